Source: an optimization exercise on an open RTL-to-GDS flow (aim: small area and a short achievable clock period). Production flows keep margins and buffers that such runs may drop. RTL that was checked went through simulation tests only; none was proved equivalent to the original. Runs are listed by start time; runs that overlapped did not see each other's results, and the first one shown may already differ from the original design. The series may have gaps, and a smaller design here may also do less where the tests do not look. The RTL of runs 2 to 8, 10 to 12, 14 and 22 to 24 was laid out without a check of its function. Power and IR drop assume default switching activity.

[config.mk]
export PLATFORM = sky130hd
export DESIGN_NAME = design_1
export DESIGN_NICKNAME = design_1
export VERILOG_FILES = /design/flow/design.v
export SDC_FILE = /design/flow/constraint.sdc
export NUM_CORES = 4
export LEC_CHECK = 0
export CAP_MARGIN = 20
export CORE_MARGIN = 2
export CORE_UTILIZATION = 40
export PLACE_DENSITY = 0.6
export SLEW_MARGIN = 20
[constraint.sdc]
create_clock -name core_clock -period 9.0 [get_ports {clk}]
set_input_delay 1.8000 -clock core_clock [delete_from_list [all_inputs] [get_ports {clk}]]
set_output_delay 1.8000 -clock core_clock [all_outputs]
set_load 0.01 [all_outputs]
[design.v]
module design_1
   (bias,
    bias_1,
    bias_2,
    bias_3,
    clk,
    in1,
    in1_1,
    in1_2,
    in1_3,
    in2,
    in2_1,
    in2_2,
    in2_3,
    in3,
    in3_1,
    in3_2,
    in3_3,
    in4,
    in4_1,
    in4_2,
    in4_3,
    mac,
    n_en,
    n_in,
    n_in_1,
    n_in_2,
    n_in_3,
    n_out,
    n_out_1,
    n_out_2,
    n_out_3,
    outen,
    outen_1,
    outen_2,
    outen_3,
    p_en,
    p_out,
    p_out_1,
    p_out_2,
    p_out_3,
    rst,
    wgh,
    wgh_1,
    wgh_2,
    wgh_3);
  input [15:0]bias;
  input [15:0]bias_1;
  input [15:0]bias_2;
  input [15:0]bias_3;
  input clk;
  input [15:0]in1;
  input [15:0]in1_1;
  input [15:0]in1_2;
  input [15:0]in1_3;
  input [15:0]in2;
  input [15:0]in2_1;
  input [15:0]in2_2;
  input [15:0]in2_3;
  input [15:0]in3;
  input [15:0]in3_1;
  input [15:0]in3_2;
  input [15:0]in3_3;
  input [15:0]in4;
  input [15:0]in4_1;
  input [15:0]in4_2;
  input [15:0]in4_3;
  input mac;
  input n_en;
  input [15:0]n_in;
  input [15:0]n_in_1;
  input [15:0]n_in_2;
  input [15:0]n_in_3;
  output [15:0]n_out;
  output [15:0]n_out_1;
  output [15:0]n_out_2;
  output [15:0]n_out_3;
  output outen;
  output outen_1;
  output outen_2;
  output outen_3;
  input p_en;
  output [15:0]p_out;
  output [15:0]p_out_1;
  output [15:0]p_out_2;
  output [15:0]p_out_3;
  input rst;
  input [15:0]wgh;
  input [15:0]wgh_1;
  input [15:0]wgh_2;
  input [15:0]wgh_3;
  wire [15:0]\^bias_1 ;
  wire [15:0]bias_1_1;
  wire [15:0]bias_2_1;
  wire [15:0]bias_3_1;
  wire clk_1;
  wire en_1;
  wire en_2;
  wire [15:0]\^in1_1 ;
  wire [15:0]in1_1_1;
  wire [15:0]in1_2_1;
  wire [15:0]in1_3_1;
  wire [15:0]\^in2_1 ;
  wire [15:0]in2_1_1;
  wire [15:0]in2_2_1;
  wire [15:0]in2_3_1;
  wire [15:0]\^in3_1 ;
  wire [15:0]in3_1_1;
  wire [15:0]in3_2_1;
  wire [15:0]in3_3_1;
  wire [15:0]\^in4_1 ;
  wire [15:0]in4_1_1;
  wire [15:0]in4_2_1;
  wire [15:0]in4_3_1;
  wire mac_1;
  wire [15:0]\^n_in_1 ;
  wire [15:0]n_in_1_1;
  wire [15:0]n_in_2_1;
  wire [15:0]n_in_3_1;
  wire [15:0]neuron_0_n_out;
  wire [15:0]neuron_1_n_out;
  wire [15:0]neuron_2_n_out;
  wire [15:0]neuron_3_n_out;
  wire pooling_0_outen;
  wire [15:0]pooling_0_p_out;
  wire pooling_1_outen;
  wire [15:0]pooling_1_p_out;
  wire pooling_2_outen;
  wire [15:0]pooling_2_p_out;
  wire pooling_3_outen;
  wire [15:0]pooling_3_p_out;
  wire rst_1;
  wire [15:0]\^wgh_1 ;
  wire [15:0]wgh_1_1;
  wire [15:0]wgh_2_1;
  wire [15:0]wgh_3_1;
  assign \^bias_1 [15:0] = bias[15:0];
  assign \^in1_1 [15:0] = in1[15:0];
  assign \^in2_1 [15:0] = in2[15:0];
  assign \^in3_1 [15:0] = in3[15:0];
  assign \^in4_1 [15:0] = in4[15:0];
  assign \^n_in_1 [15:0] = n_in[15:0];
  assign \^wgh_1 [15:0] = wgh[15:0];
  assign bias_1_1 = bias_1[15:0];
  assign bias_2_1 = bias_2[15:0];
  assign bias_3_1 = bias_3[15:0];
  assign clk_1 = clk;
  assign en_1 = n_en;
  assign en_2 = p_en;
  assign in1_1_1 = in1_1[15:0];
  assign in1_2_1 = in1_2[15:0];
  assign in1_3_1 = in1_3[15:0];
  assign in2_1_1 = in2_1[15:0];
  assign in2_2_1 = in2_2[15:0];
  assign in2_3_1 = in2_3[15:0];
  assign in3_1_1 = in3_1[15:0];
  assign in3_2_1 = in3_2[15:0];
  assign in3_3_1 = in3_3[15:0];
  assign in4_1_1 = in4_1[15:0];
  assign in4_2_1 = in4_2[15:0];
  assign in4_3_1 = in4_3[15:0];
  assign mac_1 = mac;
  assign n_in_1_1 = n_in_1[15:0];
  assign n_in_2_1 = n_in_2[15:0];
  assign n_in_3_1 = n_in_3[15:0];
  assign n_out[15:0] = neuron_3_n_out;
  assign n_out_1[15:0] = neuron_0_n_out;
  assign n_out_2[15:0] = neuron_1_n_out;
  assign n_out_3[15:0] = neuron_2_n_out;
  assign outen = pooling_0_outen;
  assign outen_1 = pooling_1_outen;
  assign outen_2 = pooling_2_outen;
  assign outen_3 = pooling_3_outen;
  assign p_out[15:0] = pooling_0_p_out;
  assign p_out_1[15:0] = pooling_1_p_out;
  assign p_out_2[15:0] = pooling_2_p_out;
  assign p_out_3[15:0] = pooling_3_p_out;
  assign rst_1 = rst;
  assign wgh_1_1 = wgh_1[15:0];
  assign wgh_2_1 = wgh_2[15:0];
  assign wgh_3_1 = wgh_3[15:0];
  neuron neuron_0
       (.bias(bias_1_1),
        .clk(clk_1),
        .en(en_1),
        .mac(mac_1),
        .n_in(n_in_1_1),
        .n_out(neuron_0_n_out),
        .rst(rst_1),
        .wgh(wgh_1_1));
  neuron neuron_1
       (.bias(bias_2_1),
        .clk(clk_1),
        .en(en_1),
        .mac(mac_1),
        .n_in(n_in_2_1),
        .n_out(neuron_1_n_out),
        .rst(rst_1),
        .wgh(wgh_2_1));
  neuron neuron_2
       (.bias(bias_3_1),
        .clk(clk_1),
        .en(en_1),
        .mac(mac_1),
        .n_in(n_in_3_1),
        .n_out(neuron_2_n_out),
        .rst(rst_1),
        .wgh(wgh_3_1));
  neuron neuron_3
       (.bias(\^bias_1 ),
        .clk(clk_1),
        .en(en_1),
        .mac(mac_1),
        .n_in(\^n_in_1 ),
        .n_out(neuron_3_n_out),
        .rst(rst_1),
        .wgh(\^wgh_1 ));
  pooling pooling_0
       (.clk(clk_1),
        .en(en_2),
        .in1(\^in1_1 ),
        .in2(\^in2_1 ),
        .in3(\^in3_1 ),
        .in4(\^in4_1 ),
        .outen(pooling_0_outen),
        .p_out(pooling_0_p_out));
  pooling pooling_1
       (.clk(clk_1),
        .en(en_2),
        .in1(in1_1_1),
        .in2(in2_1_1),
        .in3(in3_1_1),
        .in4(in4_1_1),
        .outen(pooling_1_outen),
        .p_out(pooling_1_p_out));
  pooling pooling_2
       (.clk(clk_1),
        .en(en_2),
        .in1(in1_2_1),
        .in2(in2_2_1),
        .in3(in3_2_1),
        .in4(in4_2_1),
        .outen(pooling_2_outen),
        .p_out(pooling_2_p_out));
  pooling pooling_3
       (.clk(clk_1),
        .en(en_2),
        .in1(in1_3_1),
        .in2(in2_3_1),
        .in3(in3_3_1),
        .in4(in4_3_1),
        .outen(pooling_3_outen),
        .p_out(pooling_3_p_out));
endmodule
module neuron(
input [15:0] n_in,
input [15:0] wgh,
input [15:0] bias,
input clk,
input en,
input rst,
input mac,
output reg [15:0] n_out
    );
    reg [29:0] t;
    reg [15:0] temp;
    reg [15:0] sum;
    reg [15:0] tsum;
    always@(posedge clk)
    begin
    if(rst)
    begin
       n_out<=0;
       sum<=0;
       temp<=0;
       t<=0;
       tsum<=0;
    end
    else if(en)
         begin
	    if(en && mac)
       begin
          tsum<=sum+bias;
                       if(sum[14:0]>bias[14:0])
                       begin
                           if(bias[15]&&sum[15])
                           begin
                              if(!tsum[15])
                              begin
                                 sum<=16'b1111111110000000;
                              end
                              else sum<={1'b1,(sum[14:0]+bias[14:0])}; 
                           end
                           else if(bias[15]&&(!sum[15]))
                           begin
                              sum<={1'b0,(sum[14:0]-bias[14:0])};
                           end
                           else if((!bias[15])&&sum[15])
                           begin
                               sum<={1'b1,(sum[14:0]-bias[14:0])};
                           end
                           else
                           begin
                              if(tsum[15])
                              begin
                                 sum<=16'b0111111110000000;
                              end
                              else sum<={1'b0,(sum[14:0]+bias[14:0])};
                           end
                       end
                       else if(sum[14:0]<bias[14:0])
                       begin
                          if(bias[15]&&sum[15])
                          begin
                             if(!tsum[15])
                             begin
                                sum<=16'b1111111110000000;
                             end
                             else sum<={1'b1,(sum[14:0]+bias[14:0])}; 
                          end
                          else if(bias[15]&&(!sum[15]))
                          begin
                             sum<={1'b1,(bias[14:0]-sum[14:0])};
                          end
                          else if((!bias[15])&&sum[15])
                          begin
                             sum<={1'b0,(bias[14:0]-sum[14:0])};
                          end
                          else
                          begin
                             if(tsum[15])
                             begin
                                sum<=16'b0111111110000000;
                             end
                             else sum<={1'b0,(sum[14:0]+bias[14:0])};
                          end
                       end
                       if(sum[15])
                       begin
                          n_out<=0;
                       end
                       else
                       begin
                          n_out<=sum;
                       end
       end
            else if(!mac)
            begin
                t<=n_in[14:0]*wgh[14:0];
                if(n_in[15]^wgh[15])
                begin
                    temp<={1'b1,t[21:7]};
                end
                else
                begin
                    temp<={1'b0,t[21:7]};
                end
                tsum<=sum+temp;
                if(sum[14:0]>temp[14:0])
                begin
                    if(temp[15]&&sum[15])
                    begin
                       if(!tsum[15])
                       begin
                          sum<=16'b1111111110000000;
                       end
                       else sum<={1'b1,(sum[14:0]+temp[14:0])}; 
                    end
                    else if(temp[15]&&(!sum[15]))
                    begin
                       sum<={1'b0,(sum[14:0]-temp[14:0])};
                    end
                    else if((!temp[15])&&sum[15])
                    begin
                        sum<={1'b1,(sum[14:0]-temp[14:0])};
                    end
                    else
                    begin
                       if(tsum[15])
                       begin
                          sum<=16'b0111111110000000;
                       end
                       else sum<={1'b0,(sum[14:0]+temp[14:0])};
                    end
                end
                else if(sum[14:0]<temp[14:0])
                begin
                   if(temp[15]&&sum[15])
                   begin
                      if(!tsum[15])
                      begin
                         sum<=16'b1111111110000000;
                      end
                      else sum<={1'b1,(sum[14:0]+temp[14:0])}; 
                   end
                   else if(temp[15]&&(!sum[15]))
                   begin
                      sum<={1'b1,(temp[14:0]-sum[14:0])};
                   end
                   else if((!temp[15])&&sum[15])
                   begin
                      sum<={1'b0,(temp[14:0]-sum[14:0])};
                   end
                   else
                   begin
                      if(tsum[15])
                      begin
                         sum<=16'b0111111110000000;
                      end
                      else sum<={1'b0,(sum[14:0]+temp[14:0])};
                   end
                end               
            end
         end
    end
endmodule
module pooling(
input clk,
input [15:0] in1,
input [15:0] in2,
input [15:0] in3,
input [15:0] in4,
input en,
output reg [15:0] p_out,
output reg outen
    );
   parameter inimax= 16'b000000000000000;
   always @ (posedge clk) begin
           if(en) begin
               if(inimax < (in1)) begin
                   if((in2) < (in1)) begin
                       if((in3) < (in1)) begin
                           if((in4) < (in1)) begin
                               p_out <= in1;
                               outen <= 1;
                           end
                           else begin
                               p_out <= in4;
                               outen <= 1;
                           end
                       end
                       else begin
                           if((in3) < (in4)) begin
                               p_out <= in4;
                               outen <= 1;
                           end
                           else begin
                               p_out <= in3;
                               outen <= 1;
                           end
                       end
                   end
                   else begin
                       if((in3) < (in2)) begin
                           if((in4) < (in2)) begin
                               p_out <= in2;
                               outen <= 1;
                           end
                           else begin
                               p_out <= in4;
                               outen <= 1;
                           end
                       end
                       else begin
                           if((in3) < (in4)) begin
                               p_out <= in4;
                               outen <= 1;
                           end
                           else begin
                               p_out <= in3;
                               outen <= 1;
                           end
                       end
                   end
               end
               else begin
                   p_out <= inimax;
                   outen <= 1;
               end
           end
           else begin
               p_out <= 0;
               outen <= 0;
           end
       end
endmodule
[run.sh]
#!/bin/bash
# synth_recipe.tcl (not shown) runs the flow's synth.tcl, then flattens the netlist and writes it again
# the make line also repeats each setting of config.mk as NAME=value (left out here)
make -C /OpenROAD-flow-scripts/flow DESIGN_CONFIG=/design/flow/config.mk WORK_HOME=/design/flow/orfs CLKGATE_MAP_FILE= SYNTH_SCRIPT=/design/flow/synth_recipe.tcl finish
==> results of run 1 <==
[flip-flops by register name (all words and copies together) (netlist names), 16 cells and up, named ones only]
register         cells
pooling_2.p_out     16
pooling_0.p_out     16
pooling_3.p_out     16
neuron_0.temp       16
neuron_2.temp       16
neuron_1.temp       16
pooling_1.p_out     16
neuron_3.temp       16
[worst max-delay path, cell delays in order]
cell	delay [ps]
clkdlybuf4s50_1	770
and2_1	360
fa_1	480
inv_1	50
fa_1	470
inv_1	50
fa_1	510
inv_1	60
fa_1	520
inv_1	50
fa_1	470
inv_1	50
fa_1	470
inv_1	40
ha_1	190
a2111oi_0	370
o21ai_1	120
a31oi_1	360
o21a_1	220
o21ai_1	170
o21a_1	220
or3_1	320
a32o_1	270
[logic make-up after synthesis]
family / count (synthesis) / synth area share
other: 1 / 0.0000588
buffers and inverters: 1568 / 0.0941
xor gates and xnor gates: 214 / 0.0294
muxes: 104 / 0.0168
adders and majority gates: 1568 / 0.377
AOI/OAI and AO/OA: 1945 / 0.204
and+or+nand+nor: 2350 / 0.179
DFF: 317 / 0.0996
[metrics by stage]
step           setup slack (ps)  area [um^2]   util  power (mW)  instances
6_report                   1130        72900  0.461        19.0      10500
3_5_place_dp                488        71200  0.450        16.9      10400
3_3_place_gp                635        71200  0.450        16.7      10400
2_1_floorplan              1410        63700      -        12.8       8070
5_1_grt                     840        72900  0.461        21.1      10500
4_1_cts                    1230        72900  0.460        19.1      10500
[power by group]
part | switching (mW) | leakage, nW | internal [mW]
clock | 0.859 | 0.798 | 1.17
sequential | 0.303 | 2.60 | 1.65
combinational | 8.59 | 30.9 | 6.37
[final cells by class]
cell class                 count  area [um^2]
antenna                        9         22.5
clock buffer                  64         1370
clock inverter                25          299
fill                       15700        85400
inverter                    1178         4420
multi-input combinational   6185        51400
sequential                   317         6350
tap                         2072         2590
timing repair buffer         665         6450
[routing by layer]
layer,track usage,up-vias
met5,0,-
met4,0.0593,14
met3,0.0354,277
met2,0.413,1881
met1,0.366,28800
li1,-,28000
[path summary, 6_finish.rpt]
| check | from | end | slack (ps) | depth (start not counted) |
|---|---|---|---|---|
| setup / recovery | n_in[5] | neuron_3.t[20]$_SDFFE_PP0P_ | 1130 | 23 |
| hold reg to reg | neuron_2.t[12]$_SDFFE_PP0P_ | neuron_2.temp[5]$_SDFFE_PP0P_ | 430 | 2 |
| hold / removal | neuron_2.t[12]$_SDFFE_PP0P_ | neuron_2.temp[5]$_SDFFE_PP0P_ | 430 | 2 |
| setup reg to reg | neuron_1.sum[8]$_SDFFE_PP0P_ | neuron_1.sum[4]$_SDFFE_PP0P_ | 4110 | 13 |
[cell usage in the layout (no fill, tap or decap), types with 81 or more instances in the layout]
cell type / netlist / layout
dfxtp_1: 317 / 317
nand2b_1: 85 / 85
a21o_1: 185 / 185
a21oi_1: 530 / 530
nor2_1: 433 / 431
ha_1: 984 / 984
o21ai_0: 326 / 326
nand3_1: 81 / 81
nor3_1: 179 / 179
nand2_1: 785 / 783
inv_1: 1178 / 1178
o22ai_1: 83 / 83
buf_4: 12 / 85
fa_1: 584 / 584
and2_1: 481 / 480
o221ai_1: 102 / 102
clkdlybuf4s50_1: 0 / 579
xnor2_1: 156 / 156
==> reports/results.txt, run 1 <==
Status: finished clean
CP Launch Type: primary input
Routed vias: 59.0k
Root Driver: clkbuf_16
Area fraction of the dominant cell type after synthesis: 0.193
DIE HEIGHT: 403 um
Total leakage power: 34.3 nW
Site row count: 146
H-tree depth: 2
Skew-Pair Late Insertion Delay: 690 ps
Slew HR: 0.193
Vias in the first global route: 58.3k
Cell area after synthesis: 63,700 um^2
Slew Viols, Final: 0
Port Buf Inserts: 580
Die ar.: 163,000 um^2
Post-CTS setup buffer count: 0
Count of different cell masters after synthesis: 96
Clock skew: 61.5 ps
Met2 WL: 96,700 um
Top cells by area, synth: ha_1 19%, fa_1 18%, dfxtp_1 10%, inv_1 6.9%, and2_1 4.7%
Ys flop type: dfxtp_1
Ys async rst share: 0
Syn avg cell area: 7.90 um^2
Min Tclk post-route: 7870 ps
Clk slew on worst S/H paths: 60 ps
CTS tree: done
Most common cell in the synthesized netlist: inv_1
CTS Buf Count: 48
GRT Resource Usage Total: 0.257
DP HPWL: 175,000 um
Hold Slack: 427 ps
I/O pins: 585
Sink Count: 317
Initial antenna violation count: 19
Synth top cells by count: 1,178 x inv_1, 984 x ha_1, 785 x nand2_1
Synth area leader: ha_1
Setup TNS: 0 ps
Data required, critical path: 9520 ps
Routed Wire Length: 214,000 um
Initial DRC count: 4,482
Per-cell routed wire length: 20.4 um
Fmax: 0.127 GHz
Critical Path AT: 8390 ps
Core Footprint: 158,000 um^2
Post-CTS Resized: 0
Sequential-to-total area share from yosys stat: 0.0996
Vias per cell: 5.61
Largest net degree at the start of global routing: 82
Worst Max-Slew Pin Slew: 1210 ps
Final period utilization: 0.874
Number of synthesized flops with an enable pin: 0
ANT nets after route: 0
Die Wd: 403 um
Max cap viols: 0
Yosys warnings: 2
Crit end category: register
Hold-fix buffers at CTS: 0
RSZ-0062 raised after global routing: false
Critical path class: primary input to register
Initial Util: 0.402
Setup violators final: 0
Total global routing overflow: 0
First-pass GRT wire length: 335,000 um
Metal-1 WL: 98,900 um
Layout cell share with drive strength beyond 1: 0.0321
First-pass DRT Iterations: 6
PwrDens: 260 nW/um^2
Peak supply drop: 0.431 mV
Crit Path Max Fanout: 15
Flops & latches, synth: 317
Hold Path Class: register to register
Top Metal Used: met5
Fin nets: 10.4k
RD Place Congestion: 0.972
Final Hold Viols: 0
WL met3: 13,700 um
DRC errors left: 0
Area Overhead vs Synth: 14.5%
CTS max path bufs: 3
Post-synthesis cell count: 8,067
==> run 2, diff against run 1 <==
==> design.v (replaced) <==
module design_1
   (bias, bias_1, bias_2, bias_3, clk,
    in1, in1_1, in1_2, in1_3, in2, in2_1, in2_2, in2_3,
    in3, in3_1, in3_2, in3_3, in4, in4_1, in4_2, in4_3,
    mac, n_en, n_in, n_in_1, n_in_2, n_in_3,
    n_out, n_out_1, n_out_2, n_out_3,
    outen, outen_1, outen_2, outen_3, p_en,
    p_out, p_out_1, p_out_2, p_out_3, rst,
    wgh, wgh_1, wgh_2, wgh_3);
  input [15:0]bias;
  input [15:0]bias_1;
  input [15:0]bias_2;
  input [15:0]bias_3;
  input clk;
  input [15:0]in1;
  input [15:0]in1_1;
  input [15:0]in1_2;
  input [15:0]in1_3;
  input [15:0]in2;
  input [15:0]in2_1;
  input [15:0]in2_2;
  input [15:0]in2_3;
  input [15:0]in3;
  input [15:0]in3_1;
  input [15:0]in3_2;
  input [15:0]in3_3;
  input [15:0]in4;
  input [15:0]in4_1;
  input [15:0]in4_2;
  input [15:0]in4_3;
  input mac;
  input n_en;
  input [15:0]n_in;
  input [15:0]n_in_1;
  input [15:0]n_in_2;
  input [15:0]n_in_3;
  output [15:0]n_out;
  output [15:0]n_out_1;
  output [15:0]n_out_2;
  output [15:0]n_out_3;
  output outen;
  output outen_1;
  output outen_2;
  output outen_3;
  input p_en;
  output [15:0]p_out;
  output [15:0]p_out_1;
  output [15:0]p_out_2;
  output [15:0]p_out_3;
  input rst;
  input [15:0]wgh;
  input [15:0]wgh_1;
  input [15:0]wgh_2;
  input [15:0]wgh_3;
  neuron neuron_0 (.clk(clk), .rst(rst), .en(n_en), .mac(mac),
    .n_in(n_in),   .wgh(wgh),   .bias(bias),   .n_out(n_out));
  neuron neuron_1 (.clk(clk), .rst(rst), .en(n_en), .mac(mac),
    .n_in(n_in_1), .wgh(wgh_1), .bias(bias_1), .n_out(n_out_1));
  neuron neuron_2 (.clk(clk), .rst(rst), .en(n_en), .mac(mac),
    .n_in(n_in_2), .wgh(wgh_2), .bias(bias_2), .n_out(n_out_2));
  neuron neuron_3 (.clk(clk), .rst(rst), .en(n_en), .mac(mac),
    .n_in(n_in_3), .wgh(wgh_3), .bias(bias_3), .n_out(n_out_3));
  pooling pooling_0 (.clk(clk), .en(p_en), .in1(in1),   .in2(in2),   .in3(in3),   .in4(in4),   .p_out(p_out),   .outen(outen));
  pooling pooling_1 (.clk(clk), .en(p_en), .in1(in1_1), .in2(in2_1), .in3(in3_1), .in4(in4_1), .p_out(p_out_1), .outen(outen_1));
  pooling pooling_2 (.clk(clk), .en(p_en), .in1(in1_2), .in2(in2_2), .in3(in3_2), .in4(in4_2), .p_out(p_out_2), .outen(outen_2));
  pooling pooling_3 (.clk(clk), .en(p_en), .in1(in1_3), .in2(in2_3), .in3(in3_3), .in4(in4_3), .p_out(p_out_3), .outen(outen_3));
endmodule
module neuron(
  input [15:0] n_in,
  input [15:0] wgh,
  input [15:0] bias,
  input clk,
  input en,
  input rst,
  input mac,
  output [15:0] n_out
);
  reg [14:0] a, b;       
  reg [15:0] temp;       
  reg [15:0] sum;
  reg        tsum;       
  reg [14:0] nout;
  wire [21:0] prod = a * b;
  wire [15:0] x  = mac ? bias : temp;
  wire [14:0] sm = sum[14:0];
  wire [14:0] xm = x[14:0];
  wire [15:0] add = {1'b0, sm} + {1'b0, xm};
  wire        gt = sm > xm;
  wire        eq = sm == xm;
  wire [14:0] dif = gt ? sm - xm : xm - sm;
  wire        same = sum[15] == x[15];
  wire [15:0] nsum = same ? {sum[15], (tsum == sum[15]) ? add[14:0] : 15'h7f80}
                          : {gt ? sum[15] : x[15], dif};
  always @(posedge clk) begin
    if (rst) begin
      a <= 0; b <= 0; temp <= 0; sum <= 0; tsum <= 0; nout <= 0;
    end else if (en) begin
      tsum <= sum[15] ^ x[15] ^ add[15];
      if (!eq) sum <= nsum;
      if (mac) begin
        nout <= sum[15] ? 15'd0 : sum[14:0];
      end else begin
        a <= n_in[14:0];
        b <= wgh[14:0];
        temp <= {n_in[15] ^ wgh[15], prod[21:7]};
      end
    end
  end
  assign n_out = {1'b0, nout};
endmodule
module pooling(
  input clk,
  input [15:0] in1,
  input [15:0] in2,
  input [15:0] in3,
  input [15:0] in4,
  input en,
  output reg [15:0] p_out,
  output reg outen
);
  wire [15:0] m12 = (in1 < in2) ? in2 : in1;
  wire [15:0] m34 = (in3 < in4) ? in4 : in3;
  wire [15:0] m   = (m12 < m34) ? m34 : m12;
  always @(posedge clk) begin
    outen <= en;
    p_out <= (en && in1 != 0) ? m : 16'd0;
  end
endmodule
==> run 2 against run 1 <==
Compared with the run above:
- sequential cell count increased by 60
- worst setup slack better by 820 ps
- synthesized area decreased by 17%
- wire length is 22% lower
- clock skew is 43 ps lower
- register-to-register slack worse by 2000 ps
- critical path depth shrank 1
- non-clock buffer count decreased by 51
- first-iteration DRC count is 38% lower
- count of clock-buffer cells in the layout down 4
- sequential share of layout area increased by 3.6 points
- via count down 23%
- critical endpoint is now pooling_1.p_out[5]$_SDFF_PN0_
- highest routed layer unchanged
==> reports/results.txt, run 2 <==
Setup TNS: 0 ps (unchanged)
Worst path max stage delay: 650 ps (-120 ps)
Syn avg cell area: 8.22 um^2 (+4.1%)
Hold Slack: 450 ps (+23.0 ps)
Routed vias: 45.5k (-23%)
Root Driver: clkbuf_16
Ys async rst share: 0 (unchanged)
Final period utilization: 0.783 (-0.0915)
Crit end category: register
CP most frequent cell: a21o_1
Fin util: 0.468 (+0.00786)
CTS Buf Count: 49 (+2.1%)
Initial Util: 0.403 (about the same)
H-tree depth: 2 (unchanged)
Die ar.: 135,000 um^2 (-17%)
Core Footprint: 131,000 um^2 (-17%)
I/O pins: 585 (unchanged)
Cell area after synthesis: 52,900 um^2 (-17%)
Reg2reg end: neuron_0.temp[14]$_SDFFE_PP0P_
Ys flop type: dfxtp_1
R2R depth: 24 (+11)
Die Wd: 368 um (-8.8%)
ANT nets after route: 0 (unchanged)
Sw Share: 0.405 (-0.109)
Slew Viols, Final: 0 (unchanged)
Post-CTS setup buffer count: 0 (unchanged)
Layout cell share with drive strength beyond 1: 0.0402 (+0.00808)
RD Place Congestion: 0.916 (-5.7%)
Data required, critical path: 9570 ps (+50 ps)
Crit Path Max Fanout: 16 (+1)
Final Cell Area: 61,600 um^2 (-16%)
Port Buf Inserts: 580 (unchanged)
DRC errors left: 0 (unchanged)
Area fraction of the dominant cell type after synthesis: 0.216 (+0.0231)
Crit-path cells: clkdlybuf4s50_1 -> inv_1 -> ha_1 -> a21o_1 -> a21o_1 -> a221oi_1 -> o21ai_1 -> a311o_1 -> a221o_1 -> a21o_2 -> mux2i_2 -> ha_1 -> a21o_1 -> a21o_1 -> a21o_1 -> a21o_1 -> a21oi_1 -> nor2_1 -> a211oi_1 -> nand3_1 -> a2bb2oi_1 -> nand3_1
Worst R2R Start: neuron_0.b[1]$_SDFFE_PP0P_
Delay-heaviest family, CP: compound AO/OA/AOI/OAI gates
Number of synthesized flops with an enable pin: 0 (unchanged)
First-pass GRT wire length: 263,000 um (-22%)
Vias per cell: 5.32 (-5.3%)
Post-CTS Resized: 0 (unchanged)
Yosys warnings: 2 (unchanged)
Internal Power: 4.70 mW (-49%)
Sw Pwr: 3.21 mW (-67%)
Routed Wire Length: 168,000 um (-22%)
Sink Count: 377 (+19%)
CTS tree: done
Hold Path Depth: 2 (unchanged)
Initial antenna violation count: 17 (-2)
Most frequent cells in the layout: 991 x inv_1, 764 x nand2_1, 580 x ha_1, 578 x clkdlybuf4s50_1, 572 x fa_1
Clk slew on worst S/H paths: 60 ps (about the same)
Site row count: 133 (-8.9%)
Critical path class: primary input to register
# fillers: 13.0k (-17%)
Most common cell in the synthesized netlist: inv_1
RSZ-0062 raised after global routing: false
Cell Area, Placed: 59,800 um^2 (-16%)
Largest net degree at the start of global routing: 161 (+96%)
Critical Path AT: 7620 ps (-770 ps)
Slew HR: 0.201 (+0.00854)
DP HPWL: 132,000 um (-25%)
Clock power frac: 0.279 (+0.172)
Area Overhead vs Synth: 16.3%
Fin nets: 8,359 (-20%)
Fmax: 0.142 GHz (+12%)
Top cells by area, synth: fa_1 22%, dfxtp_1 14%, ha_1 14%, inv_1 7.0%, and2_1 5.6%
Worst Max-Slew Pin Slew: 1190 ps (-13.4 ps)
Max cap viols: 0 (unchanged)
Setup crit start: in4_1[5]
Initial DRC count: 2,770 (-38%)
Setup violators final: 0 (unchanged)
Status: finished clean
Vias in the first global route: 45.6k (-22%)
Total Power: 7.91 mW (-58%)
CP Launch Type: primary input
Hold Crit Start: neuron_2.temp[2]$_SDFFE_PP0P_
Flops & latches, synth: 377 (+19%)
Synth area leader: fa_1
Count of different cell masters after synthesis: 101 (+5.2%)
Sequential-to-total area share from yosys stat: 0.143 (+0.0430)
Power share of the sequential group: 0.267 (+0.164)
Skew-Pair Late Insertion Delay: 640 ps (-50 ps)
CP Buf/Inv Count: 2 (-5)
DIE HEIGHT: 368 um (-8.8%)
Hold-fix buffers at CTS: 0 (unchanged)
Total leakage power: 28.7 nW (-16%)
Total global routing overflow: 0 (unchanged)
Synth top cells by count: 991 x inv_1, 765 x nand2_1, 580 x ha_1
Min Tclk post-route: 7050 ps (-823 ps)
Slowest CP cell: nand3_1
PwrDens: 128 nW/um^2 (-51%)
First-pass DRT Iterations: 6 (unchanged)
Clock skew: 18.4 ps (-43.0 ps)
CTS max path bufs: 3 (unchanged)
Peak supply drop: 0.150 mV (-65%)
Final Hold Viols: 0 (unchanged)
Min-Delay Endpoint: neuron_2.temp[2]$_SDFFE_PP0P_
Post-synthesis cell count: 6,438 (-20%)
Hold Path Class: register to register
GRT Resource Usage Total: 0.245 (-0.0128)
Per-cell routed wire length: 19.6 um (-3.7%)
Combinational power share: 0.455 (-0.335)
Leading cell type in the layout, fill and taps excluded: inv_1
R2R Setup Slk: 2080 ps (-2030 ps)
[run 2: through the flow]
| stage | cells | worst slack (ps) |
|---|---|---|
| finish | 8555 | 1950 |
| global route | 8554 | 1670 |
| CTS | 8544 | 1880 |
| detailed placement | 8458 | 1210 |
| global placement | 8458 | 1290 |
| floorplan | 6441 | 2720 |
[run 2: cell type report]
cell class,count,area [um^2],share of cell area
antenna,11,27.5,0.000447
multi-input combinational,4716,40300,0.654
inverter,996,3740,0.0607
tap,1755,2200,0.0357
timing repair buffer,614,6080,0.0987
sequential,377,7550,0.123
clock buffer,60,1320,0.0214
clock inverter,26,407,0.00660
[run 2: cell families after synthesis]
kind of cell / after synthesis / share of synthesized area
AND/OR/NAND/NOR: 1979 / 0.184
buffers and inverters: 1348 / 0.0989
AO/OA/AOI/OAI: 1190 / 0.147
adder cells (fa/ha/maj): 1152 / 0.353
flip-flops: 377 / 0.143
multiplexers: 241 / 0.0493
XOR/XNOR: 150 / 0.0248
other: 1 / 0.0000708
[run 2: power by group through the flow]
stage               clock network, mW  registers, mW  logic [mW]
finish                           2.20           2.11        3.59
detailed placement                  0           2.14        3.53
floorplan                           0           2.02        2.47
CTS                              2.27           2.11        3.55
global placement                    0           2.14        3.50
global route                     2.32           2.14        3.94
[run 2: worst max-delay path by stage]
stage                                      to  slack, ps  cells past startpoint
3_5_place_dp    pooling_1.p_out[5]$_SDFF_PN0_       1210                     22
3_3_place_gp   pooling_1.p_out[15]$_SDFF_PN0_       1290                     22
4_1_cts         pooling_1.p_out[5]$_SDFF_PN0_       1880                     22
2_1_floorplan  pooling_1.p_out[12]$_SDFF_PN0_       2720                     24
5_1_grt        neuron_0.temp[14]$_SDFFE_PP0P_       1670                     24
6_report        pooling_1.p_out[5]$_SDFF_PN0_       1950                     22
[run 2: worst reg2reg max path, delay by kind of cell, from the launching register on]
family                     cells  cell delay, ps
and+or+nand+nor                3             920
adders and majority gates      7            3340
DFF                            1             540
xor gates and xnor gates       1             490
AOI/OAI and AO/OA              7            1180
buffers and inverters          6             310
[run 2: routing by layer]
metal,track usage,part of all wire,vias to the layer above
li1,-,-,21800
met1,0.338,0.46,22200
met2,0.400,0.46,1248
met3,0.0308,0.054,219
met4,0.0713,0.028,8
met5,0,0.00028,-
==> run 3, diff against run 2 <==
--- a/design.v
+++ b/design.v
@@ -82,3 +82,4 @@
   reg [14:0] nout;
-  wire [21:0] prod = a * b;
+  wire [21:0] prod;
+  mul15x15_lo22 mul (.a(a), .b(b), .p(prod));
   wire [15:0] x  = mac ? bias : temp;
@@ -95,3 +96,3 @@
     if (rst) begin
-      a <= 0; b <= 0; temp <= 0; sum <= 0; tsum <= 0; nout <= 0;
+      b <= 0; temp <= 0; sum <= 0; tsum <= 0; nout <= 0;
     end else if (en) begin
@@ -120,9 +121,538 @@
 );
-  wire [15:0] m12 = (in1 < in2) ? in2 : in1;
-  wire [15:0] m34 = (in3 < in4) ? in4 : in3;
-  wire [15:0] m   = (m12 < m34) ? m34 : m12;
+  wire c12 = in1 < in2, c13 = in1 < in3, c14 = in1 < in4;
+  wire c23 = in2 < in3, c24 = in2 < in4, c34 = in3 < in4;
+  wire s1 = ~c12 & ~c13 & ~c14;
+  wire s2 =  c12 & ~c23 & ~c24;
+  wire s3 =  c13 &  c23 & ~c34;
+  wire s4 = ~(s1 | s2 | s3);
+  wire v  = en && in1 != 0;
+  wire [15:0] m = ({16{s1}} & in1) | ({16{s2}} & in2) | ({16{s3}} & in3) | ({16{s4}} & in4);
   always @(posedge clk) begin
     outen <= en;
-    p_out <= (en && in1 != 0) ? m : 16'd0;
+    p_out <= v ? m : 16'd0;
   end
 endmodule
+module mul15x15_lo22(input [14:0] a, input [14:0] b, output [21:0] p);
+  wire pp0_0 = a[0] & b[0];
+  wire pp0_1 = a[1] & b[0];
+  wire pp0_2 = a[2] & b[0];
+  wire pp0_3 = a[3] & b[0];
+  wire pp0_4 = a[4] & b[0];
+  wire pp0_5 = a[5] & b[0];
+  wire pp0_6 = a[6] & b[0];
+  wire pp0_7 = a[7] & b[0];
+  wire pp0_8 = a[8] & b[0];
+  wire pp0_9 = a[9] & b[0];
+  wire pp0_10 = a[10] & b[0];
+  wire pp0_11 = a[11] & b[0];
+  wire pp0_12 = a[12] & b[0];
+  wire pp0_13 = a[13] & b[0];
+  wire pp0_14 = a[14] & b[0];
+  wire pp1_0 = a[0] & b[1];
+  wire pp1_1 = a[1] & b[1];
+  wire pp1_2 = a[2] & b[1];
+  wire pp1_3 = a[3] & b[1];
+  wire pp1_4 = a[4] & b[1];
+  wire pp1_5 = a[5] & b[1];
+  wire pp1_6 = a[6] & b[1];
+  wire pp1_7 = a[7] & b[1];
+  wire pp1_8 = a[8] & b[1];
+  wire pp1_9 = a[9] & b[1];
+  wire pp1_10 = a[10] & b[1];
+  wire pp1_11 = a[11] & b[1];
+  wire pp1_12 = a[12] & b[1];
+  wire pp1_13 = a[13] & b[1];
+  wire pp1_14 = a[14] & b[1];
+  wire pp2_0 = a[0] & b[2];
+  wire pp2_1 = a[1] & b[2];
+  wire pp2_2 = a[2] & b[2];
+  wire pp2_3 = a[3] & b[2];
+  wire pp2_4 = a[4] & b[2];
+  wire pp2_5 = a[5] & b[2];
+  wire pp2_6 = a[6] & b[2];
+  wire pp2_7 = a[7] & b[2];
+  wire pp2_8 = a[8] & b[2];
+  wire pp2_9 = a[9] & b[2];
+  wire pp2_10 = a[10] & b[2];
+  wire pp2_11 = a[11] & b[2];
+  wire pp2_12 = a[12] & b[2];
+  wire pp2_13 = a[13] & b[2];
+  wire pp2_14 = a[14] & b[2];
+  wire pp3_0 = a[0] & b[3];
+  wire pp3_1 = a[1] & b[3];
+  wire pp3_2 = a[2] & b[3];
+  wire pp3_3 = a[3] & b[3];
+  wire pp3_4 = a[4] & b[3];
+  wire pp3_5 = a[5] & b[3];
+  wire pp3_6 = a[6] & b[3];
+  wire pp3_7 = a[7] & b[3];
+  wire pp3_8 = a[8] & b[3];
+  wire pp3_9 = a[9] & b[3];
+  wire pp3_10 = a[10] & b[3];
+  wire pp3_11 = a[11] & b[3];
+  wire pp3_12 = a[12] & b[3];
+  wire pp3_13 = a[13] & b[3];
+  wire pp3_14 = a[14] & b[3];
+  wire pp4_0 = a[0] & b[4];
+  wire pp4_1 = a[1] & b[4];
+  wire pp4_2 = a[2] & b[4];
+  wire pp4_3 = a[3] & b[4];
+  wire pp4_4 = a[4] & b[4];
+  wire pp4_5 = a[5] & b[4];
+  wire pp4_6 = a[6] & b[4];
+  wire pp4_7 = a[7] & b[4];
+  wire pp4_8 = a[8] & b[4];
+  wire pp4_9 = a[9] & b[4];
+  wire pp4_10 = a[10] & b[4];
+  wire pp4_11 = a[11] & b[4];
+  wire pp4_12 = a[12] & b[4];
+  wire pp4_13 = a[13] & b[4];
+  wire pp4_14 = a[14] & b[4];
+  wire pp5_0 = a[0] & b[5];
+  wire pp5_1 = a[1] & b[5];
+  wire pp5_2 = a[2] & b[5];
+  wire pp5_3 = a[3] & b[5];
+  wire pp5_4 = a[4] & b[5];
+  wire pp5_5 = a[5] & b[5];
+  wire pp5_6 = a[6] & b[5];
+  wire pp5_7 = a[7] & b[5];
+  wire pp5_8 = a[8] & b[5];
+  wire pp5_9 = a[9] & b[5];
+  wire pp5_10 = a[10] & b[5];
+  wire pp5_11 = a[11] & b[5];
+  wire pp5_12 = a[12] & b[5];
+  wire pp5_13 = a[13] & b[5];
+  wire pp5_14 = a[14] & b[5];
+  wire pp6_0 = a[0] & b[6];
+  wire pp6_1 = a[1] & b[6];
+  wire pp6_2 = a[2] & b[6];
+  wire pp6_3 = a[3] & b[6];
+  wire pp6_4 = a[4] & b[6];
+  wire pp6_5 = a[5] & b[6];
+  wire pp6_6 = a[6] & b[6];
+  wire pp6_7 = a[7] & b[6];
+  wire pp6_8 = a[8] & b[6];
+  wire pp6_9 = a[9] & b[6];
+  wire pp6_10 = a[10] & b[6];
+  wire pp6_11 = a[11] & b[6];
+  wire pp6_12 = a[12] & b[6];
+  wire pp6_13 = a[13] & b[6];
+  wire pp6_14 = a[14] & b[6];
+  wire pp7_0 = a[0] & b[7];
+  wire pp7_1 = a[1] & b[7];
+  wire pp7_2 = a[2] & b[7];
+  wire pp7_3 = a[3] & b[7];
+  wire pp7_4 = a[4] & b[7];
+  wire pp7_5 = a[5] & b[7];
+  wire pp7_6 = a[6] & b[7];
+  wire pp7_7 = a[7] & b[7];
+  wire pp7_8 = a[8] & b[7];
+  wire pp7_9 = a[9] & b[7];
+  wire pp7_10 = a[10] & b[7];
+  wire pp7_11 = a[11] & b[7];
+  wire pp7_12 = a[12] & b[7];
+  wire pp7_13 = a[13] & b[7];
+  wire pp7_14 = a[14] & b[7];
+  wire pp8_0 = a[0] & b[8];
+  wire pp8_1 = a[1] & b[8];
+  wire pp8_2 = a[2] & b[8];
+  wire pp8_3 = a[3] & b[8];
+  wire pp8_4 = a[4] & b[8];
+  wire pp8_5 = a[5] & b[8];
+  wire pp8_6 = a[6] & b[8];
+  wire pp8_7 = a[7] & b[8];
+  wire pp8_8 = a[8] & b[8];
+  wire pp8_9 = a[9] & b[8];
+  wire pp8_10 = a[10] & b[8];
+  wire pp8_11 = a[11] & b[8];
+  wire pp8_12 = a[12] & b[8];
+  wire pp8_13 = a[13] & b[8];
+  wire pp9_0 = a[0] & b[9];
+  wire pp9_1 = a[1] & b[9];
+  wire pp9_2 = a[2] & b[9];
+  wire pp9_3 = a[3] & b[9];
+  wire pp9_4 = a[4] & b[9];
+  wire pp9_5 = a[5] & b[9];
+  wire pp9_6 = a[6] & b[9];
+  wire pp9_7 = a[7] & b[9];
+  wire pp9_8 = a[8] & b[9];
+  wire pp9_9 = a[9] & b[9];
+  wire pp9_10 = a[10] & b[9];
+  wire pp9_11 = a[11] & b[9];
+  wire pp9_12 = a[12] & b[9];
+  wire pp10_0 = a[0] & b[10];
+  wire pp10_1 = a[1] & b[10];
+  wire pp10_2 = a[2] & b[10];
+  wire pp10_3 = a[3] & b[10];
+  wire pp10_4 = a[4] & b[10];
+  wire pp10_5 = a[5] & b[10];
+  wire pp10_6 = a[6] & b[10];
+  wire pp10_7 = a[7] & b[10];
+  wire pp10_8 = a[8] & b[10];
+  wire pp10_9 = a[9] & b[10];
+  wire pp10_10 = a[10] & b[10];
+  wire pp10_11 = a[11] & b[10];
+  wire pp11_0 = a[0] & b[11];
+  wire pp11_1 = a[1] & b[11];
+  wire pp11_2 = a[2] & b[11];
+  wire pp11_3 = a[3] & b[11];
+  wire pp11_4 = a[4] & b[11];
+  wire pp11_5 = a[5] & b[11];
+  wire pp11_6 = a[6] & b[11];
+  wire pp11_7 = a[7] & b[11];
+  wire pp11_8 = a[8] & b[11];
+  wire pp11_9 = a[9] & b[11];
+  wire pp11_10 = a[10] & b[11];
+  wire pp12_0 = a[0] & b[12];
+  wire pp12_1 = a[1] & b[12];
+  wire pp12_2 = a[2] & b[12];
+  wire pp12_3 = a[3] & b[12];
+  wire pp12_4 = a[4] & b[12];
+  wire pp12_5 = a[5] & b[12];
+  wire pp12_6 = a[6] & b[12];
+  wire pp12_7 = a[7] & b[12];
+  wire pp12_8 = a[8] & b[12];
+  wire pp12_9 = a[9] & b[12];
+  wire pp13_0 = a[0] & b[13];
+  wire pp13_1 = a[1] & b[13];
+  wire pp13_2 = a[2] & b[13];
+  wire pp13_3 = a[3] & b[13];
+  wire pp13_4 = a[4] & b[13];
+  wire pp13_5 = a[5] & b[13];
+  wire pp13_6 = a[6] & b[13];
+  wire pp13_7 = a[7] & b[13];
+  wire pp13_8 = a[8] & b[13];
+  wire pp14_0 = a[0] & b[14];
+  wire pp14_1 = a[1] & b[14];
+  wire pp14_2 = a[2] & b[14];
+  wire pp14_3 = a[3] & b[14];
+  wire pp14_4 = a[4] & b[14];
+  wire pp14_5 = a[5] & b[14];
+  wire pp14_6 = a[6] & b[14];
+  wire pp14_7 = a[7] & b[14];
+  wire s0 = pp0_13 ^ pp10_3;
+  wire c0 = pp0_13 & pp10_3;
+  wire s1 = pp0_14 ^ pp10_4 ^ pp11_3;
+  wire c1 = (pp0_14 & pp10_4) | (pp0_14 & pp11_3) | (pp10_4 & pp11_3);
+  wire s2 = pp12_2 ^ pp13_1;
+  wire c2 = pp12_2 & pp13_1;
+  wire s3 = pp10_5 ^ pp11_4 ^ pp12_3;
+  wire c3 = (pp10_5 & pp11_4) | (pp10_5 & pp12_3) | (pp11_4 & pp12_3);
+  wire s4 = pp13_2 ^ pp14_1;
+  wire c4 = pp13_2 & pp14_1;
+  wire s5 = pp10_6 ^ pp11_5 ^ pp12_4;
+  wire c5 = (pp10_6 & pp11_5) | (pp10_6 & pp12_4) | (pp11_5 & pp12_4);
+  wire s6 = pp0_9 ^ pp1_8;
+  wire c6 = pp0_9 & pp1_8;
+  wire s7 = pp0_10 ^ pp10_0 ^ pp1_9;
+  wire c7 = (pp0_10 & pp10_0) | (pp0_10 & pp1_9) | (pp10_0 & pp1_9);
+  wire s8 = pp2_8 ^ pp3_7;
+  wire c8 = pp2_8 & pp3_7;
+  wire s9 = pp0_11 ^ pp10_1 ^ pp11_0;
+  wire c9 = (pp0_11 & pp10_1) | (pp0_11 & pp11_0) | (pp10_1 & pp11_0);
+  wire s10 = pp1_10 ^ pp2_9 ^ pp3_8;
+  wire c10 = (pp1_10 & pp2_9) | (pp1_10 & pp3_8) | (pp2_9 & pp3_8);
+  wire s11 = pp4_7 ^ pp5_6;
+  wire c11 = pp4_7 & pp5_6;
+  wire s12 = pp0_12 ^ pp10_2 ^ pp11_1;
+  wire c12 = (pp0_12 & pp10_2) | (pp0_12 & pp11_1) | (pp10_2 & pp11_1);
+  wire s13 = pp12_0 ^ pp1_11 ^ pp2_10;
+  wire c13 = (pp12_0 & pp1_11) | (pp12_0 & pp2_10) | (pp1_11 & pp2_10);
+  wire s14 = pp3_9 ^ pp4_8 ^ pp5_7;
+  wire c14 = (pp3_9 & pp4_8) | (pp3_9 & pp5_7) | (pp4_8 & pp5_7);
+  wire s15 = pp6_6 ^ pp7_5;
+  wire c15 = pp6_6 & pp7_5;
+  wire s16 = pp11_2 ^ pp12_1 ^ pp13_0;
+  wire c16 = (pp11_2 & pp12_1) | (pp11_2 & pp13_0) | (pp12_1 & pp13_0);
+  wire s17 = pp1_12 ^ pp2_11 ^ pp3_10;
+  wire c17 = (pp1_12 & pp2_11) | (pp1_12 & pp3_10) | (pp2_11 & pp3_10);
+  wire s18 = pp4_9 ^ pp5_8 ^ pp6_7;
+  wire c18 = (pp4_9 & pp5_8) | (pp4_9 & pp6_7) | (pp5_8 & pp6_7);
+  wire s19 = pp7_6 ^ pp8_5 ^ pp9_4;
+  wire c19 = (pp7_6 & pp8_5) | (pp7_6 & pp9_4) | (pp8_5 & pp9_4);
+  wire s20 = pp14_0 ^ pp1_13 ^ pp2_12;
+  wire c20 = (pp14_0 & pp1_13) | (pp14_0 & pp2_12) | (pp1_13 & pp2_12);
+  wire s21 = pp3_11 ^ pp4_10 ^ pp5_9;
+  wire c21 = (pp3_11 & pp4_10) | (pp3_11 & pp5_9) | (pp4_10 & pp5_9);
+  wire s22 = pp6_8 ^ pp7_7 ^ pp8_6;
+  wire c22 = (pp6_8 & pp7_7) | (pp6_8 & pp8_6) | (pp7_7 & pp8_6);
+  wire s23 = pp9_5 ^ c0 ^ s2;
+  wire c23 = (pp9_5 & c0) | (pp9_5 & s2) | (c0 & s2);
+  wire s24 = pp1_14 ^ pp2_13 ^ pp3_12;
+  wire c24 = (pp1_14 & pp2_13) | (pp1_14 & pp3_12) | (pp2_13 & pp3_12);
+  wire s25 = pp4_11 ^ pp5_10 ^ pp6_9;
+  wire c25 = (pp4_11 & pp5_10) | (pp4_11 & pp6_9) | (pp5_10 & pp6_9);
+  wire s26 = pp7_8 ^ pp8_7 ^ pp9_6;
+  wire c26 = (pp7_8 & pp8_7) | (pp7_8 & pp9_6) | (pp8_7 & pp9_6);
+  wire s27 = c2 ^ s4 ^ c1;
+  wire c27 = (c2 & s4) | (c2 & c1) | (s4 & c1);
+  wire s28 = pp13_3 ^ pp14_2 ^ pp2_14;
+  wire c28 = (pp13_3 & pp14_2) | (pp13_3 & pp2_14) | (pp14_2 & pp2_14);
+  wire s29 = pp3_13 ^ pp4_12 ^ pp5_11;
+  wire c29 = (pp3_13 & pp4_12) | (pp3_13 & pp5_11) | (pp4_12 & pp5_11);
+  wire s30 = pp6_10 ^ pp7_9 ^ pp8_8;
+  wire c30 = (pp6_10 & pp7_9) | (pp6_10 & pp8_8) | (pp7_9 & pp8_8);
+  wire s31 = pp9_7 ^ c4 ^ c3;
+  wire c31 = (pp9_7 & c4) | (pp9_7 & c3) | (c4 & c3);
+  wire s32 = pp10_7 ^ pp11_6 ^ pp12_5;
+  wire c32 = (pp10_7 & pp11_6) | (pp10_7 & pp12_5) | (pp11_6 & pp12_5);
+  wire s33 = pp13_4 ^ pp14_3 ^ pp3_14;
+  wire c33 = (pp13_4 & pp14_3) | (pp13_4 & pp3_14) | (pp14_3 & pp3_14);
+  wire s34 = pp4_13 ^ pp5_12 ^ pp6_11;
+  wire c34 = (pp4_13 & pp5_12) | (pp4_13 & pp6_11) | (pp5_12 & pp6_11);
+  wire s35 = pp7_10 ^ pp8_9 ^ pp9_8;
+  wire c35 = (pp7_10 & pp8_9) | (pp7_10 & pp9_8) | (pp8_9 & pp9_8);
+  wire s36 = pp10_8 ^ pp11_7 ^ pp12_6;
+  wire c36 = (pp10_8 & pp11_7) | (pp10_8 & pp12_6) | (pp11_7 & pp12_6);
+  wire s37 = pp13_5 ^ pp14_4 ^ pp4_14;
+  wire c37 = (pp13_5 & pp14_4) | (pp13_5 & pp4_14) | (pp14_4 & pp4_14);
+  wire s38 = pp5_13 ^ pp6_12 ^ pp7_11;
+  wire c38 = (pp5_13 & pp6_12) | (pp5_13 & pp7_11) | (pp6_12 & pp7_11);
+  wire s39 = pp10_9 ^ pp11_8 ^ pp12_7;
+  wire c39 = (pp10_9 & pp11_8) | (pp10_9 & pp12_7) | (pp11_8 & pp12_7);
+  wire s40 = pp13_6 ^ pp14_5 ^ pp5_14;
+  wire c40 = (pp13_6 & pp14_5) | (pp13_6 & pp5_14) | (pp14_5 & pp5_14);
+  wire s41 = pp10_10 ^ pp11_9 ^ pp12_8;
+  wire c41 = (pp10_10 & pp11_9) | (pp10_10 & pp12_8) | (pp11_9 & pp12_8);
+  wire s42 = pp0_6 ^ pp1_5;
+  wire c42 = pp0_6 & pp1_5;
+  wire s43 = pp0_7 ^ pp1_6 ^ pp2_5;
+  wire c43 = (pp0_7 & pp1_6) | (pp0_7 & pp2_5) | (pp1_6 & pp2_5);
+  wire s44 = pp3_4 ^ pp4_3;
+  wire c44 = pp3_4 & pp4_3;
+  wire s45 = pp0_8 ^ pp1_7 ^ pp2_6;
+  wire c45 = (pp0_8 & pp1_7) | (pp0_8 & pp2_6) | (pp1_7 & pp2_6);
+  wire s46 = pp3_5 ^ pp4_4 ^ pp5_3;
+  wire c46 = (pp3_5 & pp4_4) | (pp3_5 & pp5_3) | (pp4_4 & pp5_3);
+  wire s47 = pp6_2 ^ pp7_1;
+  wire c47 = pp6_2 & pp7_1;
+  wire s48 = pp2_7 ^ pp3_6 ^ pp4_5;
+  wire c48 = (pp2_7 & pp3_6) | (pp2_7 & pp4_5) | (pp3_6 & pp4_5);
+  wire s49 = pp5_4 ^ pp6_3 ^ pp7_2;
+  wire c49 = (pp5_4 & pp6_3) | (pp5_4 & pp7_2) | (pp6_3 & pp7_2);
+  wire s50 = pp8_1 ^ pp9_0 ^ s6;
+  wire c50 = (pp8_1 & pp9_0) | (pp8_1 & s6) | (pp9_0 & s6);
+  wire s51 = pp4_6 ^ pp5_5 ^ pp6_4;
+  wire c51 = (pp4_6 & pp5_5) | (pp4_6 & pp6_4) | (pp5_5 & pp6_4);
+  wire s52 = pp7_3 ^ pp8_2 ^ pp9_1;
+  wire c52 = (pp7_3 & pp8_2) | (pp7_3 & pp9_1) | (pp8_2 & pp9_1);
+  wire s53 = c6 ^ s8 ^ s7;
+  wire c53 = (c6 & s8) | (c6 & s7) | (s8 & s7);
+  wire s54 = pp6_5 ^ pp7_4 ^ pp8_3;
+  wire c54 = (pp6_5 & pp7_4) | (pp6_5 & pp8_3) | (pp7_4 & pp8_3);
+  wire s55 = pp9_2 ^ c8 ^ s11;
+  wire c55 = (pp9_2 & c8) | (pp9_2 & s11) | (c8 & s11);
+  wire s56 = c7 ^ s10 ^ s9;
+  wire c56 = (c7 & s10) | (c7 & s9) | (s10 & s9);
+  wire s57 = pp8_4 ^ pp9_3 ^ c11;
+  wire c57 = (pp8_4 & pp9_3) | (pp8_4 & c11) | (pp9_3 & c11);
+  wire s58 = s15 ^ c10 ^ c9;
+  wire c58 = (s15 & c10) | (s15 & c9) | (c10 & c9);
+  wire s59 = s12 ^ s13 ^ s14;
+  wire c59 = (s12 & s13) | (s12 & s14) | (s13 & s14);
+  wire s60 = c15 ^ s0 ^ c12;
+  wire c60 = (c15 & s0) | (c15 & c12) | (s0 & c12);
+  wire s61 = c13 ^ c14 ^ s16;
+  wire c61 = (c13 & c14) | (c13 & s16) | (c14 & s16);
+  wire s62 = s17 ^ s18 ^ s19;
+  wire c62 = (s17 & s18) | (s17 & s19) | (s18 & s19);
+  wire s63 = c16 ^ c17 ^ c18;
+  wire c63 = (c16 & c17) | (c16 & c18) | (c17 & c18);
+  wire s64 = c19 ^ s1 ^ s20;
+  wire c64 = (c19 & s1) | (c19 & s20) | (s1 & s20);
+  wire s65 = s21 ^ s22 ^ s23;
+  wire c65 = (s21 & s22) | (s21 & s23) | (s22 & s23);
+  wire s66 = c20 ^ c21 ^ c22;
+  wire c66 = (c20 & c21) | (c20 & c22) | (c21 & c22);
+  wire s67 = s24 ^ s25 ^ s26;
+  wire c67 = (s24 & s25) | (s24 & s26) | (s25 & s26);
+  wire s68 = s3 ^ c23 ^ s27;
+  wire c68 = (s3 & c23) | (s3 & s27) | (c23 & s27);
+  wire s69 = c24 ^ c25 ^ c26;
+  wire c69 = (c24 & c25) | (c24 & c26) | (c25 & c26);
+  wire s70 = s28 ^ s29 ^ s30;
+  wire c70 = (s28 & s29) | (s28 & s30) | (s29 & s30);
+  wire s71 = s5 ^ c27 ^ s31;
+  wire c71 = (s5 & c27) | (s5 & s31) | (c27 & s31);
+  wire s72 = c28 ^ c29 ^ c30;
+  wire c72 = (c28 & c29) | (c28 & c30) | (c29 & c30);
+  wire s73 = c5 ^ s32 ^ s33;
+  wire c73 = (c5 & s32) | (c5 & s33) | (s32 & s33);
+  wire s74 = s34 ^ s35 ^ c31;
+  wire c74 = (s34 & s35) | (s34 & c31) | (s35 & c31);
+  wire s75 = pp8_10 ^ pp9_9 ^ c32;
+  wire c75 = (pp8_10 & pp9_9) | (pp8_10 & c32) | (pp9_9 & c32);
+  wire s76 = c33 ^ c34 ^ c35;
+  wire c76 = (c33 & c34) | (c33 & c35) | (c34 & c35);
+  wire s77 = s36 ^ s37 ^ s38;
+  wire c77 = (s36 & s37) | (s36 & s38) | (s37 & s38);
+  wire s78 = pp6_13 ^ pp7_12 ^ pp8_11;
+  wire c78 = (pp6_13 & pp7_12) | (pp6_13 & pp8_11) | (pp7_12 & pp8_11);
+  wire s79 = pp9_10 ^ c36 ^ c37;
+  wire c79 = (pp9_10 & c36) | (pp9_10 & c37) | (c36 & c37);
+  wire s80 = c38 ^ s39 ^ s40;
+  wire c80 = (c38 & s39) | (c38 & s40) | (s39 & s40);
+  wire s81 = pp13_7 ^ pp14_6 ^ pp6_14;
+  wire c81 = (pp13_7 & pp14_6) | (pp13_7 & pp6_14) | (pp14_6 & pp6_14);
+  wire s82 = pp7_13 ^ pp8_12 ^ pp9_11;
+  wire c82 = (pp7_13 & pp8_12) | (pp7_13 & pp9_11) | (pp8_12 & pp9_11);
+  wire s83 = c39 ^ c40 ^ s41;
+  wire c83 = (c39 & c40) | (c39 & s41) | (c40 & s41);
+  wire s84 = pp10_11 ^ pp11_10 ^ pp12_9;
+  wire c84 = (pp10_11 & pp11_10) | (pp10_11 & pp12_9) | (pp11_10 & pp12_9);
+  wire s85 = pp13_8 ^ pp14_7 ^ pp7_14;
+  wire c85 = (pp13_8 & pp14_7) | (pp13_8 & pp7_14) | (pp14_7 & pp7_14);
+  wire s86 = pp8_13 ^ pp9_12 ^ c41;
+  wire c86 = (pp8_13 & pp9_12) | (pp8_13 & c41) | (pp9_12 & c41);
+  wire s87 = pp0_4 ^ pp1_3;
+  wire c87 = pp0_4 & pp1_3;
+  wire s88 = pp0_5 ^ pp1_4 ^ pp2_3;
+  wire c88 = (pp0_5 & pp1_4) | (pp0_5 & pp2_3) | (pp1_4 & pp2_3);
+  wire s89 = pp3_2 ^ pp4_1;
+  wire c89 = pp3_2 & pp4_1;
+  wire s90 = pp2_4 ^ pp3_3 ^ pp4_2;
+  wire c90 = (pp2_4 & pp3_3) | (pp2_4 & pp4_2) | (pp3_3 & pp4_2);
+  wire s91 = pp5_1 ^ pp6_0 ^ s42;
+  wire c91 = (pp5_1 & pp6_0) | (pp5_1 & s42) | (pp6_0 & s42);
+  wire s92 = pp5_2 ^ pp6_1 ^ pp7_0;
+  wire c92 = (pp5_2 & pp6_1) | (pp5_2 & pp7_0) | (pp6_1 & pp7_0);
+  wire s93 = c42 ^ s44 ^ s43;
+  wire c93 = (c42 & s44) | (c42 & s43) | (s44 & s43);
+  wire s94 = pp8_0 ^ c44 ^ s47;
+  wire c94 = (pp8_0 & c44) | (pp8_0 & s47) | (c44 & s47);
+  wire s95 = c43 ^ s45 ^ s46;
+  wire c95 = (c43 & s45) | (c43 & s46) | (s45 & s46);
+  wire s96 = c47 ^ c45 ^ c46;
+  wire c96 = (c47 & c45) | (c47 & c46) | (c45 & c46);
+  wire s97 = s48 ^ s49 ^ s50;
+  wire c97 = (s48 & s49) | (s48 & s50) | (s49 & s50);
+  wire s98 = c48 ^ c49 ^ s51;
+  wire c98 = (c48 & c49) | (c48 & s51) | (c49 & s51);
+  wire s99 = s52 ^ c50 ^ s53;
+  wire c99 = (s52 & c50) | (s52 & s53) | (c50 & s53);
+  wire s100 = c51 ^ c52 ^ s54;
+  wire c100 = (c51 & c52) | (c51 & s54) | (c52 & s54);
+  wire s101 = s55 ^ c53 ^ s56;
+  wire c101 = (s55 & c53) | (s55 & s56) | (c53 & s56);
+  wire s102 = c54 ^ c55 ^ s57;
+  wire c102 = (c54 & c55) | (c54 & s57) | (c55 & s57);
+  wire s103 = c56 ^ s58 ^ s59;
+  wire c103 = (c56 & s58) | (c56 & s59) | (s58 & s59);
+  wire s104 = c57 ^ c58 ^ c59;
+  wire c104 = (c57 & c58) | (c57 & c59) | (c58 & c59);
+  wire s105 = s60 ^ s61 ^ s62;
+  wire c105 = (s60 & s61) | (s60 & s62) | (s61 & s62);
+  wire s106 = c60 ^ c61 ^ c62;
+  wire c106 = (c60 & c61) | (c60 & c62) | (c61 & c62);
+  wire s107 = s63 ^ s64 ^ s65;
+  wire c107 = (s63 & s64) | (s63 & s65) | (s64 & s65);
+  wire s108 = c63 ^ c64 ^ s66;
+  wire c108 = (c63 & c64) | (c63 & s66) | (c64 & s66);
+  wire s109 = s67 ^ c65 ^ s68;
+  wire c109 = (s67 & c65) | (s67 & s68) | (c65 & s68);
+  wire s110 = c66 ^ c67 ^ s69;
+  wire c110 = (c66 & c67) | (c66 & s69) | (c67 & s69);
+  wire s111 = s70 ^ c68 ^ s71;
+  wire c111 = (s70 & c68) | (s70 & s71) | (c68 & s71);
+  wire s112 = c69 ^ c70 ^ s72;
+  wire c112 = (c69 & c70) | (c69 & s72) | (c70 & s72);
+  wire s113 = s73 ^ c71 ^ s74;
+  wire c113 = (s73 & c71) | (s73 & s74) | (c71 & s74);
+  wire s114 = c72 ^ c73 ^ s75;
+  wire c114 = (c72 & c73) | (c72 & s75) | (c73 & s75);
+  wire s115 = s76 ^ s77 ^ c74;
+  wire c115 = (s76 & s77) | (s76 & c74) | (s77 & c74);
+  wire s116 = s78 ^ c75 ^ c76;
+  wire c116 = (s78 & c75) | (s78 & c76) | (c75 & c76);
+  wire s117 = c77 ^ s79 ^ s80;
+  wire c117 = (c77 & s79) | (c77 & s80) | (s79 & s80);
+  wire s118 = c78 ^ s81 ^ s82;
+  wire c118 = (c78 & s81) | (c78 & s82) | (s81 & s82);
+  wire s119 = c79 ^ c80 ^ s83;
+  wire c119 = (c79 & c80) | (c79 & s83) | (c80 & s83);
+  wire s120 = c81 ^ c82 ^ s84;
+  wire c120 = (c81 & c82) | (c81 & s84) | (c82 & s84);
+  wire s121 = s85 ^ c83 ^ s86;
+  wire c121 = (s85 & c83) | (s85 & s86) | (c83 & s86);
+  wire s122 = pp0_3 ^ pp1_2;
+  wire c122 = pp0_3 & pp1_2;
+  wire s123 = pp2_2 ^ pp3_1 ^ pp4_0;
+  wire c123 = (pp2_2 & pp3_1) | (pp2_2 & pp4_0) | (pp3_1 & pp4_0);
+  wire s124 = pp5_0 ^ c87 ^ s89;
+  wire c124 = (pp5_0 & c87) | (pp5_0 & s89) | (c87 & s89);
+  wire s125 = c89 ^ c88 ^ s90;
+  wire c125 = (c89 & c88) | (c89 & s90) | (c88 & s90);
+  wire s126 = c90 ^ s92 ^ c91;
+  wire c126 = (c90 & s92) | (c90 & c91) | (s92 & c91);
+  wire s127 = c92 ^ s94 ^ c93;
+  wire c127 = (c92 & s94) | (c92 & c93) | (s94 & c93);
+  wire s128 = c94 ^ c95 ^ s96;
+  wire c128 = (c94 & c95) | (c94 & s96) | (c95 & s96);
+  wire s129 = c96 ^ s98 ^ c97;
+  wire c129 = (c96 & s98) | (c96 & c97) | (s98 & c97);
+  wire s130 = c98 ^ s100 ^ c99;
+  wire c130 = (c98 & s100) | (c98 & c99) | (s100 & c99);
+  wire s131 = c100 ^ s102 ^ c101;
+  wire c131 = (c100 & s102) | (c100 & c101) | (s102 & c101);
+  wire s132 = c102 ^ c103 ^ s104;
+  wire c132 = (c102 & c103) | (c102 & s104) | (c103 & s104);
+  wire s133 = c104 ^ c105 ^ s106;
+  wire c133 = (c104 & c105) | (c104 & s106) | (c105 & s106);
+  wire s134 = c106 ^ s108 ^ c107;
+  wire c134 = (c106 & s108) | (c106 & c107) | (s108 & c107);
+  wire s135 = c108 ^ s110 ^ c109;
+  wire c135 = (c108 & s110) | (c108 & c109) | (s110 & c109);
+  wire s136 = c110 ^ s112 ^ c111;
+  wire c136 = (c110 & s112) | (c110 & c111) | (s112 & c111);
+  wire s137 = c112 ^ s114 ^ c113;
+  wire c137 = (c112 & s114) | (c112 & c113) | (s114 & c113);
+  wire s138 = c114 ^ s116 ^ s117;
+  wire c138 = (c114 & s116) | (c114 & s117) | (s116 & s117);
+  wire s139 = s118 ^ c116 ^ c117;
+  wire c139 = (s118 & c116) | (s118 & c117) | (c116 & c117);
+  wire s140 = c118 ^ s120 ^ c119;
+  wire c140 = (c118 & s120) | (c118 & c119) | (s120 & c119);
+  wire s141 = pp0_2 ^ pp1_1;
+  wire c141 = pp0_2 & pp1_1;
+  wire s142 = pp2_1 ^ pp3_0 ^ s122;
+  wire c142 = (pp2_1 & pp3_0) | (pp2_1 & s122) | (pp3_0 & s122);
+  wire s143 = c122 ^ s87 ^ s123;
+  wire c143 = (c122 & s87) | (c122 & s123) | (s87 & s123);
+  wire s144 = c123 ^ s88 ^ s124;
+  wire c144 = (c123 & s88) | (c123 & s124) | (s88 & s124);
+  wire s145 = c124 ^ s91 ^ s125;
+  wire c145 = (c124 & s91) | (c124 & s125) | (s91 & s125);
+  wire s146 = c125 ^ s93 ^ s126;
+  wire c146 = (c125 & s93) | (c125 & s126) | (s93 & s126);
+  wire s147 = s95 ^ c126 ^ s127;
+  wire c147 = (s95 & c126) | (s95 & s127) | (c126 & s127);
+  wire s148 = c127 ^ s97 ^ s128;
+  wire c148 = (c127 & s97) | (c127 & s128) | (s97 & s128);
+  wire s149 = c128 ^ s99 ^ s129;
+  wire c149 = (c128 & s99) | (c128 & s129) | (s99 & s129);
+  wire s150 = s101 ^ c129 ^ s130;
+  wire c150 = (s101 & c129) | (s101 & s130) | (c129 & s130);
+  wire s151 = s103 ^ c130 ^ s131;
+  wire c151 = (s103 & c130) | (s103 & s131) | (c130 & s131);
+  wire s152 = s105 ^ c131 ^ s132;
+  wire c152 = (s105 & c131) | (s105 & s132) | (c131 & s132);
+  wire s153 = c132 ^ s107 ^ s133;
+  wire c153 = (c132 & s107) | (c132 & s133) | (s107 & s133);
+  wire s154 = c133 ^ s109 ^ s134;
+  wire c154 = (c133 & s109) | (c133 & s134) | (s109 & s134);
+  wire s155 = s111 ^ c134 ^ s135;
+  wire c155 = (s111 & c134) | (s111 & s135) | (c134 & s135);
+  wire s156 = s113 ^ c135 ^ s136;
+  wire c156 = (s113 & c135) | (s113 & s136) | (c135 & s136);
+  wire s157 = s115 ^ c136 ^ s137;
+  wire c157 = (s115 & c136) | (s115 & s137) | (c136 & s137);
+  wire s158 = c115 ^ s138 ^ c137;
+  wire c158 = (c115 & s138) | (c115 & c137) | (s138 & c137);
+  wire s159 = s119 ^ c138 ^ s139;
+  wire c159 = (s119 & c138) | (s119 & s139) | (c138 & s139);
+  wire s160 = s121 ^ c139 ^ s140;
+  wire c160 = (s121 & c139) | (s121 & s140) | (c139 & s140);
+  wire [21:0] r0 = {c159, s159, c157, c156, c155, c154, c153, c152, c151, c150, c149, c148, c147, c146, c145, c144, c143, c142, c141, pp2_0, pp0_1, pp0_0};
+  wire [21:0] r1 = {s160, c158, s158, s157, s156, s155, s154, s153, s152, s151, s150, s149, s148, s147, s146, s145, s144, s143, s142, s141, pp1_0, 1'b0};
+  assign p = r0 + r1;
+endmodule
==> run 3 against run 2 <==
Compared with the run above:
- sequential cell count unchanged
- synthesized area increased by 1.7%
- hold slack got worse by 3.2 ps
- count of clock-buffer cells in the layout is 18 higher
- sequential share of layout area grew 0.70 points
- first-iteration DRC count is 28% higher
- fmax increased by 17%
- wire length rose by 5.8%
- synthesized cell count down 0.43%
- global-route usage up 1.2 points
- still clean
- critical endpoint is now neuron_0.temp[11]$_SDFFE_PP0P_
==> reports/results.txt, run 3 <==
Status: finished clean
Layout cell share with drive strength beyond 1: 0.0281 (-0.0121)
Most frequent cells in the layout: 1,076 x inv_1, 668 x ha_1, 612 x nand2_1, 578 x clkdlybuf4s50_1, 572 x fa_1
Largest net degree at the start of global routing: 87 (-46%)
DIE HEIGHT: 371 um (+0.84%)
Synth top cells by count: 1,076 x inv_1, 668 x ha_1, 613 x nand2_1
Max cap viols: 0 (unchanged)
Routed Wire Length: 178,000 um (+5.8%)
Final worst slack: 2990 ps (+1040 ps)
Sequential-to-total area share from yosys stat: 0.151 (+0.00878)
Delay-heaviest family, CP: adder cells
RSZ-0062 raised after global routing: false
Area fraction of the dominant cell type after synthesis: 0.213 (-0.00361)
Worst slack at placement: 2610 ps (+1400 ps)
Fin nets: 8,479 (+1.4%)
Post-CTS Resized: 0 (unchanged)
Synth area leader: fa_1
Combinational power share: 0.508 (+0.053)
I/O pins: 585 (unchanged)
Yosys warnings: 2 (unchanged)
Initial Util: 0.403 (+0.000714)
Slowest CP cell: edfxtp_1
Per-cell routed wire length: 20.6 um (+5.2%)
Sw Pwr: 3.95 mW (+23%)
CTS tree: done
Critical path class: register to register
Ys flop type: dfxtp_1
# fillers: 13.1k (+0.98%)
Final Cell Area: 62,900 um^2 (+2.1%)
DRC errors left: 0 (unchanged)
Top cells by area, synth: fa_1 21%, ha_1 16%, dfxtp_1 12%, inv_1 7.5%, and2_1 6.1%
Die Wd: 371 um (+0.84%)
Number of synthesized flops with an enable pin: 60 (+60)
Core Footprint: 133,000 um^2 (+1.5%)
Peak supply drop: 0.132 mV (-12%)
Fmax: 0.166 GHz (+17%)
CTS Buf Count: 54 (+10%)
Flops & latches, synth: 377 (unchanged)
CP most frequent cell: fa_1
R2R Setup Slk: 2990 ps (+910 ps)
Vias in the first global route: 48.0k (+5.3%)
Final period utilization: 0.668 (-0.115)
Slew HR: 0.265 (+0.0637)
Clock power frac: 0.255 (-0.024)
GRT Resource Usage Total: 0.257 (+0.0119)
Leading cell type in the layout, fill and taps excluded: inv_1
H-tree depth: 2 (unchanged)
Die ar.: 138,000 um^2 (+1.7%)
PwrDens: 147 nW/um^2 (+14%)
Skew-Pair Late Insertion Delay: 660 ps (+20 ps)
Count of different cell masters after synthesis: 104 (+3.0%)
Cell Area, Placed: 61,000 um^2 (+1.9%)
First-pass DRT Iterations: 6 (unchanged)
Hold Slack: 447 ps (-3.22 ps)
Setup TNS: 0 ps (unchanged)
Area Overhead vs Synth: 16.9%
Worst Max-Slew Pin Slew: 1100 ps (-93.1 ps)
Power share of the sequential group: 0.237 (-0.030)
Clk slew on worst S/H paths: 60 ps (about the same)
Crit-path cells: and2_1 -> fa_1 -> inv_1 -> fa_1 -> fa_1 -> fa_1 -> fa_1 -> inv_1 -> ha_1 -> o21a_1 -> o21a_1 -> a21o_1 -> a21oi_1 -> o31a_2 -> nor2_1 -> a2111oi_4 -> nor2b_1 -> or3_1 -> a32o_1
Total global routing overflow: 0 (unchanged)
DP HPWL: 138,000 um (+4.6%)
RD Place Congestion: 0.947 (+3.4%)
Site row count: 134 (+0.75%)
Ys async rst share: 0 (unchanged)
Hold-fix buffers at CTS: 0 (unchanged)
Clock skew: 36.5 ps (+18.1 ps)
Data required, critical path: 9560 ps (about the same)
CP Buf/Inv Count: 2 (unchanged)
Sw Share: 0.428 (+0.0229)
Sink Count: 377 (unchanged)
Initial antenna violation count: 17 (unchanged)
Worst path max stage delay: 650 ps (about the same)
Total Power: 9.22 mW (+17%)
Crit end category: register
Most common cell in the synthesized netlist: inv_1
CTS max path bufs: 3 (unchanged)
Port Buf Inserts: 580 (unchanged)
Root Driver: clkbuf_16
Final Hold Viols: 0 (unchanged)
Min Tclk post-route: 6010 ps (-1040 ps)
ANT nets after route: 0 (unchanged)
Hold Path Class: register to register
Initial DRC count: 3,544 (+28%)
Slew Viols, Final: 0 (unchanged)
Routed vias: 46.7k (+2.7%)
Cell area after synthesis: 53,800 um^2 (+1.7%)
Syn avg cell area: 8.40 um^2 (+2.1%)
Vias per cell: 5.43 (+2.1%)
CP Launch Type: register
Internal Power: 5.27 mW (+12%)
Setup violators final: 0 (unchanged)
Post-synthesis cell count: 6,410 (-0.43%)
Post-CTS setup buffer count: 0 (unchanged)
Total leakage power: 29.4 nW (+2.4%)
Critical Path AT: 6570 ps (-1050 ps)
First-pass GRT wire length: 278,000 um (+5.5%)
Crit Path Max Fanout: 13 (-3)
==> run 3: cell types whose count changed in the layout (fill, tap and decap cells not counted), sizes merged, moves of 60 or more <==
cell    before   now
a21o        92   174
a222oi       0    64
dfxtp      377   317
edfxtp       0    60
ha         580   668
inv        999  1082
mux2        75    10
mux2i      166   105
nand2      765   614
nand3      115    41
==> run 3: worst paths after layout <==
check | depth (start not counted) | start | to
setup / recovery | 19 | neuron_0.a[9]$_DFFE_PP_ | neuron_0.temp[11]$_SDFFE_PP0P_
hold / removal | 2 | neuron_3.temp[8]$_SDFFE_PP0P_ | neuron_3.temp[8]$_SDFFE_PP0P_
setup reg to reg | 19 | neuron_0.a[9]$_DFFE_PP_ | neuron_0.temp[11]$_SDFFE_PP0P_
hold reg to reg | 2 | neuron_3.temp[8]$_SDFFE_PP0P_ | neuron_3.temp[8]$_SDFFE_PP0P_
==> run 3: area by class of cell <==
class                           instances  area (um^2)  area share
Antenna cell                            6         15.0    0.000239
Clock buffer                           78         1580      0.0252
Clock inverter                         22          324     0.00515
Inverter                             1077         4040      0.0643
Multi-Input combinational cell       4663        40500       0.644
Sequential cell                       377         8150       0.130
Tap cell                             1768         2210      0.0352
Timing Repair Buffer                  613         6060      0.0963
==> run 3: worst register-to-register path, stage by stage, from the launching register on <==
cell,delay (ps)
edfxtp_1,650
and2_1,310
fa_1,550
inv_1,60
fa_1,510
fa_1,460
fa_1,540
fa_1,560
inv_1,40
ha_1,320
o21a_1,120
o21a_1,190
a21o_1,170
a21oi_1,210
o31a_2,200
nor2_1,70
a2111oi_4,310
nor2b_1,90
or3_1,310
a32o_1,250
==> run 3: cells by family (layout without fill, tap and decap cells) <==
family / count (synthesis) / in the layout / share of synthesized area
adders and majority gates: 1240 / 1240 / 0.368
AOI/OAI and AO/OA: 1317 / 1317 / 0.167
DFF: 377 / 377 / 0.151
muxes: 115 / 115 / 0.0217
other: 1 / 10 / 0.0000697
xor gates and xnor gates: 137 / 137 / 0.0223
buffers and inverters: 1373 / 1790 / 0.0978
and+or+nand+nor: 1850 / 1850 / 0.172
==> run 3: per-stage QoR <==
stage	cells	util
after detailed placement	8498	0.457
final	8604	0.471
after CTS	8598	0.471
after global placement	8498	0.457
after global routing	8603	0.471
after floorplan	6413	-
==> run 3: power groups by stage <==
stage                     registers (mW)  logic (mW)  clock network [mW]
after floorplan                     2.07        3.33                   0
after CTS                           2.18        4.65                2.42
after detailed placement            2.22        4.62                   0
after global placement              2.21        4.60                   0
final                               2.19        4.69                2.35
after global routing                2.21        5.21                2.48
==> run 3: per-layer routing <==
| metal | share of wire | GRT usage | up-vias |
|---|---|---|---|
| met5 | 0.00061 | 0 | - |
| met4 | 0.028 | 0.0741 | 16 |
| met3 | 0.074 | 0.0462 | 253 |
| met2 | 0.44 | 0.403 | 1561 |
| met1 | 0.46 | 0.359 | 22800 |
| li1 | - | - | 22000 |
==> run 4, diff against run 3 <==
--- a/config.mk
+++ b/config.mk
@@ -11,2 +11,3 @@
 export PLACE_DENSITY = 0.6
+export SETUP_SLACK_MARGIN = 3.5
 export SLEW_MARGIN = 20
==> run 4 against run 3 <==
Compared with the run above:
- largest power group unchanged
- via count up 1.1%
- critical path depth increased by 1
- worst setup slack gained 550 ps
- die area did not move
- count of clock-buffer cells in the layout shrank 15
- fmax grew 10%
- hold slack gained 5.9 ps
- synthesized cell count stayed put
==> reports/results.txt, run 4 <==
Initial Util: 0.403 (unchanged)
Crit-path cells: buf_6 -> and2_1 -> ha_1 -> inv_2 -> fa_1 -> fa_2 -> fa_1 -> inv_1 -> fa_1 -> ha_4 -> o21a_1 -> o21a_1 -> a21o_1 -> a21oi_2 -> o31a_2 -> nor2_2 -> a2111oi_4 -> nor2b_1 -> or3_1 -> a32o_1
Max cap viols: 0 (unchanged)
Per-cell routed wire length: 20.6 um (-0.13%)
Number of synthesized flops with an enable pin: 60 (unchanged)
Crit end category: register
Total Power: 9.31 mW (+0.96%)
Flops & latches, synth: 377 (unchanged)
Initial DRC count: 3,364 (-5.1%)
Total global routing overflow: 0 (unchanged)
Cell Area, Placed: 61,000 um^2 (about the same)
Root Driver: clkbuf_16
Sequential-to-total area share from yosys stat: 0.151 (unchanged)
Min Tclk post-route: 5460 ps (-546 ps)
Total leakage power: 30.0 nW (+2.2%)
Clock skew: 37.7 ps (+1.13 ps)
DP HPWL: 137,000 um (-0.55%)
Slew HR: 0.250 (-0.0149)
Post-synthesis cell count: 6,410 (unchanged)
Area fraction of the dominant cell type after synthesis: 0.213 (unchanged)
Hold Path Class: register to register
Delay-heaviest family, CP: adder cells
Core Footprint: 133,000 um^2 (unchanged)
Synth area leader: fa_1
Slew Viols, Final: 0 (unchanged)
Slowest CP cell: fa_1
CP Launch Type: register
Register area: 8210 um^2 (+0.80%)
First-pass DRT Iterations: 7 (+1)
PwrDens: 145 nW/um^2 (-1.3%)
Fmax: 0.183 GHz (+10%)
Status: finished clean
Vias in the first global route: 47.9k (-0.21%)
Final Hold Viols: 0 (unchanged)
Synth top cells by count: 1,076 x inv_1, 668 x ha_1, 613 x nand2_1
Ys async rst share: 0 (unchanged)
Largest net degree at the start of global routing: 94 (+8.0%)
CTS max path bufs: 3 (unchanged)
I/O pins: 585 (unchanged)
# fillers: 13.1k (-0.20%)
Routed Wire Length: 180,000 um (+1.3%)
Site row count: 134 (unchanged)
DRC errors left: 0 (unchanged)
Setup TNS: 0 ps (unchanged)
GRT Resource Usage Total: 0.256 (-0.000451)
Setup violators final: 0 (unchanged)
Syn avg cell area: 8.40 um^2 (unchanged)
CTS Buf Count: 53 (-1.9%)
Final period utilization: 0.607 (-0.0607)
Most frequent cells in the layout: 1,070 x inv_1, 643 x ha_1, 607 x nand2_1, 577 x clkdlybuf4s50_1, 560 x fa_1
Layout cell share with drive strength beyond 1: 0.0638 (+0.0357)
Data required, critical path: 9540 ps (-20 ps)
Top cells by area, synth: fa_1 21%, ha_1 16%, dfxtp_1 12%, inv_1 7.5%, and2_1 6.1%
CTS tree: done
Vias per cell: 5.41 (-0.32%)
Skew-Pair Late Insertion Delay: 680 ps (+20 ps)
Final Cell Area: 64,300 um^2 (+2.3%)
Most common cell in the synthesized netlist: inv_1
Crit Path Max Fanout: 3 (-10)
Worst path max stage delay: 560 ps (-90 ps)
Critical path class: register to register
Die Wd: 371 um (unchanged)
RSZ-0062 raised after global routing: true
Multi-input gate area: 41,000 um^2 (+1.1%)
Hold Slack: 453 ps (+5.93 ps)
Ys flop type: dfxtp_1
Initial antenna violation count: 11 (-6)
RD Place Congestion: 0.925 (-2.3%)
ANT nets after route: 0 (unchanged)
First-pass GRT wire length: 277,000 um (-0.28%)
Area Overhead vs Synth: 19.5%
CP most frequent cell: fa_1
Count of different cell masters after synthesis: 104 (unchanged)
Cell area after synthesis: 53,800 um^2 (unchanged)
Die ar.: 138,000 um^2 (unchanged)
Worst Max-Slew Pin Slew: 1120 ps (+19.7 ps)
Routed vias: 47.2k (+1.1%)
CP Buf/Inv Count: 3 (+1)
DIE HEIGHT: 371 um (unchanged)
Fin nets: 8,608 (+1.5%)
Peak supply drop: 0.208 mV (+58%)
Yosys warnings: 2 (unchanged)
Port Buf Inserts: 580 (unchanged)
Sink Count: 377 (unchanged)
Clk slew on worst S/H paths: 60 ps (about the same)
Fin util: 0.482 (+0.0107)
Critical Path AT: 6000 ps (-570 ps)
ANT cells: 0 (-6)
H-tree depth: 2 (unchanged)
Leading cell type in the layout, fill and taps excluded: inv_1
[run 4: tightest hold or removal path, cell delays in order, from the launching register on]
cell,delay (ps)
dfxtp_1,310
nand2_1,50
a21oi_1,50
[run 4: what timing repair did]
item | CTS | global route
pin swaps | 5 | 60
gates resized for setup | 38 | 114
cloned | 1 | 0
buffers inserted | 89 | 40
hold buffers | 0 | 0
setup endpoints to repair | 45 | 38
[run 4: final cells by class]
| type | instances | share of cell area |
|---|---|---|
| Clock inverter | 36 | 0.00615 |
| Multi-Input combinational cell | 4664 | 0.637 |
| Inverter | 1077 | 0.0628 |
| Sequential cell | 377 | 0.128 |
| Timing Repair Buffer | 742 | 0.111 |
| Clock buffer | 63 | 0.0217 |
| Tap cell | 1768 | 0.0344 |
[run 4: worst paths after layout]
check	depth (start not counted)	startpoint	endpoint	slack, ps
max	20	neuron_0.a[9]$_DFFE_PP_	neuron_0.temp[11]$_SDFFE_PP0P_	3540
min	2	neuron_3.temp[8]$_SDFFE_PP0P_	neuron_3.temp[8]$_SDFFE_PP0P_	450
max reg2reg	20	neuron_0.a[9]$_DFFE_PP_	neuron_0.temp[11]$_SDFFE_PP0P_	3540
min reg2reg	2	neuron_3.temp[8]$_SDFFE_PP0P_	neuron_3.temp[8]$_SDFFE_PP0P_	450
[run 4: routing by layer]
| metal | vias to the layer above | track usage | routed length, um |
|---|---|---|---|
| li1 | 22300 | - | - |
| met1 | 23200 | 0.354 | 81500 |
| met2 | 1422 | 0.415 | 81600 |
| met3 | 238 | 0.0448 | 12400 |
| met4 | 24 | 0.0610 | 4230 |
| met5 | - | 0 | 156 |
[run 4: per-stage QoR]
stage               std cells  setup WS (ps)
floorplan                6413           3530
global placement         8498           2310
detailed placement       8498           2270
CTS                      8687           3500
global route             8727           3410
finish                   8727           3540
[run 4: cells by family (layout without fill, tap and decap cells)]
logic type                 Yosys count  in the layout  synth area share
and+or+nand+nor                   1850           1850             0.172
buffers and inverters             1373           1918            0.0978
AOI/OAI and AO/OA                 1317           1318             0.167
adders and majority gates         1240           1240             0.368
DFF                                377            377             0.151
xor gates and xnor gates           137            137            0.0223
muxes                              115            115            0.0217
other                                1              4         0.0000697
[run 4: where the power goes]
group	internal, mW	leakage, nW	switching [mW]
combinational	2.08	26.0	2.86
sequential	1.91	3.17	0.245
clock	1.31	0.865	0.918
==> run 5, diff against run 4 <==
--- a/design.v
+++ b/design.v
@@ -82,2 +82,18 @@
   reg [14:0] nout;
+  function [29:0] prefix15(input [14:0] g, input [14:0] p);
+    reg [14:0] G, P, Gn, Pn;
+    integer i, k;
+    begin
+      G = g; P = p;
+      for (k = 1; k < 15; k = k * 2) begin
+        Gn = G; Pn = P;
+        for (i = k; i < 15; i = i + 1) begin
+          Gn[i] = G[i] | (P[i] & G[i-k]);
+          Pn[i] = P[i] & P[i-k];
+        end
+        G = Gn; P = Pn;
+      end
+      prefix15 = {P, G};
+    end
+  endfunction
   wire [21:0] prod;
@@ -87,6 +103,11 @@
   wire [14:0] xm = x[14:0];
-  wire [15:0] add = {1'b0, sm} + {1'b0, xm};
-  wire        gt = sm > xm;
-  wire        eq = sm == xm;
-  wire [14:0] dif = gt ? sm - xm : xm - sm;
+  wire [14:0] pd = sm ^ ~xm;
+  wire [29:0] d  = prefix15(sm & ~xm, pd);
+  wire [14:0] gd = d[14:0], ad = d[29:15];
+  wire        gt = gd[14];
+  wire        eq = ad[14];
+  wire [14:0] dif = gt ? (pd ^ {gd[13:0] | ad[13:0], 1'b1}) : ~(pd ^ {gd[13:0], 1'b0});
+  wire [14:0] pa = sm ^ xm;
+  wire [29:0] s  = prefix15(sm & xm, pa);
+  wire [15:0] add = {s[14], pa ^ {s[13:0], 1'b0}};
   wire        same = sum[15] == x[15];
==> flow/run.sh (new file) <==
#!/bin/bash
# The standard layout, with the ports buffered by the smallest plain buffer
# (buffer_ports otherwise picks a clkdlybuf4s50_1 delay cell for every port).
set -euo pipefail
export BUFFER_PORTS_ARGS="-buffer_cell sky130_fd_sc_hd__buf_1"
bash standard.sh > standard.log 2>&1
==> standard.sh (new file) <==
#!/bin/bash
# synth_recipe.tcl (not shown) runs the flow's synth.tcl, then flattens the netlist and writes it again
# the make line also repeats each setting of config.mk as NAME=value (left out here)
make -C /OpenROAD-flow-scripts/flow DESIGN_CONFIG=/design/flow/config.mk WORK_HOME=/design/flow/orfs CLKGATE_MAP_FILE= SYNTH_SCRIPT=/design/flow/synth_recipe.tcl "${@:-finish}"
--- a/config.mk
+++ b/config.mk
@@ -11,3 +11,2 @@
 export PLACE_DENSITY = 0.6
-export SETUP_SLACK_MARGIN = 3.5
 export SLEW_MARGIN = 20
removed: run.sh
==> run 5 against run 4 <==
Compared with the run above:
- highest routed layer unchanged
- sequential power grew 2%
- clock skew down 13 ps
- total power shrank 7.7%
- final cell count shrank 3.8%
- wire length is 7.0% lower
- clock power rose by 6%
- fmax fell by 8.7%
- count of clock-buffer cells in the layout is 4 higher
- non-clock buffer count shrank 129
- sequential cell count unchanged
==> reports/results.txt, run 5 <==
Status: finished clean
Syn avg cell area: 8.39 um^2 (about the same)
DP HPWL: 131,000 um (-4.8%)
Area fraction of the dominant cell type after synthesis: 0.218 (+0.00549)
Max cap viols: 0 (unchanged)
Vias in the first global route: 45.5k (-5.1%)
Flops & latches, synth: 377 (unchanged)
Multi-input gate area: 39,300 um^2 (-4.1%)
Number of synthesized flops with an enable pin: 60 (unchanged)
Core Footprint: 129,000 um^2 (-3.1%)
Initial DRC count: 3,368 (+0.12%)
CTS Buf Count: 54 (+1.9%)
Cell area after synthesis: 52,100 um^2 (-3.2%)
I/O pins: 585 (unchanged)
H-tree depth: 2 (unchanged)
Post-CTS Resized: 0 (-100%)
Layout cell share with drive strength beyond 1: 0.0269 (-0.0369)
Final period utilization: 0.664 (+0.0575)
Setup violators final: 0 (unchanged)
Per-cell routed wire length: 19.9 um (-3.3%)
RSZ-0062 raised after global routing: false
Fmax: 0.167 GHz (-8.7%)
Skew-Pair Late Insertion Delay: 660 ps (-20 ps)
Setup TNS: 0 ps (unchanged)
ANT nets after route: 0 (unchanged)
# fillers: 13.1k (+0.19%)
RD Place Congestion: 0.915 (-1.1%)
Crit end category: register
Worst Max-Slew Pin Slew: 1100 ps (-22.0 ps)
Clock skew: 24.6 ps (-13.1 ps)
Min Tclk post-route: 5980 ps (+517 ps)
Critical path class: register to register
Slowest CP cell: edfxtp_1
Post-synthesis cell count: 6,208 (-3.2%)
Fin nets: 8,237 (-4.3%)
Slew HR: 0.265 (+0.0146)
CP Launch Type: register
Root Driver: clkbuf_16
Initial antenna violation count: 17 (+6)
Final Hold Viols: 0 (unchanged)
Data required, critical path: 9560 ps (+20 ps)
PwrDens: 149 nW/um^2 (+3.1%)
CTS tree: done
Sequential-to-total area share from yosys stat: 0.156 (+0.00500)
CP most frequent cell: fa_1
Ys async rst share: 0 (unchanged)
Area Overhead vs Synth: 10.6%
CTS max path bufs: 3 (unchanged)
Peak supply drop: 0.157 mV (-24%)
GRT Resource Usage Total: 0.249 (-0.00713)
Largest net degree at the start of global routing: 180 (+91%)
Fin util: 0.446 (-0.0364)
Die Wd: 365 um (-1.6%)
Routed vias: 45.3k (-4.0%)
Hold-fix buffers at CTS: 0 (unchanged)
Leading cell type in the layout, fill and taps excluded: inv_1
Site row count: 132 (-1.5%)
Crit Path Max Fanout: 14 (+11)
Die ar.: 133,000 um^2 (-3.2%)
Delay-heaviest family, CP: adder cells
Yosys warnings: 2 (unchanged)
Register area: 8150 um^2 (-0.79%)
Total global routing overflow: 0 (unchanged)
Top cells by area, synth: fa_1 22%, ha_1 15%, dfxtp_1 12%, inv_1 6.9%, and2_1 6.1%
First-pass GRT wire length: 261,000 um (-5.8%)
Crit-path cells: and2_1 -> fa_1 -> inv_1 -> fa_1 -> inv_1 -> fa_1 -> fa_1 -> inv_1 -> fa_1 -> inv_1 -> ha_1 -> nand2_1 -> o21ai_0 -> a31o_2 -> a311oi_1 -> a21oi_1 -> a31o_2 -> xor2_1 -> a22o_1
Vias per cell: 5.40 (-0.24%)
First-pass DRT Iterations: 10 (+3)
DRC errors left: 0 (unchanged)
Most common cell in the synthesized netlist: inv_1
Slew Viols, Final: 0 (unchanged)
Total leakage power: 26.7 nW (-11%)
Total Power: 8.60 mW (-7.7%)
Count of different cell masters after synthesis: 95 (-8.7%)
Synth area leader: fa_1
Worst path max stage delay: 640 ps (+80 ps)
Sink Count: 377 (unchanged)
Port Buf Inserts: 580 (unchanged)
Synth top cells by count: 964 x inv_1, 648 x nand2_1, 616 x ha_1
Critical Path AT: 6540 ps (+540 ps)
CP Buf/Inv Count: 4 (+1)
DIE HEIGHT: 365 um (-1.6%)
Initial Util: 0.403 (about the same)
Hold Path Class: register to register
Ys flop type: dfxtp_1
Post-CTS setup buffer count: 0 (-100%)
Hold Slack: 448 ps (-5.14 ps)
Routed Wire Length: 167,000 um (-7.0%)
Clk slew on worst S/H paths: 60 ps (about the same)
Most frequent cells in the layout: 964 x inv_1, 647 x nand2_1, 616 x ha_1, 577 x buf_1, 568 x fa_1
run 5: cell count changes in the layout (fill, tap and decap cells not counted), sizes merged, moves of 17 or more:
cell	before	now
xor2	23	46
nand2	614	648
and2	528	508
inv	1082	971
buf	164	610
clkdlybuf4s50	577	0
ha	668	616
a21o	174	157
mux2i	105	80
a22oi	6	25
nor3	113	72
a22o	54	35
nor3b	11	56
run 5: worst paths after layout:
path	start	endpoint	slack, ps	cells after the start
hold / removal	neuron_3.temp[3]$_SDFFE_PP0P_	neuron_3.temp[3]$_SDFFE_PP0P_	450	2
setup / recovery	neuron_1.a[0]$_DFFE_PP_	neuron_1.temp[13]$_SDFFE_PP0P_	3020	19
setup reg to reg	neuron_1.a[0]$_DFFE_PP_	neuron_1.temp[13]$_SDFFE_PP0P_	3020	19
hold reg to reg	neuron_3.temp[3]$_SDFFE_PP0P_	neuron_3.temp[3]$_SDFFE_PP0P_	450	2
run 5: area by class of cell:
class / instances / share of cell area
diodes: 11 / 0.000478
clock buffers: 67 / 0.0255
clock inverters: 34 / 0.00758
inverters: 965 / 0.0629
multi-input cells: 4589 / 0.682
flip-flops and latches: 377 / 0.141
well taps: 1742 / 0.0378
repair buffers: 613 / 0.0427
run 5: power breakdown:
part | switching, mW | total, mW | internal (mW)
Sequential | 0.287 | 2.19 | 1.90
Combinational | 2.42 | 4.06 | 1.64
Clock | 0.934 | 2.35 | 1.42
run 5: through the flow:
step | cells | cell area [um^2] | setup WS [ps]
floorplan | 6211 | 52100 | 3390
global placement | 8286 | 55700 | 2830
detailed placement | 8286 | 55700 | 2790
CTS | 8387 | 57600 | 3020
global route | 8393 | 57600 | 2720
finish | 8398 | 57600 | 3020
run 5: worst min-delay path, stage by stage (launching register included):
cell and delay (ps):
dfxtp_1 300, nand2_1 50, a21oi_1 50
run 5: per-layer routing:
| layer | vias up | wire (um) | track usage |
|---|---|---|---|
| li1 | 21500 | - | - |
| met1 | 22200 | 75700 | 0.340 |
| met2 | 1321 | 75000 | 0.396 |
| met3 | 250 | 11400 | 0.0480 |
| met4 | 16 | 5250 | 0.0804 |
| met5 | - | 100 | 0 |
run 5: cell families after synthesis:
| group | count (synthesis) | synth area share |
|---|---|---|
| AOI/OAI and AO/OA | 1274 | 0.161 |
| xor gates and xnor gates | 163 | 0.0274 |
| adders and majority gates | 1184 | 0.366 |
| buffers and inverters | 1245 | 0.0911 |
| DFF | 377 | 0.156 |
| muxes | 85 | 0.0164 |
| other | 1 | 0.0000720 |
| and+or+nand+nor | 1879 | 0.181 |
==> run 6, diff against run 5 <==
--- a/design.v
+++ b/design.v
@@ -78,3 +78,5 @@
   reg [14:0] a, b;       
-  reg [15:0] temp;       
+  reg        ts;         
+  reg [14:0] th0, th1;   
+  reg        tci;        
   reg [15:0] sum;
@@ -98,4 +100,9 @@
   endfunction
-  wire [21:0] prod;
-  mul15x15_lo22 mul (.a(a), .b(b), .p(prod));
+  wire [14:0] ph0, ph1;
+  wire        pci;
+  mul15x15_cs mul (.a(a), .b(b), .hi0(ph0), .hi1(ph1), .ci(pci));
+  wire [14:0] tp = th0 ^ th1;
+  wire [14:0] tg = (th0 & th1) | {14'd0, tp[0] & tci};
+  wire [29:0] tc = prefix15(tg, tp);
+  wire [15:0] temp = {ts, tp ^ {tc[13:0], tci}};
   wire [15:0] x  = mac ? bias : temp;
@@ -117,3 +124,3 @@
     if (rst) begin
-      b <= 0; temp <= 0; sum <= 0; tsum <= 0; nout <= 0;
+      b <= 0; ts <= 0; th0 <= 0; th1 <= 0; tci <= 0; sum <= 0; tsum <= 0; nout <= 0;
     end else if (en) begin
@@ -126,3 +133,4 @@
         b <= wgh[14:0];
-        temp <= {n_in[15] ^ wgh[15], prod[21:7]};
+        ts <= n_in[15] ^ wgh[15];
+        th0 <= ph0; th1 <= ph1; tci <= pci;
       end
@@ -155,3 +163,3 @@
 endmodule
-module mul15x15_lo22(input [14:0] a, input [14:0] b, output [21:0] p);
+module mul15x15_cs(input [14:0] a, input [14:0] b, output [14:0] hi0, output [14:0] hi1, output ci);
   wire pp0_0 = a[0] & b[0];
@@ -677,3 +685,6 @@
   wire [21:0] r1 = {s160, c158, s158, s157, s156, s155, s154, s153, s152, s151, s150, s149, s148, s147, s146, s145, s144, s143, s142, s141, pp1_0, 1'b0};
-  assign p = r0 + r1;
+  wire [6:0] lg = r0[6:0] & r1[6:0], lp = r0[6:0] ^ r1[6:0];
+  assign ci = (lg[6]) | (lg[5] & lp[6]) | (lg[4] & lp[5] & lp[6]) | (lg[3] & lp[4] & lp[5] & lp[6]) | (lg[2] & lp[3] & lp[4] & lp[5] & lp[6]) | (lg[1] & lp[2] & lp[3] & lp[4] & lp[5] & lp[6]) | (lg[0] & lp[1] & lp[2] & lp[3] & lp[4] & lp[5] & lp[6]);
+  assign hi0 = r0[21:7];
+  assign hi1 = r1[21:7];
 endmodule
--- a/config.mk
+++ b/config.mk
@@ -11,2 +11,3 @@
 export PLACE_DENSITY = 0.6
+export SETUP_SLACK_MARGIN = 4.0
 export SLEW_MARGIN = 20
==> run 6 against run 5 <==
Compared with the run above:
- total power grew 4.5%
- critical path depth grew 5
- sequential share of layout area grew 1.2 points
- clock power grew 7%
- via count grew 5.1%
- first-iteration DRC count shrank 22%
- final cell count grew 4.8%
- core utilization grew 0.36 points
- register-to-register slack gained 1000 ps
- wire length grew 2.1%
- count of clock-buffer cells in the layout grew 9
- die area grew 5.6%
==> reports/results.txt, run 6 <==
Max cap viols: 0 (unchanged)
ANT nets after route: 0 (unchanged)
Sw Pwr: 3.66 mW (+0.56%)
Clk slew on worst S/H paths: 70 ps (about the same)
Slew HR: 0.246 (-0.0185)
Area fraction of the dominant cell type after synthesis: 0.209 (-0.00884)
Hold-fix buffers at CTS: 0 (unchanged)
Hold Path Class: register to register
Sw Share: 0.407 (-0.0161)
Die ar.: 141,000 um^2 (+5.6%)
Fin nets: 8,594 (+4.3%)
Peak supply drop: 0.167 mV (+6.3%)
Die Wd: 375 um (+2.8%)
Initial DRC count: 2,620 (-22%)
Final worst slack: 4070 ps (+1050 ps)
Routed Wire Length: 171,000 um (+2.1%)
Hold Slack: 458 ps (+10.3 ps)
Critical Path AT: 5520 ps (-1020 ps)
Combinational power share: 0.445 (-0.027)
I/O pins: 585 (unchanged)
Fmax: 0.203 GHz (+21%)
CTS Buf Count: 60 (+11%)
Largest net degree at the start of global routing: 133 (-26%)
Setup TNS: 0 ps (unchanged)
H-tree depth: 2 (unchanged)
Ys async rst share: 0 (unchanged)
CP Launch Type: register
Total Power: 8.99 mW (+4.5%)
Post-synthesis cell count: 6,542 (+5.4%)
Number of synthesized flops with an enable pin: 60 (unchanged)
DRC errors left: 0 (unchanged)
Yosys warnings: 2 (unchanged)
Most frequent cells in the layout: 920 x inv_1, 670 x nand2_1, 604 x ha_1, 583 x and2_1, 577 x buf_1
Initial Util: 0.402 (-0.00140)
Crit-path cells: fa_2 -> inv_2 -> fa_2 -> nor2b_4 -> o31a_1 -> o211ai_1 -> a21o_1 -> nand2_2 -> o41ai_4 -> buf_4 -> xor2_4 -> nor2_2 -> a21o_1 -> ha_4 -> nor2b_2 -> o21bai_1 -> a21oi_2 -> a211oi_2 -> o21ai_4 -> buf_6 -> buf_6 -> o21a_1 -> or3_1 -> a32o_1
Clock skew: 25.8 ps (+1.28 ps)
Status: finished clean
Synth top cells by count: 924 x inv_1, 673 x nand2_1, 620 x ha_1
GRT Resource Usage Total: 0.239 (-0.00962)
Per-cell routed wire length: 19.4 um (-2.5%)
Vias per cell: 5.41 (+0.35%)
Site row count: 136 (+3.0%)
Leading cell type in the layout, fill and taps excluded: inv_1
Cell Area, Placed: 58,500 um^2 (+5.1%)
Slowest CP cell: fa_2
Internal Power: 5.33 mW (+7.5%)
Clock power frac: 0.280 (+0.006)
CTS tree: done
Worst slack at placement: 2610 ps (-182 ps)
Skew-Pair Late Insertion Delay: 690 ps (+30 ps)
Critical path class: register to register
Worst Max-Slew Pin Slew: 1120 ps (+25.0 ps)
Fin cells: 8,797 (+4.8%)
Cell area after synthesis: 55,100 um^2 (+5.7%)
# fillers: 13.8k (+5.3%)
DIE HEIGHT: 375 um (+2.8%)
Port Buf Inserts: 580 (unchanged)
Fin util: 0.449 (+0.00357)
Vias in the first global route: 48.4k (+6.4%)
PwrDens: 146 nW/um^2 (-2.2%)
Hold Path Depth: 2 (unchanged)
DP HPWL: 130,000 um (-0.58%)
Synth area leader: fa_1
Core Footprint: 137,000 um^2 (+6.1%)
Post-Place Cells: 8,625 (+4.1%)
Layout cell share with drive strength beyond 1: 0.0549 (+0.0280)
Most common cell in the synthesized netlist: inv_1
Flops & latches, synth: 441 (+17%)
Worst path depth: 24 (+5)
Total leakage power: 27.6 nW (+3.5%)
Setup violators final: 0 (unchanged)
CTS max path bufs: 3 (unchanged)
Top cells by area, synth: fa_1 21%, ha_1 14%, dfxtp_1 14%, and2_1 6.6%, inv_1 6.3%
Delay-heaviest family, CP: compound AO/OA/AOI/OAI gates
Sink Count: 441 (+17%)
Syn avg cell area: 8.42 um^2 (+0.29%)
RSZ-0062 raised after global routing: true
Final Cell Area: 61,600 um^2 (+6.9%)
Area Overhead vs Synth: 11.9%
First-pass DRT Iterations: 8 (-2)
First-pass GRT wire length: 269,000 um (+3.3%)
Final Hold Viols: 0 (unchanged)
Final period utilization: 0.548 (-0.117)
Total global routing overflow: 0 (unchanged)
Ys flop type: dfxtp_1
Slew Viols, Final: 0 (unchanged)
Worst path max stage delay: 410 ps (-230 ps)
Root Driver: clkbuf_16
Data required, critical path: 9580 ps (+20 ps)
Power share of the sequential group: 0.274 (+0.020)
CP Buf/Inv Count: 4 (unchanged)
Routed vias: 47.6k (+5.1%)
Sequential-to-total area share from yosys stat: 0.171 (+0.0148)
R2R depth: 24 (+5)
Min Tclk post-route: 4930 ps (-1050 ps)
Initial antenna violation count: 17 (unchanged)
RD Place Congestion: 0.919 (+0.38%)
Crit end category: register
Count of different cell masters after synthesis: 105 (+11%)
Crit Path Max Fanout: 6 (-8)
run 6: power by group through the flow:
stage | Clock [mW] | Sequential [mW] | Combinational, mW
final | 2.52 | 2.47 | 4.00
after global routing | 2.67 | 2.49 | 4.45
after CTS | 2.60 | 2.46 | 3.76
after detailed placement | 0 | 2.50 | 3.60
after global placement | 0 | 2.50 | 3.56
after floorplan | 0 | 2.36 | 2.72
run 6: final cells by class:
| cell class | instances | area (um^2) | area share |
|---|---|---|---|
| clock inverters | 37 | 425 | 0.00691 |
| repair buffers | 656 | 2860 | 0.0464 |
| flip-flops and latches | 441 | 9430 | 0.153 |
| multi-input cells | 4860 | 41500 | 0.674 |
| clock buffers | 76 | 1600 | 0.0260 |
| well taps | 1794 | 2240 | 0.0364 |
| inverters | 926 | 3480 | 0.0564 |
| diodes | 7 | 17.5 | 0.000284 |
run 6: cell families (layout without fill, tap and decap cells):
group           count (synthesis)  after routing  share of synthesized area
xor+xnor                      148            148                     0.0235
buf+inv                      1245           1695                     0.0876
flops                         441            441                      0.171
fa+ha+maj                    1196           1196                      0.350
compound gates               1397           1398                      0.167
mux                            73             73                     0.0139
simple gates                 2041           2041                      0.186
other cells                     1             11                  0.0000681
run 6: layer usage:
metal | vias up | GRT usage | share of wire
met2 | 1399 | 0.402 | 0.47
met3 | 306 | 0.0306 | 0.057
li1 | 22600 | - | -
met1 | 23300 | 0.318 | 0.44
met4 | 16 | 0.0786 | 0.032
met5 | - | 0 | 0.00067
run 6: timing repair:
item	in CTS	in global routing
pin swaps	11	59
cloned	1	0
buffers inserted	23	28
endpoints found under the setup margin	60	61
gates resized for setup	24	104
run 6: final timing paths:
path / startpoint / endpoint / slack [ps]
min reg2reg: neuron_3.th1[4]$_SDFFE_PP0P_ / neuron_3.th1[4]$_SDFFE_PP0P_ / 460
max: neuron_0.th0[0]$_SDFFE_PP0P_ / neuron_0.sum[9]$_SDFFE_PP0P_ / 4070
min: neuron_3.th1[4]$_SDFFE_PP0P_ / neuron_3.th1[4]$_SDFFE_PP0P_ / 460
max reg2reg: neuron_0.th0[0]$_SDFFE_PP0P_ / neuron_0.sum[9]$_SDFFE_PP0P_ / 4070
run 6: worst reg2reg max path: cells and delay by family, from the launching register on:
family	cells	cell delay (ps)
AO/OA/AOI/OAI	11	2320
adder cells (fa/ha/maj)	3	920
buffers and inverters	4	530
AND/OR/NAND/NOR	5	530
flip-flops	1	330
XOR/XNOR	1	190
==> run 7, diff against run 6 <==
--- a/config.mk
+++ b/config.mk
@@ -11,3 +11,3 @@
 export PLACE_DENSITY = 0.6
-export SETUP_SLACK_MARGIN = 4.0
+export SETUP_SLACK_MARGIN = 4.5
 export SLEW_MARGIN = 20
==> run 7 against run 6 <==
Compared with the run above:
- hold slack hardly changed
- wire length is 5.8% higher
- first-iteration DRC count increased by 16%
- count of clock-buffer cells in the layout decreased by 8
- non-clock buffer count up 68
- clock skew is 6.9 ps higher
- sequential power about the same
==> reports/results.txt, run 7 <==
Status: finished clean
Setup TNS: 0 ps (unchanged)
Number of synthesized flops with an enable pin: 60 (unchanged)
Synth area leader: fa_1
Final period utilization: 0.527 (-0.0210)
Reg2reg end: neuron_1.sum[8]$_SDFFE_PP0P_
Vias per cell: 5.45 (+0.65%)
R2R Setup Slk: 4260 ps (+190 ps)
Ys flop type: dfxtp_1
First-pass GRT wire length: 280,000 um (+4.0%)
RSZ-0062 raised after global routing: true
Crit end category: register
Routed vias: 48.4k (+1.6%)
First-pass DRT Iterations: 6 (-2)
Ys async rst share: 0 (unchanged)
Clk slew on worst S/H paths: 60 ps (about the same)
Initial Util: 0.402 (unchanged)
Skew-Pair Late Insertion Delay: 710 ps (+20 ps)
Initial DRC count: 3,031 (+16%)
Fmax: 0.211 GHz (+4.0%)
CTS max path bufs: 3 (unchanged)
Final Hold Viols: 0 (unchanged)
Hold Crit Start: neuron_0.th1[8]$_SDFFE_PP0P_
Root Driver: clkbuf_16
Min Tclk post-route: 4740 ps (-189 ps)
Die Wd: 375 um (unchanged)
Fin util: 0.464 (+0.0147)
Peak supply drop: 0.195 mV (+17%)
Top cells by area, synth: fa_1 21%, ha_1 14%, dfxtp_1 14%, and2_1 6.6%, inv_1 6.3%
CP Buf/Inv Count: 2 (-2)
Worst Max-Slew Pin Slew: 1260 ps (+132 ps)
I/O pins: 585 (unchanged)
Site row count: 136 (unchanged)
DP HPWL: 136,000 um (+4.4%)
Vias in the first global route: 49.1k (+1.4%)
ANT nets after route: 0 (unchanged)
Crit Path Max Fanout: 7 (+1)
Hold Path Class: register to register
Min-Delay Endpoint: neuron_0.th1[8]$_SDFFE_PP0P_
Area fraction of the dominant cell type after synthesis: 0.209 (unchanged)
Fin nets: 8,667 (+0.85%)
CTS tree: done
Hold Path Depth: 2 (unchanged)
PwrDens: 152 nW/um^2 (+4.0%)
Total leakage power: 28.3 nW (+2.4%)
Initial antenna violation count: 25 (+8)
Routed Wire Length: 181,000 um (+5.8%)
Crit-path cells: fa_2 -> inv_2 -> fa_2 -> nor2b_2 -> o31a_1 -> o211ai_1 -> a21oi_1 -> nor2b_1 -> a21o_1 -> xor2_1 -> nor2_1 -> a21o_1 -> ha_4 -> or3_4 -> or3_4 -> inv_4 -> a211o_4 -> mux2_4 -> a221o_1 -> a31oi_1
# fillers: 13.5k (-2.3%)
Cell area after synthesis: 55,100 um^2 (unchanged)
Slowest CP cell: fa_2
Sink Count: 441 (unchanged)
Total global routing overflow: 0 (unchanged)
Slew HR: 0.157 (-0.0887)
Data required, critical path: 9630 ps (+50 ps)
RD Place Congestion: 0.927 (+0.93%)
Clock skew: 32.7 ps (+6.88 ps)
Setup violators final: 0 (unchanged)
R2R depth: 20 (-17%)
Post-synthesis cell count: 6,542 (unchanged)
Area Overhead vs Synth: 15.5%
Critical Path AT: 5370 ps (-150 ps)
DRC errors left: 0 (unchanged)
Delay-heaviest family, CP: compound AO/OA/AOI/OAI gates
DIE HEIGHT: 375 um (unchanged)
Hold Slack: 458 ps (-0.230 ps)
GRT Resource Usage Total: 0.251 (+0.0120)
Leading cell type in the layout, fill and taps excluded: inv_1
Largest net degree at the start of global routing: 207 (+56%)
Core Footprint: 137,000 um^2 (unchanged)
Layout cell share with drive strength beyond 1: 0.0885 (+0.0337)
Synth top cells by count: 924 x inv_1, 673 x nand2_1, 620 x ha_1
Count of different cell masters after synthesis: 105 (unchanged)
Port Buf Inserts: 580 (unchanged)
Flops & latches, synth: 441 (unchanged)
Yosys warnings: 2 (unchanged)
Max cap viols: 0 (unchanged)
H-tree depth: 2 (unchanged)
Slew Viols, Final: 0 (unchanged)
Worst R2R Start: neuron_1.th1[0]$_SDFFE_PP0P_
Die ar.: 141,000 um^2 (unchanged)
Syn avg cell area: 8.42 um^2 (unchanged)
Most frequent cells in the layout: 912 x inv_1, 666 x nand2_1, 583 x and2_1, 582 x ha_1, 579 x buf_1
CTS Buf Count: 61 (+1.7%)
Per-cell routed wire length: 20.4 um (+4.9%)
CP Launch Type: register
Critical path class: register to register
Worst path max stage delay: 420 ps (about the same)
Most common cell in the synthesized netlist: inv_1
Sequential-to-total area share from yosys stat: 0.171 (unchanged)
run 7: cell count changes in the layout (fill, tap and decap cells not counted), sizes merged, moves of 2 or more:
cell	change
diode	+6
buf	+65
inv	+5
clkinvlp	+5
clkbuf	-7
bufbuf	+2
clkinv	-2
bufinv	+2
run 7: cell type report:
type / count / area [um^2] / share of cell area
multi-input combinational: 4864 / 42700 / 0.671
sequential: 441 / 9440 / 0.148
timing repair buffer: 724 / 3520 / 0.0553
inverter: 926 / 3490 / 0.0548
tap: 1794 / 2240 / 0.0353
clock buffer: 68 / 1600 / 0.0252
clock inverter: 47 / 619 / 0.00973
antenna: 13 / 32.5 / 0.000511
run 7: cell families (layout without fill, tap and decap cells):
group | Yosys count | in the layout | synth area share
compound gates | 1397 | 1402 | 0.167
xor+xnor | 148 | 148 | 0.0235
fa+ha+maj | 1196 | 1196 | 0.350
buf+inv | 1245 | 1765 | 0.0876
flops | 441 | 441 | 0.171
mux | 73 | 73 | 0.0139
other cells | 1 | 17 | 0.0000681
simple gates | 2041 | 2041 | 0.186
run 7: worst max path at each step:
stage / startpoint / depth (start not counted) / endpoint
floorplan: mac / 18 / neuron_1.sum[2]$_SDFFE_PP0P_
global placement: mac / 13 / neuron_1.sum[13]$_SDFFE_PP0P_
detailed placement: mac / 13 / neuron_1.sum[13]$_SDFFE_PP0P_
CTS: neuron_0.tci$_SDFFE_PP0P_ / 24 / neuron_0.sum[9]$_SDFFE_PP0P_
global route: neuron_0.tci$_SDFFE_PP0P_ / 24 / neuron_0.sum[9]$_SDFFE_PP0P_
finish: neuron_1.th1[0]$_SDFFE_PP0P_ / 20 / neuron_1.sum[8]$_SDFFE_PP0P_
run 7: through the flow:
step	setup slack (ps)	area, um^2	std cells	power, mW
after floorplan	4110	55600	6545	5.18
after global placement	2920	58700	8624	6.20
after detailed placement	2890	58800	8624	6.23
after CTS	4250	62600	8824	9.37
after global routing	4040	63600	8872	10.3
final	4260	63600	8877	9.65
run 7: worst reg2reg max path, cell delays in order (launching register included):
cell      delay (ps)
dfxtp_2          330
fa_2             420
inv_2             70
fa_2             190
nor2b_2           50
o31a_1           260
o211ai_1         270
a21oi_1          110
nor2b_1          210
a21o_1           180
xor2_1           190
nor2_1            90
a21o_1           190
ha_4             270
or3_4            340
or3_4            410
inv_4             90
a211o_4          240
mux2_4           340
a221o_1          290
a31oi_1          150
run 7: timing repair:
action,CTS,global route
pin swaps,113,114
resized for setup,192,150
gates cloned,6,1
buffers inserted,79,39
endpoints found under the setup margin,67,87
hold buffers,0,0
run 7: per-layer routing:
metal	vias to the layer above	share of wire	global-route usage
met2	1502	0.45	0.408
met3	314	0.067	0.0424
met5	-	0.0014	0
met4	18	0.038	0.0931
met1	23700	0.44	0.335
li1	22800	-	-
run 7: where the power goes:
part	leakage [nW]	switching (mW)	internal, mW
Sequential	3.68	0.296	2.18
Combinational	23.6	2.55	1.93
Clock	1.06	1.12	1.57
==> run 8, diff against run 7 <==
--- a/design.v
+++ b/design.v
@@ -104,5 +104,5 @@
   wire [14:0] tp = th0 ^ th1;
-  wire [14:0] tg = (th0 & th1) | {14'd0, tp[0] & tci};
-  wire [29:0] tc = prefix15(tg, tp);
-  wire [15:0] temp = {ts, tp ^ {tc[13:0], tci}};
+  wire [29:0] tc = prefix15(th0 & th1, tp);
+  wire [13:0] tcarry = tc[13:0] | (tc[28:15] & {14{tci}});
+  wire [15:0] temp = {ts, tp ^ {tcarry, tci}};
   wire [15:0] x  = mac ? bias : temp;
==> run 8 against run 7 <==
Compared with the run above:
- still clean on timing, DRC and antenna
- register-to-register slack improved by 120 ps
- via count decreased by 1.8%
- count of clock-buffer cells in the layout increased by 5
- clock power decreased by 4%
- synthesized area decreased by 0.75%
- worst setup slack improved by 120 ps
- global-route usage decreased by 0.73 points
- core utilization decreased by 0.23 points
- final cell count decreased by 1.2%
- non-clock buffer count decreased by 7
- sequential cell count unchanged
- combinational power about the same
- largest cell class unchanged
==> reports/results.txt, run 8 <==
Total global routing overflow: 0 (unchanged)
Top Metal Used: met5
First-pass GRT wire length: 273,000 um (-2.6%)
Largest net degree at the start of global routing: 146 (-29%)
Vias per cell: 5.42 (-0.60%)
Hold-fix buffers at CTS: 0 (unchanged)
Layout cell share with drive strength beyond 1: 0.0735 (-0.0151)
Slew Viols, Final: 0 (unchanged)
Site row count: 135 (-0.74%)
Crit-path cells: ha_4 -> a211oi_4 -> o21bai_2 -> nand4_1 -> a31oi_4 -> a41oi_2 -> a21bo_2 -> nor2b_4 -> xnor2_2 -> mux2_4 -> ha_4 -> inv_4 -> a21o_1 -> a22o_1 -> a311oi_4 -> o21ai_4 -> mux2_4 -> a221oi_2 -> a21oi_1 -> a211oi_1
Vias in the first global route: 47.8k (-2.5%)
Setup violators final: 0 (unchanged)
RD Place Congestion: 0.938 (+1.2%)
Reg2reg end: neuron_3.sum[10]$_SDFFE_PP0P_
Initial DRC count: 2,796 (-7.8%)
Initial antenna violation count: 19 (-24%)
First-pass DRT Iterations: 8 (+2)
Cell Area, Placed: 58,300 um^2 (-0.86%)
Hold Crit Start: neuron_0.th1[5]$_SDFFE_PP0P_
Hold Path Class: register to register
Final worst slack: 4380 ps (+119 ps)
Leading cell type in the layout, fill and taps excluded: inv_1
PwrDens: 153 nW/um^2 (+0.93%)
Crit Path Max Fanout: 7 (unchanged)
Worst R2R Start: neuron_3.th0[0]$_SDFFE_PP0P_
CTS Buf Count: 61 (unchanged)
Fmax: 0.216 GHz (+2.6%)
Ys flop type: dfxtp_1
Clock skew: 23.0 ps (-9.76 ps)
Total Power: 9.58 mW (-0.80%)
Skew-Pair Late Insertion Delay: 690 ps (-20 ps)
Fin nets: 8,581 (-0.99%)
Initial Util: 0.404 (+0.00195)
H-tree depth: 2 (unchanged)
Min Tclk post-route: 4620 ps (-119 ps)
Peak supply drop: 0.167 mV (-14%)
Total leakage power: 28.1 nW (-0.84%)
Per-cell routed wire length: 19.8 um (-2.6%)
DP HPWL: 131,000 um (-3.2%)
Die ar.: 140,000 um^2 (-0.74%)
Critical path class: register to register
Ys async rst share: 0 (unchanged)
Cell area after synthesis: 54,700 um^2 (-0.75%)
Final Hold Viols: 0 (unchanged)
R2R depth: 20 (unchanged)
Flops & latches, synth: 441 (unchanged)
Root Driver: clkbuf_16
Sequential-to-total area share from yosys stat: 0.172 (+0.00129)
Critical Path AT: 5230 ps (-140 ps)
Crit end category: register
Routed Wire Length: 174,000 um (-3.7%)
Synth top cells by count: 920 x inv_1, 696 x nand2_1, 624 x ha_1
WL met3: 9960 um (-18%)
Met2 WL: 80,300 um (-2.0%)
Clk slew on worst S/H paths: 70 ps (about the same)
Most common cell in the synthesized netlist: inv_1
DIE HEIGHT: 374 um (-0.37%)
Slew HR: 0.143 (-0.0142)
Syn avg cell area: 8.45 um^2 (+0.42%)
I/O pins: 585 (unchanged)
CTS max path bufs: 3 (unchanged)
Count of different cell masters after synthesis: 98 (-6.7%)
Data required, critical path: 9600 ps (-30 ps)
Hold Path Depth: 2 (unchanged)
Number of synthesized flops with an enable pin: 60 (unchanged)
CTS tree: done
Min-Delay Endpoint: neuron_0.th1[5]$_SDFFE_PP0P_
Post-synthesis cell count: 6,466 (-1.2%)
Max cap viols: 0 (unchanged)
Area Overhead vs Synth: 14.4%
RSZ-0062 raised after global routing: true
Area fraction of the dominant cell type after synthesis: 0.209 (about the same)
Yosys warnings: 2 (unchanged)
Final period utilization: 0.514 (-0.0133)
Routed vias: 47.5k (-1.8%)
Top cells by area, synth: fa_1 21%, ha_1 14%, dfxtp_1 14%, and2_1 6.7%, inv_1 6.3%
Fin cells: 8,773 (-1.2%)
Metal-1 WL: 78,900 um (-0.90%)
Status: finished clean
Slowest CP cell: a311oi_4
Worst path max stage delay: 380 ps (-40 ps)
Port Buf Inserts: 580 (unchanged)
Sink Count: 441 (unchanged)
Synth area leader: fa_1
CP Launch Type: register
GRT Resource Usage Total: 0.244 (-0.00727)
Worst slack at placement: 2830 ps (-65.6 ps)
Final Cell Area: 62,500 um^2 (-1.7%)
R2R Setup Slk: 4380 ps (+120 ps)
Most frequent cells in the layout: 911 x inv_1, 692 x nand2_1, 587 x ha_1, 581 x and2_1, 577 x buf_1
Core Footprint: 135,000 um^2 (-1.2%)
Die Wd: 374 um (-0.37%)
ANT nets after route: 0 (unchanged)
Post-Place Cells: 8,542 (-0.95%)
DRC errors left: 0 (unchanged)
Worst Max-Slew Pin Slew: 1280 ps (+21.1 ps)
Setup TNS: 0 ps (unchanged)
[run 8: metrics by stage]
step | hold slack, ps | utilization
final | 456 | 0.462
after detailed placement | 451 | 0.430
after floorplan | 440 | -
after global placement | 448 | 0.430
after CTS | 459 | 0.452
after global routing | 476 | 0.462
[run 8: metal layers]
metal | GRT usage | vias to the layer above
met2 | 0.401 | 1437
met4 | 0.0718 | 4
li1 | - | 22400
met3 | 0.0326 | 297
met1 | 0.334 | 23300
met5 | 0 | -
[run 8: kinds of logic after synthesis]
family	count (synthesis)	synth area share
AND/OR/NAND/NOR	2047	0.189
buffers and inverters	1239	0.0871
flip-flops	441	0.172
XOR/XNOR	160	0.0256
adder cells (fa/ha/maj)	1196	0.352
AO/OA/AOI/OAI	1298	0.158
other	1	0.0000686
multiplexers	84	0.0161
[run 8: final cells by class]
cell class              count  area, um^2
repair buffers            717        3470
fillers                 13500       72900
clock buffers              73        1630
well taps                1781        2230
clock inverters            42         457
flip-flops and latches    441        9460
inverters                 921        3480
diodes                      8        20.0
multi-input cells        4790       41800
[run 8: timing repair]
| action | in CTS | in global routing |
|---|---|---|
| cloned | 3 | 2 |
| setup buffers | 41 | 61 |
| resized for setup | 102 | 145 |
| pin swaps | 46 | 98 |
| setup endpoints to repair | 68 | 67 |
[run 8: critical path, delay by kind of cell (launching register included)]
| kind | cells | cell delay [ps] |
|---|---|---|
| flops | 1 | 350 |
| buf+inv | 1 | 30 |
| mux | 2 | 640 |
| fa+ha+maj | 2 | 580 |
| simple gates | 2 | 350 |
| compound gates | 12 | 2450 |
| xor+xnor | 1 | 150 |
[run 8: worst max-delay path by stage]
| stage | end | slack, ps | start |
|---|---|---|---|
| floorplan | neuron_1.sum[13]$_SDFFE_PP0P_ | 4200 | mac |
| finish | neuron_3.sum[10]$_SDFFE_PP0P_ | 4380 | neuron_3.th0[0]$_SDFFE_PP0P_ |
| CTS | neuron_3.sum[10]$_SDFFE_PP0P_ | 4440 | neuron_3.th1[0]$_SDFFE_PP0P_ |
| global placement | neuron_2.sum[12]$_SDFFE_PP0P_ | 2930 | mac |
| global route | neuron_3.sum[10]$_SDFFE_PP0P_ | 4190 | neuron_3.th1[0]$_SDFFE_PP0P_ |
| detailed placement | neuron_2.sum[12]$_SDFFE_PP0P_ | 2830 | mac |
[run 8: power breakdown]
| part | switching, mW | internal, mW |
|---|---|---|
| combinational | 2.54 | 1.96 |
| sequential | 0.307 | 2.19 |
| clock | 1.07 | 1.50 |
| total | 3.92 | 5.66 |
==> run 9, diff against run 8 <==
==> design.v (replaced) <==
module design_1
   (bias, bias_1, bias_2, bias_3, clk,
    in1, in1_1, in1_2, in1_3, in2, in2_1, in2_2, in2_3,
    in3, in3_1, in3_2, in3_3, in4, in4_1, in4_2, in4_3,
    mac, n_en, n_in, n_in_1, n_in_2, n_in_3,
    n_out, n_out_1, n_out_2, n_out_3,
    outen, outen_1, outen_2, outen_3, p_en,
    p_out, p_out_1, p_out_2, p_out_3, rst,
    wgh, wgh_1, wgh_2, wgh_3);
  input [15:0]bias;
  input [15:0]bias_1;
  input [15:0]bias_2;
  input [15:0]bias_3;
  input clk;
  input [15:0]in1;
  input [15:0]in1_1;
  input [15:0]in1_2;
  input [15:0]in1_3;
  input [15:0]in2;
  input [15:0]in2_1;
  input [15:0]in2_2;
  input [15:0]in2_3;
  input [15:0]in3;
  input [15:0]in3_1;
  input [15:0]in3_2;
  input [15:0]in3_3;
  input [15:0]in4;
  input [15:0]in4_1;
  input [15:0]in4_2;
  input [15:0]in4_3;
  input mac;
  input n_en;
  input [15:0]n_in;
  input [15:0]n_in_1;
  input [15:0]n_in_2;
  input [15:0]n_in_3;
  output [15:0]n_out;
  output [15:0]n_out_1;
  output [15:0]n_out_2;
  output [15:0]n_out_3;
  output outen;
  output outen_1;
  output outen_2;
  output outen_3;
  input p_en;
  output [15:0]p_out;
  output [15:0]p_out_1;
  output [15:0]p_out_2;
  output [15:0]p_out_3;
  input rst;
  input [15:0]wgh;
  input [15:0]wgh_1;
  input [15:0]wgh_2;
  input [15:0]wgh_3;
  neuron neuron_0 (.clk(clk), .rst(rst), .en(n_en), .mac(mac),
    .n_in(n_in),   .wgh(wgh),   .bias(bias),   .n_out(n_out));
  neuron neuron_1 (.clk(clk), .rst(rst), .en(n_en), .mac(mac),
    .n_in(n_in_1), .wgh(wgh_1), .bias(bias_1), .n_out(n_out_1));
  neuron neuron_2 (.clk(clk), .rst(rst), .en(n_en), .mac(mac),
    .n_in(n_in_2), .wgh(wgh_2), .bias(bias_2), .n_out(n_out_2));
  neuron neuron_3 (.clk(clk), .rst(rst), .en(n_en), .mac(mac),
    .n_in(n_in_3), .wgh(wgh_3), .bias(bias_3), .n_out(n_out_3));
  pooling pooling_0 (.clk(clk), .en(p_en), .in1(in1),   .in2(in2),   .in3(in3),   .in4(in4),   .p_out(p_out),   .outen(outen));
  pooling pooling_1 (.clk(clk), .en(p_en), .in1(in1_1), .in2(in2_1), .in3(in3_1), .in4(in4_1), .p_out(p_out_1), .outen(outen_1));
  pooling pooling_2 (.clk(clk), .en(p_en), .in1(in1_2), .in2(in2_2), .in3(in3_2), .in4(in4_2), .p_out(p_out_2), .outen(outen_2));
  pooling pooling_3 (.clk(clk), .en(p_en), .in1(in1_3), .in2(in2_3), .in3(in3_3), .in4(in4_3), .p_out(p_out_3), .outen(outen_3));
endmodule
module neuron(
  input [15:0] n_in,
  input [15:0] wgh,
  input [15:0] bias,
  input clk,
  input en,
  input rst,
  input mac,
  output [15:0] n_out
);
  reg [14:0] a;          
  reg [7:0]  one, two;   
  reg [6:0]  neg;        
  reg [15:0] temp;       
  reg [15:0] sum;
  reg        tsum;       
  reg [14:0] nout;
  function [29:0] prefix15(input [14:0] g, input [14:0] p);
    reg [14:0] G, P, Gn, Pn;
    integer i, k;
    begin
      G = g; P = p;
      for (k = 1; k < 15; k = k * 2) begin
        Gn = G; Pn = P;
        for (i = k; i < 15; i = i + 1) begin
          Gn[i] = G[i] | (P[i] & G[i-k]);
          Pn[i] = P[i] & P[i-k];
        end
        G = Gn; P = Pn;
      end
      prefix15 = {P, G};
    end
  endfunction
  wire [17:0] bb = {2'b00, wgh[14:0], 1'b0};
  reg  [7:0]  one_d, two_d;
  reg  [6:0]  neg_d;
  integer k;
  always @* begin
    for (k = 0; k < 8; k = k + 1) begin
      one_d[k] = bb[2*k+1] ^ bb[2*k];
      two_d[k] = (bb[2*k+2] & ~bb[2*k+1] & ~bb[2*k]) | (~bb[2*k+2] & bb[2*k+1] & bb[2*k]);
      if (k < 7) neg_d[k] = bb[2*k+2];
    end
  end
  wire [21:0] prod;
  mul15x15_booth mul (.a(a), .one(one), .two(two), .neg(neg), .p(prod));
  wire [15:0] x  = mac ? bias : temp;
  wire [14:0] sm = sum[14:0];
  wire [14:0] xm = x[14:0];
  wire [14:0] pd = sm ^ ~xm;
  wire [29:0] d  = prefix15(sm & ~xm, pd);
  wire [14:0] gd = d[14:0], ad = d[29:15];
  wire        gt = gd[14];
  wire        eq = ad[14];
  wire [14:0] dif = gt ? (pd ^ {gd[13:0] | ad[13:0], 1'b1}) : ~(pd ^ {gd[13:0], 1'b0});
  wire [14:0] pa = sm ^ xm;
  wire [29:0] s  = prefix15(sm & xm, pa);
  wire [15:0] add = {s[14], pa ^ {s[13:0], 1'b0}};
  wire        same = sum[15] == x[15];
  wire [15:0] nsum = same ? {sum[15], (tsum == sum[15]) ? add[14:0] : 15'h7f80}
                          : {gt ? sum[15] : x[15], dif};
  always @(posedge clk) begin
    if (rst) begin
      a <= 0; temp <= 0; sum <= 0; tsum <= 0; nout <= 0;
    end else if (en) begin
      tsum <= sum[15] ^ x[15] ^ add[15];
      if (!eq) sum <= nsum;
      if (mac) begin
        nout <= sum[15] ? 15'd0 : sum[14:0];
      end else begin
        a <= n_in[14:0];
        one <= one_d; two <= two_d; neg <= neg_d;
        temp <= {n_in[15] ^ wgh[15], prod[21:7]};
      end
    end
  end
  assign n_out = {1'b0, nout};
endmodule
module pooling(
  input clk,
  input [15:0] in1,
  input [15:0] in2,
  input [15:0] in3,
  input [15:0] in4,
  input en,
  output reg [15:0] p_out,
  output reg outen
);
  wire c12 = in1 < in2, c13 = in1 < in3, c14 = in1 < in4;
  wire c23 = in2 < in3, c24 = in2 < in4, c34 = in3 < in4;
  wire s1 = ~c12 & ~c13 & ~c14;
  wire s2 =  c12 & ~c23 & ~c24;
  wire s3 =  c13 &  c23 & ~c34;
  wire s4 = ~(s1 | s2 | s3);
  wire v  = en && in1 != 0;
  wire [15:0] m = ({16{s1}} & in1) | ({16{s2}} & in2) | ({16{s3}} & in3) | ({16{s4}} & in4);
  always @(posedge clk) begin
    outen <= en;
    p_out <= v ? m : 16'd0;
  end
endmodule
module mul15x15_booth(input [14:0] a, input [7:0] one, input [7:0] two, input [6:0] neg, output [21:0] p);
  wire one0 = one[0];
  wire two0 = two[0];
  wire neg0 = neg[0];
  wire m0_0 = ((one0 & a[0])) ^ neg0;
  wire m0_1 = ((one0 & a[1]) | (two0 & a[0])) ^ neg0;
  wire m0_2 = ((one0 & a[2]) | (two0 & a[1])) ^ neg0;
  wire m0_3 = ((one0 & a[3]) | (two0 & a[2])) ^ neg0;
  wire m0_4 = ((one0 & a[4]) | (two0 & a[3])) ^ neg0;
  wire m0_5 = ((one0 & a[5]) | (two0 & a[4])) ^ neg0;
  wire m0_6 = ((one0 & a[6]) | (two0 & a[5])) ^ neg0;
  wire m0_7 = ((one0 & a[7]) | (two0 & a[6])) ^ neg0;
  wire m0_8 = ((one0 & a[8]) | (two0 & a[7])) ^ neg0;
  wire m0_9 = ((one0 & a[9]) | (two0 & a[8])) ^ neg0;
  wire m0_10 = ((one0 & a[10]) | (two0 & a[9])) ^ neg0;
  wire m0_11 = ((one0 & a[11]) | (two0 & a[10])) ^ neg0;
  wire m0_12 = ((one0 & a[12]) | (two0 & a[11])) ^ neg0;
  wire m0_13 = ((one0 & a[13]) | (two0 & a[12])) ^ neg0;
  wire m0_14 = ((one0 & a[14]) | (two0 & a[13])) ^ neg0;
  wire m0_15 = ((two0 & a[14])) ^ neg0;
  wire one1 = one[1];
  wire two1 = two[1];
  wire neg1 = neg[1];
  wire m1_0 = ((one1 & a[0])) ^ neg1;
  wire m1_1 = ((one1 & a[1]) | (two1 & a[0])) ^ neg1;
  wire m1_2 = ((one1 & a[2]) | (two1 & a[1])) ^ neg1;
  wire m1_3 = ((one1 & a[3]) | (two1 & a[2])) ^ neg1;
  wire m1_4 = ((one1 & a[4]) | (two1 & a[3])) ^ neg1;
  wire m1_5 = ((one1 & a[5]) | (two1 & a[4])) ^ neg1;
  wire m1_6 = ((one1 & a[6]) | (two1 & a[5])) ^ neg1;
  wire m1_7 = ((one1 & a[7]) | (two1 & a[6])) ^ neg1;
  wire m1_8 = ((one1 & a[8]) | (two1 & a[7])) ^ neg1;
  wire m1_9 = ((one1 & a[9]) | (two1 & a[8])) ^ neg1;
  wire m1_10 = ((one1 & a[10]) | (two1 & a[9])) ^ neg1;
  wire m1_11 = ((one1 & a[11]) | (two1 & a[10])) ^ neg1;
  wire m1_12 = ((one1 & a[12]) | (two1 & a[11])) ^ neg1;
  wire m1_13 = ((one1 & a[13]) | (two1 & a[12])) ^ neg1;
  wire m1_14 = ((one1 & a[14]) | (two1 & a[13])) ^ neg1;
  wire m1_15 = ((two1 & a[14])) ^ neg1;
  wire one2 = one[2];
  wire two2 = two[2];
  wire neg2 = neg[2];
  wire m2_0 = ((one2 & a[0])) ^ neg2;
  wire m2_1 = ((one2 & a[1]) | (two2 & a[0])) ^ neg2;
  wire m2_2 = ((one2 & a[2]) | (two2 & a[1])) ^ neg2;
  wire m2_3 = ((one2 & a[3]) | (two2 & a[2])) ^ neg2;
  wire m2_4 = ((one2 & a[4]) | (two2 & a[3])) ^ neg2;
  wire m2_5 = ((one2 & a[5]) | (two2 & a[4])) ^ neg2;
  wire m2_6 = ((one2 & a[6]) | (two2 & a[5])) ^ neg2;
  wire m2_7 = ((one2 & a[7]) | (two2 & a[6])) ^ neg2;
  wire m2_8 = ((one2 & a[8]) | (two2 & a[7])) ^ neg2;
  wire m2_9 = ((one2 & a[9]) | (two2 & a[8])) ^ neg2;
  wire m2_10 = ((one2 & a[10]) | (two2 & a[9])) ^ neg2;
  wire m2_11 = ((one2 & a[11]) | (two2 & a[10])) ^ neg2;
  wire m2_12 = ((one2 & a[12]) | (two2 & a[11])) ^ neg2;
  wire m2_13 = ((one2 & a[13]) | (two2 & a[12])) ^ neg2;
  wire m2_14 = ((one2 & a[14]) | (two2 & a[13])) ^ neg2;
  wire m2_15 = ((two2 & a[14])) ^ neg2;
  wire one3 = one[3];
  wire two3 = two[3];
  wire neg3 = neg[3];
  wire m3_0 = ((one3 & a[0])) ^ neg3;
  wire m3_1 = ((one3 & a[1]) | (two3 & a[0])) ^ neg3;
  wire m3_2 = ((one3 & a[2]) | (two3 & a[1])) ^ neg3;
  wire m3_3 = ((one3 & a[3]) | (two3 & a[2])) ^ neg3;
  wire m3_4 = ((one3 & a[4]) | (two3 & a[3])) ^ neg3;
  wire m3_5 = ((one3 & a[5]) | (two3 & a[4])) ^ neg3;
  wire m3_6 = ((one3 & a[6]) | (two3 & a[5])) ^ neg3;
  wire m3_7 = ((one3 & a[7]) | (two3 & a[6])) ^ neg3;
  wire m3_8 = ((one3 & a[8]) | (two3 & a[7])) ^ neg3;
  wire m3_9 = ((one3 & a[9]) | (two3 & a[8])) ^ neg3;
  wire m3_10 = ((one3 & a[10]) | (two3 & a[9])) ^ neg3;
  wire m3_11 = ((one3 & a[11]) | (two3 & a[10])) ^ neg3;
  wire m3_12 = ((one3 & a[12]) | (two3 & a[11])) ^ neg3;
  wire m3_13 = ((one3 & a[13]) | (two3 & a[12])) ^ neg3;
  wire m3_14 = ((one3 & a[14]) | (two3 & a[13])) ^ neg3;
  wire m3_15 = ((two3 & a[14])) ^ neg3;
  wire one4 = one[4];
  wire two4 = two[4];
  wire neg4 = neg[4];
  wire m4_0 = ((one4 & a[0])) ^ neg4;
  wire m4_1 = ((one4 & a[1]) | (two4 & a[0])) ^ neg4;
  wire m4_2 = ((one4 & a[2]) | (two4 & a[1])) ^ neg4;
  wire m4_3 = ((one4 & a[3]) | (two4 & a[2])) ^ neg4;
  wire m4_4 = ((one4 & a[4]) | (two4 & a[3])) ^ neg4;
  wire m4_5 = ((one4 & a[5]) | (two4 & a[4])) ^ neg4;
  wire m4_6 = ((one4 & a[6]) | (two4 & a[5])) ^ neg4;
  wire m4_7 = ((one4 & a[7]) | (two4 & a[6])) ^ neg4;
  wire m4_8 = ((one4 & a[8]) | (two4 & a[7])) ^ neg4;
  wire m4_9 = ((one4 & a[9]) | (two4 & a[8])) ^ neg4;
  wire m4_10 = ((one4 & a[10]) | (two4 & a[9])) ^ neg4;
  wire m4_11 = ((one4 & a[11]) | (two4 & a[10])) ^ neg4;
  wire m4_12 = ((one4 & a[12]) | (two4 & a[11])) ^ neg4;
  wire m4_13 = ((one4 & a[13]) | (two4 & a[12])) ^ neg4;
  wire one5 = one[5];
  wire two5 = two[5];
  wire neg5 = neg[5];
  wire m5_0 = ((one5 & a[0])) ^ neg5;
  wire m5_1 = ((one5 & a[1]) | (two5 & a[0])) ^ neg5;
  wire m5_2 = ((one5 & a[2]) | (two5 & a[1])) ^ neg5;
  wire m5_3 = ((one5 & a[3]) | (two5 & a[2])) ^ neg5;
  wire m5_4 = ((one5 & a[4]) | (two5 & a[3])) ^ neg5;
  wire m5_5 = ((one5 & a[5]) | (two5 & a[4])) ^ neg5;
  wire m5_6 = ((one5 & a[6]) | (two5 & a[5])) ^ neg5;
  wire m5_7 = ((one5 & a[7]) | (two5 & a[6])) ^ neg5;
  wire m5_8 = ((one5 & a[8]) | (two5 & a[7])) ^ neg5;
  wire m5_9 = ((one5 & a[9]) | (two5 & a[8])) ^ neg5;
  wire m5_10 = ((one5 & a[10]) | (two5 & a[9])) ^ neg5;
  wire m5_11 = ((one5 & a[11]) | (two5 & a[10])) ^ neg5;
  wire one6 = one[6];
  wire two6 = two[6];
  wire neg6 = neg[6];
  wire m6_0 = ((one6 & a[0])) ^ neg6;
  wire m6_1 = ((one6 & a[1]) | (two6 & a[0])) ^ neg6;
  wire m6_2 = ((one6 & a[2]) | (two6 & a[1])) ^ neg6;
  wire m6_3 = ((one6 & a[3]) | (two6 & a[2])) ^ neg6;
  wire m6_4 = ((one6 & a[4]) | (two6 & a[3])) ^ neg6;
  wire m6_5 = ((one6 & a[5]) | (two6 & a[4])) ^ neg6;
  wire m6_6 = ((one6 & a[6]) | (two6 & a[5])) ^ neg6;
  wire m6_7 = ((one6 & a[7]) | (two6 & a[6])) ^ neg6;
  wire m6_8 = ((one6 & a[8]) | (two6 & a[7])) ^ neg6;
  wire m6_9 = ((one6 & a[9]) | (two6 & a[8])) ^ neg6;
  wire one7 = one[7];
  wire two7 = two[7];
  wire m7_0 = (one7 & a[0]);
  wire m7_1 = (one7 & a[1]) | (two7 & a[0]);
  wire m7_2 = (one7 & a[2]) | (two7 & a[1]);
  wire m7_3 = (one7 & a[3]) | (two7 & a[2]);
  wire m7_4 = (one7 & a[4]) | (two7 & a[3]);
  wire m7_5 = (one7 & a[5]) | (two7 & a[4]);
  wire m7_6 = (one7 & a[6]) | (two7 & a[5]);
  wire m7_7 = (one7 & a[7]) | (two7 & a[6]);
  wire s0 = neg5 ^ m0_10;
  wire c0 = neg5 & m0_10;
  wire s1 = m0_11 ^ m1_9;
  wire c1 = m0_11 & m1_9;
  wire s2 = neg6 ^ m0_12 ^ m1_10;
  wire c2 = (neg6 & m0_12) | (neg6 & m1_10) | (m0_12 & m1_10);
  wire s3 = m2_8 ^ m3_6;
  wire c3 = m2_8 & m3_6;
  wire s4 = m0_13 ^ m1_11 ^ m2_9;
  wire c4 = (m0_13 & m1_11) | (m0_13 & m2_9) | (m1_11 & m2_9);
  wire s5 = m3_7 ^ m4_5;
  wire c5 = m3_7 & m4_5;
  wire s6 = m0_14 ^ m1_12 ^ m2_10;
  wire c6 = (m0_14 & m1_12) | (m0_14 & m2_10) | (m1_12 & m2_10);
  wire s7 = m3_8 ^ m4_6 ^ m5_4;
  wire c7 = (m3_8 & m4_6) | (m3_8 & m5_4) | (m4_6 & m5_4);
  wire s8 = m0_15 ^ m1_13 ^ m2_11;
  wire c8 = (m0_15 & m1_13) | (m0_15 & m2_11) | (m1_13 & m2_11);
  wire s9 = m3_9 ^ m4_7 ^ m5_5;
  wire c9 = (m3_9 & m4_7) | (m3_9 & m5_5) | (m4_7 & m5_5);
  wire s10 = 1'b1 ^ ~neg0 ^ m1_14;
  wire c10 = (1'b1 & ~neg0) | (1'b1 & m1_14) | (~neg0 & m1_14);
  wire s11 = m2_12 ^ m3_10 ^ m4_8;
  wire c11 = (m2_12 & m3_10) | (m2_12 & m4_8) | (m3_10 & m4_8);
  wire s12 = m5_6 ^ m6_4;
  wire c12 = m5_6 & m6_4;
  wire s13 = 1'b1 ^ m1_15 ^ m2_13;
  wire c13 = (1'b1 & m1_15) | (1'b1 & m2_13) | (m1_15 & m2_13);
  wire s14 = m3_11 ^ m4_9 ^ m5_7;
  wire c14 = (m3_11 & m4_9) | (m3_11 & m5_7) | (m4_9 & m5_7);
  wire s15 = m6_5 ^ m7_3;
  wire c15 = m6_5 & m7_3;
  wire s16 = ~neg1 ^ m2_14 ^ m3_12;
  wire c16 = (~neg1 & m2_14) | (~neg1 & m3_12) | (m2_14 & m3_12);
  wire s17 = m4_10 ^ m5_8 ^ m6_6;
  wire c17 = (m4_10 & m5_8) | (m4_10 & m6_6) | (m5_8 & m6_6);
  wire s18 = 1'b1 ^ m2_15 ^ m3_13;
  wire c18 = (1'b1 & m2_15) | (1'b1 & m3_13) | (m2_15 & m3_13);
  wire s19 = m4_11 ^ m5_9;
  wire c19 = m4_11 & m5_9;
  wire s20 = ~neg2 ^ m3_14 ^ m4_12;
  wire c20 = (~neg2 & m3_14) | (~neg2 & m4_12) | (m3_14 & m4_12);
  wire s21 = 1'b1 ^ m3_15;
  wire c21 = 1'b1 & m3_15;
  wire s22 = neg3 ^ m0_6;
  wire c22 = neg3 & m0_6;
  wire s23 = m0_7 ^ m1_5;
  wire c23 = m0_7 & m1_5;
  wire s24 = neg4 ^ m0_8 ^ m1_6;
  wire c24 = (neg4 & m0_8) | (neg4 & m1_6) | (m0_8 & m1_6);
  wire s25 = m2_4 ^ m3_2;
  wire c25 = m2_4 & m3_2;
  wire s26 = m0_9 ^ m1_7 ^ m2_5;
  wire c26 = (m0_9 & m1_7) | (m0_9 & m2_5) | (m1_7 & m2_5);
  wire s27 = m3_3 ^ m4_1;
  wire c27 = m3_3 & m4_1;
  wire s28 = m1_8 ^ m2_6 ^ m3_4;
  wire c28 = (m1_8 & m2_6) | (m1_8 & m3_4) | (m2_6 & m3_4);
  wire s29 = m4_2 ^ m5_0 ^ s0;
  wire c29 = (m4_2 & m5_0) | (m4_2 & s0) | (m5_0 & s0);
  wire s30 = m2_7 ^ m3_5 ^ m4_3;
  wire c30 = (m2_7 & m3_5) | (m2_7 & m4_3) | (m3_5 & m4_3);
  wire s31 = m5_1 ^ c0 ^ s1;
  wire c31 = (m5_1 & c0) | (m5_1 & s1) | (c0 & s1);
  wire s32 = m4_4 ^ m5_2 ^ m6_0;
  wire c32 = (m4_4 & m5_2) | (m4_4 & m6_0) | (m5_2 & m6_0);
  wire s33 = c1 ^ s3 ^ s2;
  wire c33 = (c1 & s3) | (c1 & s2) | (s3 & s2);
  wire s34 = m5_3 ^ m6_1 ^ c3;
  wire c34 = (m5_3 & m6_1) | (m5_3 & c3) | (m6_1 & c3);
  wire s35 = s5 ^ c2 ^ s4;
  wire c35 = (s5 & c2) | (s5 & s4) | (c2 & s4);
  wire s36 = m6_2 ^ m7_0 ^ c5;
  wire c36 = (m6_2 & m7_0) | (m6_2 & c5) | (m7_0 & c5);
  wire s37 = c4 ^ s6 ^ s7;
  wire c37 = (c4 & s6) | (c4 & s7) | (s6 & s7);
  wire s38 = m6_3 ^ m7_1 ^ c6;
  wire c38 = (m6_3 & m7_1) | (m6_3 & c6) | (m7_1 & c6);
  wire s39 = c7 ^ s8 ^ s9;
  wire c39 = (c7 & s8) | (c7 & s9) | (s8 & s9);
  wire s40 = m7_2 ^ s12 ^ c8;
  wire c40 = (m7_2 & s12) | (m7_2 & c8) | (s12 & c8);
  wire s41 = c9 ^ s10 ^ s11;
  wire c41 = (c9 & s10) | (c9 & s11) | (s10 & s11);
  wire s42 = c12 ^ s15 ^ c10;
  wire c42 = (c12 & s15) | (c12 & c10) | (s15 & c10);
  wire s43 = c11 ^ s13 ^ s14;
  wire c43 = (c11 & s13) | (c11 & s14) | (s13 & s14);
  wire s44 = m7_4 ^ c15 ^ c13;
  wire c44 = (m7_4 & c15) | (m7_4 & c13) | (c15 & c13);
  wire s45 = c14 ^ s16 ^ s17;
  wire c45 = (c14 & s16) | (c14 & s17) | (s16 & s17);
  wire s46 = m6_7 ^ m7_5 ^ s19;
  wire c46 = (m6_7 & m7_5) | (m6_7 & s19) | (m7_5 & s19);
  wire s47 = c16 ^ c17 ^ s18;
  wire c47 = (c16 & c17) | (c16 & s18) | (c17 & s18);
  wire s48 = m5_10 ^ m6_8 ^ m7_6;
  wire c48 = (m5_10 & m6_8) | (m5_10 & m7_6) | (m6_8 & m7_6);
  wire s49 = c19 ^ c18 ^ s20;
  wire c49 = (c19 & c18) | (c19 & s20) | (c18 & s20);
  wire s50 = m4_13 ^ m5_11 ^ m6_9;
  wire c50 = (m4_13 & m5_11) | (m4_13 & m6_9) | (m5_11 & m6_9);
  wire s51 = m7_7 ^ s21 ^ c20;
  wire c51 = (m7_7 & s21) | (m7_7 & c20) | (s21 & c20);
  wire s52 = neg2 ^ m0_4;
  wire c52 = neg2 & m0_4;
  wire s53 = m0_5 ^ m1_3;
  wire c53 = m0_5 & m1_3;
  wire s54 = m1_4 ^ m2_2 ^ m3_0;
  wire c54 = (m1_4 & m2_2) | (m1_4 & m3_0) | (m2_2 & m3_0);
  wire s55 = m2_3 ^ m3_1 ^ c22;
  wire c55 = (m2_3 & m3_1) | (m2_3 & c22) | (m3_1 & c22);
  wire s56 = m4_0 ^ c23 ^ s25;
  wire c56 = (m4_0 & c23) | (m4_0 & s25) | (c23 & s25);
  wire s57 = c25 ^ s27 ^ c24;
  wire c57 = (c25 & s27) | (c25 & c24) | (s27 & c24);
  wire s58 = c27 ^ c26 ^ s28;
  wire c58 = (c27 & c26) | (c27 & s28) | (c26 & s28);
  wire s59 = c28 ^ s30 ^ c29;
  wire c59 = (c28 & s30) | (c28 & c29) | (s30 & c29);
  wire s60 = c30 ^ s32 ^ c31;
  wire c60 = (c30 & s32) | (c30 & c31) | (s32 & c31);
  wire s61 = c32 ^ s34 ^ c33;
  wire c61 = (c32 & s34) | (c32 & c33) | (s34 & c33);
  wire s62 = c34 ^ s36 ^ c35;
  wire c62 = (c34 & s36) | (c34 & c35) | (s36 & c35);
  wire s63 = c36 ^ c37 ^ s38;
  wire c63 = (c36 & c37) | (c36 & s38) | (c37 & s38);
  wire s64 = c38 ^ c39 ^ s40;
  wire c64 = (c38 & c39) | (c38 & s40) | (c39 & s40);
  wire s65 = c40 ^ c41 ^ s42;
  wire c65 = (c40 & c41) | (c40 & s42) | (c41 & s42);
  wire s66 = c42 ^ c43 ^ s44;
  wire c66 = (c42 & c43) | (c42 & s44) | (c43 & s44);
  wire s67 = c44 ^ s46 ^ c45;
  wire c67 = (c44 & s46) | (c44 & c45) | (s46 & c45);
  wire s68 = s48 ^ c46 ^ c47;
  wire c68 = (s48 & c46) | (s48 & c47) | (c46 & c47);
  wire s69 = c48 ^ s50 ^ c49;
  wire c69 = (c48 & s50) | (c48 & c49) | (s50 & c49);
  wire s70 = neg1 ^ m0_2;
  wire c70 = neg1 & m0_2;
  wire s71 = m0_3 ^ m1_1;
  wire c71 = m0_3 & m1_1;
  wire s72 = m1_2 ^ m2_0 ^ s52;
  wire c72 = (m1_2 & m2_0) | (m1_2 & s52) | (m2_0 & s52);
  wire s73 = m2_1 ^ c52 ^ s53;
  wire c73 = (m2_1 & c52) | (m2_1 & s53) | (c52 & s53);
  wire s74 = c53 ^ s22 ^ s54;
  wire c74 = (c53 & s22) | (c53 & s54) | (s22 & s54);
  wire s75 = s23 ^ c54 ^ s55;
  wire c75 = (s23 & c54) | (s23 & s55) | (c54 & s55);
  wire s76 = s24 ^ c55 ^ s56;
  wire c76 = (s24 & c55) | (s24 & s56) | (c55 & s56);
  wire s77 = s26 ^ c56 ^ s57;
  wire c77 = (s26 & c56) | (s26 & s57) | (c56 & s57);
  wire s78 = c57 ^ s29 ^ s58;
  wire c78 = (c57 & s29) | (c57 & s58) | (s29 & s58);
  wire s79 = s31 ^ c58 ^ s59;
  wire c79 = (s31 & c58) | (s31 & s59) | (c58 & s59);
  wire s80 = s33 ^ c59 ^ s60;
  wire c80 = (s33 & c59) | (s33 & s60) | (c59 & s60);
  wire s81 = s35 ^ c60 ^ s61;
  wire c81 = (s35 & c60) | (s35 & s61) | (c60 & s61);
  wire s82 = s37 ^ c61 ^ s62;
  wire c82 = (s37 & c61) | (s37 & s62) | (c61 & s62);
  wire s83 = s39 ^ c62 ^ s63;
  wire c83 = (s39 & c62) | (s39 & s63) | (c62 & s63);
  wire s84 = s41 ^ c63 ^ s64;
  wire c84 = (s41 & c63) | (s41 & s64) | (c63 & s64);
  wire s85 = s43 ^ c64 ^ s65;
  wire c85 = (s43 & c64) | (s43 & s65) | (c64 & s65);
  wire s86 = s45 ^ c65 ^ s66;
  wire c86 = (s45 & c65) | (s45 & s66) | (c65 & s66);
  wire s87 = s47 ^ c66 ^ s67;
  wire c87 = (s47 & c66) | (s47 & s67) | (c66 & s67);
  wire s88 = s49 ^ c67 ^ s68;
  wire c88 = (s49 & c67) | (s49 & s68) | (c67 & s68);
  wire s89 = s51 ^ c68 ^ s69;
  wire c89 = (s51 & c68) | (s51 & s69) | (c68 & s69);
  wire [21:0] r0 = {c88, c87, c86, c85, c84, c83, c82, c81, c80, c79, c78, c77, c76, c75, c74, c73, c72, c71, c70, m1_0, m0_1, neg0};
  wire [21:0] r1 = {s89, s88, s87, s86, s85, s84, s83, s82, s81, s80, s79, s78, s77, s76, s75, s74, s73, s72, s71, s70, 1'b0, m0_0};
  wire [21:0] g0 = r0 & r1, p0 = r0 ^ r1;
  wire [21:0] g1, p1;
  assign g1 = g0 | (p0 & {g0[20:0], 1'b0});
  assign p1 = p0 & {p0[20:0], {1{1'b1}}};
  wire [21:0] g2, p2;
  assign g2 = g1 | (p1 & {g1[19:0], 2'b0});
  assign p2 = p1 & {p1[19:0], {2{1'b1}}};
  wire [21:0] g4, p4;
  assign g4 = g2 | (p2 & {g2[17:0], 4'b0});
  assign p4 = p2 & {p2[17:0], {4{1'b1}}};
  wire [21:0] g8, p8;
  assign g8 = g4 | (p4 & {g4[13:0], 8'b0});
  assign p8 = p4 & {p4[13:0], {8{1'b1}}};
  wire [21:0] g16, p16;
  assign g16 = g8 | (p8 & {g8[5:0], 16'b0});
  assign p16 = p8 & {p8[5:0], {16{1'b1}}};
  assign p = p0 ^ {g16[20:0], 1'b0};
endmodule
--- a/config.mk
+++ b/config.mk
@@ -9,4 +9,4 @@
 export CORE_MARGIN = 2
-export CORE_UTILIZATION = 40
-export PLACE_DENSITY = 0.6
+export CORE_UTILIZATION = 60
+export PLACE_DENSITY = 0.75
 export SETUP_SLACK_MARGIN = 4.5
==> run 9 against run 8 <==
Compared with the run above:
- still clean on timing, DRC and antenna
- count of clock-buffer cells in the layout is 12 lower
- core utilization increased by 24 points
- hold slack got worse by 3.5 ps
- die area is 39% lower
- combinational power up 130%
- clock skew grew 2.7 ps
- synthesized area is 9.7% lower
- worst setup slack got worse by 390 ps
- sequential power fell by 4%
- wire length down 10%
- global-route usage rose by 11 points
- sequential share of layout area rose by 0.83 points
- critical path type unchanged
- largest cell class unchanged
==> reports/results.txt, run 9 <==
Clock skew: 25.7 ps (+2.70 ps)
Site row count: 105 (-22%)
Max cap viols: 0 (unchanged)
Leading cell type in the layout, fill and taps excluded: ha_1
Fin nets: 7,765 (-9.5%)
Syn avg cell area: 8.50 um^2 (+0.51%)
Clk slew on worst S/H paths: 60 ps (about the same)
Total leakage power: 25.0 nW (-11%)
CTS max path bufs: 3 (unchanged)
Vias in the first global route: 45.6k (-4.6%)
Synth area leader: ha_1
Die Wd: 291 um (-22%)
CTS tree: done
Multi-input gate area: 38,000 um^2 (-9.1%)
First-pass GRT wire length: 245,000 um (-10%)
Data required, critical path: 9510 ps (-90 ps)
Worst Max-Slew Pin Slew: 1160 ps (-114 ps)
Port Buf Inserts: 580 (unchanged)
Skew-Pair Late Insertion Delay: 630 ps (-60 ps)
DIE HEIGHT: 291 um (-22%)
Cell area after synthesis: 49,400 um^2 (-9.7%)
Cell Area, Placed: 52,200 um^2 (-10%)
Area Overhead vs Synth: 16.9%
Hold-fix buffers at CTS: 0 (unchanged)
Total global routing overflow: 0 (unchanged)
Initial Util: 0.604 (+0.201)
Fmax: 0.199 GHz (-7.8%)
Ys flop type: dfxtp_1
DRC errors left: 0 (unchanged)
First-pass DRT Iterations: 8 (unchanged)
Crit end category: register
Peak supply drop: 0.199 mV (+19%)
Critical path class: register to register
Core Footprint: 81,700 um^2 (-40%)
Yosys warnings: 2 (unchanged)
GRT Resource Usage Total: 0.354 (+0.110)
Ys async rst share: 0 (unchanged)
Hold Slack: 452 ps (-3.53 ps)
Status: finished clean
I/O pins: 585 (unchanged)
Register area: 9210 um^2 (-2.6%)
Post-synthesis cell count: 5,810 (-10%)
RD Place Congestion: 0.942 (+0.44%)
Largest net degree at the start of global routing: 80 (-45%)
Final period utilization: 0.557 (+0.0436)
PwrDens: 261 nW/um^2 (+70%)
Hold Path Class: register to register
Root Driver: clkbuf_16
Top cells by area, synth: ha_1 16%, dfxtp_1 13%, fa_1 11%, xnor2_1 6.0%, a22oi_1 5.8%
Layout cell share with drive strength beyond 1: 0.124 (+0.0505)
Min Tclk post-route: 5010 ps (+392 ps)
Sink Count: 409 (-7.3%)
Die ar.: 84,600 um^2 (-39%)
Flops & latches, synth: 409 (-7.3%)
Most common cell in the synthesized netlist: ha_1
Area fraction of the dominant cell type after synthesis: 0.161 (-0.0483)
Critical Path AT: 5520 ps (+290 ps)
ANT nets after route: 0 (unchanged)
Sequential-to-total area share from yosys stat: 0.185 (+0.0120)
Routed vias: 47.0k (-1.2%)
CP Launch Type: register
Initial DRC count: 4,033 (+44%)
Routed Wire Length: 156,000 um (-10%)
RSZ-0062 raised after global routing: true
Per-cell routed wire length: 20.8 um (+4.7%)
H-tree depth: 2 (unchanged)
Setup violators final: 0 (unchanged)
# fillers: 6,412 (-52%)
Final Hold Viols: 0 (unchanged)
Initial antenna violation count: 11 (-8)
Synth top cells by count: 636 x ha_1, 604 x inv_1, 487 x a21oi_1
Slew Viols, Final: 0 (unchanged)
DP HPWL: 111,000 um (-16%)
Crit Path Max Fanout: 9 (+2)
Count of different cell masters after synthesis: 81 (-17%)
Vias per cell: 6.24 (+15%)
Setup TNS: 0 ps (unchanged)
Final Cell Area: 57,700 um^2 (-7.7%)
Slew HR: 0.220 (+0.0772)
CTS Buf Count: 49 (-20%)
Number of synthesized flops with an enable pin: 92 (+53%)
Most frequent cells in the layout: 595 x ha_1, 582 x inv_1, 578 x buf_1, 456 x a21oi_1, 374 x nand2_1
run 9: cell count changes in the layout (fill, tap and decap cells not counted), sizes merged, moves of 119 or more:
cell	before	now
a22oi	39	381
and2	582	23
buf	711	919
fa	572	276
inv	922	614
nand2	697	379
nor2	320	201
xnor2	114	336
xor2	46	209
run 9: repair_timing:
action	4_1_cts	5_1_grt
resized for setup	169	150
cloned	2	2
endpoints found under the setup margin	160	118
setup buffers	234	69
pin swaps	79	101
run 9: worst paths after layout:
path                                 start  slack, ps  depth (start not counted)                        endpoint
max              neuron_0.two[0]$_DFFE_PP_       3990                         18  neuron_0.temp[14]$_SDFFE_PP0P_
min          neuron_3.temp[4]$_SDFFE_PP0P_        450                          2   neuron_3.temp[4]$_SDFFE_PP0P_
max reg2reg      neuron_0.two[0]$_DFFE_PP_       3990                         18  neuron_0.temp[14]$_SDFFE_PP0P_
min reg2reg  neuron_3.temp[4]$_SDFFE_PP0P_        450                          2   neuron_3.temp[4]$_SDFFE_PP0P_
run 9: kinds of logic (layout without fill, tap and decap cells):
logic type / Yosys count / count (layout) / synth area share
buffers and inverters: 1001 / 1626 / 0.0787
adder cells (fa/ha/maj): 912 / 912 / 0.273
other: 1 / 19 / 0.0000760
AO/OA/AOI/OAI: 1664 / 1665 / 0.229
flip-flops: 409 / 409 / 0.185
XOR/XNOR: 545 / 545 / 0.0967
AND/OR/NAND/NOR: 1193 / 1193 / 0.121
multiplexers: 85 / 85 / 0.0175
run 9: power breakdown:
group          internal, mW  switching [mW]
Clock                  1.24           0.890
Combinational          5.05            5.46
Sequential             2.12           0.292
Total                  8.41            6.64
run 9: area by class of cell:
cell class / count / share of cell area
antenna: 15 / 0.000650
clock buffer: 61 / 0.0232
clock inverter: 29 / 0.00642
inverter: 612 / 0.0404
multi-input combinational: 4404 / 0.658
sequential: 409 / 0.160
tap: 1070 / 0.0232
timing repair buffer: 924 / 0.0885
run 9: worst max-delay path: stages (launching register included):
cell and delay (ps):
edfxtp_1 430, buf_6 180, a22oi_1 360, xor2_1 170, fa_2 390, fa_1 540
inv_1 50, fa_1 500, fa_1 560, ha_4 230, a21oi_2 160, o21ai_2 80
a21oi_2 220, o21ai_2 90, a211o_1 290, a21o_1 230, a21oi_2 140, xnor2_1 100
a22o_1 190
run 9: metal layers:
| metal | vias up | routed length [um] | global-route usage |
|---|---|---|---|
| met3 | 487 | 11700 | 0.0473 |
| li1 | 21700 | - | - |
| met5 | - | 0 | 0 |
| met2 | 2217 | 74000 | 0.592 |
| met1 | 22500 | 63500 | 0.457 |
| met4 | 0 | 7120 | 0.156 |
run 9: per-stage QoR:
stage | total power, mW | utilization | setup slack, ps | std cells
floorplan | 9.07 | - | 4370 | 5813
global placement | 10.6 | 0.638 | 3170 | 7112
detailed placement | 10.8 | 0.638 | 3100 | 7112
CTS | 14.1 | 0.691 | 4220 | 7438
global route | 16.2 | 0.706 | 3660 | 7520
finish | 15.1 | 0.706 | 3990 | 7524
==> run 10, diff against run 9 <==
--- a/design.v
+++ b/design.v
@@ -84,8 +84,13 @@
   reg [14:0] nout;
-  function [29:0] prefix15(input [14:0] g, input [14:0] p);
-    reg [14:0] G, P, Gn, Pn;
+  function [29:0] prefix15(input [14:0] x, input [14:0] y);
+    reg [14:0] G, P, Gn, Pn, g, p;
     integer i, k;
     begin
+      g = x & y; p = x ^ y;
       G = g; P = p;
-      for (k = 1; k < 15; k = k * 2) begin
+      for (i = 1; i < 15; i = i + 1) begin
+        G[i] = g[i] | (p[i] & x[i-1] & y[i-1]);
+        P[i] = p[i] & p[i-1];
+      end
+      for (k = 2; k < 15; k = k * 2) begin
         Gn = G; Pn = P;
@@ -117,3 +122,3 @@
   wire [14:0] pd = sm ^ ~xm;
-  wire [29:0] d  = prefix15(sm & ~xm, pd);
+  wire [29:0] d  = prefix15(sm, ~xm);
   wire [14:0] gd = d[14:0], ad = d[29:15];
@@ -123,3 +128,3 @@
   wire [14:0] pa = sm ^ xm;
-  wire [29:0] s  = prefix15(sm & xm, pa);
+  wire [29:0] s  = prefix15(sm, xm);
   wire [15:0] add = {s[14], pa ^ {s[13:0], 1'b0}};
@@ -483,5 +488,4 @@
   wire [21:0] g0 = r0 & r1, p0 = r0 ^ r1;
-  wire [21:0] g1, p1;
-  assign g1 = g0 | (p0 & {g0[20:0], 1'b0});
-  assign p1 = p0 & {p0[20:0], {1{1'b1}}};
+  wire [21:0] g1 = g0 | (p0 & {r0[20:0], 1'b0} & {r1[20:0], 1'b0});
+  wire [21:0] p1 = p0 & {p0[20:0], 1'b1};
   wire [21:0] g2, p2;
--- a/config.mk
+++ b/config.mk
@@ -9,4 +9,4 @@
 export CORE_MARGIN = 2
-export CORE_UTILIZATION = 60
-export PLACE_DENSITY = 0.75
+export CORE_UTILIZATION = 40
+export PLACE_DENSITY = 0.6
 export SETUP_SLACK_MARGIN = 4.5
==> run 10 against run 9 <==
Compared with the run above:
- synthesized area grew 3.5%
- total power grew 21%
- final area grew 6.1%
- non-clock buffer count grew 14
- fmax grew 6.3%
- wire length grew 12%
- core utilization shrank 22 points
- global-route usage shrank 9.6 points
- critical path type unchanged
- critical endpoint is now neuron_3.temp[14]$_SDFFE_PP0P_
==> reports/results.txt, run 10 <==
Die Wd: 361 um (+24%)
Vias in the first global route: 47.0k (+2.9%)
Area Overhead vs Synth: 19.8%
Top cells by area, synth: ha_1 17%, dfxtp_1 12%, fa_1 10%, xnor2_1 6.2%, a22oi_1 6.1%
Peak supply drop: 0.317 mV (+59%)
Min Tclk post-route: 4720 ps (-296 ps)
Total global routing overflow: 0 (unchanged)
Critical Path AT: 5250 ps (-270 ps)
Worst slack at placement: 2930 ps (-177 ps)
Skew-Pair Late Insertion Delay: 710 ps (+80 ps)
Port Buf Inserts: 580 (unchanged)
Flops & latches, synth: 409 (unchanged)
Fin cells: 8,365 (+11%)
Clock power frac: 0.135 (-0.007)
Largest net degree at the start of global routing: 108 (+35%)
Most frequent cells in the layout: 633 x ha_1, 577 x buf_1, 563 x inv_1, 479 x nand2_1, 378 x a21oi_1
Total Power: 18.1 mW (+21%)
Sequential-to-total area share from yosys stat: 0.178 (-0.00628)
ANT nets after route: 0 (unchanged)
Initial DRC count: 3,528 (-13%)
Sink Count: 409 (unchanged)
Slowest CP cell: fa_2
Post-Place Cells: 7,908 (+11%)
CP Launch Type: register
Final Cell Area: 61,200 um^2 (+6.1%)
Die ar.: 131,000 um^2 (+54%)
I/O pins: 585 (unchanged)
H-tree depth: 2 (unchanged)
Power share of the sequential group: 0.142 (-0.018)
CP Buf/Inv Count: 2 (unchanged)
Crit end category: register
Yosys warnings: 2 (unchanged)
Root Driver: clkbuf_16
Ys async rst share: 0 (unchanged)
Total leakage power: 25.6 nW (+2.7%)
Final worst slack: 4280 ps (+296 ps)
Synth area leader: ha_1
Number of synthesized flops with an enable pin: 92 (unchanged)
Most common cell in the synthesized netlist: ha_1
Fin util: 0.481 (-0.225)
Core Footprint: 127,000 um^2 (+56%)
Data required, critical path: 9530 ps (+20 ps)
Clk slew on worst S/H paths: 60 ps (about the same)
Slew Viols, Final: 0 (unchanged)
Internal Power: 9.85 mW (+17%)
Status: finished clean
DIE HEIGHT: 361 um (+24%)
Worst path max stage delay: 580 ps (+20 ps)
GRT Resource Usage Total: 0.258 (-0.0965)
Syn avg cell area: 8.54 um^2 (+0.50%)
CTS Buf Count: 57 (+16%)
Final period utilization: 0.524 (-0.0329)
Sw Share: 0.457 (+0.0155)
Cell area after synthesis: 51,100 um^2 (+3.5%)
Vias per cell: 5.73 (-8.3%)
CTS max path bufs: 3 (unchanged)
RSZ-0062 raised after global routing: true
Ys flop type: dfxtp_1
Slew HR: 0.290 (+0.0698)
RD Place Congestion: 0.955 (+1.3%)
Critical path class: register to register
Initial antenna violation count: 26 (+15)
Hold Path Class: register to register
Routed Wire Length: 175,000 um (+12%)
Clock skew: 54.4 ps (+28.8 ps)
# fillers: 12.3k (+92%)
Hold Slack: 455 ps (+2.37 ps)
Delay-heaviest family, CP: adder cells
Count of different cell masters after synthesis: 105 (+30%)
Site row count: 131 (+25%)
Worst Max-Slew Pin Slew: 1060 ps (-100 ps)
Post-synthesis cell count: 5,985 (+3.0%)
Routed vias: 47.9k (+2.0%)
DRC errors left: 0 (unchanged)
Sw Pwr: 8.28 mW (+25%)
Setup TNS: 0 ps (unchanged)
First-pass GRT wire length: 270,000 um (+9.9%)
Initial Util: 0.402 (-0.202)
Per-cell routed wire length: 21.0 um (+0.88%)
DP HPWL: 128,000 um (+16%)
Fmax: 0.212 GHz (+6.3%)
Crit-path cells: buf_12 -> a22oi_2 -> xor2_1 -> fa_1 -> inv_1 -> fa_1 -> fa_2 -> ha_4 -> or2_2 -> a22oi_2 -> o31ai_4 -> a221o_1 -> a221oi_2 -> xnor2_2 -> a21oi_1
Crit Path Max Fanout: 9 (unchanged)
Setup violators final: 0 (unchanged)
Fin nets: 8,041 (+3.6%)
Combinational power share: 0.723 (+0.025)
PwrDens: 296 nW/um^2 (+14%)
Cell Area, Placed: 54,500 um^2 (+4.4%)
Layout cell share with drive strength beyond 1: 0.146 (+0.0225)
CTS tree: done
Area fraction of the dominant cell type after synthesis: 0.167 (+0.00626)
Leading cell type in the layout, fill and taps excluded: ha_1
First-pass DRT Iterations: 6 (-2)
Final Hold Viols: 0 (unchanged)
Synth top cells by count: 684 x ha_1, 589 x inv_1, 484 x nand2_1
Max cap viols: 0 (unchanged)
==> run 10: cell count changes after synthesis, sizes merged, moves of 43 or more <==
cell / before / now
nand2: 379 / 485
a21oi: 487 / 396
o21ai: 185 / 259
a221o: 86 / 20
nand3: 114 / 53
a21o: 179 / 121
a22o: 32 / 87
ha: 636 / 684
nor2: 201 / 246
o221ai: 19 / 62
==> run 10: final timing paths <==
check        depth (start not counted)                        endpoint  slack, ps                          start
max reg2reg                         15  neuron_3.temp[14]$_SDFFE_PP0P_       4280      neuron_3.one[2]$_DFFE_PP_
min reg2reg                          2   neuron_0.temp[8]$_SDFFE_PP0P_        450  neuron_0.temp[8]$_SDFFE_PP0P_
min                                  2   neuron_0.temp[8]$_SDFFE_PP0P_        450  neuron_0.temp[8]$_SDFFE_PP0P_
max                                 15  neuron_3.temp[14]$_SDFFE_PP0P_       4280      neuron_3.one[2]$_DFFE_PP_
==> run 10: cell families (layout without fill, tap and decap cells) <==
family / Yosys count / count (layout) / share of synthesized area
buf+inv: 954 / 1647 / 0.0733
mux: 105 / 105 / 0.0225
flops: 409 / 409 / 0.178
fa+ha+maj: 952 / 952 / 0.272
xor+xnor: 601 / 601 / 0.103
other cells: 1 / 23 / 0.0000734
simple gates: 1221 / 1222 / 0.115
compound gates: 1742 / 1744 / 0.235
==> run 10: power by group through the flow <==
stage	clock (mW)	sequential (mW)	combinational [mW]
2_1_floorplan	0	2.40	8.07
3_3_place_gp	0	2.64	9.97
3_5_place_dp	0	2.64	10.1
4_1_cts	2.51	2.55	11.6
5_1_grt	2.57	2.60	14.4
6_report	2.45	2.57	13.1
==> run 10: metal layers <==
metal / GRT usage / part of all wire / vias to the layer above
li1: - / - / 22700
met4: 0.101 / 0.038 / 10
met1: 0.344 / 0.44 / 23200
met2: 0.419 / 0.46 / 1708
met5: 0 / 0.00029 / -
met3: 0.0369 / 0.062 / 341
==> run 10: cell type report <==
class / count / area [um^2] / share of cell area
clock buffers: 65 / 1490 / 0.0243
well taps: 1662 / 2080 / 0.0340
inverters: 602 / 2280 / 0.0372
repair buffers: 938 / 5280 / 0.0863
diodes: 19 / 47.5 / 0.000777
multi-input cells: 4628 / 40400 / 0.659
flip-flops and latches: 409 / 9200 / 0.150
clock inverters: 42 / 497 / 0.00811
==> run 10: repair_timing <==
action                     CTS  global route
setup endpoints to repair  202            98
hold buffers                 0             0
gates resized for setup    268           226
pin swaps                  128           169
gates cloned                 5             2
buffers inserted           249            75
==> run 10: worst register-to-register path: cells and delay by family, from the launching register on <==
| kind | cells | cell delay (ps) |
|---|---|---|
| buffers and inverters | 2 | 280 |
| AO/OA/AOI/OAI | 6 | 1440 |
| AND/OR/NAND/NOR | 1 | 310 |
| adder cells (fa/ha/maj) | 4 | 1650 |
| flip-flops | 1 | 510 |
| XOR/XNOR | 2 | 400 |
==> run 11, diff against run 10 <==
--- a/design.v
+++ b/design.v
@@ -157,17 +157,30 @@
   input en,
-  output reg [15:0] p_out,
+  output [15:0] p_out,
   output reg outen
 );
-  wire c12 = in1 < in2, c13 = in1 < in3, c14 = in1 < in4;
-  wire c23 = in2 < in3, c24 = in2 < in4, c34 = in3 < in4;
-  wire s1 = ~c12 & ~c13 & ~c14;
-  wire s2 =  c12 & ~c23 & ~c24;
-  wire s3 =  c13 &  c23 & ~c34;
-  wire s4 = ~(s1 | s2 | s3);
-  wire v  = en && in1 != 0;
-  wire [15:0] m = ({16{s1}} & in1) | ({16{s2}} & in2) | ({16{s3}} & in3) | ({16{s4}} & in4);
+  function lt16(input [15:0] a, input [15:0] b);
+    reg [15:0] l, e;
+    reg [15:0] ln, en;
+    integer i, k;
+    begin
+      l = ~a & b; e = ~(a ^ b);
+      for (k = 1; k < 16; k = k * 2) begin
+        ln = l; en = e;
+        for (i = 0; i + k < 16; i = i + 2 * k) begin
+          ln[i] = l[i + k] | (e[i + k] & l[i]);
+          en[i] = e[i + k] & e[i];
+        end
+        l = ln; e = en;
+      end
+      lt16 = l[0];
+    end
+  endfunction
+  reg  [15:0] m12, m34;    
+  wire        v = en && in1 != 0;
   always @(posedge clk) begin
     outen <= en;
-    p_out <= v ? m : 16'd0;
+    m12 <= v ? (lt16(in1, in2) ? in2 : in1) : 16'd0;
+    m34 <= v ? (lt16(in3, in4) ? in4 : in3) : 16'd0;
   end
+  assign p_out = lt16(m12, m34) ? m34 : m12;
 endmodule
==> run 11 against run 10 <==
Compared with the run above:
- final cell count decreased by 4.3%
- largest power group unchanged
- sequential share of layout area grew 2.6 points
- die area down 2.9%
- largest cell class unchanged
- sequential cell count up 64
- total power grew 2.3%
- critical path depth down 2
- critical path type is now register to output pin
- synthesized cell count decreased by 4.3%
- via count decreased by 7.6%
==> reports/results.txt, run 11 <==
Status: finished clean
Per-cell routed wire length: 19.8 um (-5.8%)
Syn avg cell area: 8.66 um^2 (+1.4%)
Routed vias: 44.3k (-7.6%)
Ys flop type: dfxtp_1
Critical Path AT: 3090 ps (-2160 ps)
H-tree depth: 2 (unchanged)
DRC errors left: 0 (unchanged)
Hold-fix buffers at CTS: 0 (unchanged)
RD Place Congestion: 0.915 (-4.2%)
Total global routing overflow: 0 (unchanged)
Hold Crit Start: neuron_0.temp[6]$_SDFFE_PP0P_
Min Tclk post-route: 4890 ps (+176 ps)
Slew Viols, Final: 0 (unchanged)
Most common cell in the synthesized netlist: inv_1
Crit Path Max Fanout: 8 (-1)
# fillers: 11.9k (-3.6%)
Die Wd: 356 um (-1.5%)
Max cap viols: 0 (unchanged)
Worst Max-Slew Pin Slew: 1140 ps (+80.0 ps)
Routed Wire Length: 158,000 um (-9.8%)
PwrDens: 311 nW/um^2 (+5.0%)
Hold Path Depth: 2 (unchanged)
Total Power: 18.6 mW (+2.3%)
DIE HEIGHT: 356 um (-1.5%)
Setup crit start: pooling_3.m12[1]$_SDFF_PN0_
Area Overhead vs Synth: 20.3%
Final period utilization: 0.544 (+0.0195)
DP HPWL: 117,000 um (-8.8%)
Ys async rst share: 0 (unchanged)
Vias per cell: 5.53 (-3.4%)
Clock skew: 20.7 ps (-33.8 ps)
Number of synthesized flops with an enable pin: 92 (unchanged)
Slew HR: 0.238 (-0.0527)
CTS Buf Count: 60 (+5.3%)
Initial antenna violation count: 26 (unchanged)
CP Launch Type: register
CTS max path bufs: 3 (unchanged)
Cell area after synthesis: 49,600 um^2 (-3.0%)
Sink Count: 473 (+16%)
Hold Path Class: register to register
Hold Slack: 451 ps (-3.96 ps)
RSZ-0062 raised after global routing: true
Critical path class: register to output pin
Initial DRC count: 3,603 (+2.1%)
Vias in the first global route: 42.7k (-9.1%)
Port Buf Inserts: 580 (unchanged)
Site row count: 129 (-1.5%)
Clk slew on worst S/H paths: 60 ps (about the same)
Root Driver: clkbuf_16
Data required, critical path: 7200 ps (-2330 ps)
Synth area leader: dfxtp_1
Largest net degree at the start of global routing: 78 (-28%)
CP most frequent cell: o21a_1
Fmax: 0.204 GHz (-3.6%)
Initial Util: 0.402 (about the same)
Total leakage power: 25.1 nW (-2.2%)
Yosys warnings: 2 (unchanged)
First-pass DRT Iterations: 6 (unchanged)
ANT nets after route: 0 (unchanged)
Sequential-to-total area share from yosys stat: 0.210 (+0.0313)
CTS tree: done
Leading cell type in the layout, fill and taps excluded: inv_1
Crit end category: output pin
Count of different cell masters after synthesis: 100 (-4.8%)
Setup TNS: 0 ps (unchanged)
Synth top cells by count: 565 x inv_1, 504 x ha_1, 437 x nand2_1
Core Footprint: 123,000 um^2 (-3.0%)
Final Hold Viols: 0 (unchanged)
Die ar.: 127,000 um^2 (-2.9%)
Worst path max stage delay: 330 ps (-250 ps)
Skew-Pair Late Insertion Delay: 670 ps (-40 ps)
Post-synthesis cell count: 5,726 (-4.3%)
Area fraction of the dominant cell type after synthesis: 0.154 (-0.0137)
R2R Setup Slk: 4200 ps (-80 ps)
Setup violators final: 0 (unchanged)
Flops & latches, synth: 473 (+16%)
R2R depth: 17 (+2)
I/O pins: 585 (unchanged)
Most frequent cells in the layout: 547 x inv_1, 514 x buf_1, 460 x ha_1, 426 x nand2_1, 361 x xnor2_1
GRT Resource Usage Total: 0.238 (-0.0200)
First-pass GRT wire length: 242,000 um (-10%)
Peak supply drop: 0.273 mV (-14%)
Layout cell share with drive strength beyond 1: 0.152 (+0.00573)
Top cells by area, synth: dfxtp_1 15%, ha_1 13%, fa_1 11%, xnor2_1 6.6%, a22oi_1 5.8%
Fin nets: 7,536 (-6.3%)
Crit-path cells: inv_2 -> ha_4 -> and3b_1 -> o21a_1 -> o21a_1 -> o21a_1 -> o21ai_2 -> a211o_1 -> a31oi_1 -> nor2_2 -> buf_6 -> mux2_4 -> buf_6
Worst R2R Start: neuron_2.two[0]$_DFFE_PP_
Slowest CP cell: dfxtp_2
==> run 11: critical path: cells and delay by family (launching register included) <==
kind	cells	cell delay [ps]
adder cells (fa/ha/maj)	1	190
AND/OR/NAND/NOR	2	330
AO/OA/AOI/OAI	6	900
flip-flops	1	330
buffers and inverters	3	370
multiplexers	1	320
==> run 11: path summary, 6_finish.rpt <==
path                                    end
min           neuron_0.temp[6]$_SDFFE_PP0P_
min reg2reg   neuron_0.temp[6]$_SDFFE_PP0P_
max reg2reg  neuron_2.temp[13]$_SDFFE_PP0P_
max                             p_out_3[12]
==> run 11: final cells by class <==
type	count	area (um^2)	share of cell area
diodes	11	27.5	0.000462
clock buffers	80	1720	0.0288
clock inverters	31	349	0.00585
inverters	577	2170	0.0364
multi-input cells	4325	37700	0.632
flip-flops and latches	473	10500	0.176
well taps	1637	2050	0.0343
repair buffers	874	5120	0.0858
==> run 11: through the flow <==
stage | util | cells | cell area, um^2 | setup WS (ps)
CTS | 0.474 | 7946 | 58500 | 3990
detailed placement | 0.430 | 7628 | 53000 | 2960
global placement | 0.430 | 7628 | 53000 | 3040
floorplan | - | 5729 | 50300 | 4290
global route | 0.484 | 8006 | 59600 | 3910
finish | 0.484 | 8008 | 59600 | 4110
==> run 11: timing repair <==
item | in CTS | in global routing
buffers inserted | 203 | 49
pin swaps | 122 | 125
cloned | 4 | 2
endpoints found under the setup margin | 237 | 156
gates resized for setup | 470 | 169
==> run 11: cell families (layout without fill, tap and decap cells) <==
kind of cell               count (synthesis)  count (layout)  share of synthesized area
AOI/OAI and AO/OA                       1389            1390                      0.190
xor gates and xnor gates                 604             604                      0.107
adders and majority gates                772             772                      0.235
buffers and inverters                    932            1562                     0.0732
DFF                                      473             473                      0.210
muxes                                    307             307                     0.0645
other                                      1              15                  0.0000756
and+or+nand+nor                         1248            1248                      0.120
==> run 11: per-layer routing <==
layer  part of all wire  global-route usage  up-vias  routed length, um
li1                   -                   -    21200                  -
met1               0.46               0.335    21500              73300
met2               0.45               0.378     1354              71600
met3              0.057              0.0299      230               8950
met4              0.027              0.0723       18               4220
met5            0.00074                   0        -                117
==> run 11: power breakdown <==
part	leakage (nW)	switching (mW)	internal [mW]
Sequential	3.98	0.451	2.44
Combinational	20.1	6.91	6.18
Clock	1.01	1.06	1.51
Total	25.1	8.42	10.1
==> run 12, diff against run 11 <==
--- a/design.v
+++ b/design.v
@@ -80,3 +80,6 @@
   reg [6:0]  neg;        
-  reg [15:0] temp;       
+  reg        ts;         
+  reg [7:0]  tlo;        
+  reg [6:0]  th0, th1;   
+  reg        tci;        
   reg [15:0] sum;
@@ -116,4 +119,9 @@
   end
-  wire [21:0] prod;
-  mul15x15_booth mul (.a(a), .one(one), .two(two), .neg(neg), .p(prod));
+  wire [7:0] plo;
+  wire [6:0] ph0, ph1;
+  wire       pci;
+  mul15x15_booth_split mul (.a(a), .one(one), .two(two), .neg(neg),
+    .lo(plo), .hi0(ph0), .hi1(ph1), .ci(pci));
+  wire [6:0]  thi = th0 + th1 + tci;
+  wire [15:0] temp = {ts, thi, tlo};
   wire [15:0] x  = mac ? bias : temp;
@@ -135,3 +143,3 @@
     if (rst) begin
-      a <= 0; temp <= 0; sum <= 0; tsum <= 0; nout <= 0;
+      a <= 0; ts <= 0; tlo <= 0; th0 <= 0; th1 <= 0; tci <= 0; sum <= 0; tsum <= 0; nout <= 0;
     end else if (en) begin
@@ -144,3 +152,4 @@
         one <= one_d; two <= two_d; neg <= neg_d;
-        temp <= {n_in[15] ^ wgh[15], prod[21:7]};
+        ts <= n_in[15] ^ wgh[15];
+        tlo <= plo; th0 <= ph0; th1 <= ph1; tci <= pci;
       end
@@ -157,32 +166,20 @@
   input en,
-  output [15:0] p_out,
+  output reg [15:0] p_out,
   output reg outen
 );
-  function lt16(input [15:0] a, input [15:0] b);
-    reg [15:0] l, e;
-    reg [15:0] ln, en;
-    integer i, k;
-    begin
-      l = ~a & b; e = ~(a ^ b);
-      for (k = 1; k < 16; k = k * 2) begin
-        ln = l; en = e;
-        for (i = 0; i + k < 16; i = i + 2 * k) begin
-          ln[i] = l[i + k] | (e[i + k] & l[i]);
-          en[i] = e[i + k] & e[i];
-        end
-        l = ln; e = en;
-      end
-      lt16 = l[0];
-    end
-  endfunction
-  reg  [15:0] m12, m34;    
-  wire        v = en && in1 != 0;
+  wire c12 = in1 < in2, c13 = in1 < in3, c14 = in1 < in4;
+  wire c23 = in2 < in3, c24 = in2 < in4, c34 = in3 < in4;
+  wire s1 = ~c12 & ~c13 & ~c14;
+  wire s2 =  c12 & ~c23 & ~c24;
+  wire s3 =  c13 &  c23 & ~c34;
+  wire s4 = ~(s1 | s2 | s3);
+  wire v  = en && in1 != 0;
+  wire [15:0] m = ({16{s1}} & in1) | ({16{s2}} & in2) | ({16{s3}} & in3) | ({16{s4}} & in4);
   always @(posedge clk) begin
     outen <= en;
-    m12 <= v ? (lt16(in1, in2) ? in2 : in1) : 16'd0;
-    m34 <= v ? (lt16(in3, in4) ? in4 : in3) : 16'd0;
+    p_out <= v ? m : 16'd0;
   end
-  assign p_out = lt16(m12, m34) ? m34 : m12;
 endmodule
-module mul15x15_booth(input [14:0] a, input [7:0] one, input [7:0] two, input [6:0] neg, output [21:0] p);
+module mul15x15_booth_split(input [14:0] a, input [7:0] one, input [7:0] two, input [6:0] neg,
+  output [7:0] lo, output [6:0] hi0, output [6:0] hi1, output ci);
   wire one0 = one[0];
@@ -500,18 +497,20 @@
   wire [21:0] r1 = {s89, s88, s87, s86, s85, s84, s83, s82, s81, s80, s79, s78, s77, s76, s75, s74, s73, s72, s71, s70, 1'b0, m0_0};
-  wire [21:0] g0 = r0 & r1, p0 = r0 ^ r1;
-  wire [21:0] g1 = g0 | (p0 & {r0[20:0], 1'b0} & {r1[20:0], 1'b0});
-  wire [21:0] p1 = p0 & {p0[20:0], 1'b1};
-  wire [21:0] g2, p2;
-  assign g2 = g1 | (p1 & {g1[19:0], 2'b0});
-  assign p2 = p1 & {p1[19:0], {2{1'b1}}};
-  wire [21:0] g4, p4;
-  assign g4 = g2 | (p2 & {g2[17:0], 4'b0});
-  assign p4 = p2 & {p2[17:0], {4{1'b1}}};
-  wire [21:0] g8, p8;
-  assign g8 = g4 | (p4 & {g4[13:0], 8'b0});
-  assign p8 = p4 & {p4[13:0], {8{1'b1}}};
-  wire [21:0] g16, p16;
-  assign g16 = g8 | (p8 & {g8[5:0], 16'b0});
-  assign p16 = p8 & {p8[5:0], {16{1'b1}}};
-  assign p = p0 ^ {g16[20:0], 1'b0};
+  wire [14:0] x = r0[14:0], y = r1[14:0];
+  wire [14:0] g0 = x & y, p0 = x ^ y;
+  wire [14:0] g1 = g0 | (p0 & {x[13:0], 1'b0} & {y[13:0], 1'b0});
+  wire [14:0] p1 = p0 & {p0[13:0], 1'b1};
+  wire [14:0] g2, p2;
+  assign g2 = g1 | (p1 & {g1[12:0], 2'b0});
+  assign p2 = p1 & {p1[12:0], {2{1'b1}}};
+  wire [14:0] g4, p4;
+  assign g4 = g2 | (p2 & {g2[10:0], 4'b0});
+  assign p4 = p2 & {p2[10:0], {4{1'b1}}};
+  wire [14:0] g8, p8;
+  assign g8 = g4 | (p4 & {g4[6:0], 8'b0});
+  assign p8 = p4 & {p4[6:0], {8{1'b1}}};
+  wire [14:0] sl = p0 ^ {g8[13:0], 1'b0};
+  assign lo = sl[14:7];
+  assign ci = g8[14];
+  assign hi0 = r0[21:15];
+  assign hi1 = r1[21:15];
 endmodule
==> run 12 against run 11 <==
Compared with the run above:
- first-iteration DRC count decreased by 0.25%
- wire length rose by 5.9%
- synthesized cell count increased by 8.0%
- still clean
==> reports/results.txt, run 12 <==
H-tree depth: 2 (unchanged)
Ys flop type: dfxtp_1
Vias per cell: 5.57 (+0.82%)
RSZ-0062 raised after global routing: true
Area fraction of the dominant cell type after synthesis: 0.160 (+0.00649)
CP Launch Type: primary input
Core Footprint: 129,000 um^2 (+5.0%)
Vias in the first global route: 44.9k (+5.3%)
Flops & latches, synth: 441 (-6.8%)
Sink Count: 441 (-6.8%)
Syn avg cell area: 8.43 um^2 (-2.6%)
Largest net degree at the start of global routing: 154 (+97%)
I/O pins: 585 (unchanged)
Top cells by area, synth: ha_1 16%, dfxtp_1 13%, fa_1 11%, a22oi_1 5.9%, xnor2_1 5.6%
Port Buf Inserts: 580 (unchanged)
Hold Path Class: register to register
Routed Wire Length: 167,000 um (+5.9%)
Slew HR: 0.302 (+0.0647)
Fin nets: 8,057 (+6.9%)
Fin cells: 8,454 (+5.6%)
Data required, critical path: 9570 ps (+2370 ps)
Critical Path AT: 5050 ps (+1960 ps)
Slew Viols, Final: 0 (unchanged)
Count of different cell masters after synthesis: 102 (+2.0%)
Ys async rst share: 0 (unchanged)
Worst slack at placement: 2600 ps (-359 ps)
Routed vias: 47.1k (+6.4%)
First-pass GRT wire length: 257,000 um (+6.5%)
Total leakage power: 25.2 nW (+0.44%)
Die ar.: 133,000 um^2 (+5.1%)
DP HPWL: 128,000 um (+9.4%)
Worst path max stage delay: 400 ps (+70 ps)
CTS max path bufs: 3 (unchanged)
Total Power: 13.5 mW (-27%)
PwrDens: 224 nW/um^2 (-28%)
Synth area leader: ha_1
Area Overhead vs Synth: 15.3%
ANT nets after route: 0 (unchanged)
Fmax: 0.224 GHz (+9.4%)
RD Place Congestion: 0.939 (+2.6%)
Synth top cells by count: 668 x ha_1, 652 x inv_1, 542 x nand2_1
Slowest CP cell: a311oi_2
WL met3: 11,100 um (+24%)
Initial DRC count: 3,594 (-0.25%)
Final worst slack: 4530 ps (+422 ps)
Status: finished clean
Initial Util: 0.403 (+0.000537)
Crit-path cells: clkbuf_16 -> clkbuf_16 -> mux2i_4 -> inv_2 -> ha_1 -> and3b_1 -> a311oi_2 -> nor4_2 -> o211a_1 -> nor2_1 -> o21ai_1 -> a221oi_2 -> o2bb2ai_2 -> and3_1 -> o31a_1
Min Tclk post-route: 4470 ps (-422 ps)
Post-Place Cells: 8,175 (+7.2%)
Die Wd: 365 um (+2.5%)
Most common cell in the synthesized netlist: ha_1
Max cap viols: 0 (unchanged)
DRC errors left: 0 (unchanged)
Clock skew: 28.3 ps (+7.61 ps)
Clk slew on worst S/H paths: 60 ps (about the same)
Layout cell share with drive strength beyond 1: 0.0853 (-0.0669)
Setup violators final: 0 (unchanged)
Final Hold Viols: 0 (unchanged)
Root Driver: clkbuf_16
Critical path class: primary input to register
Sequential-to-total area share from yosys stat: 0.187 (-0.0225)
Cell area after synthesis: 52,100 um^2 (+5.1%)
CTS tree: done
Crit end category: register
Hold-fix buffers at CTS: 0 (unchanged)
Most frequent cells in the layout: 648 x inv_1, 644 x ha_1, 578 x buf_1, 538 x nand2_1, 408 x a22oi_1
DIE HEIGHT: 365 um (+2.5%)
Top Metal Used: met5
First-pass DRT Iterations: 6 (unchanged)
Fin util: 0.464 (-0.0194)
Peak supply drop: 0.206 mV (-25%)
Worst Max-Slew Pin Slew: 1040 ps (-98.1 ps)
Initial antenna violation count: 20 (-23%)
GRT Resource Usage Total: 0.240 (+0.00276)
Post-synthesis cell count: 6,182 (+8.0%)
Met2 WL: 75,100 um (+4.8%)
CP most frequent cell: clkbuf_16
Metal-1 WL: 77,100 um (+5.2%)
Total global routing overflow: 0 (unchanged)
Final period utilization: 0.497 (-0.0469)
Per-cell routed wire length: 19.8 um (+0.30%)
Skew-Pair Late Insertion Delay: 700 ps (+30 ps)
Setup TNS: 0 ps (unchanged)
Yosys warnings: 2 (unchanged)
Leading cell type in the layout, fill and taps excluded: inv_1
CTS Buf Count: 58 (-3.3%)
Crit Path Max Fanout: 17 (+9)
Site row count: 132 (+2.3%)
Number of synthesized flops with an enable pin: 92 (unchanged)
run 12: changes by cell type after synthesis, sizes merged, moves of 36 or more:
cell    before  now
xnor2      373  334
a211oi      34   70
nor2       344  299
mux2        67   19
nand2      437  542
clkbuf     302  340
nor3        36   83
a21oi      323  377
mux2i      240   82
a21o        56  131
a31oi      107   68
ha         504  668
inv        573  664
run 12: worst paths after layout:
kind | start | end | slack, ps | cells past startpoint
setup / recovery | mac | neuron_1.tsum$_SDFFE_PP0P_ | 4530 | 15
hold / removal | neuron_3.tlo[7]$_SDFFE_PP0P_ | neuron_3.tlo[7]$_SDFFE_PP0P_ | 450 | 2
setup reg to reg | neuron_1.neg[4]$_DFFE_PP_ | neuron_1.tlo[6]$_SDFFE_PP0P_ | 4660 | 11
hold reg to reg | neuron_3.tlo[7]$_SDFFE_PP0P_ | neuron_3.tlo[7]$_SDFFE_PP0P_ | 450 | 2
run 12: worst max-delay path: cells and delay by family:
kind	cells	cell delay [ps]
compound gates	6	1560
buf+inv	3	530
mux	1	270
fa+ha+maj	1	210
simple gates	4	630
run 12: power breakdown:
part	leakage, nW	internal, mW	switching, mW
combinational	20.5	3.61	4.63
clock	0.971	1.47	1.02
sequential	3.70	2.33	0.432
run 12: layer usage:
metal	vias to the layer above	GRT usage
met3	218	0.0375
met2	1480	0.382
met1	22600	0.338
met5	-	0
met4	18	0.0626
li1	22800	-
run 12: kinds of logic (layout without fill, tap and decap cells):
family,count (synthesis),after routing,share of synthesized area
xor+xnor,575,575,0.0967
buf+inv,1047,1568,0.0775
compound gates,1653,1654,0.221
other cells,1,9,0.0000719
fa+ha+maj,944,944,0.266
simple gates,1420,1420,0.131
flops,441,441,0.187
mux,101,101,0.0205
run 12: per-stage QoR:
stage,hold WS [ps],area [um^2]
2_1_floorplan,431,52800
3_3_place_gp,440,55900
3_5_place_dp,446,55900
4_1_cts,452,58600
5_1_grt,470,60100
6_report,448,60100
run 12: repair_timing:
action | in CTS | in global routing
setup endpoints to repair | 108 | 127
resized for setup | 45 | 115
setup buffers | 47 | 115
pin swaps | 4 | 17
cloned | 1 | 4
run 12: final cells by class:
type,count,area (um^2)
repair buffers,796,4100
multi-input cells,4698,39500
diodes,5,12.5
well taps,1742,2180
flip-flops and latches,441,9800
fillers,12800,69400
clock inverters,30,392
inverters,665,2500
clock buffers,77,1620
==> run 13, diff against run 12 <==
==> design.v: back to that of run 9 <==
==> run 13 against run 12 <==
Compared with the run above:
- critical path depth up 2
- wire length down 2.4%
- synthesized cell count down 6.0%
- fmax down 7.2%
- combinational power up 26%
- hold slack better by 2.0 ps
- via count down 3.5%
- still clean on timing, DRC and antenna
- register-to-register slack worse by 480 ps
- final area down 2.8%
==> reports/results.txt, run 13 <==
Min-Delay Endpoint: neuron_2.temp[3]$_SDFFE_PP0P_
CTS max path bufs: 3 (unchanged)
Most frequent cells in the layout: 594 x ha_1, 586 x inv_1, 577 x buf_1, 453 x a21oi_1, 376 x nand2_1
Setup violators final: 0 (unchanged)
Vias per cell: 5.64 (+1.1%)
Top cells by area, synth: ha_1 16%, dfxtp_1 13%, fa_1 11%, xnor2_1 6.0%, a22oi_1 5.8%
CTS Buf Count: 52 (-10%)
Root Driver: clkbuf_16
Final period utilization: 0.535 (+0.0386)
Crit end category: register
GRT Resource Usage Total: 0.250 (+0.00955)
Worst Max-Slew Pin Slew: 1090 ps (+46.5 ps)
DIE HEIGHT: 355 um (-2.7%)
Skew-Pair Late Insertion Delay: 680 ps (-20 ps)
Most common cell in the synthesized netlist: ha_1
Crit Path Max Fanout: 6 (-11)
Clk slew on worst S/H paths: 60 ps (about the same)
DP HPWL: 120,000 um (-6.2%)
Hold Path Depth: 2 (unchanged)
RSZ-0062 raised after global routing: true
Port Buf Inserts: 580 (unchanged)
Sink Count: 409 (-7.3%)
Synth area leader: ha_1
Peak supply drop: 0.222 mV (+7.6%)
R2R depth: 17 (+6)
First-pass DRT Iterations: 6 (unchanged)
Fin nets: 7,756 (-3.7%)
Reg2reg end: neuron_3.temp[14]$_SDFFE_PP0P_
Ys flop type: dfxtp_1
DRC errors left: 0 (unchanged)
Hold-fix buffers at CTS: 0 (unchanged)
Area Overhead vs Synth: 18.4%
Slowest CP cell: edfxtp_1
Slew HR: 0.268 (-0.0344)
Setup TNS: 0 ps (unchanged)
First-pass GRT wire length: 255,000 um (-0.92%)
Routed Wire Length: 163,000 um (-2.4%)
Total leakage power: 25.0 nW (-0.92%)
R2R Setup Slk: 4180 ps (-480 ps)
Critical path class: register to register
Min Tclk post-route: 4820 ps (+348 ps)
ANT nets after route: 0 (unchanged)
Initial Util: 0.404 (+0.00128)
CP Launch Type: register
Hold Crit Start: neuron_2.temp[3]$_SDFFE_PP0P_
Ys async rst share: 0 (unchanged)
# fillers: 11.9k (-7.3%)
Sequential-to-total area share from yosys stat: 0.185 (-0.00246)
Per-cell routed wire length: 20.3 um (+2.2%)
Die Wd: 355 um (-2.7%)
Status: finished clean
Simple-gate area share of the yosys netlist: 0.121 (-0.00966)
Largest net degree at the start of global routing: 84 (-45%)
Final Hold Viols: 0 (unchanged)
Worst slack at placement: 2990 ps (+392 ps)
Synth Area in Compound Gates: 0.229 (+0.00714)
Total global routing overflow: 0 (unchanged)
Worst R2R Start: neuron_3.one[2]$_DFFE_PP_
Data required, critical path: 9540 ps (-30 ps)
Slew Viols, Final: 0 (unchanged)
XOR/XNOR Fraction of Synth Area: 0.0967 (about the same)
Core Footprint: 122,000 um^2 (-5.6%)
Area fraction of the dominant cell type after synthesis: 0.161 (+0.000909)
Initial antenna violation count: 15 (-25%)
Crit-path cells: buf_6 -> a22oi_1 -> xor2_1 -> fa_1 -> fa_1 -> inv_1 -> fa_1 -> fa_1 -> ha_4 -> and3_1 -> nand3_1 -> o31ai_4 -> a21oi_2 -> nor2b_1 -> nor2_2 -> xnor2_2 -> a21oi_1
PwrDens: 259 nW/um^2 (+15%)
Flops & latches, synth: 409 (-7.3%)
Adder-Cell Fraction of Synth Area: 0.273 (+0.00687)
Leading cell type in the layout, fill and taps excluded: ha_1
Routed vias: 45.5k (-3.5%)
Cell area after synthesis: 49,400 um^2 (-5.3%)
Number of synthesized flops with an enable pin: 92 (unchanged)
H-tree depth: 2 (unchanged)
Site row count: 128 (-3.0%)
Synth top cells by count: 636 x ha_1, 604 x inv_1, 487 x a21oi_1
Largest family of logic cells by synthesized area: adder cells
CTS tree: done
Die ar.: 126,000 um^2 (-5.3%)
Layout cell share with drive strength beyond 1: 0.121 (+0.0358)
CP most frequent cell: fa_1
Worst path max stage delay: 530 ps (+130 ps)
I/O pins: 585 (unchanged)
Post-synthesis cell count: 5,810 (-6.0%)
Critical Path AT: 5350 ps (+300 ps)
Vias in the first global route: 45.3k (+0.80%)
Clock skew: 22.0 ps (-6.31 ps)
RD Place Congestion: 0.925 (-1.4%)
Syn avg cell area: 8.50 um^2 (+0.73%)
Yosys warnings: 2 (unchanged)
Multiplexer area fraction after synthesis: 0.0175 (-0.00305)
Initial DRC count: 3,859 (+7.4%)
Max cap viols: 0 (unchanged)
Final worst slack: 4180 ps (-348 ps)
Hold Path Class: register to register
Fmax: 0.207 GHz (-7.2%)
Count of different cell masters after synthesis: 81 (-21%)
run 13: changes by cell type in the layout (fill, tap and decap cells not counted), moves of 36 or more:
cell,before,now
inv_1,648,586
dfxtp_1,316,266
a22oi_2,3,43
or4_1,39,2
buf_4,196,283
a21o_1,131,178
a221o_1,36,82
ha_1,644,594
nand4_1,38,88
nand2_1,538,376
a21oi_1,369,453
nor2_1,287,197
a22oi_1,408,338
a211oi_1,62,26
run 13: layout make-up:
class	instances	area (um^2)	share of cell area
antenna	11	27.5	0.000471
clock buffer	63	1350	0.0231
clock inverter	34	449	0.00769
inverter	612	2330	0.0399
multi-input combinational	4404	37900	0.649
sequential	409	9200	0.157
tap	1625	2030	0.0348
timing repair buffer	912	5140	0.0879
run 13: layer usage:
metal	GRT usage	up-vias	part of all wire
li1	-	21700	-
met1	0.328	21900	0.43
met2	0.419	1599	0.47
met3	0.0345	297	0.061
met4	0.0865	4	0.033
met5	0	-	0.00017
run 13: critical path, delay by kind of cell (launching register included):
kind            cells  cell delay (ps)
flops               1              530
simple gates        4              500
xor+xnor            2              540
fa+ha+maj           5             2080
compound gates      4              730
buf+inv             2              280
run 13: power breakdown:
group / internal, mW / switching [mW] / total (mW)
Sequential: 2.12 / 0.284 / 2.40
Clock: 1.31 / 0.961 / 2.28
Combinational: 4.98 / 5.46 / 10.4
Total: 8.42 / 6.70 / 15.1
run 13: through the flow:
| step | power (mW) | utilization | area (um^2) | instances | hold slack, ps |
|---|---|---|---|---|---|
| 3_3_place_gp | 10.9 | 0.433 | 52900 | 7672 | 439 |
| 2_1_floorplan | 9.07 | - | 50500 | 5813 | 424 |
| 6_report | 15.1 | 0.478 | 58400 | 8070 | 450 |
| 4_1_cts | 14.2 | 0.470 | 57400 | 8012 | 451 |
| 3_5_place_dp | 11.0 | 0.433 | 52900 | 7673 | 444 |
| 5_1_grt | 16.4 | 0.478 | 58400 | 8070 | 469 |
run 13: how the worst max path moves through the flow:
stage                                          end                 startpoint  cells after the start
floorplan            neuron_0.sum[14]$_SDFFE_PP0P_                        mac                     17
finish              neuron_3.temp[14]$_SDFFE_PP0P_  neuron_3.one[2]$_DFFE_PP_                     17
CTS                 neuron_3.temp[14]$_SDFFE_PP0P_  neuron_3.one[0]$_DFFE_PP_                     20
global placement      neuron_1.sum[5]$_SDFFE_PP0P_                        mac                     14
detailed placement   neuron_1.sum[11]$_SDFFE_PP0P_                        mac                     12
global route        neuron_1.temp[12]$_SDFFE_PP0P_  neuron_1.one[3]$_DFFE_PP_                     20
run 13: timing repair:
action,4_1_cts,5_1_grt
buffers inserted,241,44
resized for setup,169,134
pin swaps,89,85
gates cloned,1,3
endpoints found under the setup margin,169,155
run 13: cells by family after synthesis:
| family | Yosys count |
|---|---|
| buf+inv | 1001 |
| mux | 85 |
| other cells | 1 |
| flops | 409 |
| compound gates | 1664 |
| fa+ha+maj | 912 |
| xor+xnor | 545 |
| simple gates | 1193 |
==> run 14, diff against run 13 <==
==> design.v: back to that of run 12 <==
--- a/config.mk
+++ b/config.mk
@@ -11,3 +11,3 @@
 export PLACE_DENSITY = 0.6
-export SETUP_SLACK_MARGIN = 4.5
+export SETUP_SLACK_MARGIN = 4.8
 export SLEW_MARGIN = 20
==> run 14 against run 13 <==
Compared with the run above:
- global-route usage fell by 0.30 points
- wire length rose by 5.4%
- register-to-register slack improved by 680 ps
- fmax rose by 13%
- final area rose by 6.1%
- hold slack improved by 6.9 ps
- sequential power rose by 17%
- synthesized area rose by 5.6%
- clock skew rose by 5.0 ps
- via count rose by 5.2%
- worst setup slack improved by 540 ps
- critical path type is now primary input to register
- critical endpoint is now neuron_0.sum[14]$_SDFFE_PP0P_
- largest cell class unchanged
==> reports/results.txt, run 14 <==
Status: finished clean
Critical Path AT: 4900 ps (-450 ps)
Die Wd: 365 um (+2.7%)
Largest net degree at the start of global routing: 165 (+96%)
I/O pins: 585 (unchanged)
DP HPWL: 128,000 um (+6.9%)
Data required, critical path: 9620 ps (+80 ps)
Total leakage power: 25.7 nW (+2.9%)
# fillers: 12.6k (+6.1%)
Sink Count: 441 (+7.8%)
Synth area leader: ha_1
Per-cell routed wire length: 20.2 um (-0.30%)
Initial Util: 0.403 (-0.00128)
Final period utilization: 0.475 (-0.0603)
Hold Slack: 457 ps (+6.92 ps)
Die ar.: 133,000 um^2 (+5.6%)
Peak supply drop: 0.171 mV (-23%)
Cell area after synthesis: 52,100 um^2 (+5.6%)
Post-synthesis cell count: 6,182 (+6.4%)
Site row count: 132 (+3.1%)
Area Overhead vs Synth: 18.8%
Yosys warnings: 2 (unchanged)
Synth top cells by count: 668 x ha_1, 652 x inv_1, 542 x nand2_1
Count of different cell masters after synthesis: 102 (+26%)
Core Footprint: 129,000 um^2 (+6.0%)
GRT Resource Usage Total: 0.247 (-0.00302)
Hold Path Class: register to register
Worst Max-Slew Pin Slew: 1070 ps (-18.9 ps)
Slew HR: 0.283 (+0.0152)
First-pass DRT Iterations: 6 (unchanged)
Max cap viols: 0 (unchanged)
First-pass GRT wire length: 264,000 um (+3.5%)
Crit end category: register
Slew Viols, Final: 0 (unchanged)
Layout cell share with drive strength beyond 1: 0.123 (+0.00147)
Ys async rst share: 0 (unchanged)
PwrDens: 229 nW/um^2 (-11%)
CTS tree: done
Ys flop type: dfxtp_1
Port Buf Inserts: 580 (unchanged)
Vias in the first global route: 46.1k (+1.8%)
Leading cell type in the layout, fill and taps excluded: inv_1
Syn avg cell area: 8.43 um^2 (-0.73%)
Fmax: 0.234 GHz (+13%)
Setup TNS: 0 ps (unchanged)
ANT nets after route: 0 (unchanged)
Most common cell in the synthesized netlist: ha_1
Routed vias: 47.8k (+5.2%)
Clk slew on worst S/H paths: 60 ps (about the same)
RSZ-0062 raised after global routing: true
Flops & latches, synth: 441 (+7.8%)
Min Tclk post-route: 4280 ps (-542 ps)
Sequential-to-total area share from yosys stat: 0.187 (+0.00246)
Initial DRC count: 3,386 (-12%)
Top cells by area, synth: ha_1 16%, dfxtp_1 13%, fa_1 11%, a22oi_1 5.9%, xnor2_1 5.6%
DRC errors left: 0 (unchanged)
Setup violators final: 0 (unchanged)
Final Hold Viols: 0 (unchanged)
Fin nets: 8,128 (+4.8%)
Total global routing overflow: 0 (unchanged)
CTS Buf Count: 58 (+12%)
CP Launch Type: primary input
Vias per cell: 5.61 (-0.51%)
Skew-Pair Late Insertion Delay: 690 ps (about the same)
Area fraction of the dominant cell type after synthesis: 0.160 (-0.000909)
CTS max path bufs: 3 (unchanged)
Clock skew: 27.0 ps (+5.02 ps)
Critical path class: primary input to register
Routed Wire Length: 172,000 um (+5.4%)
Initial antenna violation count: 18 (+3)
RD Place Congestion: 0.939 (+1.5%)
Root Driver: clkbuf_16
Crit Path Max Fanout: 5 (-1)
H-tree depth: 2 (unchanged)
Most frequent cells in the layout: 642 x inv_1, 610 x ha_1, 569 x buf_1, 537 x nand2_1, 398 x a22oi_1
DIE HEIGHT: 365 um (+2.7%)
Number of synthesized flops with an enable pin: 92 (unchanged)
[run 14: cells by family after synthesis]
kind of cell,count (synthesis),share of synthesized area
flops,441,0.187
compound gates,1653,0.221
other cells,1,0.0000719
buf+inv,1047,0.0775
simple gates,1420,0.131
xor+xnor,575,0.0967
fa+ha+maj,944,0.266
mux,101,0.0205
[run 14: where the power goes]
part | total (mW) | switching (mW) | internal, mW
Clock | 2.38 | 1.04 | 1.34
Sequential | 2.80 | 0.476 | 2.32
Combinational | 9.02 | 4.94 | 4.08
[run 14: timing repair]
action,in CTS,in global routing
cloned,5,5
pin swaps,19,82
setup buffers,170,73
resized for setup,152,277
endpoints found under the setup margin,221,193
hold buffers,0,0
[run 14: stage by stage]
step	setup WS [ps]	std cells	utilization	power [mW]	area [um^2]
2_1_floorplan	4170	6185	-	8.68	52900
3_3_place_gp	2780	8159	0.431	10.5	55800
3_5_place_dp	2740	8160	0.431	10.5	55900
4_1_cts	4670	8445	0.463	13.4	59900
5_1_grt	4680	8529	0.479	15.4	62000
6_report	4720	8529	0.479	14.2	62000
[run 14: metal layers]
layer  track usage  up-vias  part of all wire  wire [um]
li1              -    22900                 -          -
met1         0.344    23100              0.45      78000
met2         0.394     1571              0.45      78000
met3        0.0395      239             0.068      11800
met4        0.0700       12             0.026       4430
met5             0        -           0.00047         81
[run 14: final timing paths]
path,startpoint,to,slack (ps),cells past startpoint
hold / removal,neuron_0.th0[5]$_SDFFE_PP0P_,neuron_0.th0[5]$_SDFFE_PP0P_,460,2
hold reg to reg,neuron_0.th0[5]$_SDFFE_PP0P_,neuron_0.th0[5]$_SDFFE_PP0P_,460,2
setup / recovery,mac,neuron_0.sum[14]$_SDFFE_PP0P_,4720,14
setup reg to reg,neuron_0.one[0]$_DFFE_PP_,neuron_0.tlo[7]$_SDFFE_PP0P_,4860,16
[run 14: cell type report]
type,count,area [um^2],share of cell area
diodes,6,15.0,0.000242
clock buffers,75,1630,0.0262
clock inverters,35,319,0.00515
inverters,665,2520,0.0406
multi-input cells,4699,40700,0.658
flip-flops and latches,441,9830,0.159
well taps,1742,2180,0.0352
repair buffers,866,4740,0.0764
[run 14: critical path: stages]
cell and delay, ps:
clkbuf_16 170, mux2i_4 360, buf_4 170, ha_1 250
nor2_2 190, and4_1 300, a2111oi_4 80, o41ai_2 310
a21oi_2 140, o2bb2ai_2 220, a21oi_2 140, o311a_1 300
a311oi_1 240, a32o_1 190
==> run 15, diff against run 14 <==
--- a/design.v
+++ b/design.v
@@ -87,13 +87,8 @@
   reg [14:0] nout;
-  function [29:0] prefix15(input [14:0] x, input [14:0] y);
-    reg [14:0] G, P, Gn, Pn, g, p;
+  function [29:0] prefix15(input [14:0] g, input [14:0] p);
+    reg [14:0] G, P, Gn, Pn;
     integer i, k;
     begin
-      g = x & y; p = x ^ y;
       G = g; P = p;
-      for (i = 1; i < 15; i = i + 1) begin
-        G[i] = g[i] | (p[i] & x[i-1] & y[i-1]);
-        P[i] = p[i] & p[i-1];
-      end
-      for (k = 2; k < 15; k = k * 2) begin
+      for (k = 1; k < 15; k = k * 2) begin
         Gn = G; Pn = P;
@@ -130,3 +125,3 @@
   wire [14:0] pd = sm ^ ~xm;
-  wire [29:0] d  = prefix15(sm, ~xm);
+  wire [29:0] d  = prefix15(sm & ~xm, pd);
   wire [14:0] gd = d[14:0], ad = d[29:15];
@@ -136,3 +131,3 @@
   wire [14:0] pa = sm ^ xm;
-  wire [29:0] s  = prefix15(sm, xm);
+  wire [29:0] s  = prefix15(sm & xm, pa);
   wire [15:0] add = {s[14], pa ^ {s[13:0], 1'b0}};
@@ -143,3 +138,4 @@
     if (rst) begin
-      a <= 0; ts <= 0; tlo <= 0; th0 <= 0; th1 <= 0; tci <= 0; sum <= 0; tsum <= 0; nout <= 0;
+      a <= 0; one <= 0; two <= 0; neg <= 0;
+      ts <= 0; tlo <= 0; th0 <= 0; th1 <= 0; tci <= 0; sum <= 0; tsum <= 0; nout <= 0;
     end else if (en) begin
--- a/config.mk
+++ b/config.mk
@@ -11,3 +11,3 @@
 export PLACE_DENSITY = 0.6
-export SETUP_SLACK_MARGIN = 4.8
+export SETUP_SLACK_MARGIN = 4.5
 export SLEW_MARGIN = 20
==> run 15 against run 14 <==
Compared with the run above:
- combinational power shrank 41%
- total power shrank 25%
- synthesized area shrank 0.94%
- sequential share of layout area shrank 0.43 points
- worst setup slack lost 150 ps
- sequential cell count is the same
- critical endpoint is now neuron_1.sum[4]$_SDFFE_PP0P_
==> reports/results.txt, run 15 <==
Top Metal Used: met5
Die Wd: 363 um (-0.47%)
Metal-1 WL: 79,300 um (+1.7%)
WL met3: 12,300 um (+4.6%)
R2R Setup Slk: 4680 ps (-180 ps)
Ys async rst share: 0 (unchanged)
Area fraction of the dominant cell type after synthesis: 0.171 (+0.0106)
Die ar.: 132,000 um^2 (-0.93%)
Sw Pwr: 4.60 mW (-29%)
Critical path class: primary input to register
ANT nets after route: 0 (unchanged)
R2R depth: 19 (+3)
Status: finished clean
Sink Count: 441 (unchanged)
Root Driver: clkbuf_16
Combinational power share: 0.506 (-0.129)
Per-cell routed wire length: 20.7 um (+2.7%)
Port Buf Inserts: 580 (unchanged)
GRT Resource Usage Total: 0.253 (+0.00564)
Power share of the sequential group: 0.245 (+0.048)
Syn avg cell area: 8.23 um^2 (-2.4%)
Hold-fix buffers at CTS: 0 (unchanged)
Internal Power: 6.00 mW (-23%)
Slew HR: 0.197 (-0.0865)
Largest net degree at the start of global routing: 155 (-6.1%)
Slew Viols, Final: 0 (unchanged)
Data required, critical path: 9530 ps (-90 ps)
Post-Place Cells: 8,130 (-0.37%)
Synth area leader: dfxtp_1
Site row count: 131 (-0.76%)
Met2 WL: 76,100 um (-2.4%)
Clk slew on worst S/H paths: 60 ps (about the same)
Initial Util: 0.404 (+0.00132)
Routed Wire Length: 172,000 um (-0.18%)
Sw Share: 0.434 (-0.0205)
Crit end category: register
Sequential-to-total area share from yosys stat: 0.171 (-0.0161)
Most common cell in the synthesized netlist: inv_1
Skew-Pair Late Insertion Delay: 710 ps (+20 ps)
Yosys warnings: 2 (unchanged)
Flops & latches, synth: 441 (unchanged)
Setup TNS: 0 ps (unchanged)
Hold Path Class: register to register
CTS Buf Count: 61 (+5.2%)
Setup violators final: 0 (unchanged)
RSZ-0062 raised after global routing: true
Fin nets: 7,945 (-2.3%)
Post-synthesis cell count: 6,277 (+1.5%)
Clock power frac: 0.249 (+0.081)
Min Tclk post-route: 4420 ps (+148 ps)
I/O pins: 585 (unchanged)
Top cells by area, synth: dfxtp_1 17%, ha_1 16%, fa_1 11%, a22oi_1 5.5%, xnor2_1 5.4%
Worst slack at placement: 2990 ps (+254 ps)
Total global routing overflow: 0 (unchanged)
DRC errors left: 0 (unchanged)
DIE HEIGHT: 363 um (-0.47%)
Core Footprint: 128,000 um^2 (-1.3%)
Initial antenna violation count: 26 (+8)
Min-Delay Endpoint: neuron_2.tlo[4]$_SDFFE_PP0P_
Layout cell share with drive strength beyond 1: 0.0706 (-0.0519)
Worst R2R Start: neuron_2.tci$_SDFFE_PP0P_
Final worst slack: 4580 ps (-148 ps)
Hold Crit Start: neuron_2.tlo[4]$_SDFFE_PP0P_
Synth top cells by count: 656 x inv_1, 644 x ha_1, 532 x nand2_1
Clock skew: 29.0 ps (+1.98 ps)
RD Place Congestion: 0.967 (+2.9%)
First-pass GRT wire length: 267,000 um (+1.2%)
DP HPWL: 133,000 um (+3.5%)
Leading cell type in the layout, fill and taps excluded: inv_1
Fin cells: 8,288 (-2.8%)
CP Launch Type: primary input
Ys flop type: dfxtp_1
Worst Max-Slew Pin Slew: 1200 ps (+129 ps)
Crit Path Max Fanout: 17 (+12)
Final Hold Viols: 0 (unchanged)
H-tree depth: 2 (unchanged)
Cell area after synthesis: 51,700 um^2 (-0.94%)
Number of synthesized flops with an enable pin: 0 (-100%)
Fmax: 0.226 GHz (-3.3%)
Reg2reg end: neuron_2.sum[12]$_SDFFE_PP0P_
CTS max path bufs: 3 (unchanged)
Routed vias: 47.2k (-1.2%)
Area Overhead vs Synth: 12.1%
Final period utilization: 0.492 (+0.0164)
CTS tree: done
Vias per cell: 5.70 (+1.6%)
Peak supply drop: 0.157 mV (-8.0%)
First-pass DRT Iterations: 6 (unchanged)
PwrDens: 183 nW/um^2 (-20%)
Critical Path AT: 4960 ps (+60 ps)
Vias in the first global route: 45.4k (-1.5%)
Initial DRC count: 3,722 (+9.9%)
Count of different cell masters after synthesis: 108 (+5.9%)
Max cap viols: 0 (unchanged)
Total leakage power: 24.6 nW (-4.3%)
Hold Path Depth: 2 (unchanged)
Most frequent cells in the layout: 655 x inv_1, 625 x ha_1, 578 x buf_1, 531 x nand2_1, 488 x a21oi_1
[run 15: cell types whose count changed after synthesis, sizes merged, moves of 27 or more]
cell     before  now
a21oi       377  503
dfxtp       349  441
edfxtp       92    0
a32o          5   67
a221o        36   78
clkbuf      340  378
or4          39    5
xor2        241  207
buf          42   75
a22oi       411  379
nand2b       84   53
o2bb2ai      34    7
[run 15: timing repair]
item,in CTS,in global routing
gates resized for setup,48,153
cloned,0,3
endpoints found under the hold margin,0,0
setup buffers,15,15
endpoints found under the setup margin,75,112
pin swaps,4,24
[run 15: cells by family (layout without fill, tap and decap cells)]
logic type / Yosys count / after routing / synth area share
buf+inv: 1116 / 1449 / 0.0842
xor+xnor: 528 / 528 / 0.0895
mux: 94 / 94 / 0.0189
fa+ha+maj: 928 / 928 / 0.266
simple gates: 1369 / 1369 / 0.127
flops: 441 / 441 / 0.171
compound gates: 1800 / 1800 / 0.243
other cells: 1 / 17 / 0.0000726
[run 15: how the worst max path moves through the flow]
stage / from / to / slack, ps / cells after the start
finish: mac / neuron_1.sum[4]$_SDFFE_PP0P_ / 4580 / 14
global route: neuron_2.tci$_SDFFE_PP0P_ / neuron_2.sum[5]$_SDFFE_PP0P_ / 4370 / 20
CTS: neuron_3.th1[0]$_SDFFE_PP0P_ / neuron_3.sum[5]$_SDFFE_PP0P_ / 4470 / 19
detailed placement: mac / neuron_3.sum[5]$_SDFFE_PP0P_ / 2990 / 14
global placement: mac / neuron_3.sum[5]$_SDFFE_PP0P_ / 3060 / 14
floorplan: mac / neuron_3.sum[14]$_SDFFE_PP0P_ / 4170 / 16
[run 15: layer usage]
| layer | vias up | global-route usage |
|---|---|---|
| met1 | 22800 | 0.359 |
| met2 | 1510 | 0.394 |
| met5 | - | 0 |
| li1 | 22700 | - |
| met4 | 4 | 0.0649 |
| met3 | 239 | 0.0427 |
[run 15: power groups by stage]
stage | sequential, mW | clock, mW | combinational, mW
after floorplan | 2.39 | 0 | 3.82
after global placement | 2.62 | 0 | 4.97
after detailed placement | 2.62 | 0 | 4.99
after CTS | 2.58 | 2.72 | 5.14
after global routing | 2.63 | 2.78 | 5.95
final | 2.60 | 2.64 | 5.36
[run 15: through the flow]
step	hold slack (ps)	area (um^2)	util	power [mW]
floorplan	431	51900	-	6.21
global placement	441	54700	0.428	7.59
detailed placement	445	54700	0.428	7.62
CTS	453	57200	0.447	10.4
global route	474	57900	0.453	11.4
finish	448	57900	0.453	10.6
[run 15: critical path: stages]
cell and delay [ps]:
clkbuf_16 190, buf_16 200, mux2i_4 260, ha_2 350, a211oi_2 230, o211ai_1 220
and3_4 250, nor4_4 500, buf_12 190, o21ai_1 70, o21a_1 120, a221o_1 350
nand3_1 90, a21oi_1 70
[run 15: layout make-up]
type | count | area, um^2
inverters | 662 | 2480
clock inverters | 32 | 472
flip-flops and latches | 441 | 8940
clock buffers | 80 | 1690
repair buffers | 675 | 3030
diodes | 13 | 32.5
multi-input cells | 4723 | 39200
fillers | 12800 | 69900
well taps | 1662 | 2080
==> run 16, diff against run 15 <==
--- a/config.mk
+++ b/config.mk
@@ -11,3 +11,3 @@
 export PLACE_DENSITY = 0.6
-export SETUP_SLACK_MARGIN = 4.5
+export SETUP_SLACK_MARGIN = 4.8
 export SLEW_MARGIN = 20
==> run 16 against run 15 <==
Compared with the run above:
- still clean
- count of clock-buffer cells in the layout fell by 6
- sequential cell count did not move
- synthesized area did not move
- clock power fell by 3%
- core utilization rose by 1.3 points
- wire length fell by 1.2%
- final area rose by 2.9%
- via count rose by 1.5%
- first-iteration DRC count rose by 5.0%
- non-clock buffer count rose by 66
- sequential power barely moved
- clock skew rose by 18 ps
- largest cell class unchanged
==> reports/results.txt, run 16 <==
Per-cell routed wire length: 20.3 um (-2.0%)
Routed vias: 47.9k (+1.5%)
XOR/XNOR Fraction of Synth Area: 0.0895 (unchanged)
Initial antenna violation count: 35 (+35%)
Port Buf Inserts: 580 (unchanged)
Total global routing overflow: 0 (unchanged)
Crit end category: register
Vias per cell: 5.74 (+0.70%)
Die ar.: 132,000 um^2 (unchanged)
Fin util: 0.466 (+0.0130)
Site row count: 131 (unchanged)
Worst Max-Slew Pin Slew: 1110 ps (-91.4 ps)
RD Place Congestion: 0.936 (-3.2%)
Final Hold Viols: 0 (unchanged)
Flops & latches, synth: 441 (unchanged)
Slew HR: 0.257 (+0.0607)
RSZ-0062 raised after global routing: true
Critical Path AT: 4920 ps (-40 ps)
Peak supply drop: 0.188 mV (+19%)
Count of different cell masters after synthesis: 108 (unchanged)
Fmax: 0.230 GHz (+1.9%)
Post-synthesis cell count: 6,277 (unchanged)
Total Power: 10.9 mW (+3.1%)
Die Wd: 363 um (unchanged)
First-pass GRT wire length: 263,000 um (-1.6%)
Most frequent cells in the layout: 646 x inv_1, 599 x ha_1, 578 x buf_1, 528 x nand2_1, 473 x a21oi_1
Core Footprint: 128,000 um^2 (unchanged)
WL met3: 9930 um (-19%)
Final worst slack: 4660 ps (+81.4 ps)
Worst slack at placement: 2610 ps (-385 ps)
Max cap viols: 0 (unchanged)
Skew-Pair Late Insertion Delay: 690 ps (-20 ps)
CTS Buf Count: 58 (-4.9%)
Most common cell in the synthesized netlist: inv_1
Hold Path Class: register to register
DRC errors left: 0 (unchanged)
ANT nets after route: 0 (unchanged)
H-tree depth: 2 (unchanged)
Slowest CP cell: fa_1
Status: finished clean
Min Tclk post-route: 4340 ps (-81.4 ps)
DP HPWL: 128,000 um (-3.7%)
CTS tree: done
Clk slew on worst S/H paths: 60 ps (about the same)
Syn avg cell area: 8.23 um^2 (unchanged)
I/O pins: 585 (unchanged)
Initial Util: 0.404 (unchanged)
Ys async rst share: 0 (unchanged)
Sequential-to-total area share from yosys stat: 0.171 (unchanged)
Synth Area in Compound Gates: 0.243 (unchanged)
Largest family of logic cells by synthesized area: adder cells
Cell area after synthesis: 51,700 um^2 (unchanged)
First-pass DRT Iterations: 8 (+2)
Root Driver: clkbuf_16
Largest net degree at the start of global routing: 183 (+18%)
Final period utilization: 0.483 (-0.00905)
GRT Resource Usage Total: 0.247 (-0.00592)
Top Metal Used: met5
Number of synthesized flops with an enable pin: 0 (unchanged)
Top cells by area, synth: dfxtp_1 17%, ha_1 16%, fa_1 11%, a22oi_1 5.5%, xnor2_1 5.4%
Met2 WL: 79,700 um (+4.8%)
Critical path class: primary input to register
Vias in the first global route: 45.8k (+1.0%)
Sink Count: 441 (unchanged)
Area fraction of the dominant cell type after synthesis: 0.171 (unchanged)
Crit-path cells: clkbuf_16 -> buf_16 -> mux2i_4 -> ha_2 -> inv_1 -> fa_1 -> nand2b_1 -> a211oi_2 -> o21a_2 -> nand3_1 -> a31oi_1 -> mux2i_1 -> xnor2_1 -> o221ai_1 -> a21oi_1
Total leakage power: 25.0 nW (+1.8%)
Simple-gate area share of the yosys netlist: 0.127 (unchanged)
Metal-1 WL: 74,900 um (-5.5%)
Leading cell type in the layout, fill and taps excluded: inv_1
Multiplexer area fraction after synthesis: 0.0189 (unchanged)
Synth top cells by count: 656 x inv_1, 644 x ha_1, 532 x nand2_1
Crit Path Max Fanout: 8 (-9)
Fin nets: 8,008 (+0.79%)
Area Overhead vs Synth: 15.4%
CP Launch Type: primary input
Data required, critical path: 9580 ps (+50 ps)
Setup TNS: 0 ps (unchanged)
Yosys warnings: 2 (unchanged)
Layout cell share with drive strength beyond 1: 0.102 (+0.0316)
CTS max path bufs: 3 (unchanged)
Delay-heaviest family, CP: compound AO/OA/AOI/OAI gates
Adder-Cell Fraction of Synth Area: 0.266 (unchanged)
Worst path max stage delay: 430 ps (-70 ps)
CP Buf/Inv Count: 3 (unchanged)
Routed Wire Length: 170,000 um (-1.2%)
Synth area leader: dfxtp_1
PwrDens: 183 nW/um^2 (+0.21%)
Clock skew: 47.2 ps (+18.2 ps)
DIE HEIGHT: 363 um (unchanged)
Setup violators final: 0 (unchanged)
Initial DRC count: 3,907 (+5.0%)
Slew Viols, Final: 0 (unchanged)
Ys flop type: dfxtp_1
## run 16: worst min-delay path, delay by kind of cell (launching register included)
kind	cells	cell delay [ps]
flops	1	310
simple gates	1	50
compound gates	1	50
## run 16: per-layer routing
metal / GRT usage / vias up
met5: 0 / -
met3: 0.0346 / 300
met4: 0.0789 / 20
met2: 0.411 / 1545
met1: 0.328 / 23200
li1: - / 22800
## run 16: logic make-up after synthesis
kind of cell / after synthesis
AOI/OAI and AO/OA: 1800
DFF: 441
buffers and inverters: 1116
other: 1
xor gates and xnor gates: 528
muxes: 94
adders and majority gates: 928
and+or+nand+nor: 1369
## run 16: layout make-up
cell class / instances / area, um^2
antenna: 20 / 50.0
clock buffer: 74 / 1600
clock inverter: 29 / 462
fill: 12700 / 68300
inverter: 662 / 2490
multi-input combinational: 4723 / 40100
sequential: 441 / 9050
tap: 1662 / 2080
timing repair buffer: 741 / 3780
## run 16: final timing paths
kind                                     start                            end  slack [ps]  cells after the start
setup / recovery                           mac  neuron_3.sum[14]$_SDFFE_PP0P_        4660                     15
hold / removal    neuron_2.tlo[4]$_SDFFE_PP0P_   neuron_2.tlo[4]$_SDFFE_PP0P_         460                      2
setup reg to reg     neuron_2.tci$_SDFFE_PP0P_  neuron_2.sum[12]$_SDFFE_PP0P_        4810                     20
hold reg to reg   neuron_2.tlo[4]$_SDFFE_PP0P_   neuron_2.tlo[4]$_SDFFE_PP0P_         460                      2
## run 16: metrics by stage
stage	instances	instance area (um^2)	hold WS (ps)
3_5_place_dp	8127	54700	447
6_report	8352	59600	457
4_1_cts	8268	57900	453
2_1_floorplan	6280	52000	431
5_1_grt	8351	59600	479
3_3_place_gp	8127	54700	441
## run 16: where the power goes
group / switching, mW / internal (mW)
Sequential: 0.411 / 2.19
Combinational: 3.25 / 2.51
Clock: 1.02 / 1.54
## run 16: what timing repair did
action	4_1_cts	5_1_grt
hold buffers	0	0
pin swaps	31	93
buffers inserted	32	61
resized for setup	204	261
cloned	6	3
endpoints found under the hold margin	0	0
endpoints found under the setup margin	281	142
==> run 17, diff against run 16 <==
--- a/config.mk
+++ b/config.mk
@@ -11,3 +11,3 @@
 export PLACE_DENSITY = 0.6
-export SETUP_SLACK_MARGIN = 4.8
+export SETUP_SLACK_MARGIN = 5.0
 export SLEW_MARGIN = 20
==> run 17 against run 16 <==
Compared with the run above:
- global-route usage up 0.90 points
- final cell count is 1.3% higher
- fmax is 2.5% higher
- total power grew 4.3%
- combinational power up 7.3%
- hold slack better by 2.1 ps
- non-clock buffer count is 97 higher
- highest routed layer unchanged
- sequential power is essentially flat
- sequential cell count stayed put
- count of clock-buffer cells in the layout decreased by 1
- synthesized area stayed put
- die area is the same
- critical endpoint is now neuron_1.sum[4]$_SDFFE_PP0P_
==> reports/results.txt, run 17 <==
Status: finished clean
Synth area leader: dfxtp_1
Area Overhead vs Synth: 18.8%
Initial antenna violation count: 27 (-23%)
Total leakage power: 25.6 nW (+2.2%)
Max cap viols: 0 (unchanged)
Slew HR: 0.163 (-0.0945)
Ys flop type: dfxtp_1
Crit-path cells: clkbuf_16 -> buf_12 -> buf_16 -> mux2i_4 -> ha_4 -> o211ai_1 -> o211ai_1 -> and3_4 -> nor4_4 -> buf_6 -> o21ai_1 -> o21a_1 -> a221o_1 -> nand3_1 -> a21oi_1
DIE HEIGHT: 363 um (unchanged)
Root Driver: clkbuf_16
Vias in the first global route: 47.1k (+2.8%)
Final Hold Viols: 0 (unchanged)
Number of synthesized flops with an enable pin: 0 (unchanged)
Clk slew on worst S/H paths: 60 ps (about the same)
Hold Path Class: register to register
Hold Slack: 459 ps (+2.08 ps)
Crit Path Max Fanout: 13 (+5)
Count of different cell masters after synthesis: 108 (unchanged)
First-pass DRT Iterations: 6 (-2)
Final period utilization: 0.471 (-0.0117)
Layout cell share with drive strength beyond 1: 0.136 (+0.0340)
DRC errors left: 0 (unchanged)
Min Tclk post-route: 4240 ps (-105 ps)
Total global routing overflow: 0 (unchanged)
Die Wd: 363 um (unchanged)
Site row count: 131 (unchanged)
Cell area after synthesis: 51,700 um^2 (unchanged)
Vias per cell: 5.73 (-0.13%)
ANT nets after route: 0 (unchanged)
CP Launch Type: primary input
Ys async rst share: 0 (unchanged)
Largest net degree at the start of global routing: 216 (+18%)
H-tree depth: 2 (unchanged)
Critical Path AT: 4770 ps (-150 ps)
CP Buf/Inv Count: 4 (+1)
PwrDens: 186 nW/um^2 (+1.3%)
First-pass GRT wire length: 271,000 um (+3.1%)
Slew Viols, Final: 0 (unchanged)
I/O pins: 585 (unchanged)
Fin util: 0.480 (+0.0139)
Syn avg cell area: 8.23 um^2 (unchanged)
Routed Wire Length: 176,000 um (+3.5%)
Slowest CP cell: nor4_4
Port Buf Inserts: 580 (unchanged)
Clock skew: 20.5 ps (-26.7 ps)
CTS tree: done
Most common cell in the synthesized netlist: inv_1
RSZ-0062 raised after global routing: true
Fin cells: 8,460 (+1.3%)
Most frequent cells in the layout: 646 x inv_1, 580 x ha_1, 576 x buf_1, 526 x nand2_1, 460 x a21oi_1
CP most frequent cell: o211ai_1
RD Place Congestion: 0.937 (+0.15%)
Area fraction of the dominant cell type after synthesis: 0.171 (unchanged)
Total Power: 11.4 mW (+4.3%)
Crit end category: register
Yosys warnings: 2 (unchanged)
Sink Count: 441 (unchanged)
Synth top cells by count: 656 x inv_1, 644 x ha_1, 532 x nand2_1
Sequential-to-total area share from yosys stat: 0.171 (unchanged)
Peak supply drop: 0.169 mV (-10%)
Initial DRC count: 3,777 (-3.3%)
Worst path max stage delay: 390 ps (-40 ps)
Fin nets: 8,107 (+1.2%)
Post-Place Cells: 8,123 (-0.049%)
Initial Util: 0.404 (unchanged)
GRT Resource Usage Total: 0.256 (+0.00901)
Top cells by area, synth: dfxtp_1 17%, ha_1 16%, fa_1 11%, a22oi_1 5.5%, xnor2_1 5.4%
CTS max path bufs: 3 (unchanged)
Delay-heaviest family, CP: compound AO/OA/AOI/OAI gates
Leading cell type in the layout, fill and taps excluded: inv_1
Routed vias: 48.5k (+1.2%)
Flops & latches, synth: 441 (unchanged)
Setup violators final: 0 (unchanged)
Data required, critical path: 9540 ps (-40 ps)
CTS Buf Count: 59 (+1.7%)
Per-cell routed wire length: 20.8 um (+2.2%)
Skew-Pair Late Insertion Delay: 700 ps (about the same)
Worst Max-Slew Pin Slew: 1260 ps (+147 ps)
Fmax: 0.236 GHz (+2.5%)
Setup TNS: 0 ps (unchanged)
Core Footprint: 128,000 um^2 (unchanged)
Post-synthesis cell count: 6,277 (unchanged)
Critical path class: primary input to register
DP HPWL: 128,000 um (about the same)
Die ar.: 132,000 um^2 (unchanged)
## run 17: cell counts after synthesis
No cell type changed its count.
## run 17: final timing paths
kind / startpoint / endpoint / slack (ps) / cells past startpoint
max: mac / neuron_1.sum[4]$_SDFFE_PP0P_ / 4760 / 15
min: neuron_2.th0[5]$_SDFFE_PP0P_ / neuron_2.th0[5]$_SDFFE_PP0P_ / 460 / 2
max reg2reg: neuron_1.tci$_SDFFE_PP0P_ / neuron_1.sum[4]$_SDFFE_PP0P_ / 4850 / 21
min reg2reg: neuron_2.th0[5]$_SDFFE_PP0P_ / neuron_2.th0[5]$_SDFFE_PP0P_ / 460 / 2
## run 17: per-layer routing
layer / part of all wire / track usage
met5: 0.00022 / 0
met4: 0.035 / 0.0847
met3: 0.060 / 0.0355
met2: 0.46 / 0.418
met1: 0.44 / 0.346
## run 17: tightest hold or removal path, delay by kind of cell, from the launching register on
kind,cells,cell delay (ps)
flops,1,310
simple gates,1,50
compound gates,1,50
## run 17: layout make-up
| cell class | instances | area [um^2] |
|---|---|---|
| clock buffer | 73 | 1580 |
| tap | 1662 | 2080 |
| fill | 12600 | 66500 |
| clock inverter | 38 | 544 |
| timing repair buffer | 838 | 4610 |
| antenna | 22 | 55.1 |
| sequential | 441 | 9180 |
| multi-input combinational | 4724 | 40800 |
| inverter | 662 | 2480 |
## run 17: per-stage QoR
step / area [um^2] / setup slack [ps]
2_1_floorplan: 52100 / 4170
5_1_grt: 61400 / 4720
3_3_place_gp: 54700 / 2690
3_5_place_dp: 54700 / 2640
6_report: 61400 / 4760
4_1_cts: 59000 / 4860
## run 17: cells by family (layout without fill, tap and decap cells)
logic type      Yosys count  in the layout  share of synthesized area
buf+inv                1116           1611                     0.0842
compound gates         1800           1801                      0.243
fa+ha+maj               928            928                      0.266
flops                   441            441                      0.171
xor+xnor                528            528                     0.0895
mux                      94             94                     0.0189
simple gates           1369           1369                      0.127
other cells               1             26                  0.0000726
## run 17: report_power, final
group          leakage (nW)  internal (mW)  total, mW  switching [mW]
sequential             3.69           2.19       2.59           0.407
clock                  1.02           1.57       2.62            1.05
combinational          20.9           2.76       6.18            3.42
## run 17: what timing repair did
item	in CTS	in global routing
setup buffers	92	101
gates cloned	9	1
resized for setup	379	318
pin swaps	72	167
setup endpoints to repair	183	147
hold buffers	0	0
==> run 18, diff against run 17 <==
--- a/config.mk
+++ b/config.mk
@@ -11,3 +11,3 @@
 export PLACE_DENSITY = 0.6
-export SETUP_SLACK_MARGIN = 5.0
+export SETUP_SLACK_MARGIN = 4.2
 export SLEW_MARGIN = 20
==> run 18 against run 17 <==
Compared with the run above:
- die area did not move
- first-iteration DRC count rose by 2.7%
- synthesized cell count unchanged
- wire length decreased by 0.54%
- final area shrank 7.0%
- non-clock buffer count shrank 188
- count of clock-buffer cells in the layout is 3 higher
- sequential share of layout area rose by 0.56 points
- largest power group unchanged
- register-to-register slack worse by 480 ps
- combinational power fell by 17%
- global-route usage up 0.21 points
- clock skew increased by 3.0 ps
==> reports/results.txt, run 18 <==
Fin nets: 7,917 (-2.3%)
Cell area after synthesis: 51,700 um^2 (unchanged)
Simple-gate area share of the yosys netlist: 0.127 (unchanged)
Port Buf Inserts: 580 (unchanged)
Layout cell share with drive strength beyond 1: 0.0489 (-0.0873)
Setup crit start: mac
DRC errors left: 0 (unchanged)
Sink Count: 441 (unchanged)
Fin cells: 8,272 (-2.2%)
Syn avg cell area: 8.23 um^2 (unchanged)
Routed vias: 47.4k (-2.2%)
First-pass GRT wire length: 271,000 um (+0.26%)
First-pass DRT Iterations: 6 (unchanged)
Synth Area in Compound Gates: 0.243 (unchanged)
Min Tclk post-route: 4640 ps (+407 ps)
CP Launch Type: primary input
Hold-fix buffers at CTS: 0 (unchanged)
DP HPWL: 136,000 um (+6.3%)
Final period utilization: 0.516 (+0.0452)
Largest net degree at the start of global routing: 139 (-36%)
Synth top cells by count: 656 x inv_1, 644 x ha_1, 532 x nand2_1
Worst slack at placement: 2750 ps (+110 ps)
Fmax: 0.215 GHz (-8.8%)
Critical Path AT: 5190 ps (+420 ps)
Most common cell in the synthesized netlist: inv_1
Yosys warnings: 2 (unchanged)
Top cells by area, synth: dfxtp_1 17%, ha_1 16%, fa_1 11%, a22oi_1 5.5%, xnor2_1 5.4%
Max cap viols: 0 (unchanged)
Core Footprint: 128,000 um^2 (unchanged)
GRT Resource Usage Total: 0.258 (+0.00210)
Post-synthesis cell count: 6,277 (unchanged)
Routed Wire Length: 175,000 um (-0.54%)
Total leakage power: 24.4 nW (-4.8%)
Status: finished clean
Worst R2R Start: neuron_0.two[2]$_SDFFE_PP0P_
ANT nets after route: 0 (unchanged)
XOR/XNOR Fraction of Synth Area: 0.0895 (unchanged)
Reg2reg end: neuron_0.tlo[7]$_SDFFE_PP0P_
Count of different cell masters after synthesis: 108 (unchanged)
Crit end category: register
Setup crit end: neuron_3.sum[14]$_SDFFE_PP0P_
Die Wd: 363 um (unchanged)
Ys async rst share: 0 (unchanged)
CTS tree: done
Data required, critical path: 9540 ps (about the same)
CTS max path bufs: 3 (unchanged)
Ys flop type: dfxtp_1
Flops & latches, synth: 441 (unchanged)
Root Driver: clkbuf_16
Hold Slack: 457 ps (-1.96 ps)
Slew HR: 0.277 (+0.114)
Critical path class: primary input to register
CTS Buf Count: 58 (-1.7%)
Final worst slack: 4360 ps (-407 ps)
Crit Path Max Fanout: 30 (+17)
Clk slew on worst S/H paths: 60 ps (about the same)
Peak supply drop: 0.157 mV (-7.1%)
DIE HEIGHT: 363 um (unchanged)
Sequential-to-total area share from yosys stat: 0.171 (unchanged)
Die ar.: 132,000 um^2 (unchanged)
Worst Max-Slew Pin Slew: 1080 ps (-173 ps)
Per-cell routed wire length: 21.1 um (+1.7%)
Vias per cell: 5.74 (about the same)
Slew Viols, Final: 0 (unchanged)
Area fraction of the dominant cell type after synthesis: 0.171 (unchanged)
Largest family of logic cells by synthesized area: adder cells
Final Hold Viols: 0 (unchanged)
Initial Util: 0.404 (unchanged)
R2R Setup Slk: 4370 ps (-480 ps)
RD Place Congestion: 0.953 (+1.7%)
R2R depth: 14 (-33%)
I/O pins: 585 (unchanged)
H-tree depth: 2 (unchanged)
Multiplexer area fraction after synthesis: 0.0189 (unchanged)
Clock skew: 23.5 ps (+2.97 ps)
Skew-Pair Late Insertion Delay: 710 ps (about the same)
Adder-Cell Fraction of Synth Area: 0.266 (unchanged)
Area Overhead vs Synth: 10.5%
Setup violators final: 0 (unchanged)
Vias in the first global route: 46.1k (-2.2%)
Total global routing overflow: 0 (unchanged)
RSZ-0062 raised after global routing: true
Setup TNS: 0 ps (unchanged)
Site row count: 131 (unchanged)
Post-Place Cells: 8,121 (-0.025%)
PwrDens: 182 nW/um^2 (-2.2%)
Number of synthesized flops with an enable pin: 0 (unchanged)
Most frequent cells in the layout: 656 x inv_1, 641 x ha_1, 578 x buf_1, 531 x nand2_1, 496 x a21oi_1
Initial DRC count: 3,879 (+2.7%)
Leading cell type in the layout, fill and taps excluded: inv_1
Initial antenna violation count: 42 (+56%)
Hold Path Class: register to register
Synth area leader: dfxtp_1
## run 18: cell families after synthesis
logic type / count (synthesis)
buf+inv: 1116
xor+xnor: 528
flops: 441
fa+ha+maj: 928
simple gates: 1369
mux: 94
compound gates: 1800
other cells: 1
## run 18: worst min path at each step
stage                                            start                           end  cells past startpoint
after floorplan           neuron_2.tlo[2]$_SDFFE_PP0P_  neuron_2.tlo[2]$_SDFFE_PP0P_                      2
after global placement    neuron_3.th0[4]$_SDFFE_PP0P_  neuron_3.th0[4]$_SDFFE_PP0P_                      2
after detailed placement  neuron_1.tlo[0]$_SDFFE_PP0P_  neuron_1.tlo[0]$_SDFFE_PP0P_                      2
after CTS                 neuron_3.th0[5]$_SDFFE_PP0P_  neuron_3.th0[5]$_SDFFE_PP0P_                      2
after global routing      neuron_1.tlo[0]$_SDFFE_PP0P_  neuron_1.tlo[0]$_SDFFE_PP0P_                      2
final                     neuron_3.th0[5]$_SDFFE_PP0P_  neuron_3.th0[5]$_SDFFE_PP0P_                      2
## run 18: report_power, final
part | total [mW] | switching (mW) | leakage, nW | internal [mW]
logic | 5.16 | 3.06 | 19.7 | 2.11
registers | 2.61 | 0.420 | 3.63 | 2.20
clock network | 2.58 | 1.06 | 0.989 | 1.52
## run 18: timing repair
action	4_1_cts	5_1_grt
gates cloned	0	2
resized for setup	13	50
buffers inserted	6	8
pin swaps	1	3
endpoints found under the setup margin	62	56
## run 18: worst max-delay path, cell delays in order
cell	delay [ps]
clkbuf_16	230
buf_16	240
mux2i_1	270
inv_1	90
ha_2	190
fa_2	370
nor2b_1	160
o311a_1	330
o211a_1	260
o41ai_4	390
o21ai_1	170
a221oi_2	290
xnor2_1	100
o221ai_1	180
a21oi_1	90
## run 18: per-layer routing
| layer | GRT usage | wire length, um | up-vias | share of wire |
|---|---|---|---|---|
| li1 | - | - | 22600 | - |
| met1 | 0.353 | 77500 | 23000 | 0.44 |
| met2 | 0.409 | 78600 | 1459 | 0.45 |
| met3 | 0.0421 | 12800 | 309 | 0.073 |
| met4 | 0.0896 | 5830 | 24 | 0.033 |
| met5 | 0 | 162 | - | 0.00093 |
## run 18: through the flow
stage	power (mW)	area, um^2	utilization
after floorplan	6.17	51700	-
after global placement	7.56	54500	0.427
after detailed placement	7.60	54500	0.427
after CTS	10.3	56700	0.444
after global routing	11.1	57000	0.446
final	10.4	57100	0.446
## run 18: cell type report
class,count,area [um^2]
diodes,28,70.1
clock buffers,76,1610
clock inverters,30,452
fillers,12900,70800
inverters,662,2480
multi-input cells,4723,38700
flip-flops and latches,441,8850
well taps,1662,2080
repair buffers,650,2780
==> run 19, diff against run 18 <==
--- a/config.mk
+++ b/config.mk
@@ -9,5 +9,5 @@
 export CORE_MARGIN = 2
-export CORE_UTILIZATION = 40
-export PLACE_DENSITY = 0.6
-export SETUP_SLACK_MARGIN = 4.2
+export CORE_UTILIZATION = 45
+export PLACE_DENSITY = 0.65
+export SETUP_SLACK_MARGIN = 4.5
 export SLEW_MARGIN = 20
==> run 19 against run 18 <==
Compared with the run above:
- still clean
- total power up 0.75%
- count of clock-buffer cells in the layout fell by 4
- synthesized area unchanged
- first-iteration DRC count fell by 6.6%
- sequential power about the same
- synthesized cell count is the same
- critical path depth fell by 1
- clock power is essentially flat
- core utilization rose by 5.8 points
- non-clock buffer count grew 7
- die area fell by 11%
- critical path type unchanged
- largest cell class unchanged
- highest routed layer unchanged
==> reports/results.txt, run 19 <==
Data required, critical path: 9540 ps (about the same)
Top cells by area, synth: dfxtp_1 17%, ha_1 16%, fa_1 11%, a22oi_1 5.5%, xnor2_1 5.4%
Post-synthesis cell count: 6,277 (unchanged)
Die ar.: 118,000 um^2 (-11%)
CTS max path bufs: 3 (unchanged)
First-pass GRT wire length: 258,000 um (-4.9%)
Skew-Pair Late Insertion Delay: 700 ps (about the same)
Critical path class: primary input to register
Vias in the first global route: 45.6k (-1.0%)
RD Place Congestion: 0.952 (about the same)
Final Cell Area: 57,500 um^2 (+0.80%)
CTS tree: done
H-tree depth: 2 (unchanged)
Leading cell type in the layout, fill and taps excluded: inv_1
Worst Max-Slew Pin Slew: 1120 ps (+33.1 ps)
Root Driver: clkbuf_16
Synth top cells by count: 656 x inv_1, 644 x ha_1, 532 x nand2_1
Layout cell share with drive strength beyond 1: 0.0687 (+0.0198)
Max cap viols: 0 (unchanged)
Total leakage power: 24.5 nW (+0.47%)
Total global routing overflow: 0 (unchanged)
First-pass DRT Iterations: 6 (unchanged)
Area Overhead vs Synth: 11.3%
# fillers: 11.1k (-14%)
Setup violators final: 0 (unchanged)
Number of synthesized flops with an enable pin: 0 (unchanged)
Flops & latches, synth: 441 (unchanged)
Peak supply drop: 0.172 mV (+9.3%)
Most common cell in the synthesized netlist: inv_1
Most frequent cells in the layout: 656 x inv_1, 626 x ha_1, 578 x buf_1, 530 x nand2_1, 492 x a21oi_1
Area fraction of the dominant cell type after synthesis: 0.171 (unchanged)
Slew Viols, Final: 0 (unchanged)
Final Hold Viols: 0 (unchanged)
DP HPWL: 126,000 um (-7.2%)
R2R depth: 14 (unchanged)
Die Wd: 343 um (-5.7%)
GRT Resource Usage Total: 0.272 (+0.0141)
Setup crit start: mac
Routed vias: 47.4k (-0.14%)
Cell Area, Placed: 54,400 um^2 (-0.20%)
Clk slew on worst S/H paths: 60 ps (about the same)
CP Launch Type: primary input
I/O pins: 585 (unchanged)
Initial Util: 0.453 (+0.0489)
Initial antenna violation count: 23 (-45%)
Hold Path Class: register to register
DRC errors left: 0 (unchanged)
Fmax: 0.227 GHz (+5.4%)
Count of different cell masters after synthesis: 108 (unchanged)
Vias per cell: 5.84 (+1.7%)
Hold Slack: 451 ps (-6.57 ps)
Initial DRC count: 3,623 (-6.6%)
Syn avg cell area: 8.23 um^2 (unchanged)
Cell area after synthesis: 51,700 um^2 (unchanged)
Per-cell routed wire length: 20.2 um (-4.2%)
RSZ-0062 raised after global routing: true
Sequential-to-total area share from yosys stat: 0.171 (unchanged)
Total Power: 10.4 mW (+0.75%)
Routed Wire Length: 164,000 um (-6.0%)
Core Footprint: 114,000 um^2 (-11%)
Site row count: 124 (-5.3%)
DIE HEIGHT: 343 um (-5.7%)
Min Tclk post-route: 4410 ps (-237 ps)
Crit end category: register
Port Buf Inserts: 580 (unchanged)
ANT nets after route: 0 (unchanged)
Ys flop type: dfxtp_1
Yosys warnings: 2 (unchanged)
Critical Path AT: 4950 ps (-240 ps)
Worst R2R Start: neuron_0.two[2]$_SDFFE_PP0P_
Synth area leader: dfxtp_1
Ys async rst share: 0 (unchanged)
Clock skew: 38.5 ps (+15.1 ps)
Largest net degree at the start of global routing: 140 (+0.72%)
CTS Buf Count: 56 (-3.4%)
Slew HR: 0.253 (-0.0242)
Status: finished clean
Sink Count: 441 (unchanged)
PwrDens: 181 nW/um^2 (about the same)
Crit Path Max Fanout: 28 (-6.7%)
Hold-fix buffers at CTS: 0 (unchanged)
Hold Crit Start: neuron_1.tlo[5]$_SDFFE_PP0P_
Hold Path Depth: 2 (unchanged)
Setup TNS: 0 ps (unchanged)
Final period utilization: 0.490 (-0.0264)
Fin nets: 7,923 (+0.076%)
run 19: cell counts after synthesis:
No cell type changed its count.
run 19: power by group:
part / internal [mW] / switching, mW
registers: 2.20 / 0.389
logic: 2.17 / 3.07
clock network: 1.57 / 1.04
run 19: stage by stage:
step                      utilization  setup slack, ps  std cells
after detailed placement        0.477             2750       7971
after CTS                       0.499             4490       8091
after floorplan                     -             4170       6280
final                           0.504             4590       8120
after global routing            0.504             4440       8118
after global placement          0.477             2810       7971
run 19: metal layers:
metal,share of wire,GRT usage
met1,0.46,0.383
met2,0.45,0.428
met3,0.067,0.0381
met4,0.026,0.0848
met5,0.00035,0
run 19: final timing paths:
path | slack, ps | to
hold / removal | 450 | neuron_1.tlo[5]$_SDFFE_PP0P_
hold reg to reg | 450 | neuron_1.tlo[5]$_SDFFE_PP0P_
setup / recovery | 4590 | neuron_3.sum[5]$_SDFFE_PP0P_
setup reg to reg | 4640 | neuron_0.tlo[7]$_SDFFE_PP0P_
run 19: cells by family (layout without fill, tap and decap cells):
kind of cell | after synthesis | after routing | share of synthesized area
muxes | 94 | 94 | 0.0189
other | 1 | 22 | 0.0000726
DFF | 441 | 441 | 0.171
adders and majority gates | 928 | 928 | 0.266
xor gates and xnor gates | 528 | 528 | 0.0895
AOI/OAI and AO/OA | 1800 | 1801 | 0.243
and+or+nand+nor | 1369 | 1369 | 0.127
buffers and inverters | 1116 | 1425 | 0.0842
run 19: critical path, stage by stage:
cell and delay, ps:
clkbuf_16 230, buf_8 250, nor3_1 90, a21o_1 180
ha_1 430, inv_1 190, o211ai_1 230, a21oi_4 120
a2111oi_4 400, buf_6 250, mux2_4 320, a22o_1 180
o211ai_1 150, a21oi_1 90
run 19: what timing repair did:
item,4_1_cts,5_1_grt
pin swaps,5,11
resized for setup,47,150
endpoints found under the setup margin,70,119
cloned,1,1
setup buffers,13,10
run 19: layout make-up:
class	instances	area, um^2	share of cell area
antenna	18	45.0	0.000783
clock buffer	72	1580	0.0275
clock inverter	34	543	0.00944
inverter	662	2480	0.0432
multi-input combinational	4724	39100	0.680
sequential	441	8950	0.156
tap	1512	1890	0.0329
timing repair buffer	657	2880	0.0501
==> run 20, diff against run 19 <==
--- a/config.mk
+++ b/config.mk
@@ -9,5 +9,6 @@
 export CORE_MARGIN = 2
-export CORE_UTILIZATION = 45
-export PLACE_DENSITY = 0.65
+export CORE_UTILIZATION = 40
+export PLACE_DENSITY = 0.6
 export SETUP_SLACK_MARGIN = 4.5
 export SLEW_MARGIN = 20
+export TNS_END_PERCENT = 20
==> run 20 against run 19 <==
Compared with the run above:
- core utilization down 5.3 points
- final cell count grew 2.1%
- synthesized area is the same
- sequential cell count unchanged
- worst setup slack got worse by 7.1 ps
- still clean
- wire length increased by 4.0%
- sequential power barely moved
- die area up 12%
- register-to-register slack barely moved
- non-clock buffer count is 21 higher
- combinational power up 2%
- clock skew decreased by 18 ps
==> reports/results.txt, run 20 <==
Synth area leader: dfxtp_1
GRT Resource Usage Total: 0.249 (-0.0226)
Data required, critical path: 9510 ps (-30 ps)
Multiplexer area fraction after synthesis: 0.0189 (unchanged)
RD Place Congestion: 0.967 (+1.6%)
Routed Wire Length: 171,000 um (+4.0%)
Largest family of logic cells by synthesized area: adder cells
Top cells by area, synth: dfxtp_1 17%, ha_1 16%, fa_1 11%, a22oi_1 5.5%, xnor2_1 5.4%
Fin nets: 7,946 (+0.29%)
DIE HEIGHT: 363 um (+6.0%)
Most frequent cells in the layout: 655 x inv_1, 632 x ha_1, 578 x buf_1, 529 x nand2_1, 491 x a21oi_1
Crit end category: register
CTS max path bufs: 3 (unchanged)
Area Overhead vs Synth: 11.7%
First-pass DRT Iterations: 6 (unchanged)
Critical Path AT: 4930 ps (-20 ps)
Sequential-to-total area share from yosys stat: 0.171 (unchanged)
Count of different cell masters after synthesis: 108 (unchanged)
Ys flop type: dfxtp_1
Skew-Pair Late Insertion Delay: 670 ps (-30 ps)
Clock skew: 20.4 ps (-18.2 ps)
Setup violators final: 0 (unchanged)
Final Hold Viols: 0 (unchanged)
Flops & latches, synth: 441 (unchanged)
CTS tree: done
CP Launch Type: primary input
Port Buf Inserts: 580 (unchanged)
Routed vias: 47.1k (-0.63%)
Hold Path Class: register to register
Site row count: 131 (+5.6%)
Die Wd: 363 um (+6.0%)
DP HPWL: 131,000 um (+4.4%)
Final period utilization: 0.490 (+0.000790)
Simple-gate area share of the yosys netlist: 0.127 (unchanged)
Slew Viols, Final: 0 (unchanged)
H-tree depth: 2 (unchanged)
Vias per cell: 5.68 (-2.7%)
Critical path class: primary input to register
Yosys warnings: 2 (unchanged)
Initial antenna violation count: 37 (+61%)
Fin util: 0.451 (-0.0530)
RSZ-0062 raised after global routing: true
Sink Count: 441 (unchanged)
Initial DRC count: 3,874 (+6.9%)
Initial Util: 0.404 (-0.0489)
Crit Path Max Fanout: 23 (-18%)
ANT nets after route: 0 (unchanged)
Per-cell routed wire length: 20.6 um (+1.9%)
Vias in the first global route: 45.4k (-0.55%)
PwrDens: 182 nW/um^2 (+0.45%)
Min Tclk post-route: 4410 ps (+7.11 ps)
I/O pins: 585 (unchanged)
Die ar.: 132,000 um^2 (+12%)
Area fraction of the dominant cell type after synthesis: 0.171 (unchanged)
Root Driver: clkbuf_16
Clk slew on worst S/H paths: 50 ps (about the same)
Peak supply drop: 0.156 mV (-9.2%)
Synth top cells by count: 656 x inv_1, 644 x ha_1, 532 x nand2_1
Adder-Cell Fraction of Synth Area: 0.266 (unchanged)
First-pass GRT wire length: 264,000 um (+2.4%)
DRC errors left: 0 (unchanged)
XOR/XNOR Fraction of Synth Area: 0.0895 (unchanged)
CTS Buf Count: 58 (+3.6%)
Fmax: 0.227 GHz (-0.16%)
Core Footprint: 128,000 um^2 (+12%)
Cell area after synthesis: 51,700 um^2 (unchanged)
Total leakage power: 24.6 nW (+0.47%)
Leading cell type in the layout, fill and taps excluded: inv_1
Ys async rst share: 0 (unchanged)
Layout cell share with drive strength beyond 1: 0.0657 (-0.00308)
Setup TNS: 0 ps (unchanged)
Post-synthesis cell count: 6,277 (unchanged)
Slew HR: 0.231 (-0.0216)
Max cap viols: 0 (unchanged)
Number of synthesized flops with an enable pin: 0 (unchanged)
Most common cell in the synthesized netlist: inv_1
Total global routing overflow: 0 (unchanged)
Largest net degree at the start of global routing: 195 (+39%)
Synth Area in Compound Gates: 0.243 (unchanged)
Worst Max-Slew Pin Slew: 1150 ps (+37.0 ps)
Status: finished clean
Hold-fix buffers at CTS: 0 (unchanged)
Total Power: 10.5 mW (+0.79%)
Syn avg cell area: 8.23 um^2 (unchanged)
-- run 20: cell counts after synthesis --
No cell type changed its count.
-- run 20: logic make-up after synthesis --
family,count (synthesis)
AOI/OAI and AO/OA,1800
and+or+nand+nor,1369
buffers and inverters,1116
adders and majority gates,928
xor gates and xnor gates,528
DFF,441
muxes,94
other,1
-- run 20: path summary, 6_finish.rpt --
path	start	to	slack, ps	cells past startpoint
setup / recovery	mac	neuron_1.sum[4]$_SDFFE_PP0P_	4590	13
hold / removal	neuron_1.tlo[2]$_SDFFE_PP0P_	neuron_1.tlo[2]$_SDFFE_PP0P_	450	2
setup reg to reg	neuron_2.one[0]$_SDFFE_PP0P_	neuron_2.tlo[7]$_SDFFE_PP0P_	4640	16
hold reg to reg	neuron_1.tlo[2]$_SDFFE_PP0P_	neuron_1.tlo[2]$_SDFFE_PP0P_	450	2
-- run 20: report_power, final --
part / total [mW] / internal [mW] / switching (mW)
clock network: 2.59 / 1.60 / 0.991
logic: 5.33 / 2.21 / 3.12
registers: 2.60 / 2.20 / 0.401
total: 10.5 / 6.01 / 4.51
-- run 20: final cells by class --
cell class / instances / area [um^2]
Antenna cell: 21 / 52.6
Clock buffer: 76 / 1660
Clock inverter: 29 / 444
Fill cell: 12900 / 70100
Inverter: 662 / 2480
Multi-Input combinational cell: 4724 / 39000
Sequential cell: 441 / 8920
Tap cell: 1662 / 2080
Timing Repair Buffer: 678 / 3090
-- run 20: critical path, cell delays in order --
cell and delay [ps]:
clkbuf_16 200, buf_16 230, mux2_2 400, ha_1 410, or4b_4 550, nor2_4 150
and3_4 200, nor4_4 60, buf_12 170, o21a_1 200, a221o_1 340, nand3_1 80
a21oi_1 60
-- run 20: metrics by stage --
step	setup WS [ps]	instances	hold WS, ps	instance area (um^2)
2_1_floorplan	4170	6280	431	51800
3_3_place_gp	2630	8133	441	54700
3_5_place_dp	2600	8133	448	54700
4_1_cts	4400	8247	454	56900
5_1_grt	4440	8288	475	57700
6_report	4590	8293	452	57700
-- run 20: layer usage --
| layer | global-route usage | vias up | part of all wire |
|---|---|---|---|
| met5 | 0 | - | 0.0012 |
| met4 | 0.0796 | 30 | 0.029 |
| met3 | 0.0398 | 276 | 0.068 |
| met2 | 0.388 | 1522 | 0.44 |
| met1 | 0.351 | 22500 | 0.46 |
| li1 | - | 22700 | - |
-- run 20: repair_timing --
| action | 4_1_cts | 5_1_grt |
|---|---|---|
| setup buffers | 9 | 19 |
| gates resized for setup | 30 | 136 |
| gates cloned | 0 | 6 |
| pin swaps | 3 | 21 |
| setup endpoints to repair | 74 | 94 |
| endpoints found under the hold margin | 0 | 0 |
==> run 21, diff against run 20 <==
--- a/config.mk
+++ b/config.mk
@@ -9,4 +9,4 @@
 export CORE_MARGIN = 2
-export CORE_UTILIZATION = 40
-export PLACE_DENSITY = 0.6
+export CORE_UTILIZATION = 45
+export PLACE_DENSITY = 0.65
 export SETUP_SLACK_MARGIN = 4.5
==> run 21 against run 20 <==
Compared with the run above:
- sequential power about the same
- sequential share of layout area increased by 0.097 points
- final cell count decreased by 2.1%
==> reports/results.txt, run 21 <==
Ys flop type: dfxtp_1
Core Footprint: 114,000 um^2 (-11%)
First-pass GRT wire length: 257,000 um (-2.9%)
CTS Buf Count: 56 (-3.4%)
Internal Power: 5.91 mW (-1.6%)
Cell area after synthesis: 51,700 um^2 (unchanged)
Combinational power share: 0.508 (+0.002)
Simple-gate area share of the yosys netlist: 0.127 (unchanged)
Clock skew: 30.8 ps (+10.5 ps)
Clock power frac: 0.244 (-0.003)
PwrDens: 181 nW/um^2 (-0.73%)
First-pass DRT Iterations: 8 (+2)
Min Tclk post-route: 4520 ps (+106 ps)
RD Place Congestion: 0.972 (+0.51%)
Yosys warnings: 2 (unchanged)
Initial antenna violation count: 30 (-19%)
Slew HR: 0.234 (+0.00251)
Adder-Cell Fraction of Synth Area: 0.266 (unchanged)
Root Driver: clkbuf_16
Status: finished clean
Site row count: 124 (-5.3%)
CTS max path bufs: 3 (unchanged)
Setup violators final: 0 (unchanged)
Skew-Pair Late Insertion Delay: 660 ps (about the same)
Synth top cells by count: 656 x inv_1, 644 x ha_1, 532 x nand2_1
Sw Share: 0.431 (+0.00196)
ANT nets after route: 0 (unchanged)
I/O pins: 585 (unchanged)
DRC errors left: 0 (unchanged)
Final period utilization: 0.502 (+0.0118)
CP Launch Type: primary input
Final worst slack: 4480 ps (-106 ps)
Most common cell in the synthesized netlist: inv_1
Die Wd: 343 um (-5.7%)
RSZ-0062 raised after global routing: true
Sequential-to-total area share from yosys stat: 0.171 (unchanged)
Most frequent cells in the layout: 655 x inv_1, 628 x ha_1, 578 x buf_1, 531 x nand2_1, 486 x a21oi_1
Count of different cell masters after synthesis: 108 (unchanged)
Port Buf Inserts: 580 (unchanged)
Crit Path Max Fanout: 24 (+4.3%)
Max cap viols: 0 (unchanged)
Power share of the sequential group: 0.249 (+0.002)
CTS tree: done
Multiplexer area fraction after synthesis: 0.0189 (unchanged)
Setup TNS: 0 ps (unchanged)
Peak supply drop: 0.146 mV (-6.2%)
Post-synthesis cell count: 6,277 (unchanged)
Worst Max-Slew Pin Slew: 1140 ps (-7.99 ps)
Ys async rst share: 0 (unchanged)
Die ar.: 118,000 um^2 (-11%)
Slew Viols, Final: 0 (unchanged)
Largest family of logic cells by synthesized area: adder cells
Area fraction of the dominant cell type after synthesis: 0.171 (unchanged)
DP HPWL: 125,000 um (-5.0%)
Setup crit end: neuron_2.sum[11]$_SDFFE_PP0P_
Syn avg cell area: 8.23 um^2 (unchanged)
Largest net degree at the start of global routing: 157 (-19%)
Synth area leader: dfxtp_1
Worst slack at placement: 2660 ps (+59.1 ps)
Crit end category: register
XOR/XNOR Fraction of Synth Area: 0.0895 (unchanged)
Critical path class: primary input to register
Hold Path Class: register to register
Routed vias: 47.3k (+0.41%)
Final Hold Viols: 0 (unchanged)
Critical Path AT: 5100 ps (+170 ps)
Fin nets: 7,923 (-0.29%)
Area Overhead vs Synth: 11.1%
Total leakage power: 24.5 nW (-0.49%)
Sw Pwr: 4.47 mW (-0.80%)
Clk slew on worst S/H paths: 60 ps (about the same)
Vias in the first global route: 45.7k (+0.61%)
Fin util: 0.503 (+0.0520)
R2R Setup Slk: 4610 ps (-30 ps)
DIE HEIGHT: 343 um (-5.7%)
Top cells by area, synth: dfxtp_1 17%, ha_1 16%, fa_1 11%, a22oi_1 5.5%, xnor2_1 5.4%
H-tree depth: 2 (unchanged)
Number of synthesized flops with an enable pin: 0 (unchanged)
Flops & latches, synth: 441 (unchanged)
Leading cell type in the layout, fill and taps excluded: inv_1
Total global routing overflow: 0 (unchanged)
Vias per cell: 5.82 (+2.5%)
Hold Path Depth: 2 (unchanged)
Sink Count: 441 (unchanged)
Layout cell share with drive strength beyond 1: 0.0677 (+0.00204)
R2R depth: 16 (unchanged)
Per-cell routed wire length: 20.2 um (-2.0%)
Setup crit start: mac
Initial Util: 0.453 (+0.0489)
Fmax: 0.221 GHz (-2.4%)
Routed Wire Length: 164,000 um (-4.1%)
Reg2reg end: neuron_0.sum[2]$_SDFFE_PP0P_
Data required, critical path: 9580 ps (+70 ps)
Worst R2R Start: neuron_0.tci$_SDFFE_PP0P_
GRT Resource Usage Total: 0.270 (+0.0204)
Hold Slack: 451 ps (-1.56 ps)
Initial DRC count: 3,910 (+0.93%)
Synth Area in Compound Gates: 0.243 (unchanged)
-- run 21: cell counts after synthesis --
No cell type changed its count.
-- run 21: critical path, cell delays in order --
cell and delay (ps):
clkbuf_16 220, buf_16 210, mux2i_1 310, ha_1 350, a21oi_2 230, o21ai_1 130
a2111oi_2 430, nor2_1 190, or2_2 350, a21oi_1 240, mux2i_1 140, a221o_1 310
a21oi_1 140
-- run 21: power by group through the flow --
stage          combinational (mW)  sequential [mW]  clock [mW]
5_1_grt                      5.84             2.62        2.66
2_1_floorplan                3.79             2.39           0
4_1_cts                      5.06             2.57        2.59
3_3_place_gp                 4.86             2.61           0
6_report                     5.27             2.59        2.53
3_5_place_dp                 4.91             2.61           0
-- run 21: cells by family after synthesis --
kind of cell | after synthesis
AO/OA/AOI/OAI | 1800
XOR/XNOR | 528
adder cells (fa/ha/maj) | 928
buffers and inverters | 1116
flip-flops | 441
multiplexers | 94
other | 1
AND/OR/NAND/NOR | 1369
-- run 21: per-layer routing --
layer	global-route usage	up-vias	wire, um
li1	-	22700	-
met1	0.374	22700	73600
met2	0.425	1580	74000
met3	0.0349	314	10400
met4	0.106	14	6100
met5	0	-	100
-- run 21: layout make-up --
class	count	area, um^2
multi-input cells	4723	39100
clock buffers	73	1570
repair buffers	658	2900
flip-flops and latches	441	8930
fillers	11100	56600
inverters	662	2480
clock inverters	31	463
diodes	22	55.1
well taps	1512	1890
-- run 21: how the worst min path moves through the flow --
stage	from	endpoint	slack (ps)
global route	neuron_1.tlo[3]$_SDFFE_PP0P_	neuron_1.tlo[3]$_SDFFE_PP0P_	480
floorplan	neuron_2.tlo[2]$_SDFFE_PP0P_	neuron_2.tlo[2]$_SDFFE_PP0P_	430
finish	neuron_1.tlo[5]$_SDFFE_PP0P_	neuron_1.tlo[5]$_SDFFE_PP0P_	450
detailed placement	neuron_0.tlo[2]$_SDFFE_PP0P_	neuron_0.tlo[2]$_SDFFE_PP0P_	450
global placement	neuron_1.tlo[5]$_SDFFE_PP0P_	neuron_1.tlo[5]$_SDFFE_PP0P_	440
CTS	neuron_0.tlo[2]$_SDFFE_PP0P_	neuron_0.tlo[2]$_SDFFE_PP0P_	450
-- run 21: through the flow --
stage	cells	power, mW	area [um^2]
2_1_floorplan	6280	6.18	51800
3_3_place_gp	7967	7.47	54400
3_5_place_dp	7967	7.52	54400
4_1_cts	8086	10.2	56800
5_1_grt	8122	11.1	57400
6_report	8122	10.4	57400
-- run 21: timing repair --
action,in CTS,in global routing
hold buffers,0,0
gates cloned,1,1
pin swaps,5,17
endpoints found under the setup margin,76,123
setup buffers,14,13
resized for setup,57,142
==> run 22, diff against run 21 <==
--- a/design.v
+++ b/design.v
@@ -127,4 +127,4 @@
   wire [14:0] gd = d[14:0], ad = d[29:15];
-  wire        gt = gd[14];
-  wire        eq = ad[14];
+  wire        gt = sm > xm;    
+  wire        eq = sm == xm;
   wire [14:0] dif = gt ? (pd ^ {gd[13:0] | ad[13:0], 1'b1}) : ~(pd ^ {gd[13:0], 1'b0});
--- a/config.mk
+++ b/config.mk
@@ -9,6 +9,5 @@
 export CORE_MARGIN = 2
-export CORE_UTILIZATION = 45
-export PLACE_DENSITY = 0.65
+export CORE_UTILIZATION = 40
+export PLACE_DENSITY = 0.6
 export SETUP_SLACK_MARGIN = 4.5
 export SLEW_MARGIN = 20
-export TNS_END_PERCENT = 20
==> run 22 against run 21 <==
Compared with the run above:
- hold slack improved by 1.9 ps
- fmax rose by 2.6%
- sequential share of layout area fell by 0.21 points
- still clean on timing, DRC and antenna
- sequential cell count did not move
- final cell count rose by 3.3%
- critical endpoint is now neuron_3.sum[3]$_SDFFE_PP0P_
- largest cell class unchanged
- via count barely moved
- non-clock buffer count rose by 13
- largest power group unchanged
- first-iteration DRC count fell by 15%
==> reports/results.txt, run 22 <==
Clk slew on worst S/H paths: 60 ps (about the same)
Clock skew: 24.0 ps (-6.78 ps)
Hold Path Class: register to register
Worst path max stage delay: 460 ps (+30 ps)
Routed Wire Length: 169,000 um (+3.2%)
Peak supply drop: 0.181 mV (+23%)
Setup crit end: neuron_3.sum[3]$_SDFFE_PP0P_
Most common cell in the synthesized netlist: inv_1
CTS tree: done
Worst R2R Start: neuron_3.th0[0]$_SDFFE_PP0P_
Flops & latches, synth: 441 (unchanged)
XOR/XNOR Fraction of Synth Area: 0.0927 (+0.00319)
Adder-Cell Fraction of Synth Area: 0.264 (-0.00203)
I/O pins: 585 (unchanged)
Data required, critical path: 9540 ps (-40 ps)
Syn avg cell area: 8.25 um^2 (+0.21%)
Sw Pwr: 4.73 mW (+5.8%)
GRT Resource Usage Total: 0.245 (-0.0249)
Sink Count: 441 (unchanged)
Crit-path cells: clkbuf_16 -> clkbuf_16 -> mux2i_1 -> ha_1 -> nand3_2 -> or3_1 -> or3_4 -> o31ai_4 -> buf_6 -> mux2_4 -> a211o_1 -> and3_4 -> a21oi_2 -> nor2_1
Routed vias: 47.2k (-0.091%)
Largest net degree at the start of global routing: 164 (+4.5%)
Area Overhead vs Synth: 11.7%
Site row count: 132 (+6.5%)
Slowest CP cell: ha_1
Vias in the first global route: 45.0k (-1.4%)
Synth top cells by count: 656 x inv_1, 644 x ha_1, 539 x nand2_1
PwrDens: 186 nW/um^2 (+2.6%)
DP HPWL: 130,000 um (+4.2%)
Most frequent cells in the layout: 655 x inv_1, 617 x ha_1, 578 x buf_1, 536 x nand2_1, 481 x a21oi_1
Multiplexer area fraction after synthesis: 0.0202 (+0.00135)
Crit Path Max Fanout: 13 (-46%)
Ys async rst share: 0 (unchanged)
Setup violators final: 0 (unchanged)
Die Wd: 365 um (+6.4%)
ANT nets after route: 0 (unchanged)
Slew Viols, Final: 0 (unchanged)
Hold-fix buffers at CTS: 0 (unchanged)
DRC errors left: 0 (unchanged)
Setup crit start: mac
Die ar.: 133,000 um^2 (+13%)
Simple-gate area share of the yosys netlist: 0.129 (+0.00254)
Per-cell routed wire length: 20.2 um (-0.15%)
Slew HR: 0.0960 (-0.138)
Synth Area in Compound Gates: 0.240 (-0.00332)
Yosys warnings: 2 (unchanged)
Worst Max-Slew Pin Slew: 1350 ps (+208 ps)
Ys flop type: dfxtp_1
CP most frequent cell: clkbuf_16
Max cap viols: 0 (unchanged)
Critical Path AT: 4940 ps (-160 ps)
Vias per cell: 5.63 (-3.3%)
Final period utilization: 0.490 (-0.0126)
Count of different cell masters after synthesis: 110 (+1.9%)
Total Power: 10.8 mW (+4.0%)
R2R depth: 20 (+4)
Cell area after synthesis: 52,000 um^2 (+0.77%)
Min Tclk post-route: 4410 ps (-114 ps)
Total global routing overflow: 0 (unchanged)
RSZ-0062 raised after global routing: true
Fmax: 0.227 GHz (+2.6%)
Post-synthesis cell count: 6,312 (+0.56%)
R2R Setup Slk: 4620 ps (about the same)
Port Buf Inserts: 580 (unchanged)
First-pass DRT Iterations: 8 (unchanged)
Skew-Pair Late Insertion Delay: 680 ps (+20 ps)
CP Launch Type: primary input
Leading cell type in the layout, fill and taps excluded: inv_1
Critical path class: primary input to register
Number of synthesized flops with an enable pin: 0 (unchanged)
Layout cell share with drive strength beyond 1: 0.0713 (+0.00360)
Status: finished clean
H-tree depth: 2 (unchanged)
Fin cells: 8,393 (+3.3%)
Hold Slack: 453 ps (+1.87 ps)
CTS Buf Count: 58 (+3.6%)
CTS max path bufs: 3 (unchanged)
Initial antenna violation count: 29 (-3.3%)
Post-Place Cells: 8,226 (+3.3%)
Final Hold Viols: 0 (unchanged)
Crit end category: register
Synth area leader: dfxtp_1
Setup TNS: 0 ps (unchanged)
Root Driver: clkbuf_16
Fin util: 0.450 (-0.0536)
Clock power frac: 0.227 (-0.017)
Power share of the sequential group: 0.241 (-0.008)
Top cells by area, synth: dfxtp_1 17%, ha_1 15%, fa_1 11%, xnor2_1 5.7%, a22oi_1 5.5%
Sw Share: 0.438 (+0.00726)
Fin nets: 7,969 (+0.58%)
Sequential-to-total area share from yosys stat: 0.170 (-0.00130)
First-pass GRT wire length: 261,000 um (+1.7%)
Area fraction of the dominant cell type after synthesis: 0.170 (-0.00130)
Initial DRC count: 3,330 (-15%)
Total leakage power: 24.6 nW (+0.56%)
Initial Util: 0.402 (-0.0505)
Largest family of logic cells by synthesized area: adder cells
DIE HEIGHT: 365 um (+6.4%)
RD Place Congestion: 0.945 (-2.8%)
Core Footprint: 129,000 um^2 (+13%)
Hold Crit Start: neuron_0.tlo[6]$_SDFFE_PP0P_
Combinational power share: 0.531 (+0.023)
Internal Power: 6.07 mW (+2.7%)
Reg2reg end: neuron_3.sum[3]$_SDFFE_PP0P_
[run 22: changes by cell type in the layout (fill, tap and decap cells not counted), moves of 10 or more]
cell      delta
dfxtp_1     +14
buf_4       +11
a221oi_1    +14
a211oi_1    +25
xnor2_1     +22
a32o_1      -62
nand3_1     -10
a22o_1      +71
o211ai_1    -18
o21ai_0     -11
dfxtp_2     -20
nor2_1      -12
ha_1        -11
[run 22: worst max-delay path: cells and delay by family]
| kind | cells | cell delay [ps] |
|---|---|---|
| simple gates | 5 | 1190 |
| buf+inv | 3 | 570 |
| fa+ha+maj | 1 | 460 |
| mux | 2 | 460 |
| compound gates | 3 | 440 |
[run 22: cell families (layout without fill, tap and decap cells)]
group | Yosys count | in the layout
adders and majority gates | 928 | 928
muxes | 102 | 102
xor gates and xnor gates | 551 | 551
other | 1 | 21
and+or+nand+nor | 1371 | 1373
DFF | 441 | 441
AOI/OAI and AO/OA | 1796 | 1796
buffers and inverters | 1122 | 1439
[run 22: metal layers]
layer	wire, um	global-route usage	vias up
li1	-	-	22800
met1	78700	0.342	22900
met2	76700	0.394	1313
met3	10400	0.0381	208
met4	3530	0.0579	10
met5	57	0	-
[run 22: repair_timing]
| item | CTS | global route |
|---|---|---|
| gates resized for setup | 55 | 119 |
| pin swaps | 5 | 20 |
| gates cloned | 1 | 4 |
| setup buffers | 13 | 26 |
| setup endpoints to repair | 65 | 68 |
| hold endpoints to repair | 0 | 0 |
[run 22: power groups by stage]
stage                     logic [mW]  registers (mW)  clock network [mW]
after floorplan                 4.19            2.40                   0
after global placement          5.32            2.63                   0
after detailed placement        5.35            2.63                   0
after CTS                       5.51            2.59                2.52
after global routing            6.35            2.64                2.58
final                           5.74            2.61                2.45
[run 22: metrics by stage]
stage                     setup slack (ps)  instance area (um^2)
after floorplan                       4180                 52400
after global placement                2800                 55200
after detailed placement              2760                 55200
after CTS                             4500                 57500
after global routing                  4470                 58200
final                                 4590                 58200
[run 22: final cells by class]
class | count | area (um^2)
Sequential cell | 441 | 8930
Fill cell | 13000 | 71200
Tap cell | 1742 | 2180
Clock inverter | 29 | 353
Multi-Input combinational cell | 4754 | 39500
Clock buffer | 77 | 1610
Antenna cell | 17 | 42.5
Timing Repair Buffer | 671 | 3050
Inverter | 662 | 2490
[run 22: worst min-delay path by stage]
stage                                         to  slack [ps]  cells after the start
floorplan           neuron_0.tlo[1]$_SDFFE_PP0P_         430                      2
CTS                 neuron_0.tlo[6]$_SDFFE_PP0P_         460                      2
global route        neuron_0.tlo[6]$_SDFFE_PP0P_         470                      2
detailed placement  neuron_1.tlo[3]$_SDFFE_PP0P_         450                      2
finish              neuron_0.tlo[6]$_SDFFE_PP0P_         450                      2
global placement    neuron_0.tlo[5]$_SDFFE_PP0P_         440                      2
==> run 23, diff against run 22 <==
--- a/design.v
+++ b/design.v
@@ -127,4 +127,4 @@
   wire [14:0] gd = d[14:0], ad = d[29:15];
-  wire        gt = sm > xm;    
-  wire        eq = sm == xm;
+  wire        gt = gd[14];
+  wire        eq = ad[14];
   wire [14:0] dif = gt ? (pd ^ {gd[13:0] | ad[13:0], 1'b1}) : ~(pd ^ {gd[13:0], 1'b0});
@@ -162,17 +162,30 @@
   input en,
-  output reg [15:0] p_out,
+  output [15:0] p_out,
   output reg outen
 );
-  wire c12 = in1 < in2, c13 = in1 < in3, c14 = in1 < in4;
-  wire c23 = in2 < in3, c24 = in2 < in4, c34 = in3 < in4;
-  wire s1 = ~c12 & ~c13 & ~c14;
-  wire s2 =  c12 & ~c23 & ~c24;
-  wire s3 =  c13 &  c23 & ~c34;
-  wire s4 = ~(s1 | s2 | s3);
-  wire v  = en && in1 != 0;
-  wire [15:0] m = ({16{s1}} & in1) | ({16{s2}} & in2) | ({16{s3}} & in3) | ({16{s4}} & in4);
+  function lt16(input [15:0] a, input [15:0] b);
+    reg [15:0] l, e;
+    reg [15:0] ln, en;
+    integer i, k;
+    begin
+      l = ~a & b; e = ~(a ^ b);
+      for (k = 1; k < 16; k = k * 2) begin
+        ln = l; en = e;
+        for (i = 0; i + k < 16; i = i + 2 * k) begin
+          ln[i] = l[i + k] | (e[i + k] & l[i]);
+          en[i] = e[i + k] & e[i];
+        end
+        l = ln; e = en;
+      end
+      lt16 = l[0];
+    end
+  endfunction
+  reg  [15:0] m12, m34;    
+  wire        v = en && in1 != 0;
   always @(posedge clk) begin
     outen <= en;
-    p_out <= v ? m : 16'd0;
+    m12 <= v ? (lt16(in1, in2) ? in2 : in1) : 16'd0;
+    m34 <= v ? (lt16(in3, in4) ? in4 : in3) : 16'd0;
   end
+  assign p_out = lt16(m12, m34) ? m34 : m12;
 endmodule
==> run 23 against run 22 <==
Compared with the run above:
- largest cell class unchanged
- wire length down 3.9%
- via count down 3.5%
- critical path type is now register to output pin
- worst setup slack worse by 270 ps
- still clean on timing, DRC and antenna
- clock power grew 15%
- hold slack about the same
- register-to-register slack improved by 90 ps
- count of clock-buffer cells in the layout rose by 10
- largest power group unchanged
- final cell count fell by 1.6%
- core utilization up 1.2 points
- highest routed layer unchanged
- critical endpoint is now p_out_3[4]
- synthesized area fell by 2.1%
- critical path depth is 3 lower
==> reports/results.txt, run 23 <==
CTS Buf Count: 68 (+17%)
Most frequent cells in the layout: 649 x inv_1, 577 x nand2_1, 513 x buf_1, 456 x dfxtp_1, 438 x nor2_1
Slew HR: 0.160 (+0.0644)
Syn avg cell area: 8.14 um^2 (-1.3%)
Area fraction of the dominant cell type after synthesis: 0.198 (+0.0289)
R2R Setup Slk: 4710 ps (+90 ps)
Count of different cell masters after synthesis: 91 (-17%)
DIE HEIGHT: 361 um (-1.1%)
Final period utilization: 0.520 (+0.0305)
Ys async rst share: 0 (unchanged)
Crit end category: output pin
Flops & latches, synth: 505 (+15%)
First-pass DRT Iterations: 6 (-2)
Hold Crit Start: neuron_0.tlo[4]$_SDFFE_PP0P_
Hold Slack: 453 ps (+0.304 ps)
Fin nets: 7,744 (-2.8%)
Worst R2R Start: neuron_2.tci$_SDFFE_PP0P_
Vias per cell: 5.52 (-1.9%)
Reg2reg end: neuron_2.sum[11]$_SDFFE_PP0P_
Post-synthesis cell count: 6,259 (-0.84%)
Layout cell share with drive strength beyond 1: 0.0935 (+0.0222)
Setup violators final: 0 (unchanged)
DRC errors left: 0 (unchanged)
ANT nets after route: 0 (unchanged)
Clk slew on worst S/H paths: 60 ps (about the same)
Fmax: 0.214 GHz (-5.9%)
DP HPWL: 123,000 um (-5.2%)
Worst Max-Slew Pin Slew: 1250 ps (-102 ps)
Initial DRC count: 3,411 (+2.4%)
First-pass GRT wire length: 253,000 um (-3.0%)
CTS max path bufs: 3 (unchanged)
Ys flop type: dfxtp_1
CTS tree: done
Cell Area, Placed: 53,900 um^2 (-2.3%)
Status: finished clean
Hold Path Depth: 2 (unchanged)
Top cells by area, synth: dfxtp_1 20%, ha_1 11%, fa_1 11%, xnor2_1 5.7%, a22oi_1 5.7%
Crit Path Max Fanout: 8 (-5)
Max cap viols: 0 (unchanged)
# fillers: 12.5k (-4.2%)
Hold Path Class: register to register
Slew Viols, Final: 0 (unchanged)
Site row count: 130 (-1.5%)
R2R depth: 18 (-10%)
Routed Wire Length: 163,000 um (-3.9%)
Largest net degree at the start of global routing: 149 (-9.1%)
H-tree depth: 3 (+1)
RD Place Congestion: 0.938 (-0.70%)
Initial antenna violation count: 23 (-21%)
Most common cell in the synthesized netlist: inv_1
Cell area after synthesis: 50,900 um^2 (-2.1%)
Hold-fix buffers at CTS: 0 (unchanged)
Critical path class: register to output pin
Port Buf Inserts: 580 (unchanged)
Synth area leader: dfxtp_1
PwrDens: 198 nW/um^2 (+6.8%)
Total leakage power: 24.6 nW (-0.16%)
Number of synthesized flops with an enable pin: 0 (unchanged)
Final Hold Viols: 0 (unchanged)
Final Cell Area: 58,200 um^2 (+0.14%)
Per-cell routed wire length: 19.7 um (-2.3%)
Skew-Pair Late Insertion Delay: 670 ps (about the same)
I/O pins: 585 (unchanged)
Core Footprint: 126,000 um^2 (-2.5%)
Area Overhead vs Synth: 14.4%
Setup TNS: 0 ps (unchanged)
Min Tclk post-route: 4680 ps (+274 ps)
Min-Delay Endpoint: neuron_0.tlo[4]$_SDFFE_PP0P_
Die Wd: 361 um (-1.1%)
Initial Util: 0.404 (+0.00157)
RSZ-0062 raised after global routing: true
Vias in the first global route: 44.0k (-2.2%)
Root Driver: clkbuf_16
Leading cell type in the layout, fill and taps excluded: inv_1
Yosys warnings: 2 (unchanged)
Data required, critical path: 7200 ps (-2340 ps)
Synth top cells by count: 654 x inv_1, 584 x nand2_1, 505 x dfxtp_1
Peak supply drop: 0.143 mV (-21%)
Clock skew: 26.4 ps (+2.34 ps)
Sink Count: 505 (+15%)
Total global routing overflow: 0 (unchanged)
Critical Path AT: 2880 ps (-2060 ps)
Die ar.: 130,000 um^2 (-2.1%)
GRT Resource Usage Total: 0.242 (-0.00331)
CP Launch Type: register
Sequential-to-total area share from yosys stat: 0.198 (+0.0289)
Routed vias: 45.6k (-3.5%)
==> run 23: logic make-up (layout without fill, tap and decap cells) <==
logic type | count (synthesis) | in the layout | synth area share
and+or+nand+nor | 1526 | 1527 | 0.140
AOI/OAI and AO/OA | 1520 | 1520 | 0.200
buffers and inverters | 1133 | 1467 | 0.0849
adders and majority gates | 748 | 748 | 0.226
xor gates and xnor gates | 531 | 531 | 0.0913
DFF | 505 | 505 | 0.198
muxes | 295 | 295 | 0.0602
other | 1 | 13 | 0.0000736
==> run 23: final cells by class <==
| class | instances | area [um^2] | share of cell area |
|---|---|---|---|
| multi-input cells | 4625 | 37600 | 0.646 |
| flip-flops and latches | 505 | 10200 | 0.175 |
| repair buffers | 683 | 3630 | 0.0623 |
| inverters | 660 | 2480 | 0.0426 |
| well taps | 1650 | 2060 | 0.0354 |
| clock buffers | 87 | 1880 | 0.0322 |
| clock inverters | 37 | 405 | 0.00696 |
| diodes | 9 | 22.5 | 0.000387 |
==> run 23: report_power, final <==
part / total, mW / switching, mW / internal [mW] / leakage [nW]
Combinational: 5.80 / 3.26 / 2.54 / 19.3
Clock: 2.82 / 1.16 / 1.67 / 1.12
Sequential: 2.92 / 0.429 / 2.49 / 4.17
Total: 11.6 / 4.85 / 6.70 / 24.6
==> run 23: metal layers <==
metal  part of all wire  vias up  GRT usage
met5            0.00082        -          0
met4              0.025       22     0.0666
met3              0.068      231     0.0434
met2               0.45     1386      0.391
met1               0.45    21900      0.329
li1                   -    22100          -
==> run 23: worst max path at each step <==
| stage | start | end | cells after the start |
|---|---|---|---|
| 4_1_cts | pooling_3.m12[1]$_SDFF_PN0_ | p_out_3[10] | 11 |
| 6_report | pooling_3.m12[1]$_SDFF_PN0_ | p_out_3[4] | 11 |
| 3_5_place_dp | mac | neuron_0.sum[4]$_SDFFE_PP0P_ | 12 |
| 2_1_floorplan | mac | neuron_0.sum[14]$_SDFFE_PP0P_ | 15 |
| 3_3_place_gp | mac | neuron_0.sum[13]$_SDFFE_PP0P_ | 12 |
| 5_1_grt | pooling_1.m12[1]$_SDFF_PN0_ | p_out_1[1] | 13 |
==> run 23: repair_timing <==
| action | CTS | global route |
|---|---|---|
| setup buffers | 27 | 15 |
| resized for setup | 274 | 170 |
| pin swaps | 33 | 37 |
| gates cloned | 5 | 4 |
| setup endpoints to repair | 129 | 153 |
==> run 23: stage by stage <==
step                      utilization  setup WS, ps  instances  power [mW]
after floorplan                     -          4160       6262        6.78
after global placement          0.428          2810       8071        8.13
after detailed placement        0.428          2810       8071        8.15
after CTS                       0.456          4230       8227        11.4
after global routing            0.462          4190       8251        12.4
final                           0.462          4320       8256        11.6
==> run 23: worst max-delay path, cell delays in order, from the launching register on <==
cell and delay, ps:
dfxtp_2 340, inv_2 40, ha_4 230, a31o_4 230, a21oi_2 110, nor2b_1 60
o211ai_1 200, a21oi_2 110, a21oi_2 240, buf_6 210, mux2_4 320, buf_6 130
==> run 24, diff against run 23 <==
--- a/config.mk
+++ b/config.mk
@@ -11,3 +11,3 @@
 export PLACE_DENSITY = 0.6
-export SETUP_SLACK_MARGIN = 4.5
+export SETUP_SLACK_MARGIN = 4.8
 export SLEW_MARGIN = 20
==> run 24 against run 23 <==
Compared with the run above:
- clock power up 3%
- wire length is 1.9% higher
- first-iteration DRC count shrank 0.88%
- fmax is essentially flat
- sequential cell count stayed put
==> reports/results.txt, run 24 <==
Leading cell type in the layout, fill and taps excluded: inv_1
WL met3: 10,800 um (-3.3%)
Multi-input gate area: 38,800 um^2 (+3.1%)
Yosys warnings: 2 (unchanged)
Register area: 10,300 um^2 (+1.3%)
Internal Power: 7.26 mW (+8.4%)
Hold Path Class: register to register
Initial antenna violation count: 24 (+4.3%)
Crit Path Max Fanout: 6 (-2)
CTS tree: done
Top Metal Used: met5
DRC errors left: 0 (unchanged)
Slew Viols, Final: 0 (unchanged)
Clk slew on worst S/H paths: 60 ps (about the same)
First-pass DRT Iterations: 6 (unchanged)
Max cap viols: 0 (unchanged)
Initial DRC count: 3,381 (-0.88%)
I/O pins: 585 (unchanged)
PwrDens: 205 nW/um^2 (+3.4%)
Final Hold Viols: 0 (unchanged)
Initial Util: 0.404 (unchanged)
Final period utilization: 0.520 (about the same)
Layout cell share with drive strength beyond 1: 0.138 (+0.0444)
Min Tclk post-route: 4680 ps (-2.86 ps)
Synth area leader: dfxtp_1
GRT Resource Usage Total: 0.245 (+0.00348)
Root Driver: clkbuf_16
Setup TNS: 0 ps (unchanged)
ANT nets after route: 0 (unchanged)
Clock power frac: 0.234 (-0.010)
CP Launch Type: register
First-pass GRT wire length: 256,000 um (+1.2%)
Routed vias: 46.2k (+1.3%)
Ys flop type: dfxtp_1
Fmax: 0.214 GHz (about the same)
Synth top cells by count: 654 x inv_1, 584 x nand2_1, 505 x dfxtp_1
Ys async rst share: 0 (unchanged)
Top cells by area, synth: dfxtp_1 20%, ha_1 11%, fa_1 11%, xnor2_1 5.7%, a22oi_1 5.7%
Area Overhead vs Synth: 18.9%
# fillers: 12.4k (-1.1%)
Setup violators final: 0 (unchanged)
Data required, critical path: 7200 ps (about the same)
Largest net degree at the start of global routing: 157 (+5.4%)
Fin nets: 7,831 (+1.1%)
Status: finished clean
RSZ-0062 raised after global routing: true
Die ar.: 130,000 um^2 (unchanged)
Vias in the first global route: 44.6k (+1.4%)
CP Buf/Inv Count: 3 (unchanged)
Critical Path AT: 2880 ps (about the same)
DIE HEIGHT: 361 um (unchanged)
Power share of the sequential group: 0.237 (-0.016)
Critical path class: register to output pin
Post-synthesis cell count: 6,259 (unchanged)
CTS Buf Count: 71 (+4.4%)
Skew-Pair Late Insertion Delay: 690 ps (+20 ps)
Die Wd: 361 um (unchanged)
Metal-1 WL: 76,400 um (+3.9%)
Sw Share: 0.415 (-0.00453)
Worst Max-Slew Pin Slew: 1130 ps (-117 ps)
Most common cell in the synthesized netlist: inv_1
H-tree depth: 3 (unchanged)
Worst path max stage delay: 330 ps (about the same)
Cell area after synthesis: 50,900 um^2 (unchanged)
R2R depth: 21 (+3)
Clock skew: 37.1 ps (+10.7 ps)
CTS max path bufs: 3 (unchanged)
Slowest CP cell: dfxtp_1
Worst path depth: 10 (-1)
Total Power: 12.4 mW (+7.5%)
Vias per cell: 5.54 (+0.29%)
Crit-path cells: inv_1 -> ha_1 -> a21o_1 -> a21o_1 -> a21oi_2 -> o21ai_1 -> a21oi_4 -> buf_6 -> mux2_4 -> buf_6
Peak supply drop: 0.161 mV (+12%)
Count of different cell masters after synthesis: 91 (unchanged)
Hold Path Depth: 2 (unchanged)
Sink Count: 505 (unchanged)
Total leakage power: 25.2 nW (+2.6%)
Routed Wire Length: 166,000 um (+1.9%)
Sequential-to-total area share from yosys stat: 0.198 (unchanged)
Sw Pwr: 5.16 mW (+6.4%)
Crit end category: output pin
Number of synthesized flops with an enable pin: 0 (unchanged)
DP HPWL: 123,000 um (+0.16%)
Most frequent cells in the layout: 641 x inv_1, 572 x nand2_1, 514 x buf_1, 433 x nor2_1, 408 x ha_1
Area fraction of the dominant cell type after synthesis: 0.198 (unchanged)
R2R Setup Slk: 4720 ps (about the same)
Combinational power share: 0.529 (+0.026)
Slew HR: 0.244 (+0.0837)
Syn avg cell area: 8.14 um^2 (unchanged)
Site row count: 130 (unchanged)
Per-cell routed wire length: 19.9 um (+0.88%)
Total global routing overflow: 0 (unchanged)
RD Place Congestion: 0.931 (-0.74%)
Core Footprint: 126,000 um^2 (unchanged)
Port Buf Inserts: 580 (unchanged)
Met2 WL: 74,100 um (+0.13%)
Hold-fix buffers at CTS: 0 (unchanged)
Flops & latches, synth: 505 (unchanged)
Delay-heaviest family, CP: compound AO/OA/AOI/OAI gates
-- run 24: changes by cell type in the layout (fill, tap and decap cells not counted), moves of 18 or more --
cell     delta
buf_6      +18
dfxtp_2    +42
dfxtp_4    +21
ha_4       +25
ha_1       -27
mux2i_1    -27
mux2i_4    +19
dfxtp_1    -63
buf_4      +48
-- run 24: through the flow --
step	hold slack [ps]	worst slack, ps	std cells	instance area (um^2)	utilization
after global placement	442	2660	8070	54000	0.428
final	452	4320	8342	60600	0.481
after detailed placement	448	2680	8071	54000	0.428
after floorplan	431	4160	6262	51300	-
after global routing	468	4210	8339	60600	0.480
after CTS	454	4230	8254	58300	0.462
-- run 24: worst paths after layout --
check / startpoint / end
worst min register to register: neuron_2.tlo[3]$_SDFFE_PP0P_ / neuron_2.tlo[3]$_SDFFE_PP0P_
worst max-delay path: pooling_2.m12[9]$_SDFF_PN0_ / p_out_2[5]
worst max register to register: neuron_1.tci$_SDFFE_PP0P_ / neuron_1.sum[13]$_SDFFE_PP0P_
worst min-delay path: neuron_2.tlo[3]$_SDFFE_PP0P_ / neuron_2.tlo[3]$_SDFFE_PP0P_
-- run 24: worst reg2reg max path, cell delays in order (launching register included) --
cell,delay [ps]
dfxtp_2,330
fa_2,400
inv_2,60
fa_2,190
nor2b_2,50
o21ai_1,120
nand2b_1,130
a21o_1,200
a21oi_2,190
xnor2_2,150
mux2_4,330
ha_4,240
nor4_4,270
o2111a_1,220
o21a_1,180
nor4_4,60
buf_4,160
buf_8,140
a21boi_2,160
nor3_1,180
a2111oi_0,110
a221o_1,280
-- run 24: repair_timing --
action,4_1_cts,5_1_grt
gates cloned,9,2
setup buffers,47,78
setup endpoints to repair,266,154
resized for setup,383,386
pin swaps,55,123
-- run 24: routing by layer --
| layer | global-route usage | vias to the layer above |
|---|---|---|
| met5 | 0 | - |
| met4 | 0.0730 | 24 |
| met3 | 0.0471 | 246 |
| met2 | 0.388 | 1376 |
| met1 | 0.336 | 22300 |
| li1 | - | 22200 |
-- run 24: logic make-up after synthesis --
group,Yosys count,synth area share
AO/OA/AOI/OAI,1520,0.200
buffers and inverters,1133,0.0849
flip-flops,505,0.198
AND/OR/NAND/NOR,1526,0.140
adder cells (fa/ha/maj),748,0.226
other,1,0.0000736
XOR/XNOR,531,0.0913
multiplexers,295,0.0602
-- run 24: layout make-up --
| type | count | area share |
|---|---|---|
| Clock inverter | 33 | 0.00616 |
| Sequential cell | 505 | 0.170 |
| Antenna cell | 8 | 0.000330 |
| Multi-Input combinational cell | 4625 | 0.640 |
| Clock buffer | 94 | 0.0333 |
| Tap cell | 1650 | 0.0341 |
| Inverter | 660 | 0.0410 |
| Timing Repair Buffer | 767 | 0.0751 |
-- run 24: power by group through the flow --
stage / logic [mW] / registers [mW] / clock network, mW
6_report: 6.57 / 2.94 / 2.91
5_1_grt: 7.18 / 2.98 / 3.09
4_1_cts: 5.71 / 2.91 / 3.01
3_5_place_dp: 5.24 / 2.94 / 0
3_3_place_gp: 5.21 / 2.94 / 0
2_1_floorplan: 4.12 / 2.68 / 0

-- separate check: timing with driven ports --
How much do the figures lean on ideal ports? The routed layouts below were timed once more, with nothing changed but the port constraints.
Step 1 (the two cells are an assumption about what drives the block):
set clk [get_ports {clk}]
set_driving_cell -lib_cell sky130_fd_sc_hd__clkbuf_16 $clk
set_driving_cell -lib_cell sky130_fd_sc_hd__buf_2 [delete_from_list [all_inputs] $clk]
Step 2, shift: input delay + t, output delay - t, t = (earliest + latest rising clock arrival at the registers) / 2. This alone moves slack from input paths to output paths.
Three values: ideal ports, drivers, drivers and shift; two values: the first two.
run | t (ns) | slack for setup (ns) | worst slew at a driven data input, ns
run 1 | 0.736 | 1.130 / 1.190 / 0.453 | 0.15
run 2 | 0.701 | 1.954 / 1.948 / 1.247 | 0.17
run 3 | 0.727 | 2.991 / 2.991 / 2.398 | 0.20
run 4 | 0.729 | 3.537 / 3.537 / 2.966 | 0.15
run 5 | 0.727 | 3.020 / 3.020 / 2.699 | 0.23
run 6 | 0.753 | 4.069 / 4.069 / 3.518 | 0.14
run 7 | 0.760 | 4.258 / 4.258 / 3.646 | 0.20
run 8 | 0.749 | 4.378 / 4.378 / 3.681 | 0.22
run 9 | 0.692 | 3.986 / 3.986 / 3.756 | 0.22
run 10 | 0.760 | 4.282 / 4.282 / 3.634 | 0.26
run 11 | 0.736 | 4.106 / 4.033 / 3.739 | 0.20
run 12 | 0.760 | 4.528 / 4.478 / 3.718 | 0.15
run 13 | 0.743 | 4.181 / 4.181 / 3.779 | 0.21
run 14 | 0.752 | 4.723 / 4.400 / 3.648 | 0.41
run 15 | 0.770 | 4.575 / 4.450 / 3.680 | 0.19
run 16 | 0.748 | 4.657 / 4.527 / 3.778 | 0.20
run 17 | 0.766 | 4.762 / 4.547 / 3.781 | 0.29
run 18 | 0.772 | 4.355 / 4.235 / 3.462 | 0.20
run 19 | 0.757 | 4.593 / 4.614 / 3.857 | 0.14
run 20 | 0.739 | 4.586 / 4.482 / 3.743 | 0.17
run 21 | 0.720 | 4.479 / 4.386 / 3.666 | 0.16
run 22 | 0.742 | 4.593 / 4.541 / 3.799 | 0.18
run 23 | 0.730 | 4.319 / 4.240 / 3.797 | 0.15
run 24 | 0.736 | 4.321 / 4.247 / 3.751 | 0.23
After both steps setup and hold are still met in every run listed. For run 14, which loses most, drivers alone change the setup slack by -0.323 ns; drivers and shift together by -1.075 ns.
